From an optimization exercise on the open Yosys and OpenROAD flow, aimed at small area and a short achievable clock period; shortcuts taken in it are not production practice. At most, simulation tests tie the RTL to the original design; equivalence was not proved. The runs stand in the order in which they began. Some may have run side by side, so a run need not build on the results above it, and the first need not be the original design. Some runs may be left out. An edit can pass the tests and still lose a function that they never use. Function not checked in runs 5, 7, 8 and 10 to 18: the RTL went through the layout flow alone.

==> flow/design.v <==
module mul_pipe(  clk, reset, X1, X2, X3, X4, Y1,Y2, Y3, Y4, ans);
	input clk, reset;
	input [31:0] X1, Y1, X2, Y2, X3, Y3, X4, Y4;
	output [31:0] ans;
	wire  X1_s, Y1_s, X2_s, Y2_s, X3_s, Y3_s, X4_s, Y4_s;
	wire [7:0] x_exp1, y_exp1, x_exp2, y_exp2, x_exp3, y_exp3, x_exp4, y_exp4;
	wire  [12:0] x_ext1_1, x_ext2_1, y_ext1_1, y_ext2_1,x_ext1_2, x_ext2_2, y_ext1_2, y_ext2_2, x_ext1_3, x_ext2_3, y_ext1_3, y_ext2_3, x_ext1_4, x_ext2_4, y_ext1_4, y_ext2_4;
	wire  X1_s_reg, Y1_s_reg, X2_s_reg, Y2_s_reg, X3_s_reg, Y3_s_reg, X4_s_reg, Y4_s_reg;
	wire [7:0] x_exp1_reg, y_exp1_reg, x_exp2_reg, y_exp2_reg, x_exp3_reg, y_exp3_reg, x_exp4_reg, y_exp4_reg;
	wire  [12:0] x_ext1_1_reg, x_ext2_1_reg, y_ext1_1_reg, y_ext2_1_reg,x_ext1_2_reg, x_ext2_2_reg, y_ext1_2_reg, y_ext2_2_reg, x_ext1_3_reg, x_ext2_3_reg, y_ext1_3_reg, y_ext2_3_reg, x_ext1_4_reg, x_ext2_4_reg, y_ext1_4_reg, y_ext2_4_reg;
	wire s1, s2, s3, s4;
	wire [7:0] exp1, exp2, exp3, exp4;
	wire [51:0] add1, add2, add3, add4;
	wire s1_reg, s2_reg, s3_reg, s4_reg;
	wire [7:0] exp1_reg, exp2_reg, exp3_reg, exp4_reg;
	wire [51:0] add1_reg, add2_reg, add3_reg, add4_reg;
	wire [51:0] sum1, sum2;
	wire [7:0] exp_1, exp_2;
	wire [51:0] sum1_reg, sum2_reg;
	wire [7:0] exp_1_reg, exp_2_reg;
	wire sign;
	wire [7:0] exp;
	wire [50:0] sum;
	wire sign_reg;
	wire [7:0] exp_reg;
	wire [50:0] sum_reg;
	wire s;
	wire [7:0] exp_o;
	wire [46:0] sum_o;
	wire sign_flag ;
	assign sign_flag = (X1[31:16] != 1'b0)? 1 : 0; 
	Unpack m1 (X1, Y1, X2, Y2, X3, Y3, X4, Y4, sign_flag, X1_s, Y1_s, X2_s, Y2_s, X3_s, Y3_s, X4_s, Y4_s, x_exp1, y_exp1, x_exp2, y_exp2, x_exp3, y_exp3, x_exp4, y_exp4, x_ext1_1, x_ext2_1, y_ext1_1, y_ext2_1,x_ext1_2, x_ext2_2, y_ext1_2, y_ext2_2, x_ext1_3, x_ext2_3, y_ext1_3, y_ext2_3, x_ext1_4, x_ext2_4, y_ext1_4, y_ext2_4);
	reg1 reg1( clk, reset,  X1_s, Y1_s, X2_s, Y2_s, X3_s, Y3_s, X4_s, Y4_s, x_exp1, y_exp1, x_exp2, y_exp2, x_exp3, y_exp3, x_exp4, y_exp4, x_ext1_1, x_ext2_1, y_ext1_1, y_ext2_1,x_ext1_2, x_ext2_2, y_ext1_2, y_ext2_2, x_ext1_3, x_ext2_3, y_ext1_3, y_ext2_3, x_ext1_4, x_ext2_4, y_ext1_4, y_ext2_4,
			X1_s_reg, Y1_s_reg, X2_s_reg, Y2_s_reg, X3_s_reg, Y3_s_reg, X4_s_reg, Y4_s_reg, x_exp1_reg, y_exp1_reg, x_exp2_reg, y_exp2_reg, x_exp3_reg, y_exp3_reg, x_exp4_reg, y_exp4_reg, x_ext1_1_reg, x_ext2_1_reg, y_ext1_1_reg, y_ext2_1_reg,x_ext1_2_reg, x_ext2_2_reg, y_ext1_2_reg, y_ext2_2_reg, x_ext1_3_reg, x_ext2_3_reg, y_ext1_3_reg, y_ext2_3_reg, x_ext1_4_reg, x_ext2_4_reg, y_ext1_4_reg, y_ext2_4_reg);
	mul_add m2 ( X1_s_reg, Y1_s_reg, X2_s_reg, Y2_s_reg, X3_s_reg, Y3_s_reg, X4_s_reg, Y4_s_reg, x_exp1_reg, y_exp1_reg, x_exp2_reg, y_exp2_reg, x_exp3_reg, y_exp3_reg, x_exp4_reg, y_exp4_reg, x_ext1_1_reg, x_ext2_1_reg, y_ext1_1_reg, y_ext2_1_reg,x_ext1_2_reg, x_ext2_2_reg, y_ext1_2_reg, y_ext2_2_reg, x_ext1_3_reg, x_ext2_3_reg, y_ext1_3_reg, y_ext2_3_reg, x_ext1_4_reg, x_ext2_4_reg, y_ext1_4_reg, y_ext2_4_reg, s1, s2, s3, s4, exp1, exp2, exp3, exp4, add1, add2, add3, add4);
	reg2 reg2( clk, reset, s1, s2, s3, s4, exp1, exp2, exp3, exp4, add1, add2, add3, add4, s1_reg, s2_reg, s3_reg, s4_reg, exp1_reg, exp2_reg, exp3_reg, exp4_reg, add1_reg, add2_reg, add3_reg, add4_reg);
	alig_sum1 m3( s1_reg, s2_reg, s3_reg, s4_reg, exp1_reg, exp2_reg, exp3_reg, exp4_reg, add1_reg, add2_reg, add3_reg, add4_reg, sum1, sum2, exp_1, exp_2);
	reg3 reg3( clk, reset, sum1, sum2, exp_1, exp_2, sum1_reg, sum2_reg, exp_1_reg, exp_2_reg);
	alig_sum2 m4(  exp_1_reg, exp_2_reg, sum1_reg, sum2_reg, sign, exp, sum);
	reg4 reg4( clk, reset, sign, exp, sum, sign_reg, exp_reg, sum_reg);
	normal m5( sign_reg, exp_reg, sum_reg, s, exp_o, sum_o);
	pack m6( s, exp_o, sum_o, ans);
endmodule
module reg4( clk, reset, sign, exp, sum, sign_reg, exp_reg, sum_reg);
	input clk, reset;
	input sign;
	input [7:0] exp;
	input [50:0] sum;
	output reg sign_reg;
	output reg [7:0] exp_reg;
	output reg [50:0] sum_reg;
	always@(posedge clk or posedge reset)begin
		if(reset)begin
			sign_reg <= 0;
			exp_reg  <= 0;
			sum_reg  <= 0;
		end
		else begin
			sign_reg <=	sign;
			exp_reg  <=	exp ;
			sum_reg  <=	sum ;
		end
	end
endmodule
module Unpack(  X1, Y1, X2, Y2, X3, Y3, X4, Y4, sign_flag, X1_s, Y1_s, X2_s, Y2_s, X3_s, Y3_s, X4_s, Y4_s, x_exp1, y_exp1, x_exp2, y_exp2, x_exp3, y_exp3, x_exp4, y_exp4, x_ext1_1, x_ext2_1, y_ext1_1, y_ext2_1,x_ext1_2, x_ext2_2, y_ext1_2, y_ext2_2, x_ext1_3, x_ext2_3, y_ext1_3, y_ext2_3, x_ext1_4, x_ext2_4, y_ext1_4, y_ext2_4);
	input sign_flag;
	input [31:0] X1, Y1, X2, Y2, X3, Y3, X4, Y4;
	output  X1_s, Y1_s, X2_s, Y2_s, X3_s, Y3_s, X4_s, Y4_s;
	output [7:0] x_exp1, y_exp1, x_exp2, y_exp2, x_exp3, y_exp3, x_exp4, y_exp4;
	output  [12:0] x_ext1_1, x_ext2_1, y_ext1_1, y_ext2_1,x_ext1_2, x_ext2_2, y_ext1_2, y_ext2_2, x_ext1_3, x_ext2_3, y_ext1_3, y_ext2_3, x_ext1_4, x_ext2_4, y_ext1_4, y_ext2_4;
	assign X1_s = (sign_flag)? X1[31] : X1[15]; 
	assign Y1_s = (sign_flag)? Y1[31] : Y1[15];
	assign X2_s = (sign_flag)? X2[31] : X2[15]; 
	assign Y2_s = (sign_flag)? Y2[31] : Y2[15];
	assign X3_s = (sign_flag)? X3[31] : X3[15]; 
	assign Y3_s = (sign_flag)? Y3[31] : Y3[15];
	assign X4_s = (sign_flag)? X4[31] : X4[15]; 
	assign Y4_s = (sign_flag)? Y4[31] : Y4[15];
	assign x_exp1 = (sign_flag)? X1[30:23] : X1[14:10];
	assign y_exp1 = (sign_flag)? Y1[30:23] : Y1[14:10];
	assign x_exp2 = (sign_flag)? X2[30:23] : X2[14:10];
	assign y_exp2 = (sign_flag)? Y2[30:23] : Y2[14:10];
	assign x_exp3 = (sign_flag)? X3[30:23] : X3[14:10];
	assign y_exp3 = (sign_flag)? Y3[30:23] : Y3[14:10];
	assign x_exp4 = (sign_flag)? X4[30:23] : X4[14:10];
	assign y_exp4 = (sign_flag)? Y4[30:23] : Y4[14:10];
	assign x_ext1_1 = (sign_flag)? {3'b001, X1[22:13]} : 0;
	assign x_ext1_2 = (sign_flag)? {3'b001, X2[22:13]} : 0;
	assign x_ext1_3 = (sign_flag)? {3'b001, X3[22:13]} : 0;
	assign x_ext1_4 = (sign_flag)? {3'b001, X4[22:13]} : 0;
	assign x_ext2_1 = (sign_flag)? X1[12:0] : {3'b001, X1[9:0]};
	assign x_ext2_2 = (sign_flag)? X2[12:0] : {3'b001, X2[9:0]};
	assign x_ext2_3 = (sign_flag)? X3[12:0] : {3'b001, X3[9:0]};
	assign x_ext2_4 = (sign_flag)? X4[12:0] : {3'b001, X4[9:0]};
	assign y_ext1_1 = (sign_flag)? {3'b001, Y1[22:13]} : 0;
	assign y_ext1_2 = (sign_flag)? {3'b001, Y2[22:13]} : 0;
	assign y_ext1_3 = (sign_flag)? {3'b001, Y3[22:13]} : 0;
	assign y_ext1_4 = (sign_flag)? {3'b001, Y4[22:13]} : 0;
	assign y_ext2_1 = (sign_flag)? Y1[12:0] : {3'b001, Y1[9:0]};
	assign y_ext2_2 = (sign_flag)? Y2[12:0] : {3'b001, Y2[9:0]};
	assign y_ext2_3 = (sign_flag)? Y3[12:0] : {3'b001, Y3[9:0]};
	assign y_ext2_4 = (sign_flag)? Y4[12:0] : {3'b001, Y4[9:0]};
endmodule
module reg1( clk, reset,  X1_s, Y1_s, X2_s, Y2_s, X3_s, Y3_s, X4_s, Y4_s, x_exp1, y_exp1, x_exp2, y_exp2, x_exp3, y_exp3, x_exp4, y_exp4, x_ext1_1, x_ext2_1, y_ext1_1, y_ext2_1,x_ext1_2, x_ext2_2, y_ext1_2, y_ext2_2, x_ext1_3, x_ext2_3, y_ext1_3, y_ext2_3, x_ext1_4, x_ext2_4, y_ext1_4, y_ext2_4,
			X1_s_reg, Y1_s_reg, X2_s_reg, Y2_s_reg, X3_s_reg, Y3_s_reg, X4_s_reg, Y4_s_reg, x_exp1_reg, y_exp1_reg, x_exp2_reg, y_exp2_reg, x_exp3_reg, y_exp3_reg, x_exp4_reg, y_exp4_reg, x_ext1_1_reg, x_ext2_1_reg, y_ext1_1_reg, y_ext2_1_reg,x_ext1_2_reg, x_ext2_2_reg, y_ext1_2_reg, y_ext2_2_reg, x_ext1_3_reg, x_ext2_3_reg, y_ext1_3_reg, y_ext2_3_reg, x_ext1_4_reg, x_ext2_4_reg, y_ext1_4_reg, y_ext2_4_reg);
	input  clk, reset, X1_s, Y1_s, X2_s, Y2_s, X3_s, Y3_s, X4_s, Y4_s;
	input [7:0] x_exp1, y_exp1, x_exp2, y_exp2, x_exp3, y_exp3, x_exp4, y_exp4;
	input  [12:0] x_ext1_1, x_ext2_1, y_ext1_1, y_ext2_1,x_ext1_2, x_ext2_2, y_ext1_2, y_ext2_2, x_ext1_3, x_ext2_3, y_ext1_3, y_ext2_3, x_ext1_4, x_ext2_4, y_ext1_4, y_ext2_4;
	output reg X1_s_reg, Y1_s_reg, X2_s_reg, Y2_s_reg, X3_s_reg, Y3_s_reg, X4_s_reg, Y4_s_reg;
	output reg [7:0] x_exp1_reg, y_exp1_reg, x_exp2_reg, y_exp2_reg, x_exp3_reg, y_exp3_reg, x_exp4_reg, y_exp4_reg;
	output reg [12:0] x_ext1_1_reg, x_ext2_1_reg, y_ext1_1_reg, y_ext2_1_reg,x_ext1_2_reg, x_ext2_2_reg, y_ext1_2_reg, y_ext2_2_reg, x_ext1_3_reg, x_ext2_3_reg, y_ext1_3_reg, y_ext2_3_reg, x_ext1_4_reg, x_ext2_4_reg, y_ext1_4_reg, y_ext2_4_reg;
	always@(posedge clk or posedge reset)begin
		if(reset)begin
			X1_s_reg <= 0;
			Y1_s_reg <= 0; 
			X2_s_reg <= 0; 
			Y2_s_reg <= 0; 
			X3_s_reg <= 0; 
			Y3_s_reg <= 0; 
			X4_s_reg <= 0;
			Y4_s_reg <= 0;
			x_exp1_reg <= 0;
			y_exp1_reg <= 0;
			x_exp2_reg <= 0; 
			y_exp2_reg <= 0;
			x_exp3_reg <= 0;
			y_exp3_reg <= 0;
			x_exp4_reg <= 0;
			y_exp4_reg <= 0;
			x_ext2_1_reg <= 0;
			x_ext2_2_reg <= 0;
			x_ext2_3_reg <= 0;
			x_ext2_4_reg <= 0;
			y_ext2_1_reg <= 0;
			y_ext2_2_reg <= 0;
			y_ext2_3_reg <= 0;
			y_ext2_4_reg <= 0;
		end 
		else begin
			X1_s_reg <= X1_s;
			Y1_s_reg <= Y1_s; 
			X2_s_reg <= X2_s; 
			Y2_s_reg <= Y2_s; 
			X3_s_reg <= X3_s; 
			Y3_s_reg <= Y3_s; 
			X4_s_reg <= X4_s;
			Y4_s_reg <= Y4_s;
			x_exp1_reg <= x_exp1;
			y_exp1_reg <= y_exp1;
			x_exp2_reg <= x_exp2; 
			y_exp2_reg <= y_exp2;
			x_exp3_reg <= x_exp3;
			y_exp3_reg <= y_exp3;
			x_exp4_reg <= x_exp4;
			y_exp4_reg <= y_exp4;
			x_ext2_1_reg <= x_ext2_1;
			x_ext2_2_reg <= x_ext2_2;
			x_ext2_3_reg <= x_ext2_3;
			x_ext2_4_reg <= x_ext2_4;
			y_ext2_1_reg <= y_ext2_1;
			y_ext2_2_reg <= y_ext2_2;
			y_ext2_3_reg <= y_ext2_3;
			y_ext2_4_reg <= y_ext2_4;
		end
	end
	always@(posedge clk or posedge reset)begin
		if(reset)begin
			x_ext1_1_reg <= 0 ;
			x_ext1_2_reg <= 0 ;
			x_ext1_3_reg <= 0 ;
			x_ext1_4_reg <= 0 ;
			y_ext1_1_reg <= 0 ;
			y_ext1_2_reg <= 0 ;
			y_ext1_3_reg <= 0 ;
			y_ext1_4_reg <= 0 ;
		end
		else begin
			x_ext1_1_reg <= x_ext1_1 ;
			x_ext1_2_reg <= x_ext1_2 ;
			x_ext1_3_reg <= x_ext1_3 ;
			x_ext1_4_reg <= x_ext1_4 ;
			y_ext1_1_reg <= y_ext1_1 ;
			y_ext1_2_reg <= y_ext1_2 ;
			y_ext1_3_reg <= y_ext1_3 ;
			y_ext1_4_reg <= y_ext1_4 ;
		end
	end
endmodule
module mul_add(  X1_s, Y1_s, X2_s, Y2_s, X3_s, Y3_s, X4_s, Y4_s, x_exp1, y_exp1, x_exp2, y_exp2, x_exp3, y_exp3, x_exp4, y_exp4, x_ext1_1, x_ext2_1, y_ext1_1, y_ext2_1,x_ext1_2, x_ext2_2, y_ext1_2, y_ext2_2, x_ext1_3, x_ext2_3, y_ext1_3, y_ext2_3, x_ext1_4, x_ext2_4, y_ext1_4, y_ext2_4, s1, s2, s3, s4, exp1, exp2, exp3, exp4, add1, add2, add3, add4);
	input  X1_s, Y1_s, X2_s, Y2_s, X3_s, Y3_s, X4_s, Y4_s;
	input [7:0] x_exp1, y_exp1, x_exp2, y_exp2, x_exp3, y_exp3, x_exp4, y_exp4;
	input  [12:0] x_ext1_1, x_ext2_1, y_ext1_1, y_ext2_1,x_ext1_2, x_ext2_2, y_ext1_2, y_ext2_2, x_ext1_3, x_ext2_3, y_ext1_3, y_ext2_3, x_ext1_4, x_ext2_4, y_ext1_4, y_ext2_4;
	output s1, s2, s3, s4;
	output [7:0] exp1, exp2, exp3, exp4;
	output [51:0] add1, add2, add3, add4;
	wire sign_flag;
	reg [25:0] m1[1:4];
	reg [25:0] m2[1:4];
	reg [25:0] m3[1:4];
	reg [25:0] m4[1:4];
	assign sign_flag = (x_ext1_1)? 1 : 0;
	assign s1 =  X1_s ^ Y1_s;
	assign s2 =  X2_s ^ Y2_s;
	assign s3 =  X3_s ^ Y3_s;
	assign s4 =  X4_s ^ Y4_s;
	assign exp1 = (sign_flag)? x_exp1 + y_exp1 - 127 : x_exp1 + y_exp1 - 15;
	assign exp2 = (sign_flag)? x_exp2 + y_exp2 - 127 : x_exp2 + y_exp2 - 15;
	assign exp3 = (sign_flag)? x_exp3 + y_exp3 - 127 : x_exp3 + y_exp3 - 15;
	assign exp4 = (sign_flag)? x_exp4 + y_exp4 - 127 : x_exp4 + y_exp4 - 15;
	assign add1 = {m1[4], 26'b0} + {m1[3], {13{1'b0}}} + {m1[2], {13{1'b0}}} + m1[1];
	assign add2 = {m2[4], 26'b0} + {m2[3], {13{1'b0}}} + {m2[2], {13{1'b0}}} + m2[1];
	assign add3 = {m3[4], 26'b0} + {m3[3], {13{1'b0}}} + {m3[2], {13{1'b0}}} + m3[1];
	assign add4 = {m4[4], 26'b0} + {m4[3], {13{1'b0}}} + {m4[2], {13{1'b0}}} + m4[1];
	always@(*)begin
		m1[4] = x_ext1_1 * y_ext1_1;
		m2[4] = x_ext1_2 * y_ext1_2;
		m3[4] = x_ext1_3 * y_ext1_3;
		m4[4] = x_ext1_4 * y_ext1_4;
	end
	always@(*)begin
		m1[3] = x_ext2_1 * y_ext1_1;
		m2[3] = x_ext2_2 * y_ext1_2;
		m3[3] = x_ext2_3 * y_ext1_3;
		m4[3] = x_ext2_4 * y_ext1_4;
	end
	always@(*)begin
		m1[2] = x_ext1_1 * y_ext2_1;
		m2[2] = x_ext1_2 * y_ext2_2;
		m3[2] = x_ext1_3 * y_ext2_3;
		m4[2] = x_ext1_4 * y_ext2_4;
	end
	always@(*)begin
		m1[1] = x_ext2_1 * y_ext2_1;
		m2[1] = x_ext2_2 * y_ext2_2;
		m3[1] = x_ext2_3 * y_ext2_3;
		m4[1] = x_ext2_4 * y_ext2_4;
	end
endmodule
module reg2(clk, reset, s1, s2, s3, s4, exp1, exp2, exp3, exp4, add1, add2, add3, add4, s1_reg, s2_reg, s3_reg, s4_reg, exp1_reg, exp2_reg, exp3_reg, exp4_reg, add1_reg, add2_reg, add3_reg, add4_reg);
	input clk, reset;
	input s1, s2, s3, s4;
	input [7:0] exp1, exp2, exp3, exp4;
	input [51:0] add1, add2, add3, add4;
	output reg s1_reg, s2_reg, s3_reg, s4_reg;
	output reg [7:0] exp1_reg, exp2_reg, exp3_reg, exp4_reg;
	output reg [51:0] add1_reg, add2_reg, add3_reg, add4_reg;
	always@(posedge clk or posedge reset)begin
		if(reset)begin
			s1_reg <= 0;
			s2_reg <= 0;
			s3_reg <= 0;
			s4_reg <= 0;
			exp1_reg <= 0;
			exp2_reg <= 0;
			exp3_reg <= 0;
			exp4_reg <= 0; 
			add1_reg <= 0;
			add2_reg <= 0;
			add3_reg <= 0;
			add4_reg <= 0;
		end
		else begin
			s1_reg <= s1;
			s2_reg <= s2;
			s3_reg <= s3;
			s4_reg <= s4;
			exp1_reg <= exp1;
			exp2_reg <= exp2;
			exp3_reg <= exp3;
			exp4_reg <= exp4; 
			add1_reg <= add1;
			add2_reg <= add2;
			add3_reg <= add3;
			add4_reg <= add4;
		end
	end
endmodule
module alig_sum1(s1, s2, s3, s4, exp1, exp2, exp3, exp4, add1, add2, add3, add4, sum1, sum2, exp_1, exp_2);
	input s1, s2, s3, s4;
	input [7:0] exp1, exp2, exp3, exp4;
	input [51:0] add1, add2, add3, add4;
	output [51:0] sum1, sum2;
	output [7:0] exp_1, exp_2;
	wire [51:0] add_1, add_2, add_3, add_4;
	wire [51:0] add_1_2, add_2_2, add_3_2, add_4_2;
	assign exp_1 = (exp1 > exp2)? exp1 : exp2;
	assign exp_2 = (exp3 > exp4)? exp3 : exp4;
	assign add_1 = (exp1 > exp2)? add1 : add1 >> (exp2 - exp1);
	assign add_2 = (exp1 > exp2)? add2 >> (exp1 - exp2) : add2;
	assign add_3 = (exp3 > exp4)? add3 : add3 >> (exp4 - exp3);
	assign add_4 = (exp3 > exp4)? add4 >> (exp3 - exp4) : add4;
	assign add_1_2 = (s1) ? ~add_1 + 1 : add_1;
	assign add_2_2 = (s2) ? ~add_2 + 1 : add_2;
	assign add_3_2 = (s3) ? ~add_3 + 1 : add_3;
	assign add_4_2 = (s4) ? ~add_4 + 1 : add_4;
	assign sum1 = add_1_2 + add_2_2;
	assign sum2 = add_3_2 + add_4_2;
endmodule
module reg3 ( clk, reset, sum1, sum2, exp_1, exp_2, sum1_reg, sum2_reg, exp_1_reg, exp_2_reg);
	input clk, reset;
	input [51:0] sum1, sum2;
	input [7:0] exp_1, exp_2;
	output reg  [51:0] sum1_reg, sum2_reg;
	output reg  [7:0] exp_1_reg, exp_2_reg;
	always@(posedge clk or posedge reset)begin
		if(reset)begin
			sum1_reg <= 0;
			sum2_reg <= 0;
			exp_1_reg <= 0;
			exp_2_reg <= 0;
		end
		else begin
			sum1_reg <= sum1;
			sum2_reg <= sum2;
			exp_1_reg <= exp_1;
			exp_2_reg <= exp_2;
		end
	end
endmodule
module alig_sum2(  exp_1, exp_2, sum1, sum2, sign, exp, sum);
	input signed[51:0] sum1, sum2;
	input [7:0] exp_1, exp_2;
	output sign;
	output [7:0] exp;
	output [50:0] sum;
	wire s1, s2;
	wire signed [51:0] sum1_1, sum2_1;
	wire [52:0] add;
	assign s1 = sum1[51];
	assign s2 = sum2[51];
	assign exp = (exp_1 > exp_2)? exp_1 : exp_2;
	assign sum1_1 = (exp_1 > exp_2)? sum1 : sum1 >>> (exp_2 - exp_1);
	assign sum2_1 = (exp_1 > exp_2)? sum2 >>> (exp_1 - exp_2) : sum2;
	assign add = sum1_1 + sum2_1;
	assign sign = add[51];
	assign sum = (add[51])? ~add[50:0] + 1 : add[50:0];
endmodule
module normal( sign, exp, sum, s, exp_o, sum_o);
	input sign;
	input [7:0] exp;
	input [50:0] sum;
	output s;
	output reg [7:0] exp_o;
	output reg [46:0] sum_o;
	reg [5:0] zero_cnt;
	wire flag;
	reg con;
	integer i;
	assign flag = (sum[50:24] == 0)? 0 : 1;
	assign s = sign;
	always@(*)begin
		con = 1'b1;
		zero_cnt = 0;
		for( i = 50 ; i>=0; i = i - 1)begin
			if(con)begin
				zero_cnt = (sum[i])? 6'd50 - i : 0;
				con = (sum[i])? 1'b0 : 1'b1;
			end
		end
	end
	always@(*)begin
		if(flag)begin
			if(sum[49])begin
				exp_o = exp + 3;
				sum_o = sum[48:0] >> 2;
			end
			else if(sum[48])begin
				exp_o = exp + 2;
				sum_o = sum[47:0] >> 1;
			end
			else if(sum[47])begin
				exp_o = exp + 1;
				sum_o = sum[46:0];
			end
			else begin
				exp_o = exp - (zero_cnt - 4);
				sum_o = sum[46:0] << (zero_cnt - 3);
			end
		end
		else begin
			if(sum[23])begin
				exp_o = exp + 3;
				sum_o = sum[22:0] >> 2;
			end
			else if(sum[22])begin
				exp_o = exp + 2;
				sum_o = sum[21:0] >> 1;
			end
			else if(sum[21])begin
				exp_o = exp + 1;
				sum_o = sum[20:0];
			end
			else begin
				exp_o = exp - (zero_cnt - 30);
				sum_o = sum[20:0] << (zero_cnt - 29);
			end
		end
	end
endmodule
module pack(sign, exp, sum, ans);
	input sign;
	input [7:0] exp;
	input [46:0] sum;
	output [31:0] ans;
	wire flag;
	assign flag = (sum[46:24] == 0)? 0 : 1;
	wire G, R, S, L, Gh, Rh, Sh, Lh;
	reg [22:0] sum_1;
	assign G = sum[23];
	assign R = sum[22];
	assign S = (sum[21:0] != 0) ? 1 : 0;
	assign L = sum[24];
	assign Gh = sum[10];
	assign Rh = sum[9];
	assign Sh = (sum[8:0] != 0) ? 1 : 0;
	assign Lh = sum[11];
	assign ans = (flag)? {sign, exp, sum_1} : {16'b0,sign,exp[4:0],sum_1[9:0]};
	always@(*)begin
		if(flag)begin
			if(G && ( R || S || L))	sum_1 = sum[46:24] + 1;
			else sum_1 = sum[46:24];
		end
		else begin
			if(Gh && (Rh || Sh || Lh)) sum_1 = sum[20:11] + 1;
			else sum_1 = sum[20:11] ;
		end
	end
endmodule
==> flow/run.sh <==
#!/bin/bash
# synth_recipe.tcl (not shown) runs the flow's synth.tcl, then flattens the netlist and writes it again
# the make line also repeats each setting of config.mk as NAME=value (left out here)
make -C /OpenROAD-flow-scripts/flow DESIGN_CONFIG=/design/flow/config.mk WORK_HOME=/design/flow/orfs CLKGATE_MAP_FILE= SYNTH_SCRIPT=/design/flow/synth_recipe.tcl finish
==> flow/config.mk <==
export PLATFORM = sky130hd
export DESIGN_NAME = mul_pipe
export DESIGN_NICKNAME = mul_pipe
export VERILOG_FILES = /design/flow/design.v
export SDC_FILE = /design/flow/constraint.sdc
export NUM_CORES = 4
export LEC_CHECK = 0
export CAP_MARGIN = 20
export CORE_MARGIN = 2
export CORE_UTILIZATION = 40
export PLACE_DENSITY = 0.6
export SLEW_MARGIN = 20
==> flow/constraint.sdc <==
create_clock -name core_clock -period 11.0 [get_ports {clk}]
set_input_delay 2.2000 -clock core_clock [delete_from_list [all_inputs] [get_ports {clk}]]
set_output_delay 2.2000 -clock core_clock [all_outputs]
set_load 0.01 [all_outputs]
==> results list, run 1 <==
- Counting every instance in the synthesized netlist gives 18.1k.
- The die covers 382000 um2.
- Count of TritonRoute iterations in the first routing pass: 7
* Vias: 132k
- The slowest stage of the critical path is the sky130_fd_sc_hd__or4_4 cell.
- Post-synth cell types: 125
* Via count of the first global-routing pass: 131k
- Summing the areas of all compound-gate instances in the mapped netlist gives 14.7% of the synthesized area.
- Timing would allow up to 92.7 MHz.
- The initial utilization of the core area, before any placement, comes to 40.2%.
- TritonCTS built the clock tree.
- Placed instance area: 160000 um2
- Die height: 618 um
- Clock-pin slew was measured on the worst setup and hold paths at 0.06 ns.
- The flow ran to the end and the layout has no timing, DRC or antenna violations.
* Worst slew margin relative to its limit: 14.3%
- Synthesized-area fraction occupied by xor and xnor cells: 5.54%
* Post-synthesis cell type with the largest combined area: sky130_fd_sc_hd__fa_1
- Number of max-slew violations in the final report: 0
- Number of warnings issued by yosys: 11
- Slowest Stage Delay on Critical Path: 0.65 ns
- The tree is rooted in a sky130_fd_sc_hd__clkbuf_16.
* Clock latency reported for the late side of the worst-skew pair: 0.88 ns
- The H-tree generated during clock tree synthesis spans 3 levels.
- The worst setup path is launched from a flop.
- Area Overhead vs Synth: 8.64%
- Placeable core area: 375000 um2
- After detailed routing, the average wire length per cell comes to 22.3 um.
- Clock tree skew after final layout: 0.0816 ns
* Worst setup margin: 0.209 ns
- Initial antenna violation count: 34
- After synthesis, the largest family of logic cells by area is adder cells.
- Final ANT Viol Nets: 0
* Boundary pin count: 290
- Fraction of final layout cells with drive strength greater than 1: 6.41%
- The cell area that synthesis handed to floorplanning was 151000 um2.
- Of the synthesized area, sequential elements account for 11.2%.
* Aggregate routed wire length: 516000 um
- The cell family contributing the most delay on the critical path is simple AND/OR/NAND/NOR gates.
- Depth of the worst hold-timing path: 1
* MaxCap Viol Count: 0
* Overall die width: 618 um
* Worst Path Required: 8.80 ns
- Crit path DAT: 8.59 ns
- The critical path contains buffers and inverters numbering 5 combined.
- In this run, the number of DRC markers left after iteration 0 of detailed routing was 12.3k.
- In the synthesized netlist, mux cells make up 6.11% of the area.
* Synth area leaders: sky130_fd_sc_hd__fa_1 23%, sky130_fd_sc_hd__ha_1 13%, sky130_fd_sc_hd__dfrtp_1 11%
- Setup violations remaining at the end of the flow were counted as 0.
* Clock period minus worst slack: 10.79 ns
- The congestion estimate from routability-driven global placement came to 1.05.
- GRT Resource Usage Total: 26.8%
- Reg2Reg Capture Point: reg2.add3_reg[47]
- Total number of nets in the final design: 21.5k
- Buffers inserted during clock tree synthesis total 91.
- For this run, the leading register cell type out of synthesis is sky130_fd_sc_hd__dfrtp_1.
- Post-synthesis average cell area: 8.33 um2
- After the flow finishes, the layout carries non-filler instances totaling 23.2k.
- The first global-routing pass estimated 797000 um of wire.
- CTS sink cnt: 673
- Of the post-synthesis cell area, the dominant cell type holds 22.8%.
* Classification of the worst-slack hold path: reg2reg
- The worst path uses 98.1% of the clock period.
- In this design, the critical path's most frequently occurring cell is sky130_fd_sc_hd__o21a_1.
- Dpl ws: 0.511 ns
- Post-synthesis simple-gate area fraction: 18.3%
* Hold path startpoint: reg1.Y3_s_reg
- After global routing the overflow that remains totals 0.
- Count of port buffers added during placement: 289
- R2r setup slk: 0.95 ns
- The final hold violation count was 0.
- Entering global routing, the biggest net connects 159 pins.
- Traced cell by cell, the critical path runs through or4_1 -> or4_4 -> or4_4 -> o31a_2 -> nor2_2 -> inv_1 -> ha_1 -> a21boi_1 -> o21a_1 -> buf_6 -> nor3b_1 -> o21ai_0 -> o21a_1 -> mux4_2 -> a21oi_1 -> a21oi_1 -> o21a_1 -> and4bb_1 -> nand4_1 -> nor3_4 -> buf_4 -> a211oi_1 -> buf_4 -> clkdlybuf4s50_1.
- R2R Path Start: reg1.y_ext1_3_reg[3]
* Total of flip-flops plus latches after synthesis: 673
* Share of synthesized cell area in full adder, half adder and majority cells: 35.6%
- Worst-case clock buffer depth: 4
- For the worst flop-to-flop path, the logic depth is 43.
- In the routed layout, each cell is associated on average with a via count of 5.67.
- Number of hold buffers added after CTS: 0
- At the pin with the least slew margin, the transition time is 1.27 ns.
- Type of element capturing the critical path: output pin
- Type of the setup path with the least slack: reg2out
- End point of the worst hold path: reg2.s3_reg
* Ys async rst share: 100%
- Once layout is done, the placed cells without fillers occupy 164000 um2.
- After floorplanning, the core was divided into 225 placement rows.
* Cell Count Post-Placement: 22.8k
- Of all nets on the critical path, the largest fanout is 35.
- Half-perimeter wire length after placement: 415000 um
- Post-route DRC violation count: 0
- Number of flops mapped to enable cells by yosys: 0
-- worst max-delay path by stage --
stage / from / endpoint / depth (start not counted)
after detailed placement: reg4.sum_reg[46] / ans[8] / 27
final: reg4.sum_reg[46] / ans[30] / 24
after CTS: reg4.sum_reg[46] / ans[30] / 27
after global routing: reg4.sum_reg[46] / ans[8] / 29
after floorplan: reset / reg1.X1_s_reg / 1
after global placement: reg4.sum_reg[46] / ans[8] / 27
-- synth_stat cells, drive strengths merged, types with 33 or more instances --
cell,instances
a2111oi,50
a211o,33
a211oi,154
a21boi,37
a21o,195
a21oi,865
a221o,34
a221oi,88
a22o,62
a22oi,60
a31oi,103
and2,1051
and3,138
buf,201
clkbuf,802
dfrtp,673
fa,1715
ha,1547
inv,2324
mux2,120
mux2i,460
mux4,144
nand2,2427
nand2b,127
nand3,314
nand4,81
nor2,882
nor2b,103
nor3,267
nor4,74
o211ai,154
o21a,109
o21ai,777
o21bai,163
o22ai,40
o31ai,117
or2,69
or3,109
xnor2,694
xor2,258
-- through the flow --
stage	TNS [ns]	hold WS (ns)	util [%]
2_1_floorplan	-272.10	0.417	-
3_3_place_gp	0	0.456	42.6
3_5_place_dp	0	0.451	42.6
4_1_cts	0	0.461	43.4
5_1_grt	-0.0196	0.471	43.6
6_report	0	0.468	43.6
-- repair_timing --
action,CTS,global route
pin swaps,1,1
buffers inserted,2,7
endpoints found under the setup margin,32,32
resized for setup,4,46
-- worst reg2reg max path, delay by kind of cell, from the launching register on --
| family | cells | cell delay [ns] |
|---|---|---|
| compound gates | 20 | 3.62 |
| flops | 1 | 0.99 |
| xor+xnor | 2 | 0.34 |
| buf+inv | 4 | 0.23 |
| simple gates | 7 | 1.03 |
| fa+ha+maj | 10 | 3.72 |
-- cells in the final DEF, fill, tap and decap left out, types with 109 or more instances in the layout --
master / Yosys / layout
sky130_fd_sc_hd__nor3_1: 261 / 261
sky130_fd_sc_hd__a21oi_1: 863 / 849
sky130_fd_sc_hd__mux4_2: 142 / 142
sky130_fd_sc_hd__diode_2: 0 / 173
sky130_fd_sc_hd__clkdlybuf4s50_1: 0 / 287
sky130_fd_sc_hd__o21bai_1: 163 / 163
sky130_fd_sc_hd__nor2_1: 878 / 866
sky130_fd_sc_hd__a211oi_1: 150 / 150
sky130_fd_sc_hd__a21o_1: 195 / 195
sky130_fd_sc_hd__xnor2_1: 694 / 677
sky130_fd_sc_hd__buf_4: 15 / 451
sky130_fd_sc_hd__nand3_1: 313 / 313
sky130_fd_sc_hd__ha_1: 1547 / 1543
sky130_fd_sc_hd__mux2_2: 120 / 120
sky130_fd_sc_hd__inv_1: 2320 / 2318
sky130_fd_sc_hd__o211ai_1: 154 / 154
sky130_fd_sc_hd__dfrtp_1: 673 / 670
sky130_fd_sc_hd__nand2b_1: 126 / 124
sky130_fd_sc_hd__mux2i_1: 460 / 459
sky130_fd_sc_hd__o21a_1: 109 / 109
sky130_fd_sc_hd__o21ai_0: 754 / 747
sky130_fd_sc_hd__and2_1: 1051 / 1051
sky130_fd_sc_hd__nand2_1: 2425 / 2423
sky130_fd_sc_hd__o31ai_1: 116 / 112
sky130_fd_sc_hd__fa_1: 1715 / 1709
sky130_fd_sc_hd__xor2_1: 256 / 250
sky130_fd_sc_hd__and3_1: 138 / 138
-- cell families after synthesis --
logic type | Yosys count
AND/OR/NAND/NOR | 5775
AO/OA/AOI/OAI | 3383
buffers and inverters | 3331
adder cells (fa/ha/maj) | 3262
XOR/XNOR | 952
multiplexers | 724
flip-flops | 673
other | 1
-- final cells by class --
cell class              count  area [um2]
fillers                 37500      212000
repair buffers            760        6640
flip-flops and latches    673       16800
clock inverters            57         718
well taps                4994        6250
clock buffers             105        2430
multi-input cells       14100      122000
inverters                2328        8750
diodes                    173         433
-- per-layer routing --
metal / track usage [%] / routed length [um]
met2: 43.3 / 235000
met5: 0 / 57
met1: 35.3 / 218000
met3: 4.17 / 36500
met4: 12.0 / 26400
Power of run 1 is left out: the tool's default activity adds up to more than one toggle a clock period on the data nets, which glitch-free logic cannot reach.
==> run 2, diff against run 1 <==
==> flow/design.v (replaced) <==
module mul_pipe(clk, reset, X1, X2, X3, X4, Y1, Y2, Y3, Y4, ans);
	input clk, reset;
	input [31:0] X1, Y1, X2, Y2, X3, Y3, X4, Y4;
	output [31:0] ans;
	wire f32 = |X1[31:16];
	wire        s0_1, s0_2, s0_3, s0_4;
	wire [7:0]  e0_1, e0_2, e0_3, e0_4;
	wire [23:0] a0_1, a0_2, a0_3, a0_4, b0_1, b0_2, b0_3, b0_4;
	unpack u1(f32, X1, Y1, s0_1, e0_1, a0_1, b0_1);
	unpack u2(f32, X2, Y2, s0_2, e0_2, a0_2, b0_2);
	unpack u3(f32, X3, Y3, s0_3, e0_3, a0_3, b0_3);
	unpack u4(f32, X4, Y4, s0_4, e0_4, a0_4, b0_4);
	reg        s1_1, s1_2, s1_3, s1_4;
	reg [7:0]  e1_1, e1_2, e1_3, e1_4;
	reg [23:0] a1_1, a1_2, a1_3, a1_4, b1_1, b1_2, b1_3, b1_4;
	always @(posedge clk) begin
		s1_1 <= s0_1; s1_2 <= s0_2; s1_3 <= s0_3; s1_4 <= s0_4;
		e1_1 <= e0_1; e1_2 <= e0_2; e1_3 <= e0_3; e1_4 <= e0_4;
		a1_1 <= a0_1; a1_2 <= a0_2; a1_3 <= a0_3; a1_4 <= a0_4;
		b1_1 <= b0_1; b1_2 <= b0_2; b1_3 <= b0_3; b1_4 <= b0_4;
	end
	wire [47:0] p1 = a1_1 * b1_1;
	wire [47:0] p2 = a1_2 * b1_2;
	wire [47:0] p3 = a1_3 * b1_3;
	wire [47:0] p4 = a1_4 * b1_4;
	wire       gt12, gt34, gtp;
	wire [5:0] sh12, sh34, shp;
	wire [7:0] m12, m34, mp;
	expcmp c12(e1_1, e1_2, gt12, sh12, m12);
	expcmp c34(e1_3, e1_4, gt34, sh34, m34);
	expcmp cp(m12, m34, gtp, shp, mp);
	reg [47:0] p2_1, p2_2, p2_3, p2_4;
	reg        s2_1, s2_2, s2_3, s2_4;
	reg        gt2_12, gt2_34, gt2_p;
	reg [5:0]  sh2_12, sh2_34, sh2_p;
	reg [7:0]  e2;
	always @(posedge clk) begin
		p2_1 <= p1; p2_2 <= p2; p2_3 <= p3; p2_4 <= p4;
		s2_1 <= s1_1; s2_2 <= s1_2; s2_3 <= s1_3; s2_4 <= s1_4;
		gt2_12 <= gt12; gt2_34 <= gt34; gt2_p <= gtp;
		sh2_12 <= sh12; sh2_34 <= sh34; sh2_p <= shp;
		e2 <= mp;
	end
	wire [49:0] q12, q34;
	pairsum ps12(gt2_12, sh2_12, s2_1, s2_2, p2_1, p2_2, q12);
	pairsum ps34(gt2_34, sh2_34, s2_3, s2_4, p2_3, p2_4, q34);
	reg [49:0] q3_12, q3_34;
	reg        gt3;
	reg [5:0]  sh3;
	reg [7:0]  e3;
	always @(posedge clk) begin
		q3_12 <= q12; q3_34 <= q34;
		gt3 <= gt2_p; sh3 <= sh2_p; e3 <= e2;
	end
	wire signed [49:0] big   = gt3 ? q3_12 : q3_34;
	wire signed [49:0] sml = gt3 ? q3_34 : q3_12;
	wire signed [49:0] sml_sh = sml >>> sh3;
	wire [50:0] tot = {big[49], big} + {sml_sh[49], sml_sh};
	wire        sgn = tot[50];
	wire [49:0] mag = sgn ? -tot[49:0] : tot[49:0];
	reg        sgn4;
	reg [7:0]  e4;
	reg [49:0] mag4;
	always @(posedge clk or posedge reset) begin
		if (reset) begin
			sgn4 <= 1'b0; e4 <= 8'd0; mag4 <= 50'd0;
		end else begin
			sgn4 <= sgn; e4 <= e3; mag4 <= mag;
		end
	end
	normpack np(sgn4, e4, mag4, ans);
endmodule
module unpack(f32, X, Y, s, e, a, b);
	input f32;
	input [31:0] X, Y;
	output s;
	output [7:0] e;
	output [23:0] a, b;
	assign s = f32 ? X[31] ^ Y[31] : X[15] ^ Y[15];
	assign e = f32 ? X[30:23] + Y[30:23] - 8'd127 : {3'b0, X[14:10]} + {3'b0, Y[14:10]} - 8'd15;
	assign a = f32 ? {1'b1, X[22:0]} : {13'b0, 1'b1, X[9:0]};
	assign b = f32 ? {1'b1, Y[22:0]} : {13'b0, 1'b1, Y[9:0]};
endmodule
module expcmp(x, y, gt, sh, m);
	input [7:0] x, y;
	output gt;
	output [5:0] sh;
	output [7:0] m;
	wire [8:0] dxy = {1'b0, x} - {1'b0, y};
	wire [7:0] dyx = y - x;
	assign gt = ~dxy[8] & (|dxy[7:0]);
	wire [7:0] d = gt ? dxy[7:0] : dyx;
	assign sh = (|d[7:6]) ? 6'd63 : d[5:0];
	assign m = gt ? x : y;
endmodule
module pairsum(gt, sh, sa, sb, pa, pb, q);
	input gt;
	input [5:0] sh;
	input sa, sb;
	input [47:0] pa, pb;
	output [49:0] q;
	wire [47:0] big   = gt ? pa : pb;
	wire [47:0] sml = gt ? pb : pa;
	wire sbig   = gt ? sa : sb;
	wire ssmall = gt ? sb : sa;
	wire [47:0] sml_sh = sml >> sh;
	wire [49:0] x = {2'b0, big} ^ {50{sbig}};
	wire [49:0] y = {2'b0, sml_sh} ^ {50{ssmall}};
	assign q = x + y + {48'd0, sbig & ssmall, sbig ^ ssmall};
endmodule
module normpack(sgn, e, mag, ans);
	input sgn;
	input [7:0] e;
	input [49:0] mag;
	output [31:0] ans;
	reg [5:0] lzc;
	integer i;
	always @(*) begin
		lzc = 6'd50;
		for (i = 0; i < 50; i = i + 1)
			if (mag[i]) lzc = 6'd49 - i;
	end
	wire [49:0] norm = mag << lzc;
	wire [48:0] bl = norm[48:0];	 
	wire zero = ~|mag;
	wire flag = |mag[49:24];
	wire [7:0] eo = zero ? e + 8'd30 : flag ? e + 8'd3 - {2'b0, lzc} : e + 8'd29 - {2'b0, lzc};
	wire f2 = flag & (|bl[48:26]);
	wire [22:0] m23 = bl[48:26] + (bl[25] & (bl[24] | (|bl[23:2]) | bl[26]));
	wire [20:0] w = flag ? bl[22:2] : bl[48:28];
	wire [9:0] m10 = w[20:11] + (w[10] & (w[9] | (|w[8:0]) | w[11]));
	assign ans = f2 ? {sgn, eo, m23} : {16'b0, sgn, eo[4:0], m10};
endmodule
==> results list, run 2 <==
- Status: timing/DRC/antenna clean
* Initial DRC Count: 6903
- The final hold violation count was 0.
- Register area: 12700 um2
- Post-CTS clock slew at the launch and capture registers of the worst setup and hold paths: 0.07 ns
- Aggregate routed wire length: 350000 um
* Worst-case clock buffer depth: 3
- Commonest cells after routing, fill and taps aside: 2133 x sky130_fd_sc_hd__inv_1, 1951 x sky130_fd_sc_hd__fa_1, 1886 x sky130_fd_sc_hd__nand2_1
* Leading cell type in the layout, fill and taps excluded: sky130_fd_sc_hd__inv_1
- Buffers inserted by post-CTS timing repair: 0
- Highest fanout seen on the critical path: 35
* Type of element capturing the critical path: output pin
- TritonCTS built the clock tree.
- The synthesized netlist devotes 4.85% of its cell area to XOR and XNOR gates.
- Boundary pin count: 290
- Worst slew margin relative to its limit: 16.3%
- Ys async rst share: 9.52%
- The portion of synthesized area spent on multiplexers is 7.68%.
* Overflow after GRT: 0
- Crit path DAT: 7.26 ns
- The number of different library cells used by synthesis comes to 96.
- Post-synthesis average cell area: 8.92 um2
* Largest net degree at the start of global routing: 106
- First-pass GRT wire length: 552000 um
* Cts bufs inserted: 77
- Slowest Stage Delay on Critical Path: 0.86 ns
* Clock tree skew after final layout: 0.0430 ns
- Most common flop cell mapped by yosys: sky130_fd_sc_hd__dfxtp_1
- Setup repair after global routing left no endpoint under its margin.
* Post-synthesis simple-gate area fraction: 15.6%
* Row count: 200
- Root buf cell: sky130_fd_sc_hd__clkbuf_16
- Library cell contributing the largest single delay on the critical path: sky130_fd_sc_hd__a21oi_1
- Detail-routed via count per cell: 5.30
* Resized cells post-CTS: 0
- Number of flops mapped to enable cells by yosys: 0
- Share of synthesized cell area in full adder, half adder and majority cells: 44.0%
- Count of TritonRoute iterations in the first routing pass: 5
- The setup path with the least slack is of type reg2out.
- In the final timing run, aggregate negative setup slack is 0 ns.
- Count of buffering cells on the critical path with inverters included: 4
- For this run, the register share of the synthesized area comes to 10.6%.
* Fill count: 29.1k
* H-Tree Level Count: 3
* Main combinational cell family by area after synthesis: adder cells
- The total count of max-transition violations in the final report is 0.
- Clock period minus worst slack: 9.46 ns
- Critical path origin: mag4[4]
- For this design, the CTS-stage hold fixing added 0 buffers.
* Worst Path Required: 8.80 ns
* Final critical-path share of the clock period: 86.0%
- Tightest Pin Transition: 1.25 ns
- Synth Instances: 13.4k
- The min-delay analysis places its worst path in the category reg2reg.
* Post-synthesis cell type with the largest combined area: sky130_fd_sc_hd__fa_1
- In this run the remaining antenna-violating nets after routing total 0.
- Cell chain of the critical path: inv_1 -> a221oi_1 -> o41ai_1 -> o211ai_1 -> a21oi_1 -> o21ai_4 -> buf_4 -> mux2i_1 -> o22ai_1 -> a222oi_1 -> o2111ai_1 -> nor3_1 -> nand4b_1 -> o31ai_4 -> buf_4 -> mux2_2 -> clkdlybuf4s50_1
- Clock latency reported for the late side of the worst-skew pair: 0.73 ns
- Via count of the first global-routing pass: 93.9k
- Footprint of the multi-input gates: 96300 um2
* Routability Congestion: 0.964
* Number of warnings issued by yosys: 2
* Number of setup violations in the final report: 0
- Die Area: 303000 um2
- Vias: 91.7k
- Total number of nets in the final design: 16.6k
- The synthesized netlist devotes 8.36% of its cell area to compound gates.
- Cells with a size suffix above 1 make up 5.68% of the layout.
- Max Freq: 106 MHz
* Dpl ws: 2.00 ns
* MaxCap Viol Count: 0
- Half-perimeter wire length after placement: 279000 um
- After detailed routing, the number of remaining DRC violations is 0.
- Mapped Area: 120000 um2
- Initial Util: 40.2%
* Synth area leaders: sky130_fd_sc_hd__fa_1 33%, sky130_fd_sc_hd__ha_1 11%, sky130_fd_sc_hd__dfxtp_1 9.4%
* Total of flip-flops plus latches after synthesis: 620
- The region available for standard cell placement spans 297000 um2.
- From synthesis to final layout, the design area changed by 8.07%.
- Across every metal layer, demand over resource in global routing totals 23.4%.
- After layout, the worst setup slack is 1.54 ns.
- Top cell by count, worst path: sky130_fd_sc_hd__buf_4
* Top cell types by occurrence after synthesis: 2134 x sky130_fd_sc_hd__inv_1, 1951 x sky130_fd_sc_hd__fa_1, 1886 x sky130_fd_sc_hd__nand2_1, 1083 x sky130_fd_sc_hd__ha_1, 920 x sky130_fd_sc_hd__and2_1
* Startpoint types: flop
* Hold path startpoint: s1_4
* WL/cell: 20.3 um
- After synthesis, the largest area contributor takes up 32.7% of total cell area.
* Leading cell type by number of instances after synthesis: sky130_fd_sc_hd__inv_1
- Buffers placed on the I/O ports in this run total 289.
- In this run the horizontal extent of the chip is 551 um.
- R2R Path Start: a1_1[8]
- CTS sink cnt: 620
- On the critical path the largest part of the delay comes from compound AO/OA/AOI/OAI gates.
- In this run the vertical extent of the chip is 551 um.
- Initial antenna violation count: 17
==> run 2: final timing paths <==
kind / end / slack [ns] / depth (start not counted)
max: ans[0] / 1.54 / 17
min: s2_4 / 0.32 / 0
max reg2reg: p2_1[47] / 2.01 / 25
min reg2reg: s2_4 / 0.32 / 0
max in group asynchronous: e4[5] / 8.47 / 3
min in group asynchronous: mag4[32] / 2.05 / 3
==> run 2: metrics by stage <==
stage | area [um2] | utilization, % | instances | hold slack [ns]
3_3_place_gp | 126000 | 42.6 | 17100 | 0.312
4_1_cts | 129000 | 43.5 | 17300 | 0.318
5_1_grt | 129000 | 43.5 | 17300 | 0.327
3_5_place_dp | 126000 | 42.6 | 17100 | 0.312
2_1_floorplan | 120000 | - | 13400 | 0.310
6_report | 129000 | 43.5 | 17300 | 0.318
==> run 2: kinds of logic (layout without fill, tap and decap cells) <==
group           count (synthesis)  in the layout
simple gates                 3971           3971
flops                         620            620
mux                           698            698
compound gates               1581           1581
other cells                     0              7
fa+ha+maj                    3034           3034
buf+inv                      2833           2780
xor+xnor                      662            662
==> run 2: cell type report <==
| class | count | area share, % |
|---|---|---|
| antenna | 7 | 0.0136 |
| clock buffer | 89 | 1.60 |
| sequential | 620 | 9.86 |
| multi-input combinational | 9946 | 74.5 |
| tap | 3939 | 3.81 |
| clock inverter | 53 | 0.504 |
| timing repair buffer | 493 | 3.46 |
| inverter | 2145 | 6.23 |
==> run 2: per-layer routing <==
layer	track usage, %	vias to the layer above	wire length, um
met5	0	-	27
met4	7.45	4	12700
met3	4.02	468	25300
met2	36.8	3036	157000
met1	32.6	46100	156000
li1	-	42100	-
Power of run 2 is left out for the same reason.
==> run 3, diff against run 2 <==
--- a/flow/config.mk
+++ b/flow/config.mk
@@ -9,4 +9,5 @@
 export CORE_MARGIN = 2
 export CORE_UTILIZATION = 40
 export PLACE_DENSITY = 0.6
+export SETUP_SLACK_MARGIN = 4.5
 export SLEW_MARGIN = 20
==> results list, run 3 <==
* Via count of the first global-routing pass: 99.3k
* H-Tree Level Count: 3
- Buffers placed on the I/O ports in this run total 289.
- Sequential area share after synthesis: 10.6%
* R2r setup slk: 3.43 ns
* Overflow after GRT: 0
- Die height: 551 um
- Vias: 97.6k
* Max Freq: 132 MHz
* Top cell by count, worst path: sky130_fd_sc_hd__fa_1
* MaxCap Viol Count: 0
* Row count: 200
- The largest single stage delay on the critical path is 0.54 ns.
- Adding up every negative setup slack in the final design gives 0 ns.
- The final layout contains routed wiring with a total length of 397000 um.
* Worst slew margin relative to its limit: 29.6%
- After synthesis, the largest family of logic cells by area is adder cells.
* Half-perimeter wire length after placement: 273000 um
* Total of flip-flops plus latches after synthesis: 620
* Post-synth cell types: 96
- Initial antenna violation count: 24
* Number of warnings issued by yosys: 2
- First-pass GRT wire length: 599000 um
- Data arrives at the worst endpoint at 8.19 ns.
* Count of TritonRoute iterations in the first routing pass: 6
- Clock period minus worst slack: 7.57 ns
* Hold path startpoint: s1_2
* Total number of nets in the final design: 17.4k
- The synthesized netlist devotes 4.85% of its cell area to XOR and XNOR gates.
- Summed over all instances, the cell type with the most area after synthesis is sky130_fd_sc_hd__fa_1.
- The min-delay analysis places its worst path in the category reg2reg.
- Synth area leaders: sky130_fd_sc_hd__fa_1 33%, sky130_fd_sc_hd__ha_1 11%, sky130_fd_sc_hd__dfxtp_1 9.4%
- In this run, the number of DRC markers left after iteration 0 of detailed routing was 7692.
- From left edge to right edge, the die measures 551 um.
- Fraction of final layout cells with drive strength greater than 1: 19.2%
- For the pin with the worst max-slew slack, the measured transition is 1.05 ns.
* R2R Path Start: a1_3[17]
* CTS sink cnt: 620
- Entering global routing, the biggest net connects 161 pins.
- Routability-driven placement finished with a final weighted congestion of 0.945.
- Post-synthesis average cell area: 8.92 um2
- Most common flop cell mapped by yosys: sky130_fd_sc_hd__dfxtp_1
- Buffers inserted to repair hold after CTS numbered 0.
- The floorplan step defined a die boundary enclosing 303000 um2.
* Reg2Reg Capture Point: p2_3[46]
* Area Overhead vs Synth: 21.9%
* Highest fanout seen on the critical path: 8
- Critical path origin: a1_3[17]
- The region available for standard cell placement spans 297000 um2.
- The final hold violation count was 0.
- In the routed layout, each cell is associated on average with a via count of 5.38.
* Boundary pin count: 290
* Root buf cell: sky130_fd_sc_hd__clkbuf_16
- The flow ran to the end and the layout has no timing, DRC or antenna violations.
- Leading cell type in the layout, fill and taps excluded: sky130_fd_sc_hd__inv_1
- After Yosys synthesis, full adders, half adders and majority gates account for 44.0% of the synthesized area.
- Across every metal layer, demand over resource in global routing totals 25.6%.
- Ranked by instance count, the synthesized netlist is headed by 2134 x sky130_fd_sc_hd__inv_1, 1951 x sky130_fd_sc_hd__fa_1, 1886 x sky130_fd_sc_hd__nand2_1, 1083 x sky130_fd_sc_hd__ha_1, 920 x sky130_fd_sc_hd__and2_1.
* Number of flops mapped to enable cells by yosys: 0
* Compound-cell area share of the yosys netlist: 8.36%
- After technology mapping, the gate count stands at 13.4k.
- Post-CTS clock slew at the launch and capture registers of the worst setup and hold paths: 0.08 ns
- Summing every instance area after synthesis gives 120000 um2.
- In the routed design, unresolved DRC markers number 0.
- Post-synthesis simple-gate area fraction: 15.6%
- End of the critical path: p2_3[46]
- Portion of synthesized cell area occupied by the leading cell type: 32.7%
* WL/cell: 21.9 um
- Final ANT Viol Nets: 0
- Clock latency reported for the late side of the worst-skew pair: 0.77 ns
* Number of max-slew violations in the final report: 0
- Clock tree skew after final layout: 0.0769 ns
- Commonest cells after routing, fill and taps aside: 2086 x sky130_fd_sc_hd__inv_1, 1887 x sky130_fd_sc_hd__fa_1, 1829 x sky130_fd_sc_hd__nand2_1
- Ys async rst share: 9.52%
- The number of clock buffers added by TritonCTS is 78.
- The most common cell in the synthesized netlist is sky130_fd_sc_hd__inv_1.
- No sink is reached through more buffers than the 3 on the longest clock path.
- Fraction of synthesized area in multiplexers: 7.68%
- Library cell contributing the largest single delay on the critical path: sky130_fd_sc_hd__fa_1
- Worst R2R Path Depth: 30
- The worst setup path is launched from a flop.
- Worst Path Required: 11.62 ns
- Number of setup violations in the final report: 0
- Final critical-path share of the clock period: 68.8%
- The worst setup path is captured at a flop.
- Setup repair after global routing missed its margin: yes
* Initial Util: 40.2%
- Type of the setup path with the least slack: reg2reg
- TritonCTS built the clock tree.
## run 3: changes by cell type in the layout (fill, tap and decap cells not counted), moves of 93 or more
cell,previous run,this run
sky130_fd_sc_hd__a21oi_1,442,322
sky130_fd_sc_hd__a21oi_2,1,102
sky130_fd_sc_hd__buf_12,3,128
sky130_fd_sc_hd__buf_4,200,672
sky130_fd_sc_hd__buf_6,0,152
sky130_fd_sc_hd__dfxtp_1,546,415
sky130_fd_sc_hd__dfxtp_4,5,128
sky130_fd_sc_hd__ha_1,1083,990
sky130_fd_sc_hd__mux2i_1,364,270
sky130_fd_sc_hd__o21ai_0,397,274
## run 3: how the worst min path moves through the flow
stage | endpoint | slack, ns | cells past startpoint
2_1_floorplan | e3[0] | 0.31 | 0
3_3_place_gp | sh3[1] | 0.31 | 0
3_5_place_dp | sh3[5] | 0.31 | 0
4_1_cts | s2_2 | 0.27 | 0
5_1_grt | s2_2 | 0.28 | 0
6_report | s2_2 | 0.27 | 0
## run 3: logic make-up (layout without fill, tap and decap cells)
family                     count (synthesis)  count (layout)
and+or+nand+nor                         3971            3971
adders and majority gates               3034            3034
buffers and inverters                   2833            3635
AOI/OAI and AO/OA                       1581            1583
muxes                                    698             698
xor gates and xnor gates                 662             662
DFF                                      620             620
other                                      0               5
## run 3: cell type report
| class | count | area (um2) |
|---|---|---|
| repair inverters | 8 | 68.8 |
| inverters | 2145 | 8110 |
| clock buffers | 92 | 2110 |
| well taps | 3939 | 4930 |
| fillers | 27600 | 151000 |
| clock inverters | 51 | 614 |
| multi-input cells | 9948 | 102000 |
| diodes | 5 | 12.5 |
| repair buffers | 1339 | 14500 |
| flip-flops and latches | 620 | 13200 |
## run 3: what timing repair did
action	4_1_cts	5_1_grt
gates resized for setup	1223	688
setup endpoints to repair	254	207
buffers inserted	551	292
gates cloned	50	16
pin swaps	311	448
## run 3: per-stage QoR
stage               instances  instance area [um2]  utilization, %  hold WS (ns)  setup slack [ns]
floorplan               13400               122000               -         0.310              4.04
global placement        17100               127000            42.7         0.312              2.47
detailed placement      17100               127000            42.7         0.314              2.49
CTS                     17800               140000            47.2         0.267              3.48
global route            18100               146000            49.1         0.282              3.19
finish                  18100               146000            49.1         0.266              3.43
## run 3: routing by layer
metal | vias to the layer above | share of wire, % | global-route usage, %
li1 | 43900 | - | -
met1 | 49000 | 42 | 35.1
met3 | 770 | 8.4 | 4.22
met5 | - | 0.010 | 0
met4 | 6 | 4.5 | 9.07
met2 | 3930 | 45 | 40.9
## run 3: worst max-delay path: cells and delay by family (launching register included)
| family | cells | cell delay [ns] |
|---|---|---|
| AO/OA/AOI/OAI | 12 | 2.39 |
| adder cells (fa/ha/maj) | 8 | 3.74 |
| XOR/XNOR | 1 | 0.13 |
| flip-flops | 1 | 0.35 |
| buffers and inverters | 7 | 0.63 |
| AND/OR/NAND/NOR | 2 | 0.26 |
Power of run 3 is left out for the same reason.
==> run 4, diff against run 3 <==
--- a/flow/config.mk
+++ b/flow/config.mk
@@ -9,5 +9,5 @@
 export CORE_MARGIN = 2
 export CORE_UTILIZATION = 40
 export PLACE_DENSITY = 0.6
-export SETUP_SLACK_MARGIN = 4.5
+export SETUP_SLACK_MARGIN = 3
 export SLEW_MARGIN = 20
==> results list, run 4 <==
- Largest net degree at the start of global routing: 106
- TritonCTS built the clock tree.
- The die covers 303000 um2.
- Aggregate routed wire length: 359000 um
- The first TritonRoute pass finished after 6 iterations.
- The initial antenna violation count was 16.
* Worst-case clock buffer depth: 3
- Reg2Reg Capture Point: p2_3[47]
* Startpoint types: flop
- From synthesis to final layout, the design area changed by 11.1%.
- Total of flip-flops plus latches after synthesis: 620
* Total number of nets in the final design: 16.7k
- Status: timing/DRC/antenna clean
- Synth area leaders: sky130_fd_sc_hd__fa_1 33%, sky130_fd_sc_hd__ha_1 11%, sky130_fd_sc_hd__dfxtp_1 9.4%
* Clock tree skew after final layout: 0.0416 ns
* CTS sink cnt: 620
- In the synthesized netlist the async set-or-reset flop fraction comes to 9.52%.
- Mapped Area: 120000 um2
* Worst R2R Path Depth: 28
* Routability Congestion: 0.964
- Global routing used 23.6% of the available tracks across all layers.
* Overflow after GRT: 0
* Clock latency reported for the late side of the worst-skew pair: 0.73 ns
- R2r setup slk: 3.32 ns
- Portion of synthesized cell area occupied by the leading cell type: 32.7%
- The clock tree synthesis step divided the H-tree into 3 levels.
- Tightest Pin Transition: 1.22 ns
* Sequential area share after synthesis: 10.6%
* Root buf cell: sky130_fd_sc_hd__clkbuf_16
- Die height: 551 um
* Placeable core area: 297000 um2
- STA puts the critical path data required time at 8.80 ns.
- Post-route DRC violation count: 0
- Once the floorplan was initialized, standard cells occupied 40.2% of the core.
- The commonest cells after synthesis are 2134 x sky130_fd_sc_hd__inv_1, 1951 x sky130_fd_sc_hd__fa_1, 1886 x sky130_fd_sc_hd__nand2_1, 1083 x sky130_fd_sc_hd__ha_1, 920 x sky130_fd_sc_hd__and2_1.
* Final ANT Viol Nets: 0
- Post-synthesis average cell area: 8.92 um2
- Leading cell type by number of instances after synthesis: sky130_fd_sc_hd__inv_1
* Leading cell type in the layout, fill and taps excluded: sky130_fd_sc_hd__inv_1
- The number of hold buffers added after CTS was 0.
- During I/O placement, the number of pins put on the boundary was 290.
- In the routed layout, each cell is associated on average with a via count of 5.33.
* Post-synthesis cell type with the largest combined area: sky130_fd_sc_hd__fa_1
- Most common flop cell mapped by yosys: sky130_fd_sc_hd__dfxtp_1
* Setup repair after global routing missed its margin: yes
* Fraction of final layout cells with drive strength greater than 1: 8.52%
* Worst slew margin relative to its limit: 18.3%
- Hold path startpoint: s1_4
- Post-synth cell types: 96
* WL/cell: 20.6 um
- Via count of the first global-routing pass: 94.9k
* Max Freq: 126 MHz
- The die is 551 um wide.
- End of the critical path: ans[30]
- Clock period minus worst slack: 7.93 ns
- The worst setup path is captured at an output pin.
- During synthesis, Yosys emitted a total of 2 warnings.
- Endpoints failing hold: 0
- Number of flops mapped to enable cells by yosys: 0
- Initial DRC Count: 7015
* Number of setup violations in the final report: 0
- Highest fanout seen on the critical path: 28
* Number of max-slew violations in the final report: 0
* Final critical-path share of the clock period: 72.1%
- The wire-length estimate of the detail-placed layout is 279000 um.
- Synth Instances: 13.4k
- First-pass GRT wire length: 558000 um
- The worst register-to-register path begins at a1_3[15].
- Row generation in the floorplan step produced 200 rows.
* Vias: 92.8k
- The number of clock buffers added by TritonCTS is 77.
- Critical path origin: mag4[19]
- Setup total negative slack on the finished layout was measured at 0 ns.
- The tightest min-delay check is of the reg2reg type.
- Crit path DAT: 5.73 ns
- Type of the setup path with the least slack: reg2out
- Across the run, the number of max-cap violations was 0.
- Buffers placed on the I/O ports in this run total 289.
- In the layout the commonest cells are 2132 x sky130_fd_sc_hd__inv_1, 1951 x sky130_fd_sc_hd__fa_1, 1885 x sky130_fd_sc_hd__nand2_1.
* Post-CTS clock slew at the launch and capture registers of the worst setup and hold paths: 0.06 ns
==> run 4: cell counts after synthesis <==
Identical to the previous run, type by type.
==> run 4: timing repair <==
| action | 4_1_cts | 5_1_grt |
|---|---|---|
| gates resized for setup | 272 | 281 |
| buffers inserted | 60 | 61 |
| pin swaps | 20 | 30 |
| endpoints found under the setup margin | 117 | 127 |
| cloned | 12 | 5 |
==> run 4: critical path: stages (launching register included) <==
cell and delay [ns]:
sky130_fd_sc_hd__dfrtp_2 0.46, sky130_fd_sc_hd__or4_4 0.58, sky130_fd_sc_hd__o211a_1 0.25, sky130_fd_sc_hd__a21oi_1 0.19, sky130_fd_sc_hd__a211o_4 0.19, sky130_fd_sc_hd__bufbuf_16 0.37, sky130_fd_sc_hd__mux2i_1 0.27, sky130_fd_sc_hd__o211ai_1 0.18
sky130_fd_sc_hd__nand3_1 0.17, sky130_fd_sc_hd__o21ai_2 0.16, sky130_fd_sc_hd__a32oi_2 0.26, sky130_fd_sc_hd__o21ai_2 0.12, sky130_fd_sc_hd__nor4_2 0.32, sky130_fd_sc_hd__nand3_2 0.18, sky130_fd_sc_hd__o31ai_4 0.27, sky130_fd_sc_hd__buf_6 0.16
sky130_fd_sc_hd__buf_4 0.10, sky130_fd_sc_hd__bufbuf_16 0.26, sky130_fd_sc_hd__nor2_1 0.05, sky130_fd_sc_hd__clkdlybuf4s50_1 0.48
==> run 4: through the flow <==
| stage | utilization, % | std cells | area, um2 | setup WS, ns | hold slack, ns |
|---|---|---|---|---|---|
| after detailed placement | 42.6 | 17100 | 126000 | 2.00 | 0.312 |
| after floorplan | - | 13400 | 120000 | 3.45 | 0.310 |
| final | 44.7 | 17400 | 133000 | 3.07 | 0.318 |
| after CTS | 44.1 | 17400 | 131000 | 3.00 | 0.318 |
| after global placement | 42.6 | 17100 | 126000 | 2.00 | 0.312 |
| after global routing | 44.7 | 17400 | 133000 | 2.84 | 0.327 |
==> run 4: layout make-up <==
cell class	instances	area [um2]
diodes	9	22.5
clock buffers	89	2060
clock inverters	53	651
fillers	28800	164000
inverters	2145	8080
multi-input cells	9946	97500
flip-flops and latches	620	12900
well taps	3939	4930
repair buffers	626	6500
repair inverters	4	31.3
==> run 4: cells by family after synthesis <==
| group | after synthesis | synth area share, % |
|---|---|---|
| buffers and inverters | 2833 | 8.93 |
| AOI/OAI and AO/OA | 1581 | 8.36 |
| DFF | 620 | 10.6 |
| xor gates and xnor gates | 662 | 4.85 |
| muxes | 698 | 7.68 |
| and+or+nand+nor | 3971 | 15.6 |
| adders and majority gates | 3034 | 44.0 |
==> run 4: per-layer routing <==
layer	track usage (%)	up-vias	wire [um]
li1	-	42400	-
met3	4.10	537	27800
met2	37.3	3210	162000
met4	7.61	6	13100
met1	32.8	46700	157000
met5	0	-	34
==> run 4: worst min path at each step <==
| stage | to | depth (start not counted) |
|---|---|---|
| after floorplan | e3[0] | 0 |
| after global placement | sh3[2] | 0 |
| after detailed placement | e3[2] | 0 |
| after CTS | s2_4 | 0 |
| after global routing | e3[2] | 0 |
| final | s2_4 | 0 |
Power of run 4 is left out for the same reason.
--- run 5: outline of the changes from run 4 ---
flow/design.v: 133 -> 1815 lines; modules unchanged: 2
  mul_pipe: edited, 72 -> 99 lines
  pairsum: edited, 15 -> 10 lines
  normpack: edited, 23 -> 27 lines
  mul_lo: new, 580 lines, not shown
  mul_hi: new, 1076 lines, shown in part
==> module mul_pipe as of run 5 <==
module mul_pipe(clk, reset, X1, X2, X3, X4, Y1, Y2, Y3, Y4, ans);
	input clk, reset;
	input [31:0] X1, Y1, X2, Y2, X3, Y3, X4, Y4;
	output [31:0] ans;
	wire f32 = |X1[31:16];
	wire        s0_1, s0_2, s0_3, s0_4;
	wire [7:0]  e0_1, e0_2, e0_3, e0_4;
	wire [23:0] a0_1, a0_2, a0_3, a0_4, b0_1, b0_2, b0_3, b0_4;
	unpack u1(f32, X1, Y1, s0_1, e0_1, a0_1, b0_1);
	unpack u2(f32, X2, Y2, s0_2, e0_2, a0_2, b0_2);
	unpack u3(f32, X3, Y3, s0_3, e0_3, a0_3, b0_3);
	unpack u4(f32, X4, Y4, s0_4, e0_4, a0_4, b0_4);
	wire [32:0] l0_1;
	mul_lo ml1(a0_1, b0_1[8:0], l0_1);
	wire [32:0] l0_2;
	mul_lo ml2(a0_2, b0_2[8:0], l0_2);
	wire [32:0] l0_3;
	mul_lo ml3(a0_3, b0_3[8:0], l0_3);
	wire [32:0] l0_4;
	mul_lo ml4(a0_4, b0_4[8:0], l0_4);
	reg        s1_1, s1_2, s1_3, s1_4;
	reg [7:0]  e1_1, e1_2, e1_3, e1_4;
	reg [23:0] a1_1, a1_2, a1_3, a1_4;
	reg [14:0] b1_1, b1_2, b1_3, b1_4;
	reg [32:0] l1_1, l1_2, l1_3, l1_4;
	always @(posedge clk) begin
		s1_1 <= s0_1; s1_2 <= s0_2; s1_3 <= s0_3; s1_4 <= s0_4;
		e1_1 <= e0_1; e1_2 <= e0_2; e1_3 <= e0_3; e1_4 <= e0_4;
		a1_1 <= a0_1; a1_2 <= a0_2; a1_3 <= a0_3; a1_4 <= a0_4;
		b1_1 <= b0_1[23:9]; b1_2 <= b0_2[23:9]; b1_3 <= b0_3[23:9]; b1_4 <= b0_4[23:9];
		l1_1 <= l0_1; l1_2 <= l0_2; l1_3 <= l0_3; l1_4 <= l0_4;
	end
	wire [47:0] p1;
	mul_hi mh1(a1_1, b1_1, l1_1, p1);
	wire [47:0] p2;
	mul_hi mh2(a1_2, b1_2, l1_2, p2);
	wire [47:0] p3;
	mul_hi mh3(a1_3, b1_3, l1_3, p3);
	wire [47:0] p4;
	mul_hi mh4(a1_4, b1_4, l1_4, p4);
	wire       gt12, gt34, gtp;
	wire [5:0] sh12, sh34, shp;
	wire [7:0] m12, m34, mp;
	expcmp c12(e1_1, e1_2, gt12, sh12, m12);
	expcmp c34(e1_3, e1_4, gt34, sh34, m34);
	expcmp cp(m12, m34, gtp, shp, mp);
	wire gtb = gtp ? gt12 : gt34;
	wire gts = gtp ? gt34 : gt12;
	reg [47:0] p2_1, p2_2, p2_3, p2_4;
	reg        s2_1, s2_2, s2_3, s2_4;
	reg        gt2_p, gt2_b, gt2_s;
	reg [5:0]  sh2_b, sh2_s, sh2_p;
	reg [7:0]  e2;
	always @(posedge clk) begin
		p2_1 <= p1; p2_2 <= p2; p2_3 <= p3; p2_4 <= p4;
		s2_1 <= s1_1; s2_2 <= s1_2; s2_3 <= s1_3; s2_4 <= s1_4;
		gt2_p <= gtp; gt2_b <= gtb; gt2_s <= gts;
		sh2_b <= gtp ? sh12 : sh34;
		sh2_s <= gtp ? sh34 : sh12;
		sh2_p <= shp;
		e2 <= mp;
	end
	wire [47:0] pa = gt2_p ? (gt2_b ? p2_1 : p2_2) : (gt2_b ? p2_3 : p2_4);
	wire [47:0] pb = gt2_p ? (gt2_b ? p2_2 : p2_1) : (gt2_b ? p2_4 : p2_3);
	wire [47:0] pc = gt2_p ? (gt2_s ? p2_3 : p2_4) : (gt2_s ? p2_1 : p2_2);
	wire [47:0] pd = gt2_p ? (gt2_s ? p2_4 : p2_3) : (gt2_s ? p2_2 : p2_1);
	wire sa = gt2_p ? (gt2_b ? s2_1 : s2_2) : (gt2_b ? s2_3 : s2_4);
	wire sb = gt2_p ? (gt2_b ? s2_2 : s2_1) : (gt2_b ? s2_4 : s2_3);
	wire sc = gt2_p ? (gt2_s ? s2_3 : s2_4) : (gt2_s ? s2_1 : s2_2);
	wire sd = gt2_p ? (gt2_s ? s2_4 : s2_3) : (gt2_s ? s2_2 : s2_1);
	wire [49:0] qb, qs;
	pairsum psb(sh2_b, sa, sb, pa, pb, qb);
	pairsum pss(sh2_s, sc, sd, pc, pd, qs);
	reg [49:0] q3_b, q3_s;
	reg [5:0]  sh3;
	reg [7:0]  e3;
	always @(posedge clk) begin
		q3_b <= qb; q3_s <= qs;
		sh3 <= sh2_p; e3 <= e2;
	end
	wire signed [49:0] qs_sh = $signed(q3_s) >>> sh3;
	wire [50:0] x = {q3_b[49], q3_b};
	wire [50:0] y = {qs_sh[49], qs_sh};
	wire [50:0] tot = x + y;
	wire [50:0] totm1 = x + y + {51{1'b1}};
	wire        sgn = tot[50];
	wire [49:0] mag = sgn ? ~totm1[49:0] : tot[49:0];
	reg        sgn4;
	reg [7:0]  e4;
	reg [49:0] mag4;
	always @(posedge clk or posedge reset) begin
		if (reset) begin
			sgn4 <= 1'b0; e4 <= 8'd0; mag4 <= 50'd0;
		end else begin
			sgn4 <= sgn; e4 <= e3; mag4 <= mag;
		end
	end
	normpack np(sgn4, e4, mag4, ans);
endmodule
==> module pairsum as of run 5 <==
module pairsum(sh, sbig, ssml, big, sml, q);
	input [5:0] sh;
	input sbig, ssml;
	input [47:0] big, sml;
	output [49:0] q;
	wire [47:0] sml_sh = sml >> sh;
	wire [49:0] x = {2'b0, big} ^ {50{sbig}};
	wire [49:0] y = {2'b0, sml_sh} ^ {50{ssml}};
	assign q = x + y + {48'd0, sbig & ssml, sbig ^ ssml};
endmodule
==> module normpack as of run 5 <==
module normpack(sgn, e, mag, ans);
	input sgn;
	input [7:0] e;
	input [49:0] mag;
	output [31:0] ans;
	reg [5:0] lzc;
	integer i;
	always @(*) begin
		lzc = 6'd50;
		for (i = 0; i < 50; i = i + 1)
			if (mag[i]) lzc = 6'd49 - i;
	end
	wire [49:0] norm = mag << lzc;
	wire [48:0] bl = norm[48:0];	 
	wire zero = ~|mag;
	wire flag = |mag[49:24];
	wire [7:0] eo = zero ? e + 8'd30 : flag ? e + 8'd3 - {2'b0, lzc} : e + 8'd29 - {2'b0, lzc};
	wire f2 = flag & (|bl[48:26]);
	wire [22:0] m23i = bl[48:26] + 23'd1;
	wire r23 = bl[25] & (bl[24] | (|bl[23:2]) | bl[26]);
	wire [22:0] m23 = r23 ? m23i : bl[48:26];
	wire [20:0] w = flag ? bl[22:2] : bl[48:28];
	wire [9:0] m10i = w[20:11] + 10'd1;
	wire r10 = w[10] & (w[9] | (|w[8:0]) | w[11]);
	wire [9:0] m10 = r10 ? m10i : w[20:11];
	assign ans = f2 ? {sgn, eo, m23} : {16'b0, sgn, eo[4:0], m10};
endmodule
==> module mul_hi as of run 5, first 18 of 1076 lines <==
module mul_hi(a, b, l, p);
	input [23:0] a;
	input [14:0] b;
	input [32:0] l;
	output [47:0] p;
	wire pp0_0, pp0_1, pp0_2, pp0_3, pp0_4, pp0_5, pp0_6, pp0_7, pp0_8, pp0_9, pp0_10, pp0_11, pp0_12, pp0_13, pp0_14, pp1_0;
	wire pp1_1, pp1_2, pp1_3, pp1_4, pp1_5, pp1_6, pp1_7, pp1_8, pp1_9, pp1_10, pp1_11, pp1_12, pp1_13, pp1_14, pp2_0, pp2_1;
	wire pp2_2, pp2_3, pp2_4, pp2_5, pp2_6, pp2_7, pp2_8, pp2_9, pp2_10, pp2_11, pp2_12, pp2_13, pp2_14, pp3_0, pp3_1, pp3_2;
	wire pp3_3, pp3_4, pp3_5, pp3_6, pp3_7, pp3_8, pp3_9, pp3_10, pp3_11, pp3_12, pp3_13, pp3_14, pp4_0, pp4_1, pp4_2, pp4_3;
	wire pp4_4, pp4_5, pp4_6, pp4_7, pp4_8, pp4_9, pp4_10, pp4_11, pp4_12, pp4_13, pp4_14, pp5_0, pp5_1, pp5_2, pp5_3, pp5_4;
	wire pp5_5, pp5_6, pp5_7, pp5_8, pp5_9, pp5_10, pp5_11, pp5_12, pp5_13, pp5_14, pp6_0, pp6_1, pp6_2, pp6_3, pp6_4, pp6_5;
	wire pp6_6, pp6_7, pp6_8, pp6_9, pp6_10, pp6_11, pp6_12, pp6_13, pp6_14, pp7_0, pp7_1, pp7_2, pp7_3, pp7_4, pp7_5, pp7_6;
	wire pp7_7, pp7_8, pp7_9, pp7_10, pp7_11, pp7_12, pp7_13, pp7_14, pp8_0, pp8_1, pp8_2, pp8_3, pp8_4, pp8_5, pp8_6, pp8_7;
	wire pp8_8, pp8_9, pp8_10, pp8_11, pp8_12, pp8_13, pp8_14, pp9_0, pp9_1, pp9_2, pp9_3, pp9_4, pp9_5, pp9_6, pp9_7, pp9_8;
	wire pp9_9, pp9_10, pp9_11, pp9_12, pp9_13, pp9_14, pp10_0, pp10_1, pp10_2, pp10_3, pp10_4, pp10_5, pp10_6, pp10_7, pp10_8, pp10_9;
	wire pp10_10, pp10_11, pp10_12, pp10_13, pp10_14, pp11_0, pp11_1, pp11_2, pp11_3, pp11_4, pp11_5, pp11_6, pp11_7, pp11_8, pp11_9, pp11_10;
	wire pp11_11, pp11_12, pp11_13, pp11_14, pp12_0, pp12_1, pp12_2, pp12_3, pp12_4, pp12_5, pp12_6, pp12_7, pp12_8, pp12_9, pp12_10, pp12_11;
	wire pp12_12, pp12_13, pp12_14, pp13_0, pp13_1, pp13_2, pp13_3, pp13_4, pp13_5, pp13_6, pp13_7, pp13_8, pp13_9, pp13_10, pp13_11, pp13_12;
--- a/flow/config.mk
+++ b/flow/config.mk
@@ -9,5 +9,5 @@
 export CORE_MARGIN = 2
 export CORE_UTILIZATION = 40
 export PLACE_DENSITY = 0.6
-export SETUP_SLACK_MARGIN = 3
+export SETUP_SLACK_MARGIN = 3.5
 export SLEW_MARGIN = 20
==> results list, run 5 <==
* Total of flip-flops plus latches after synthesis: 715
* Register area: 14700 um2
* Post-synthesis cell type with the largest combined area: sky130_fd_sc_hd__fa_1
- Non-filler cells, final: 17.5k
- The floorplan step defined a die boundary enclosing 307000 um2.
- Cell Count Post-Placement: 17.1k
* Max Freq: 130 MHz
- Dividing the detail-routed via count by the number of cells gives 5.53.
- Initial DRC Count: 7961
- Number of setup violations in the final report: 0
* Initial antenna violation count: 27
- Boundary pin count: 290
- Ys async rst share: 8.25%
- Placeable core area: 301000 um2
- Post-route DRC violation count: 0
- GRT Resource Usage Total: 26.2%
* Mapped Area: 121000 um2
- Clock latency reported for the late side of the worst-skew pair: 0.81 ns
- Via count of the first global-routing pass: 98.8k
* Worst slew margin relative to its limit: 21.8%
- In this run the tool buffered the top-level ports with 289 buffer cells.
- Crit path DAT: 5.49 ns
- Summing all placed instances gives a cell area of 128000 um2.
- Detailed placement ended at an HPWL of 313000 um.
- The routed layout has 96.9k vias.
- The H-tree was split into 3 levels.
- Clock tree skew after final layout: 0.0498 ns
- At the pin with the least slew margin, the transition time is 1.16 ns.
* Number of flops mapped to enable cells by yosys: 0
- The cell sitting at the root of the clock tree is a sky130_fd_sc_hd__clkbuf_16.
* Count of TritonRoute iterations in the first routing pass: 6
- In this run the core area contains 201 standard-cell rows.
- The library cells used most frequently in the layout, excluding fill and tap cells, are 1910 x sky130_fd_sc_hd__inv_1, 1856 x sky130_fd_sc_hd__fa_1, 1434 x sky130_fd_sc_hd__and2_1.
- Synth area leaders: sky130_fd_sc_hd__fa_1 31%, sky130_fd_sc_hd__dfxtp_1 11%, sky130_fd_sc_hd__ha_1 7.8%
- The final hold violation count came to 0.
* TritonCTS clock tree: done
* Post-CTS clock slew at the launch and capture registers of the worst setup and hold paths: 0.06 ns
* Overall die width: 554 um
- Status: timing/DRC/antenna clean
- The routed design could run at a clock period as short as 7.69 ns.
- For this design, the CTS-stage hold fixing added 0 buffers.
* Library cell contributing the largest single delay on the critical path: sky130_fd_sc_hd__dfrtp_2
- Cts bufs inserted: 91
* Largest net degree at the start of global routing: 82
* Leading cell type by number of instances after synthesis: sky130_fd_sc_hd__inv_1
* WL/cell: 23.3 um
- During synthesis, Yosys emitted a total of 2 warnings.
- CTS sink cnt: 715
- The total count of max-transition violations in the final report came to 0.
- Area Overhead vs Synth: 12.4%
- Type of the setup path with the least slack: reg2out
- At the end of routability-driven placement, the weighted congestion stood at 1.01.
* Highest fanout seen on the critical path: 27
* Post-synth cell types: 106
- Setup repair after global routing missed its margin: yes
* Cell family contributing the most delay on the critical path: compound AO/OA/AOI/OAI gates
* Total number of nets in the final design: 16.4k
* Highest signal layer in the routed design: met5
* Initial Util: 40.3%
- Routed length on met3: 31800 um
- Slowest Stage Delay on Critical Path: 0.54 ns
- Fill count: 29.1k
* Post-synthesis average cell area: 9.05 um2
- The count of nets left with antenna violations once routing finished came out at 0.
- Cell chain of the critical path: nor2_4 -> o311ai_2 -> a211oi_2 -> o21ai_2 -> buf_4 -> nand3_1 -> a21boi_1 -> mux2i_1 -> mux2_4 -> a221oi_1 -> o211ai_1 -> nor4b_2 -> nand3_1 -> o31ai_4 -> buf_6 -> buf_6 -> buf_16 -> buf_4 -> mux2i_4 -> buf_2
- For this run, the leading register cell type out of synthesis is sky130_fd_sc_hd__dfxtp_1.
* First-pass GRT wire length: 616000 um
- After routing, the total negative slack on setup checks comes to 0 ns.
* Synth Instances: 13.4k
- Summed over all nets, wire length on met2 after detailed routing comes to 186000 um.
- Summing all non-filler instances in the final layout gives an area of 136000 um2.
- Aggregate routed wire length: 408000 um
* Worst Path Required: 8.80 ns
- Startpoint types: flop
* Die height: 554 um
- For this run the aggregate overflow at the end of global routing stands at 0.
- Met1 wire length: 168000 um
- Portion of synthesized cell area occupied by the leading cell type: 31.0%
* Classification of the worst-slack hold path: reg2reg
- In the finished design, the share of the clock period the worst path needs comes to 69.9%.
* Count of buffering cells on the critical path with inverters included: 6
- Across the run, the number of max-cap violations was 0.
- Fraction of final layout cells with drive strength greater than 1: 11.5%
- Final hold slack: 0.322 ns
* Sequential area share after synthesis: 12.1%
- In the synthesized netlist, the cells that appear most often are 1921 x sky130_fd_sc_hd__inv_1, 1875 x sky130_fd_sc_hd__fa_1, 1444 x sky130_fd_sc_hd__and2_1, 1138 x sky130_fd_sc_hd__nand2_1, 752 x sky130_fd_sc_hd__ha_1.
- Type of element capturing the critical path: output pin
* Leading cell type in the layout, fill and taps excluded: sky130_fd_sc_hd__inv_1
- Counting along the longest clock path gives a buffer depth of 4.
- Footprint of the multi-input gates: 98700 um2
[run 5: routing by layer]
layer,GRT usage [%],up-vias
li1,-,43300
met1,34.5,48800
met2,41.8,3852
met3,4.60,852
met4,12.0,8
met5,0,-
[run 5: logic make-up (layout without fill, tap and decap cells)]
| logic type | Yosys count | after routing | share of synthesized area (%) |
|---|---|---|---|
| multiplexers | 668 | 668 | 8.31 |
| flip-flops | 715 | 715 | 12.1 |
| buffers and inverters | 2626 | 2799 | 8.22 |
| AO/OA/AOI/OAI | 1839 | 1839 | 9.56 |
| AND/OR/NAND/NOR | 4170 | 4171 | 17.8 |
| other | 0 | 26 | 0 |
| XOR/XNOR | 721 | 721 | 5.22 |
| adder cells (fa/ha/maj) | 2627 | 2627 | 38.8 |
[run 5: worst reg2reg max path, delay by kind of cell (launching register included)]
kind | cells | cell delay (ns)
flip-flops | 1 | 0.36
AND/OR/NAND/NOR | 1 | 0.16
multiplexers | 4 | 1.47
adder cells (fa/ha/maj) | 2 | 0.62
AO/OA/AOI/OAI | 15 | 3.65
buffers and inverters | 4 | 0.55
XOR/XNOR | 2 | 0.43
[run 5: repair_timing]
item / 4_1_cts / 5_1_grt
pin swaps: 54 / 73
resized for setup: 564 / 346
buffers inserted: 119 / 73
cloned: 20 / 11
endpoints found under the setup margin: 160 / 146
[run 5: worst paths after layout]
check                           end  slack (ns)  startpoint  cells past startpoint
setup / recovery             ans[8]        3.31    mag4[25]                     20
hold / removal              p2_2[0]        0.32     l1_2[0]                      0
setup reg to reg           q3_s[47]        3.63       gt2_p                     28
hold reg to reg             p2_2[0]        0.32     l1_2[0]                      0
max in group asynchronous   mag4[7]        8.42       reset                      3
min in group asynchronous      sgn4        1.97       reset                      3
[run 5: stage by stage]
step | utilization [%] | setup WS, ns
after detailed placement | 42.5 | 1.59
after global routing | 45.2 | 3.16
after CTS | 44.6 | 3.33
after floorplan | - | 3.49
after global placement | 42.5 | -0.112
final | 45.2 | 3.31
[run 5: layout make-up]
class / instances / share of cell area (%)
Timing Repair inverter: 3 / 0.0212
Clock buffer: 106 / 1.77
Inverter: 1932 / 5.37
Multi-Input combinational cell: 10000 / 72.6
Tap cell: 3958 / 3.64
Timing Repair Buffer: 701 / 5.18
Clock inverter: 57 / 0.585
Sequential cell: 715 / 10.8
Antenna cell: 26 / 0.0479
Power of run 5 is left out for the same reason.
==> run 6, diff against run 5 <==
==> flow/design.v: back to that of run 2 <==
==> flow/flow/run.sh (new file) <==
#!/bin/bash
# Standard ORFS layout with one extra step between synthesis and floorplan:
# flow/polopt.py removes the inverters that Yosys' full-adder extraction leaves
# between adder cells (full adders are self-dual), without changing the logic
# function or any register. Everything else is the standard flow.
set -euo pipefail
R=orfs/results/${FLOW_PLATFORM}/mul_pipe/base
bash standard.sh synth > synth.log 2>&1
cp $R/1_2_yosys.v yosys_netlist.v
python3 flow/polopt.py yosys_netlist.v polopt_netlist.v > polopt.log 2>&1
cp polopt_netlist.v $R/1_2_yosys.v
touch $R/1_2_yosys.v
rm -f $R/1_synth.odb
bash standard.sh > layout.log 2>&1
==> flow/flow/polopt.py (new file) <==
#!/usr/bin/env python3
"""Inverter clean-up for a Yosys gate netlist (sky130hd).

Full adders are self-dual: FA(~a,~b,~c) = (~sum, ~cout). Yosys' full-adder
extraction leaves many inverters between adder cells. This pass chooses, for
every fa cell, whether it computes in true or complemented polarity, so that
as few inverted nets as possible are needed, then rewires every pin that was
fed from an inverter chain and rebuilds one inverter per net whose
complement is still needed. The logic function of the netlist is unchanged.

usage: polopt.py IN.v OUT.v
"""
import re
import sys
from collections import defaultdict

INV_RE = re.compile(r'^sky130_fd_sc_hd__(inv|clkinv)_\d+$')
SWAP = {'and2_1': ('nand2_1', 'X', 'Y'), 'nand2_1': ('and2_1', 'Y', 'X'),
        'and3_1': ('nand3_1', 'X', 'Y'), 'nand3_1': ('and3_1', 'Y', 'X'),
        'or2_1': ('nor2_1', 'X', 'Y'), 'nor2_1': ('or2_1', 'Y', 'X'),
        'xor2_1': ('xnor2_1', 'X', 'Y'), 'xnor2_1': ('xor2_1', 'Y', 'X')}
OUT_PINS = {'X', 'Y', 'Q', 'Q_N', 'SUM', 'COUT', 'HI', 'LO'}
CELL_RE = re.compile(r'^  (sky130_fd_sc_hd__\w+) (\\\S+ |\S+) \($')
PIN_RE = re.compile(r'^    \.(\w+)\((.*)\),?$')


def parse(path):
    lines = open(path).read().split('\n')
    head, cells, tail = [], [], []
    i = 0
    while i < len(lines) and not CELL_RE.match(lines[i]):
        head.append(lines[i])
        i += 1
    while i < len(lines):
        m = CELL_RE.match(lines[i])
        if not m:
            break
        typ, name = m.group(1), m.group(2)
        pins = []
        i += 1
        while lines[i] != '  );':
            pm = PIN_RE.match(lines[i])
            assert pm, lines[i]
            pins.append([pm.group(1), pm.group(2)])
            i += 1
        i += 1
        cells.append({'type': typ, 'name': name, 'pins': pins})
    tail = lines[i:]
    # anything else (assign statements) must not appear between cells
    assert all(not l.strip().startswith('sky130') for l in tail)
    return head, cells, tail


def main(inp, outp):
    head, cells, tail = parse(inp)
    for l in tail:
        assert 'assign' not in l, l
    driver = {}          # net -> (cell index, pin)
    for ci, c in enumerate(cells):
        for p, n in c['pins']:
            if p in OUT_PINS:
                driver[n] = (ci, p)
    is_inv = [bool(INV_RE.match(c['type'])) for c in cells]
    is_fa = [c['type'].startswith('sky130_fd_sc_hd__fa_') for c in cells]

    def base_of(net):
        par = 0
        seen = 0
        while net in driver and is_inv[driver[net][0]]:
            c = cells[driver[net][0]]
            net = dict(c['pins'])['A']
            par ^= 1
            seen += 1
            assert seen < 100
        return net, par

    # consumers: every input pin of every non-inverter cell, plus output ports
    # (ports are handled by keeping nets: a port net driven by an inverter keeps it)
    port_nets = set()
    for l in head:
        m = re.match(r'^  output (?:\[(\d+):(\d+)\] )?(\S+);$', l)
        if m:
            if m.group(1):
                for k in range(int(m.group(2)), int(m.group(1)) + 1):
                    port_nets.add(f"{m.group(3)}[{k}]")
            else:
                port_nets.add(m.group(3))

    cons = []            # (cell index, pin index, base net, parity)
    for ci, c in enumerate(cells):
        if is_inv[ci]:
            continue
        for pi, (p, n) in enumerate(c['pins']):
            if p in OUT_PINS or p == 'CLK':
                continue
            b, par = base_of(n)
            cons.append((ci, pi, b, par))

    # inverters that drive ports must stay as they are (port name is the net)
    keep_inv = set()
    for n in port_nets:
        if n in driver and is_inv[driver[n][0]]:
            # keep whole chain
            net = n
            while net in driver and is_inv[driver[net][0]]:
                keep_inv.add(driver[net][0])
                net = dict(cells[driver[net][0]]['pins'])['A']

    keep_bases = set()
    for ci in keep_inv:
        keep_bases.add(dict(cells[ci]['pins'])['A'])
    flip = [0] * len(cells)
    # per base net: list of (consumer cell, parity)
    by_base = defaultdict(list)
    for (ci, pi, b, par) in cons:
        by_base[b].append((ci, par))

    def drv_flip(b):
        d = driver.get(b)
        return flip[d[0]] if d and is_fa[d[0]] else 0

    def swappable(b):
        d = driver.get(b)
        return d is not None and cells[d[0]]['type'][17:] in SWAP and b not in port_nets \
            and b not in keep_bases

    def wants(b):
        f = drv_flip(b)
        return set(par ^ (flip[ci] if is_fa[ci] else 0) ^ f for (ci, par) in by_base[b])

    def need_inv(b):
        w = wants(b)
        if swappable(b):
            return 1 if len(w) == 2 else 0
        return 1 if 1 in w else 0

    def need_true(b):
        f = drv_flip(b)
        for (ci, par) in by_base[b]:
            want = par ^ (flip[ci] if is_fa[ci] else 0) ^ f
            if not want:
                return 1
        return 0

    # nets touching each fa
    fa_nets = {}
    for ci, c in enumerate(cells):
        if is_fa[ci]:
            s = set()
            for p, n in c['pins']:
                if p in OUT_PINS:
                    s.add(n)
                else:
                    s.add(base_of(n)[0])
            fa_nets[ci] = s

    def local_cost(ci):
        return sum(need_inv(b) for b in fa_nets[ci])

    before = sum(need_inv(b) for b in by_base)
    # exact parity propagation over fa->fa edges (BFS), then greedy clean-up
    adj = defaultdict(list)
    for (ci, pi, b, par) in cons:
        if is_fa[ci]:
            d = driver.get(b)
            if d and is_fa[d[0]]:
                adj[ci].append((d[0], par))
                adj[d[0]].append((ci, par))
    seen = set()
    for root in fa_nets:
        if root in seen:
            continue
        comp = [root]
        seen.add(root)
        flip[root] = 0
        q = [root]
        while q:
            u = q.pop()
            for v, e in adj[u]:
                if v not in seen:
                    seen.add(v)
                    flip[v] = flip[u] ^ e
                    comp.append(v)
                    q.append(v)
        # choose the better global polarity of the component
        nets = set()
        for u in comp:
            nets |= fa_nets[u]
        c0 = sum(need_inv(b) for b in nets)
        for u in comp:
            flip[u] ^= 1
        c1 = sum(need_inv(b) for b in nets)
        if c0 <= c1:
            for u in comp:
                flip[u] ^= 1
    improved = True
    rounds = 0
    while improved and rounds < 50:
        improved = False
        rounds += 1
        for ci in fa_nets:
            c0 = local_cost(ci)
            flip[ci] ^= 1
            c1 = local_cost(ci)
            if c1 < c0:
                improved = True
            else:
                flip[ci] ^= 1
    after = sum(need_inv(b) for b in by_base)
    nflip = sum(flip)

    # rewire
    inv_net = {}
    new_cells = []
    k = 0

    def inv_of(b):
        nonlocal k
        if b not in inv_net:
            k += 1
            nn = f"\\polinv_{k} "
            inv_net[b] = nn
            new_cells.append({'type': 'sky130_fd_sc_hd__inv_1', 'name': f"\\polinv_c{k} ",
                              'pins': [['A', b], ['Y', nn]]})
        return inv_net[b]

    swapped = set()
    for b in list(by_base):
        if swappable(b) and wants(b) == {1}:
            ci = driver[b][0]
            t = cells[ci]['type'][17:]
            nt, op, np_ = SWAP[t]
            cells[ci]['type'] = 'sky130_fd_sc_hd__' + nt
            for pp in cells[ci]['pins']:
                if pp[0] == op:
                    pp[0] = np_
            swapped.add(b)
    for (ci, pi, b, par) in cons:
        want = par ^ (flip[ci] if is_fa[ci] else 0) ^ drv_flip(b)
        if b in swapped:
            want ^= 1
        cells[ci]['pins'][pi][1] = inv_of(b) if want else b
    # a flipped fa computes complemented outputs: nets keep their names and now
    # carry the complement, which the rewiring above already accounts for.
    # Port nets driven by flipped fa outputs need the true value back.
    for ci in fa_nets:
        if flip[ci]:
            for p, n in cells[ci]['pins']:
                if p in OUT_PINS and n in port_nets:
                    raise SystemExit(f"flipped fa drives port {n}")
    # drop inverters no longer used (all except kept chains)
    out_cells = [c for ci, c in enumerate(cells) if not is_inv[ci] or ci in keep_inv]
    # inverters kept for ports read their chain input: if that base is a flipped fa
    # output, make it read the true value
    for ci in keep_inv:
        c = cells[ci]
        a = dict(c['pins'])['A']
        if not (a in driver and is_inv[driver[a][0]]):
            if drv_flip(a):
                raise SystemExit("port inverter fed by flipped fa")
    out_cells += new_cells
    declared = set()
    decl = []
    for nn in inv_net.values():
        decl.append(f"  wire {nn};")
    # strip the old endmodule region: head holds declarations, tail holds endmodule
    with open(outp, 'w') as f:
        f.write('\n'.join(head) + '\n')
        f.write('\n'.join(decl) + '\n')
        for c in out_cells:
            f.write(f"  {c['type']} {c['name']} (\n")
            f.write(',\n'.join(f"    .{p}({n})" for p, n in c['pins']) + '\n')
            f.write("  );\n")
        f.write('\n'.join(tail) + '\n')
    ninv_before = sum(is_inv)
    ninv_after = len(new_cells) + len(keep_inv)
    sys.stderr.write(f"polopt: fa {len(fa_nets)}, flipped {nflip}, inverted nets {before} -> {after}, "
                     f"inverter cells {ninv_before} -> {ninv_after}, swapped gates {len(swapped)}\n")


if __name__ == '__main__':
    main(sys.argv[1], sys.argv[2])
==> flow/standard.sh (new file) <==
#!/bin/bash
# synth_recipe.tcl (not shown) runs the flow's synth.tcl, then flattens the netlist and writes it again
# the make line also repeats each setting of config.mk as NAME=value (left out here)
make -C /OpenROAD-flow-scripts/flow DESIGN_CONFIG=/design/flow/config.mk WORK_HOME=/design/flow/orfs CLKGATE_MAP_FILE= SYNTH_SCRIPT=/design/flow/synth_recipe.tcl "${@:-finish}"
--- a/flow/config.mk
+++ b/flow/config.mk
@@ -9,5 +9,5 @@
 export CORE_MARGIN = 2
 export CORE_UTILIZATION = 40
 export PLACE_DENSITY = 0.6
-export SETUP_SLACK_MARGIN = 3.5
+export SETUP_SLACK_MARGIN = 3
 export SLEW_MARGIN = 20
removed: flow/run.sh
==> results list, run 6 <==
* Post-route DRC violation count: 0
- First-pass GRT wire length: 574000 um
* GRT Resource Usage Total: 25.3%
- The worst setup path is captured at an output pin.
* Post-CTS clock slew at the launch and capture registers of the worst setup and hold paths: 0.06 ns
- Total number of nets in the final design: 14.7k
- Worst-case clock buffer depth: 3
* Overall die width: 543 um
- Met2 wire length: 176000 um
- Die height: 543 um
- For the pin with the worst max-slew slack, the measured transition is 1.20 ns.
* Worst slew margin relative to its limit: 19.7%
* Highest fanout seen on the critical path: 14
- Number of max-slew violations in the final report: 0
* Routability Congestion: 0.951
- Root buf cell: sky130_fd_sc_hd__clkbuf_16
- Traced cell by cell, the critical path runs through or4_1 -> o211a_1 -> a21oi_2 -> a211o_4 -> bufbuf_16 -> mux2i_4 -> mux2i_1 -> mux2_2 -> a2bb2oi_4 -> o221a_2 -> nor4_2 -> nand3_1 -> o31ai_4 -> buf_12 -> buf_12 -> buf_16 -> mux2i_1 -> clkdlybuf4s15_2.
* WL/cell: 24.2 um
* Vias: 86.7k
- Averaged over all synthesized cells, the footprint is 10.1 um2.
- In this run the register-to-register setup slack is 3.25 ns.
- Initial antenna violation count: 28
* Reg2Reg Capture Point: p2_2[47]
- Clock latency reported for the late side of the worst-skew pair: 0.74 ns
- In the routed layout, each cell is associated on average with a via count of 5.66.
* Routed length on met3: 22600 um
- In this run the cell area of the synthesized design comes to 116000 um2.
- The detail route stage leaves a number of antenna-violating nets equal to 0.
- Met1 wire length: 157000 um
* R2R Path Start: a1_2[7]
- Buffers inserted to repair hold after CTS numbered 0.
- Max-cap violations in this run came to 0.
- The core region is 288000 um2.
* Via count of the first global-routing pass: 94.4k
- Count of TritonRoute iterations in the first routing pass: 5
- Measured in cells, the most critical reg-to-reg path has a length of 25.
- For this design, the sink count on the clock tree is 620.
* Die Area: 294000 um2
* Count of buffering cells on the critical path with inverters included: 5
- TritonCTS created 86 clock buffers.
- In this design, the largest share of critical-path delay is due to compound AO/OA/AOI/OAI gates.
* Fraction of final layout cells with drive strength greater than 1: 10.4%
- Half-perimeter wire length after placement: 293000 um
- Compared with the post-synthesis result, the final layout area differs by 10.9%.
- Crit path DAT: 5.70 ns
* TritonCTS clock tree: done
- Depth of the worst hold-timing path: 0
- Largest net degree at the start of global routing: 72
- For hold timing, the worst endpoint is sh3[0].
* Type of the setup path with the least slack: reg2out
- Total Negative Setup Slacks: 0 ns
* Row count: 197
- Endpoints failing hold: 0
- Library cell contributing the largest single delay on the critical path: sky130_fd_sc_hd__or4_1
- Classification of the worst-slack hold path: reg2reg
- Between clock sinks in the finished design, the worst skew comes to 0.0439 ns.
- Number of warnings issued by yosys: 2
- In this run the number of H-tree levels came out at 3.
* Synth Instances: 11.5k
- The first routing iteration left 6290 violations.
- Boundary pin count: 290
* Final critical-path share of the clock period: 71.8%
- In this run the most critical hold path is launched from sh2_p[0].
* Highest signal layer in the routed design: met5
- Clock period minus worst slack: 7.90 ns
- The run finished with no timing, DRC or antenna violations.
- Worst Path Required: 8.80 ns
- Leaving out fill and tap cells, the most frequent cells in the layout are 2418 x sky130_fd_sc_hd__and2_1, 1950 x sky130_fd_sc_hd__fa_1, 1079 x sky130_fd_sc_hd__ha_1.
- For this run, the top clock speed supported by timing is 127 MHz.
- The largest single stage delay on the critical path is 0.63 ns.
* Number of setup violations in the final report: 0
* Initial Util: 40.2%
- The routed design has 371000 um of wire.
- Startpoint types: flop
* Leading cell type in the layout, fill and taps excluded: sky130_fd_sc_hd__and2_1
- Overflow after GRT: 0
- Setup repair after global routing could not meet its margin everywhere.
- Count of port buffers added during placement: 289
==> run 6: timing repair <==
item	CTS	global route
setup endpoints to repair	121	128
gates cloned	10	1
setup buffers	71	61
pin swaps	31	51
resized for setup	367	246
==> run 6: how the worst max path moves through the flow <==
stage / end / depth (start not counted) / from / slack [ns]
2_1_floorplan: mag4[49] / 28 / gt3 / 3.45
3_3_place_gp: ans[14] / 18 / mag4[1] / 1.98
3_5_place_dp: ans[14] / 18 / mag4[0] / 1.95
4_1_cts: ans[14] / 22 / mag4[6] / 2.91
5_1_grt: q3_12[47] / 28 / sh2_12[0] / 2.91
6_report: ans[7] / 18 / mag4[19] / 3.10
==> run 6: per-layer routing <==
| layer | track usage, % | up-vias |
|---|---|---|
| li1 | - | 38500 |
| met4 | 9.02 | 4 |
| met3 | 3.79 | 589 |
| met1 | 33.2 | 44900 |
| met5 | 0 | - |
| met2 | 42.2 | 2737 |
==> run 6: area by class of cell <==
class	count	area, um2
fill	27200	160000
multi-input combinational	9946	101000
tap	3781	4730
timing repair inverter	2	12.5
clock buffer	110	2390
clock inverter	49	554
sequential	620	13100
inverter	209	807
timing repair buffer	567	5590
antenna	25	62.6
==> run 6: metrics by stage <==
stage / area (um2) / util (%) / hold WS, ns / worst slack [ns] / instances
after floorplan: 116000 / - / 0.310 / 3.45 / 11500
after global placement: 122000 / 42.4 / 0.312 / 1.98 / 15000
after detailed placement: 122000 / 42.4 / 0.312 / 1.95 / 15000
after CTS: 127000 / 44.1 / 0.325 / 2.91 / 15200
after global routing: 129000 / 44.6 / 0.330 / 2.91 / 15300
final: 129000 / 44.6 / 0.325 / 3.10 / 15300
==> run 6: worst register-to-register path, stage by stage, from the launching register on <==
cell                        delay, ns
sky130_fd_sc_hd__dfxtp_1         0.31
sky130_fd_sc_hd__buf_4           0.33
sky130_fd_sc_hd__and2_1          0.24
sky130_fd_sc_hd__fa_1            0.45
sky130_fd_sc_hd__fa_1            0.53
sky130_fd_sc_hd__fa_1            0.49
sky130_fd_sc_hd__ha_1            0.20
sky130_fd_sc_hd__fa_1            0.46
sky130_fd_sc_hd__fa_1            0.59
sky130_fd_sc_hd__fa_1            0.44
sky130_fd_sc_hd__ha_1            0.35
sky130_fd_sc_hd__o21a_1          0.23
sky130_fd_sc_hd__o21ai_0         0.23
sky130_fd_sc_hd__o21ai_0         0.16
sky130_fd_sc_hd__a31oi_2         0.36
sky130_fd_sc_hd__o31ai_4         0.14
sky130_fd_sc_hd__a31oi_2         0.27
sky130_fd_sc_hd__a211oi_1        0.13
sky130_fd_sc_hd__nor2_1          0.13
sky130_fd_sc_hd__a31oi_1         0.18
sky130_fd_sc_hd__a41o_1          0.35
sky130_fd_sc_hd__nor4_2          0.23
sky130_fd_sc_hd__nor3_1          0.12
sky130_fd_sc_hd__a2111oi_2       0.39
sky130_fd_sc_hd__a21oi_1         0.16
sky130_fd_sc_hd__xnor2_1         0.16
Power of run 6 is left out for the same reason.
==> run 7, diff against run 6 <==
==> flow/design.v: back to that of run 5 <==
--- a/flow/flow/polopt.py
+++ b/flow/flow/polopt.py
@@ -15,6 +15,9 @@
 from collections import defaultdict
 
 INV_RE = re.compile(r'^sky130_fd_sc_hd__(inv|clkinv)_\d+$')
+A_INV = 3.7536
+AREA = {'and2_1': 6.256, 'nand2_1': 3.7536, 'and3_1': 6.256, 'nand3_1': 5.0048,
+        'or2_1': 6.256, 'nor2_1': 3.7536, 'xor2_1': 8.7584, 'xnor2_1': 8.7584}
 SWAP = {'and2_1': ('nand2_1', 'X', 'Y'), 'nand2_1': ('and2_1', 'Y', 'X'),
         'and3_1': ('nand3_1', 'X', 'Y'), 'nand3_1': ('and3_1', 'Y', 'X'),
         'or2_1': ('nor2_1', 'X', 'Y'), 'nor2_1': ('or2_1', 'Y', 'X'),
@@ -130,9 +133,12 @@
 
     def need_inv(b):
         w = wants(b)
-        if swappable(b):
-            return 1 if len(w) == 2 else 0
-        return 1 if 1 in w else 0
+        if 1 not in w:
+            return 0.0
+        if swappable(b) and 0 not in w:
+            t = cells[driver[b][0]]['type'][17:]
+            return min(A_INV, AREA[SWAP[t][0]] - AREA[t])
+        return A_INV
 
     def need_true(b):
         f = drv_flip(b)
@@ -202,7 +208,7 @@
             c0 = local_cost(ci)
             flip[ci] ^= 1
             c1 = local_cost(ci)
-            if c1 < c0:
+            if c1 < c0 - 1e-9:
                 improved = True
             else:
                 flip[ci] ^= 1
@@ -226,7 +232,7 @@
 
     swapped = set()
     for b in list(by_base):
-        if swappable(b) and wants(b) == {1}:
+        if swappable(b) and wants(b) == {1} and need_inv(b) < A_INV:
             ci = driver[b][0]
             t = cells[ci]['type'][17:]
             nt, op, np_ = SWAP[t]
@@ -274,7 +280,7 @@
         f.write('\n'.join(tail) + '\n')
     ninv_before = sum(is_inv)
     ninv_after = len(new_cells) + len(keep_inv)
-    sys.stderr.write(f"polopt: fa {len(fa_nets)}, flipped {nflip}, inverted nets {before} -> {after}, "
+    sys.stderr.write(f"polopt: fa {len(fa_nets)}, flipped {nflip}, polarity cost {before:.0f} -> {after:.0f} um2, "
                      f"inverter cells {ninv_before} -> {ninv_after}, swapped gates {len(swapped)}\n")
 
 
--- a/flow/config.mk
+++ b/flow/config.mk
@@ -7,7 +7,7 @@
 export LEC_CHECK = 0
 export CAP_MARGIN = 20
 export CORE_MARGIN = 2
-export CORE_UTILIZATION = 40
-export PLACE_DENSITY = 0.6
-export SETUP_SLACK_MARGIN = 3
+export CORE_UTILIZATION = 55
+export PLACE_DENSITY = 0.7
+export SETUP_SLACK_MARGIN = 3.5
 export SLEW_MARGIN = 20
==> results list, run 7 <==
- Wires add up to 394000 um.
- Highest signal layer in the routed design: met5
- Clock tree skew after final layout: 0.0583 ns
- Final critical-path share of the clock period: 70.1%
- For this run the aggregate overflow at the end of global routing stands at 0.
- Crit path DAT: 5.51 ns
* Routed length on met3: 47800 um
- Of the cells placed in the final design, the portion with a size suffix greater than 1 is 13.4%.
- Classification of the worst-slack hold path: reg2reg
- Post-route DRC violation count: 0
* Number of setup violations in the final report: 0
- The run finished with no timing, DRC or antenna violations.
* Cts bufs inserted: 85
- Setup repair after global routing could not meet its margin everywhere.
- The worst register-to-register path begins at gt2_p.
* Met2 wire length: 175000 um
- Commonest cells after routing, fill and taps aside: 2358 x sky130_fd_sc_hd__nand2_1, 1842 x sky130_fd_sc_hd__fa_1, 800 x sky130_fd_sc_hd__inv_1
* Mapped Area: 113000 um2
- Row count: 166
- At the end of the flow, the number of nets in the layout was 15.3k.
- In this run the most critical hold path is launched from e3[6].
* CTS sink cnt: 715
- R2r setup slk: 3.58 ns
- Boundary pin count: 290
- Timing would allow up to 130 MHz.
- Measured along the x axis, the die boundary spans 458 um.
- The count of buffers added on input and output ports is 289.
- From synthesis to final layout, the design area changed by 12.4%.
* Via count of the first global-routing pass: 99.0k
- Worst R2R Path Depth: 28
- For hold timing, the worst endpoint is e4[6].
- The Yosys step of the flow raised 2 warnings.
- Clock-pin slew was measured on the worst setup and hold paths at 0.08 ns.
* Count of TritonRoute iterations in the first routing pass: 8
- Max-cap violations in this run came to 0.
* Highest fanout seen on the critical path: 8
* Leading cell type in the layout, fill and taps excluded: sky130_fd_sc_hd__nand2_1
- The initial antenna violation count is 21.
* Met1 wire length: 147000 um
- Worst slew margin relative to its limit: 27.5%
- Worst-case clock buffer depth: 3
- Clock latency on the worst-skew pair, taken at its later pin, is 0.77 ns.
- Clock period minus worst slack: 7.71 ns
- The worst setup path is captured at an output pin.
* First-pass GRT wire length: 594000 um
* Initial Util: 55.4%
* Detail-routed via count per cell: 6.37
- Vias: 96.5k
- Largest net degree at the start of global routing: 79
* GRT Resource Usage Total: 36.8%
- Final hold slack: 0.275 ns
- The die covers 210000 um2.
* Endpoints failing hold: 0
- For the worst setup path, the data required time is 8.80 ns.
* WL/cell: 26.0 um
- Routability Congestion: 1.04
* Type of the setup path with the least slack: reg2out
* Root buf cell: sky130_fd_sc_hd__clkbuf_16
- After floorplanning, the core was sized to cover 205000 um2.
- Die height: 458 um
- Final ANT Viol Nets: 0
* Tightest Pin Transition: 1.08 ns
- H-Tree Level Count: 3
- Initial DRC Count: 10.6k
* Reg2Reg Capture Point: q3_s[47]
- Number of max-slew violations in the final report: 0
- Post-synthesis average cell area: 9.26 um2
* Half-perimeter wire length after placement: 299000 um
* Startpoint types: flop
* Synth Instances: 12.3k
- Total Negative Setup Slacks: 0 ns
* Depth of the worst hold-timing path: 0
- TritonCTS clock tree: done
==> run 7: cell types whose count changed in the layout (fill, tap and decap cells not counted), moves of 92 or more <==
cell,delta
sky130_fd_sc_hd__fa_1,-108
sky130_fd_sc_hd__ha_1,-350
sky130_fd_sc_hd__a21oi_1,+128
sky130_fd_sc_hd__mux4_2,+92
sky130_fd_sc_hd__dfxtp_1,+173
sky130_fd_sc_hd__and2_1,-2220
sky130_fd_sc_hd__nand2_1,+1974
sky130_fd_sc_hd__mux2i_1,-112
sky130_fd_sc_hd__nand3_1,+311
sky130_fd_sc_hd__inv_1,+599
==> run 7: how the worst max path moves through the flow <==
stage | start | to | slack [ns] | depth (start not counted)
floorplan | gt2_p | q3_s[47] | 3.47 | 28
global placement | X1[16] | l1_1[30] | 1.67 | 23
detailed placement | X1[16] | l1_1[30] | 1.54 | 23
CTS | mag4[1] | ans[7] | 3.38 | 19
global route | mag4[8] | ans[9] | 3.18 | 19
finish | mag4[5] | ans[9] | 3.29 | 18
==> run 7: per-layer routing <==
layer	vias up	global-route usage, %
li1	41200	-
met1	47700	47.5
met2	6177	56.9
met3	1457	10.8
met4	22	18.1
met5	-	0
==> run 7: stage by stage <==
stage	setup WS, ns	area, um2	cells	util (%)
after floorplan	3.47	113000	12300	-
after global placement	1.67	118000	14700	57.9
after detailed placement	1.54	118000	14700	57.9
after CTS	3.38	125000	15000	60.9
after global routing	3.18	127000	15100	62.3
final	3.29	127000	15200	62.3
==> run 7: area by class of cell <==
| type | instances | area [um2] |
|---|---|---|
| clock inverters | 47 | 536 |
| flip-flops and latches | 715 | 14800 |
| inverters | 818 | 3100 |
| fillers | 16800 | 77300 |
| repair inverters | 3 | 22.5 |
| clock buffers | 104 | 2270 |
| well taps | 2688 | 3360 |
| multi-input cells | 10000 | 95700 |
| diodes | 6 | 15.0 |
| repair buffers | 738 | 7740 |
==> run 7: critical path, stage by stage, from the launching register on <==
cell                              delay, ns
sky130_fd_sc_hd__dfrtp_1               0.56
sky130_fd_sc_hd__a221oi_2              0.28
sky130_fd_sc_hd__o31a_1                0.23
sky130_fd_sc_hd__o311ai_4              0.13
sky130_fd_sc_hd__a211o_4               0.40
sky130_fd_sc_hd__nor2_8                0.17
sky130_fd_sc_hd__clkinvlp_4            0.23
sky130_fd_sc_hd__buf_12                0.22
sky130_fd_sc_hd__mux2i_1               0.24
sky130_fd_sc_hd__a221o_1               0.24
sky130_fd_sc_hd__nand2_2               0.12
sky130_fd_sc_hd__o211ai_1              0.40
sky130_fd_sc_hd__buf_4                 0.22
sky130_fd_sc_hd__o211a_1               0.26
sky130_fd_sc_hd__nor4b_1               0.25
sky130_fd_sc_hd__nand4_1               0.20
sky130_fd_sc_hd__xor2_1                0.19
sky130_fd_sc_hd__mux2i_1               0.15
sky130_fd_sc_hd__clkdlybuf4s15_1       0.26
==> run 7: timing repair <==
action                                  in CTS  in global routing
gates resized for setup                    598                533
endpoints found under the hold margin        0                  0
gates cloned                                27                 27
buffers inserted                           135                 95
hold buffers                                 0                  0
endpoints found under the setup margin     143                161
pin swaps                                   84                112
Power of run 7 is left out for the same reason.
==> run 8, diff against run 7 <==
--- a/flow/design.v
+++ b/flow/design.v
@@ -44,45 +44,37 @@
 	expcmp c12(e1_1, e1_2, gt12, sh12, m12);
 	expcmp c34(e1_3, e1_4, gt34, sh34, m34);
 	expcmp cp(m12, m34, gtp, shp, mp);
-	wire gtb = gtp ? gt12 : gt34;
-	wire gts = gtp ? gt34 : gt12;
 	reg [47:0] p2_1, p2_2, p2_3, p2_4;
 	reg        s2_1, s2_2, s2_3, s2_4;
-	reg        gt2_p, gt2_b, gt2_s;
-	reg [5:0]  sh2_b, sh2_s, sh2_p;
+	reg        gt2_12, gt2_34, gt2_p;
+	reg [5:0]  sh2_12, sh2_34, sh2_p;
 	reg [7:0]  e2;
 	always @(posedge clk) begin
 		p2_1 <= p1; p2_2 <= p2; p2_3 <= p3; p2_4 <= p4;
 		s2_1 <= s1_1; s2_2 <= s1_2; s2_3 <= s1_3; s2_4 <= s1_4;
-		gt2_p <= gtp; gt2_b <= gtb; gt2_s <= gts;
-		sh2_b <= gtp ? sh12 : sh34;
-		sh2_s <= gtp ? sh34 : sh12;
-		sh2_p <= shp;
+		gt2_12 <= gt12; gt2_34 <= gt34; gt2_p <= gtp;
+		sh2_12 <= sh12; sh2_34 <= sh34; sh2_p <= shp;
 		e2 <= mp;
 	end
-	wire [47:0] pa = gt2_p ? (gt2_b ? p2_1 : p2_2) : (gt2_b ? p2_3 : p2_4);
-	wire [47:0] pb = gt2_p ? (gt2_b ? p2_2 : p2_1) : (gt2_b ? p2_4 : p2_3);
-	wire [47:0] pc = gt2_p ? (gt2_s ? p2_3 : p2_4) : (gt2_s ? p2_1 : p2_2);
-	wire [47:0] pd = gt2_p ? (gt2_s ? p2_4 : p2_3) : (gt2_s ? p2_2 : p2_1);
-	wire sa = gt2_p ? (gt2_b ? s2_1 : s2_2) : (gt2_b ? s2_3 : s2_4);
-	wire sb = gt2_p ? (gt2_b ? s2_2 : s2_1) : (gt2_b ? s2_4 : s2_3);
-	wire sc = gt2_p ? (gt2_s ? s2_3 : s2_4) : (gt2_s ? s2_1 : s2_2);
-	wire sd = gt2_p ? (gt2_s ? s2_4 : s2_3) : (gt2_s ? s2_2 : s2_1);
-	wire [49:0] qb, qs;
-	pairsum psb(sh2_b, sa, sb, pa, pb, qb);
-	pairsum pss(sh2_s, sc, sd, pc, pd, qs);
-	reg [49:0] q3_b, q3_s;
+	wire [49:0] q12, q34;
+	pairsum ps12(gt2_12, sh2_12, s2_1, s2_2, p2_1, p2_2, q12);
+	pairsum ps34(gt2_34, sh2_34, s2_3, s2_4, p2_3, p2_4, q34);
+	reg [49:0] q3_12, q3_34;
+	reg        gt3;
 	reg [5:0]  sh3;
 	reg [7:0]  e3;
 	always @(posedge clk) begin
-		q3_b <= qb; q3_s <= qs;
-		sh3 <= sh2_p; e3 <= e2;
+		q3_12 <= q12; q3_34 <= q34;
+		gt3 <= gt2_p; sh3 <= sh2_p; e3 <= e2;
 	end
-	wire signed [49:0] qs_sh = $signed(q3_s) >>> sh3;
-	wire [50:0] x = {q3_b[49], q3_b};
-	wire [50:0] y = {qs_sh[49], qs_sh};
-	wire [50:0] tot = x + y;
-	wire [50:0] totm1 = x + y + {51{1'b1}};
+	wire signed [49:0] big   = gt3 ? q3_12 : q3_34;
+	wire signed [49:0] sml = gt3 ? q3_34 : q3_12;
+	wire signed [49:0] sml_sh = sml >>> sh3;
+	wire [50:0] x = {big[49], big};
+	wire [50:0] y = {sml_sh[49], sml_sh};
+	wire [50:0] tot, totm1;
+	add_sk51 at(x, y, tot);
+	add_sk51 am(~(x ^ y), {x[49:0] | y[49:0], 1'b0}, totm1);
 	wire        sgn = tot[50];
 	wire [49:0] mag = sgn ? ~totm1[49:0] : tot[49:0];
 	reg        sgn4;
@@ -90,11 +82,13 @@
 	reg [49:0] mag4;
 	always @(posedge clk or posedge reset) begin
 		if (reset) begin
-			sgn4 <= 1'b0; e4 <= 8'd0; mag4 <= 50'd0;
+			sgn4 <= 1'b0; e4 <= 8'd0;
 		end else begin
-			sgn4 <= sgn; e4 <= e3; mag4 <= mag;
+			sgn4 <= sgn; e4 <= e3;
 		end
 	end
+	always @(posedge clk)
+		mag4 <= mag;
 	normpack np(sgn4, e4, mag4, ans);
 endmodule
 module unpack(f32, X, Y, s, e, a, b);
@@ -120,15 +114,20 @@
 	assign sh = (|d[7:6]) ? 6'd63 : d[5:0];
 	assign m = gt ? x : y;
 endmodule
-module pairsum(sh, sbig, ssml, big, sml, q);
+module pairsum(gt, sh, sa, sb, pa, pb, q);
+	input gt;
 	input [5:0] sh;
-	input sbig, ssml;
-	input [47:0] big, sml;
+	input sa, sb;
+	input [47:0] pa, pb;
 	output [49:0] q;
+	wire [47:0] big   = gt ? pa : pb;
+	wire [47:0] sml = gt ? pb : pa;
+	wire sbig   = gt ? sa : sb;
+	wire ssmall = gt ? sb : sa;
 	wire [47:0] sml_sh = sml >> sh;
 	wire [49:0] x = {2'b0, big} ^ {50{sbig}};
-	wire [49:0] y = {2'b0, sml_sh} ^ {50{ssml}};
-	assign q = x + y + {48'd0, sbig & ssml, sbig ^ ssml};
+	wire [49:0] y = {2'b0, sml_sh} ^ {50{ssmall}};
+	assign q = x + y + {48'd0, sbig & ssmall, sbig ^ ssmall};
 endmodule
 module normpack(sgn, e, mag, ans);
 	input sgn;
@@ -148,13 +147,9 @@
 	wire flag = |mag[49:24];
 	wire [7:0] eo = zero ? e + 8'd30 : flag ? e + 8'd3 - {2'b0, lzc} : e + 8'd29 - {2'b0, lzc};
 	wire f2 = flag & (|bl[48:26]);
-	wire [22:0] m23i = bl[48:26] + 23'd1;
-	wire r23 = bl[25] & (bl[24] | (|bl[23:2]) | bl[26]);
-	wire [22:0] m23 = r23 ? m23i : bl[48:26];
+	wire [22:0] m23 = bl[48:26] + (bl[25] & (bl[24] | (|bl[23:2]) | bl[26]));
 	wire [20:0] w = flag ? bl[22:2] : bl[48:28];
-	wire [9:0] m10i = w[20:11] + 10'd1;
-	wire r10 = w[10] & (w[9] | (|w[8:0]) | w[11]);
-	wire [9:0] m10 = r10 ? m10i : w[20:11];
+	wire [9:0] m10 = w[20:11] + (w[10] & (w[9] | (|w[8:0]) | w[11]));
 	assign ans = f2 ? {sgn, eo, m23} : {16'b0, sgn, eo[4:0], m10};
 endmodule
 module mul_lo(a, b, p);
@@ -735,7 +730,7 @@
 	assign t322 = (pp22_8 & pp23_7) | (pp22_8 & t318) | (pp23_7 & t318);
 	wire [32:0] r0 = {1'b0, pp23_8, t321, t319, t310, t309, t292, t280, t277, t252, t238, t224, t210, t196, t182, t168, t154, t140, t126, t112, t98, t84, t83, t54, t53, t39, t27, t17, t11, t3, pp2_0, pp0_1, pp0_0};
 	wire [32:0] r1 = {1'b0, t322, t320, t316, t315, t302, t301, t291, t279, t265, t251, t237, t223, t209, t195, t181, t167, t153, t139, t125, t111, t97, t70, t69, t55, t41, t29, t19, t9, t5, t1, pp1_0, 1'b0};
-	assign p = r0 + r1;
+	add_sk33 fa(r0, r1, p);
 endmodule
 module mul_hi(a, b, l, p);
 	input [23:0] a;
@@ -1811,5 +1806,716 @@
 	assign t644 = (pp22_14 & pp23_13) | (pp22_14 & t640) | (pp23_13 & t640);
 	wire [47:0] r0 = {1'b0, pp23_14, t643, t641, t637, t631, t614, t602, t588, t587, t554, t534, t512, t488, t462, t434, t406, t378, t350, t322, t294, t266, t238, t210, t182, t156, t132, t110, t107, t72, t69, t53, t39, t27, t17, t11, t3, pp1_0, l[9], l[8], l[7], l[6], l[5], l[4], l[3], l[2], l[1], l[0]};
 	wire [47:0] r1 = {1'b0, t644, t642, t638, t632, t624, t623, t613, t601, t572, t571, t553, t533, t511, t487, t461, t433, t405, t377, t349, t321, t293, t265, t237, t209, t181, t155, t131, t109, t89, t71, t55, t41, t29, t19, t9, t5, t1, pp0_0, 1'b0, 1'b0, 1'b0, 1'b0, 1'b0, 1'b0, 1'b0, 1'b0, 1'b0};
-	assign p = r0 + r1;
+	add_sk48 fa(r0, r1, p);
+endmodule
+module add_sk33(a, b, s);
+	input [32:0] a, b;
+	output [32:0] s;
+	wire [32:0] p = a ^ b;
+	wire [32:0] g0 = a & b;
+	wire G1 = g0[1] | (p[1] & g0[0]);
+	wire P1 = p[1] & p[0];
+	wire G2 = g0[3] | (p[3] & g0[2]);
+	wire P2 = p[3] & p[2];
+	wire G3 = g0[5] | (p[5] & g0[4]);
+	wire P3 = p[5] & p[4];
+	wire G4 = g0[7] | (p[7] & g0[6]);
+	wire P4 = p[7] & p[6];
+	wire G5 = g0[9] | (p[9] & g0[8]);
+	wire P5 = p[9] & p[8];
+	wire G6 = g0[11] | (p[11] & g0[10]);
+	wire P6 = p[11] & p[10];
+	wire G7 = g0[13] | (p[13] & g0[12]);
+	wire P7 = p[13] & p[12];
+	wire G8 = g0[15] | (p[15] & g0[14]);
+	wire P8 = p[15] & p[14];
+	wire G9 = g0[17] | (p[17] & g0[16]);
+	wire P9 = p[17] & p[16];
+	wire G10 = g0[19] | (p[19] & g0[18]);
+	wire P10 = p[19] & p[18];
+	wire G11 = g0[21] | (p[21] & g0[20]);
+	wire P11 = p[21] & p[20];
+	wire G12 = g0[23] | (p[23] & g0[22]);
+	wire P12 = p[23] & p[22];
+	wire G13 = g0[25] | (p[25] & g0[24]);
+	wire P13 = p[25] & p[24];
+	wire G14 = g0[27] | (p[27] & g0[26]);
+	wire P14 = p[27] & p[26];
+	wire G15 = g0[29] | (p[29] & g0[28]);
+	wire P15 = p[29] & p[28];
+	wire G16 = g0[31] | (p[31] & g0[30]);
+	wire P16 = p[31] & p[30];
+	wire G17 = g0[2] | (p[2] & G1);
+	wire P17 = p[2] & P1;
+	wire G18 = G2 | (P2 & G1);
+	wire P18 = P2 & P1;
+	wire G19 = g0[6] | (p[6] & G3);
+	wire P19 = p[6] & P3;
+	wire G20 = G4 | (P4 & G3);
+	wire P20 = P4 & P3;
+	wire G21 = g0[10] | (p[10] & G5);
+	wire P21 = p[10] & P5;
+	wire G22 = G6 | (P6 & G5);
+	wire P22 = P6 & P5;
+	wire G23 = g0[14] | (p[14] & G7);
+	wire P23 = p[14] & P7;
+	wire G24 = G8 | (P8 & G7);
+	wire P24 = P8 & P7;
+	wire G25 = g0[18] | (p[18] & G9);
+	wire P25 = p[18] & P9;
+	wire G26 = G10 | (P10 & G9);
+	wire P26 = P10 & P9;
+	wire G27 = g0[22] | (p[22] & G11);
+	wire P27 = p[22] & P11;
+	wire G28 = G12 | (P12 & G11);
+	wire P28 = P12 & P11;
+	wire G29 = g0[26] | (p[26] & G13);
+	wire P29 = p[26] & P13;
+	wire G30 = G14 | (P14 & G13);
+	wire P30 = P14 & P13;
+	wire G31 = g0[30] | (p[30] & G15);
+	wire P31 = p[30] & P15;
+	wire G32 = G16 | (P16 & G15);
+	wire P32 = P16 & P15;
+	wire G33 = g0[4] | (p[4] & G18);
+	wire P33 = p[4] & P18;
+	wire G34 = G3 | (P3 & G18);
+	wire P34 = P3 & P18;
+	wire G35 = G19 | (P19 & G18);
+	wire P35 = P19 & P18;
+	wire G36 = G20 | (P20 & G18);
+	wire P36 = P20 & P18;
+	wire G37 = g0[12] | (p[12] & G22);
+	wire P37 = p[12] & P22;
+	wire G38 = G7 | (P7 & G22);
+	wire P38 = P7 & P22;
+	wire G39 = G23 | (P23 & G22);
+	wire P39 = P23 & P22;
+	wire G40 = G24 | (P24 & G22);
+	wire P40 = P24 & P22;
+	wire G41 = g0[20] | (p[20] & G26);
+	wire P41 = p[20] & P26;
+	wire G42 = G11 | (P11 & G26);
+	wire P42 = P11 & P26;
+	wire G43 = G27 | (P27 & G26);
+	wire P43 = P27 & P26;
+	wire G44 = G28 | (P28 & G26);
+	wire P44 = P28 & P26;
+	wire G45 = g0[28] | (p[28] & G30);
+	wire P45 = p[28] & P30;
+	wire G46 = G15 | (P15 & G30);
+	wire P46 = P15 & P30;
+	wire G47 = G31 | (P31 & G30);
+	wire P47 = P31 & P30;
+	wire G48 = G32 | (P32 & G30);
+	wire P48 = P32 & P30;
+	wire G49 = g0[8] | (p[8] & G36);
+	wire P49 = p[8] & P36;
+	wire G50 = G5 | (P5 & G36);
+	wire P50 = P5 & P36;
+	wire G51 = G21 | (P21 & G36);
+	wire P51 = P21 & P36;
+	wire G52 = G22 | (P22 & G36);
+	wire P52 = P22 & P36;
+	wire G53 = G37 | (P37 & G36);
+	wire P53 = P37 & P36;
+	wire G54 = G38 | (P38 & G36);
+	wire P54 = P38 & P36;
+	wire G55 = G39 | (P39 & G36);
+	wire P55 = P39 & P36;
+	wire G56 = G40 | (P40 & G36);
+	wire P56 = P40 & P36;
+	wire G57 = g0[24] | (p[24] & G44);
+	wire P57 = p[24] & P44;
+	wire G58 = G13 | (P13 & G44);
+	wire P58 = P13 & P44;
+	wire G59 = G29 | (P29 & G44);
+	wire P59 = P29 & P44;
+	wire G60 = G30 | (P30 & G44);
+	wire P60 = P30 & P44;
+	wire G61 = G45 | (P45 & G44);
+	wire P61 = P45 & P44;
+	wire G62 = G46 | (P46 & G44);
+	wire P62 = P46 & P44;
+	wire G63 = G47 | (P47 & G44);
+	wire P63 = P47 & P44;
+	wire G64 = G48 | (P48 & G44);
+	wire P64 = P48 & P44;
+	wire G65 = g0[16] | (p[16] & G56);
+	wire P65 = p[16] & P56;
+	wire G66 = G9 | (P9 & G56);
+	wire P66 = P9 & P56;
+	wire G67 = G25 | (P25 & G56);
+	wire P67 = P25 & P56;
+	wire G68 = G26 | (P26 & G56);
+	wire P68 = P26 & P56;
+	wire G69 = G41 | (P41 & G56);
+	wire P69 = P41 & P56;
+	wire G70 = G42 | (P42 & G56);
+	wire P70 = P42 & P56;
+	wire G71 = G43 | (P43 & G56);
+	wire P71 = P43 & P56;
+	wire G72 = G44 | (P44 & G56);
+	wire P72 = P44 & P56;
+	wire G73 = G57 | (P57 & G56);
+	wire P73 = P57 & P56;
+	wire G74 = G58 | (P58 & G56);
+	wire P74 = P58 & P56;
+	wire G75 = G59 | (P59 & G56);
+	wire P75 = P59 & P56;
+	wire G76 = G60 | (P60 & G56);
+	wire P76 = P60 & P56;
+	wire G77 = G61 | (P61 & G56);
+	wire P77 = P61 & P56;
+	wire G78 = G62 | (P62 & G56);
+	wire P78 = P62 & P56;
+	wire G79 = G63 | (P63 & G56);
+	wire P79 = P63 & P56;
+	wire G80 = G64 | (P64 & G56);
+	wire P80 = P64 & P56;
+	wire G81 = g0[32] | (p[32] & G80);
+	wire P81 = p[32] & P80;
+	assign s = p ^ {G80, G79, G78, G77, G76, G75, G74, G73, G72, G71, G70, G69, G68, G67, G66, G65, G56, G55, G54, G53, G52, G51, G50, G49, G36, G35, G34, G33, G18, G17, G1, g0[0], 1'b0};
+endmodule
+module add_sk48(a, b, s);
+	input [47:0] a, b;
+	output [47:0] s;
+	wire [47:0] p = a ^ b;
+	wire [47:0] g0 = a & b;
+	wire G1 = g0[1] | (p[1] & g0[0]);
+	wire P1 = p[1] & p[0];
+	wire G2 = g0[3] | (p[3] & g0[2]);
+	wire P2 = p[3] & p[2];
+	wire G3 = g0[5] | (p[5] & g0[4]);
+	wire P3 = p[5] & p[4];
+	wire G4 = g0[7] | (p[7] & g0[6]);
+	wire P4 = p[7] & p[6];
+	wire G5 = g0[9] | (p[9] & g0[8]);
+	wire P5 = p[9] & p[8];
+	wire G6 = g0[11] | (p[11] & g0[10]);
+	wire P6 = p[11] & p[10];
+	wire G7 = g0[13] | (p[13] & g0[12]);
+	wire P7 = p[13] & p[12];
+	wire G8 = g0[15] | (p[15] & g0[14]);
+	wire P8 = p[15] & p[14];
+	wire G9 = g0[17] | (p[17] & g0[16]);
+	wire P9 = p[17] & p[16];
+	wire G10 = g0[19] | (p[19] & g0[18]);
+	wire P10 = p[19] & p[18];
+	wire G11 = g0[21] | (p[21] & g0[20]);
+	wire P11 = p[21] & p[20];
+	wire G12 = g0[23] | (p[23] & g0[22]);
+	wire P12 = p[23] & p[22];
+	wire G13 = g0[25] | (p[25] & g0[24]);
+	wire P13 = p[25] & p[24];
+	wire G14 = g0[27] | (p[27] & g0[26]);
+	wire P14 = p[27] & p[26];
+	wire G15 = g0[29] | (p[29] & g0[28]);
+	wire P15 = p[29] & p[28];
+	wire G16 = g0[31] | (p[31] & g0[30]);
+	wire P16 = p[31] & p[30];
+	wire G17 = g0[33] | (p[33] & g0[32]);
+	wire P17 = p[33] & p[32];
+	wire G18 = g0[35] | (p[35] & g0[34]);
+	wire P18 = p[35] & p[34];
+	wire G19 = g0[37] | (p[37] & g0[36]);
+	wire P19 = p[37] & p[36];
+	wire G20 = g0[39] | (p[39] & g0[38]);
+	wire P20 = p[39] & p[38];
+	wire G21 = g0[41] | (p[41] & g0[40]);
+	wire P21 = p[41] & p[40];
+	wire G22 = g0[43] | (p[43] & g0[42]);
+	wire P22 = p[43] & p[42];
+	wire G23 = g0[45] | (p[45] & g0[44]);
+	wire P23 = p[45] & p[44];
+	wire G24 = g0[47] | (p[47] & g0[46]);
+	wire P24 = p[47] & p[46];
+	wire G25 = g0[2] | (p[2] & G1);
+	wire P25 = p[2] & P1;
+	wire G26 = G2 | (P2 & G1);
+	wire P26 = P2 & P1;
+	wire G27 = g0[6] | (p[6] & G3);
+	wire P27 = p[6] & P3;
+	wire G28 = G4 | (P4 & G3);
+	wire P28 = P4 & P3;
+	wire G29 = g0[10] | (p[10] & G5);
+	wire P29 = p[10] & P5;
+	wire G30 = G6 | (P6 & G5);
+	wire P30 = P6 & P5;
+	wire G31 = g0[14] | (p[14] & G7);
+	wire P31 = p[14] & P7;
+	wire G32 = G8 | (P8 & G7);
+	wire P32 = P8 & P7;
+	wire G33 = g0[18] | (p[18] & G9);
+	wire P33 = p[18] & P9;
+	wire G34 = G10 | (P10 & G9);
+	wire P34 = P10 & P9;
+	wire G35 = g0[22] | (p[22] & G11);
+	wire P35 = p[22] & P11;
+	wire G36 = G12 | (P12 & G11);
+	wire P36 = P12 & P11;
+	wire G37 = g0[26] | (p[26] & G13);
+	wire P37 = p[26] & P13;
+	wire G38 = G14 | (P14 & G13);
+	wire P38 = P14 & P13;
+	wire G39 = g0[30] | (p[30] & G15);
+	wire P39 = p[30] & P15;
+	wire G40 = G16 | (P16 & G15);
+	wire P40 = P16 & P15;
+	wire G41 = g0[34] | (p[34] & G17);
+	wire P41 = p[34] & P17;
+	wire G42 = G18 | (P18 & G17);
+	wire P42 = P18 & P17;
+	wire G43 = g0[38] | (p[38] & G19);
+	wire P43 = p[38] & P19;
+	wire G44 = G20 | (P20 & G19);
+	wire P44 = P20 & P19;
+	wire G45 = g0[42] | (p[42] & G21);
+	wire P45 = p[42] & P21;
+	wire G46 = G22 | (P22 & G21);
+	wire P46 = P22 & P21;
+	wire G47 = g0[46] | (p[46] & G23);
+	wire P47 = p[46] & P23;
+	wire G48 = G24 | (P24 & G23);
+	wire P48 = P24 & P23;
+	wire G49 = g0[4] | (p[4] & G26);
+	wire P49 = p[4] & P26;
+	wire G50 = G3 | (P3 & G26);
+	wire P50 = P3 & P26;
+	wire G51 = G27 | (P27 & G26);
+	wire P51 = P27 & P26;
+	wire G52 = G28 | (P28 & G26);
+	wire P52 = P28 & P26;
+	wire G53 = g0[12] | (p[12] & G30);
+	wire P53 = p[12] & P30;
+	wire G54 = G7 | (P7 & G30);
+	wire P54 = P7 & P30;
+	wire G55 = G31 | (P31 & G30);
+	wire P55 = P31 & P30;
+	wire G56 = G32 | (P32 & G30);
+	wire P56 = P32 & P30;
+	wire G57 = g0[20] | (p[20] & G34);
+	wire P57 = p[20] & P34;
+	wire G58 = G11 | (P11 & G34);
+	wire P58 = P11 & P34;
+	wire G59 = G35 | (P35 & G34);
+	wire P59 = P35 & P34;
+	wire G60 = G36 | (P36 & G34);
+	wire P60 = P36 & P34;
+	wire G61 = g0[28] | (p[28] & G38);
+	wire P61 = p[28] & P38;
+	wire G62 = G15 | (P15 & G38);
+	wire P62 = P15 & P38;
+	wire G63 = G39 | (P39 & G38);
+	wire P63 = P39 & P38;
+	wire G64 = G40 | (P40 & G38);
+	wire P64 = P40 & P38;
+	wire G65 = g0[36] | (p[36] & G42);
+	wire P65 = p[36] & P42;
+	wire G66 = G19 | (P19 & G42);
+	wire P66 = P19 & P42;
+	wire G67 = G43 | (P43 & G42);
+	wire P67 = P43 & P42;
+	wire G68 = G44 | (P44 & G42);
+	wire P68 = P44 & P42;
+	wire G69 = g0[44] | (p[44] & G46);
+	wire P69 = p[44] & P46;
+	wire G70 = G23 | (P23 & G46);
+	wire P70 = P23 & P46;
+	wire G71 = G47 | (P47 & G46);
+	wire P71 = P47 & P46;
+	wire G72 = G48 | (P48 & G46);
+	wire P72 = P48 & P46;
+	wire G73 = g0[8] | (p[8] & G52);
+	wire P73 = p[8] & P52;
+	wire G74 = G5 | (P5 & G52);
+	wire P74 = P5 & P52;
+	wire G75 = G29 | (P29 & G52);
+	wire P75 = P29 & P52;
+	wire G76 = G30 | (P30 & G52);
+	wire P76 = P30 & P52;
+	wire G77 = G53 | (P53 & G52);
+	wire P77 = P53 & P52;
+	wire G78 = G54 | (P54 & G52);
+	wire P78 = P54 & P52;
+	wire G79 = G55 | (P55 & G52);
+	wire P79 = P55 & P52;
+	wire G80 = G56 | (P56 & G52);
+	wire P80 = P56 & P52;
+	wire G81 = g0[24] | (p[24] & G60);
+	wire P81 = p[24] & P60;
+	wire G82 = G13 | (P13 & G60);
+	wire P82 = P13 & P60;
+	wire G83 = G37 | (P37 & G60);
+	wire P83 = P37 & P60;
+	wire G84 = G38 | (P38 & G60);
+	wire P84 = P38 & P60;
+	wire G85 = G61 | (P61 & G60);
+	wire P85 = P61 & P60;
+	wire G86 = G62 | (P62 & G60);
+	wire P86 = P62 & P60;
+	wire G87 = G63 | (P63 & G60);
+	wire P87 = P63 & P60;
+	wire G88 = G64 | (P64 & G60);
+	wire P88 = P64 & P60;
+	wire G89 = g0[40] | (p[40] & G68);
+	wire P89 = p[40] & P68;
+	wire G90 = G21 | (P21 & G68);
+	wire P90 = P21 & P68;
+	wire G91 = G45 | (P45 & G68);
+	wire P91 = P45 & P68;
+	wire G92 = G46 | (P46 & G68);
+	wire P92 = P46 & P68;
+	wire G93 = G69 | (P69 & G68);
+	wire P93 = P69 & P68;
+	wire G94 = G70 | (P70 & G68);
+	wire P94 = P70 & P68;
+	wire G95 = G71 | (P71 & G68);
+	wire P95 = P71 & P68;
+	wire G96 = G72 | (P72 & G68);
+	wire P96 = P72 & P68;
+	wire G97 = g0[16] | (p[16] & G80);
+	wire P97 = p[16] & P80;
+	wire G98 = G9 | (P9 & G80);
+	wire P98 = P9 & P80;
+	wire G99 = G33 | (P33 & G80);
+	wire P99 = P33 & P80;
+	wire G100 = G34 | (P34 & G80);
+	wire P100 = P34 & P80;
+	wire G101 = G57 | (P57 & G80);
+	wire P101 = P57 & P80;
+	wire G102 = G58 | (P58 & G80);
+	wire P102 = P58 & P80;
+	wire G103 = G59 | (P59 & G80);
+	wire P103 = P59 & P80;
+	wire G104 = G60 | (P60 & G80);
+	wire P104 = P60 & P80;
+	wire G105 = G81 | (P81 & G80);
+	wire P105 = P81 & P80;
+	wire G106 = G82 | (P82 & G80);
+	wire P106 = P82 & P80;
+	wire G107 = G83 | (P83 & G80);
+	wire P107 = P83 & P80;
+	wire G108 = G84 | (P84 & G80);
+	wire P108 = P84 & P80;
+	wire G109 = G85 | (P85 & G80);
+	wire P109 = P85 & P80;
+	wire G110 = G86 | (P86 & G80);
+	wire P110 = P86 & P80;
+	wire G111 = G87 | (P87 & G80);
+	wire P111 = P87 & P80;
+	wire G112 = G88 | (P88 & G80);
+	wire P112 = P88 & P80;
+	wire G113 = g0[32] | (p[32] & G112);
+	wire P113 = p[32] & P112;
+	wire G114 = G17 | (P17 & G112);
+	wire P114 = P17 & P112;
+	wire G115 = G41 | (P41 & G112);
+	wire P115 = P41 & P112;
+	wire G116 = G42 | (P42 & G112);
+	wire P116 = P42 & P112;
+	wire G117 = G65 | (P65 & G112);
+	wire P117 = P65 & P112;
+	wire G118 = G66 | (P66 & G112);
+	wire P118 = P66 & P112;
+	wire G119 = G67 | (P67 & G112);
+	wire P119 = P67 & P112;
+	wire G120 = G68 | (P68 & G112);
+	wire P120 = P68 & P112;
+	wire G121 = G89 | (P89 & G112);
+	wire P121 = P89 & P112;
+	wire G122 = G90 | (P90 & G112);
+	wire P122 = P90 & P112;
+	wire G123 = G91 | (P91 & G112);
+	wire P123 = P91 & P112;
+	wire G124 = G92 | (P92 & G112);
+	wire P124 = P92 & P112;
+	wire G125 = G93 | (P93 & G112);
+	wire P125 = P93 & P112;
+	wire G126 = G94 | (P94 & G112);
+	wire P126 = P94 & P112;
+	wire G127 = G95 | (P95 & G112);
+	wire P127 = P95 & P112;
+	wire G128 = G96 | (P96 & G112);
+	wire P128 = P96 & P112;
+	assign s = p ^ {G127, G126, G125, G124, G123, G122, G121, G120, G119, G118, G117, G116, G115, G114, G113, G112, G111, G110, G109, G108, G107, G106, G105, G104, G103, G102, G101, G100, G99, G98, G97, G80, G79, G78, G77, G76, G75, G74, G73, G52, G51, G50, G49, G26, G25, G1, g0[0], 1'b0};
+endmodule
+module add_sk51(a, b, s);
+	input [50:0] a, b;
+	output [50:0] s;
+	wire [50:0] p = a ^ b;
+	wire [50:0] g0 = a & b;
+	wire G1 = g0[1] | (p[1] & g0[0]);
+	wire P1 = p[1] & p[0];
+	wire G2 = g0[3] | (p[3] & g0[2]);
+	wire P2 = p[3] & p[2];
+	wire G3 = g0[5] | (p[5] & g0[4]);
+	wire P3 = p[5] & p[4];
+	wire G4 = g0[7] | (p[7] & g0[6]);
+	wire P4 = p[7] & p[6];
+	wire G5 = g0[9] | (p[9] & g0[8]);
+	wire P5 = p[9] & p[8];
+	wire G6 = g0[11] | (p[11] & g0[10]);
+	wire P6 = p[11] & p[10];
+	wire G7 = g0[13] | (p[13] & g0[12]);
+	wire P7 = p[13] & p[12];
+	wire G8 = g0[15] | (p[15] & g0[14]);
+	wire P8 = p[15] & p[14];
+	wire G9 = g0[17] | (p[17] & g0[16]);
+	wire P9 = p[17] & p[16];
+	wire G10 = g0[19] | (p[19] & g0[18]);
+	wire P10 = p[19] & p[18];
+	wire G11 = g0[21] | (p[21] & g0[20]);
+	wire P11 = p[21] & p[20];
+	wire G12 = g0[23] | (p[23] & g0[22]);
+	wire P12 = p[23] & p[22];
+	wire G13 = g0[25] | (p[25] & g0[24]);
+	wire P13 = p[25] & p[24];
+	wire G14 = g0[27] | (p[27] & g0[26]);
+	wire P14 = p[27] & p[26];
+	wire G15 = g0[29] | (p[29] & g0[28]);
+	wire P15 = p[29] & p[28];
+	wire G16 = g0[31] | (p[31] & g0[30]);
+	wire P16 = p[31] & p[30];
+	wire G17 = g0[33] | (p[33] & g0[32]);
+	wire P17 = p[33] & p[32];
+	wire G18 = g0[35] | (p[35] & g0[34]);
+	wire P18 = p[35] & p[34];
+	wire G19 = g0[37] | (p[37] & g0[36]);
+	wire P19 = p[37] & p[36];
+	wire G20 = g0[39] | (p[39] & g0[38]);
+	wire P20 = p[39] & p[38];
+	wire G21 = g0[41] | (p[41] & g0[40]);
+	wire P21 = p[41] & p[40];
+	wire G22 = g0[43] | (p[43] & g0[42]);
+	wire P22 = p[43] & p[42];
+	wire G23 = g0[45] | (p[45] & g0[44]);
+	wire P23 = p[45] & p[44];
+	wire G24 = g0[47] | (p[47] & g0[46]);
+	wire P24 = p[47] & p[46];
+	wire G25 = g0[49] | (p[49] & g0[48]);
+	wire P25 = p[49] & p[48];
+	wire G26 = g0[2] | (p[2] & G1);
+	wire P26 = p[2] & P1;
+	wire G27 = G2 | (P2 & G1);
+	wire P27 = P2 & P1;
+	wire G28 = g0[6] | (p[6] & G3);
+	wire P28 = p[6] & P3;
+	wire G29 = G4 | (P4 & G3);
+	wire P29 = P4 & P3;
+	wire G30 = g0[10] | (p[10] & G5);
+	wire P30 = p[10] & P5;
+	wire G31 = G6 | (P6 & G5);
+	wire P31 = P6 & P5;
+	wire G32 = g0[14] | (p[14] & G7);
+	wire P32 = p[14] & P7;
+	wire G33 = G8 | (P8 & G7);
+	wire P33 = P8 & P7;
+	wire G34 = g0[18] | (p[18] & G9);
+	wire P34 = p[18] & P9;
+	wire G35 = G10 | (P10 & G9);
+	wire P35 = P10 & P9;
+	wire G36 = g0[22] | (p[22] & G11);
+	wire P36 = p[22] & P11;
+	wire G37 = G12 | (P12 & G11);
+	wire P37 = P12 & P11;
+	wire G38 = g0[26] | (p[26] & G13);
+	wire P38 = p[26] & P13;
+	wire G39 = G14 | (P14 & G13);
+	wire P39 = P14 & P13;
+	wire G40 = g0[30] | (p[30] & G15);
+	wire P40 = p[30] & P15;
+	wire G41 = G16 | (P16 & G15);
+	wire P41 = P16 & P15;
+	wire G42 = g0[34] | (p[34] & G17);
+	wire P42 = p[34] & P17;
+	wire G43 = G18 | (P18 & G17);
+	wire P43 = P18 & P17;
+	wire G44 = g0[38] | (p[38] & G19);
+	wire P44 = p[38] & P19;
+	wire G45 = G20 | (P20 & G19);
+	wire P45 = P20 & P19;
+	wire G46 = g0[42] | (p[42] & G21);
+	wire P46 = p[42] & P21;
+	wire G47 = G22 | (P22 & G21);
+	wire P47 = P22 & P21;
+	wire G48 = g0[46] | (p[46] & G23);
+	wire P48 = p[46] & P23;
+	wire G49 = G24 | (P24 & G23);
+	wire P49 = P24 & P23;
+	wire G50 = g0[50] | (p[50] & G25);
+	wire P50 = p[50] & P25;
+	wire G51 = g0[4] | (p[4] & G27);
+	wire P51 = p[4] & P27;
+	wire G52 = G3 | (P3 & G27);
+	wire P52 = P3 & P27;
+	wire G53 = G28 | (P28 & G27);
+	wire P53 = P28 & P27;
+	wire G54 = G29 | (P29 & G27);
+	wire P54 = P29 & P27;
+	wire G55 = g0[12] | (p[12] & G31);
+	wire P55 = p[12] & P31;
+	wire G56 = G7 | (P7 & G31);
+	wire P56 = P7 & P31;
+	wire G57 = G32 | (P32 & G31);
+	wire P57 = P32 & P31;
+	wire G58 = G33 | (P33 & G31);
+	wire P58 = P33 & P31;
+	wire G59 = g0[20] | (p[20] & G35);
+	wire P59 = p[20] & P35;
+	wire G60 = G11 | (P11 & G35);
+	wire P60 = P11 & P35;
+	wire G61 = G36 | (P36 & G35);
+	wire P61 = P36 & P35;
+	wire G62 = G37 | (P37 & G35);
+	wire P62 = P37 & P35;
+	wire G63 = g0[28] | (p[28] & G39);
+	wire P63 = p[28] & P39;
+	wire G64 = G15 | (P15 & G39);
+	wire P64 = P15 & P39;
+	wire G65 = G40 | (P40 & G39);
+	wire P65 = P40 & P39;
+	wire G66 = G41 | (P41 & G39);
+	wire P66 = P41 & P39;
+	wire G67 = g0[36] | (p[36] & G43);
+	wire P67 = p[36] & P43;
+	wire G68 = G19 | (P19 & G43);
+	wire P68 = P19 & P43;
+	wire G69 = G44 | (P44 & G43);
+	wire P69 = P44 & P43;
+	wire G70 = G45 | (P45 & G43);
+	wire P70 = P45 & P43;
+	wire G71 = g0[44] | (p[44] & G47);
+	wire P71 = p[44] & P47;
+	wire G72 = G23 | (P23 & G47);
+	wire P72 = P23 & P47;
+	wire G73 = G48 | (P48 & G47);
+	wire P73 = P48 & P47;
+	wire G74 = G49 | (P49 & G47);
+	wire P74 = P49 & P47;
+	wire G75 = g0[8] | (p[8] & G54);
+	wire P75 = p[8] & P54;
+	wire G76 = G5 | (P5 & G54);
+	wire P76 = P5 & P54;
+	wire G77 = G30 | (P30 & G54);
+	wire P77 = P30 & P54;
+	wire G78 = G31 | (P31 & G54);
+	wire P78 = P31 & P54;
+	wire G79 = G55 | (P55 & G54);
+	wire P79 = P55 & P54;
+	wire G80 = G56 | (P56 & G54);
+	wire P80 = P56 & P54;
+	wire G81 = G57 | (P57 & G54);
+	wire P81 = P57 & P54;
+	wire G82 = G58 | (P58 & G54);
+	wire P82 = P58 & P54;
+	wire G83 = g0[24] | (p[24] & G62);
+	wire P83 = p[24] & P62;
+	wire G84 = G13 | (P13 & G62);
+	wire P84 = P13 & P62;
+	wire G85 = G38 | (P38 & G62);
+	wire P85 = P38 & P62;
+	wire G86 = G39 | (P39 & G62);
+	wire P86 = P39 & P62;
+	wire G87 = G63 | (P63 & G62);
+	wire P87 = P63 & P62;
+	wire G88 = G64 | (P64 & G62);
+	wire P88 = P64 & P62;
+	wire G89 = G65 | (P65 & G62);
+	wire P89 = P65 & P62;
+	wire G90 = G66 | (P66 & G62);
+	wire P90 = P66 & P62;
+	wire G91 = g0[40] | (p[40] & G70);
+	wire P91 = p[40] & P70;
+	wire G92 = G21 | (P21 & G70);
+	wire P92 = P21 & P70;
+	wire G93 = G46 | (P46 & G70);
+	wire P93 = P46 & P70;
+	wire G94 = G47 | (P47 & G70);
+	wire P94 = P47 & P70;
+	wire G95 = G71 | (P71 & G70);
+	wire P95 = P71 & P70;
+	wire G96 = G72 | (P72 & G70);
+	wire P96 = P72 & P70;
+	wire G97 = G73 | (P73 & G70);
+	wire P97 = P73 & P70;
+	wire G98 = G74 | (P74 & G70);
+	wire P98 = P74 & P70;
+	wire G99 = g0[16] | (p[16] & G82);
+	wire P99 = p[16] & P82;
+	wire G100 = G9 | (P9 & G82);
+	wire P100 = P9 & P82;
+	wire G101 = G34 | (P34 & G82);
+	wire P101 = P34 & P82;
+	wire G102 = G35 | (P35 & G82);
+	wire P102 = P35 & P82;
+	wire G103 = G59 | (P59 & G82);
+	wire P103 = P59 & P82;
+	wire G104 = G60 | (P60 & G82);
+	wire P104 = P60 & P82;
+	wire G105 = G61 | (P61 & G82);
+	wire P105 = P61 & P82;
+	wire G106 = G62 | (P62 & G82);
+	wire P106 = P62 & P82;
+	wire G107 = G83 | (P83 & G82);
+	wire P107 = P83 & P82;
+	wire G108 = G84 | (P84 & G82);
+	wire P108 = P84 & P82;
+	wire G109 = G85 | (P85 & G82);
+	wire P109 = P85 & P82;
+	wire G110 = G86 | (P86 & G82);
+	wire P110 = P86 & P82;
+	wire G111 = G87 | (P87 & G82);
+	wire P111 = P87 & P82;
+	wire G112 = G88 | (P88 & G82);
+	wire P112 = P88 & P82;
+	wire G113 = G89 | (P89 & G82);
+	wire P113 = P89 & P82;
+	wire G114 = G90 | (P90 & G82);
+	wire P114 = P90 & P82;
+	wire G115 = g0[48] | (p[48] & G98);
+	wire P115 = p[48] & P98;
+	wire G116 = G25 | (P25 & G98);
+	wire P116 = P25 & P98;
+	wire G117 = G50 | (P50 & G98);
+	wire P117 = P50 & P98;
+	wire G118 = g0[32] | (p[32] & G114);
+	wire P118 = p[32] & P114;
+	wire G119 = G17 | (P17 & G114);
+	wire P119 = P17 & P114;
+	wire G120 = G42 | (P42 & G114);
+	wire P120 = P42 & P114;
+	wire G121 = G43 | (P43 & G114);
+	wire P121 = P43 & P114;
+	wire G122 = G67 | (P67 & G114);
+	wire P122 = P67 & P114;
+	wire G123 = G68 | (P68 & G114);
+	wire P123 = P68 & P114;
+	wire G124 = G69 | (P69 & G114);
+	wire P124 = P69 & P114;
+	wire G125 = G70 | (P70 & G114);
+	wire P125 = P70 & P114;
+	wire G126 = G91 | (P91 & G114);
+	wire P126 = P91 & P114;
+	wire G127 = G92 | (P92 & G114);
+	wire P127 = P92 & P114;
+	wire G128 = G93 | (P93 & G114);
+	wire P128 = P93 & P114;
+	wire G129 = G94 | (P94 & G114);
+	wire P129 = P94 & P114;
+	wire G130 = G95 | (P95 & G114);
+	wire P130 = P95 & P114;
+	wire G131 = G96 | (P96 & G114);
+	wire P131 = P96 & P114;
+	wire G132 = G97 | (P97 & G114);
+	wire P132 = P97 & P114;
+	wire G133 = G98 | (P98 & G114);
+	wire P133 = P98 & P114;
+	wire G134 = G115 | (P115 & G114);
+	wire P134 = P115 & P114;
+	wire G135 = G116 | (P116 & G114);
+	wire P135 = P116 & P114;
+	wire G136 = G117 | (P117 & G114);
+	wire P136 = P117 & P114;
+	assign s = p ^ {G135, G134, G133, G132, G131, G130, G129, G128, G127, G126, G125, G124, G123, G122, G121, G120, G119, G118, G114, G113, G112, G111, G110, G109, G108, G107, G106, G105, G104, G103, G102, G101, G100, G99, G82, G81, G80, G79, G78, G77, G76, G75, G54, G53, G52, G51, G27, G26, G1, g0[0], 1'b0};
 endmodule
--- a/flow/config.mk
+++ b/flow/config.mk
@@ -9,5 +9,5 @@
 export CORE_MARGIN = 2
 export CORE_UTILIZATION = 55
 export PLACE_DENSITY = 0.7
-export SETUP_SLACK_MARGIN = 3.5
+export SETUP_SLACK_MARGIN = 3.7
 export SLEW_MARGIN = 20
==> results list, run 8 <==
* Classification of the worst-slack hold path: reg2reg
- Overall die width: 454 um
* Endpoints failing hold: 0
- For the pin with the worst max-slew slack, the measured transition is 1.21 ns.
- GRT Resource Usage Total: 35.8%
- Routability Congestion: 1.04
* Final hold slack: 0.324 ns
- Placeable core area: 202000 um2
* TritonCTS clock tree: done
* Post-route DRC violation count: 0
* Final ANT Viol Nets: 0
* Mapped Area: 111000 um2
- Clock latency reported for the late side of the worst-skew pair: 0.75 ns
* Vias: 92.5k
- Overflow after GRT: 0
- The routed design could run at a clock period as short as 7.61 ns.
* Post-synthesis average cell area: 9.32 um2
- Largest net degree at the start of global routing: 92
- The floorplan has 165 rows.
* R2r setup slk: 3.90 ns
- Setup repair after global routing missed its margin: yes
- End of the critical path: ans[9]
- Worst Path Required: 8.80 ns
* Type of the setup path with the least slack: reg2out
* Root buf cell: sky130_fd_sc_hd__clkbuf_16
- Setup total negative slack on the finished layout was measured at 0 ns.
- Number of warnings issued by yosys: 2
- The total count of max-transition violations in the final report came to 0.
- Including well taps, the total number of placed cells is 14.4k.
- Via count of the first global-routing pass: 95.6k
- Leading cell type in the layout, fill and taps excluded: sky130_fd_sc_hd__nand2_1
* Initial DRC Count: 9237
- Count of TritonRoute iterations in the first routing pass: 9
* Die Area: 206000 um2
* Initial antenna violation count: 23
- After clock tree synthesis, the flow added hold-fix buffers numbering 0.
- Type of element capturing the critical path: output pin
- Summing all flip-flop and latch instances after layout gives 14600 um2.
- Total number of nets in the final design: 15.2k
- Post-CTS clock slew at the launch and capture registers of the worst setup and hold paths: 0.06 ns
- STA classifies the critical path startpoint as a flop.
- For this design, the sink count on the clock tree is 716.
- Using the TritonRoute via totals, the vias-per-cell ratio works out to 6.19.
* R2R Path Start: sh2_34[0]
- For this run, the top clock speed supported by timing is 131 MHz.
- After detailed routing, the total wire length is 376000 um.
- Commonest cells after routing, fill and taps aside: 2283 x sky130_fd_sc_hd__nand2_1, 1850 x sky130_fd_sc_hd__fa_1, 939 x sky130_fd_sc_hd__inv_1
* Worst R2R Path Depth: 27
- First-pass GRT wire length: 565000 um
- The H-tree was split into 3 levels.
* Worst slew margin relative to its limit: 19.4%
* Initial Util: 55.2%
* Cts bufs inserted: 87
* Placed instance area: 117000 um2
* Count of port buffers added during placement: 289
* Clock tree skew after final layout: 0.0678 ns
- Synth Instances: 12.0k
* Fill count: 16.2k
- After legalization and detailed placement, the total HPWL measured 284000 um.
* Post-route cell area: 127000 um2
* Fraction of final layout cells with drive strength greater than 1: 13.3%
- The multi-input combinational cells in the finished layout cover a total of 93600 um2.
- WL/cell: 25.2 um
* Die height: 454 um
- Status: timing/DRC/antenna clean
* Non-filler cells, final: 14.9k
- In the finished design, the share of the clock period the worst path needs comes to 69.2%.
* Boundary pin count: 290
- Number of setup violations in the final report: 0
- Data arrives at the worst endpoint at 5.41 ns.
- Worst-case clock buffer depth: 3
- From synthesis to final layout, the design area changed by 13.9%.
* Critical path origin: mag4[6]
- Along the worst path, the maximum fanout reaches 10.
* Reg2Reg Capture Point: q3_34[45]
- Across the run, the number of max-cap violations was 0.
-- run 8: repair_timing --
item | 4_1_cts | 5_1_grt
endpoints found under the hold margin | 0 | 0
setup buffers | 167 | 115
pin swaps | 130 | 179
resized for setup | 770 | 546
setup endpoints to repair | 181 | 148
cloned | 24 | 21
-- run 8: layer usage --
layer	vias to the layer above	share of wire, %	wire length [um]	GRT usage (%)
li1	39800	-	-	-
met1	45900	38	144000	47.1
met2	5580	44	167000	54.9
met3	1200	12	46400	10.8
met4	14	5.1	19200	14.9
met5	-	0.057	214	0.466
-- run 8: per-stage QoR --
stage | util [%] | worst slack [ns]
floorplan | - | 3.27
global placement | 57.9 | 1.44
detailed placement | 57.9 | 1.41
CTS | 61.2 | 3.55
global route | 62.9 | 3.22
finish | 62.9 | 3.39
-- run 8: how the worst min path moves through the flow --
stage            start       to  slack (ns)  cells after the start
2_1_floorplan    e2[0]    e3[0]        0.31                      0
3_3_place_gp   l1_1[3]  p2_1[3]        0.31                      0
3_5_place_dp   l1_2[6]  p2_2[6]        0.31                      0
4_1_cts          gt2_p      gt3        0.32                      0
5_1_grt        l1_4[4]  p2_4[4]        0.33                      0
6_report         gt2_p      gt3        0.32                      0
-- run 8: critical path: stages, from the launching register on --
cell	delay, ns
sky130_fd_sc_hd__dfxtp_4	0.35
sky130_fd_sc_hd__or4_4	0.56
sky130_fd_sc_hd__o211a_1	0.27
sky130_fd_sc_hd__o21ai_4	0.24
sky130_fd_sc_hd__buf_4	0.16
sky130_fd_sc_hd__buf_6	0.18
sky130_fd_sc_hd__a21oi_1	0.11
sky130_fd_sc_hd__a21oi_2	0.22
sky130_fd_sc_hd__mux2i_1	0.14
sky130_fd_sc_hd__mux2i_2	0.37
sky130_fd_sc_hd__nor2_1	0.16
sky130_fd_sc_hd__a31oi_4	0.28
sky130_fd_sc_hd__o2111ai_4	0.19
sky130_fd_sc_hd__nor4_4	0.17
sky130_fd_sc_hd__nand4_1	0.23
sky130_fd_sc_hd__o21ai_2	0.28
sky130_fd_sc_hd__buf_6	0.19
sky130_fd_sc_hd__buf_6	0.12
sky130_fd_sc_hd__mux2i_2	0.23
sky130_fd_sc_hd__buf_4	0.20
-- run 8: cell type report --
| class | count | share of cell area (%) |
|---|---|---|
| clock inverter | 56 | 0.538 |
| inverter | 960 | 2.87 |
| antenna | 15 | 0.0296 |
| sequential | 716 | 11.5 |
| timing repair inverter | 4 | 0.0217 |
| clock buffer | 107 | 1.85 |
| timing repair buffer | 783 | 6.76 |
| tap | 2672 | 2.63 |
| multi-input combinational | 9626 | 73.8 |
Power of run 8 is left out for the same reason.
==> run 9, diff against run 8 <==
--- a/flow/design.v
+++ b/flow/design.v
@@ -82,13 +82,11 @@
 	reg [49:0] mag4;
 	always @(posedge clk or posedge reset) begin
 		if (reset) begin
-			sgn4 <= 1'b0; e4 <= 8'd0;
+			sgn4 <= 1'b0; e4 <= 8'd0; mag4 <= 50'd0;
 		end else begin
-			sgn4 <= sgn; e4 <= e3;
+			sgn4 <= sgn; e4 <= e3; mag4 <= mag;
 		end
 	end
-	always @(posedge clk)
-		mag4 <= mag;
 	normpack np(sgn4, e4, mag4, ans);
 endmodule
 module unpack(f32, X, Y, s, e, a, b);
--- a/flow/config.mk
+++ b/flow/config.mk
@@ -9,5 +9,5 @@
 export CORE_MARGIN = 2
 export CORE_UTILIZATION = 55
 export PLACE_DENSITY = 0.7
-export SETUP_SLACK_MARGIN = 3.7
+export SETUP_SLACK_MARGIN = 3.5
 export SLEW_MARGIN = 20
==> results list, run 9 <==
- Status: timing/DRC/antenna clean
* Worst-case clock buffer depth: 3
- The startpoint identified for the worst register-to-register timing path is gt3.
* Top cell by count, worst path: sky130_fd_sc_hd__ha_1
* Clock period minus worst slack: 7.65 ns
- The slowest stage of the critical path belongs to the cell sky130_fd_sc_hd__fa_1.
- Overflow after GRT: 0
- Synth Instances: 12.0k
- Setup repair after global routing could not meet its margin everywhere.
- The wire-length estimate of the detail-placed layout is 279000 um.
- Worst slew margin relative to its limit: 21.0%
- The worst setup path is launched from a primary input.
- First-pass GRT wire length: 553000 um
- The critical path goes through clkdlybuf4s15_1 -> and2_1 -> fa_1 -> fa_1 -> ha_1 -> ha_1 -> ha_1 -> ha_1 -> fa_1 -> ha_4 -> a21oi_1 -> nand2_1 -> a21oi_1 -> o21ai_1 -> a21oi_2 -> o31ai_2 -> o311a_1 -> a31o_4 -> o211a_1 -> o21a_1 -> o21a_1 -> o41a_1 -> a21oi_2 -> o21bai_1.
- On the final layout, the worst hold slack is 0.326 ns.
* Cts bufs inserted: 84
- Entering global routing, the biggest net connects 90 pins.
- GRT Resource Usage Total: 34.8%
- Routing layer with the top usage in global route: met2
* Endpoints failing hold: 0
- Dividing the detail-routed wire length by the instance count gives 24.5 um.
- Routability Congestion: 0.996
* Number of max-slew violations in the final report: 0
* TritonCTS clock tree: done
- Aggregate routed wire length: 365000 um
- The critical path ends at l1_3[32].
- The library cell used most frequently in the layout, excluding fill and tap cells, is sky130_fd_sc_hd__nand2_1.
- Fraction of met2 tracks used by global routing: 53.4%
* Slowest Stage Delay on Critical Path: 0.54 ns
* Die height: 455 um
- Detailed routing inserted a total of 91.3k vias.
- The via count of the first global-routing pass is 94.8k.
* Tightest Pin Transition: 1.18 ns
* Post-route DRC violation count: 0
- Using the TritonRoute via totals, the vias-per-cell ratio works out to 6.14.
- The clock tree synthesis step divided the H-tree into 3 levels.
- The area growth from synthesis to layout is 12.5%.
- Crit path DAT: 8.25 ns
- Overall die width: 455 um
- In this run the worst setup path begins at X3[2].
- The initial antenna violation count came to 20.
* Initial DRC Count: 8638
* Die Area: 207000 um2
- Clock-pin slew was measured on the worst setup and hold paths at 0.06 ns.
- Count of port buffers added during placement: 289
- Classification of the worst-slack hold path: reg2reg
* Number of warnings issued by yosys: 2
* Fraction of final layout cells with drive strength greater than 1: 12.0%
- The initial utilization of the core area, before any placement, comes to 55.3%.
- Global-route track usage on met1: 46.6%
* Post-synthesis average cell area: 9.34 um2
* Clock latency reported for the late side of the worst-skew pair: 0.75 ns
* Worst Path Required: 11.60 ns
* Type of the setup path with the least slack: in2reg
- The setup check on the worst reg-to-reg path leaves a slack of 3.75 ns.
- Row count: 165
* Commonest cells after routing, fill and taps aside: 2285 x sky130_fd_sc_hd__nand2_1, 1864 x sky130_fd_sc_hd__fa_1, 946 x sky130_fd_sc_hd__inv_1
* Met3 global-route usage: 9.47%
- Final ANT Viol Nets: 0
- In this run the count of I/O pins placed on the die edge is 290.
* Worst R2R Path Depth: 23
- Clock skew on the completed layout was measured at 0.0547 ns.
- Count of TritonRoute iterations in the first routing pass: 6
* Number of hold buffers added after CTS: 0
- After layout, the worst path uses 69.5% of the clock period.
- Mapped Area: 112000 um2
- Reg2Reg Capture Point: mag4[49]
- MaxCap Viol Count: 0
- In this run the clock root is driven by a sky130_fd_sc_hd__clkbuf_16.
- Number of setup violations in the final report: 0
- In this run the worst path has a maximum fanout of 10.
* Max Freq: 131 MHz
* Placeable core area: 202000 um2
- Adding up every negative setup slack in the final design gives 0 ns.
- Total number of nets in the final design: 15.1k
- Clock tree synthesis found a total of 716 sinks.
- The worst setup path is captured at a flop.
## run 9: critical path, delay by kind of cell
family,cells,cell delay (ns)
and+or+nand+nor,2,0.39
buffers and inverters,1,0.45
AOI/OAI and AO/OA,13,2.71
adders and majority gates,8,2.48
## run 9: how the worst min path moves through the flow
| stage | endpoint | slack [ns] | depth (start not counted) | start |
|---|---|---|---|---|
| finish | s2_2 | 0.33 | 0 | s1_2 |
| global route | e4[0] | 0.33 | 0 | e3[0] |
| CTS | p2_3[2] | 0.33 | 0 | l1_3[2] |
| detailed placement | p2_4[3] | 0.31 | 0 | l1_4[3] |
| global placement | p2_3[5] | 0.31 | 0 | l1_3[5] |
| floorplan | e3[0] | 0.31 | 0 | e2[0] |
## run 9: timing repair
action | in CTS | in global routing
endpoints found under the setup margin | 163 | 134
pin swaps | 95 | 156
resized for setup | 613 | 403
hold endpoints to repair | 0 | 0
gates cloned | 31 | 12
setup buffers | 118 | 105
## run 9: per-stage QoR
step	instances	setup WS, ns	util, %	area, um2
global placement	14400	1.30	57.9	117000
finish	14900	3.35	62.2	126000
floorplan	12000	3.27	-	112000
detailed placement	14400	1.09	57.9	117000
CTS	14700	3.37	60.9	123000
global route	14800	3.20	62.2	126000
## run 9: area by class of cell
class                           count  area [um2]
Multi-Input combinational cell   9626       93100
Fill cell                       16700       76300
Antenna cell                       11        27.5
Timing Repair inverter              1        7.51
Inverter                          960        3620
Clock inverter                     56         744
Tap cell                         2672        3340
Timing Repair Buffer              716        7670
Clock buffer                      100        2260
Sequential cell                   716       14800
## run 9: layer usage
metal | up-vias | part of all wire [%]
met5 | - | 0.036
met4 | 10 | 4.8
met1 | 45400 | 39
li1 | 39600 | -
met3 | 1008 | 11
met2 | 5264 | 44
Power of run 9 is left out for the same reason.
==> run 10, diff against run 9 <==
--- a/flow/design.v
+++ b/flow/design.v
@@ -82,11 +82,13 @@
 	reg [49:0] mag4;
 	always @(posedge clk or posedge reset) begin
 		if (reset) begin
-			sgn4 <= 1'b0; e4 <= 8'd0; mag4 <= 50'd0;
+			sgn4 <= 1'b0; e4 <= 8'd0;
 		end else begin
-			sgn4 <= sgn; e4 <= e3; mag4 <= mag;
+			sgn4 <= sgn; e4 <= e3;
 		end
 	end
+	always @(posedge clk)
+		mag4 <= mag;
 	normpack np(sgn4, e4, mag4, ans);
 endmodule
 module unpack(f32, X, Y, s, e, a, b);
@@ -96,7 +98,9 @@
 	output [7:0] e;
 	output [23:0] a, b;
 	assign s = f32 ? X[31] ^ Y[31] : X[15] ^ Y[15];
-	assign e = f32 ? X[30:23] + Y[30:23] - 8'd127 : {3'b0, X[14:10]} + {3'b0, Y[14:10]} - 8'd15;
+	wire [7:0] xe = f32 ? X[30:23] : {3'b0, X[14:10]};
+	wire [7:0] ye = f32 ? Y[30:23] : {3'b0, Y[14:10]};
+	assign e = xe + ye + (f32 ? 8'h81 : 8'hf1);	 
 	assign a = f32 ? {1'b1, X[22:0]} : {13'b0, 1'b1, X[9:0]};
 	assign b = f32 ? {1'b1, Y[22:0]} : {13'b0, 1'b1, Y[9:0]};
 endmodule
--- a/flow/config.mk
+++ b/flow/config.mk
@@ -9,5 +9,5 @@
 export CORE_MARGIN = 2
 export CORE_UTILIZATION = 55
 export PLACE_DENSITY = 0.7
-export SETUP_SLACK_MARGIN = 3.5
+export SETUP_SLACK_MARGIN = 3.7
 export SLEW_MARGIN = 20
==> results list, run 10 <==
- The core region is 200000 um2.
* Clock latency reported for the late side of the worst-skew pair: 0.75 ns
- The startpoint identified for the worst hold timing path is e3[5].
- Vias: 91.2k
* Total Negative Setup Slacks: 0 ns
- In this run the most used layer during global routing was met2.
* Cell chain of the critical path: nor2_1 -> a2111o_1 -> or3_4 -> o211a_4 -> a21oi_4 -> buf_6 -> buf_6 -> a221o_1 -> a2bb2oi_1 -> o211ai_1 -> mux2_2 -> a221oi_4 -> ha_2 -> inv_2 -> nor3b_4 -> nand2_2 -> buf_6 -> nor4_4 -> buf_4 -> a31oi_1 -> nor3_1 -> buf_2
* Worst-case clock buffer depth: 3
* Root buf cell: sky130_fd_sc_hd__clkbuf_16
- At the end of routability-driven placement, the weighted congestion stood at 1.02.
- Number of hold buffers added after CTS: 0
- R2R Path Start: gt3
- Critical path origin: mag4[28]
- The worst hold path terminates at e4[5].
- Grouping stages by cell kind, the critical path spends the most delay in compound AO/OA/AOI/OAI gates.
* Highest fanout seen on the critical path: 10
- Measured along the y axis, the die boundary spans 453 um.
- Area Overhead vs Synth: 12.7%
* Clock period minus worst slack: 8.22 ns
- Reg2Reg Capture Point: mag4[49]
* Count of buffering cells on the critical path with inverters included: 6
- Tightest Pin Transition: 1.07 ns
* TritonCTS clock tree: done
* Crit path DAT: 6.02 ns
* Overall die width: 453 um
* GRT Resource Usage Total: 35.1%
* Final ANT Viol Nets: 0
- Initial DRC Count: 9204
* Library cell contributing the largest single delay on the critical path: sky130_fd_sc_hd__a2111o_1
* Synth Instances: 11.9k
- The wire-length estimate of the detail-placed layout is 276000 um.
* Mapped Area: 111000 um2
- Global-route track usage on met1: 46.4%
* Slowest Stage Delay on Critical Path: 0.43 ns
- The library cell used most frequently in the layout, excluding fill and tap cells, is sky130_fd_sc_hd__nand2_1.
* Commonest cells after routing, fill and taps aside: 2350 x sky130_fd_sc_hd__nand2_1, 1845 x sky130_fd_sc_hd__fa_1, 940 x sky130_fd_sc_hd__inv_1
- CTS sink cnt: 716
- Top cell by count, worst path: sky130_fd_sc_hd__buf_6
* Via count of the first global-routing pass: 95.3k
- Fraction of final layout cells with drive strength greater than 1: 12.4%
- R2r setup slk: 3.88 ns
* Number of max-slew violations in the final report: 0
- In the routed layout, each cell is associated on average with a via count of 6.16.
- Initial Util: 55.4%
- Setup repair after global routing could not meet its margin everywhere.
- Fill cells in the final layout number 16.5k.
* Classification of the worst-slack hold path: reg2reg
- Final critical-path share of the clock period: 74.8%
- Worst slew margin relative to its limit: 28.1%
- Entering global routing, the biggest net connects 93 pins.
- The clock arrives with 0.0392 ns of skew.
* Number of warnings issued by yosys: 2
- MaxCap Viol Count: 0
- Type of the setup path with the least slack: reg2out
* Worst Path Required: 8.80 ns
- Depth of the worst hold-timing path: 0
- Boundary pin count: 290
* Initial antenna violation count: 21
- Max Freq: 122 MHz
* Number of setup violations in the final report: 0
- Endpoints failing hold: 0
- Summed over all layers, the routed wires come to 364000 um.
* Cts bufs inserted: 85
- During placement, the flow inserted port buffers numbering 289.
- Fraction of met2 tracks used by global routing: 54.1%
- Post-synthesis average cell area: 9.30 um2
- First-pass GRT wire length: 556000 um
* Post-CTS clock slew at the launch and capture registers of the worst setup and hold paths: 0.06 ns
- Die Area: 205000 um2
- Row count: 164
- For the worst flop-to-flop path, the logic depth is 23.
- The H-tree was split into 3 levels.
- Startpoint types: flop
- WL/cell: 24.6 um
- Global routing finished with a remaining overflow of 0.
- STA classifies the critical path endpoint as an output pin.
* Count of TritonRoute iterations in the first routing pass: 9
- Post-route DRC violation count: 0
* Total number of nets in the final design: 15.1k
* Status: timing/DRC/antenna clean
* Met3 global-route usage: 9.26%
[run 10: through the flow]
stage | cells | area, um2 | utilization [%] | worst slack (ns) | hold slack [ns]
2_1_floorplan | 11900 | 111000 | - | 3.44 | 0.310
3_3_place_gp | 14400 | 116000 | 58.1 | 1.83 | 0.312
3_5_place_dp | 14400 | 116000 | 58.1 | 1.68 | 0.312
4_1_cts | 14700 | 123000 | 61.3 | 3.16 | 0.320
5_1_grt | 14800 | 125000 | 62.4 | 2.71 | 0.321
6_report | 14800 | 125000 | 62.4 | 2.78 | 0.318
[run 10: layout make-up]
type,count,area (um2),area share (%)
diodes,18,45.0,0.0361
clock buffers,98,2290,1.83
clock inverters,58,746,0.597
inverters,953,3600,2.89
multi-input cells,9581,92400,74.0
flip-flops and latches,716,14600,11.7
well taps,2656,3320,2.66
repair buffers,733,7890,6.32
repair inverters,1,7.51,0.00601
[run 10: routing by layer]
layer,share of wire [%],routed length [um]
met5,0.0036,13
met4,5.3,19400
met3,11,40500
met2,45,162000
met1,39,142000
[run 10: worst register-to-register path, stage by stage, from the launching register on]
cell and delay, ns:
sky130_fd_sc_hd__dfxtp_4 0.41, sky130_fd_sc_hd__buf_4 0.15, sky130_fd_sc_hd__buf_12 0.18, sky130_fd_sc_hd__mux4_2 0.55
sky130_fd_sc_hd__mux2_2 0.32, sky130_fd_sc_hd__o21ai_0 0.27, sky130_fd_sc_hd__o21ai_0 0.43, sky130_fd_sc_hd__o211ai_1 0.34
sky130_fd_sc_hd__o21a_1 0.28, sky130_fd_sc_hd__ha_1 0.27, sky130_fd_sc_hd__inv_1 0.08, sky130_fd_sc_hd__ha_1 0.35
sky130_fd_sc_hd__o21ai_0 0.14, sky130_fd_sc_hd__a211o_1 0.36, sky130_fd_sc_hd__a21oi_1 0.40, sky130_fd_sc_hd__o31ai_4 0.15
sky130_fd_sc_hd__o31ai_2 0.63, sky130_fd_sc_hd__a311o_1 0.36, sky130_fd_sc_hd__a41o_1 0.31, sky130_fd_sc_hd__a211oi_2 0.13
sky130_fd_sc_hd__o21bai_1 0.21, sky130_fd_sc_hd__xor2_1 0.21, sky130_fd_sc_hd__o21ai_0 0.10, sky130_fd_sc_hd__o21ai_0 0.35
[run 10: how the worst max path moves through the flow]
stage,to,cells past startpoint
2_1_floorplan,l1_3[32],24
3_3_place_gp,l1_2[31],25
3_5_place_dp,l1_2[31],25
4_1_cts,ans[22],20
5_1_grt,ans[20],25
6_report,ans[18],22
[run 10: what timing repair did]
action	CTS	global route
pin swaps	84	113
buffers inserted	175	76
gates cloned	16	21
setup endpoints to repair	193	158
resized for setup	684	390
Power of run 10 is left out for the same reason.
==> run 11, diff against run 10 <==
--- a/flow/config.mk
+++ b/flow/config.mk
@@ -8,6 +8,7 @@
 export CAP_MARGIN = 20
 export CORE_MARGIN = 2
 export CORE_UTILIZATION = 55
+export CTS_BUF_LIST = sky130_fd_sc_hd__clkbuf_8
 export PLACE_DENSITY = 0.7
 export SETUP_SLACK_MARGIN = 3.7
 export SLEW_MARGIN = 20
==> results list, run 11 <==
* Clock latency reported for the late side of the worst-skew pair: 0.93 ns
- The slowest stage of the critical path belongs to the cell sky130_fd_sc_hd__or3_4.
* Met3 global-route usage: 9.57%
* Worst Path Required: 8.80 ns
* Clock period minus worst slack: 8.26 ns
- On the worst path, the slowest cell contributes a delay of 0.40 ns.
- In the global route stage, met1 resource usage came out at 46.0%.
* Worst R2R Path Depth: 24
- Counting the fill cells in the layout gives 16.6k.
- Post-route DRC violation count: 0
- Summed over all layers, the global routing overflow is 0.
- Summing over every cut layer, the via total after detailed routing is 91.1k.
* MaxCap Viol Count: 0
* CTS sink cnt: 716
- End of the critical path: ans[18]
- The congestion estimate from routability-driven global placement came to 1.02.
* Count of TritonRoute iterations in the first routing pass: 9
* Initial Util: 55.4%
- In this run the most used layer during global routing was met2.
- Initial DRC Count: 9145
* R2R Path Start: b1_4[7]
- Of the available clock period, the critical path in the final layout requires 75.1%.
- STA classifies the critical path endpoint as an output pin.
* Leading cell type in the layout, fill and taps excluded: sky130_fd_sc_hd__nand2_1
* Critical path origin: mag4[25]
- Area Overhead vs Synth: 11.9%
- In this run the vertical extent of the chip is 453 um.
* GRT Resource Usage Total: 34.9%
- Max Freq: 121 MHz
- H-Tree Level Count: 4
- The finished cells cover 124000 um2.
- In this run the cell area measured after placement is 116000 um2.
* Number of max-slew violations in the final report: 0
- Detail-routed via count per cell: 6.13
- Once placement completed, the tool counted placed cells totaling 14.4k.
- The final hold violation count is 0.
- Entering global routing, the biggest net connects 93 pins.
- Mapped Area: 111000 um2
- For the final database, setup skew stands at 0.0557 ns.
- Count of buffering cells on the critical path with inverters included: 5
- For the final routed database, the setup TNS stands at 0 ns.
- First-pass GRT wire length: 553000 um
- The floorplan step defined a die boundary enclosing 205000 um2.
- Headroom to the max-slew limit came out at 25.8%.
* Via count of the first global-routing pass: 95.2k
- Crit path DAT: 6.06 ns
* Worst-case clock buffer depth: 3
* Cts bufs inserted: 132
- Total number of nets in the final design: 15.1k
* Placeable core area: 200000 um2
* Reg2Reg Capture Point: p2_4[47]
- In this run the worst hold path is classified as reg2reg.
* Cell family contributing the most delay on the critical path: compound AO/OA/AOI/OAI gates
- Synthesis produced 11.9k cells.
- In the layout the commonest cells are 2351 x sky130_fd_sc_hd__nand2_1, 1854 x sky130_fd_sc_hd__fa_1, 968 x sky130_fd_sc_hd__inv_1.
- TritonCTS clock tree: done
- Boundary pin count: 290
* Cell chain of the critical path: or2_0 -> a2111o_1 -> or3_4 -> o211a_4 -> a21oi_4 -> buf_4 -> buf_6 -> a221o_1 -> a2bb2oi_1 -> o211ai_1 -> mux2_2 -> a221oi_4 -> ha_2 -> inv_2 -> nor3b_4 -> nand2_2 -> buf_6 -> nor4_4 -> a31oi_1 -> nor3_1 -> buf_2
* Status: timing/DRC/antenna clean
- In this run the remaining antenna-violating nets after routing total 0.
* Aggregate routed wire length: 361000 um
- Setup violations remaining at the end of the flow were counted as 0.
- Tightest Pin Transition: 1.09 ns
- The critical path in this run is classified as reg2out.
- Row count: 164
* Non-filler cells, final: 14.8k
* Startpoint types: flop
- The HPWL after detailed placement is 276000 um.
- Post-CTS clock slew at the launch and capture registers of the worst setup and hold paths: 0.07 ns
- Cells with a size suffix above 1 make up 12.3% of the layout.
* WL/cell: 24.3 um
- Each instance of the synthesized netlist takes up on average 9.30 um2.
* Number of warnings issued by yosys: 2
- Fraction of met2 tracks used by global routing: 53.7%
- Logic depth of the worst setup path including buffers: 21
* Setup repair after global routing missed its margin: yes
* Root buf cell: sky130_fd_sc_hd__clkbuf_8
- The initial antenna violation count came to 22.
- Count of port buffers added during placement: 289
* Top cell by count, worst path: sky130_fd_sc_hd__buf_6
- R2r setup slk: 3.88 ns
- In this run the horizontal extent of the chip is 453 um.
- Highest fanout seen on the critical path: 6
## run 11: changes by cell type in the layout (fill, tap and decap cells not counted), moves of 14 or more
| cell | previous run | this run |
|---|---|---|
| sky130_fd_sc_hd__buf_4 | 272 | 258 |
| sky130_fd_sc_hd__clkbuf_8 | 12 | 152 |
| sky130_fd_sc_hd__clkdlybuf4s15_2 | 19 | 4 |
| sky130_fd_sc_hd__clkbuf_2 | 21 | 36 |
| sky130_fd_sc_hd__inv_1 | 940 | 968 |
| sky130_fd_sc_hd__clkbuf_16 | 104 | 22 |
## run 11: through the flow
step	utilization [%]	setup WS, ns	hold slack (ns)
floorplan	-	3.44	0.310
global placement	58.1	1.83	0.312
detailed placement	58.1	1.68	0.312
CTS	60.8	2.95	0.324
global route	62.0	2.55	0.325
finish	62.0	2.74	0.320
## run 11: worst register-to-register path: cells and delay by family (launching register included)
kind,cells,cell delay (ns)
DFF,1,0.42
and+or+nand+nor,4,0.53
AOI/OAI and AO/OA,11,2.51
buffers and inverters,2,0.22
adders and majority gates,7,3.35
## run 11: what timing repair did
item / 4_1_cts / 5_1_grt
setup buffers: 146 / 74
resized for setup: 539 / 439
hold endpoints to repair: 0 / 0
hold buffers: 0 / 0
pin swaps: 88 / 103
setup endpoints to repair: 181 / 150
cloned: 9 / 22
## run 11: layout make-up
type	count	area, um2	share of cell area [%]
diodes	18	45.0	0.0363
clock buffers	152	2090	1.69
clock inverters	74	711	0.573
inverters	953	3610	2.91
multi-input cells	9579	92300	74.4
flip-flops and latches	716	14600	11.8
well taps	2656	3320	2.68
repair buffers	697	7280	5.87
repair inverters	1	7.51	0.00606
## run 11: worst min-delay path by stage
stage	start	to	slack, ns	cells past startpoint
6_report	sh2_p[0]	sh3[0]	0.32	0
5_1_grt	sh2_p[0]	sh3[0]	0.32	0
4_1_cts	e2[7]	e3[7]	0.32	0
3_5_place_dp	e2[7]	e3[7]	0.31	0
3_3_place_gp	s1_1	s2_1	0.31	0
2_1_floorplan	e2[0]	e3[0]	0.31	0
## run 11: per-layer routing
metal,share of wire [%],vias to the layer above
met1,39,45400
met2,45,5220
met5,0.0036,-
li1,-,39500
met3,11,1030
met4,5.1,2
Power of run 11 is left out for the same reason.
==> run 12, diff against run 11 <==
--- a/flow/design.v
+++ b/flow/design.v
@@ -147,11 +147,28 @@
 	wire [48:0] bl = norm[48:0];	 
 	wire zero = ~|mag;
 	wire flag = |mag[49:24];
-	wire [7:0] eo = zero ? e + 8'd30 : flag ? e + 8'd3 - {2'b0, lzc} : e + 8'd29 - {2'b0, lzc};
+	wire [7:0] ebase = flag ? e + 8'd3 : e + 8'd29;
+	wire [7:0] ez = e + 8'd30;
+	wire [7:0] eo = zero ? ez : ebase - {2'b0, lzc};
 	wire f2 = flag & (|bl[48:26]);
-	wire [22:0] m23 = bl[48:26] + (bl[25] & (bl[24] | (|bl[23:2]) | bl[26]));
+	wire [22:0] x23 = bl[48:26];
+	wire r23 = bl[25] & (bl[24] | (|bl[23:2]) | bl[26]);
+	wire [22:0] a23;
+	assign a23[0] = 1'b1;
+	genvar k;
+	generate for (k = 1; k < 23; k = k + 1) begin : g23
+		assign a23[k] = &x23[k-1:0];
+	end endgenerate
+	wire [22:0] m23 = x23 ^ (a23 & {23{r23}});
 	wire [20:0] w = flag ? bl[22:2] : bl[48:28];
-	wire [9:0] m10 = w[20:11] + (w[10] & (w[9] | (|w[8:0]) | w[11]));
+	wire [9:0] x10 = w[20:11];
+	wire r10 = w[10] & (w[9] | (|w[8:0]) | w[11]);
+	wire [9:0] a10;
+	assign a10[0] = 1'b1;
+	generate for (k = 1; k < 10; k = k + 1) begin : g10
+		assign a10[k] = &x10[k-1:0];
+	end endgenerate
+	wire [9:0] m10 = x10 ^ (a10 & {10{r10}});
 	assign ans = f2 ? {sgn, eo, m23} : {16'b0, sgn, eo[4:0], m10};
 endmodule
 module mul_lo(a, b, p);
--- a/flow/flow/polopt.py
+++ b/flow/flow/polopt.py
@@ -65,6 +65,9 @@
                 driver[n] = (ci, p)
     is_inv = [bool(INV_RE.match(c['type'])) for c in cells]
     is_fa = [c['type'].startswith('sky130_fd_sc_hd__fa_') for c in cells]
+    # half adders can take either input polarity: ha(~a,~b) = (xor2(a,b), nor2(a,b)),
+    # ha(~a,b) = (xnor2(a,b), nor2b(a,b))
+    is_ha = [c['type'] == 'sky130_fd_sc_hd__ha_1' for c in cells]
 
     def base_of(net):
         par = 0
@@ -129,7 +132,8 @@
 
     def wants(b):
         f = drv_flip(b)
-        return set(par ^ (flip[ci] if is_fa[ci] else 0) ^ f for (ci, par) in by_base[b])
+        return set(par ^ (flip[ci] if is_fa[ci] else 0) ^ f for (ci, par) in by_base[b]
+                   if not is_ha[ci])
 
     def need_inv(b):
         w = wants(b)
@@ -241,11 +245,47 @@
                 if pp[0] == op:
                     pp[0] = np_
             swapped.add(b)
+    ha_want = defaultdict(dict)
     for (ci, pi, b, par) in cons:
         want = par ^ (flip[ci] if is_fa[ci] else 0) ^ drv_flip(b)
         if b in swapped:
             want ^= 1
+        if is_ha[ci]:
+            ha_want[ci][cells[ci]['pins'][pi][0]] = (b, want)
+            continue
         cells[ci]['pins'][pi][1] = inv_of(b) if want else b
+    ha_cells = []
+    nha = [0, 0, 0]
+    drop = set()
+    for ci, w in ha_want.items():
+        (ba, wa), (bb, wb) = w['A'], w['B']
+        pins = dict(cells[ci]['pins'])
+        s, co = pins['SUM'], pins['COUT']
+        nm = cells[ci]['name'].strip().lstrip('\\')
+        if wa == 0 and wb == 0:
+            cells[ci]['pins'] = [['A', ba], ['B', bb], ['COUT', co], ['SUM', s]]
+            nha[0] += 1
+        elif wa and wb:
+            drop.add(ci)
+            ha_cells.append({'type': 'sky130_fd_sc_hd__xor2_1', 'name': f"\\polx_{nm} ",
+                             'pins': [['A', ba], ['B', bb], ['X', s]]})
+            ha_cells.append({'type': 'sky130_fd_sc_hd__nor2_1', 'name': f"\\poln_{nm} ",
+                             'pins': [['A', ba], ['B', bb], ['Y', co]]})
+            nha[1] += 1
+        else:
+            bi, bt = (ba, bb) if wa else (bb, ba)     # inverted-want input, true-want input
+            if bi in inv_net:
+                ia = inv_net[bi]
+                cells[ci]['pins'] = [['A', ia if wa else ba], ['B', ia if wb else bb],
+                                     ['COUT', co], ['SUM', s]]
+                nha[0] += 1
+            else:
+                drop.add(ci)
+                ha_cells.append({'type': 'sky130_fd_sc_hd__xnor2_1', 'name': f"\\polx_{nm} ",
+                                 'pins': [['A', bi], ['B', bt], ['Y', s]]})
+                ha_cells.append({'type': 'sky130_fd_sc_hd__nor2b_1', 'name': f"\\poln_{nm} ",
+                                 'pins': [['A', bi], ['B_N', bt], ['Y', co]]})
+                nha[2] += 1
     # a flipped fa computes complemented outputs: nets keep their names and now
     # carry the complement, which the rewiring above already accounts for.
     # Port nets driven by flipped fa outputs need the true value back.
@@ -255,7 +295,9 @@
                 if p in OUT_PINS and n in port_nets:
                     raise SystemExit(f"flipped fa drives port {n}")
     # drop inverters no longer used (all except kept chains)
-    out_cells = [c for ci, c in enumerate(cells) if not is_inv[ci] or ci in keep_inv]
+    out_cells = [c for ci, c in enumerate(cells)
+                 if (not is_inv[ci] or ci in keep_inv) and ci not in drop]
+    out_cells += ha_cells
     # inverters kept for ports read their chain input: if that base is a flipped fa
     # output, make it read the true value
     for ci in keep_inv:
@@ -281,7 +323,8 @@
     ninv_before = sum(is_inv)
     ninv_after = len(new_cells) + len(keep_inv)
     sys.stderr.write(f"polopt: fa {len(fa_nets)}, flipped {nflip}, polarity cost {before:.0f} -> {after:.0f} um2, "
-                     f"inverter cells {ninv_before} -> {ninv_after}, swapped gates {len(swapped)}\n")
+                     f"inverter cells {ninv_before} -> {ninv_after}, swapped gates {len(swapped)}, "
+                     f"half adders kept/xor-nor/xnor-nor2b {nha}\n")
 
 
 if __name__ == '__main__':
==> results list, run 12 <==
* Status: timing/DRC/antenna clean
* Placeable core area: 197000 um2
- After layout, the worst path uses 73.6% of the clock period.
- Final ANT Viol Nets: 0
* Die height: 449 um
- The startpoint identified for the worst register-to-register timing path is b1_1[14].
* WL/cell: 25.4 um
- The worst hold path begins at sh2_p[2].
- The first TritonRoute pass finished after 11 iterations.
* Half-perimeter wire length after placement: 282000 um
- Across the run, the number of max-cap violations was 0.
- Number of warnings issued by yosys: 2
- The cell area that synthesis handed to floorplanning was 109000 um2.
- End point of the worst hold path: sh3[2]
* Vias: 91.8k
* Commonest cells after routing, fill and taps aside: 2350 x sky130_fd_sc_hd__nand2_1, 1829 x sky130_fd_sc_hd__fa_1, 830 x sky130_fd_sc_hd__nor2_1
- Data on the critical path arrives at its endpoint at 5.89 ns.
- CTS sink cnt: 716
* Cts bufs inserted: 134
- Synth Instances: 11.7k
* Fraction of final layout cells with drive strength greater than 1: 13.5%
* Total number of nets in the final design: 14.5k
- Clock latency reported for the late side of the worst-skew pair: 0.94 ns
- The worst setup path is launched from a flop.
* Die Area: 201000 um2
- Root buf cell: sky130_fd_sc_hd__clkbuf_8
- Adding up every negative setup slack in the final design gives 0 ns.
* Largest net degree at the start of global routing: 85
- R2r setup slk: 3.85 ns
* Boundary pin count: 290
- The min-delay analysis places its worst path in the category reg2reg.
- Setup violations remaining at the end of the flow were counted as 0.
* Worst Path Required: 8.80 ns
* Detail-routed via count per cell: 6.24
- Post-route DRC violation count: 0
- The worst hold path passes through 0 cells.
- First-pass GRT wire length: 562000 um
* Aggregate routed wire length: 374000 um
- Compared with the post-synthesis result, the final layout area differs by 13.2%.
- Worst-case clock buffer depth: 3
- The final hold violation count was 0.
- The clock tree synthesis step divided the H-tree into 4 levels.
* Post-CTS clock slew at the launch and capture registers of the worst setup and hold paths: 0.05 ns
- Initial DRC Count: 9578
* Reg2Reg Capture Point: p2_2[47]
- Between clock sinks in the finished design, the worst skew comes to 0.0969 ns.
- Summed over all layers, the global routing overflow is 0.
- Row count: 163
- Highest fanout seen on the critical path: 9
* Number of max-slew violations in the final report: 0
- The routed design could run at a clock period as short as 8.09 ns.
* Initial Util: 55.2%
* Overall die width: 449 um
* Worst R2R Path Depth: 21
- Measured against its own limit, the worst slew margin works out to 23.0%.
- The worst setup path is captured at an output pin.
- Fill count: 16.3k
* Critical path origin: mag4[5]
- The worst setup path is of the reg2out kind.
- At the pin with the least slew margin, the transition time is 1.15 ns.
* GRT Resource Usage Total: 36.2%
* Leading cell type in the layout, fill and taps excluded: sky130_fd_sc_hd__nand2_1
- Setup repair after global routing could not meet its margin everywhere.
* Max Freq: 124 MHz
- The via count of the first global-routing pass came to 95.1k.
- Count of port buffers added during placement: 289
- The initial antenna violation count is 49.
- TritonCTS built the clock tree.
- The congestion estimate from routability-driven global placement came to 0.993.
- Post-synthesis average cell area: 9.26 um2
run 12: cell types whose count changed in the layout (fill, tap and decap cells not counted), moves of 27 or more:
| cell | previous run | this run |
|---|---|---|
| sky130_fd_sc_hd__a21o_1 | 161 | 132 |
| sky130_fd_sc_hd__ha_1 | 794 | 382 |
| sky130_fd_sc_hd__inv_1 | 968 | 352 |
| sky130_fd_sc_hd__nor2_1 | 507 | 830 |
| sky130_fd_sc_hd__nor2b_1 | 68 | 214 |
| sky130_fd_sc_hd__o21ai_0 | 331 | 304 |
| sky130_fd_sc_hd__xnor2_1 | 385 | 520 |
| sky130_fd_sc_hd__xor2_1 | 242 | 440 |
run 12: area by class of cell:
type | count | area, um2 | area share [%]
flip-flops and latches | 716 | 14700 | 11.9
diodes | 23 | 57.6 | 0.0468
repair inverters | 5 | 37.5 | 0.0305
repair buffers | 735 | 8050 | 6.54
clock buffers | 155 | 2130 | 1.73
clock inverters | 82 | 782 | 0.635
well taps | 2640 | 3300 | 2.68
multi-input cells | 10000 | 92700 | 75.3
inverters | 337 | 1300 | 1.06
run 12: worst max-delay path, cell delays in order (launching register included):
cell,delay [ns]
sky130_fd_sc_hd__dfxtp_1,0.73
sky130_fd_sc_hd__nor4_1,0.15
sky130_fd_sc_hd__o2111a_2,0.33
sky130_fd_sc_hd__o21a_4,0.22
sky130_fd_sc_hd__nor2_4,0.20
sky130_fd_sc_hd__clkinvlp_4,0.18
sky130_fd_sc_hd__buf_6,0.15
sky130_fd_sc_hd__buf_8,0.13
sky130_fd_sc_hd__mux2i_1,0.13
sky130_fd_sc_hd__mux4_2,0.63
sky130_fd_sc_hd__and2_4,0.19
sky130_fd_sc_hd__a211oi_2,0.16
sky130_fd_sc_hd__a2111oi_2,0.08
sky130_fd_sc_hd__buf_4,0.18
sky130_fd_sc_hd__nand4_4,0.13
sky130_fd_sc_hd__nor3_4,0.07
sky130_fd_sc_hd__a31oi_4,0.44
sky130_fd_sc_hd__clkinvlp_4,0.22
sky130_fd_sc_hd__buf_6,0.17
sky130_fd_sc_hd__buf_4,0.13
sky130_fd_sc_hd__buf_6,0.11
sky130_fd_sc_hd__nor2_2,0.11
sky130_fd_sc_hd__buf_2,0.15
run 12: per-layer routing:
metal	share of wire (%)	vias up	GRT usage [%]
li1	-	39400	-
met1	37	45300	46.8
met2	43	5870	54.2
met3	13	1265	12.1
met4	6.0	36	18.6
met5	0.064	-	0
run 12: what timing repair did:
item	4_1_cts	5_1_grt
endpoints found under the setup margin	193	161
resized for setup	707	478
setup buffers	165	83
hold buffers	0	0
gates cloned	20	27
pin swaps	142	173
run 12: how the worst max path moves through the flow:
stage                     depth (start not counted)  endpoint  slack [ns]
final                                            22   ans[26]        2.91
after global routing                             21    ans[8]        2.73
after CTS                                        21    ans[8]        3.08
after detailed placement                         21  l1_1[32]        1.07
after global placement                           21  l1_1[32]        1.09
after floorplan                                  20  l1_2[32]        3.30
run 12: metrics by stage:
stage                     cell area [um2]  cells  worst slack, ns  hold slack (ns)  util (%)
after floorplan                    109000  11700             3.30            0.310         -
after detailed placement           114000  14200             1.07            0.312      57.8
after global routing               123000  14700             2.73            0.305      62.5
after global placement             114000  14200             1.09            0.312      57.8
final                              123000  14700             2.91            0.292      62.5
after CTS                          120000  14600             3.08            0.289      61.1
Power of run 12 is left out for the same reason.
==> run 13, diff against run 12 <==
--- a/flow/config.mk
+++ b/flow/config.mk
@@ -10,5 +10,5 @@
 export CORE_UTILIZATION = 55
 export CTS_BUF_LIST = sky130_fd_sc_hd__clkbuf_8
 export PLACE_DENSITY = 0.7
-export SETUP_SLACK_MARGIN = 3.7
+export SETUP_SLACK_MARGIN = 3.4
 export SLEW_MARGIN = 20
==> results list, run 13 <==
- Total number of nets in the final design: 14.4k
- Initial antenna violation count: 35
- Half-perimeter wire length after placement: 277000 um
- At the worst endpoint, the required time is 8.80 ns.
- Input and output buffers added on the ports amount to 289.
- Summed over all failing endpoints, the final setup total negative slack is 0 ns.
- Counting the fill cells in the layout gives 16.6k.
* Type of the setup path with the least slack: reg2out
- Of the cells placed in the final design, the portion with a size suffix greater than 1 is 11.4%.
* Number of setup violations in the final report: 0
* Number of max-slew violations in the final report: 0
* Final ANT Viol Nets: 0
* Endpoints failing hold: 0
- First-pass GRT wire length: 555000 um
* Die Area: 201000 um2
- At the end of routability-driven placement, the weighted congestion stood at 0.999.
* Critical path origin: mag4[45]
* Vias: 90.6k
- R2R Path Start: b1_2[13]
* Initial DRC Count: 9162
- Hold path startpoint: l1_3[2]
* Row count: 163
* Overflow after GRT: 0
- Clock latency on the worst-skew pair, taken at its later pin, is 0.93 ns.
- Of all nets on the critical path, the largest fanout is 11.
- The first TritonRoute pass finished after 6 iterations.
- In the layout the commonest cells are 2354 x sky130_fd_sc_hd__nand2_1, 1862 x sky130_fd_sc_hd__fa_1, 841 x sky130_fd_sc_hd__nor2_1.
* Post-synthesis average cell area: 9.26 um2
* Number of warnings issued by yosys: 2
- In the routed design, unresolved DRC markers number 0.
- Dividing the detail-routed wire length by the instance count gives 24.8 um.
- Clock tree skew after final layout: 0.0709 ns
- GRT Resource Usage Total: 35.7%
* Status: timing/DRC/antenna clean
- The cell sitting at the root of the clock tree is a sky130_fd_sc_hd__clkbuf_8.
- Setup repair after global routing missed its margin: yes
* Detail-routed via count per cell: 6.20
* Clock period minus worst slack: 7.92 ns
* Aggregate routed wire length: 363000 um
- Worst slew margin relative to its limit: 28.7%
- Worst-case clock buffer depth: 3
- Max-cap violations in this run came to 0.
* Placeable core area: 197000 um2
- At the pin with the least slew margin, the transition time is 1.07 ns.
- Area Overhead vs Synth: 11.3%
- Based on the critical path, the design can be clocked at up to 126 MHz.
- Initial Util: 55.2%
- Die height: 449 um
* Via count of the first global-routing pass: 94.5k
- After technology mapping, the gate count stands at 11.7k.
- The final critical path takes up 72.0% of the cycle.
- Boundary pin count: 290
- The clock tree synthesis step divided the H-tree into 4 levels.
* Startpoint types: flop
- Entering global routing, the biggest net connects 85 pins.
* Overall die width: 449 um
- Leading cell type in the layout, fill and taps excluded: sky130_fd_sc_hd__nand2_1
* Cts bufs inserted: 134
* CTS sink cnt: 716
* TritonCTS clock tree: done
* Type of element capturing the critical path: output pin
* Mapped Area: 109000 um2
* Post-CTS clock slew at the launch and capture registers of the worst setup and hold paths: 0.06 ns
- At the worst endpoint, the arrival time is 5.72 ns.
- The worst hold path belongs to the class reg2reg.
-- run 13: worst paths after layout --
check | slack, ns | cells past startpoint | end
max reg2reg | 3.68 | 22 | p2_2[45]
max | 3.08 | 20 | ans[4]
max in group asynchronous | 9.17 | 2 | e4[0]
min reg2reg | 0.31 | 0 | p2_3[2]
min in group asynchronous | 1.58 | 2 | e4[1]
min | 0.31 | 0 | p2_3[2]
-- run 13: worst max-delay path, stage by stage (launching register included) --
cell and delay [ns]:
sky130_fd_sc_hd__dfxtp_1 0.42, sky130_fd_sc_hd__or4_4 0.47, sky130_fd_sc_hd__buf_12 0.16, sky130_fd_sc_hd__a211oi_4 0.25
sky130_fd_sc_hd__buf_4 0.17, sky130_fd_sc_hd__buf_4 0.17, sky130_fd_sc_hd__o21a_4 0.27, sky130_fd_sc_hd__o21ai_0 0.23
sky130_fd_sc_hd__mux4_2 0.61, sky130_fd_sc_hd__nand2_1 0.11, sky130_fd_sc_hd__o21ai_1 0.10, sky130_fd_sc_hd__a211oi_4 0.26
sky130_fd_sc_hd__o211ai_1 0.18, sky130_fd_sc_hd__buf_4 0.18, sky130_fd_sc_hd__o31ai_4 0.31, sky130_fd_sc_hd__buf_4 0.18
sky130_fd_sc_hd__a2111oi_4 0.09, sky130_fd_sc_hd__buf_4 0.16, sky130_fd_sc_hd__xnor2_1 0.13, sky130_fd_sc_hd__mux2i_1 0.20
sky130_fd_sc_hd__buf_2 0.18
-- run 13: timing repair --
action	CTS	global route
setup buffers	123	54
endpoints found under the hold margin	0	0
hold buffers	0	0
resized for setup	457	289
pin swaps	109	83
endpoints found under the setup margin	154	143
gates cloned	20	6
-- run 13: area by class of cell --
type	count	area [um2]	share of cell area, %
Multi-Input combinational cell	10000	92100	76.1
Sequential cell	716	14500	12.0
Timing Repair Buffer	647	6630	5.48
Tap cell	2640	3300	2.73
Clock buffer	151	2080	1.72
Inverter	337	1300	1.07
Clock inverter	93	1040	0.858
Antenna cell	10	25.0	0.0207
Timing Repair inverter	3	17.5	0.0145
-- run 13: routing by layer --
| metal | up-vias | part of all wire [%] | GRT usage, % |
|---|---|---|---|
| met2 | 5313 | 44 | 54.5 |
| met5 | - | 0.097 | 0 |
| met1 | 45000 | 38 | 46.5 |
| met4 | 32 | 5.4 | 16.5 |
| met3 | 1080 | 12 | 11.0 |
| li1 | 39100 | - | - |
-- run 13: metrics by stage --
| stage | utilization, % | cells | setup WS, ns | hold slack (ns) | cell area, um2 |
|---|---|---|---|---|---|
| after floorplan | - | 11700 | 3.30 | 0.310 | 109000 |
| after global placement | 57.8 | 14200 | 1.35 | 0.310 | 114000 |
| after detailed placement | 57.8 | 14200 | 1.25 | 0.312 | 114000 |
| after CTS | 60.7 | 14500 | 3.20 | 0.311 | 120000 |
| after global routing | 61.5 | 14600 | 2.92 | 0.326 | 121000 |
| final | 61.5 | 14600 | 3.08 | 0.308 | 121000 |
Power of run 13 is left out for the same reason.
==> run 14, diff against run 13 <==
--- a/flow/design.v
+++ b/flow/design.v
@@ -160,17 +160,25 @@
 		assign a23[k] = &x23[k-1:0];
 	end endgenerate
 	wire [22:0] m23 = x23 ^ (a23 & {23{r23}});
-	wire [20:0] w = flag ? bl[22:2] : bl[48:28];
-	wire [9:0] x10 = w[20:11];
-	wire r10 = w[10] & (w[9] | (|w[8:0]) | w[11]);
-	wire [9:0] a10;
-	assign a10[0] = 1'b1;
-	generate for (k = 1; k < 10; k = k + 1) begin : g10
-		assign a10[k] = &x10[k-1:0];
-	end endgenerate
-	wire [9:0] m10 = x10 ^ (a10 & {10{r10}});
+	wire [9:0] m10a, m10b;
+	round10 ra(bl[48:28], m10a);
+	round10 rb(bl[22:2], m10b);
+	wire [9:0] m10 = flag ? m10b : m10a;
 	assign ans = f2 ? {sgn, eo, m23} : {16'b0, sgn, eo[4:0], m10};
 endmodule
+module round10(w, m);
+	input [20:0] w;
+	output [9:0] m;
+	wire [9:0] x = w[20:11];
+	wire r = w[10] & (w[9] | (|w[8:0]) | w[11]);
+	wire [9:0] a;
+	assign a[0] = 1'b1;
+	genvar k;
+	generate for (k = 1; k < 10; k = k + 1) begin : g
+		assign a[k] = &x[k-1:0];
+	end endgenerate
+	assign m = x ^ (a & {10{r}});
+endmodule
 module mul_lo(a, b, p);
 	input [23:0] a;
 	input [8:0] b;
--- a/flow/config.mk
+++ b/flow/config.mk
@@ -8,7 +8,6 @@
 export CAP_MARGIN = 20
 export CORE_MARGIN = 2
 export CORE_UTILIZATION = 55
-export CTS_BUF_LIST = sky130_fd_sc_hd__clkbuf_8
 export PLACE_DENSITY = 0.7
-export SETUP_SLACK_MARGIN = 3.4
+export SETUP_SLACK_MARGIN = 3.5
 export SLEW_MARGIN = 20
==> results list, run 14 <==
* Status: timing/DRC/antenna clean
* R2R Path Start: sh2_12[0]
- The clock passes through at most 3 buffers.
- The min-delay analysis places its worst path in the category reg2reg.
- Largest net degree at the start of global routing: 68
- Number of warnings issued by yosys: 2
- The die is 449 um tall.
- In this run the most critical hold path is launched from l1_4[4].
* Worst R2R Path Depth: 28
- H-Tree Level Count: 3
- Mapped Area: 109000 um2
- Initial DRC Count: 8839
- Via count of the first global-routing pass: 95.3k
- The worst pin sits at a relative slew slack of 28.1%.
- Setup repair after global routing could not meet its margin everywhere.
- In the final layout, flip-flops and latches occupy 14600 um2.
- The final route contains 91.1k vias.
- Total Negative Setup Slacks: 0 ns
- Placeable core area: 197000 um2
- The tool flagged a number of max-cap violations equal to 0.
* Aggregate routed wire length: 369000 um
- Count of TritonRoute iterations in the first routing pass: 8
- Final ANT Viol Nets: 0
* Total number of nets in the final design: 14.4k
- The multi-input combinational cells in the finished layout cover a total of 92900 um2.
- Clock period minus worst slack: 7.79 ns
- Hold timing on the final database bottoms out at a slack of 0.323 ns.
* Fill count: 16.4k
- Post-synthesis average cell area: 9.24 um2
- The post-route netlist has 12.7% of its cells at a drive strength greater than 1.
- Once layout is complete, the utilization of the core stands at 62.1%.
* Non-filler cells, final: 14.6k
- Half-perimeter wire length after placement: 280000 um
- R2r setup slk: 3.76 ns
* CTS sink cnt: 716
- Post-CTS clock slew at the launch and capture registers of the worst setup and hold paths: 0.06 ns
* Type of element capturing the critical path: output pin
- Number of max-slew violations in the final report: 0
- Die Area: 201000 um2
- Dividing the final minimum period by the clock period gives 70.9%.
- Number of setup violations in the final report: 0
* Count of port buffers added during placement: 289
- The final hold violation count was 0.
* Root buf cell: sky130_fd_sc_hd__clkbuf_16
* Clock latency reported for the late side of the worst-skew pair: 0.77 ns
- Startpoint types: flop
* Highest fanout seen on the critical path: 7
- For this run, the total global-route usage over all layers was measured as 36.0%.
* Cell Count Post-Placement: 14.2k
* Type of the setup path with the least slack: reg2out
- Row count: 163
- TritonCTS clock tree: done
* Reg2Reg Capture Point: q3_12[49]
- Depth of the worst hold-timing path: 0
- For the worst setup path, the data required time is 8.80 ns.
* Initial Util: 55.2%
- For the final database, setup skew stands at 0.0509 ns.
- 290 I/O pins were placed.
- In the routed design, unresolved DRC markers number 0.
* Tightest Pin Transition: 1.07 ns
- Routability Congestion: 0.985
- First-pass GRT wire length: 561000 um
- Cts bufs inserted: 85
* Initial antenna violation count: 29
* Area Overhead vs Synth: 12.4%
* Overall die width: 449 um
- Timing would allow up to 128 MHz.
- Global routing finished with a remaining overflow of 0.
* Synth Instances: 11.8k
- The library cells used most frequently in the layout, excluding fill and tap cells, are 2366 x sky130_fd_sc_hd__nand2_1, 1857 x sky130_fd_sc_hd__fa_1, 810 x sky130_fd_sc_hd__nor2_1.
- Using the TritonRoute via totals, the vias-per-cell ratio works out to 6.24.
* End point of the worst hold path: p2_4[4]
- Crit path DAT: 5.59 ns
- In the final routed layout, each cell accounts on average for 25.2 um.
- Leaving out fill and tap cells, the most frequent cell in the layout is sky130_fd_sc_hd__nand2_1.
[run 14: how the worst max path moves through the flow]
stage | startpoint | to | slack (ns) | depth (start not counted)
6_report | mag4[6] | ans[1] | 3.21 | 22
5_1_grt | mag4[1] | ans[7] | 3.08 | 20
4_1_cts | mag4[7] | ans[7] | 3.37 | 19
3_5_place_dp | X1[16] | l1_3[31] | 1.42 | 25
3_3_place_gp | X1[16] | l1_3[31] | 1.46 | 24
2_1_floorplan | X1[19] | l1_3[32] | 3.22 | 23
[run 14: stage by stage]
| step | worst slack, ns | instance area, um2 |
|---|---|---|
| after floorplan | 3.22 | 109000 |
| after global placement | 1.46 | 114000 |
| after detailed placement | 1.42 | 114000 |
| after CTS | 3.37 | 120000 |
| after global routing | 3.08 | 122000 |
| final | 3.21 | 122000 |
[run 14: cell type report]
type | count | area share [%]
well taps | 2640 | 2.70
flip-flops and latches | 716 | 12.0
clock buffers | 101 | 1.87
diodes | 52 | 0.107
repair inverters | 1 | 0.00615
multi-input cells | 10000 | 76.1
repair buffers | 708 | 5.78
inverters | 302 | 0.956
clock inverters | 54 | 0.564
[run 14: what timing repair did]
| item | CTS | global route |
|---|---|---|
| setup endpoints to repair | 164 | 143 |
| buffers inserted | 136 | 91 |
| resized for setup | 661 | 498 |
| pin swaps | 112 | 150 |
| cloned | 23 | 8 |
| hold buffers | 0 | 0 |
[run 14: critical path, stage by stage, from the launching register on]
cell and delay [ns]:
sky130_fd_sc_hd__dfxtp_4 0.35, sky130_fd_sc_hd__or4_4 0.56, sky130_fd_sc_hd__o21ai_4 0.19, sky130_fd_sc_hd__a31oi_4 0.11
sky130_fd_sc_hd__buf_6 0.16, sky130_fd_sc_hd__o21ai_4 0.20, sky130_fd_sc_hd__a21o_4 0.18, sky130_fd_sc_hd__clkinvlp_4 0.20
sky130_fd_sc_hd__buf_6 0.20, sky130_fd_sc_hd__buf_4 0.15, sky130_fd_sc_hd__nand3_1 0.34, sky130_fd_sc_hd__a31oi_4 0.18
sky130_fd_sc_hd__a22oi_2 0.33, sky130_fd_sc_hd__nand4_1 0.22, sky130_fd_sc_hd__nor4_4 0.38, sky130_fd_sc_hd__buf_4 0.17
sky130_fd_sc_hd__buf_4 0.10, sky130_fd_sc_hd__a21oi_2 0.04, sky130_fd_sc_hd__ha_2 0.18, sky130_fd_sc_hd__xnor2_2 0.17
sky130_fd_sc_hd__a21oi_1 0.09, sky130_fd_sc_hd__mux2i_1 0.18, sky130_fd_sc_hd__buf_2 0.16
[run 14: metal layers]
| layer | global-route usage [%] | vias up | part of all wire, % |
|---|---|---|---|
| met1 | 44.7 | 45400 | 37 |
| met3 | 7.52 | 1221 | 9.6 |
| met4 | 22.9 | 18 | 7.7 |
| li1 | - | 39300 | - |
| met2 | 57.4 | 5207 | 46 |
| met5 | 0 | - | 0.031 |
Power of run 14 is left out for the same reason.
==> run 15, diff against run 14 <==
--- a/flow/config.mk
+++ b/flow/config.mk
@@ -8,6 +8,7 @@
 export CAP_MARGIN = 20
 export CORE_MARGIN = 2
 export CORE_UTILIZATION = 55
+export CTS_BUF_LIST = sky130_fd_sc_hd__clkbuf_8
 export PLACE_DENSITY = 0.7
-export SETUP_SLACK_MARGIN = 3.5
+export SETUP_SLACK_MARGIN = 3.4
 export SLEW_MARGIN = 20
==> results list, run 15 <==
* Status: timing/DRC/antenna clean
- Hold repair after CTS inserted 0 buffers.
* Half-perimeter wire length after placement: 280000 um
* Area Overhead vs Synth: 11.5%
* Reg2Reg Capture Point: p2_3[47]
- Max Freq: 125 MHz
* Vias: 91.4k
* Count of port buffers added during placement: 289
* Post-CTS clock slew at the launch and capture registers of the worst setup and hold paths: 0.07 ns
- Setup violations remaining at the end of the flow were counted as 0.
- The final hold violation count is 0.
* Number of warnings issued by yosys: 2
- Post-synthesis average cell area: 9.24 um2
- Clock tree skew after final layout: 0.0630 ns
- The top cell types in the final layout, fill and taps aside, are 2370 x sky130_fd_sc_hd__nand2_1, 1891 x sky130_fd_sc_hd__fa_1, 818 x sky130_fd_sc_hd__nor2_1.
* Leading cell type in the layout, fill and taps excluded: sky130_fd_sc_hd__nand2_1
- R2R Path Start: b1_3[1]
* Classification of the worst-slack hold path: reg2reg
- MaxCap Viol Count: 0
- For this block, the initial DRC count from the detailed router was 8944.
- The floorplan has 163 rows.
* H-Tree Level Count: 4
* Clock latency reported for the late side of the worst-skew pair: 0.93 ns
- At the worst endpoint, the required time is 8.80 ns.
* Final ANT Viol Nets: 0
* Routability Congestion: 1.01
- R2r setup slk: 3.58 ns
* Number of max-slew violations in the final report: 0
- The initial antenna violation count came to 21.
* Finished Core Util: 61.6%
* Aggregate routed wire length: 369000 um
- Highest fanout seen on the critical path: 51
- The net count of the finished layout is 14.4k.
* Total Negative Setup Slacks: 0 ns
* Final critical-path share of the clock period: 72.9%
* End of the critical path: ans[8]
- Mapped Area: 109000 um2
* Post-route DRC violation count: 0
- The number of cells on the worst reg-to-reg path is 24.
- Entering global routing, the biggest net connects 122 pins.
- TritonCTS built the clock tree.
- Type of element capturing the critical path: output pin
- 290 I/O pins were placed.
- The worst path needs 8.02 ns of the cycle, external delays included.
- Overall die width: 449 um
- The worst pin sits at a relative slew slack of 29.1%.
* First-pass GRT wire length: 560000 um
- WL/cell: 25.2 um
- Critical path origin: mag4[14]
- Fraction of final layout cells with drive strength greater than 1: 12.0%
- Cts bufs inserted: 137
- Die height: 449 um
* CTS sink cnt: 716
* Crit path DAT: 5.82 ns
- Tightest Pin Transition: 1.06 ns
* Detail-routed via count per cell: 6.23
- In the global route stage, overall resource usage came out at 36.1%.
- Synth Instances: 11.8k
* Setup repair after global routing missed its margin: yes
- Overflow after GRT: 0
- By startpoint and endpoint, the worst setup path is classified as reg2out.
- The die covers 201000 um2.
- Worst-case clock buffer depth: 3
- Placeable core area: 197000 um2
- The via count of the first global-routing pass came to 95.4k.
* Initial Util: 55.2%
- Startpoint types: flop
- Count of TritonRoute iterations in the first routing pass: 9
- Root buf cell: sky130_fd_sc_hd__clkbuf_8
[run 15: worst min-delay path by stage]
stage                 start       to  slack, ns  cells after the start
floorplan             e2[0]    e3[0]       0.31                      0
global placement    l1_3[5]  p2_3[5]       0.31                      0
detailed placement  l1_2[1]  p2_2[1]       0.31                      0
CTS                   e2[4]    e3[4]       0.31                      0
global route          e2[4]    e3[4]       0.31                      0
finish                e2[4]    e3[4]       0.29                      0
[run 15: critical path, stage by stage, from the launching register on]
cell                       delay [ns]
sky130_fd_sc_hd__dfxtp_2         0.46
sky130_fd_sc_hd__nor2_1          0.15
sky130_fd_sc_hd__o31ai_1         0.21
sky130_fd_sc_hd__nand2_1         0.08
sky130_fd_sc_hd__a21oi_1         0.35
sky130_fd_sc_hd__o41ai_4         0.13
sky130_fd_sc_hd__buf_6           0.16
sky130_fd_sc_hd__nand2_8         0.12
sky130_fd_sc_hd__buf_12          0.29
sky130_fd_sc_hd__mux2_2          0.44
sky130_fd_sc_hd__o221ai_1        0.42
sky130_fd_sc_hd__a31oi_1         0.23
sky130_fd_sc_hd__a311oi_4        0.42
sky130_fd_sc_hd__nand2_1         0.14
sky130_fd_sc_hd__nor4_2          0.22
sky130_fd_sc_hd__nand4_1         0.27
sky130_fd_sc_hd__buf_6           0.24
sky130_fd_sc_hd__nand2_8         0.12
sky130_fd_sc_hd__mux2i_4         0.26
sky130_fd_sc_hd__buf_2           0.16
[run 15: stage by stage]
stage               instance area (um2)  std cells  worst slack (ns)  hold WS, ns
finish                           121000      14700              2.98        0.291
global route                     121000      14700              2.86        0.315
floorplan                        109000      11800              3.22        0.310
detailed placement               114000      14200              1.35        0.312
CTS                              119000      14500              3.20        0.307
global placement                 114000      14200              1.41        0.312
[run 15: cell type report]
| type | instances | area, um2 |
|---|---|---|
| Antenna cell | 50 | 125 |
| Clock inverter | 77 | 689 |
| Timing Repair inverter | 3 | 21.3 |
| Timing Repair Buffer | 686 | 6720 |
| Tap cell | 2640 | 3300 |
| Fill cell | 16600 | 75600 |
| Multi-Input combinational cell | 10000 | 92500 |
| Sequential cell | 716 | 14500 |
| Clock buffer | 158 | 2170 |
| Inverter | 302 | 1180 |
[run 15: metal layers]
layer / up-vias / track usage, % / routed length [um]
li1: 39300 / - / -
met4: 12 / 23.5 / 28500
met5: - / 0 / 76
met3: 1312 / 6.89 / 34500
met1: 45600 / 45.5 / 138000
met2: 5201 / 57.0 / 168000
[run 15: repair_timing]
item                       in CTS  in global routing
buffers inserted              119                 82
setup endpoints to repair     136                140
resized for setup             542                330
cloned                         21                  8
pin swaps                      80                 99
Power of run 15 is left out for the same reason.
==> run 16, diff against run 15 <==
--- a/flow/config.mk
+++ b/flow/config.mk
@@ -8,7 +8,7 @@
 export CAP_MARGIN = 20
 export CORE_MARGIN = 2
 export CORE_UTILIZATION = 55
-export CTS_BUF_LIST = sky130_fd_sc_hd__clkbuf_8
 export PLACE_DENSITY = 0.7
-export SETUP_SLACK_MARGIN = 3.4
+export SETUP_SLACK_MARGIN = 3.5
 export SLEW_MARGIN = 20
+export TNS_END_PERCENT = 10
==> results list, run 16 <==
- Clock tree skew after final layout: 0.0305 ns
* Top cell by count, worst path: sky130_fd_sc_hd__buf_4
- In this run the worst hold path is classified as reg2reg.
- Once detail routing completed, the nets flagged for antenna violations numbered 0.
- Of all nets on the critical path, the largest fanout is 18.
- The final hold violation count is 0.
- Setup violations remaining at the end of the flow were counted as 0.
* MaxCap Viol Count: 0
* Setup repair after global routing missed its margin: yes
- Boundary pin count: 290
- WL/cell: 25.0 um
- After synthesis the cells add up to 109000 um2.
* Leading cell type in the layout, fill and taps excluded: sky130_fd_sc_hd__nand2_1
- The critical path in this run is classified as reg2out.
- Library cell contributing the largest single delay on the critical path: sky130_fd_sc_hd__o211ai_1
- The final critical path takes up 70.2% of the cycle.
- Aggregate routed wire length: 365000 um
- The initialized floorplan defines 163 standard-cell rows.
- For this block, the via count after detailed routing is 91.2k.
- STA classifies the critical path endpoint as an output pin.
- End point of the worst hold path: s2_3
- Depth of the worst hold-timing path: 0
- Status: timing/DRC/antenna clean
- After clock tree synthesis, the clock-pin slew on the worst setup and hold paths is 0.06 ns.
- Post-route DRC violation count: 0
- Synth Instances: 11.8k
- The number of cells on the worst reg-to-reg path is 29.
- Max Freq: 130 MHz
- The die covers 201000 um2.
* Die height: 449 um
- The total count of max-transition violations in the final report came to 0.
- Fill count: 16.5k
- Number of warnings issued by yosys: 2
* Half-perimeter wire length after placement: 277000 um
* TritonCTS clock tree: done
- Worst Path Required: 8.80 ns
* Count of TritonRoute iterations in the first routing pass: 9
- For this configuration, the core starts out at a cell density of 55.2%.
- Hold path startpoint: s1_3
- Summed over all layers, the global routing overflow is 0.
- The post-route netlist has 11.7% of its cells at a drive strength greater than 1.
* Startpoint types: flop
* Final hold slack: 0.318 ns
* Area Overhead vs Synth: 12.0%
* Worst slew margin relative to its limit: 24.1%
- First-pass GRT wire length: 557000 um
- Critical path origin: mag4[48]
- The worst path in the final design needs a cycle of 7.72 ns, including I/O delays and setup.
- The H-tree generated during clock tree synthesis spans 3 levels.
- Tightest Pin Transition: 1.13 ns
* Crit path DAT: 5.52 ns
- Count of port buffers added during placement: 289
* Cts bufs inserted: 89
- Post-synthesis average cell area: 9.24 um2
* Initial DRC Count: 9067
- For the worst-skew pair, the clock arrives at the later sink with an insertion delay of 0.73 ns.
- Total Negative Setup Slacks: 0 ns
- In this run the critical register-to-register path is launched from sh2_12[0].
- Via count of the first global-routing pass: 94.8k
* Slowest Stage Delay on Critical Path: 0.61 ns
- Commonest cells after routing, fill and taps aside: 2374 x sky130_fd_sc_hd__nand2_1, 1885 x sky130_fd_sc_hd__fa_1, 823 x sky130_fd_sc_hd__nor2_1
- Entering global routing, the biggest net connects 93 pins.
* Cell chain of the critical path: inv_1 -> a211oi_2 -> o21ai_2 -> o21a_2 -> a21oi_4 -> o21ai_4 -> buf_12 -> o211ai_1 -> a32o_1 -> o221a_1 -> buf_4 -> nor4b_4 -> buf_4 -> buf_4 -> nand4b_4 -> nor4_4 -> a21bo_2 -> a41o_1 -> clkbuf_2
- GRT Resource Usage Total: 35.7%
- Total number of nets in the final design: 14.4k
- Worst-case clock buffer depth: 3
- Initial antenna violation count: 32
- The core region is 197000 um2.
- Detail-routed via count per cell: 6.24
* Root buf cell: sky130_fd_sc_hd__clkbuf_16
- The worst register-to-register path has a setup slack of 3.45 ns.
- From left edge to right edge, the die measures 449 um.
- Routability Congestion: 1.01
* Reg2Reg Capture Point: q3_12[49]
- CTS sink cnt: 716
run 16: critical path: cells and delay by family, from the launching register on:
family,cells,cell delay (ns)
AOI/OAI and AO/OA,10,2.72
DFF,1,0.46
buffers and inverters,6,0.91
and+or+nand+nor,3,0.70
run 16: layout make-up:
class	instances	area [um2]	area share (%)
sequential	716	14500	11.9
timing repair buffer	715	7060	5.80
timing repair inverter	2	15.0	0.0123
multi-input combinational	10000	92400	75.9
inverter	302	1180	0.967
antenna	48	120	0.0987
tap	2640	3300	2.71
clock buffer	110	2440	2.00
clock inverter	53	684	0.562
run 16: stage by stage:
| stage | instance area (um2) | util [%] | cells | worst slack, ns |
|---|---|---|---|---|
| 3_3_place_gp | 114000 | 57.7 | 14200 | 1.34 |
| 6_report | 122000 | 61.9 | 14600 | 3.28 |
| 5_1_grt | 122000 | 61.9 | 14600 | 3.15 |
| 3_5_place_dp | 114000 | 57.7 | 14200 | 1.21 |
| 4_1_cts | 120000 | 60.9 | 14500 | 3.37 |
| 2_1_floorplan | 109000 | - | 11800 | 3.22 |
run 16: worst max-delay path by stage:
stage | endpoint | cells past startpoint
final | ans[11] | 19
after detailed placement | l1_2[32] | 24
after CTS | l1_4[31] | 24
after global routing | ans[26] | 20
after global placement | l1_2[32] | 24
after floorplan | l1_3[32] | 23
run 16: layer usage:
metal | part of all wire (%) | track usage, % | vias to the layer above | wire length [um]
li1 | - | - | 39300 | -
met1 | 37 | 45.6 | 45500 | 136000
met2 | 46 | 56.5 | 5262 | 167000
met3 | 9.9 | 6.69 | 1182 | 36200
met4 | 7.1 | 21.5 | 16 | 26000
met5 | 0.028 | 0 | - | 103
run 16: repair_timing:
item                       CTS  global route
hold buffers                 0             0
gates resized for setup    494           342
setup endpoints to repair  179           155
cloned                      20             8
buffers inserted           130           105
pin swaps                   74            92
Power of run 16 is left out for the same reason.
==> run 17, diff against run 16 <==
--- a/flow/config.mk
+++ b/flow/config.mk
@@ -9,6 +9,6 @@
 export CORE_MARGIN = 2
 export CORE_UTILIZATION = 55
 export PLACE_DENSITY = 0.7
-export SETUP_SLACK_MARGIN = 3.5
+export SETUP_SLACK_MARGIN = 3.8
 export SLEW_MARGIN = 20
 export TNS_END_PERCENT = 10
==> results list, run 17 <==
- CTS sink cnt: 716
- First-pass GRT wire length: 559000 um
- Among all stages on the critical path, the largest delay is contributed by sky130_fd_sc_hd__or4_4.
- The worst setup path is of the reg2out kind.
- Non-filler cells, final: 14.7k
- Initial antenna violation count: 32
- Of the available clock period, the critical path in the final layout requires 70.3%.
- Total Negative Setup Slacks: 0 ns
- Leading cell type in the layout, fill and taps excluded: sky130_fd_sc_hd__nand2_1
* Initial DRC Count: 9200
* Root buf cell: sky130_fd_sc_hd__clkbuf_16
* TritonCTS clock tree: done
- By instance count, the cell type seen most on the critical path is sky130_fd_sc_hd__buf_6.
- Cell Count Post-Placement: 14.2k
* Die height: 449 um
* Placeable core area: 197000 um2
- Registers take 14500 um2.
* Routability Congestion: 1.01
* Footprint of the multi-input gates: 92900 um2
- The tool flagged a number of max-cap violations equal to 0.
* Startpoint types: flop
- The clock reaches the later pin of the worst-skew pair after 0.74 ns.
- The routed design could run at a clock period as short as 7.73 ns.
- Number of warnings issued by yosys: 2
- After technology mapping, the gate count stands at 11.8k.
- For the worst setup path, the data required time is 8.80 ns.
- Static timing analysis puts the maximum clock frequency at 129 MHz.
- Number of setup violations in the final report: 0
- Entering global routing, the biggest net connects 93 pins.
* GRT Resource Usage Total: 35.8%
- Worst-case clock buffer depth: 3
* Fraction of final layout cells with drive strength greater than 1: 12.9%
- The final hold violation count came to 0.
* Vias: 91.7k
* Commonest cells after routing, fill and taps aside: 2373 x sky130_fd_sc_hd__nand2_1, 1869 x sky130_fd_sc_hd__fa_1, 819 x sky130_fd_sc_hd__nor2_1
- Measured along the x axis, the die boundary spans 449 um.
* Total number of nets in the final design: 14.5k
* Half-perimeter wire length after placement: 277000 um
- The number of buffers and inverters on the critical path is 6.
- TritonCTS created 89 clock buffers.
- Status: timing/DRC/antenna clean
- Grouping stages by cell kind, the critical path spends the most delay in compound AO/OA/AOI/OAI gates.
- In this run the worst hold path is classified as reg2reg.
- Crit path DAT: 5.53 ns
* Post-CTS clock slew at the launch and capture registers of the worst setup and hold paths: 0.06 ns
- Once detail routing completed, the nets flagged for antenna violations numbered 0.
* Tightest Pin Transition: 1.12 ns
- STA classifies the critical path endpoint as an output pin.
* Highest fanout seen on the critical path: 9
- Post-synthesis average cell area: 9.24 um2
* H-Tree Level Count: 3
- Number of max-slew violations in the final report: 0
* Row count: 163
- Count of TritonRoute iterations in the first routing pass: 10
* Die Area: 201000 um2
- Setup repair after global routing could not meet its margin everywhere.
- WL/cell: 25.1 um
* Aggregate routed wire length: 368000 um
- The via count of the first global-routing pass came to 95.3k.
- Slowest Stage Delay on Critical Path: 0.48 ns
- Initial Util: 55.2%
* Post-route DRC violation count: 0
- Cell chain of the critical path: or4_4 -> o21ai_2 -> a31oi_2 -> buf_6 -> o21ai_4 -> a21o_4 -> clkinvlp_4 -> buf_6 -> mux4_2 -> a21oi_2 -> o21a_1 -> o2111a_2 -> nand2_1 -> nor4_2 -> nand4_1 -> buf_6 -> buf_8 -> a21oi_1 -> a41o_1 -> clkdlybuf4s15_1
* Worst slew margin relative to its limit: 24.7%
- Mapped Area: 109000 um2
* Detail-routed via count per cell: 6.25
- Buffers placed on the I/O ports in this run total 289.
- For this design the top-level I/O count stands at 290.
- Overflow after GRT: 0
- The layout has 16.4k filler cells.
- Clock tree skew after final layout: 0.0361 ns
- Area Overhead vs Synth: 13.1%
-- run 17: worst reg2reg max path: cells and delay by family, from the launching register on --
kind | cells | cell delay (ns)
xor gates and xnor gates | 2 | 0.40
AOI/OAI and AO/OA | 10 | 2.41
adders and majority gates | 6 | 3.01
and+or+nand+nor | 4 | 0.50
DFF | 1 | 0.97
-- run 17: cell type report --
cell class,count,share of cell area [%]
flip-flops and latches,716,11.8
inverters,302,0.965
repair buffers,764,6.28
well taps,2640,2.69
multi-input cells,10000,75.6
clock buffers,110,1.98
repair inverters,3,0.0183
clock inverters,53,0.557
diodes,48,0.0977
-- run 17: path summary, 6_finish.rpt --
path	start	end	slack, ns	cells after the start
setup / recovery	mag4[9]	ans[11]	3.27	20
hold / removal	l1_2[2]	p2_2[2]	0.31	0
setup reg to reg	a1_1[15]	p2_1[46]	3.63	22
hold reg to reg	l1_2[2]	p2_2[2]	0.31	0
max in group asynchronous	reset	e4[4]	8.98	2
min in group asynchronous	reset	sgn4	1.72	2
-- run 17: timing repair --
item	CTS	global route
buffers inserted	168	104
hold buffers	0	0
resized for setup	624	425
setup endpoints to repair	211	191
pin swaps	106	107
gates cloned	23	18
-- run 17: per-layer routing --
metal	share of wire, %	GRT usage (%)	up-vias
li1	-	-	39400
met1	37	45.6	45600
met2	46	56.8	5446
met5	0.030	0	-
met4	7.3	21.5	16
met3	10	6.75	1221
-- run 17: stage by stage --
stage / cell area (um2) / util, % / setup WS, ns / hold WS [ns]
2_1_floorplan: 109000 / - / 3.22 / 0.310
3_3_place_gp: 114000 / 57.7 / 1.34 / 0.311
3_5_place_dp: 114000 / 57.7 / 1.21 / 0.312
4_1_cts: 120000 / 61.2 / 3.44 / 0.319
5_1_grt: 123000 / 62.4 / 3.11 / 0.328
6_report: 123000 / 62.4 / 3.27 / 0.308
Power of run 17 is left out for the same reason.
==> run 18, diff against run 17 <==
--- a/flow/config.mk
+++ b/flow/config.mk
@@ -7,8 +7,8 @@
 export LEC_CHECK = 0
 export CAP_MARGIN = 20
 export CORE_MARGIN = 2
-export CORE_UTILIZATION = 55
-export PLACE_DENSITY = 0.7
-export SETUP_SLACK_MARGIN = 3.8
+export CORE_UTILIZATION = 65
+export PLACE_DENSITY = 0.8
+export SETUP_SLACK_MARGIN = 3.5
 export SLEW_MARGIN = 20
 export TNS_END_PERCENT = 10
==> results list, run 18 <==
- The first global-routing pass estimated 558000 um of wire.
- Final critical-path share of the clock period: 70.6%
* Commonest cells after routing, fill and taps aside: 2375 x sky130_fd_sc_hd__nand2_1, 1877 x sky130_fd_sc_hd__fa_1, 823 x sky130_fd_sc_hd__nor2_1
- Fill count: 12.4k
* Endpoints failing hold: 0
- Half-perimeter wire length after placement: 279000 um
- Once routing completed, OpenROAD measured the worst setup slack at 3.23 ns.
- Overall die width: 413 um
- The initial antenna violation count was 32.
* GRT Resource Usage Total: 42.9%
- No sink is reached through more buffers than the 3 on the longest clock path.
- In this run the worst hold path is classified as reg2reg.
- Fraction of final layout cells with drive strength greater than 1: 11.0%
* R2r setup slk: 3.39 ns
- The worst setup path is launched from a primary input.
* Largest net degree at the start of global routing: 74
* Post-CTS clock slew at the launch and capture registers of the worst setup and hold paths: 0.07 ns
* Number of hold buffers added after CTS: 0
- Max-cap violations in this run came to 0.
* WL/cell: 26.0 um
- Counting every instance in the synthesized netlist gives 11.8k.
* Cell Count Post-Placement: 13.7k
- In this run the tightest slew margin relative to its limit is 23.0%.
- The die is 413 um tall.
- Number of max-slew violations in the final report: 0
- Count of TritonRoute iterations in the first routing pass: 10
- Post-route DRC violation count: 0
* Clock latency reported for the late side of the worst-skew pair: 0.76 ns
- The worst setup path is captured at a flop.
- Wires add up to 367000 um.
- For the pin with the worst max-slew slack, the measured transition is 1.15 ns.
- Detail-routed via count per cell: 6.58
- The number of clock buffers added by TritonCTS is 81.
- At the placement stage, the worst setup path has a slack of 1.38 ns.
- STA puts the critical path data required time at 11.58 ns.
- Post-route cell area: 120000 um2
* Via count of the first global-routing pass: 96.5k
- Row count: 150
- Clock period minus worst slack: 7.77 ns
* Final ANT Viol Nets: 0
- Area Overhead vs Synth: 10.7%
- Post-synthesis average cell area: 9.24 um2
- TritonCTS clock tree: done
- The library cell used most frequently in the layout, excluding fill and tap cells, is sky130_fd_sc_hd__nand2_1.
- In this run the standard cell core region covers 167000 um2.
* Crit path DAT: 8.35 ns
- Derived from the worst setup path, the maximum achievable clock frequency is 129 MHz.
* Initial Util: 65.2%
* Number of setup violations in the final report: 0
- Highest fanout seen on the critical path: 10
- Die Area: 171000 um2
- CTS sink cnt: 716
- Total number of nets in the final design: 14.3k
* Boundary pin count: 290
* Initial DRC Count: 10.2k
* H-Tree Level Count: 3
- Mapped Area: 109000 um2
* Total Negative Setup Slacks: 0 ns
* Clock tree skew after final layout: 0.0442 ns
- The detailed router placed 92.9k vias in this run.
- Count of port buffers added during placement: 289
- The total overflow left after global routing is 0.
- Routability Congestion: 1.04
* Number of warnings issued by yosys: 2
* Status: timing/DRC/antenna clean
- Non-filler cells, final: 14.1k
- The critical path is of the in2reg type.
- Setup repair after global routing could not meet its margin everywhere.
* Placed instance area: 113000 um2
* Root buf cell: sky130_fd_sc_hd__clkbuf_16
==> run 18: metal layers <==
layer | GRT usage (%) | routed length, um
met3 | 11.3 | 44900
met4 | 27.7 | 30600
met2 | 66.7 | 164000
met1 | 53.0 | 127000
met5 | 0 | 104
==> run 18: repair_timing <==
action,in CTS,in global routing
pin swaps,71,91
cloned,19,11
buffers inserted,108,74
gates resized for setup,428,337
endpoints found under the setup margin,165,162
==> run 18: area by class of cell <==
class	count	area [um2]	share of cell area, %
timing repair inverter	3	20.0	0.0166
antenna	30	75.1	0.0624
tap	2204	2760	2.29
timing repair buffer	655	6500	5.40
inverter	302	1170	0.975
sequential	716	14500	12.1
clock buffer	93	2170	1.81
multi-input combinational	10000	92300	76.7
clock inverter	57	845	0.702
==> run 18: final timing paths <==
path / from / endpoint / cells after the start
max: X3[9] / l1_3[31] / 21
min: l1_2[8] / p2_2[8] / 0
max reg2reg: a1_4[10] / p2_4[46] / 22
min reg2reg: l1_2[8] / p2_2[8] / 0
max in group asynchronous: reset / e4[0] / 2
min in group asynchronous: reset / e4[7] / 2
==> run 18: critical path, stage by stage <==
cell,delay [ns]
sky130_fd_sc_hd__clkdlybuf4s15_1,0.55
sky130_fd_sc_hd__nand2_1,0.17
sky130_fd_sc_hd__fa_1,0.58
sky130_fd_sc_hd__fa_1,0.43
sky130_fd_sc_hd__fa_2,0.37
sky130_fd_sc_hd__fa_1,0.56
sky130_fd_sc_hd__fa_1,0.45
sky130_fd_sc_hd__xor2_1,0.19
sky130_fd_sc_hd__o21a_1,0.12
sky130_fd_sc_hd__o21a_1,0.17
sky130_fd_sc_hd__o211ai_1,0.20
sky130_fd_sc_hd__a31oi_2,0.08
sky130_fd_sc_hd__o41a_1,0.38
sky130_fd_sc_hd__a41o_1,0.24
sky130_fd_sc_hd__o21a_4,0.23
sky130_fd_sc_hd__o41ai_4,0.38
sky130_fd_sc_hd__o21ai_2,0.14
sky130_fd_sc_hd__o41ai_4,0.36
sky130_fd_sc_hd__o21ai_1,0.13
sky130_fd_sc_hd__or2_1,0.25
sky130_fd_sc_hd__xor2_1,0.15
==> run 18: stage by stage <==
step                      util (%)  hold WS (ns)
after global routing          72.2         0.323
after global placement        67.8         0.311
after detailed placement      67.8         0.312
after CTS                     71.2         0.321
after floorplan                  -         0.310
final                         72.2         0.313
Power of run 18 is left out for the same reason.
==> run 19, diff against run 18 <==
--- a/flow/design.v
+++ b/flow/design.v
@@ -77,9 +77,14 @@
 	add_sk51 am(~(x ^ y), {x[49:0] | y[49:0], 1'b0}, totm1);
 	wire        sgn = tot[50];
 	wire [49:0] mag = sgn ? ~totm1[49:0] : tot[49:0];
+	wire [12:0] nz;
+	wire [25:0] lz;
+	nibsum ns(mag, nz, lz);
 	reg        sgn4;
 	reg [7:0]  e4;
 	reg [49:0] mag4;
+	reg [12:0] nz4;
+	reg [25:0] lz4;
 	always @(posedge clk or posedge reset) begin
 		if (reset) begin
 			sgn4 <= 1'b0; e4 <= 8'd0;
@@ -87,9 +92,10 @@
 			sgn4 <= sgn; e4 <= e3;
 		end
 	end
-	always @(posedge clk)
-		mag4 <= mag;
-	normpack np(sgn4, e4, mag4, ans);
+	always @(posedge clk) begin
+		mag4 <= mag; nz4 <= nz; lz4 <= lz;
+	end
+	normpack np(sgn4, e4, mag4, nz4, lz4, ans);
 endmodule
 module unpack(f32, X, Y, s, e, a, b);
 	input f32;
@@ -131,25 +137,28 @@
 	wire [49:0] y = {2'b0, sml_sh} ^ {50{ssmall}};
 	assign q = x + y + {48'd0, sbig & ssmall, sbig ^ ssmall};
 endmodule
-module normpack(sgn, e, mag, ans);
+module normpack(sgn, e, mag, nz, lz, ans);
 	input sgn;
 	input [7:0] e;
 	input [49:0] mag;
+	input [12:0] nz;	 
+	input [25:0] lz;	 
 	output [31:0] ans;
-	reg [5:0] lzc;
+	reg [5:0] lzc52;
 	integer i;
 	always @(*) begin
-		lzc = 6'd50;
-		for (i = 0; i < 50; i = i + 1)
-			if (mag[i]) lzc = 6'd49 - i;
+		lzc52 = 6'd0;
+		for (i = 0; i < 13; i = i + 1)
+			if (nz[i]) lzc52 = {4'd12 - i[3:0], lz[2*i +: 2]};
 	end
-	wire [49:0] norm = mag << lzc;
+	wire [51:0] n52 = {2'b0, mag} << lzc52;
+	wire [49:0] norm = n52[51:2];
 	wire [48:0] bl = norm[48:0];	 
-	wire zero = ~|mag;
+	wire zero = ~|nz;
 	wire flag = |mag[49:24];
-	wire [7:0] ebase = flag ? e + 8'd3 : e + 8'd29;
+	wire [7:0] ebase = flag ? e + 8'd5 : e + 8'd31;
 	wire [7:0] ez = e + 8'd30;
-	wire [7:0] eo = zero ? ez : ebase - {2'b0, lzc};
+	wire [7:0] eo = zero ? ez : ebase - {2'b0, lzc52};
 	wire f2 = flag & (|bl[48:26]);
 	wire [22:0] x23 = bl[48:26];
 	wire r23 = bl[25] & (bl[24] | (|bl[23:2]) | bl[26]);
@@ -166,6 +175,19 @@
 	wire [9:0] m10 = flag ? m10b : m10a;
 	assign ans = f2 ? {sgn, eo, m23} : {16'b0, sgn, eo[4:0], m10};
 endmodule
+module nibsum(mag, nz, lz);
+	input [49:0] mag;
+	output [12:0] nz;
+	output [25:0] lz;
+	wire [51:0] m = {2'b0, mag};
+	genvar k;
+	generate for (k = 0; k < 13; k = k + 1) begin : g
+		wire [3:0] q = m[4*k+3:4*k];
+		assign nz[k] = |q;
+		assign lz[2*k+1] = ~(q[3] | q[2]);
+		assign lz[2*k] = ~q[3] & (q[2] | ~q[1]);
+	end endgenerate
+endmodule
 module round10(w, m);
 	input [20:0] w;
 	output [9:0] m;
--- a/flow/config.mk
+++ b/flow/config.mk
@@ -7,8 +7,8 @@
 export LEC_CHECK = 0
 export CAP_MARGIN = 20
 export CORE_MARGIN = 2
-export CORE_UTILIZATION = 65
-export PLACE_DENSITY = 0.8
+export CORE_UTILIZATION = 55
+export PLACE_DENSITY = 0.7
 export SETUP_SLACK_MARGIN = 3.5
 export SLEW_MARGIN = 20
 export TNS_END_PERCENT = 10
==> results list, run 19 <==
* Status: timing/DRC/antenna clean
- Buffers inserted during clock tree synthesis total 89.
- From bottom edge to top edge, the die measures 450 um.
* Tightest Pin Transition: 1.13 ns
- Worst-case clock buffer depth: 3
* Clock tree skew after final layout: 0.0367 ns
- Fraction of final layout cells with drive strength greater than 1: 8.53%
- The first global-routing pass estimated 546000 um of wire.
* Number of setup violations in the final report: 0
- Counting every instance in the synthesized netlist gives 11.8k.
- Post-CTS clock slew at the launch and capture registers of the worst setup and hold paths: 0.06 ns
- Highest fanout seen on the critical path: 15
- MaxCap Viol Count: 0
* Final ANT Viol Nets: 0
* Non-filler cells, final: 14.5k
- Worst slew margin relative to its limit: 25.0%
* Initial antenna violation count: 18
- The clock tree synthesis step divided the H-tree into 3 levels.
* GRT Resource Usage Total: 34.7%
* Total number of nets in the final design: 14.3k
- TritonCTS built the clock tree.
* Mapped Area: 109000 um2
* Final hold slack: 0.322 ns
- For the worst-skew pair, the clock arrives at the later sink with an insertion delay of 0.75 ns.
* Row count: 163
* Final critical-path share of the clock period: 69.7%
- A synthesized cell averages 9.26 um2.
- Buffers placed on the I/O ports in this run total 289.
* Number of max-slew violations in the final report: 0
* Overall die width: 450 um
- In the final timing run, aggregate negative setup slack is 0 ns.
* Die Area: 203000 um2
- Initial DRC Count: 8396
* Number of hold buffers added after CTS: 0
* Area Overhead vs Synth: 9.81%
- Cell Count Post-Placement: 14.2k
* Aggregate routed wire length: 354000 um
* Startpoint types: flop
- Data on the critical path is required at its endpoint by 8.80 ns.
* Post-route DRC violation count: 0
- Based on the critical path, the design can be clocked at up to 130 MHz.
* Initial Util: 55.4%
- The pre-antenna-repair detailed-routing pass consisted of 8 iterations.
- After detailed routing, the average wire length per cell comes to 24.4 um.
* Overflow after GRT: 0
- Half-perimeter wire length after placement: 275000 um
- CTS sink cnt: 754
* Endpoints failing hold: 0
- Vias: 89.6k
- Routability Congestion: 0.993
- Type of element capturing the critical path: output pin
- Via count of the first global-routing pass: 93.9k
- Leading cell type in the layout, fill and taps excluded: sky130_fd_sc_hd__nand2_1
- Root buf cell: sky130_fd_sc_hd__clkbuf_16
- Using the TritonRoute via totals, the vias-per-cell ratio works out to 6.17.
- Placeable core area: 197000 um2
- Number of warnings issued by yosys: 2
- Subtracting the final worst setup slack from the clock period gives 7.67 ns.
- The path class of the tightest hold or removal check is reg2reg.
- 290 I/O pins were placed.
* Crit path DAT: 5.47 ns
- Entering global routing, the biggest net connects 148 pins.
- Commonest cells after routing, fill and taps aside: 2447 x sky130_fd_sc_hd__nand2_1, 1902 x sky130_fd_sc_hd__fa_1, 814 x sky130_fd_sc_hd__nor2_1
- Setup repair after global routing could not meet its margin everywhere.
* Type of the setup path with the least slack: reg2out
-- run 19: layout make-up --
cell class	instances	area [um2]
Multi-Input combinational cell	10000	91400
Antenna cell	14	35.0
Tap cell	2640	3300
Inverter	331	1260
Timing Repair Buffer	562	5770
Sequential cell	754	15200
Timing Repair inverter	2	11.3
Fill cell	16900	77300
Clock buffer	116	2540
Clock inverter	49	602
-- run 19: timing repair --
item,in CTS,in global routing
setup buffers,86,22
cloned,9,6
pin swaps,33,31
endpoints found under the setup margin,178,220
gates resized for setup,227,219
-- run 19: path summary, 6_finish.rpt --
kind	cells after the start	startpoint	end	slack, ns
max in group asynchronous	2	reset	e4[0]	8.99
min in group asynchronous	2	reset	e4[5]	1.75
hold / removal	0	gt2_p	gt3	0.32
setup / recovery	18	nz4[5]	ans[15]	3.33
hold reg to reg	0	gt2_p	gt3	0.32
setup reg to reg	21	a1_3[14]	p2_3[46]	3.47
-- run 19: routing by layer --
layer  share of wire (%)  wire (um)  vias to the layer above  track usage [%]
li1                    -          -                    39000                -
met2                  45     160000                     4842             54.2
met1                  39     140000                    44900             46.5
met5               0.026         91                        -                0
met4                 4.9      17200                        8             15.1
met3                  10      37100                      891             7.85
-- run 19: worst max-delay path, stage by stage, from the launching register on --
cell and delay (ns):
sky130_fd_sc_hd__dfxtp_1 0.38, sky130_fd_sc_hd__nor2b_2 0.21, sky130_fd_sc_hd__nor4_4 0.24, sky130_fd_sc_hd__a21oi_4 0.10, sky130_fd_sc_hd__buf_12 0.16, sky130_fd_sc_hd__inv_8 0.16
sky130_fd_sc_hd__mux2i_1 0.47, sky130_fd_sc_hd__mux2i_1 0.29, sky130_fd_sc_hd__mux2i_1 0.32, sky130_fd_sc_hd__o22a_1 0.22, sky130_fd_sc_hd__o211ai_1 0.19, sky130_fd_sc_hd__nor4_2 0.30
sky130_fd_sc_hd__nand4_1 0.15, sky130_fd_sc_hd__and4b_4 0.38, sky130_fd_sc_hd__buf_4 0.15, sky130_fd_sc_hd__a21oi_4 0.07, sky130_fd_sc_hd__buf_12 0.15, sky130_fd_sc_hd__mux2_4 0.29
sky130_fd_sc_hd__clkdlybuf4s50_1 0.49
-- run 19: per-stage QoR --
| stage | area, um2 | worst slack (ns) | utilization [%] |
|---|---|---|---|
| floorplan | 109000 | 3.41 | - |
| global placement | 114000 | 2.06 | 57.9 |
| detailed placement | 114000 | 1.89 | 57.9 |
| CTS | 119000 | 3.33 | 60.4 |
| global route | 120000 | 3.15 | 60.8 |
| finish | 120000 | 3.33 | 60.9 |
Power of run 19 is left out for the same reason.
==> run 20, diff against run 19 <==
--- a/flow/config.mk
+++ b/flow/config.mk
@@ -9,6 +9,6 @@
 export CORE_MARGIN = 2
 export CORE_UTILIZATION = 55
 export PLACE_DENSITY = 0.7
-export SETUP_SLACK_MARGIN = 3.5
+export SETUP_SLACK_MARGIN = 3.3
 export SLEW_MARGIN = 20
 export TNS_END_PERCENT = 10
==> results list, run 20 <==
* Root buf cell: sky130_fd_sc_hd__clkbuf_16
* Detail-routed via count per cell: 6.17
- GRT Resource Usage Total: 34.7%
- Input and output buffers added on the ports amount to 289.
- Leading cell type in the layout, fill and taps excluded: sky130_fd_sc_hd__nand2_1
* Highest fanout seen on the critical path: 10
- For the pin with the worst max-slew slack, the measured transition is 1.19 ns.
- Routability-driven placement finished with a final weighted congestion of 0.995.
- Commonest cells after routing, fill and taps aside: 2447 x sky130_fd_sc_hd__nand2_1, 1898 x sky130_fd_sc_hd__fa_1, 815 x sky130_fd_sc_hd__nor2_1
* Clock period minus worst slack: 7.66 ns
- The H-tree generated during clock tree synthesis spans 3 levels.
- For hold timing, the worst endpoint is p2_4[4].
- Highest signal layer in the routed design: met5
- Max Freq: 131 MHz
* Die height: 450 um
- Aggregate routed wire length: 354000 um
* Total Negative Setup Slacks: 0 ns
- Counting the buffers created by CTS gives 86.
* R2R Path Start: b1_2[2]
- From left edge to right edge, the die measures 450 um.
- Count of TritonRoute iterations in the first routing pass: 6
* Initial antenna violation count: 18
* Met2 wire length: 158000 um
* Classification of the worst-slack hold path: reg2reg
* Worst R2R Path Depth: 21
- Post-synthesis average cell area: 9.26 um2
- TritonCTS built the clock tree.
* Final critical-path share of the clock period: 69.7%
- Along the worst hold path, the cell count comes to 0.
- Post-route DRC violation count: 0
* Worst Path Required: 8.80 ns
- After clock tree synthesis, the clock-pin slew on the worst setup and hold paths is 0.06 ns.
- Counting every instance in the synthesized netlist gives 11.8k.
- CTS sink cnt: 754
- Half-perimeter wire length after placement: 276000 um
* Initial Util: 55.4%
- The region available for standard cell placement spans 197000 um2.
- The via count of the first global-routing pass is 92.9k.
* Number of warnings issued by yosys: 2
- Crit path DAT: 5.46 ns
- Dividing the detail-routed wire length by the instance count gives 24.5 um.
* Non-filler cells, final: 14.5k
* Fraction of final layout cells with drive strength greater than 1: 8.43%
* Mapped Area: 109000 um2
- Startpoint types: flop
- In this run the deepest clock path goes through 3 buffers.
- Area Overhead vs Synth: 9.40%
- Clock tree skew after final layout: 0.0363 ns
- The run finished with no timing, DRC or antenna violations.
* Met1 wire length: 139000 um
- The later pin in the worst-skew pair is clocked with a latency of 0.74 ns.
- Wire segments on met3 add up to 38700 um in the final route.
* Setup repair after global routing missed its margin: yes
* Final ANT Viol Nets: 0
- Boundary pin count: 290
* Largest net degree at the start of global routing: 80
- For this run the aggregate overflow at the end of global routing stands at 0.
- The total count of max-transition violations in the final report came to 0.
- The first global-routing pass estimated 544000 um of wire.
- Die Area: 203000 um2
- Reg2Reg Capture Point: p2_2[47]
- The setup path with the least slack is of type reg2out.
* Type of element capturing the critical path: output pin
- For this block, the initial DRC count from the detailed router was 8531.
- Setup violations remaining at the end of the flow were counted as 0.
* MaxCap Viol Count: 0
* Endpoints failing hold: 0
* Hold path startpoint: l1_4[4]
- The detailed router placed 89.4k vias in this run.
- R2r setup slk: 3.40 ns
- Headroom to the max-slew limit came out at 20.8%.
- The initialized floorplan defines 163 standard-cell rows.
- Cell Count Post-Placement: 14.2k
- Total number of nets in the final design: 14.3k
- Critical path origin: nz4[4]
[run 20: timing repair]
action / 4_1_cts / 5_1_grt
pin swaps: 20 / 43
gates resized for setup: 196 / 200
endpoints found under the hold margin: 0 / 0
setup endpoints to repair: 173 / 171
cloned: 9 / 7
setup buffers: 42 / 41
hold buffers: 0 / 0
[run 20: through the flow]
step	cell area (um2)	setup slack, ns	util, %	hold WS (ns)
after floorplan	109000	3.28	-	0.310
after global placement	114000	1.46	57.9	0.310
after detailed placement	114000	1.43	57.9	0.313
after CTS	119000	3.13	60.1	0.320
after global routing	120000	3.17	60.6	0.325
final	120000	3.34	60.6	0.314
[run 20: routing by layer]
layer	GRT usage [%]	vias up
li1	-	38900
met1	46.5	44600
met2	53.9	4929
met3	8.02	949
met4	15.1	6
met5	0	-
[run 20: worst max-delay path, cell delays in order (launching register included)]
cell	delay, ns
sky130_fd_sc_hd__dfxtp_2	0.40
sky130_fd_sc_hd__a211o_1	0.32
sky130_fd_sc_hd__a211o_1	0.25
sky130_fd_sc_hd__a311o_1	0.34
sky130_fd_sc_hd__nand2_4	0.17
sky130_fd_sc_hd__clkinvlp_4	0.19
sky130_fd_sc_hd__a2111oi_0	0.46
sky130_fd_sc_hd__a221oi_1	0.18
sky130_fd_sc_hd__o31ai_1	0.10
sky130_fd_sc_hd__buf_4	0.24
sky130_fd_sc_hd__nand4b_1	0.20
sky130_fd_sc_hd__or3_4	0.47
sky130_fd_sc_hd__nor4_4	0.30
sky130_fd_sc_hd__xnor2_1	0.22
sky130_fd_sc_hd__a311oi_1	0.15
sky130_fd_sc_hd__a31oi_1	0.19
sky130_fd_sc_hd__clkdlybuf4s50_1	0.56
[run 20: worst max-delay path by stage]
stage / end / slack (ns) / cells after the start
floorplan: l1_3[31] / 3.28 / 22
global placement: l1_3[31] / 1.46 / 23
detailed placement: l1_3[32] / 1.43 / 23
CTS: q3_34[47] / 3.13 / 27
global route: ans[9] / 3.17 / 16
finish: ans[9] / 3.34 / 16
[run 20: cell type report]
| type | instances | area, um2 |
|---|---|---|
| Antenna cell | 9 | 22.5 |
| Clock buffer | 109 | 2480 |
| Clock inverter | 50 | 632 |
| Fill cell | 16900 | 77700 |
| Inverter | 331 | 1280 |
| Multi-Input combinational cell | 10000 | 91500 |
| Sequential cell | 754 | 15200 |
| Tap cell | 2640 | 3300 |
| Timing Repair Buffer | 530 | 5250 |
| Timing Repair inverter | 5 | 31.3 |
Power of run 20 is left out for the same reason.
==> run 21, diff against run 20 <==
==> flow/flow/run.sh (replaced) <==
#!/bin/bash
# Standard ORFS layout with two changes:
# - flow/polopt.py runs between synthesis and floorplan. It removes the
#   inverters that Yosys' full-adder extraction leaves between adder cells
#   (full adders are self-dual), without changing the logic function or any
#   register.
# - every input and output port is still buffered, but with buf_2 instead of
#   the delay cell (clkdlybuf4s50_1) that buffer_ports picks by default; the
#   resizer cannot swap a delay cell for a faster buffer later.
# Everything else is the standard flow.
set -euo pipefail
R=orfs/results/${FLOW_PLATFORM}/mul_pipe/base
export BUFFER_PORTS_ARGS="-buffer_cell sky130_fd_sc_hd__buf_2"
bash standard.sh synth > synth.log 2>&1
cp $R/1_2_yosys.v yosys_netlist.v
python3 flow/polopt.py yosys_netlist.v polopt_netlist.v > polopt.log 2>&1
cp polopt_netlist.v $R/1_2_yosys.v
touch $R/1_2_yosys.v
rm -f $R/1_synth.odb
bash standard.sh > layout.log 2>&1
--- a/flow/config.mk
+++ b/flow/config.mk
@@ -9,6 +9,6 @@
 export CORE_MARGIN = 2
 export CORE_UTILIZATION = 55
 export PLACE_DENSITY = 0.7
-export SETUP_SLACK_MARGIN = 3.3
+export SETUP_SLACK_MARGIN = 3.5
 export SLEW_MARGIN = 20
 export TNS_END_PERCENT = 10
==> results list, run 21 <==
- H-Tree Level Count: 3
* GRT Resource Usage Total: 34.3%
* TritonCTS clock tree: done
* Highest signal layer in the routed design: met5
- For this design, the sink count on the clock tree is 754.
- The layout has 17.1k filler cells.
* Cts bufs inserted: 85
- Clock tree skew after final layout: 0.0586 ns
- Type of element capturing the critical path: output pin
* First-pass GRT wire length: 539000 um
* Leading cell type in the layout, fill and taps excluded: sky130_fd_sc_hd__nand2_1
- Count of buffering cells on the critical path with inverters included: 2
- Worst Path Required: 8.80 ns
* Die height: 450 um
- Boundary pin count: 290
* Post-synthesis average cell area: 9.26 um2
- Tightest Pin Transition: 1.10 ns
- Once detailed placement completed, the half-perimeter wirelength came to 271000 um.
* Fraction of final layout cells with drive strength greater than 1: 9.94%
* Worst slew margin relative to its limit: 26.6%
- Entering global routing, the biggest net connects 90 pins.
- Status: timing/DRC/antenna clean
- Type of the setup path with the least slack: reg2out
* Clock period minus worst slack: 7.53 ns
- Post-route DRC violation count: 0
* Initial DRC Count: 8419
- Critical path origin: nz4[4]
- Clock latency reported for the late side of the worst-skew pair: 0.76 ns
* Vias: 88.9k
- Commonest cells after routing, fill and taps aside: 2448 x sky130_fd_sc_hd__nand2_1, 1907 x sky130_fd_sc_hd__fa_1, 815 x sky130_fd_sc_hd__nor2_1
- After global routing the overflow that remains totals 0.
- Static timing analysis puts the maximum clock frequency at 133 MHz.
* Routability Congestion: 1.00
- Area Overhead vs Synth: 7.21%
* Met2 wire length: 157000 um
- The most numerous cell type found on the critical path is sky130_fd_sc_hd__a211o_1.
- The final hold violation count came to 0.
- Mapped Area: 109000 um2
- Overall die width: 450 um
- In this run the deepest clock path goes through 3 buffers.
* Crit path DAT: 5.33 ns
- Setup repair after global routing missed its margin: yes
* Library cell contributing the largest single delay on the critical path: sky130_fd_sc_hd__or4_1
* Root buf cell: sky130_fd_sc_hd__clkbuf_16
- Hold path startpoint: l1_1[3]
- The worst setup path is launched from a flop.
- The final layout contains routed wiring with a total length of 349000 um.
* Classification of the worst-slack hold path: reg2reg
- Number of setup violations in the final report: 0
- Initial antenna violation count: 15
- During synthesis, Yosys emitted a total of 2 warnings.
- Max-cap violations in this run came to 0.
- The initial utilization of the core area, before any placement, comes to 55.4%.
* Count of port buffers added during placement: 289
- The floorplan step defined a die boundary enclosing 203000 um2.
* Total Negative Setup Slacks: 0 ns
- Via count of the first global-routing pass: 92.6k
- The total count of max-transition violations in the final report was 0.
- Placeable core area: 197000 um2
- Cell family contributing the most delay on the critical path: compound AO/OA/AOI/OAI gates
* Count of TritonRoute iterations in the first routing pass: 7
* WL/cell: 24.2 um
- Detail-routed via count per cell: 6.17
- Final critical-path share of the clock period: 68.5%
- At the end of the flow, the number of nets in the layout was 14.2k.
- For this run, the slowest stage of the critical path takes 0.50 ns.
* Number of hold buffers added after CTS: 0
* Row count: 163
- Post-CTS clock slew at the launch and capture registers of the worst setup and hold paths: 0.06 ns
- The worst register-to-register path begins at b1_1[7].
- Synth Instances: 11.8k
- In the detailed route, the total length drawn on met3 is 38400 um.
- Of all nets on the critical path, the largest fanout is 28.
* Cell chain of the critical path: a211o_1 -> a211o_1 -> a311o_1 -> nand2_4 -> buf_12 -> mux2_2 -> a22o_1 -> a211oi_2 -> a211o_1 -> o21ai_1 -> nor4_4 -> nand4b_1 -> or4_1 -> a21oi_1 -> buf_2
* Final ANT Viol Nets: 0
- Met1 wire length: 137000 um
run 21: routing by layer:
layer | global-route usage (%) | vias to the layer above
met1 | 45.7 | 44500
li1 | - | 38700
met5 | 0 | -
met3 | 8.57 | 859
met4 | 13.7 | 14
met2 | 53.6 | 4785
run 21: what timing repair did:
action | in CTS | in global routing
gates resized for setup | 107 | 182
setup endpoints to repair | 152 | 156
pin swaps | 7 | 17
gates cloned | 6 | 5
buffers inserted | 23 | 28
hold endpoints to repair | 0 | 0
run 21: path summary, 6_finish.rpt:
check	end	slack, ns	cells after the start
setup / recovery	ans[22]	3.47	15
hold / removal	p2_1[3]	0.32	0
setup reg to reg	p2_1[45]	3.57	21
hold reg to reg	p2_1[3]	0.32	0
max in group asynchronous	e4[7]	9.32	2
min in group asynchronous	sgn4	1.41	2
run 21: worst register-to-register path: cells and delay by family, from the launching register on:
family                     cells  cell delay, ns
adders and majority gates      6            2.95
AOI/OAI and AO/OA             11            2.66
DFF                            1            0.86
xor gates and xnor gates       2            0.38
buffers and inverters          1            0.35
and+or+nand+nor                1            0.11
run 21: area by class of cell:
| class | instances | area [um2] | share of cell area (%) |
|---|---|---|---|
| multi-input combinational | 10100 | 91200 | 77.8 |
| sequential | 754 | 15200 | 13.0 |
| tap | 2640 | 3300 | 2.82 |
| timing repair buffer | 459 | 3300 | 2.81 |
| clock buffer | 101 | 2260 | 1.93 |
| inverter | 331 | 1270 | 1.08 |
| clock inverter | 57 | 651 | 0.555 |
| timing repair inverter | 4 | 28.8 | 0.0245 |
| antenna | 10 | 25.0 | 0.0213 |
run 21: metrics by stage:
stage	hold WS (ns)	std cells	util (%)	cell area, um2	setup slack, ns
CTS	0.318	14400	58.9	116000	3.38
finish	0.321	14400	59.4	117000	3.47
global route	0.324	14400	59.4	117000	3.32
floorplan	0.310	11800	-	109000	3.41
global placement	0.312	14200	57.0	113000	2.28
detailed placement	0.312	14200	57.0	113000	2.32
Power of run 21 is left out for the same reason.
==> run 22, diff against run 21 <==
--- a/flow/config.mk
+++ b/flow/config.mk
@@ -9,6 +9,6 @@
 export CORE_MARGIN = 2
 export CORE_UTILIZATION = 55
 export PLACE_DENSITY = 0.7
-export SETUP_SLACK_MARGIN = 3.5
+export SETUP_SLACK_MARGIN = 3.8
 export SLEW_MARGIN = 20
 export TNS_END_PERCENT = 10
==> results list, run 22 <==
- The floorplan has 163 rows.
* Number of warnings issued by yosys: 2
* Area Overhead vs Synth: 8.73%
- Final critical-path share of the clock period: 67.2%
- The first global-routing pass estimated 538000 um of wire.
* Total number of nets in the final design: 14.3k
* Post-synthesis average cell area: 9.26 um2
- Number of hold buffers added after CTS: 0
- The initial antenna violation count is 9.
* Highest fanout seen on the critical path: 8
* Startpoint types: flop
- Setup violations remaining at the end of the flow were counted as 0.
- Detail-routed via count per cell: 6.17
- The tightest min-delay check is of the reg2reg type.
- Final ANT Viol Nets: 0
- For this run the aggregate overflow at the end of global routing stands at 0.
- Cell chain of the critical path: a211o_1 -> a211o_1 -> a311o_2 -> nand2_4 -> clkinvlp_4 -> buf_12 -> buf_6 -> nor2_4 -> buf_4 -> a22oi_1 -> nand2_1 -> a21oi_2 -> or3_4 -> nor4_2 -> xnor2_1 -> a311oi_1 -> a31oi_1 -> buf_2
* Worst Path Required: 8.80 ns
* H-Tree Level Count: 3
- Clock-pin slew was measured on the worst setup and hold paths at 0.06 ns.
* Cts bufs inserted: 87
* Library cell contributing the largest single delay on the critical path: sky130_fd_sc_hd__or3_4
* Root buf cell: sky130_fd_sc_hd__clkbuf_16
- Count of port buffers added during placement: 289
- Headroom to the max-slew limit came out at 30.1%.
- At the end of routability-driven placement, the weighted congestion stood at 0.983.
- Fraction of final layout cells with drive strength greater than 1: 11.6%
- For this configuration, the core starts out at a cell density of 55.4%.
- Count of TritonRoute iterations in the first routing pass: 6
* Endpoints failing hold: 0
- The clock net in this run drives a total of 754 sinks.
* Total Negative Setup Slacks: 0 ns
- Via count of the first global-routing pass: 92.8k
- For the pin with the worst max-slew slack, the measured transition is 1.05 ns.
- Between clock sinks in the finished design, the worst skew comes to 0.0357 ns.
* Worst-case clock buffer depth: 3
- Summing every instance area after synthesis gives 109000 um2.
- Counting stages on the worst path, the most repeated cell is sky130_fd_sc_hd__a211o_1.
* Aggregate routed wire length: 348000 um
* Clock period minus worst slack: 7.40 ns
- The run finished with no timing, DRC or antenna violations.
- Clock latency reported for the late side of the worst-skew pair: 0.75 ns
* Crit path DAT: 5.20 ns
- The tool flagged a number of max-cap violations equal to 0.
- TritonCTS built the clock tree.
- Slowest Stage Delay on Critical Path: 0.45 ns
- STA classifies the critical path endpoint as an output pin.
- Timing analysis after detailed placement gives a worst setup slack of 2.28 ns.
- Setup repair after global routing could not meet its margin everywhere.
* Post-route DRC violation count: 0
* Synth Instances: 11.8k
* Initial DRC Count: 8734
- Number of max-slew violations in the final report: 0
- Vias: 89.3k
- GRT Resource Usage Total: 34.1%
- The library cell used most frequently in the layout, excluding fill and tap cells, is sky130_fd_sc_hd__nand2_1.
- Setup slack closes at 3.60 ns.
* Half-perimeter wire length after placement: 269000 um
- For this run, the top clock speed supported by timing is 135 MHz.
* Die height: 450 um
* Commonest cells after routing, fill and taps aside: 2444 x sky130_fd_sc_hd__nand2_1, 1885 x sky130_fd_sc_hd__fa_1, 806 x sky130_fd_sc_hd__nor2_1
* Die Area: 203000 um2
- Overall die width: 450 um
- Largest net degree at the start of global routing: 130
- Boundary pin count: 290
- The core region is 197000 um2.
- After detailed routing, the average wire length per cell comes to 24.1 um.
- Type of the setup path with the least slack: reg2out
==> run 22: timing repair <==
| item | CTS | global route |
|---|---|---|
| setup buffers | 64 | 56 |
| pin swaps | 24 | 50 |
| setup endpoints to repair | 185 | 191 |
| gates resized for setup | 211 | 284 |
| cloned | 9 | 11 |
==> run 22: cell type report <==
cell class	count	area, um2
Clock inverter	51	502
Inverter	331	1270
Tap cell	2640	3300
Fill cell	16800	78500
Antenna cell	6	15.0
Clock buffer	109	2460
Sequential cell	754	15300
Multi-Input combinational cell	10100	92000
Timing Repair Buffer	535	4160
Timing Repair inverter	2	13.8
==> run 22: layer usage <==
metal  GRT usage, %  up-vias  routed length [um]  share of wire [%]
li1               -    38900                   -                  -
met1           45.9    44600              137000                 39
met2           53.2     4838              157000                 45
met3           8.02      901               37500                 11
met4           14.0        2               16500                4.7
met5              0        -                  13             0.0037
==> run 22: path summary, 6_finish.rpt <==
path                       slack [ns]  cells past startpoint       end     start
max                              3.60                     18    ans[9]    nz4[2]
min                              0.32                      0   p2_4[5]   l1_4[5]
max reg2reg                      3.74                     21  p2_1[45]  b1_1[14]
min reg2reg                      0.32                      0   p2_4[5]   l1_4[5]
max in group asynchronous        9.19                      2      sgn4     reset
min in group asynchronous        1.47                      2     e4[5]     reset
==> run 22: metrics by stage <==
stage          std cells  hold WS (ns)  instance area [um2]  utilization [%]
6_report           14500         0.320               119000             60.3
5_1_grt            14500         0.329               119000             60.3
4_1_cts            14400         0.325               117000             59.4
3_5_place_dp       14200         0.313               113000             57.1
3_3_place_gp       14200         0.310               113000             57.1
2_1_floorplan      11800         0.310               110000                -
==> run 22: worst max-delay path: cells and delay by family, from the launching register on <==
family / cells / cell delay, ns
compound gates: 7 / 1.66
buf+inv: 5 / 0.88
xor+xnor: 1 / 0.20
simple gates: 5 / 1.37
flops: 1 / 0.36
Power of run 22 is left out for the same reason.
==> run 23, diff against run 22 <==
--- a/flow/config.mk
+++ b/flow/config.mk
@@ -9,6 +9,6 @@
 export CORE_MARGIN = 2
 export CORE_UTILIZATION = 55
 export PLACE_DENSITY = 0.7
-export SETUP_SLACK_MARGIN = 3.8
+export SETUP_SLACK_MARGIN = 4.1
 export SLEW_MARGIN = 20
 export TNS_END_PERCENT = 10
==> results list, run 23 <==
- H-Tree Level Count: 3
- Status: complete, but fails checks
* Post-synthesis average cell area: 9.26 um2
* Placeable core area: 197000 um2
- Worst slew margin relative to its limit: 13.6%
- Startpoint types: flop
- After detailed routing, the number of remaining DRC violations is 0.
- R2r setup slk: 3.84 ns
* Die Area: 203000 um2
* Number of hold buffers added after CTS: 0
- After global routing the overflow that remains totals 0.
- Mapped Area: 109000 um2
- At the later pin of the worst-skew pair, clock insertion delay measures 0.76 ns.
- Fill count: 16.7k
* Cts bufs inserted: 86
- Number of warnings issued by yosys: 2
- The cell family contributing the most delay on the critical path is compound AO/OA/AOI/OAI gates.
- Summing all multi-input logic gate instances after layout gives 92700 um2.
- Adding up every negative setup slack in the final design gives 0 ns.
- Aggregate routed wire length: 358000 um
- R2R Path Start: b1_3[10]
* Max Freq: 137 MHz
* Final hold slack: 0.311 ns
- The tightest min-delay check is of the reg2reg type.
- Buffers placed on the I/O ports in this run total 289.
- Type of element capturing the critical path: output pin
- Using the TritonRoute via totals, the vias-per-cell ratio works out to 6.20.
* Overall die width: 450 um
* Vias: 90.4k
* Row count: 163
* Largest net degree at the start of global routing: 98
- Once routing completed, OpenROAD measured the worst setup slack at 3.68 ns.
- The clock passes through at most 3 buffers.
- Counting buffers and inverters, the worst setup path is 15 cells deep.
- Count of TritonRoute iterations in the first routing pass: 6
- Setup violations remaining at the end of the flow were counted as 0.
- Post-CTS clock slew at the launch and capture registers of the worst setup and hold paths: 0.08 ns
- In the final layout, the share of cells above drive strength 1 is 13.2%.
- In the final design database the tool counted 14.4k nets.
- Detailed placement finished with a half-perimeter wire length of 272000 um.
- The final critical path takes up 66.6% of the cycle.
- The tool flagged a number of max-cap violations equal to 0.
- The tree built by TritonCTS fans out to 754 sinks.
- Measured in cells, the most critical reg-to-reg path has a length of 22.
- The first global-routing pass estimated 547000 um of wire.
* Cell chain of the critical path: a211o_1 -> a211o_1 -> a311o_2 -> nand2_4 -> buf_12 -> mux2i_2 -> o22ai_1 -> a211oi_4 -> o22ai_4 -> nor4b_4 -> and4b_2 -> nand3b_4 -> or4_1 -> a21oi_1 -> buf_2
- The sequential cells in the finished layout cover a total of 15300 um2.
* Initial Util: 55.4%
- The slowest stage of the critical path belongs to the cell sky130_fd_sc_hd__or4_1.
* End of the critical path: ans[22]
* Count of buffering cells on the critical path with inverters included: 2
* TritonCTS clock tree: done
- Area Overhead vs Synth: 10.4%
- The total count of max-transition violations in the final report was 0.
* Worst Path Required: 8.80 ns
* Initial antenna violation count: 13
- The smallest clock period supported by the final layout is computed as 7.32 ns.
- Endpoints failing hold: 0
* Reg2Reg Capture Point: p2_3[46]
* Highest fanout seen on the critical path: 14
* Routability Congestion: 0.979
- Type of the setup path with the least slack: reg2out
* Boundary pin count: 290
* GRT Resource Usage Total: 34.7%
* Top cell by count, worst path: sky130_fd_sc_hd__a211o_1
- The library cells used most frequently in the layout, excluding fill and tap cells, are 2440 x sky130_fd_sc_hd__nand2_1, 1855 x sky130_fd_sc_hd__fa_1, 808 x sky130_fd_sc_hd__nor2_1.
- Leading cell type in the layout, fill and taps excluded: sky130_fd_sc_hd__nand2_1
- WL/cell: 24.6 um
- Tightest Pin Transition: 1.26 ns
- The first routing iteration left 8885 violations.
* Dpl ws: 2.41 ns
* Via count of the first global-routing pass: 94.1k
* Violated Checks: antenna violations
- The tree is rooted in a sky130_fd_sc_hd__clkbuf_16.
* Clock tree skew after final layout: 0.0359 ns
- Setup repair after global routing missed its margin: yes
- Die height: 450 um
- Final ANT Viol Nets: 1
- Data on the critical path arrives at its endpoint at 5.12 ns.
- Slowest Stage Delay on Critical Path: 0.47 ns
- Critical path origin: nz4[4]
* Synth Instances: 11.8k
-- run 23: changes by cell type in the layout (fill, tap and decap cells not counted), moves of 9 or more --
cell                      delta
sky130_fd_sc_hd__mux2i_4    +11
sky130_fd_sc_hd__mux2i_1    -25
sky130_fd_sc_hd__and2_1      -9
sky130_fd_sc_hd__buf_4      +69
sky130_fd_sc_hd__fa_1       -30
sky130_fd_sc_hd__fa_2       +30
sky130_fd_sc_hd__mux2i_2    +14
sky130_fd_sc_hd__buf_2      -15
sky130_fd_sc_hd__o21ai_0    -12
sky130_fd_sc_hd__dfxtp_2    +10
-- run 23: metal layers --
layer  GRT usage [%]  vias up  part of all wire (%)
li1                -    39100                     -
met1            46.7    45300                    39
met2            53.6     5073                    45
met3            8.00      933                    11
met4            15.7        6                   5.2
met5          0.0473        -                 0.011
-- run 23: timing repair --
action	in CTS	in global routing
endpoints found under the setup margin	236	234
setup buffers	102	88
gates resized for setup	388	301
pin swaps	67	113
gates cloned	18	14
-- run 23: worst reg2reg max path: stages, from the launching register on --
cell and delay (ns):
sky130_fd_sc_hd__dfxtp_4 0.47, sky130_fd_sc_hd__buf_4 0.30, sky130_fd_sc_hd__nand2_1 0.12, sky130_fd_sc_hd__fa_1 0.56, sky130_fd_sc_hd__fa_1 0.44, sky130_fd_sc_hd__fa_1 0.46, sky130_fd_sc_hd__fa_1 0.50, sky130_fd_sc_hd__fa_1 0.53
sky130_fd_sc_hd__fa_1 0.47, sky130_fd_sc_hd__xor2_1 0.21, sky130_fd_sc_hd__a21o_1 0.20, sky130_fd_sc_hd__a21oi_1 0.18, sky130_fd_sc_hd__o21ai_0 0.14, sky130_fd_sc_hd__a31oi_1 0.25, sky130_fd_sc_hd__o31ai_2 0.18, sky130_fd_sc_hd__a31oi_2 0.31
sky130_fd_sc_hd__o21ai_0 0.23, sky130_fd_sc_hd__o41ai_4 0.39, sky130_fd_sc_hd__o211ai_1 0.22, sky130_fd_sc_hd__o221a_2 0.31, sky130_fd_sc_hd__a21o_1 0.20, sky130_fd_sc_hd__a21oi_1 0.24, sky130_fd_sc_hd__xnor2_1 0.17
-- run 23: final cells by class --
type / instances / share of cell area, %
clock buffers: 112 / 2.00
repair inverters: 3 / 0.0155
diodes: 14 / 0.0290
well taps: 2640 / 2.73
flip-flops and latches: 754 / 12.6
multi-input cells: 10100 / 76.7
repair buffers: 617 / 4.32
clock inverters: 49 / 0.521
inverters: 331 / 1.06
-- run 23: metrics by stage --
step	instance area, um2	cells	utilization (%)
after CTS	119000	14500	60.1
final	121000	14600	61.2
after floorplan	110000	11800	-
after detailed placement	113000	14200	57.1
after global routing	121000	14600	61.2
after global placement	113000	14200	57.1
-- run 23: worst min-delay path by stage --
stage          endpoint  cells after the start  startpoint
2_1_floorplan     e3[0]                      0       e2[0]
3_3_place_gp    p2_3[8]                      0     l1_3[8]
3_5_place_dp    p2_1[7]                      0     l1_1[7]
4_1_cts         p2_1[1]                      0     l1_1[1]
5_1_grt         p2_1[0]                      0     l1_1[0]
6_report        p2_1[1]                      0     l1_1[1]
Power of run 23 is left out for the same reason.
==> run 24, diff against run 23 <==
--- a/flow/config.mk
+++ b/flow/config.mk
@@ -8,7 +8,8 @@
 export CAP_MARGIN = 20
 export CORE_MARGIN = 2
 export CORE_UTILIZATION = 55
+export CTS_CLUSTER_SIZE = 30
 export PLACE_DENSITY = 0.7
-export SETUP_SLACK_MARGIN = 4.1
+export SETUP_SLACK_MARGIN = 3.8
 export SLEW_MARGIN = 20
 export TNS_END_PERCENT = 10
==> results list, run 24 <==
* Initial DRC Count: 8734
- Max Freq: 135 MHz
- Number of setup violations in the final report: 0
* Type of the setup path with the least slack: reg2out
- At the end of routability-driven placement, the weighted congestion stood at 0.983.
- Worst Path Required: 8.80 ns
- Half-perimeter wire length after placement: 269000 um
- Mapped Area: 109000 um2
- In this run the tightest slew margin relative to its limit is 30.1%.
- Largest net degree at the start of global routing: 130
- TritonCTS created 87 clock buffers.
- Die Area: 203000 um2
- The pre-antenna-repair detailed-routing pass consisted of 6 iterations.
- Final critical-path share of the clock period: 67.2%
- Overall die width: 450 um
* Clock latency reported for the late side of the worst-skew pair: 0.75 ns
* Area Overhead vs Synth: 8.73%
- Total Negative Setup Slacks: 0 ns
- The worst setup path is captured at an output pin.
- The worst hold path belongs to the class reg2reg.
* Hold path startpoint: l1_4[5]
- Counting instances, the worst hold path has a depth of 0.
- The routed design has 348000 um of wire.
- Worst R2R Path Depth: 21
- No sink is reached through more buffers than the 3 on the longest clock path.
* Tightest Pin Transition: 1.05 ns
- The routed layout has 89.3k vias.
- Total number of nets in the final design: 14.3k
- After layout, the minimum clock period comes to 7.40 ns.
* Placeable core area: 197000 um2
- The tree is rooted in a sky130_fd_sc_hd__clkbuf_16.
- Boundary pin count: 290
- The endpoint identified for the worst register-to-register timing path is p2_1[45].
* Initial antenna violation count: 9
- In the layout the commonest cells are 2444 x sky130_fd_sc_hd__nand2_1, 1885 x sky130_fd_sc_hd__fa_1, 806 x sky130_fd_sc_hd__nor2_1.
- The post-route netlist has 11.6% of its cells at a drive strength greater than 1.
* Post-route DRC violation count: 0
- MaxCap Viol Count: 0
* Die height: 450 um
- Clock tree skew after final layout: 0.0357 ns
- Final ANT Viol Nets: 0
* R2R Path Start: b1_1[14]
* Post-CTS clock slew at the launch and capture registers of the worst setup and hold paths: 0.06 ns
- Crit path DAT: 5.20 ns
- Non-filler cells, final: 14.5k
- TritonCTS clock tree: done
- Startpoint types: flop
- Detail-routed via count per cell: 6.17
- Row count: 163
- For hold timing, the worst endpoint is p2_4[5].
- Post-synthesis average cell area: 9.26 um2
- The critical path starts at nz4[2].
* CTS sink cnt: 754
- Leading cell type in the layout, fill and taps excluded: sky130_fd_sc_hd__nand2_1
* Overflow after GRT: 0
- Via count of the first global-routing pass: 92.8k
- The total count of max-transition violations in the final report is 0.
- Number of warnings issued by yosys: 2
- Cell Count Post-Placement: 14.2k
- Status: timing/DRC/antenna clean
- For this run, the total global-route usage over all layers was measured as 34.1%.
- Highest fanout seen on the critical path: 8
- Initial Util: 55.4%
* R2r setup slk: 3.74 ns
- Setup repair after global routing could not meet its margin everywhere.
* Fill count: 16.8k
* Endpoints failing hold: 0
- The clock tree synthesis step divided the H-tree into 3 levels.
* Count of port buffers added during placement: 289
* First-pass GRT wire length: 538000 um
* WL/cell: 24.1 um
- The cell count after synthesis came out at 11.8k.
run 24: cell types whose count changed in the layout (fill, tap and decap cells not counted), sizes merged:
cell      previous run  this run
buf                580       505
o21a               126       127
clkbuf             140       135
diode               14         6
inv                338       336
clkinv              23        26
bufbuf               9         4
clkinvlp            13        16
bufinv               9         6
run 24: layout make-up:
| type | count | area [um2] | share of cell area, % |
|---|---|---|---|
| Clock inverter | 51 | 502 | 0.422 |
| Clock buffer | 109 | 2460 | 2.07 |
| Timing Repair inverter | 2 | 13.8 | 0.0116 |
| Tap cell | 2640 | 3300 | 2.78 |
| Antenna cell | 6 | 15.0 | 0.0126 |
| Timing Repair Buffer | 535 | 4160 | 3.49 |
| Inverter | 331 | 1270 | 1.07 |
| Sequential cell | 754 | 15300 | 12.8 |
| Multi-Input combinational cell | 10100 | 92000 | 77.3 |
run 24: worst max-delay path, cell delays in order (launching register included):
cell                         delay (ns)
sky130_fd_sc_hd__dfxtp_4           0.36
sky130_fd_sc_hd__a211o_1           0.28
sky130_fd_sc_hd__a211o_1           0.30
sky130_fd_sc_hd__a311o_2           0.44
sky130_fd_sc_hd__nand2_4           0.11
sky130_fd_sc_hd__clkinvlp_4        0.19
sky130_fd_sc_hd__buf_12            0.19
sky130_fd_sc_hd__buf_6             0.16
sky130_fd_sc_hd__nor2_4            0.17
sky130_fd_sc_hd__buf_4             0.18
sky130_fd_sc_hd__a22oi_1           0.10
sky130_fd_sc_hd__nand2_1           0.29
sky130_fd_sc_hd__a21oi_2           0.17
sky130_fd_sc_hd__or3_4             0.45
sky130_fd_sc_hd__nor4_2            0.35
sky130_fd_sc_hd__xnor2_1           0.20
sky130_fd_sc_hd__a311oi_1          0.30
sky130_fd_sc_hd__a31oi_1           0.07
sky130_fd_sc_hd__buf_2             0.16
run 24: routing by layer:
metal  wire, um  vias up  track usage, %
met5         13        -               0
met4      16500        2            14.0
met3      37500      901            8.02
met2     157000     4838            53.2
met1     137000    44600            45.9
li1           -    38900               -
run 24: per-stage QoR:
stage / hold WS [ns] / area [um2] / utilization (%) / setup WS, ns
detailed placement: 0.313 / 113000 / 57.1 / 2.28
global route: 0.329 / 119000 / 60.3 / 3.46
finish: 0.320 / 119000 / 60.3 / 3.60
floorplan: 0.310 / 110000 / - / 3.69
global placement: 0.310 / 113000 / 57.1 / 2.43
CTS: 0.325 / 117000 / 59.4 / 3.57
run 24: worst max-delay path by stage:
| stage | end | slack, ns | depth (start not counted) |
|---|---|---|---|
| 6_report | ans[9] | 3.60 | 18 |
| 5_1_grt | ans[1] | 3.46 | 20 |
| 4_1_cts | l1_2[31] | 3.57 | 24 |
| 3_5_place_dp | l1_2[31] | 2.28 | 23 |
| 3_3_place_gp | l1_2[31] | 2.43 | 23 |
| 2_1_floorplan | l1_1[31] | 3.69 | 20 |
run 24: what timing repair did:
item	4_1_cts	5_1_grt
setup endpoints to repair	185	191
gates cloned	9	11
buffers inserted	64	56
hold buffers	0	0
endpoints found under the hold margin	0	0
resized for setup	211	284
pin swaps	24	50
Power of run 24 is left out for the same reason.
==> run 25, diff against run 24 <==
--- a/flow/config.mk
+++ b/flow/config.mk
@@ -8,7 +8,8 @@
 export CAP_MARGIN = 20
 export CORE_MARGIN = 2
 export CORE_UTILIZATION = 55
-export CTS_CLUSTER_SIZE = 30
+export CTS_CLUSTER_DIAMETER = 100
+export CTS_CLUSTER_SIZE = 24
 export PLACE_DENSITY = 0.7
 export SETUP_SLACK_MARGIN = 3.8
 export SLEW_MARGIN = 20
==> results list, run 25 <==
- 290 I/O pins were placed.
* Worst setup margin: 3.66 ns
- From bottom edge to top edge, the die measures 450 um.
- Routability Congestion: 0.983
- Initial DRC Count: 8605
- Synth Instances: 11.8k
- After legalization and detailed placement, the total HPWL measured 269000 um.
* Classification of the worst-slack hold path: reg2reg
- Footprint of the multi-input gates: 92000 um2
- Summed over all failing endpoints, the final setup total negative slack is 0 ns.
* GRT Resource Usage Total: 33.8%
* Row count: 163
* Post-route DRC violation count: 0
- In the global route stage, met1 resource usage came out at 45.8%.
- Type of element capturing the critical path: output pin
* Root buf cell: sky130_fd_sc_hd__clkbuf_16
- Summing every instance area after synthesis gives 109000 um2.
- Tightest Pin Transition: 1.10 ns
* CTS sink cnt: 754
- The layout has 16.9k filler cells.
- The first TritonRoute pass finished after 6 iterations.
- For this design, the CTS-stage hold fixing added 0 buffers.
- Startpoint types: flop
- Worst slew margin relative to its limit: 26.8%
* Overall die width: 450 um
- Static timing analysis puts the maximum clock frequency at 136 MHz.
- Met3 global-route usage: 7.56%
* Clock tree skew after final layout: 0.0451 ns
- Timing analysis after detailed placement gives a worst setup slack of 2.28 ns.
- Initial antenna violation count: 14
- Post-CTS clock slew at the launch and capture registers of the worst setup and hold paths: 0.09 ns
- Buffers placed on the I/O ports in this run total 289.
- Dividing the detail-routed wire length by the instance count gives 24.1 um.
- The tool flagged a number of max-cap violations equal to 0.
- The total count of max-transition violations in the final report is 0.
- The post-route netlist has 11.0% of its cells at a drive strength greater than 1.
- Die Area: 203000 um2
* Clock latency reported for the late side of the worst-skew pair: 0.73 ns
- Detail-routed via count per cell: 6.17
- TritonCTS clock tree: done
- Cts bufs inserted: 50
- Leading cell type in the layout, fill and taps excluded: sky130_fd_sc_hd__nand2_1
* Endpoints failing hold: 0
* Worst Path Required: 8.80 ns
* Register area: 15300 um2
- The initial utilization of the core area, before any placement, comes to 55.4%.
- Placeable core area: 197000 um2
* Number of setup violations in the final report: 0
- Type of the setup path with the least slack: reg2out
- Commonest cells after routing, fill and taps aside: 2446 x sky130_fd_sc_hd__nand2_1, 1886 x sky130_fd_sc_hd__fa_1, 807 x sky130_fd_sc_hd__nor2_1
* Final critical-path share of the clock period: 66.7%
- Clock period minus worst slack: 7.34 ns
- The clock passes through at most 3 buffers.
* Area Overhead vs Synth: 7.67%
* Total number of nets in the final design: 14.3k
* Via count of the first global-routing pass: 92.3k
* Vias: 88.9k
- Crit path DAT: 5.14 ns
- After detailed routing, the total wire length is 347000 um.
- Setup repair after global routing could not meet its margin everywhere.
- In this run the number of H-tree levels came out at 2.
* Overflow after GRT: 0
* Highest fanout seen on the critical path: 10
- Post-synthesis average cell area: 9.26 um2
* Number of warnings issued by yosys: 2
- The first global-routing pass estimated 534000 um of wire.
* Fraction of met2 tracks used by global routing: 52.7%
- In this run the remaining antenna-violating nets after routing total 0.
- Entering global routing, the biggest net connects 130 pins.
- Status: timing/DRC/antenna clean
* Routing layer with the top usage in global route: met2
## run 25: cell types whose count changed in the layout (fill, tap and decap cells not counted), sizes merged
cell / before / now
inv: 336 / 340
clkbuf: 135 / 85
bufbuf: 4 / 3
clkinv: 26 / 8
clkinvlp: 16 / 10
buf: 505 / 501
diode: 6 / 13
bufinv: 6 / 2
## run 25: worst paths after layout
check	slack, ns	to	depth (start not counted)	from
worst max register to register	3.84	p2_1[45]	20	a1_1[11]
worst max-delay path	3.66	ans[22]	17	nz4[2]
min in group asynchronous	1.50	e4[5]	2	reset
worst min-delay path	0.33	sh3[0]	0	sh2_p[0]
max in group asynchronous	9.15	e4[1]	2	reset
worst min register to register	0.33	sh3[0]	0	sh2_p[0]
## run 25: routing by layer
metal,up-vias,part of all wire (%)
met1,44400,40
met3,821,11
li1,38800,-
met4,2,4.6
met2,4816,45
met5,-,0.0037
## run 25: metrics by stage
| step | cells | hold slack [ns] | instance area (um2) | util [%] |
|---|---|---|---|---|
| after floorplan | 11800 | 0.310 | 110000 | - |
| after global routing | 14400 | 0.331 | 118000 | 59.7 |
| after CTS | 14300 | 0.330 | 116000 | 58.7 |
| after detailed placement | 14200 | 0.313 | 113000 | 57.1 |
| final | 14400 | 0.330 | 118000 | 59.7 |
| after global placement | 14200 | 0.310 | 113000 | 57.1 |
## run 25: worst max-delay path, stage by stage (launching register included)
cell and delay [ns]:
sky130_fd_sc_hd__dfxtp_4 0.38, sky130_fd_sc_hd__a211o_1 0.29, sky130_fd_sc_hd__a211o_1 0.26, sky130_fd_sc_hd__a311o_2 0.37, sky130_fd_sc_hd__nand2_4 0.14, sky130_fd_sc_hd__clkinvlp_4 0.15, sky130_fd_sc_hd__buf_12 0.18, sky130_fd_sc_hd__buf_6 0.17
sky130_fd_sc_hd__o211ai_1 0.16, sky130_fd_sc_hd__o32ai_4 0.18, sky130_fd_sc_hd__a211oi_4 0.29, sky130_fd_sc_hd__o22ai_4 0.15, sky130_fd_sc_hd__nor4b_4 0.36, sky130_fd_sc_hd__and4b_2 0.38, sky130_fd_sc_hd__nand3b_4 0.13, sky130_fd_sc_hd__or4_1 0.54
sky130_fd_sc_hd__a21oi_1 0.15, sky130_fd_sc_hd__buf_2 0.14
## run 25: layout make-up
| class | instances | area share, % |
|---|---|---|
| timing repair buffer | 531 | 3.50 |
| multi-input combinational | 10100 | 78.1 |
| antenna | 13 | 0.0276 |
| clock inverter | 27 | 0.372 |
| sequential | 754 | 13.0 |
| tap | 2640 | 2.80 |
| timing repair inverter | 2 | 0.0117 |
| clock buffer | 58 | 1.11 |
| inverter | 331 | 1.09 |
## run 25: what timing repair did
action                                  4_1_cts  5_1_grt
pin swaps                                    27       55
gates cloned                                  8        9
buffers inserted                             49       70
endpoints found under the setup margin      185      195
resized for setup                           187      319
Power of run 25 is left out for the same reason.
==> run 26, diff against run 25 <==
--- a/flow/config.mk
+++ b/flow/config.mk
@@ -8,8 +8,8 @@
 export CAP_MARGIN = 20
 export CORE_MARGIN = 2
 export CORE_UTILIZATION = 55
-export CTS_CLUSTER_DIAMETER = 100
-export CTS_CLUSTER_SIZE = 24
+export CTS_CLUSTER_DIAMETER = 120
+export CTS_CLUSTER_SIZE = 32
 export PLACE_DENSITY = 0.7
 export SETUP_SLACK_MARGIN = 3.8
 export SLEW_MARGIN = 20
==> results list, run 26 <==
- The critical path is of the reg2out type.
* Endpoints failing hold: 0
- After detailed routing, the average wire length per cell comes to 24.1 um.
- Summing all non-filler instances in the final layout gives an area of 118000 um2.
* First-pass GRT wire length: 534000 um
* Max Freq: 137 MHz
* GRT Resource Usage Total: 33.7%
- Die height: 450 um
- Synthesis produced 11.8k cells.
- For this block, the initial DRC count from the detailed router was 8433.
* MaxCap Viol Count: 0
- Via count of the first global-routing pass: 92.1k
* Leading cell type in the layout, fill and taps excluded: sky130_fd_sc_hd__nand2_1
- The worst hold path belongs to the class reg2reg.
* Startpoint types: flop
- For this run, global-route usage on met1 was measured as 45.8%.
- After synthesis the cells add up to 109000 um2.
* Vias: 88.9k
* Placed instance area: 113000 um2
* Post-route DRC violation count: 0
- Input and output buffers added on the ports amount to 289.
* Worst slew margin relative to its limit: 30.0%
- A synthesized cell averages 9.26 um2.
- Worst R2R Path Depth: 20
* Half-perimeter wire length after placement: 269000 um
* Total Negative Setup Slacks: 0 ns
- Type of element capturing the critical path: output pin
* Fill count: 17.0k
* Highest fanout seen on the critical path: 7
- Final ANT Viol Nets: 0
- Initial antenna violation count: 14
- The total count of max-transition violations in the final report came to 0.
* Non-filler cells, final: 14.4k
* Largest net degree at the start of global routing: 130
- Hold repair after CTS inserted 0 buffers.
- Depth of the worst hold-timing path: 0
- In the routed layout, each cell is associated on average with a via count of 6.17.
- For the pin with the worst max-slew slack, the measured transition is 1.05 ns.
- Relative to the synthesized area, the layout overhead comes to 7.64%.
- The floorplan step set the die width to 450 um.
* H-Tree Level Count: 2
- Count of TritonRoute iterations in the first routing pass: 7
* Worst-case clock buffer depth: 3
- Post-CTS clock slew at the launch and capture registers of the worst setup and hold paths: 0.12 ns
- Setup repair after global routing missed its margin: yes
* Initial Util: 55.4%
- Boundary pin count: 290
- Finished Core Util: 59.7%
* Root buf cell: sky130_fd_sc_hd__clkbuf_16
* Fraction of final layout cells with drive strength greater than 1: 11.3%
- Worst Path Required: 8.80 ns
- Met3 global-route usage: 7.44%
- Cell Count Post-Placement: 14.2k
- Overflow after GRT: 0
- Routing layer with the top usage in global route: met2
- Clock tree synthesis found a total of 754 sinks.
* Crit path DAT: 5.08 ns
* Final critical-path share of the clock period: 66.2%
* Clock period minus worst slack: 7.28 ns
* Cts bufs inserted: 38
- Global routing consumed, on the met2 layer, 53.0% of the routing resources.
* Number of setup violations in the final report: 0
- The die covers 203000 um2.
- The clock arrives with 0.0668 ns of skew.
- The library cells used most frequently in the layout, excluding fill and tap cells, are 2444 x sky130_fd_sc_hd__nand2_1, 1888 x sky130_fd_sc_hd__fa_1, 807 x sky130_fd_sc_hd__nor2_1.
- The flow ran to the end and the layout has no timing, DRC or antenna violations.
- Routability-driven placement finished with a final weighted congestion of 0.983.
- Total number of nets in the final design: 14.3k
- The clock reaches the later pin of the worst-skew pair after 0.71 ns.
* Aggregate routed wire length: 347000 um
- TritonCTS built the clock tree.
- Number of warnings issued by yosys: 2
* Row count: 163
- The floorplan step defined a core boundary enclosing 197000 um2.
==> run 26: worst max-delay path, stage by stage (launching register included) <==
cell	delay [ns]
sky130_fd_sc_hd__dfxtp_4	0.38
sky130_fd_sc_hd__a211o_1	0.26
sky130_fd_sc_hd__a211o_1	0.30
sky130_fd_sc_hd__a311o_2	0.37
sky130_fd_sc_hd__nand2_4	0.11
sky130_fd_sc_hd__clkinvlp_4	0.14
sky130_fd_sc_hd__buf_4	0.15
sky130_fd_sc_hd__buf_4	0.15
sky130_fd_sc_hd__mux2i_1	0.44
sky130_fd_sc_hd__a21oi_1	0.14
sky130_fd_sc_hd__a22oi_1	0.50
sky130_fd_sc_hd__o221ai_2	0.26
sky130_fd_sc_hd__o211ai_1	0.23
sky130_fd_sc_hd__nor3_4	0.08
sky130_fd_sc_hd__buf_4	0.15
sky130_fd_sc_hd__a21oi_4	0.26
sky130_fd_sc_hd__mux2_4	0.33
sky130_fd_sc_hd__buf_2	0.14
==> run 26: repair_timing <==
action | CTS | global route
cloned | 8 | 13
pin swaps | 29 | 51
buffers inserted | 56 | 84
resized for setup | 188 | 350
endpoints found under the setup margin | 186 | 199
==> run 26: layout make-up <==
class	instances	area [um2]	share of cell area, %
Sequential cell	754	15300	13.0
Inverter	331	1280	1.08
Antenna cell	9	22.5	0.0191
Tap cell	2640	3300	2.80
Clock buffer	44	993	0.844
Multi-Input combinational cell	10100	92100	78.2
Timing Repair inverter	2	13.8	0.0117
Timing Repair Buffer	555	4330	3.68
Clock inverter	23	412	0.350
==> run 26: per-stage QoR <==
step | worst slack (ns) | hold WS [ns]
2_1_floorplan | 3.69 | 0.310
3_3_place_gp | 2.43 | 0.310
3_5_place_dp | 2.28 | 0.313
4_1_cts | 3.53 | 0.318
5_1_grt | 3.63 | 0.318
6_report | 3.72 | 0.310
==> run 26: final timing paths <==
| check | start | to | slack, ns |
|---|---|---|---|
| max reg2reg | a1_1[11] | p2_1[45] | 3.85 |
| max in group asynchronous | reset | e4[1] | 9.14 |
| min in group asynchronous | reset | sgn4 | 1.52 |
| min | e3[5] | e4[5] | 0.31 |
| min reg2reg | e3[5] | e4[5] | 0.31 |
| max | nz4[4] | ans[15] | 3.72 |
==> run 26: metal layers <==
metal	vias up	wire length (um)
li1	38800	-
met1	44400	138000
met2	4876	157000
met3	818	36600
met4	4	15000
met5	-	23
Power of run 26 is left out for the same reason.

==> separate check: timing with driven ports <==
In the flow no input, the clock included, has a driving cell. The finished layouts below were timed again as built, in two steps.
Step 1 sets driving cells, clkbuf_16 on the clock port and buf_2 on the other inputs (assumed; they add their load-dependent delay and slew).
Step 2 moves the port delays by t, midway between the first and last clock arrival at a register: inputs arrive t later, outputs are due t later. That takes back most of the time a late clock gives input paths.
Slacks: no drivers / after step 1 / after step 2; pairs: no drivers / after step 1.
run | shift t [ns] | setup WS [ns] | hold WS [ns] | worst slew at a driven data input, ns
run 1 | 0.954 | 0.209 / 0.098 / 0.947 | 0.468 / 0.468 / 0.468 | 0.09
run 2 | 0.827 | 1.541 / 1.423 / 2.010 | 0.318 / 0.318 / 0.318 | 0.11
run 3 | 0.816 | 3.433 / 3.397 / 3.433 | 0.266 / 0.266 / 0.266 | 0.06
run 4 | 0.828 | 3.071 / 2.951 / 3.319 | 0.318 / 0.318 / 0.318 | 0.11
run 5 | 0.897 | 3.307 / 3.200 / 2.846 | 0.322 / 0.322 / 0.322 | 0.11
run 6 | 0.820 | 3.104 / 3.007 / 3.249 | 0.325 / 0.325 / 0.325 | 0.16
run 7 | 0.836 | 3.285 / 3.191 / 2.838 | 0.275 / 0.275 / 0.275 | 0.13
run 8 | 0.840 | 3.385 / 3.283 / 2.639 | 0.324 / 0.324 / 0.324 | 0.15
run 9 | 0.804 | 3.355 / 3.298 / 2.588 | 0.326 / 0.326 / 0.326 | 0.11
run 10 | 0.824 | 2.777 / 2.684 / 2.738 | 0.318 / 0.318 / 0.318 | 0.20
run 11 | 0.988 | 2.742 / 2.651 / 2.795 | 0.320 / 0.320 / 0.320 | 0.17
run 12 | 0.979 | 2.908 / 2.820 / 2.381 | 0.292 / 0.292 / 0.292 | 0.15
run 13 | 0.986 | 3.079 / 2.989 / 2.550 | 0.308 / 0.308 / 0.308 | 0.10
run 14 | 0.816 | 3.206 / 3.124 / 2.816 | 0.323 / 0.323 / 0.323 | 0.15
run 15 | 0.979 | 2.981 / 2.898 / 2.572 | 0.291 / 0.291 / 0.291 | 0.10
run 16 | 0.798 | 3.280 / 3.196 / 2.667 | 0.318 / 0.318 / 0.318 | 0.10
run 17 | 0.807 | 3.272 / 3.185 / 2.725 | 0.308 / 0.308 / 0.308 | 0.10
run 18 | 0.806 | 3.231 / 3.175 / 2.479 | 0.313 / 0.313 / 0.313 | 0.16
run 19 | 0.812 | 3.333 / 3.247 / 2.673 | 0.322 / 0.322 / 0.322 | 0.09
run 20 | 0.801 | 3.337 / 3.256 / 2.656 | 0.314 / 0.314 / 0.314 | 0.09
run 21 | 0.814 | 3.467 / 3.382 / 2.921 | 0.321 / 0.321 / 0.321 | 0.09
run 22 | 0.819 | 3.603 / 3.516 / 3.091 | 0.320 / 0.320 / 0.320 | 0.07
run 23 | 0.828 | 3.677 / 3.585 / 3.083 | 0.311 / 0.311 / 0.311 | 0.17
run 24 | 0.819 | 3.603 / 3.516 / 3.091 | 0.320 / 0.320 / 0.320 | 0.07
run 25 | 0.794 | 3.659 / 3.572 / 3.105 | 0.330 / 0.330 / 0.330 | 0.06
run 26 | 0.774 | 3.721 / 3.627 / 3.141 | 0.310 / 0.310 / 0.310 | 0.06
For run 9, which loses most, drivers alone change the setup slack by -0.057 ns; drivers and shift together by -0.767 ns.
